From an optimization exercise on the open Yosys and OpenROAD flow, aimed at small area, a short achievable clock period and few clock cycles per item; shortcuts taken in it are not production practice.
Where RTL was checked, it was by simulation tests only, not by an equivalence proof against the original.
The runs stand in the order in which they began. Some may have run side by side, so a run need not build on the results above it, and the first need not be the original design.
Not every run is shown, and edits may drop behaviour that the tests do not exercise.
Function not checked in runs 2 to 14, 16, 17, 21 to 23, 25 to 31 and 34: the RTL went through the layout flow alone.

==> flow/config.mk <==
export PLATFORM = sky130hd
export DESIGN_NAME = mul_op
export DESIGN_NICKNAME = mul_op
export VERILOG_FILES = /design/flow/design.v
export SDC_FILE = /design/flow/constraint.sdc
export NUM_CORES = 4
export LEC_CHECK = 0
export CAP_MARGIN = 20
export CORE_MARGIN = 2
export CORE_UTILIZATION = 40
export SLEW_MARGIN = 20
==> flow/constraint.sdc <==
create_clock -name core_clock -period 8.0 [get_ports {clk}]
set_input_delay 1.6000 -clock core_clock [delete_from_list [all_inputs] [get_ports {clk}]]
set_output_delay 1.6000 -clock core_clock [all_outputs]
set_load 0.01 [all_outputs]
==> flow/design.v <==
module joinC #(parameter N = 2)(
	input [N - 1 : 0] valid_in,
	output reg  [N - 1 : 0] ready_in,
	output valid_out,
	input ready_out
);
	assign valid_out = &valid_in; 
	reg[N - 1 : 0] singleValid;
	integer i, j;
	always @(*)begin
		for(i = 0; i < N; i = i + 1)begin
			singleValid[i] = 1;
			for(j = 0; j < N; j = j + 1)
				if(i != j)
					singleValid[i] = singleValid[i] & valid_in[j];
		end
		for(i = 0; i < N; i = i + 1)begin
			ready_in[i] = singleValid[i] & ready_out;
		end
	end
endmodule
module OEHB #(parameter INPUTS = 2,
		parameter OUTPUTS = 1,
		parameter DATA_IN_SIZE = 32,
		parameter DATA_OUT_SIZE = 32)
	(
		input clk,
		input rst,
		input [INPUTS * (DATA_IN_SIZE)- 1 : 0]data_in_bus,
		input [INPUTS - 1 : 0]valid_in_bus,
		output [INPUTS - 1 : 0] ready_in_bus,
		output [OUTPUTS * (DATA_OUT_SIZE) - 1 : 0]data_out_bus,
		output reg [OUTPUTS - 1 : 0]valid_out_bus,
		input 	[OUTPUTS - 1 : 0] ready_out_bus
);
	wire reg_en;
	reg [DATA_IN_SIZE - 1 : 0] data_reg;
	always@(posedge clk, posedge rst)
		if(rst)
			valid_out_bus[0] <= 0;
		else
			valid_out_bus[0] <= valid_in_bus[0] | ~ready_in_bus[0];
	always@(posedge clk, posedge rst)
		if(rst)
			data_reg <= 0;
		else if(reg_en)
			data_reg <= data_in_bus[0 * DATA_IN_SIZE +: DATA_IN_SIZE];
	assign data_out_bus[0 * DATA_OUT_SIZE +: DATA_OUT_SIZE] = data_reg;
	assign ready_in_bus[0] = ~valid_out_bus[0] | ready_out_bus[0];
	assign reg_en = ready_in_bus[0] & valid_in_bus[0];
endmodule
module delay_buffer #(parameter SIZE = 32) (
	input clk, rst,
	input valid_in, ready_in,
	output valid_out
);
	reg [SIZE - 1 : 0] shift_reg;
	always @(posedge clk)begin
		if(ready_in | rst)
			shift_reg[0] <= valid_in;
	end
	always @(posedge clk)begin
		if(rst)
			shift_reg[SIZE - 1 : 1] <= 0;
		else if(ready_in)
			shift_reg[SIZE - 1 : 1] <= shift_reg[SIZE - 2 : 0];
	end
	assign valid_out = shift_reg[SIZE - 1];
endmodule
module mul_4_stage (
	input clk, ce,
	input[31 : 0] a,
	input [31 : 0] b,
	output [31 : 0] p
);
	reg [31 : 0] a_reg, b_reg, q0, q1, q2;
	wire [63 : 0] mul_wire;
	assign mul_wire = a_reg * b_reg;
	wire [31 : 0] mul;
	assign mul = mul_wire[31 : 0];
	always @(posedge clk)
		if(ce)begin
			a_reg <= a;
			b_reg <= b;
			q0 <= mul;
			q1 <= q0;
			q2 <= q1;
		end
	assign p = q2;
endmodule
module mul_op #(parameter INPUTS = 2,
		parameter OUTPUTS = 1,
		parameter DATA_IN_SIZE = 32,
		parameter DATA_OUT_SIZE = 32)
		(
		input clk,
		input rst,
		input [INPUTS * (DATA_IN_SIZE)- 1 : 0]data_in_bus,
		input [INPUTS - 1 : 0]valid_in_bus,
		output [INPUTS - 1 : 0] ready_in_bus,
		output [OUTPUTS * (DATA_OUT_SIZE) - 1 : 0]data_out_bus,
		output [OUTPUTS - 1 : 0]valid_out_bus,
		input 	[OUTPUTS - 1 : 0] ready_out_bus
);
	localparam LATENCY = 4;
	wire [2 * DATA_OUT_SIZE - 1 : 0] temp_result;
	wire join_valid;
	wire buff_valid, oehb_valid, oehb_ready;
	wire oehb_dataOut, oehb_datain;
	joinC #(.N(INPUTS)) add_fork(.valid_in(valid_in_bus), .ready_in(ready_in_bus), .valid_out(join_valid), .ready_out(oehb_ready));
	mul_4_stage multiply_unit (.clk(clk), .ce(oehb_ready), .a(data_in_bus[0 * DATA_IN_SIZE +: DATA_IN_SIZE]), .b(data_in_bus[1 * DATA_IN_SIZE +: DATA_IN_SIZE]), .p(data_out_bus[0 * DATA_OUT_SIZE +: DATA_OUT_SIZE]));
	delay_buffer #(.SIZE(LATENCY - 1))delay_buff(.clk(clk), .rst(rst), .valid_in(join_valid), .ready_in(oehb_ready), .valid_out(buff_valid));
	OEHB #(.INPUTS(1), .OUTPUTS(1), .DATA_IN_SIZE(1), .DATA_OUT_SIZE(1)) oehb_buffer (.clk(clk), .rst(rst),
										 .data_in_bus(1'b0), .valid_in_bus(buff_valid), .ready_in_bus(oehb_ready),
										 .data_out_bus(oehb_dataOut), .valid_out_bus(valid_out_bus[0]), .ready_out_bus(ready_out_bus[0]));
endmodule
==> flow/run.sh <==
#!/bin/bash
# synth_recipe.tcl (not shown) runs the flow's synth.tcl, then flattens the netlist and writes it again
# the make line also repeats each setting of config.mk as NAME=value (left out here)
make -C /OpenROAD-flow-scripts/flow DESIGN_CONFIG=/design/flow/config.mk WORK_HOME=/design/flow/orfs CLKGATE_MAP_FILE= SYNTH_SCRIPT=/design/flow/synth_recipe.tcl finish
==> results of run 1 <==
-- Yosys cell counts, drive strengths merged (5+ instances only) --
library cell  instances  area (µm²)
nor2                 17        63.8
nand2b                5        31.3
nand3                 5        25.0
nand2               163         612
ha                  123        1540
a21oi                23         126
and2                370        2310
o21bai                5        37.5
o21ai                12        71.3
clkbuf               82         309
xor2                 20         175
a21o                 12        90.1
inv                 366        1370
and3                  5        32.5
o21a                  6        45.0
xnor2                64         561
fa                  408        8170
edfxtp              161        4830
-- layer usage --
metal | part of all wire | vias up
met4 | 0.023 | 0
met1 | 0.45 | 6575
met3 | 0.037 | 48
met2 | 0.49 | 226
met5 | 0 | -
li1 | - | 5770
-- stage by stage --
stage | setup slack [ps] | cell area (µm²) | hold slack [ps]
after CTS | 565 | 23100 | 421
after floorplan | 1250 | 20800 | 400
final | 585 | 23100 | 419
after global routing | 259 | 23100 | 422
after detailed placement | 582 | 22500 | 405
after global placement | 741 | 22500 | 403
-- logic make-up after synthesis --
| family | after synthesis |
|---|---|
| and+or+nand+nor | 578 |
| buffers and inverters | 448 |
| DFF | 164 |
| muxes | 2 |
| adders and majority gates | 531 |
| xor gates and xnor gates | 84 |
| AOI/OAI and AO/OA | 78 |
-- critical path, delay by kind of cell, from the launching register on --
kind | cells | cell delay [ps]
flip-flops | 1 | 1010
adder cells (fa/ha/maj) | 9 | 4190
AO/OA/AOI/OAI | 7 | 1420
buffers and inverters | 3 | 200
AND/OR/NAND/NOR | 1 | 210
XOR/XNOR | 1 | 100
-- worst max path at each step --
stage	slack [ps]	cells after the start	endpoint	from
finish	590	21	multiply_unit.q0[31]$_DFFE_PN_	multiply_unit.b_reg[8]$_DFFE_PN_
global route	260	23	multiply_unit.q0[29]$_DFFE_PN_	multiply_unit.b_reg[8]$_DFFE_PN_
CTS	560	23	multiply_unit.q0[30]$_DFFE_PN_	multiply_unit.b_reg[8]$_DFFE_PN_
detailed placement	580	23	multiply_unit.q0[30]$_DFFE_PN_	multiply_unit.b_reg[8]$_DFFE_PN_
global placement	740	23	multiply_unit.q0[31]$_DFFE_PN_	multiply_unit.b_reg[8]$_DFFE_PN_
floorplan	1250	22	multiply_unit.q0[31]$_DFFE_PN_	multiply_unit.a_reg[13]$_DFFE_PN_
-- area by class of cell --
cell class	instances	area (µm²)
clock buffers	18	429
clock inverters	14	169
fillers	4740	28300
inverters	366	1370
multi-input cells	1273	14200
flip-flops and latches	164	4900
well taps	680	851
repair buffers	120	1180
==> reports/results.txt, run 1 <==
The xor/xnor cell area share of the yosys netlist is 0.0354. The flow ran to the end and the layout has no timing, DRC or antenna violations. In this run the critical register-to-register path is launched from multiply_unit.b_reg[8]$_DFFE_PN_. For the overflow left after global routing, the log shows 0.

At the pin with the least slew margin, the transition time is 1130 ps. The per-instance average area after synthesis was 11.0 µm². For the setup slack on the worst flop-to-flop path, the log shows 590 ps.

The non-filler instance count after layout came out at 2,635. The reported max-cap violation count is 0, and the post-route fraction of the period consumed by the critical path is 0.927. The synthesized-area fraction occupied by adder cells was 0.467; the met3 track demand over resource in global routing was 0.0338. The number of buffers inserted by hold repair at cts was 0; the highest cell delay on the worst timing path was 1010 ps.

The average routed wire per standard cell is 17.9 µm. The count of pins on the block boundary was 104; the final number of hold-violating endpoints was 0. The worst hold path passes through 0 cells. The area growth from synthesis to layout is 11.2%. For this block, the routed nets add up to 47.3 mm of wire. In this run the cell area of the synthesized design comes to 20,800 µm². The fraction of final layout cells sized beyond drive strength 1 was 0.0338. Number of setup buffers added after CTS: 0. The height of the die was 232 µm; the number of iterations in the first detailed-routing pass was 7.

The class of the tightest hold or removal check was reg2reg. The DRC violation count after routing is 0, and the post-cts repair resize count is 0. The path with the worst hold slack has its endpoint at multiply_unit.q2[9]$_DFFE_PN_.

The run gives 0.236 as the post-synthesis sequential area ratio. Kind of start point of the critical path: a flop. Setup skew after layout: 13.8 ps. The floorplan step defined a die boundary enclosing 53,800 µm².

The final layout net count was 2,542; the number of global-route vias before repair was 13,901. The number of sinks on the clock net was 164. Fraction of met2 tracks used by global routing: 0.313. The synthesized-area fraction occupied by ao, oa, aoi and oai cells is 0.0282, and the core area is 51,400 µm². The proportion of synthesized area in mux cells came out at 0.000963. Along the worst path, the maximum fanout reaches 24. The standard cell with the maximum stage delay on the critical path was edfxtp_1.

The first global-routing pass estimated 77.4 mm of wire. The worst register-to-register path has a depth of 21. The type of the worst setup path is reg2reg. The simple-gate portion of the synthesized area is 0.152, and the total number of vias is 12,619. Clock tree synthesis selected as its root buffer the cell clkbuf_16. Once detailed placement completed, the half-perimeter wirelength came to 37.9 mm.

By area, the combinational part of the netlist is dominated by adder cells. Final number of setup-violating endpoints: 0. The total count of max-transition violations in the final report came out at 0. Data on the critical path arrives at its endpoint at 7630 ps. TritonCTS built the clock tree. The run gives 490 ps as the clock insertion delay at the later pin of the skew report. The number of flip-flops and latches in the synthesized netlist came out at 164.

The worst slew slack as a fraction of its limit was 0.244. The most common flop cell mapped by yosys was edfxtp_1. The number of unique standard cell types used by synthesis came out at 48. Static timing analysis puts the maximum clock frequency at 135 MHz.

The average via count per standard cell is 4.79. Critical hold path startpoint: multiply_unit.q1[9]$_DFFE_PN_. The count of buffers from port buffering is 103.

STA classifies the critical path endpoint as a flop. The H-tree was split into 4 levels. The library cells used most frequently in the layout, excluding fill and tap cells, are fa_1, and2_1, inv_1, nand2_1, edfxtp_1. The logs give 0 for the post-route antenna net violation count and 4 for the synthesis warning total. The number of antenna violations at the first check in global routing came out at 0.

The final-layout setup total negative slack came out at 0 ps. The die is 232 µm wide. The synthesized design contains 161 enable-type register cells. Entering global routing, the biggest net connects 73 pins. Setup repair after global routing left no endpoint under its margin. The worst endpoint required time came out at 8210 ps. Proportion of synthesized flip-flops having asynchronous set or reset: 0.00610. The logs give 2 for the buffer depth of the longest clock path and 0 for the number of antenna cells inserted. The cell count after placement was 2,600. The global-route usage over all layers came out at 0.191. Traced cell by cell, the critical path runs through nand2_1 > fa_1 > inv_1 > fa_1 > fa_1 > inv_1 > fa_1 > inv_1 > fa_1 > fa_1 > fa_1 > fa_1 > ha_1 > a21o_1 > a21oi_2 > o21ai_1 > a221o_1 > a21oi_2 > o31ai_4 > a311oi_2 > xnor2_1. After clock tree synthesis, the clock-pin slew on the worst setup and hold paths is 70 ps. Most common library cell in the layout ignoring fill and taps: fa_1. The logs give 0.844 for the global placer's final weighted congestion and 0.450 for the utilization of the core after routing.

After floorplanning, the core was divided into 83 placement rows. Cell type with the highest occurrence count on the critical path: fa_1. The run gives 1,885 as the number of cells produced by synthesis. Clock tree synthesis inserted a total of 17 buffers. In this run the critical register-to-register path is captured at multiply_unit.q0[31]$_DFFE_PN_. Global routing met1 resource utilization: 0.257. Initial core utilization: 0.405.

The most utilized layer in the global route result is met2. The worst path in the final design needs a cycle of 7410 ps, including I/O delays and setup. After the first detailed-routing iteration, the DRC count stood at 621.
Testbench counts, summed over its fixed seeds: cycles 2,432, items 2,400.
Power of run 1 is left out: the tool's default activity adds up to more than one toggle a clock period on the data nets, which glitch-free logic cannot reach.
==> inputs of run 2 (changes only) <==
==> flow/design.v (replaced) <==
module mul_op #(parameter INPUTS = 2,
		parameter OUTPUTS = 1,
		parameter DATA_IN_SIZE = 32,
		parameter DATA_OUT_SIZE = 32)
		(
		input clk,
		input rst,
		input [INPUTS * (DATA_IN_SIZE)- 1 : 0]data_in_bus,
		input [INPUTS - 1 : 0]valid_in_bus,
		output [INPUTS - 1 : 0] ready_in_bus,
		output [OUTPUTS * (DATA_OUT_SIZE) - 1 : 0]data_out_bus,
		output [OUTPUTS - 1 : 0]valid_out_bus,
		input 	[OUTPUTS - 1 : 0] ready_out_bus
);
  localparam L = 2;
  reg [L-1:0] v;
  wire ce = ~v[L-1] | ready_out_bus[0];
  assign ready_in_bus[0] = valid_in_bus[1] & ce;
  assign ready_in_bus[1] = valid_in_bus[0] & ce;
  wire join_valid = valid_in_bus[0] & valid_in_bus[1];
  always @(posedge clk, posedge rst)
    if (rst) v <= 0;
    else if (ce) v <= {v[L-2:0], join_valid};
  assign valid_out_bus[0] = v[L-1];
  wire [31:0] a_s = data_in_bus[31:0];
  wire [31:0] b_s = data_in_bus[63:32];
  wire one0;
  wire two0;
  wire neg0;
  wire pp0_0;
  wire pp0_1;
  wire pp0_2;
  wire pp0_3;
  wire pp0_4;
  wire pp0_5;
  wire pp0_6;
  wire pp0_7;
  wire pp0_8;
  wire pp0_9;
  wire pp0_10;
  wire pp0_11;
  wire pp0_12;
  wire pp0_13;
  wire pp0_14;
  wire pp0_15;
  wire pp0_16;
  wire pp0_17;
  wire pp0_18;
  wire pp0_19;
  wire pp0_20;
  wire pp0_21;
  wire pp0_22;
  wire pp0_23;
  wire pp0_24;
  wire pp0_25;
  wire pp0_26;
  wire pp0_27;
  wire pp0_28;
  wire pp0_29;
  wire pp0_30;
  wire pp0_31;
  wire one1;
  wire two1;
  wire neg1;
  wire pp1_0;
  wire pp1_1;
  wire pp1_2;
  wire pp1_3;
  wire pp1_4;
  wire pp1_5;
  wire pp1_6;
  wire pp1_7;
  wire pp1_8;
  wire pp1_9;
  wire pp1_10;
  wire pp1_11;
  wire pp1_12;
  wire pp1_13;
  wire pp1_14;
  wire pp1_15;
  wire pp1_16;
  wire pp1_17;
  wire pp1_18;
  wire pp1_19;
  wire pp1_20;
  wire pp1_21;
  wire pp1_22;
  wire pp1_23;
  wire pp1_24;
  wire pp1_25;
  wire pp1_26;
  wire pp1_27;
  wire pp1_28;
  wire pp1_29;
  wire one2;
  wire two2;
  wire neg2;
  wire pp2_0;
  wire pp2_1;
  wire pp2_2;
  wire pp2_3;
  wire pp2_4;
  wire pp2_5;
  wire pp2_6;
  wire pp2_7;
  wire pp2_8;
  wire pp2_9;
  wire pp2_10;
  wire pp2_11;
  wire pp2_12;
  wire pp2_13;
  wire pp2_14;
  wire pp2_15;
  wire pp2_16;
  wire pp2_17;
  wire pp2_18;
  wire pp2_19;
  wire pp2_20;
  wire pp2_21;
  wire pp2_22;
  wire pp2_23;
  wire pp2_24;
  wire pp2_25;
  wire pp2_26;
  wire pp2_27;
  wire one3;
  wire two3;
  wire neg3;
  wire pp3_0;
  wire pp3_1;
  wire pp3_2;
  wire pp3_3;
  wire pp3_4;
  wire pp3_5;
  wire pp3_6;
  wire pp3_7;
  wire pp3_8;
  wire pp3_9;
  wire pp3_10;
  wire pp3_11;
  wire pp3_12;
  wire pp3_13;
  wire pp3_14;
  wire pp3_15;
  wire pp3_16;
  wire pp3_17;
  wire pp3_18;
  wire pp3_19;
  wire pp3_20;
  wire pp3_21;
  wire pp3_22;
  wire pp3_23;
  wire pp3_24;
  wire pp3_25;
  wire one4;
  wire two4;
  wire neg4;
  wire pp4_0;
  wire pp4_1;
  wire pp4_2;
  wire pp4_3;
  wire pp4_4;
  wire pp4_5;
  wire pp4_6;
  wire pp4_7;
  wire pp4_8;
  wire pp4_9;
  wire pp4_10;
  wire pp4_11;
  wire pp4_12;
  wire pp4_13;
  wire pp4_14;
  wire pp4_15;
  wire pp4_16;
  wire pp4_17;
  wire pp4_18;
  wire pp4_19;
  wire pp4_20;
  wire pp4_21;
  wire pp4_22;
  wire pp4_23;
  wire one5;
  wire two5;
  wire neg5;
  wire pp5_0;
  wire pp5_1;
  wire pp5_2;
  wire pp5_3;
  wire pp5_4;
  wire pp5_5;
  wire pp5_6;
  wire pp5_7;
  wire pp5_8;
  wire pp5_9;
  wire pp5_10;
  wire pp5_11;
  wire pp5_12;
  wire pp5_13;
  wire pp5_14;
  wire pp5_15;
  wire pp5_16;
  wire pp5_17;
  wire pp5_18;
  wire pp5_19;
  wire pp5_20;
  wire pp5_21;
  wire one6;
  wire two6;
  wire neg6;
  wire pp6_0;
  wire pp6_1;
  wire pp6_2;
  wire pp6_3;
  wire pp6_4;
  wire pp6_5;
  wire pp6_6;
  wire pp6_7;
  wire pp6_8;
  wire pp6_9;
  wire pp6_10;
  wire pp6_11;
  wire pp6_12;
  wire pp6_13;
  wire pp6_14;
  wire pp6_15;
  wire pp6_16;
  wire pp6_17;
  wire pp6_18;
  wire pp6_19;
  wire one7;
  wire two7;
  wire neg7;
  wire pp7_0;
  wire pp7_1;
  wire pp7_2;
  wire pp7_3;
  wire pp7_4;
  wire pp7_5;
  wire pp7_6;
  wire pp7_7;
  wire pp7_8;
  wire pp7_9;
  wire pp7_10;
  wire pp7_11;
  wire pp7_12;
  wire pp7_13;
  wire pp7_14;
  wire pp7_15;
  wire pp7_16;
  wire pp7_17;
  wire one8;
  wire two8;
  wire neg8;
  wire pp8_0;
  wire pp8_1;
  wire pp8_2;
  wire pp8_3;
  wire pp8_4;
  wire pp8_5;
  wire pp8_6;
  wire pp8_7;
  wire pp8_8;
  wire pp8_9;
  wire pp8_10;
  wire pp8_11;
  wire pp8_12;
  wire pp8_13;
  wire pp8_14;
  wire pp8_15;
  wire one9;
  wire two9;
  wire neg9;
  wire pp9_0;
  wire pp9_1;
  wire pp9_2;
  wire pp9_3;
  wire pp9_4;
  wire pp9_5;
  wire pp9_6;
  wire pp9_7;
  wire pp9_8;
  wire pp9_9;
  wire pp9_10;
  wire pp9_11;
  wire pp9_12;
  wire pp9_13;
  wire one10;
  wire two10;
  wire neg10;
  wire pp10_0;
  wire pp10_1;
  wire pp10_2;
  wire pp10_3;
  wire pp10_4;
  wire pp10_5;
  wire pp10_6;
  wire pp10_7;
  wire pp10_8;
  wire pp10_9;
  wire pp10_10;
  wire pp10_11;
  wire one11;
  wire two11;
  wire neg11;
  wire pp11_0;
  wire pp11_1;
  wire pp11_2;
  wire pp11_3;
  wire pp11_4;
  wire pp11_5;
  wire pp11_6;
  wire pp11_7;
  wire pp11_8;
  wire pp11_9;
  wire one12;
  wire two12;
  wire neg12;
  wire pp12_0;
  wire pp12_1;
  wire pp12_2;
  wire pp12_3;
  wire pp12_4;
  wire pp12_5;
  wire pp12_6;
  wire pp12_7;
  wire one13;
  wire two13;
  wire neg13;
  wire pp13_0;
  wire pp13_1;
  wire pp13_2;
  wire pp13_3;
  wire pp13_4;
  wire pp13_5;
  wire one14;
  wire two14;
  wire neg14;
  wire pp14_0;
  wire pp14_1;
  wire pp14_2;
  wire pp14_3;
  wire one15;
  wire two15;
  wire neg15;
  wire pp15_0;
  wire pp15_1;
  wire s1;
  wire c2;
  wire s3;
  wire c4;
  wire s5;
  wire c6;
  wire s7;
  wire c8;
  wire s9;
  wire c10;
  wire s11;
  wire c12;
  wire s13;
  wire c14;
  wire s15;
  wire c16;
  wire s17;
  wire c18;
  wire s19;
  wire c20;
  wire s21;
  wire c22;
  wire s23;
  wire c24;
  wire s25;
  wire c26;
  wire s27;
  wire c28;
  wire s29;
  wire c30;
  wire s31;
  wire c32;
  wire s33;
  wire c34;
  wire s35;
  wire c36;
  wire s37;
  wire c38;
  wire s39;
  wire c40;
  wire s41;
  wire c42;
  wire s43;
  wire c44;
  wire s45;
  wire c46;
  wire s47;
  wire c48;
  wire s49;
  wire c50;
  wire s51;
  wire c52;
  wire s53;
  wire c54;
  wire s55;
  wire c56;
  wire s57;
  wire c58;
  wire s59;
  wire c60;
  wire s61;
  wire c62;
  wire s63;
  wire c64;
  wire s65;
  wire c66;
  wire s67;
  wire c68;
  wire s69;
  wire c70;
  wire s71;
  wire c72;
  wire s73;
  wire c74;
  wire s75;
  wire c76;
  wire s77;
  wire c78;
  wire s79;
  wire c80;
  wire s81;
  wire c82;
  wire s83;
  wire c84;
  wire s85;
  wire c86;
  wire s87;
  wire c88;
  wire s89;
  wire c90;
  wire s91;
  wire c92;
  wire s93;
  wire c94;
  wire s95;
  wire c96;
  wire s97;
  wire c98;
  wire s99;
  wire c100;
  wire s101;
  wire c102;
  wire s103;
  wire c104;
  wire s105;
  wire c106;
  wire s107;
  wire c108;
  wire s109;
  wire c110;
  wire s111;
  wire c112;
  wire s113;
  wire c114;
  wire s115;
  wire c116;
  wire s117;
  wire c118;
  wire s119;
  wire c120;
  wire s121;
  wire c122;
  wire s123;
  wire c124;
  wire s125;
  wire c126;
  wire s127;
  wire c128;
  wire s129;
  wire c130;
  wire s131;
  wire c132;
  wire s133;
  wire c134;
  wire s135;
  wire c136;
  wire s137;
  wire c138;
  wire s139;
  wire c140;
  wire s141;
  wire c142;
  wire s143;
  wire c144;
  wire s145;
  wire c146;
  wire s147;
  wire c148;
  wire s149;
  wire c150;
  wire s151;
  wire c152;
  wire s153;
  wire c154;
  wire s155;
  wire c156;
  wire s157;
  wire c158;
  wire s159;
  wire c160;
  wire s161;
  wire c162;
  wire s163;
  wire c164;
  wire s165;
  wire c166;
  wire s167;
  wire c168;
  wire s169;
  wire c170;
  wire s171;
  wire c172;
  wire s173;
  wire c174;
  wire s175;
  wire c176;
  wire s177;
  wire c178;
  wire s179;
  wire c180;
  wire s181;
  wire c182;
  wire s183;
  wire c184;
  wire s185;
  wire c186;
  wire s187;
  wire c188;
  wire s189;
  wire c190;
  wire s191;
  wire c192;
  wire s193;
  wire c194;
  wire s195;
  wire c196;
  wire s197;
  wire c198;
  wire s199;
  wire c200;
  wire s201;
  wire c202;
  wire s203;
  wire c204;
  wire s205;
  wire c206;
  wire s207;
  wire c208;
  wire s209;
  wire c210;
  wire s211;
  wire c212;
  wire s213;
  wire c214;
  wire s215;
  wire c216;
  wire s217;
  wire c218;
  wire s219;
  wire c220;
  wire s221;
  wire c222;
  wire s223;
  wire c224;
  wire s225;
  wire c226;
  wire s227;
  wire c228;
  wire s229;
  wire c230;
  wire s231;
  wire c232;
  wire s233;
  wire c234;
  wire s235;
  wire c236;
  wire s237;
  wire c238;
  wire s239;
  wire c240;
  wire s241;
  wire c242;
  wire s243;
  wire c244;
  wire s245;
  wire c246;
  wire s247;
  wire c248;
  wire s249;
  wire c250;
  wire s251;
  wire c252;
  wire s253;
  wire c254;
  wire s255;
  wire c256;
  wire s257;
  wire c258;
  wire s259;
  wire c260;
  wire s261;
  wire c262;
  wire s263;
  wire c264;
  reg [166:0] rL3;
  wire s265;
  wire c266;
  wire s267;
  wire c268;
  wire s269;
  wire c270;
  wire s271;
  wire c272;
  wire s273;
  wire c274;
  wire s275;
  wire c276;
  wire s277;
  wire c278;
  wire s279;
  wire c280;
  wire s281;
  wire c282;
  wire s283;
  wire c284;
  wire s285;
  wire c286;
  wire s287;
  wire c288;
  wire s289;
  wire c290;
  wire s291;
  wire c292;
  wire s293;
  wire c294;
  wire s295;
  wire c296;
  wire s297;
  wire c298;
  wire s299;
  wire c300;
  wire s301;
  wire c302;
  wire s303;
  wire c304;
  wire s305;
  wire c306;
  wire s307;
  wire c308;
  wire s309;
  wire c310;
  wire s311;
  wire c312;
  wire s313;
  wire c314;
  wire s315;
  wire c316;
  wire s317;
  wire c318;
  wire s319;
  wire c320;
  wire s321;
  wire c322;
  wire s323;
  wire c324;
  wire s325;
  wire c326;
  wire s327;
  wire c328;
  wire s329;
  wire c330;
  wire s331;
  wire c332;
  wire s333;
  wire c334;
  wire s335;
  wire c336;
  wire s337;
  wire c338;
  wire s339;
  wire c340;
  wire s341;
  wire c342;
  wire s343;
  wire c344;
  wire s345;
  wire c346;
  wire s347;
  wire c348;
  wire s349;
  wire c350;
  wire s351;
  wire c352;
  wire s353;
  wire c354;
  wire s355;
  wire c356;
  wire s357;
  wire c358;
  wire s359;
  wire c360;
  wire s361;
  wire c362;
  wire s363;
  wire c364;
  wire s365;
  wire c366;
  wire s367;
  wire c368;
  wire s369;
  wire c370;
  wire s371;
  wire c372;
  wire s373;
  wire c374;
  wire s375;
  wire c376;
  wire s377;
  wire c378;
  wire s379;
  wire c380;
  wire s381;
  wire c382;
  wire s383;
  wire c384;
  wire s385;
  wire c386;
  wire s387;
  wire c388;
  wire s389;
  wire c390;
  wire s391;
  wire c392;
  wire s393;
  wire c394;
  wire s395;
  wire c396;
  wire s397;
  wire c398;
  wire s399;
  wire c400;
  wire s401;
  wire c402;
  wire s403;
  wire c404;
  wire s405;
  wire c406;
  wire s407;
  wire c408;
  wire s409;
  wire c410;
  wire s411;
  wire c412;
  wire s413;
  wire c414;
  wire s415;
  wire c416;
  wire s417;
  wire c418;
  wire s419;
  wire c420;
  wire s421;
  wire c422;
  wire s423;
  wire c424;
  wire s425;
  wire c426;
  wire s427;
  wire c428;
  wire s429;
  wire c430;
  wire s431;
  wire c432;
  wire s433;
  wire c434;
  wire s435;
  wire c436;
  wire s437;
  wire c438;
  wire s439;
  wire c440;
  wire s441;
  wire c442;
  wire s443;
  wire c444;
  wire s445;
  wire c446;
  wire s447;
  wire c448;
  wire s449;
  wire c450;
  wire s451;
  wire c452;
  wire s453;
  wire c454;
  wire s455;
  wire c456;
  wire s457;
  wire c458;
  wire s459;
  wire c460;
  wire s461;
  wire c462;
  wire s463;
  wire c464;
  wire s465;
  wire c466;
  wire s467;
  wire c468;
  wire s469;
  wire c470;
  wire s471;
  wire c472;
  wire s473;
  wire c474;
  wire s475;
  wire c476;
  wire s477;
  wire c478;
  wire s479;
  wire c480;
  assign one0 = b_s[0] ^ 1'b0;
  assign two0 = (b_s[1] & ~b_s[0] & ~1'b0) | (~b_s[1] & b_s[0] & 1'b0);
  assign neg0 = b_s[1];
  assign pp0_0 = ((one0 & a_s[0]) | (two0 & 1'b0)) ^ neg0;
  assign pp0_1 = ((one0 & a_s[1]) | (two0 & a_s[0])) ^ neg0;
  assign pp0_2 = ((one0 & a_s[2]) | (two0 & a_s[1])) ^ neg0;
  assign pp0_3 = ((one0 & a_s[3]) | (two0 & a_s[2])) ^ neg0;
  assign pp0_4 = ((one0 & a_s[4]) | (two0 & a_s[3])) ^ neg0;
  assign pp0_5 = ((one0 & a_s[5]) | (two0 & a_s[4])) ^ neg0;
  assign pp0_6 = ((one0 & a_s[6]) | (two0 & a_s[5])) ^ neg0;
  assign pp0_7 = ((one0 & a_s[7]) | (two0 & a_s[6])) ^ neg0;
  assign pp0_8 = ((one0 & a_s[8]) | (two0 & a_s[7])) ^ neg0;
  assign pp0_9 = ((one0 & a_s[9]) | (two0 & a_s[8])) ^ neg0;
  assign pp0_10 = ((one0 & a_s[10]) | (two0 & a_s[9])) ^ neg0;
  assign pp0_11 = ((one0 & a_s[11]) | (two0 & a_s[10])) ^ neg0;
  assign pp0_12 = ((one0 & a_s[12]) | (two0 & a_s[11])) ^ neg0;
  assign pp0_13 = ((one0 & a_s[13]) | (two0 & a_s[12])) ^ neg0;
  assign pp0_14 = ((one0 & a_s[14]) | (two0 & a_s[13])) ^ neg0;
  assign pp0_15 = ((one0 & a_s[15]) | (two0 & a_s[14])) ^ neg0;
  assign pp0_16 = ((one0 & a_s[16]) | (two0 & a_s[15])) ^ neg0;
  assign pp0_17 = ((one0 & a_s[17]) | (two0 & a_s[16])) ^ neg0;
  assign pp0_18 = ((one0 & a_s[18]) | (two0 & a_s[17])) ^ neg0;
  assign pp0_19 = ((one0 & a_s[19]) | (two0 & a_s[18])) ^ neg0;
  assign pp0_20 = ((one0 & a_s[20]) | (two0 & a_s[19])) ^ neg0;
  assign pp0_21 = ((one0 & a_s[21]) | (two0 & a_s[20])) ^ neg0;
  assign pp0_22 = ((one0 & a_s[22]) | (two0 & a_s[21])) ^ neg0;
  assign pp0_23 = ((one0 & a_s[23]) | (two0 & a_s[22])) ^ neg0;
  assign pp0_24 = ((one0 & a_s[24]) | (two0 & a_s[23])) ^ neg0;
  assign pp0_25 = ((one0 & a_s[25]) | (two0 & a_s[24])) ^ neg0;
  assign pp0_26 = ((one0 & a_s[26]) | (two0 & a_s[25])) ^ neg0;
  assign pp0_27 = ((one0 & a_s[27]) | (two0 & a_s[26])) ^ neg0;
  assign pp0_28 = ((one0 & a_s[28]) | (two0 & a_s[27])) ^ neg0;
  assign pp0_29 = ((one0 & a_s[29]) | (two0 & a_s[28])) ^ neg0;
  assign pp0_30 = ((one0 & a_s[30]) | (two0 & a_s[29])) ^ neg0;
  assign pp0_31 = ((one0 & a_s[31]) | (two0 & a_s[30])) ^ neg0;
  assign one1 = b_s[2] ^ b_s[1];
  assign two1 = (b_s[3] & ~b_s[2] & ~b_s[1]) | (~b_s[3] & b_s[2] & b_s[1]);
  assign neg1 = b_s[3];
  assign pp1_0 = ((one1 & a_s[0]) | (two1 & 1'b0)) ^ neg1;
  assign pp1_1 = ((one1 & a_s[1]) | (two1 & a_s[0])) ^ neg1;
  assign pp1_2 = ((one1 & a_s[2]) | (two1 & a_s[1])) ^ neg1;
  assign pp1_3 = ((one1 & a_s[3]) | (two1 & a_s[2])) ^ neg1;
  assign pp1_4 = ((one1 & a_s[4]) | (two1 & a_s[3])) ^ neg1;
  assign pp1_5 = ((one1 & a_s[5]) | (two1 & a_s[4])) ^ neg1;
  assign pp1_6 = ((one1 & a_s[6]) | (two1 & a_s[5])) ^ neg1;
  assign pp1_7 = ((one1 & a_s[7]) | (two1 & a_s[6])) ^ neg1;
  assign pp1_8 = ((one1 & a_s[8]) | (two1 & a_s[7])) ^ neg1;
  assign pp1_9 = ((one1 & a_s[9]) | (two1 & a_s[8])) ^ neg1;
  assign pp1_10 = ((one1 & a_s[10]) | (two1 & a_s[9])) ^ neg1;
  assign pp1_11 = ((one1 & a_s[11]) | (two1 & a_s[10])) ^ neg1;
  assign pp1_12 = ((one1 & a_s[12]) | (two1 & a_s[11])) ^ neg1;
  assign pp1_13 = ((one1 & a_s[13]) | (two1 & a_s[12])) ^ neg1;
  assign pp1_14 = ((one1 & a_s[14]) | (two1 & a_s[13])) ^ neg1;
  assign pp1_15 = ((one1 & a_s[15]) | (two1 & a_s[14])) ^ neg1;
  assign pp1_16 = ((one1 & a_s[16]) | (two1 & a_s[15])) ^ neg1;
  assign pp1_17 = ((one1 & a_s[17]) | (two1 & a_s[16])) ^ neg1;
  assign pp1_18 = ((one1 & a_s[18]) | (two1 & a_s[17])) ^ neg1;
  assign pp1_19 = ((one1 & a_s[19]) | (two1 & a_s[18])) ^ neg1;
  assign pp1_20 = ((one1 & a_s[20]) | (two1 & a_s[19])) ^ neg1;
  assign pp1_21 = ((one1 & a_s[21]) | (two1 & a_s[20])) ^ neg1;
  assign pp1_22 = ((one1 & a_s[22]) | (two1 & a_s[21])) ^ neg1;
  assign pp1_23 = ((one1 & a_s[23]) | (two1 & a_s[22])) ^ neg1;
  assign pp1_24 = ((one1 & a_s[24]) | (two1 & a_s[23])) ^ neg1;
  assign pp1_25 = ((one1 & a_s[25]) | (two1 & a_s[24])) ^ neg1;
  assign pp1_26 = ((one1 & a_s[26]) | (two1 & a_s[25])) ^ neg1;
  assign pp1_27 = ((one1 & a_s[27]) | (two1 & a_s[26])) ^ neg1;
  assign pp1_28 = ((one1 & a_s[28]) | (two1 & a_s[27])) ^ neg1;
  assign pp1_29 = ((one1 & a_s[29]) | (two1 & a_s[28])) ^ neg1;
  assign one2 = b_s[4] ^ b_s[3];
  assign two2 = (b_s[5] & ~b_s[4] & ~b_s[3]) | (~b_s[5] & b_s[4] & b_s[3]);
  assign neg2 = b_s[5];
  assign pp2_0 = ((one2 & a_s[0]) | (two2 & 1'b0)) ^ neg2;
  assign pp2_1 = ((one2 & a_s[1]) | (two2 & a_s[0])) ^ neg2;
  assign pp2_2 = ((one2 & a_s[2]) | (two2 & a_s[1])) ^ neg2;
  assign pp2_3 = ((one2 & a_s[3]) | (two2 & a_s[2])) ^ neg2;
  assign pp2_4 = ((one2 & a_s[4]) | (two2 & a_s[3])) ^ neg2;
  assign pp2_5 = ((one2 & a_s[5]) | (two2 & a_s[4])) ^ neg2;
  assign pp2_6 = ((one2 & a_s[6]) | (two2 & a_s[5])) ^ neg2;
  assign pp2_7 = ((one2 & a_s[7]) | (two2 & a_s[6])) ^ neg2;
  assign pp2_8 = ((one2 & a_s[8]) | (two2 & a_s[7])) ^ neg2;
  assign pp2_9 = ((one2 & a_s[9]) | (two2 & a_s[8])) ^ neg2;
  assign pp2_10 = ((one2 & a_s[10]) | (two2 & a_s[9])) ^ neg2;
  assign pp2_11 = ((one2 & a_s[11]) | (two2 & a_s[10])) ^ neg2;
  assign pp2_12 = ((one2 & a_s[12]) | (two2 & a_s[11])) ^ neg2;
  assign pp2_13 = ((one2 & a_s[13]) | (two2 & a_s[12])) ^ neg2;
  assign pp2_14 = ((one2 & a_s[14]) | (two2 & a_s[13])) ^ neg2;
  assign pp2_15 = ((one2 & a_s[15]) | (two2 & a_s[14])) ^ neg2;
  assign pp2_16 = ((one2 & a_s[16]) | (two2 & a_s[15])) ^ neg2;
  assign pp2_17 = ((one2 & a_s[17]) | (two2 & a_s[16])) ^ neg2;
  assign pp2_18 = ((one2 & a_s[18]) | (two2 & a_s[17])) ^ neg2;
  assign pp2_19 = ((one2 & a_s[19]) | (two2 & a_s[18])) ^ neg2;
  assign pp2_20 = ((one2 & a_s[20]) | (two2 & a_s[19])) ^ neg2;
  assign pp2_21 = ((one2 & a_s[21]) | (two2 & a_s[20])) ^ neg2;
  assign pp2_22 = ((one2 & a_s[22]) | (two2 & a_s[21])) ^ neg2;
  assign pp2_23 = ((one2 & a_s[23]) | (two2 & a_s[22])) ^ neg2;
  assign pp2_24 = ((one2 & a_s[24]) | (two2 & a_s[23])) ^ neg2;
  assign pp2_25 = ((one2 & a_s[25]) | (two2 & a_s[24])) ^ neg2;
  assign pp2_26 = ((one2 & a_s[26]) | (two2 & a_s[25])) ^ neg2;
  assign pp2_27 = ((one2 & a_s[27]) | (two2 & a_s[26])) ^ neg2;
  assign one3 = b_s[6] ^ b_s[5];
  assign two3 = (b_s[7] & ~b_s[6] & ~b_s[5]) | (~b_s[7] & b_s[6] & b_s[5]);
  assign neg3 = b_s[7];
  assign pp3_0 = ((one3 & a_s[0]) | (two3 & 1'b0)) ^ neg3;
  assign pp3_1 = ((one3 & a_s[1]) | (two3 & a_s[0])) ^ neg3;
  assign pp3_2 = ((one3 & a_s[2]) | (two3 & a_s[1])) ^ neg3;
  assign pp3_3 = ((one3 & a_s[3]) | (two3 & a_s[2])) ^ neg3;
  assign pp3_4 = ((one3 & a_s[4]) | (two3 & a_s[3])) ^ neg3;
  assign pp3_5 = ((one3 & a_s[5]) | (two3 & a_s[4])) ^ neg3;
  assign pp3_6 = ((one3 & a_s[6]) | (two3 & a_s[5])) ^ neg3;
  assign pp3_7 = ((one3 & a_s[7]) | (two3 & a_s[6])) ^ neg3;
  assign pp3_8 = ((one3 & a_s[8]) | (two3 & a_s[7])) ^ neg3;
  assign pp3_9 = ((one3 & a_s[9]) | (two3 & a_s[8])) ^ neg3;
  assign pp3_10 = ((one3 & a_s[10]) | (two3 & a_s[9])) ^ neg3;
  assign pp3_11 = ((one3 & a_s[11]) | (two3 & a_s[10])) ^ neg3;
  assign pp3_12 = ((one3 & a_s[12]) | (two3 & a_s[11])) ^ neg3;
  assign pp3_13 = ((one3 & a_s[13]) | (two3 & a_s[12])) ^ neg3;
  assign pp3_14 = ((one3 & a_s[14]) | (two3 & a_s[13])) ^ neg3;
  assign pp3_15 = ((one3 & a_s[15]) | (two3 & a_s[14])) ^ neg3;
  assign pp3_16 = ((one3 & a_s[16]) | (two3 & a_s[15])) ^ neg3;
  assign pp3_17 = ((one3 & a_s[17]) | (two3 & a_s[16])) ^ neg3;
  assign pp3_18 = ((one3 & a_s[18]) | (two3 & a_s[17])) ^ neg3;
  assign pp3_19 = ((one3 & a_s[19]) | (two3 & a_s[18])) ^ neg3;
  assign pp3_20 = ((one3 & a_s[20]) | (two3 & a_s[19])) ^ neg3;
  assign pp3_21 = ((one3 & a_s[21]) | (two3 & a_s[20])) ^ neg3;
  assign pp3_22 = ((one3 & a_s[22]) | (two3 & a_s[21])) ^ neg3;
  assign pp3_23 = ((one3 & a_s[23]) | (two3 & a_s[22])) ^ neg3;
  assign pp3_24 = ((one3 & a_s[24]) | (two3 & a_s[23])) ^ neg3;
  assign pp3_25 = ((one3 & a_s[25]) | (two3 & a_s[24])) ^ neg3;
  assign one4 = b_s[8] ^ b_s[7];
  assign two4 = (b_s[9] & ~b_s[8] & ~b_s[7]) | (~b_s[9] & b_s[8] & b_s[7]);
  assign neg4 = b_s[9];
  assign pp4_0 = ((one4 & a_s[0]) | (two4 & 1'b0)) ^ neg4;
  assign pp4_1 = ((one4 & a_s[1]) | (two4 & a_s[0])) ^ neg4;
  assign pp4_2 = ((one4 & a_s[2]) | (two4 & a_s[1])) ^ neg4;
  assign pp4_3 = ((one4 & a_s[3]) | (two4 & a_s[2])) ^ neg4;
  assign pp4_4 = ((one4 & a_s[4]) | (two4 & a_s[3])) ^ neg4;
  assign pp4_5 = ((one4 & a_s[5]) | (two4 & a_s[4])) ^ neg4;
  assign pp4_6 = ((one4 & a_s[6]) | (two4 & a_s[5])) ^ neg4;
  assign pp4_7 = ((one4 & a_s[7]) | (two4 & a_s[6])) ^ neg4;
  assign pp4_8 = ((one4 & a_s[8]) | (two4 & a_s[7])) ^ neg4;
  assign pp4_9 = ((one4 & a_s[9]) | (two4 & a_s[8])) ^ neg4;
  assign pp4_10 = ((one4 & a_s[10]) | (two4 & a_s[9])) ^ neg4;
  assign pp4_11 = ((one4 & a_s[11]) | (two4 & a_s[10])) ^ neg4;
  assign pp4_12 = ((one4 & a_s[12]) | (two4 & a_s[11])) ^ neg4;
  assign pp4_13 = ((one4 & a_s[13]) | (two4 & a_s[12])) ^ neg4;
  assign pp4_14 = ((one4 & a_s[14]) | (two4 & a_s[13])) ^ neg4;
  assign pp4_15 = ((one4 & a_s[15]) | (two4 & a_s[14])) ^ neg4;
  assign pp4_16 = ((one4 & a_s[16]) | (two4 & a_s[15])) ^ neg4;
  assign pp4_17 = ((one4 & a_s[17]) | (two4 & a_s[16])) ^ neg4;
  assign pp4_18 = ((one4 & a_s[18]) | (two4 & a_s[17])) ^ neg4;
  assign pp4_19 = ((one4 & a_s[19]) | (two4 & a_s[18])) ^ neg4;
  assign pp4_20 = ((one4 & a_s[20]) | (two4 & a_s[19])) ^ neg4;
  assign pp4_21 = ((one4 & a_s[21]) | (two4 & a_s[20])) ^ neg4;
  assign pp4_22 = ((one4 & a_s[22]) | (two4 & a_s[21])) ^ neg4;
  assign pp4_23 = ((one4 & a_s[23]) | (two4 & a_s[22])) ^ neg4;
  assign one5 = b_s[10] ^ b_s[9];
  assign two5 = (b_s[11] & ~b_s[10] & ~b_s[9]) | (~b_s[11] & b_s[10] & b_s[9]);
  assign neg5 = b_s[11];
  assign pp5_0 = ((one5 & a_s[0]) | (two5 & 1'b0)) ^ neg5;
  assign pp5_1 = ((one5 & a_s[1]) | (two5 & a_s[0])) ^ neg5;
  assign pp5_2 = ((one5 & a_s[2]) | (two5 & a_s[1])) ^ neg5;
  assign pp5_3 = ((one5 & a_s[3]) | (two5 & a_s[2])) ^ neg5;
  assign pp5_4 = ((one5 & a_s[4]) | (two5 & a_s[3])) ^ neg5;
  assign pp5_5 = ((one5 & a_s[5]) | (two5 & a_s[4])) ^ neg5;
  assign pp5_6 = ((one5 & a_s[6]) | (two5 & a_s[5])) ^ neg5;
  assign pp5_7 = ((one5 & a_s[7]) | (two5 & a_s[6])) ^ neg5;
  assign pp5_8 = ((one5 & a_s[8]) | (two5 & a_s[7])) ^ neg5;
  assign pp5_9 = ((one5 & a_s[9]) | (two5 & a_s[8])) ^ neg5;
  assign pp5_10 = ((one5 & a_s[10]) | (two5 & a_s[9])) ^ neg5;
  assign pp5_11 = ((one5 & a_s[11]) | (two5 & a_s[10])) ^ neg5;
  assign pp5_12 = ((one5 & a_s[12]) | (two5 & a_s[11])) ^ neg5;
  assign pp5_13 = ((one5 & a_s[13]) | (two5 & a_s[12])) ^ neg5;
  assign pp5_14 = ((one5 & a_s[14]) | (two5 & a_s[13])) ^ neg5;
  assign pp5_15 = ((one5 & a_s[15]) | (two5 & a_s[14])) ^ neg5;
  assign pp5_16 = ((one5 & a_s[16]) | (two5 & a_s[15])) ^ neg5;
  assign pp5_17 = ((one5 & a_s[17]) | (two5 & a_s[16])) ^ neg5;
  assign pp5_18 = ((one5 & a_s[18]) | (two5 & a_s[17])) ^ neg5;
  assign pp5_19 = ((one5 & a_s[19]) | (two5 & a_s[18])) ^ neg5;
  assign pp5_20 = ((one5 & a_s[20]) | (two5 & a_s[19])) ^ neg5;
  assign pp5_21 = ((one5 & a_s[21]) | (two5 & a_s[20])) ^ neg5;
  assign one6 = b_s[12] ^ b_s[11];
  assign two6 = (b_s[13] & ~b_s[12] & ~b_s[11]) | (~b_s[13] & b_s[12] & b_s[11]);
  assign neg6 = b_s[13];
  assign pp6_0 = ((one6 & a_s[0]) | (two6 & 1'b0)) ^ neg6;
  assign pp6_1 = ((one6 & a_s[1]) | (two6 & a_s[0])) ^ neg6;
  assign pp6_2 = ((one6 & a_s[2]) | (two6 & a_s[1])) ^ neg6;
  assign pp6_3 = ((one6 & a_s[3]) | (two6 & a_s[2])) ^ neg6;
  assign pp6_4 = ((one6 & a_s[4]) | (two6 & a_s[3])) ^ neg6;
  assign pp6_5 = ((one6 & a_s[5]) | (two6 & a_s[4])) ^ neg6;
  assign pp6_6 = ((one6 & a_s[6]) | (two6 & a_s[5])) ^ neg6;
  assign pp6_7 = ((one6 & a_s[7]) | (two6 & a_s[6])) ^ neg6;
  assign pp6_8 = ((one6 & a_s[8]) | (two6 & a_s[7])) ^ neg6;
  assign pp6_9 = ((one6 & a_s[9]) | (two6 & a_s[8])) ^ neg6;
  assign pp6_10 = ((one6 & a_s[10]) | (two6 & a_s[9])) ^ neg6;
  assign pp6_11 = ((one6 & a_s[11]) | (two6 & a_s[10])) ^ neg6;
  assign pp6_12 = ((one6 & a_s[12]) | (two6 & a_s[11])) ^ neg6;
  assign pp6_13 = ((one6 & a_s[13]) | (two6 & a_s[12])) ^ neg6;
  assign pp6_14 = ((one6 & a_s[14]) | (two6 & a_s[13])) ^ neg6;
  assign pp6_15 = ((one6 & a_s[15]) | (two6 & a_s[14])) ^ neg6;
  assign pp6_16 = ((one6 & a_s[16]) | (two6 & a_s[15])) ^ neg6;
  assign pp6_17 = ((one6 & a_s[17]) | (two6 & a_s[16])) ^ neg6;
  assign pp6_18 = ((one6 & a_s[18]) | (two6 & a_s[17])) ^ neg6;
  assign pp6_19 = ((one6 & a_s[19]) | (two6 & a_s[18])) ^ neg6;
  assign one7 = b_s[14] ^ b_s[13];
  assign two7 = (b_s[15] & ~b_s[14] & ~b_s[13]) | (~b_s[15] & b_s[14] & b_s[13]);
  assign neg7 = b_s[15];
  assign pp7_0 = ((one7 & a_s[0]) | (two7 & 1'b0)) ^ neg7;
  assign pp7_1 = ((one7 & a_s[1]) | (two7 & a_s[0])) ^ neg7;
  assign pp7_2 = ((one7 & a_s[2]) | (two7 & a_s[1])) ^ neg7;
  assign pp7_3 = ((one7 & a_s[3]) | (two7 & a_s[2])) ^ neg7;
  assign pp7_4 = ((one7 & a_s[4]) | (two7 & a_s[3])) ^ neg7;
  assign pp7_5 = ((one7 & a_s[5]) | (two7 & a_s[4])) ^ neg7;
  assign pp7_6 = ((one7 & a_s[6]) | (two7 & a_s[5])) ^ neg7;
  assign pp7_7 = ((one7 & a_s[7]) | (two7 & a_s[6])) ^ neg7;
  assign pp7_8 = ((one7 & a_s[8]) | (two7 & a_s[7])) ^ neg7;
  assign pp7_9 = ((one7 & a_s[9]) | (two7 & a_s[8])) ^ neg7;
  assign pp7_10 = ((one7 & a_s[10]) | (two7 & a_s[9])) ^ neg7;
  assign pp7_11 = ((one7 & a_s[11]) | (two7 & a_s[10])) ^ neg7;
  assign pp7_12 = ((one7 & a_s[12]) | (two7 & a_s[11])) ^ neg7;
  assign pp7_13 = ((one7 & a_s[13]) | (two7 & a_s[12])) ^ neg7;
  assign pp7_14 = ((one7 & a_s[14]) | (two7 & a_s[13])) ^ neg7;
  assign pp7_15 = ((one7 & a_s[15]) | (two7 & a_s[14])) ^ neg7;
  assign pp7_16 = ((one7 & a_s[16]) | (two7 & a_s[15])) ^ neg7;
  assign pp7_17 = ((one7 & a_s[17]) | (two7 & a_s[16])) ^ neg7;
  assign one8 = b_s[16] ^ b_s[15];
  assign two8 = (b_s[17] & ~b_s[16] & ~b_s[15]) | (~b_s[17] & b_s[16] & b_s[15]);
  assign neg8 = b_s[17];
  assign pp8_0 = ((one8 & a_s[0]) | (two8 & 1'b0)) ^ neg8;
  assign pp8_1 = ((one8 & a_s[1]) | (two8 & a_s[0])) ^ neg8;
  assign pp8_2 = ((one8 & a_s[2]) | (two8 & a_s[1])) ^ neg8;
  assign pp8_3 = ((one8 & a_s[3]) | (two8 & a_s[2])) ^ neg8;
  assign pp8_4 = ((one8 & a_s[4]) | (two8 & a_s[3])) ^ neg8;
  assign pp8_5 = ((one8 & a_s[5]) | (two8 & a_s[4])) ^ neg8;
  assign pp8_6 = ((one8 & a_s[6]) | (two8 & a_s[5])) ^ neg8;
  assign pp8_7 = ((one8 & a_s[7]) | (two8 & a_s[6])) ^ neg8;
  assign pp8_8 = ((one8 & a_s[8]) | (two8 & a_s[7])) ^ neg8;
  assign pp8_9 = ((one8 & a_s[9]) | (two8 & a_s[8])) ^ neg8;
  assign pp8_10 = ((one8 & a_s[10]) | (two8 & a_s[9])) ^ neg8;
  assign pp8_11 = ((one8 & a_s[11]) | (two8 & a_s[10])) ^ neg8;
  assign pp8_12 = ((one8 & a_s[12]) | (two8 & a_s[11])) ^ neg8;
  assign pp8_13 = ((one8 & a_s[13]) | (two8 & a_s[12])) ^ neg8;
  assign pp8_14 = ((one8 & a_s[14]) | (two8 & a_s[13])) ^ neg8;
  assign pp8_15 = ((one8 & a_s[15]) | (two8 & a_s[14])) ^ neg8;
  assign one9 = b_s[18] ^ b_s[17];
  assign two9 = (b_s[19] & ~b_s[18] & ~b_s[17]) | (~b_s[19] & b_s[18] & b_s[17]);
  assign neg9 = b_s[19];
  assign pp9_0 = ((one9 & a_s[0]) | (two9 & 1'b0)) ^ neg9;
  assign pp9_1 = ((one9 & a_s[1]) | (two9 & a_s[0])) ^ neg9;
  assign pp9_2 = ((one9 & a_s[2]) | (two9 & a_s[1])) ^ neg9;
  assign pp9_3 = ((one9 & a_s[3]) | (two9 & a_s[2])) ^ neg9;
  assign pp9_4 = ((one9 & a_s[4]) | (two9 & a_s[3])) ^ neg9;
  assign pp9_5 = ((one9 & a_s[5]) | (two9 & a_s[4])) ^ neg9;
  assign pp9_6 = ((one9 & a_s[6]) | (two9 & a_s[5])) ^ neg9;
  assign pp9_7 = ((one9 & a_s[7]) | (two9 & a_s[6])) ^ neg9;
  assign pp9_8 = ((one9 & a_s[8]) | (two9 & a_s[7])) ^ neg9;
  assign pp9_9 = ((one9 & a_s[9]) | (two9 & a_s[8])) ^ neg9;
  assign pp9_10 = ((one9 & a_s[10]) | (two9 & a_s[9])) ^ neg9;
  assign pp9_11 = ((one9 & a_s[11]) | (two9 & a_s[10])) ^ neg9;
  assign pp9_12 = ((one9 & a_s[12]) | (two9 & a_s[11])) ^ neg9;
  assign pp9_13 = ((one9 & a_s[13]) | (two9 & a_s[12])) ^ neg9;
  assign one10 = b_s[20] ^ b_s[19];
  assign two10 = (b_s[21] & ~b_s[20] & ~b_s[19]) | (~b_s[21] & b_s[20] & b_s[19]);
  assign neg10 = b_s[21];
  assign pp10_0 = ((one10 & a_s[0]) | (two10 & 1'b0)) ^ neg10;
  assign pp10_1 = ((one10 & a_s[1]) | (two10 & a_s[0])) ^ neg10;
  assign pp10_2 = ((one10 & a_s[2]) | (two10 & a_s[1])) ^ neg10;
  assign pp10_3 = ((one10 & a_s[3]) | (two10 & a_s[2])) ^ neg10;
  assign pp10_4 = ((one10 & a_s[4]) | (two10 & a_s[3])) ^ neg10;
  assign pp10_5 = ((one10 & a_s[5]) | (two10 & a_s[4])) ^ neg10;
  assign pp10_6 = ((one10 & a_s[6]) | (two10 & a_s[5])) ^ neg10;
  assign pp10_7 = ((one10 & a_s[7]) | (two10 & a_s[6])) ^ neg10;
  assign pp10_8 = ((one10 & a_s[8]) | (two10 & a_s[7])) ^ neg10;
  assign pp10_9 = ((one10 & a_s[9]) | (two10 & a_s[8])) ^ neg10;
  assign pp10_10 = ((one10 & a_s[10]) | (two10 & a_s[9])) ^ neg10;
  assign pp10_11 = ((one10 & a_s[11]) | (two10 & a_s[10])) ^ neg10;
  assign one11 = b_s[22] ^ b_s[21];
  assign two11 = (b_s[23] & ~b_s[22] & ~b_s[21]) | (~b_s[23] & b_s[22] & b_s[21]);
  assign neg11 = b_s[23];
  assign pp11_0 = ((one11 & a_s[0]) | (two11 & 1'b0)) ^ neg11;
  assign pp11_1 = ((one11 & a_s[1]) | (two11 & a_s[0])) ^ neg11;
  assign pp11_2 = ((one11 & a_s[2]) | (two11 & a_s[1])) ^ neg11;
  assign pp11_3 = ((one11 & a_s[3]) | (two11 & a_s[2])) ^ neg11;
  assign pp11_4 = ((one11 & a_s[4]) | (two11 & a_s[3])) ^ neg11;
  assign pp11_5 = ((one11 & a_s[5]) | (two11 & a_s[4])) ^ neg11;
  assign pp11_6 = ((one11 & a_s[6]) | (two11 & a_s[5])) ^ neg11;
  assign pp11_7 = ((one11 & a_s[7]) | (two11 & a_s[6])) ^ neg11;
  assign pp11_8 = ((one11 & a_s[8]) | (two11 & a_s[7])) ^ neg11;
  assign pp11_9 = ((one11 & a_s[9]) | (two11 & a_s[8])) ^ neg11;
  assign one12 = b_s[24] ^ b_s[23];
  assign two12 = (b_s[25] & ~b_s[24] & ~b_s[23]) | (~b_s[25] & b_s[24] & b_s[23]);
  assign neg12 = b_s[25];
  assign pp12_0 = ((one12 & a_s[0]) | (two12 & 1'b0)) ^ neg12;
  assign pp12_1 = ((one12 & a_s[1]) | (two12 & a_s[0])) ^ neg12;
  assign pp12_2 = ((one12 & a_s[2]) | (two12 & a_s[1])) ^ neg12;
  assign pp12_3 = ((one12 & a_s[3]) | (two12 & a_s[2])) ^ neg12;
  assign pp12_4 = ((one12 & a_s[4]) | (two12 & a_s[3])) ^ neg12;
  assign pp12_5 = ((one12 & a_s[5]) | (two12 & a_s[4])) ^ neg12;
  assign pp12_6 = ((one12 & a_s[6]) | (two12 & a_s[5])) ^ neg12;
  assign pp12_7 = ((one12 & a_s[7]) | (two12 & a_s[6])) ^ neg12;
  assign one13 = b_s[26] ^ b_s[25];
  assign two13 = (b_s[27] & ~b_s[26] & ~b_s[25]) | (~b_s[27] & b_s[26] & b_s[25]);
  assign neg13 = b_s[27];
  assign pp13_0 = ((one13 & a_s[0]) | (two13 & 1'b0)) ^ neg13;
  assign pp13_1 = ((one13 & a_s[1]) | (two13 & a_s[0])) ^ neg13;
  assign pp13_2 = ((one13 & a_s[2]) | (two13 & a_s[1])) ^ neg13;
  assign pp13_3 = ((one13 & a_s[3]) | (two13 & a_s[2])) ^ neg13;
  assign pp13_4 = ((one13 & a_s[4]) | (two13 & a_s[3])) ^ neg13;
  assign pp13_5 = ((one13 & a_s[5]) | (two13 & a_s[4])) ^ neg13;
  assign one14 = b_s[28] ^ b_s[27];
  assign two14 = (b_s[29] & ~b_s[28] & ~b_s[27]) | (~b_s[29] & b_s[28] & b_s[27]);
  assign neg14 = b_s[29];
  assign pp14_0 = ((one14 & a_s[0]) | (two14 & 1'b0)) ^ neg14;
  assign pp14_1 = ((one14 & a_s[1]) | (two14 & a_s[0])) ^ neg14;
  assign pp14_2 = ((one14 & a_s[2]) | (two14 & a_s[1])) ^ neg14;
  assign pp14_3 = ((one14 & a_s[3]) | (two14 & a_s[2])) ^ neg14;
  assign one15 = b_s[30] ^ b_s[29];
  assign two15 = (b_s[31] & ~b_s[30] & ~b_s[29]) | (~b_s[31] & b_s[30] & b_s[29]);
  assign neg15 = b_s[31];
  assign pp15_0 = ((one15 & a_s[0]) | (two15 & 1'b0)) ^ neg15;
  assign pp15_1 = ((one15 & a_s[1]) | (two15 & a_s[0])) ^ neg15;
  assign s1 = pp0_24 ^ pp1_22;
  assign c2 = pp0_24 & pp1_22;
  assign s3 = pp0_25 ^ pp1_23;
  assign c4 = pp0_25 & pp1_23;
  assign s5 = pp0_26 ^ pp1_24 ^ pp2_22;
  assign c6 = (pp0_26 & pp1_24) | (pp0_26 & pp2_22) | (pp1_24 & pp2_22);
  assign s7 = pp3_20 ^ pp4_18;
  assign c8 = pp3_20 & pp4_18;
  assign s9 = pp0_27 ^ pp1_25 ^ pp2_23;
  assign c10 = (pp0_27 & pp1_25) | (pp0_27 & pp2_23) | (pp1_25 & pp2_23);
  assign s11 = pp3_21 ^ pp4_19;
  assign c12 = pp3_21 & pp4_19;
  assign s13 = pp0_28 ^ pp1_26 ^ pp2_24;
  assign c14 = (pp0_28 & pp1_26) | (pp0_28 & pp2_24) | (pp1_26 & pp2_24);
  assign s15 = pp3_22 ^ pp4_20 ^ pp5_18;
  assign c16 = (pp3_22 & pp4_20) | (pp3_22 & pp5_18) | (pp4_20 & pp5_18);
  assign s17 = pp6_16 ^ pp7_14;
  assign c18 = pp6_16 & pp7_14;
  assign s19 = pp0_29 ^ pp1_27 ^ pp2_25;
  assign c20 = (pp0_29 & pp1_27) | (pp0_29 & pp2_25) | (pp1_27 & pp2_25);
  assign s21 = pp3_23 ^ pp4_21 ^ pp5_19;
  assign c22 = (pp3_23 & pp4_21) | (pp3_23 & pp5_19) | (pp4_21 & pp5_19);
  assign s23 = pp6_17 ^ pp7_15;
  assign c24 = pp6_17 & pp7_15;
  assign s25 = pp0_30 ^ pp1_28 ^ pp2_26;
  assign c26 = (pp0_30 & pp1_28) | (pp0_30 & pp2_26) | (pp1_28 & pp2_26);
  assign s27 = pp3_24 ^ pp4_22 ^ pp5_20;
  assign c28 = (pp3_24 & pp4_22) | (pp3_24 & pp5_20) | (pp4_22 & pp5_20);
  assign s29 = pp6_18 ^ pp7_16 ^ pp8_14;
  assign c30 = (pp6_18 & pp7_16) | (pp6_18 & pp8_14) | (pp7_16 & pp8_14);
  assign s31 = pp9_12 ^ pp10_10;
  assign c32 = pp9_12 & pp10_10;
  assign s33 = pp0_31 ^ pp1_29 ^ pp2_27;
  assign c34 = (pp0_31 & pp1_29) | (pp0_31 & pp2_27) | (pp1_29 & pp2_27);
  assign s35 = pp3_25 ^ pp4_23 ^ pp5_21;
  assign c36 = (pp3_25 & pp4_23) | (pp3_25 & pp5_21) | (pp4_23 & pp5_21);
  assign s37 = pp6_19 ^ pp7_17 ^ pp8_15;
  assign c38 = (pp6_19 & pp7_17) | (pp6_19 & pp8_15) | (pp7_17 & pp8_15);
  assign s39 = pp9_13 ^ pp10_11;
  assign c40 = pp9_13 & pp10_11;
  assign s41 = pp0_16 ^ pp1_14;
  assign c42 = pp0_16 & pp1_14;
  assign s43 = pp0_17 ^ pp1_15;
  assign c44 = pp0_17 & pp1_15;
  assign s45 = pp0_18 ^ pp1_16 ^ pp2_14;
  assign c46 = (pp0_18 & pp1_16) | (pp0_18 & pp2_14) | (pp1_16 & pp2_14);
  assign s47 = pp3_12 ^ pp4_10;
  assign c48 = pp3_12 & pp4_10;
  assign s49 = pp0_19 ^ pp1_17 ^ pp2_15;
  assign c50 = (pp0_19 & pp1_17) | (pp0_19 & pp2_15) | (pp1_17 & pp2_15);
  assign s51 = pp3_13 ^ pp4_11;
  assign c52 = pp3_13 & pp4_11;
  assign s53 = pp0_20 ^ pp1_18 ^ pp2_16;
  assign c54 = (pp0_20 & pp1_18) | (pp0_20 & pp2_16) | (pp1_18 & pp2_16);
  assign s55 = pp3_14 ^ pp4_12 ^ pp5_10;
  assign c56 = (pp3_14 & pp4_12) | (pp3_14 & pp5_10) | (pp4_12 & pp5_10);
  assign s57 = pp6_8 ^ pp7_6;
  assign c58 = pp6_8 & pp7_6;
  assign s59 = pp0_21 ^ pp1_19 ^ pp2_17;
  assign c60 = (pp0_21 & pp1_19) | (pp0_21 & pp2_17) | (pp1_19 & pp2_17);
  assign s61 = pp3_15 ^ pp4_13 ^ pp5_11;
  assign c62 = (pp3_15 & pp4_13) | (pp3_15 & pp5_11) | (pp4_13 & pp5_11);
  assign s63 = pp6_9 ^ pp7_7;
  assign c64 = pp6_9 & pp7_7;
  assign s65 = pp0_22 ^ pp1_20 ^ pp2_18;
  assign c66 = (pp0_22 & pp1_20) | (pp0_22 & pp2_18) | (pp1_20 & pp2_18);
  assign s67 = pp3_16 ^ pp4_14 ^ pp5_12;
  assign c68 = (pp3_16 & pp4_14) | (pp3_16 & pp5_12) | (pp4_14 & pp5_12);
  assign s69 = pp6_10 ^ pp7_8 ^ pp8_6;
  assign c70 = (pp6_10 & pp7_8) | (pp6_10 & pp8_6) | (pp7_8 & pp8_6);
  assign s71 = pp9_4 ^ pp10_2;
  assign c72 = pp9_4 & pp10_2;
  assign s73 = pp0_23 ^ pp1_21 ^ pp2_19;
  assign c74 = (pp0_23 & pp1_21) | (pp0_23 & pp2_19) | (pp1_21 & pp2_19);
  assign s75 = pp3_17 ^ pp4_15 ^ pp5_13;
  assign c76 = (pp3_17 & pp4_15) | (pp3_17 & pp5_13) | (pp4_15 & pp5_13);
  assign s77 = pp6_11 ^ pp7_9 ^ pp8_7;
  assign c78 = (pp6_11 & pp7_9) | (pp6_11 & pp8_7) | (pp7_9 & pp8_7);
  assign s79 = pp9_5 ^ pp10_3;
  assign c80 = pp9_5 & pp10_3;
  assign s81 = s1 ^ pp2_20 ^ pp3_18;
  assign c82 = (s1 & pp2_20) | (s1 & pp3_18) | (pp2_20 & pp3_18);
  assign s83 = pp4_16 ^ pp5_14 ^ pp6_12;
  assign c84 = (pp4_16 & pp5_14) | (pp4_16 & pp6_12) | (pp5_14 & pp6_12);
  assign s85 = pp7_10 ^ pp8_8 ^ pp9_6;
  assign c86 = (pp7_10 & pp8_8) | (pp7_10 & pp9_6) | (pp8_8 & pp9_6);
  assign s87 = pp10_4 ^ pp11_2 ^ pp12_0;
  assign c88 = (pp10_4 & pp11_2) | (pp10_4 & pp12_0) | (pp11_2 & pp12_0);
  assign s89 = s3 ^ pp2_21 ^ pp3_19;
  assign c90 = (s3 & pp2_21) | (s3 & pp3_19) | (pp2_21 & pp3_19);
  assign s91 = pp4_17 ^ pp5_15 ^ pp6_13;
  assign c92 = (pp4_17 & pp5_15) | (pp4_17 & pp6_13) | (pp5_15 & pp6_13);
  assign s93 = pp7_11 ^ pp8_9 ^ pp9_7;
  assign c94 = (pp7_11 & pp8_9) | (pp7_11 & pp9_7) | (pp8_9 & pp9_7);
  assign s95 = pp10_5 ^ pp11_3 ^ pp12_1;
  assign c96 = (pp10_5 & pp11_3) | (pp10_5 & pp12_1) | (pp11_3 & pp12_1);
  assign s97 = s5 ^ s7 ^ pp5_16;
  assign c98 = (s5 & s7) | (s5 & pp5_16) | (s7 & pp5_16);
  assign s99 = pp6_14 ^ pp7_12 ^ pp8_10;
  assign c100 = (pp6_14 & pp7_12) | (pp6_14 & pp8_10) | (pp7_12 & pp8_10);
  assign s101 = pp9_8 ^ pp10_6 ^ pp11_4;
  assign c102 = (pp9_8 & pp10_6) | (pp9_8 & pp11_4) | (pp10_6 & pp11_4);
  assign s103 = pp12_2 ^ pp13_0 ^ neg13;
  assign c104 = (pp12_2 & pp13_0) | (pp12_2 & neg13) | (pp13_0 & neg13);
  assign s105 = s9 ^ s11 ^ pp5_17;
  assign c106 = (s9 & s11) | (s9 & pp5_17) | (s11 & pp5_17);
  assign s107 = pp6_15 ^ pp7_13 ^ pp8_11;
  assign c108 = (pp6_15 & pp7_13) | (pp6_15 & pp8_11) | (pp7_13 & pp8_11);
  assign s109 = pp9_9 ^ pp10_7 ^ pp11_5;
  assign c110 = (pp9_9 & pp10_7) | (pp9_9 & pp11_5) | (pp10_7 & pp11_5);
  assign s111 = pp12_3 ^ pp13_1 ^ c6;
  assign c112 = (pp12_3 & pp13_1) | (pp12_3 & c6) | (pp13_1 & c6);
  assign s113 = s13 ^ s15 ^ s17;
  assign c114 = (s13 & s15) | (s13 & s17) | (s15 & s17);
  assign s115 = pp8_12 ^ pp9_10 ^ pp10_8;
  assign c116 = (pp8_12 & pp9_10) | (pp8_12 & pp10_8) | (pp9_10 & pp10_8);
  assign s117 = pp11_6 ^ pp12_4 ^ pp13_2;
  assign c118 = (pp11_6 & pp12_4) | (pp11_6 & pp13_2) | (pp12_4 & pp13_2);
  assign s119 = pp14_0 ^ neg14 ^ c10;
  assign c120 = (pp14_0 & neg14) | (pp14_0 & c10) | (neg14 & c10);
  assign s121 = s19 ^ s21 ^ s23;
  assign c122 = (s19 & s21) | (s19 & s23) | (s21 & s23);
  assign s123 = pp8_13 ^ pp9_11 ^ pp10_9;
  assign c124 = (pp8_13 & pp9_11) | (pp8_13 & pp10_9) | (pp9_11 & pp10_9);
  assign s125 = pp11_7 ^ pp12_5 ^ pp13_3;
  assign c126 = (pp11_7 & pp12_5) | (pp11_7 & pp13_3) | (pp12_5 & pp13_3);
  assign s127 = pp14_1 ^ c14 ^ c16;
  assign c128 = (pp14_1 & c14) | (pp14_1 & c16) | (c14 & c16);
  assign s129 = s25 ^ s27 ^ s29;
  assign c130 = (s25 & s27) | (s25 & s29) | (s27 & s29);
  assign s131 = s31 ^ pp11_8 ^ pp12_6;
  assign c132 = (s31 & pp11_8) | (s31 & pp12_6) | (pp11_8 & pp12_6);
  assign s133 = pp13_4 ^ pp14_2 ^ pp15_0;
  assign c134 = (pp13_4 & pp14_2) | (pp13_4 & pp15_0) | (pp14_2 & pp15_0);
  assign s135 = neg15 ^ c20 ^ c22;
  assign c136 = (neg15 & c20) | (neg15 & c22) | (c20 & c22);
  assign s137 = s33 ^ s35 ^ s37;
  assign c138 = (s33 & s35) | (s33 & s37) | (s35 & s37);
  assign s139 = s39 ^ pp11_9 ^ pp12_7;
  assign c140 = (s39 & pp11_9) | (s39 & pp12_7) | (pp11_9 & pp12_7);
  assign s141 = pp13_5 ^ pp14_3 ^ pp15_1;
  assign c142 = (pp13_5 & pp14_3) | (pp13_5 & pp15_1) | (pp14_3 & pp15_1);
  assign s143 = c26 ^ c28 ^ c30;
  assign c144 = (c26 & c28) | (c26 & c30) | (c28 & c30);
  assign s145 = pp0_10 ^ pp1_8;
  assign c146 = pp0_10 & pp1_8;
  assign s147 = pp0_11 ^ pp1_9;
  assign c148 = pp0_11 & pp1_9;
  assign s149 = pp0_12 ^ pp1_10 ^ pp2_8;
  assign c150 = (pp0_12 & pp1_10) | (pp0_12 & pp2_8) | (pp1_10 & pp2_8);
  assign s151 = pp3_6 ^ pp4_4;
  assign c152 = pp3_6 & pp4_4;
  assign s153 = pp0_13 ^ pp1_11 ^ pp2_9;
  assign c154 = (pp0_13 & pp1_11) | (pp0_13 & pp2_9) | (pp1_11 & pp2_9);
  assign s155 = pp3_7 ^ pp4_5;
  assign c156 = pp3_7 & pp4_5;
  assign s157 = pp0_14 ^ pp1_12 ^ pp2_10;
  assign c158 = (pp0_14 & pp1_12) | (pp0_14 & pp2_10) | (pp1_12 & pp2_10);
  assign s159 = pp3_8 ^ pp4_6 ^ pp5_4;
  assign c160 = (pp3_8 & pp4_6) | (pp3_8 & pp5_4) | (pp4_6 & pp5_4);
  assign s161 = pp6_2 ^ pp7_0;
  assign c162 = pp6_2 & pp7_0;
  assign s163 = pp0_15 ^ pp1_13 ^ pp2_11;
  assign c164 = (pp0_15 & pp1_13) | (pp0_15 & pp2_11) | (pp1_13 & pp2_11);
  assign s165 = pp3_9 ^ pp4_7 ^ pp5_5;
  assign c166 = (pp3_9 & pp4_7) | (pp3_9 & pp5_5) | (pp4_7 & pp5_5);
  assign s167 = pp6_3 ^ pp7_1;
  assign c168 = pp6_3 & pp7_1;
  assign s169 = s41 ^ pp2_12 ^ pp3_10;
  assign c170 = (s41 & pp2_12) | (s41 & pp3_10) | (pp2_12 & pp3_10);
  assign s171 = pp4_8 ^ pp5_6 ^ pp6_4;
  assign c172 = (pp4_8 & pp5_6) | (pp4_8 & pp6_4) | (pp5_6 & pp6_4);
  assign s173 = pp7_2 ^ pp8_0 ^ neg8;
  assign c174 = (pp7_2 & pp8_0) | (pp7_2 & neg8) | (pp8_0 & neg8);
  assign s175 = s43 ^ pp2_13 ^ pp3_11;
  assign c176 = (s43 & pp2_13) | (s43 & pp3_11) | (pp2_13 & pp3_11);
  assign s177 = pp4_9 ^ pp5_7 ^ pp6_5;
  assign c178 = (pp4_9 & pp5_7) | (pp4_9 & pp6_5) | (pp5_7 & pp6_5);
  assign s179 = pp7_3 ^ pp8_1 ^ c42;
  assign c180 = (pp7_3 & pp8_1) | (pp7_3 & c42) | (pp8_1 & c42);
  assign s181 = s45 ^ s47 ^ pp5_8;
  assign c182 = (s45 & s47) | (s45 & pp5_8) | (s47 & pp5_8);
  assign s183 = pp6_6 ^ pp7_4 ^ pp8_2;
  assign c184 = (pp6_6 & pp7_4) | (pp6_6 & pp8_2) | (pp7_4 & pp8_2);
  assign s185 = pp9_0 ^ neg9 ^ c44;
  assign c186 = (pp9_0 & neg9) | (pp9_0 & c44) | (neg9 & c44);
  assign s187 = s49 ^ s51 ^ pp5_9;
  assign c188 = (s49 & s51) | (s49 & pp5_9) | (s51 & pp5_9);
  assign s189 = pp6_7 ^ pp7_5 ^ pp8_3;
  assign c190 = (pp6_7 & pp7_5) | (pp6_7 & pp8_3) | (pp7_5 & pp8_3);
  assign s191 = pp9_1 ^ c46 ^ c48;
  assign c192 = (pp9_1 & c46) | (pp9_1 & c48) | (c46 & c48);
  assign s193 = s53 ^ s55 ^ s57;
  assign c194 = (s53 & s55) | (s53 & s57) | (s55 & s57);
  assign s195 = pp8_4 ^ pp9_2 ^ pp10_0;
  assign c196 = (pp8_4 & pp9_2) | (pp8_4 & pp10_0) | (pp9_2 & pp10_0);
  assign s197 = neg10 ^ c50 ^ c52;
  assign c198 = (neg10 & c50) | (neg10 & c52) | (c50 & c52);
  assign s199 = s59 ^ s61 ^ s63;
  assign c200 = (s59 & s61) | (s59 & s63) | (s61 & s63);
  assign s201 = pp8_5 ^ pp9_3 ^ pp10_1;
  assign c202 = (pp8_5 & pp9_3) | (pp8_5 & pp10_1) | (pp9_3 & pp10_1);
  assign s203 = c54 ^ c56 ^ c58;
  assign c204 = (c54 & c56) | (c54 & c58) | (c56 & c58);
  assign s205 = s65 ^ s67 ^ s69;
  assign c206 = (s65 & s67) | (s65 & s69) | (s67 & s69);
  assign s207 = s71 ^ pp11_0 ^ neg11;
  assign c208 = (s71 & pp11_0) | (s71 & neg11) | (pp11_0 & neg11);
  assign s209 = c60 ^ c62 ^ c64;
  assign c210 = (c60 & c62) | (c60 & c64) | (c62 & c64);
  assign s211 = s73 ^ s75 ^ s77;
  assign c212 = (s73 & s75) | (s73 & s77) | (s75 & s77);
  assign s213 = s79 ^ pp11_1 ^ c66;
  assign c214 = (s79 & pp11_1) | (s79 & c66) | (pp11_1 & c66);
  assign s215 = c68 ^ c70 ^ c72;
  assign c216 = (c68 & c70) | (c68 & c72) | (c70 & c72);
  assign s217 = s81 ^ s83 ^ s85;
  assign c218 = (s81 & s83) | (s81 & s85) | (s83 & s85);
  assign s219 = s87 ^ neg12 ^ c74;
  assign c220 = (s87 & neg12) | (s87 & c74) | (neg12 & c74);
  assign s221 = c76 ^ c78 ^ c80;
  assign c222 = (c76 & c78) | (c76 & c80) | (c78 & c80);
  assign s223 = s89 ^ s91 ^ s93;
  assign c224 = (s89 & s91) | (s89 & s93) | (s91 & s93);
  assign s225 = s95 ^ c2 ^ c82;
  assign c226 = (s95 & c2) | (s95 & c82) | (c2 & c82);
  assign s227 = c84 ^ c86 ^ c88;
  assign c228 = (c84 & c86) | (c84 & c88) | (c86 & c88);
  assign s229 = s97 ^ s99 ^ s101;
  assign c230 = (s97 & s99) | (s97 & s101) | (s99 & s101);
  assign s231 = s103 ^ c4 ^ c90;
  assign c232 = (s103 & c4) | (s103 & c90) | (c4 & c90);
  assign s233 = c92 ^ c94 ^ c96;
  assign c234 = (c92 & c94) | (c92 & c96) | (c94 & c96);
  assign s235 = s105 ^ s107 ^ s109;
  assign c236 = (s105 & s107) | (s105 & s109) | (s107 & s109);
  assign s237 = s111 ^ c8 ^ c98;
  assign c238 = (s111 & c8) | (s111 & c98) | (c8 & c98);
  assign s239 = c100 ^ c102 ^ c104;
  assign c240 = (c100 & c102) | (c100 & c104) | (c102 & c104);
  assign s241 = s113 ^ s115 ^ s117;
  assign c242 = (s113 & s115) | (s113 & s117) | (s115 & s117);
  assign s243 = s119 ^ c12 ^ c106;
  assign c244 = (s119 & c12) | (s119 & c106) | (c12 & c106);
  assign s245 = c108 ^ c110 ^ c112;
  assign c246 = (c108 & c110) | (c108 & c112) | (c110 & c112);
  assign s247 = s121 ^ s123 ^ s125;
  assign c248 = (s121 & s123) | (s121 & s125) | (s123 & s125);
  assign s249 = s127 ^ c18 ^ c114;
  assign c250 = (s127 & c18) | (s127 & c114) | (c18 & c114);
  assign s251 = c116 ^ c118 ^ c120;
  assign c252 = (c116 & c118) | (c116 & c120) | (c118 & c120);
  assign s253 = s129 ^ s131 ^ s133;
  assign c254 = (s129 & s131) | (s129 & s133) | (s131 & s133);
  assign s255 = s135 ^ c24 ^ c122;
  assign c256 = (s135 & c24) | (s135 & c122) | (c24 & c122);
  assign s257 = c124 ^ c126 ^ c128;
  assign c258 = (c124 & c126) | (c124 & c128) | (c126 & c128);
  assign s259 = s137 ^ s139 ^ s141;
  assign c260 = (s137 & s139) | (s137 & s141) | (s139 & s141);
  assign s261 = s143 ^ c32 ^ c130;
  assign c262 = (s143 & c32) | (s143 & c130) | (c32 & c130);
  assign s263 = c132 ^ c134 ^ c136;
  assign c264 = (c132 & c134) | (c132 & c136) | (c134 & c136);
  assign s265 = rL3[15] ^ rL3[16];
  assign c266 = rL3[15] & rL3[16];
  assign s267 = rL3[20] ^ rL3[21];
  assign c268 = rL3[20] & rL3[21];
  assign s269 = rL3[24] ^ rL3[25] ^ rL3[26];
  assign c270 = (rL3[24] & rL3[25]) | (rL3[24] & rL3[26]) | (rL3[25] & rL3[26]);
  assign s271 = rL3[27] ^ rL3[28];
  assign c272 = rL3[27] & rL3[28];
  assign s273 = rL3[30] ^ rL3[31] ^ rL3[32];
  assign c274 = (rL3[30] & rL3[31]) | (rL3[30] & rL3[32]) | (rL3[31] & rL3[32]);
  assign s275 = rL3[33] ^ rL3[34];
  assign c276 = rL3[33] & rL3[34];
  assign s277 = rL3[35] ^ rL3[36] ^ rL3[37];
  assign c278 = (rL3[35] & rL3[36]) | (rL3[35] & rL3[37]) | (rL3[36] & rL3[37]);
  assign s279 = rL3[38] ^ rL3[39] ^ rL3[40];
  assign c280 = (rL3[38] & rL3[39]) | (rL3[38] & rL3[40]) | (rL3[39] & rL3[40]);
  assign s281 = rL3[41] ^ rL3[42] ^ rL3[43];
  assign c282 = (rL3[41] & rL3[42]) | (rL3[41] & rL3[43]) | (rL3[42] & rL3[43]);
  assign s283 = rL3[44] ^ rL3[45] ^ rL3[46];
  assign c284 = (rL3[44] & rL3[45]) | (rL3[44] & rL3[46]) | (rL3[45] & rL3[46]);
  assign s285 = rL3[47] ^ rL3[48] ^ rL3[49];
  assign c286 = (rL3[47] & rL3[48]) | (rL3[47] & rL3[49]) | (rL3[48] & rL3[49]);
  assign s287 = rL3[50] ^ rL3[51] ^ rL3[52];
  assign c288 = (rL3[50] & rL3[51]) | (rL3[50] & rL3[52]) | (rL3[51] & rL3[52]);
  assign s289 = rL3[53] ^ rL3[54] ^ rL3[55];
  assign c290 = (rL3[53] & rL3[54]) | (rL3[53] & rL3[55]) | (rL3[54] & rL3[55]);
  assign s291 = rL3[56] ^ rL3[57] ^ rL3[58];
  assign c292 = (rL3[56] & rL3[57]) | (rL3[56] & rL3[58]) | (rL3[57] & rL3[58]);
  assign s293 = rL3[59] ^ rL3[60] ^ rL3[61];
  assign c294 = (rL3[59] & rL3[60]) | (rL3[59] & rL3[61]) | (rL3[60] & rL3[61]);
  assign s295 = rL3[62] ^ rL3[63] ^ rL3[64];
  assign c296 = (rL3[62] & rL3[63]) | (rL3[62] & rL3[64]) | (rL3[63] & rL3[64]);
  assign s297 = rL3[65] ^ rL3[66] ^ rL3[67];
  assign c298 = (rL3[65] & rL3[66]) | (rL3[65] & rL3[67]) | (rL3[66] & rL3[67]);
  assign s299 = rL3[68] ^ rL3[69] ^ rL3[70];
  assign c300 = (rL3[68] & rL3[69]) | (rL3[68] & rL3[70]) | (rL3[69] & rL3[70]);
  assign s301 = rL3[71] ^ rL3[72] ^ rL3[73];
  assign c302 = (rL3[71] & rL3[72]) | (rL3[71] & rL3[73]) | (rL3[72] & rL3[73]);
  assign s303 = rL3[74] ^ rL3[75] ^ rL3[76];
  assign c304 = (rL3[74] & rL3[75]) | (rL3[74] & rL3[76]) | (rL3[75] & rL3[76]);
  assign s305 = rL3[77] ^ rL3[78] ^ rL3[79];
  assign c306 = (rL3[77] & rL3[78]) | (rL3[77] & rL3[79]) | (rL3[78] & rL3[79]);
  assign s307 = rL3[80] ^ rL3[81] ^ rL3[82];
  assign c308 = (rL3[80] & rL3[81]) | (rL3[80] & rL3[82]) | (rL3[81] & rL3[82]);
  assign s309 = rL3[83] ^ rL3[84] ^ rL3[85];
  assign c310 = (rL3[83] & rL3[84]) | (rL3[83] & rL3[85]) | (rL3[84] & rL3[85]);
  assign s311 = rL3[86] ^ rL3[87] ^ rL3[88];
  assign c312 = (rL3[86] & rL3[87]) | (rL3[86] & rL3[88]) | (rL3[87] & rL3[88]);
  assign s313 = rL3[89] ^ rL3[90] ^ rL3[91];
  assign c314 = (rL3[89] & rL3[90]) | (rL3[89] & rL3[91]) | (rL3[90] & rL3[91]);
  assign s315 = rL3[92] ^ rL3[93] ^ rL3[94];
  assign c316 = (rL3[92] & rL3[93]) | (rL3[92] & rL3[94]) | (rL3[93] & rL3[94]);
  assign s317 = rL3[95] ^ rL3[96] ^ rL3[97];
  assign c318 = (rL3[95] & rL3[96]) | (rL3[95] & rL3[97]) | (rL3[96] & rL3[97]);
  assign s319 = rL3[98] ^ rL3[99] ^ rL3[100];
  assign c320 = (rL3[98] & rL3[99]) | (rL3[98] & rL3[100]) | (rL3[99] & rL3[100]);
  assign s321 = rL3[101] ^ rL3[102] ^ rL3[103];
  assign c322 = (rL3[101] & rL3[102]) | (rL3[101] & rL3[103]) | (rL3[102] & rL3[103]);
  assign s323 = rL3[104] ^ rL3[105] ^ rL3[106];
  assign c324 = (rL3[104] & rL3[105]) | (rL3[104] & rL3[106]) | (rL3[105] & rL3[106]);
  assign s325 = rL3[107] ^ rL3[108] ^ rL3[109];
  assign c326 = (rL3[107] & rL3[108]) | (rL3[107] & rL3[109]) | (rL3[108] & rL3[109]);
  assign s327 = rL3[110] ^ rL3[111] ^ rL3[112];
  assign c328 = (rL3[110] & rL3[111]) | (rL3[110] & rL3[112]) | (rL3[111] & rL3[112]);
  assign s329 = rL3[113] ^ rL3[114] ^ rL3[115];
  assign c330 = (rL3[113] & rL3[114]) | (rL3[113] & rL3[115]) | (rL3[114] & rL3[115]);
  assign s331 = rL3[116] ^ rL3[117] ^ rL3[118];
  assign c332 = (rL3[116] & rL3[117]) | (rL3[116] & rL3[118]) | (rL3[117] & rL3[118]);
  assign s333 = rL3[119] ^ rL3[120] ^ rL3[121];
  assign c334 = (rL3[119] & rL3[120]) | (rL3[119] & rL3[121]) | (rL3[120] & rL3[121]);
  assign s335 = rL3[122] ^ rL3[123] ^ rL3[124];
  assign c336 = (rL3[122] & rL3[123]) | (rL3[122] & rL3[124]) | (rL3[123] & rL3[124]);
  assign s337 = rL3[125] ^ rL3[126] ^ rL3[127];
  assign c338 = (rL3[125] & rL3[126]) | (rL3[125] & rL3[127]) | (rL3[126] & rL3[127]);
  assign s339 = rL3[128] ^ rL3[129] ^ rL3[130];
  assign c340 = (rL3[128] & rL3[129]) | (rL3[128] & rL3[130]) | (rL3[129] & rL3[130]);
  assign s341 = rL3[131] ^ rL3[132] ^ rL3[133];
  assign c342 = (rL3[131] & rL3[132]) | (rL3[131] & rL3[133]) | (rL3[132] & rL3[133]);
  assign s343 = rL3[134] ^ rL3[135] ^ rL3[136];
  assign c344 = (rL3[134] & rL3[135]) | (rL3[134] & rL3[136]) | (rL3[135] & rL3[136]);
  assign s345 = rL3[137] ^ rL3[138] ^ rL3[139];
  assign c346 = (rL3[137] & rL3[138]) | (rL3[137] & rL3[139]) | (rL3[138] & rL3[139]);
  assign s347 = rL3[140] ^ rL3[141] ^ rL3[142];
  assign c348 = (rL3[140] & rL3[141]) | (rL3[140] & rL3[142]) | (rL3[141] & rL3[142]);
  assign s349 = rL3[143] ^ rL3[144] ^ rL3[145];
  assign c350 = (rL3[143] & rL3[144]) | (rL3[143] & rL3[145]) | (rL3[144] & rL3[145]);
  assign s351 = rL3[146] ^ rL3[147] ^ rL3[148];
  assign c352 = (rL3[146] & rL3[147]) | (rL3[146] & rL3[148]) | (rL3[147] & rL3[148]);
  assign s353 = rL3[149] ^ rL3[150] ^ rL3[151];
  assign c354 = (rL3[149] & rL3[150]) | (rL3[149] & rL3[151]) | (rL3[150] & rL3[151]);
  assign s355 = rL3[152] ^ rL3[153] ^ rL3[154];
  assign c356 = (rL3[152] & rL3[153]) | (rL3[152] & rL3[154]) | (rL3[153] & rL3[154]);
  assign s357 = rL3[155] ^ rL3[156] ^ rL3[157];
  assign c358 = (rL3[155] & rL3[156]) | (rL3[155] & rL3[157]) | (rL3[156] & rL3[157]);
  assign s359 = rL3[158] ^ rL3[159] ^ rL3[160];
  assign c360 = (rL3[158] & rL3[159]) | (rL3[158] & rL3[160]) | (rL3[159] & rL3[160]);
  assign s361 = rL3[161] ^ rL3[162] ^ rL3[163];
  assign c362 = (rL3[161] & rL3[162]) | (rL3[161] & rL3[163]) | (rL3[162] & rL3[163]);
  assign s363 = rL3[164] ^ rL3[165] ^ rL3[166];
  assign c364 = (rL3[164] & rL3[165]) | (rL3[164] & rL3[166]) | (rL3[165] & rL3[166]);
  assign s365 = rL3[8] ^ rL3[9];
  assign c366 = rL3[8] & rL3[9];
  assign s367 = rL3[12] ^ rL3[13];
  assign c368 = rL3[12] & rL3[13];
  assign s369 = s265 ^ rL3[17] ^ rL3[18];
  assign c370 = (s265 & rL3[17]) | (s265 & rL3[18]) | (rL3[17] & rL3[18]);
  assign s371 = s267 ^ rL3[22] ^ rL3[23];
  assign c372 = (s267 & rL3[22]) | (s267 & rL3[23]) | (rL3[22] & rL3[23]);
  assign s373 = s269 ^ s271 ^ rL3[29];
  assign c374 = (s269 & s271) | (s269 & rL3[29]) | (s271 & rL3[29]);
  assign s375 = s273 ^ s275 ^ c270;
  assign c376 = (s273 & s275) | (s273 & c270) | (s275 & c270);
  assign s377 = s277 ^ s279 ^ c274;
  assign c378 = (s277 & s279) | (s277 & c274) | (s279 & c274);
  assign s379 = s281 ^ s283 ^ c278;
  assign c380 = (s281 & s283) | (s281 & c278) | (s283 & c278);
  assign s381 = s285 ^ s287 ^ c282;
  assign c382 = (s285 & s287) | (s285 & c282) | (s287 & c282);
  assign s383 = s289 ^ s291 ^ c286;
  assign c384 = (s289 & s291) | (s289 & c286) | (s291 & c286);
  assign s385 = s293 ^ s295 ^ c290;
  assign c386 = (s293 & s295) | (s293 & c290) | (s295 & c290);
  assign s387 = s297 ^ s299 ^ c294;
  assign c388 = (s297 & s299) | (s297 & c294) | (s299 & c294);
  assign s389 = s301 ^ s303 ^ c298;
  assign c390 = (s301 & s303) | (s301 & c298) | (s303 & c298);
  assign s391 = s305 ^ s307 ^ c302;
  assign c392 = (s305 & s307) | (s305 & c302) | (s307 & c302);
  assign s393 = s309 ^ s311 ^ c306;
  assign c394 = (s309 & s311) | (s309 & c306) | (s311 & c306);
  assign s395 = s313 ^ s315 ^ c310;
  assign c396 = (s313 & s315) | (s313 & c310) | (s315 & c310);
  assign s397 = s317 ^ s319 ^ c314;
  assign c398 = (s317 & s319) | (s317 & c314) | (s319 & c314);
  assign s399 = s321 ^ s323 ^ c318;
  assign c400 = (s321 & s323) | (s321 & c318) | (s323 & c318);
  assign s401 = s325 ^ s327 ^ c322;
  assign c402 = (s325 & s327) | (s325 & c322) | (s327 & c322);
  assign s403 = s329 ^ s331 ^ c326;
  assign c404 = (s329 & s331) | (s329 & c326) | (s331 & c326);
  assign s405 = s333 ^ s335 ^ c330;
  assign c406 = (s333 & s335) | (s333 & c330) | (s335 & c330);
  assign s407 = s337 ^ s339 ^ c334;
  assign c408 = (s337 & s339) | (s337 & c334) | (s339 & c334);
  assign s409 = s341 ^ s343 ^ c338;
  assign c410 = (s341 & s343) | (s341 & c338) | (s343 & c338);
  assign s411 = s345 ^ s347 ^ c342;
  assign c412 = (s345 & s347) | (s345 & c342) | (s347 & c342);
  assign s413 = s349 ^ s351 ^ c346;
  assign c414 = (s349 & s351) | (s349 & c346) | (s351 & c346);
  assign s415 = s353 ^ s355 ^ c350;
  assign c416 = (s353 & s355) | (s353 & c350) | (s355 & c350);
  assign s417 = s357 ^ s359 ^ c354;
  assign c418 = (s357 & s359) | (s357 & c354) | (s359 & c354);
  assign s419 = s361 ^ s363 ^ c358;
  assign c420 = (s361 & s363) | (s361 & c358) | (s363 & c358);
  assign s421 = rL3[3] ^ rL3[4];
  assign c422 = rL3[3] & rL3[4];
  assign s423 = rL3[6] ^ rL3[7];
  assign c424 = rL3[6] & rL3[7];
  assign s425 = s365 ^ rL3[10] ^ rL3[11];
  assign c426 = (s365 & rL3[10]) | (s365 & rL3[11]) | (rL3[10] & rL3[11]);
  assign s427 = s367 ^ rL3[14] ^ c366;
  assign c428 = (s367 & rL3[14]) | (s367 & c366) | (rL3[14] & c366);
  assign s429 = s369 ^ rL3[19] ^ c368;
  assign c430 = (s369 & rL3[19]) | (s369 & c368) | (rL3[19] & c368);
  assign s431 = s371 ^ c266 ^ c370;
  assign c432 = (s371 & c266) | (s371 & c370) | (c266 & c370);
  assign s433 = s373 ^ c268 ^ c372;
  assign c434 = (s373 & c268) | (s373 & c372) | (c268 & c372);
  assign s435 = s375 ^ c272 ^ c374;
  assign c436 = (s375 & c272) | (s375 & c374) | (c272 & c374);
  assign s437 = s377 ^ c276 ^ c376;
  assign c438 = (s377 & c276) | (s377 & c376) | (c276 & c376);
  assign s439 = s379 ^ c280 ^ c378;
  assign c440 = (s379 & c280) | (s379 & c378) | (c280 & c378);
  assign s441 = s381 ^ c284 ^ c380;
  assign c442 = (s381 & c284) | (s381 & c380) | (c284 & c380);
  assign s443 = s383 ^ c288 ^ c382;
  assign c444 = (s383 & c288) | (s383 & c382) | (c288 & c382);
  assign s445 = s385 ^ c292 ^ c384;
  assign c446 = (s385 & c292) | (s385 & c384) | (c292 & c384);
  assign s447 = s387 ^ c296 ^ c386;
  assign c448 = (s387 & c296) | (s387 & c386) | (c296 & c386);
  assign s449 = s389 ^ c300 ^ c388;
  assign c450 = (s389 & c300) | (s389 & c388) | (c300 & c388);
  assign s451 = s391 ^ c304 ^ c390;
  assign c452 = (s391 & c304) | (s391 & c390) | (c304 & c390);
  assign s453 = s393 ^ c308 ^ c392;
  assign c454 = (s393 & c308) | (s393 & c392) | (c308 & c392);
  assign s455 = s395 ^ c312 ^ c394;
  assign c456 = (s395 & c312) | (s395 & c394) | (c312 & c394);
  assign s457 = s397 ^ c316 ^ c396;
  assign c458 = (s397 & c316) | (s397 & c396) | (c316 & c396);
  assign s459 = s399 ^ c320 ^ c398;
  assign c460 = (s399 & c320) | (s399 & c398) | (c320 & c398);
  assign s461 = s401 ^ c324 ^ c400;
  assign c462 = (s401 & c324) | (s401 & c400) | (c324 & c400);
  assign s463 = s403 ^ c328 ^ c402;
  assign c464 = (s403 & c328) | (s403 & c402) | (c328 & c402);
  assign s465 = s405 ^ c332 ^ c404;
  assign c466 = (s405 & c332) | (s405 & c404) | (c332 & c404);
  assign s467 = s407 ^ c336 ^ c406;
  assign c468 = (s407 & c336) | (s407 & c406) | (c336 & c406);
  assign s469 = s409 ^ c340 ^ c408;
  assign c470 = (s409 & c340) | (s409 & c408) | (c340 & c408);
  assign s471 = s411 ^ c344 ^ c410;
  assign c472 = (s411 & c344) | (s411 & c410) | (c344 & c410);
  assign s473 = s413 ^ c348 ^ c412;
  assign c474 = (s413 & c348) | (s413 & c412) | (c348 & c412);
  assign s475 = s415 ^ c352 ^ c414;
  assign c476 = (s415 & c352) | (s415 & c414) | (c352 & c414);
  assign s477 = s417 ^ c356 ^ c416;
  assign c478 = (s417 & c356) | (s417 & c416) | (c356 & c416);
  assign s479 = s419 ^ c360 ^ c418;
  assign c480 = (s419 & c360) | (s419 & c418) | (c360 & c418);
  wire [31:0] x0 = {s479, s477, s475, s473, s471, s469, s467, s465, s463, s461, s459, s457, s455, s453, s451, s449, s447, s445, s443, s441, s439, s437, s435, s433, s431, s429, s427, s425, s423, s421, rL3[2], rL3[0]};
  wire [31:0] x1 = {c478, c476, c474, c472, c470, c468, c466, c464, c462, c460, c458, c456, c454, c452, c450, c448, c446, c444, c442, c440, c438, c436, c434, c432, c430, c428, c426, c424, c422, rL3[5], 1'b0, rL3[1]};
  wire [31:0] prod = x0 + x1;
  always @(posedge clk) if (ce) begin
    rL3[0] <= pp0_0;
    rL3[1] <= neg0;
    rL3[2] <= pp0_1;
    rL3[3] <= pp0_2;
    rL3[4] <= pp1_0;
    rL3[5] <= neg1;
    rL3[6] <= pp0_3;
    rL3[7] <= pp1_1;
    rL3[8] <= pp0_4;
    rL3[9] <= pp1_2;
    rL3[10] <= pp2_0;
    rL3[11] <= neg2;
    rL3[12] <= pp0_5;
    rL3[13] <= pp1_3;
    rL3[14] <= pp2_1;
    rL3[15] <= pp0_6;
    rL3[16] <= pp1_4;
    rL3[17] <= pp2_2;
    rL3[18] <= pp3_0;
    rL3[19] <= neg3;
    rL3[20] <= pp0_7;
    rL3[21] <= pp1_5;
    rL3[22] <= pp2_3;
    rL3[23] <= pp3_1;
    rL3[24] <= pp0_8;
    rL3[25] <= pp1_6;
    rL3[26] <= pp2_4;
    rL3[27] <= pp3_2;
    rL3[28] <= pp4_0;
    rL3[29] <= neg4;
    rL3[30] <= pp0_9;
    rL3[31] <= pp1_7;
    rL3[32] <= pp2_5;
    rL3[33] <= pp3_3;
    rL3[34] <= pp4_1;
    rL3[35] <= s145;
    rL3[36] <= pp2_6;
    rL3[37] <= pp3_4;
    rL3[38] <= pp4_2;
    rL3[39] <= pp5_0;
    rL3[40] <= neg5;
    rL3[41] <= s147;
    rL3[42] <= pp2_7;
    rL3[43] <= pp3_5;
    rL3[44] <= pp4_3;
    rL3[45] <= pp5_1;
    rL3[46] <= c146;
    rL3[47] <= s149;
    rL3[48] <= s151;
    rL3[49] <= pp5_2;
    rL3[50] <= pp6_0;
    rL3[51] <= neg6;
    rL3[52] <= c148;
    rL3[53] <= s153;
    rL3[54] <= s155;
    rL3[55] <= pp5_3;
    rL3[56] <= pp6_1;
    rL3[57] <= c150;
    rL3[58] <= c152;
    rL3[59] <= s157;
    rL3[60] <= s159;
    rL3[61] <= s161;
    rL3[62] <= neg7;
    rL3[63] <= c154;
    rL3[64] <= c156;
    rL3[65] <= s163;
    rL3[66] <= s165;
    rL3[67] <= s167;
    rL3[68] <= c158;
    rL3[69] <= c160;
    rL3[70] <= c162;
    rL3[71] <= s169;
    rL3[72] <= s171;
    rL3[73] <= s173;
    rL3[74] <= c164;
    rL3[75] <= c166;
    rL3[76] <= c168;
    rL3[77] <= s175;
    rL3[78] <= s177;
    rL3[79] <= s179;
    rL3[80] <= c170;
    rL3[81] <= c172;
    rL3[82] <= c174;
    rL3[83] <= s181;
    rL3[84] <= s183;
    rL3[85] <= s185;
    rL3[86] <= c176;
    rL3[87] <= c178;
    rL3[88] <= c180;
    rL3[89] <= s187;
    rL3[90] <= s189;
    rL3[91] <= s191;
    rL3[92] <= c182;
    rL3[93] <= c184;
    rL3[94] <= c186;
    rL3[95] <= s193;
    rL3[96] <= s195;
    rL3[97] <= s197;
    rL3[98] <= c188;
    rL3[99] <= c190;
    rL3[100] <= c192;
    rL3[101] <= s199;
    rL3[102] <= s201;
    rL3[103] <= s203;
    rL3[104] <= c194;
    rL3[105] <= c196;
    rL3[106] <= c198;
    rL3[107] <= s205;
    rL3[108] <= s207;
    rL3[109] <= s209;
    rL3[110] <= c200;
    rL3[111] <= c202;
    rL3[112] <= c204;
    rL3[113] <= s211;
    rL3[114] <= s213;
    rL3[115] <= s215;
    rL3[116] <= c206;
    rL3[117] <= c208;
    rL3[118] <= c210;
    rL3[119] <= s217;
    rL3[120] <= s219;
    rL3[121] <= s221;
    rL3[122] <= c212;
    rL3[123] <= c214;
    rL3[124] <= c216;
    rL3[125] <= s223;
    rL3[126] <= s225;
    rL3[127] <= s227;
    rL3[128] <= c218;
    rL3[129] <= c220;
    rL3[130] <= c222;
    rL3[131] <= s229;
    rL3[132] <= s231;
    rL3[133] <= s233;
    rL3[134] <= c224;
    rL3[135] <= c226;
    rL3[136] <= c228;
    rL3[137] <= s235;
    rL3[138] <= s237;
    rL3[139] <= s239;
    rL3[140] <= c230;
    rL3[141] <= c232;
    rL3[142] <= c234;
    rL3[143] <= s241;
    rL3[144] <= s243;
    rL3[145] <= s245;
    rL3[146] <= c236;
    rL3[147] <= c238;
    rL3[148] <= c240;
    rL3[149] <= s247;
    rL3[150] <= s249;
    rL3[151] <= s251;
    rL3[152] <= c242;
    rL3[153] <= c244;
    rL3[154] <= c246;
    rL3[155] <= s253;
    rL3[156] <= s255;
    rL3[157] <= s257;
    rL3[158] <= c248;
    rL3[159] <= c250;
    rL3[160] <= c252;
    rL3[161] <= s259;
    rL3[162] <= s261;
    rL3[163] <= s263;
    rL3[164] <= c254;
    rL3[165] <= c256;
    rL3[166] <= c258;
  end
  reg [31:0] p_reg;
  always @(posedge clk) if (ce) p_reg <= prod;
  assign data_out_bus[31:0] = p_reg;
endmodule
==> run 2 against run 1 <==
- still clean
- global-route usage rose by 4.7 points
- synthesized cell count rose by 52%
- critical path depth fell by 13
- count of clock-buffer cells in the layout rose by 13
- first-iteration DRC count rose to 3.7 times the previous value
- die area rose by 12%
- fmax rose by 54%
- sequential cell count rose by 37
- critical path type is now in2reg
==> reports/results.txt, run 2 <==
The number of enable-type register cells in the synthesized netlist is 199 (+24%). The global placer's final weighted congestion came out at 0.867 (+2.7%). The post-cts repair resize count was 0 (unchanged). The tools report the worst flop-to-flop path endpoint as p_reg[31]$_DFFE_PN_. By instance count, the cell type seen most on the critical path is fa_1. The run gives 201 (+23%) as the number of sinks on the clock net.

By count the netlist is led by inv_1, a21oi_1, nor2_1. The run gives 57,600 µm² (+12%) as the core area. TritonCTS built the clock tree. The synthesis warning total is 1 (-3).

The logs give 0.237 (+0.0467) for the global-route usage over all layers and 5120 ps (-2510 ps) for the data arrival time at the worst-slack endpoint. The area of the die is 60,100 µm² (+12%). Buffer depth of the longest clock path: 3 (+1). The tools report the floorplan row count as 88 (+6.0%). Among all flip-flop cells after synthesis, the most frequent one is edfxtp_1. The kind of start point of the critical path was an input pin. The cell depth of the worst hold path came out at 2 (+2). The average via count per standard cell is 5.85 (+22%). Relative to the synthesized area, the layout overhead comes to 8.61%. The level count of the clock H-tree was 1 (-3).

The run gives 26 (+9) as the total clock buffers created by CTS. Overall routed net length: 72.3 mm (+53%). The top-area cell type share of the netlist area is 0.257 (-0.136). The number of setup buffers added after CTS was 0 (unchanged).

The fraction of final layout cells sized beyond drive strength 1 was 0.0449 (+0.0111). The proportion of synthesized flip-flops having asynchronous set or reset is 0.00995 (+0.00385). Of all cell types, the one taking the most synthesized area is edfxtp_1.

The slew at the pin closest to its max-slew limit was 1100 ps (-30.9 ps); the overflow left after global routing was 0 (unchanged). The maximum clock rate was 207 MHz (+54%). Most numerous cell in the Yosys netlist: inv_1.

The run gives 65 (+35%) as the number of unique standard cell types used by synthesis. The run gives 8290 ps (+80 ps) as the worst endpoint required time. The height of the die came out at 245 µm (+5.7%). For the worst slew slack as a fraction of its limit, the log shows 0.265 (+0.0206). The most common library cell in the layout ignoring fill and taps was inv_1. Per-instance average area after synthesis: 8.14 µm² (-26%).

The min-delay analysis places its worst path in the category reg2reg. By area the synthesized netlist is led by edfxtp_1, fa_1, a21oi_1. The setup skew after layout was 22.1 ps (+8.37 ps).

The logs give 2,856 (+52%) for the number of cells produced by synthesis and 20,503 (+62%) for the total number of vias. The highest cell delay on the worst timing path came out at 960 ps (-50 ps). The flow ran to the end and the layout has no timing, DRC or antenna violations. Average routed wire per standard cell: 20.6 µm (+15%). The logs give 3190 ps (+2600 ps) for the setup slack on the worst flop-to-flop path and 6 (-1) for the number of iterations in the first detailed-routing pass.

The count of buffers from port buffering is 103 (unchanged), and the number of global-route vias before repair is 18,760 (+35%). The count of pins on the block boundary was 104 (unchanged). The run gives 51.7 mm (+36%) as the HPWL after detailed placement. The DRC violation count after routing is 0 (unchanged), and the die extent in x is 245 µm (+5.7%). The cell sitting at the root of the clock tree is a clkbuf_16.

The final layout net count is 3,041 (+20%). Setup repair after global routing left no endpoint under its margin. STA classifies the critical path endpoint as a flop. Traced cell by cell, the critical path runs through clkdlybuf4s50_1 > nand2_1 > a211oi_1 > nor2_1 > a221oi_1 > ha_1 > fa_1 > fa_1. The startpoint identified for the worst hold timing path is v[0]$_DFFE_PP0N_. The register with the most flip-flops in the layout has 167 of them. The post-route antenna net violation count is 0 (unchanged), and the number of buffers inserted by hold repair at cts is 0 (unchanged). The tools report the final number of setup-violating endpoints as 0 (unchanged).

The logs give 0 (unchanged) for the total count of max-transition violations in the final report and 111 mm (+44%) for the wire length of the first global-routing pass. The worst hold path endpoint is v[1]$_DFFE_PP0N_. The number of flip-flops and latches in the synthesized netlist was 201 (+23%).

The reported max-cap violation count came out at 0 (unchanged). Post-route fraction of the period consumed by the critical path: 0.603 (-0.324). The maximum fanout encountered on the critical timing path is 22 (-8.3%), and the cell count of the worst reg-to-reg path is 14 (-33%). The clock slew at the register clock pins of the worst setup and hold paths is 60 ps (about the same). For the pin count of the biggest net entering global routing, the log shows 109 (+49%).

The source of the worst register-to-register timing path is rL3[45]$_DFFE_PN_. The slowest stage of the critical path is the clkdlybuf4s50_1 cell. The run gives 2,274 (+270%) as the count of routing violations after the opening detailed-route iteration.

The minimum period implied by the final worst setup slack came out at 4820 ps (-2590 ps). The most critical setup path has its startpoint at data_in_bus[51]. The number of antenna violations at the first check in global routing came out at 1 (+1). The run gives 23,300 µm² (+12%) as the synthesized area. In the layout the commonest cells are inv_1, a21oi_1, nor2_1, nand2_1, o21ai_0.

The worst setup path is of the in2reg kind. The logs give 0 (unchanged) for the final number of hold-violating endpoints and 560 ps (+70 ps) for the clock insertion delay at the later pin of the skew report. The final-layout setup total negative slack was 0 ps (unchanged); the initial core utilization was 0.404 (-0.000659). Post-synthesis sequential area ratio: 0.259 (+0.0235).
-- run 2: cell count changes in the layout (fill, tap and decap cells not counted), moves of 68 or more --
| cell | previous run | this run |
|---|---|---|
| and2_1 | 370 | 19 |
| nor2_1 | 17 | 291 |
| a21oi_1 | 20 | 295 |
| a211oi_1 | 1 | 98 |
| maj3_1 | 0 | 70 |
| fa_1 | 408 | 191 |
| inv_1 | 366 | 298 |
| nand2_1 | 163 | 286 |
| o22ai_1 | 0 | 95 |
| o21ai_0 | 7 | 207 |
-- run 2: metal layers --
metal,wire length [µm],up-vias,GRT usage
met3,5470,128,0.0260
met5,0,-,0
li1,-,9560,-
met2,33400,956,0.381
met4,2750,0,0.0870
met1,30700,9859,0.331
-- run 2: cell families (layout without fill, tap and decap cells) --
| kind of cell | Yosys count | after routing | share of synthesized area |
|---|---|---|---|
| other cells | 0 | 1 | 0 |
| fa+ha+maj | 321 | 321 | 0.227 |
| mux | 5 | 5 | 0.00237 |
| simple gates | 669 | 669 | 0.118 |
| compound gates | 914 | 914 | 0.244 |
| buf+inv | 611 | 496 | 0.0989 |
| xor+xnor | 135 | 135 | 0.0514 |
| flops | 201 | 201 | 0.259 |
-- run 2: worst max-delay path, delay by kind of cell --
| family | cells | cell delay (ps) |
|---|---|---|
| AO/OA/AOI/OAI | 2 | 610 |
| adder cells (fa/ha/maj) | 3 | 1300 |
| buffers and inverters | 1 | 960 |
| AND/OR/NAND/NOR | 2 | 630 |
-- run 2: layout make-up --
type	instances	area, µm²
inverters	299	1120
well taps	765	957
multi-input cells	2044	14900
repair buffers	149	1300
diodes	1	2.50
clock inverters	17	213
fillers	5587	32300
clock buffers	31	691
flip-flops and latches	201	6030
-- run 2: how the worst max path moves through the flow --
stage | end | slack (ps) | cells after the start
detailed placement | rL3[155]$_DFFE_PN_ | 2650 | 8
floorplan | ready_in_bus[0] | 1830 | 2
CTS | p_reg[31]$_DFFE_PN_ | 2990 | 14
global route | rL3[155]$_DFFE_PN_ | 2900 | 8
finish | rL3[155]$_DFFE_PN_ | 3180 | 8
global placement | rL3[155]$_DFFE_PN_ | 2730 | 8
-- run 2: metrics by stage --
step,hold WS [ps],util,setup slack (ps),area [µm²],std cells
after CTS,452,0.439,2990,25300,3506
after detailed placement,437,0.423,2650,24400,3458
after global placement,425,0.423,2730,24400,3458
after floorplan,411,-,1830,23300,2856
after global routing,489,0.439,2900,25300,3507
final,444,0.439,3180,25300,3507
Power of run 2 is not shown: the default activity estimate is doubtful for this run.
--- run 3: outline of the changes from run 2 ---
flow/design.v: 1803 -> 1632 lines; modules unchanged: 0
  mul_op: edited, 1803 -> 1632 lines, shown in part
==> module mul_op, changes in run 3, first 34 of 464 lines <==
@@ -12,16 +12,15 @@
 		output [OUTPUTS - 1 : 0]valid_out_bus,
 		input 	[OUTPUTS - 1 : 0] ready_out_bus
 );
-  localparam L = 2;
-  reg [L-1:0] v;
-  wire ce = ~v[L-1] | ready_out_bus[0];
+  reg v;
+  wire ce = ~v | ready_out_bus[0];
   assign ready_in_bus[0] = valid_in_bus[1] & ce;
   assign ready_in_bus[1] = valid_in_bus[0] & ce;
   wire join_valid = valid_in_bus[0] & valid_in_bus[1];
   always @(posedge clk, posedge rst)
     if (rst) v <= 0;
-    else if (ce) v <= {v[L-2:0], join_valid};
-  assign valid_out_bus[0] = v[L-1];
+    else if (ce) v <= join_valid;
+  assign valid_out_bus[0] = v;
   wire [31:0] a_s = data_in_bus[31:0];
   wire [31:0] b_s = data_in_bus[63:32];
   wire one0;
@@ -608,7 +607,6 @@
   wire c262;
   wire s263;
   wire c264;
-  reg [166:0] rL3;
   wire s265;
   wire c266;
   wire s267;
@@ -1409,116 +1407,116 @@
   assign c262 = (s143 & c32) | (s143 & c130) | (c32 & c130);
   assign s263 = c132 ^ c134 ^ c136;
   assign c264 = (c132 & c134) | (c132 & c136) | (c134 & c136);
-  assign s265 = rL3[15] ^ rL3[16];
==> run 3 against run 2 <==
- register-to-register slack improved by 3400 ps
- clock skew decreased by 19 ps
- critical path type unchanged
- synthesized area decreased by 27%
- largest cell class unchanged
==> reports/results.txt, run 3 <==
The number of iterations in the first detailed-routing pass was 6 (unchanged); the per-instance average area after synthesis was 7.11 µm² (-13%). The average via count per standard cell is 6.16 (+5.3%). The logs give 101 mm (-9.8%) for the wire length of the first global-routing pass and 0 (unchanged) for the overflow left after global routing. Buffer depth of the longest clock path: 2 (-1). The flip-flop count of the largest register after layout was 32 (-81%); the core area was 41,800 µm² (-27%). The maximum fanout encountered on the critical timing path is 6 (-73%). The xor/xnor cell area share of the yosys netlist was 0.0676 (+0.0161). The tools report the count of routing violations after the opening detailed-route iteration as 2,166 (-4.7%).

Reported max-cap violation count: 0 (unchanged). For the synthesis warning total, the log shows 1 (unchanged). The worst slew slack as a fraction of its limit was 0.438 (+0.173).

The setup slack on the worst flop-to-flop path is 6610 ps (+3420 ps), and the synthesized-area fraction occupied by adder cells is 0.291 (+0.0640). The HPWL after detailed placement was 50.6 mm (-2.0%). The worst hold path endpoint was v$_DFFE_PP0N_. The main combinational cell family by area after synthesis was compound AO/OA/AOI/OAI gates. The final layout net count was 2,689 (-12%); the number of flip-flops and latches in the synthesized netlist was 33 (-84%).

The cell count of the worst reg-to-reg path was 1 (-13); the sequential cell area was 986 µm² (-84%). The worst endpoint required time was 8040 ps (-250 ps); the data arrival time at the worst-slack endpoint was 7700 ps (+2580 ps). The total count of max-transition violations in the final report is 0 (unchanged).

The number of sinks on the clock net was 33 (-84%). The proportion of synthesized flip-flops having asynchronous set or reset was 0.0303 (+0.0204). The area growth from synthesis to layout is 13.4%, and the synthesized area is 16,900 µm² (-27%). The maximum clock rate is 130 MHz (-37%), and the number of global-route vias before repair is 16,851 (-10%). The die extent in x was 209 µm (-15%). The slew at the pin closest to its max-slew limit works out to 843 ps (-259 ps).

The count of buffers from port buffering came out at 103 (unchanged). The global placer's final weighted congestion was 1.01 (+16%). The tools report the clock insertion delay at the later pin of the skew report as 290 ps (-270 ps).

For the total number of vias, the log shows 17,931 (-13%). The setup skew after layout came out at 3.55 ps (-18.6 ps). The average routed wire per standard cell works out to 22.4 µm (+8.6%). Among the stages of the critical path, the cell type that occurs most often is fa_1. TritonCTS built the clock tree. The post-cts repair resize count is 0 (unchanged), and the height of the die is 209 µm (-15%).

Minimum period implied by the final worst setup slack: 7660 ps (+2840 ps). Broken down by cell family, the worst path's largest delay share belongs to adder cells. Critical hold path startpoint: v$_DFFE_PP0N_.

The logs give 0 (unchanged) for the number of buffers inserted by hold repair at cts and 65.2 mm (-9.8%) for the overall routed net length. The clock slew at the register clock pins of the worst setup and hold paths was 60 ps (about the same). For the number of antenna cells inserted, the log shows 0 (-1). The worst setup path is captured at a flop.

The tools report the count of pins on the block boundary as 104 (unchanged). The logs give 0.458 (+0.0194) for the utilization of the core after routing and 0 (unchanged) for the final number of hold-violating endpoints. Post-route antenna net violation count: 0 (unchanged). Setup repair after global routing left no endpoint under its margin.

The endpoint identified for the worst register-to-register timing path is p_reg[26]$_DFFE_PN_. The logs give 5 (-81%) for the total clock buffers created by CTS and 19,100 µm² (-24%) for the final instance area. The flow ran to the end and the layout has no timing, DRC or antenna violations. Standard cell area after detailed placement: 18,900 µm² (-22%). Most numerous cell in the Yosys netlist: nor2_1. The proportion of synthesized area in mux cells is 0.00579 (+0.00342), and the number of enable-type register cells in the synthesized netlist is 32 (-84%). The setup path with the least slack is of type in2reg.

The tools report the number of antenna violations at the first check in global routing as 1 (unchanged). The fraction of final layout cells sized beyond drive strength 1 is 0.100 (+0.0554). The cell accounting for the most synthesized area was fa_1.

The most common library cell in the layout ignoring fill and taps was nor2_1. Simple-gate portion of the synthesized area: 0.147 (+0.0293). The highest cell delay on the worst timing path was 690 ps (-270 ps); the level count of the clock H-tree was 2 (+1). Sorting the synthesized cells by area gives the leading types as fa_1, a21oi_1, nor2_1.

The floorplan row count was 75 (-15%). The run gives 2,374 (-17%) as the number of cells produced by synthesis. STA classifies the critical path startpoint as an input pin. The tightest min-delay check is of the reg2reg type.

The synthesized-area fraction occupied by ao, oa, aoi and oai cells was 0.320 (+0.0760); the final number of setup-violating endpoints was 0 (unchanged). The logs give 71 (-35%) for the pin count of the biggest net entering global routing and 14,100 µm² (-5.8%) for the area of the multi-input gates. The top-area cell type share of the netlist area was 0.223 (-0.0338). The largest individual stage delay along the critical path comes from the cell clkdlybuf4s50_1. Number of setup buffers added after CTS: 0 (unchanged).

The source of the worst register-to-register timing path is v$_DFFE_PP0N_. Area of the die: 43,800 µm² (-27%). The post-synthesis sequential area ratio came out at 0.0584 (-0.201). The library cells used most frequently in the layout, excluding fill and tap cells, are nor2_1, a21oi_1, inv_1, fa_1, nand2_1. The cell depth of the worst hold path was 2 (unchanged).

The filler cell count is 4,226 (-24%). The worst path buffer plus inverter count was 2 (+1). The post-route fraction of the period consumed by the critical path is 0.958 (+0.355).

The DRC violation count after routing is 0 (unchanged), and the instance count on the critical path is 20 (+12). The CTS root buffer is clkbuf_16. Number of unique standard cell types used by synthesis: 66 (+1.5%).

The logs give 0.295 (+0.0575) for the global-route usage over all layers and 0.404 (about the same) for the initial core utilization. For this run, the leading register cell type out of synthesis is edfxtp_1. The signal on the critical path passes through clkdlybuf4s50_1 > and2_1 > nor2_1 > a211oi_1 > o21ai_0 > fa_1 > fa_1 > fa_1 > fa_1 > fa_1 > inv_1 > fa_1 > xor2_1 > xnor2_1 > xnor2_1 > xnor2_1 > xnor2_1 > xnor3_1 > xnor3_1 > xnor2_1. The commonest cells after synthesis are nor2_1, a21oi_1, clkbuf_1.
-- run 3: changes by cell type after synthesis, sizes merged, moves of 16 or more --
cell,change
nand2,-104
a22oi,+18
inv,-98
o22ai,+28
nor2b,+16
buf,-17
a211oi,-49
o31ai,-19
edfxtp,-167
o21ai,-69
a221oi,+43
a21oi,-41
xnor2,-22
maj3,-31
-- run 3: worst max path at each step --
| stage | from | end | slack [ps] |
|---|---|---|---|
| final | data_in_bus[46] | p_reg[31]$_DFFE_PN_ | 340 |
| after global routing | data_in_bus[38] | p_reg[31]$_DFFE_PN_ | 40 |
| after CTS | data_in_bus[34] | p_reg[30]$_DFFE_PN_ | 80 |
| after detailed placement | data_in_bus[34] | p_reg[30]$_DFFE_PN_ | -190 |
| after global placement | data_in_bus[34] | p_reg[30]$_DFFE_PN_ | -70 |
| after floorplan | data_in_bus[35] | p_reg[31]$_DFFE_PN_ | 500 |
-- run 3: cell type report --
cell class / count / share of cell area
flip-flops and latches: 33 / 0.0515
clock inverters: 2 / 0.000523
clock buffers: 6 / 0.00674
repair buffers: 281 / 0.130
inverters: 205 / 0.0402
multi-input cells: 1846 / 0.736
well taps: 539 / 0.0353
-- run 3: through the flow --
step / setup TNS [ps] / std cells / hold slack [ps] / worst slack [ps]
floorplan: 0 / 2374 / 1210 / 502
global placement: -77.9 / 2904 / 1070 / -71.9
detailed placement: -466 / 2904 / 1080 / -190
CTS: 0 / 2912 / 1100 / 84.4
global route: 0 / 2912 / 1160 / 39.2
finish: 0 / 2912 / 1050 / 335
-- run 3: worst min-delay path, delay by kind of cell, from the launching register on --
kind | cells | cell delay (ps)
AND/OR/NAND/NOR | 2 | 650
flip-flops | 1 | 360
-- run 3: kinds of logic (layout without fill, tap and decap cells) --
family                   after synthesis  in the layout
XOR/XNOR                             127            127
flip-flops                            33             33
AND/OR/NAND/NOR                      585            585
AO/OA/AOI/OAI                        838            838
buffers and inverters                495            494
multiplexers                           9              9
adder cells (fa/ha/maj)              287            287
-- run 3: routing by layer --
metal,up-vias,track usage,routed length (µm)
li1,8271,-,-
met1,8578,0.401,27100
met2,938,0.464,29000
met3,142,0.0459,5830
met4,2,0.132,3230
met5,-,0,11
Power of run 3 is not shown: the default activity estimate is doubtful for this run.
==> inputs of run 4 (changes only) <==
--- a/flow/config.mk
+++ b/flow/config.mk
@@ -8,4 +8,5 @@
 export CAP_MARGIN = 20
 export CORE_MARGIN = 2
 export CORE_UTILIZATION = 40
+export SETUP_SLACK_MARGIN = 3
 export SLEW_MARGIN = 20
==> run 4 against run 3 <==
- final cell count grew 3.8%
- synthesized area is the same
- wire length increased by 5.6%
- still clean
- via count is 4.1% higher
- count of clock-buffer cells in the layout increased by 2
- sequential cell count unchanged
- worst setup slack better by 720 ps
- critical path type unchanged
- clock skew rose by 3.9 ps
==> reports/results.txt, run 4 <==
The flow ran to the end and the layout has no timing, DRC or antenna violations. The number of antenna violations at the first check in global routing was 0 (-1); the initial core utilization was 0.404 (unchanged). The worst endpoint required time was 8040 ps (about the same); the number of sinks on the clock net was 33 (unchanged). For the DRC violation count after routing, the log shows 0 (unchanged). The final layout net count was 2,800 (+4.1%). Maximum fanout encountered on the critical timing path: 6 (unchanged).

Among all cell types in the netlist, the one instantiated most often is nor2_1. The count of buffers from port buffering is 103 (unchanged). The run gives 290 ps (about the same) as the clock insertion delay at the later pin of the skew report. Total clock buffers created by CTS: 5 (unchanged). The count of routing violations after the opening detailed-route iteration is 2,167 (+0.046%).

The slew at the pin closest to its max-slew limit was 789 ps (-54.7 ps); the final number of hold-violating endpoints was 0 (unchanged). The number of buffers inserted by hold repair at cts was 0 (unchanged). The number of enable-type register cells in the synthesized netlist came out at 32 (unchanged). The logs give 1 (unchanged) for the synthesis warning total and 41,800 µm² (unchanged) for the core area. Data arrival time at the worst-slack endpoint: 6990 ps (-710 ps). The tools report the count of pins on the block boundary as 104 (unchanged).

The clock slew at the register clock pins of the worst setup and hold paths was 60 ps (about the same). The number of cells produced by synthesis was 2,374 (unchanged); the global placer's final weighted congestion was 0.946 (-6.2%). Number of flip-flops and latches in the synthesized netlist: 33 (unchanged). The final number of setup-violating endpoints was 0 (unchanged); the setup skew after layout was 7.48 ps (+3.93 ps).

In this run the worst setup path terminates at p_reg[31]$_DFFE_PN_. The total count of max-transition violations in the final report is 0 (unchanged). Worst flop-to-flop path endpoint: p_reg[23]$_DFFE_PN_.

TritonCTS built the clock tree. Leaving out fill and tap cells, the most frequent cells in the layout are nor2_1, a21oi_1, buf_4, inv_1, nand2_1. The type of the worst setup path is in2reg. Final-layout setup total negative slack: 0 ps (unchanged). The pin count of the biggest net entering global routing came out at 58 (-18%). In this run the critical register-to-register path is launched from v$_DFFE_PP0N_. The number of global-route vias before repair is 17,589 (+4.4%). The reported max-cap violation count came out at 0 (unchanged). The setup slack on the worst flop-to-flop path came out at 6830 ps (+220 ps). The logs give 16,900 µm² (unchanged) for the synthesized area and 66 (unchanged) for the number of unique standard cell types used by synthesis. The floorplan row count is 75 (unchanged). The flip-flop count of the largest register after layout was 32 (unchanged). STA classifies the critical path endpoint as a flop. The timing startpoint of the critical path was data_in_bus[34]. The overflow left after global routing is 0 (unchanged). The fraction of final layout cells sized beyond drive strength 1 was 0.225 (+0.125); the top-area cell type share of the netlist area was 0.223 (unchanged). The most common library cell in the layout ignoring fill and taps is nor2_1.

The level count of the clock H-tree is 2 (unchanged). The utilization of the core after routing was 0.521 (+0.0629). The tools report the buffer depth of the longest clock path as 2 (unchanged). The wire length of the first global-routing pass is 105 mm (+4.9%), and the number of antenna cells inserted is 0 (unchanged). The minimum period implied by the final worst setup slack is 6950 ps (-715 ps), and the cell count of the worst reg-to-reg path is 1 (unchanged). The post-route antenna net violation count is 0 (unchanged), and the cell depth of the worst hold path is 2 (unchanged). The tools report the maximum clock rate as 144 MHz (+10%).

The number of iterations in the first detailed-routing pass is 6 (unchanged), and the post-synthesis sequential area ratio is 0.0584 (unchanged). The final instance area came out at 21,800 µm² (+14%). The die extent in x was 209 µm (unchanged); the standard cell area after detailed placement was 19,300 µm² (+2.0%).

The synthesized design spends more area on one cell type than any other, namely fa_1. The class of the tightest hold or removal check is reg2reg. Ranked by total cell area, the synthesized netlist is headed by fa_1, a21oi_1, nor2_1. The area growth from synthesis to layout came out at 29.0%. The worst setup path is launched from an input pin.

For the HPWL after detailed placement, the log shows 50.4 mm (-0.45%). The post-route fraction of the period consumed by the critical path works out to 0.869 (-0.0894). The average via count per standard cell was 6.17 (+0.28%). Clock tree synthesis selected as its root buffer the cell clkbuf_16. The global-route usage over all layers was 0.309 (+0.0141); the filler cell count was 3,965 (-6.2%). For this run, the leading register cell type out of synthesis is edfxtp_1.

The height of the die came out at 209 µm (unchanged). The area of the die is 43,800 µm² (unchanged). Setup repair after global routing could not meet its margin everywhere. Overall routed net length: 68.9 mm (+5.6%).

The average routed wire per standard cell came out at 22.8 µm (+1.8%). For the worst slew slack as a fraction of its limit, the log shows 0.474 (+0.0359). The per-instance average area after synthesis came out at 7.11 µm² (unchanged). The run gives 18,666 (+4.1%) as the total number of vias.

The commonest cells after synthesis are nor2_1, a21oi_1, clkbuf_1. The proportion of synthesized flip-flops having asynchronous set or reset came out at 0.0303 (unchanged).
==> run 4: cell counts after synthesis <==
Identical to the previous run, type by type.
==> run 4: through the flow <==
step / hold slack, ps / instances / setup WS, ps
global route: 916 / 3023 / 846
finish: 851 / 3023 / 1050
CTS: 881 / 2999 / 1020
global placement: 1080 / 2900 / 25.3
floorplan: 1210 / 2374 / 1020
detailed placement: 1110 / 2900 / 2.39
==> run 4: metal layers <==
layer | vias up | track usage | part of all wire
met4 | 0 | 0.150 | 0.053
li1 | 8506 | - | -
met3 | 149 | 0.0259 | 0.073
met5 | - | 0 | 0
met1 | 9052 | 0.417 | 0.42
met2 | 959 | 0.502 | 0.46
==> run 4: worst max-delay path, stage by stage <==
cell and delay [ps]:
buf_8 110, buf_8 130, buf_4 150, nor2_4 250, a211oi_1 90, o21ai_2 180, fa_2 490, fa_1 600
fa_1 450, fa_1 480, fa_1 500, inv_2 40, fa_2 390, xor2_2 160, xnor2_1 180, xnor2_1 160
xnor2_1 150, xnor2_1 140, xnor3_1 240, xnor3_2 330, xnor2_1 160
==> run 4: layout make-up <==
class                      count  area (µm²)  area share
clock buffer                   8         146     0.00673
inverter                     205         790      0.0363
multi-input combinational   1851       15400       0.706
sequential                    33         986      0.0453
tap                          539         674      0.0310
timing repair buffer         387        3790       0.174
==> run 4: repair_timing <==
action	4_1_cts	5_1_grt
setup buffers	79	22
hold endpoints to repair	0	0
pin swaps	98	56
gates cloned	12	2
endpoints found under the setup margin	28	26
gates resized for setup	356	86
==> run 4: worst min path at each step <==
stage | end | slack (ps) | start
global route | v$_DFFE_PP0N_ | 920 | v$_DFFE_PP0N_
finish | v$_DFFE_PP0N_ | 850 | v$_DFFE_PP0N_
CTS | v$_DFFE_PP0N_ | 880 | v$_DFFE_PP0N_
detailed placement | v$_DFFE_PP0N_ | 1110 | v$_DFFE_PP0N_
floorplan | v$_DFFE_PP0N_ | 1210 | v$_DFFE_PP0N_
global placement | v$_DFFE_PP0N_ | 1080 | v$_DFFE_PP0N_
==> run 4: cells by family after synthesis <==
kind of cell,Yosys count,share of synthesized area
AOI/OAI and AO/OA,838,0.320
and+or+nand+nor,585,0.147
xor gates and xnor gates,127,0.0676
buffers and inverters,495,0.111
adders and majority gates,287,0.291
DFF,33,0.0584
muxes,9,0.00579
Power of run 4 is not shown: the default activity estimate is doubtful for this run.
==> inputs of run 5 (changes only) <==
==> flow/design.v: back to that of run 2 <==
--- a/flow/config.mk
+++ b/flow/config.mk
@@ -8,5 +8,5 @@
 export CAP_MARGIN = 20
 export CORE_MARGIN = 2
 export CORE_UTILIZATION = 40
-export SETUP_SLACK_MARGIN = 3
+export SETUP_SLACK_MARGIN = 4
 export SLEW_MARGIN = 20
==> run 5 against run 4 <==
- still clean
- clock skew increased by 31 ps
- final cell count grew 18%
- via count up 12%
==> reports/results.txt, run 5 <==
The timing startpoint of the critical path is rL3[42]$_DFFE_PN_. The number of unique standard cell types used by synthesis is 65 (-1.5%). TritonCTS built the clock tree. The proportion of synthesized flip-flops having asynchronous set or reset works out to 0.00995 (-0.0204). The worst setup slack after layout is 3740 ps (+2690 ps). Worst hold path endpoint: v[1]$_DFFE_PP0N_. The post-route fraction of the period consumed by the critical path works out to 0.533 (-0.336).

The number of cells produced by synthesis was 2,856 (+20%). The run gives 0.248 (-0.0609) as the global-route usage over all layers. For the post-synthesis sequential area ratio, the log shows 0.259 (+0.201). Leaving out fill and tap cells, the most frequent cell in the layout is a21oi_1. The tools report the number of antenna violations at the first check in global routing as 0 (unchanged). The count of buffers from port buffering is 103 (unchanged), and the total clock buffers created by CTS is 26 (+21). The number of sinks on the clock net is 201 (+510%). The tools report the pin count of the biggest net entering global routing as 85 (+47%). In the post-synthesis netlist, the biggest area contributors are edfxtp_1, fa_1, a21oi_1. The logs give 19,143 (+8.8%) for the number of global-route vias before repair and 8300 ps (+260 ps) for the worst endpoint required time. The setup slack on the worst flop-to-flop path is 3740 ps (-3090 ps).

The endpoint identified for the worst register-to-register timing path is p_reg[31]$_DFFE_PN_. The tools report the endpoint class of the critical path as a flop. The synthesized area was 23,300 µm² (+38%); the wire length of the first global-routing pass was 115 mm (+9.3%).

The count of routing violations after the opening detailed-route iteration was 2,335 (+7.8%); the clock slew at the register clock pins of the worst setup and hold paths was 60 ps (about the same). The logs give 0.404 (about the same) for the initial core utilization and 3,567 (+18%) for the non-filler instance count after layout. Counting instances in the post-synthesis netlist gives the leading cell types as inv_1, a21oi_1, nor2_1. Fraction of final layout cells sized beyond drive strength 1: 0.118 (-0.107). Setup repair after global routing could not meet its margin everywhere. For the maximum clock rate, the log shows 235 MHz (+63%). The cell count after placement came out at 3,453 (+19%). The type of the worst setup path is reg2reg.

Kind of start point of the critical path: a flop. The total number of vias was 20,985 (+12%). The cell count of the worst reg-to-reg path was 15 (+14). The filler cell count came out at 5,416 (+37%).

The tools report the CTS root buffer as clkbuf_16. For the floorplan row count, the log shows 88 (+17%). The average routed wire per standard cell is 21.7 µm (-4.9%), and the average via count per standard cell is 5.88 (-4.7%). The top-area cell type share of the netlist area came out at 0.257 (+0.0338). For the overflow left after global routing, the log shows 0 (unchanged).

The per-instance average area after synthesis is 8.14 µm² (+15%). The tightest min-delay check is of the reg2reg type. The level count of the clock H-tree was 1 (-1); the die extent in x was 245 µm (+17%).

Number of enable-type register cells in the synthesized netlist: 199 (+520%). The most numerous cell in the Yosys netlist is inv_1. Global placer's final weighted congestion: 0.878 (-7.2%).

The reported max-cap violation count came out at 0 (unchanged). The final number of hold-violating endpoints was 0 (unchanged); the slew at the pin closest to its max-slew limit was 1000 ps (+213 ps). The tools report the area of the die as 60,100 µm² (+37%). The height of the die was 245 µm (+17%).

For the final layout net count, the log shows 3,103 (+11%). Post-route antenna net violation count: 0 (unchanged). In the layout the commonest cells are a21oi_1, nor2_1, nand2_1, inv_1, edfxtp_1. The tools report the worst slack at placement as 2600 ps (+2600 ps).

The cell accounting for the most synthesized area is edfxtp_1. The number of buffers inserted by hold repair at cts came out at 0 (unchanged). The DRC violation count after routing was 0 (unchanged). The flow ran to the end and the layout has no timing, DRC or antenna violations. The cell depth of the worst hold path is 2 (unchanged), and the core area is 57,600 µm² (+38%). Minimum period implied by the final worst setup slack: 4260 ps (-2690 ps). The flip-flop count of the largest register after layout is 167 (+420%). The tools report the overall routed net length as 77.2 mm (+12%). The data arrival time at the worst-slack endpoint was 4560 ps (-2430 ps); the area growth from synthesis to layout was 15.3%.

The final-layout setup total negative slack came out at 0 ps (unchanged). Synthesis warning total: 1 (unchanged). The number of flip-flops and latches in the synthesized netlist was 201 (+510%); the setup skew after layout was 38.1 ps (+30.7 ps).

The maximum fanout encountered on the critical timing path was 5 (-1); the worst hold margin was 443 ps (-408 ps). The tools report the critical hold path startpoint as v[0]$_DFFE_PP0N_. The logs give 0 (unchanged) for the number of antenna cells inserted and 560 ps (+270 ps) for the clock insertion delay at the later pin of the skew report.

The run gives 104 (unchanged) as the count of pins on the block boundary. The most common flop cell mapped by yosys is edfxtp_1. The total count of max-transition violations in the final report is 0 (unchanged), and the final number of setup-violating endpoints is 0 (unchanged). The logs give 3 (+1) for the buffer depth of the longest clock path and 0.332 (-0.142) for the worst slew slack as a fraction of its limit. The source of the worst register-to-register timing path was rL3[42]$_DFFE_PN_.

The number of iterations in the first detailed-routing pass was 9 (+3). The HPWL after detailed placement was 51.3 mm (+1.8%).
run 5: how the worst max path moves through the flow:
stage / to / slack [ps] / cells after the start
after CTS: p_reg[31]$_DFFE_PN_ / 3720 / 14
after global routing: p_reg[31]$_DFFE_PN_ / 3610 / 14
after floorplan: ready_in_bus[0] / 3030 / 2
after global placement: rL3[155]$_DFFE_PN_ / 2670 / 8
final: p_reg[31]$_DFFE_PN_ / 3740 / 15
after detailed placement: rL3[155]$_DFFE_PN_ / 2600 / 8
run 5: repair_timing:
action,in CTS,in global routing
cloned,8,5
pin swaps,17,23
gates resized for setup,194,103
buffers inserted,43,11
endpoints found under the setup margin,175,62
run 5: layout make-up:
type | instances | area [µm²] | share of cell area
timing repair inverter | 1 | 5.00 | 0.000187
sequential | 201 | 6030 | 0.225
tap | 765 | 957 | 0.0357
timing repair buffer | 208 | 2260 | 0.0843
inverter | 299 | 1180 | 0.0440
clock inverter | 17 | 201 | 0.00751
clock buffer | 30 | 687 | 0.0256
multi-input combinational | 2046 | 15500 | 0.578
run 5: routing by layer:
metal  global-route usage  part of all wire
met1                0.337              0.41
met2                0.396              0.46
met3               0.0414             0.087
met4               0.0951             0.045
met5                    0                 0
run 5: worst max-delay path, cell delays in order, from the launching register on:
cell      delay [ps]
edfxtp_1         370
inv_1            170
fa_1             430
inv_1             80
fa_2             430
fa_1             490
ha_4             330
and3_4           210
nand2_4           70
buf_4            130
nor3_2           170
a221oi_4         120
a41o_4           270
or3b_4           420
a311oi_2         230
xnor2_1          110
run 5: cells by family after synthesis:
group / synth area share
muxes: 0.00237
DFF: 0.259
AOI/OAI and AO/OA: 0.244
buffers and inverters: 0.0989
xor gates and xnor gates: 0.0514
adders and majority gates: 0.227
and+or+nand+nor: 0.118
run 5: per-stage QoR:
stage	area [µm²]	utilization
CTS	26500	0.459
floorplan	23900	-
global route	26800	0.466
finish	26800	0.466
detailed placement	24500	0.425
global placement	24500	0.425
Power of run 5 is not shown: the default activity estimate is doubtful for this run.
## Run 6: large edit since run 5, in outline
flow/design.v: 1803 -> 1614 lines; modules unchanged: 0
  mul_op: edited, 1803 -> 1604 lines, shown in part
  mul_fa: new, 4 lines
  mul_bsel: new, 3 lines
  mul_xor: new, 3 lines
==> module mul_op, changes in run 6, first 14 of 2688 lines <==
@@ -12,16 +12,17 @@
 		output [OUTPUTS - 1 : 0]valid_out_bus,
 		input 	[OUTPUTS - 1 : 0] ready_out_bus
 );
-  localparam L = 2;
-  reg [L-1:0] v;
-  wire ce = ~v[L-1] | ready_out_bus[0];
+  reg [1:0] v;
+  wire ce = ~v[1] | ready_out_bus[0];
   assign ready_in_bus[0] = valid_in_bus[1] & ce;
   assign ready_in_bus[1] = valid_in_bus[0] & ce;
   wire join_valid = valid_in_bus[0] & valid_in_bus[1];
   always @(posedge clk, posedge rst)
     if (rst) v <= 0;
==> module mul_fa as of run 6 <==
module mul_fa (input a, input b, input c, output s, output co);
  assign s = a ^ b ^ c;
  assign co = (a & b) | (a & c) | (b & c);
endmodule
==> module mul_bsel as of run 6 <==
module mul_bsel (input one, input two, input neg, input a, input am, output p);
  assign p = ((one & a) | (two & am)) ^ neg;
endmodule
==> module mul_xor as of run 6 <==
module mul_xor (input a, input b, output y);
  assign y = a ^ b;
endmodule
--- a/flow/config.mk
+++ b/flow/config.mk
@@ -10,3 +10,4 @@
 export CORE_UTILIZATION = 40
 export SETUP_SLACK_MARGIN = 4
 export SLEW_MARGIN = 20
+export SYNTH_HIERARCHICAL = 1
==> run 6 against run 5 <==
- sequential cell count is the same
- global-route usage is 1.8 points lower
- count of clock-buffer cells in the layout is 1 lower
- sequential share of layout area is 3.7 points higher
- critical path depth down 5
- critical endpoint is now p_reg[30]$_DFFE_PN_
- die area fell by 19%
- wire length down 27%
- still clean
- fmax increased by 7.2%
- worst setup slack better by 280 ps
- clock skew decreased by 27 ps
- first-iteration DRC count decreased by 61%
==> reports/results.txt, run 6 <==
The number of antenna cells inserted was 0 (unchanged). The met2 wire length was 28.1 mm (-20%); the clock slew at the register clock pins of the worst setup and hold paths was 60 ps (about the same). The cell accounting for the most synthesized area was edfxtp_1. The worst slack at placement was 2440 ps (-159 ps); the slew at the pin closest to its max-slew limit was 1090 ps (+90.3 ps). The clock insertion delay at the later pin of the skew report is 560 ps (about the same).

The most common flop cell mapped by yosys was edfxtp_1. The highest cell delay on the worst timing path was 610 ps (+120 ps); the top-area cell type share of the netlist area was 0.317 (+0.0601). The flip-flop count of the largest register after layout is 167 (unchanged). The number of flip-flops and latches in the synthesized netlist came out at 201 (unchanged). Uppermost metal layer occupied by signal nets: met5.

The synthesis warning total was 7 (+6); the overall routed net length was 56.7 mm (-27%). The overflow left after global routing was 0 (unchanged). STA classifies the critical path endpoint as a flop. The type of the worst setup path is reg2reg. The minimum period implied by the final worst setup slack was 3980 ps (-285 ps). The tools report the initial core utilization as 0.405 (+0.000934). The cell depth of the worst hold path is 2 (unchanged), and the number of antenna violations at the first check in global routing is 2 (+2). The post-route fraction of the period consumed by the critical path is 0.497 (-0.0356), and the worst setup slack after layout is 4020 ps (+285 ps). The logs give 201 (unchanged) for the number of sinks on the clock net and 0.271 (-0.0614) for the worst slew slack as a fraction of its limit. The final number of setup-violating endpoints is 0 (unchanged), and the area growth from synthesis to layout is 22.4%. In this run the critical register-to-register path is captured at p_reg[30]$_DFFE_PN_. The average via count per standard cell is 5.69 (-3.2%). The setup slack on the worst flop-to-flop path came out at 4020 ps (+280 ps). The DRC violation count after routing was 0 (unchanged). Proportion of synthesized flip-flops having asynchronous set or reset: 0.00995 (unchanged).

Buffer depth of the longest clock path: 3 (unchanged). The per-instance average area after synthesis is 13.9 µm² (+70%), and the final number of hold-violating endpoints is 0 (unchanged). For the area of the multi-input gates, the log shows 13,400 µm² (-14%). The filler cell count was 4,089 (-25%). Setup repair after global routing could not meet its margin everywhere. For the total number of vias, the log shows 12,588 (-40%). Post-route antenna net violation count: 0 (unchanged). The number of cells produced by synthesis was 1,360 (-52%). The signal on the critical path passes through fa_1 > fa_1 > fa_1 > ha_1 > a21oi_1 > o21ai_0 > a2111oi_1 > o21bai_1 > a211oi_1 > xnor2_1. The maximum fanout encountered on the critical timing path came out at 6 (+1). The met1 wire length is 24.7 mm (-22%), and the count of routing violations after the opening detailed-route iteration is 921 (-61%). The HPWL after detailed placement is 38.0 mm (-26%), and the reported max-cap violation count is 0 (unchanged).

The library cells used most frequently in the layout, excluding fill and tap cells, are xnor2_1, a22oi_2, edfxtp_1, fa_1, clkdlybuf4s50_1. The root buffer cell chosen for the clock tree is clkbuf_16. Die extent in x: 221 µm (-9.8%). Leaving out fill and tap cells, the most frequent cell in the layout is xnor2_1. The logs give 2.34 mm (-65%) for the met3 layer wire length in the routed design and 46,600 µm² (-19%) for the core area. The run gives 4 (-5) as the number of iterations in the first detailed-routing pass. Worst endpoint required time: 8290 ps (about the same).

TritonCTS built the clock tree. The height of the die is 221 µm (-9.8%). Number of enable-type register cells in the synthesized netlist: 199 (unchanged). The sequential cell area is 6030 µm² (unchanged).

The class of the tightest hold or removal check was reg2reg. Count of buffers from port buffering: 103 (unchanged). The kind of cell with the highest combined delay along the critical path is adder cells. The fraction of final layout cells sized beyond drive strength 1 was 0.319 (+0.201); the final-layout setup total negative slack was 0 ps (unchanged).

The maximum clock rate was 251 MHz (+7.2%); the setup skew after layout was 11.3 ps (-26.8 ps). The worst setup path is launched from a flop. The data arrival time at the worst-slack endpoint is 4270 ps (-290 ps), and the total count of max-transition violations in the final report is 0 (unchanged). Worst hold path endpoint: v[1]$_DFFE_PP0N_. The floorplan row count is 79 (-10%), and the final layout net count is 1,911 (-38%). The pin count of the biggest net entering global routing is 77 (-9.4%), and the number of global-route vias before repair is 13,849 (-28%). The worst path buffer plus inverter count was 0 (-3). In the synthesized netlist, the cells that appear most often are xnor2_1, a22oi_2, edfxtp_1.

For the number of buffers inserted by hold repair at cts, the log shows 0 (unchanged). After synthesis, the cell types taking the most area are edfxtp_1, fa_1, a22oi_2. The count of pins on the block boundary is 104 (unchanged), and the total clock buffers created by CTS is 25 (-3.8%). The level count of the clock H-tree is 1 (unchanged). Critical hold path startpoint: v[0]$_DFFE_PP0N_. Cell count of the worst reg-to-reg path: 10 (-5). The global-route usage over all layers is 0.230 (-0.0178). The run finished with no timing, DRC or antenna violations. On the critical path, the stage with the largest delay is an instance of fa_1. The tools report the number of unique standard cell types used by synthesis as 63 (-3.1%). The logs give 85.9 mm (-25%) for the wire length of the first global-routing pass and 0.320 (+0.0606) for the post-synthesis sequential area ratio. Most numerous cell in the Yosys netlist: xnor2_1.

For the synthesized area, the log shows 18,800 µm² (-19%). The global placer's final weighted congestion was 0.864 (-1.6%). The cell that appears most often on the critical path is fa_1. The tools report the area of the die as 48,900 µm² (-19%). The standard cell area after detailed placement was 21,200 µm² (-13%); the final instance area was 23,100 µm² (-14%). The average routed wire per standard cell works out to 25.7 µm (+19%). The worst register-to-register path begins at rc3[125]$_DFFE_PN_.
## run 6: changes by cell type in the layout (fill, tap and decap cells not counted), sizes merged, moves of 19 or more
cell / before / now
o31ai: 20 / 1
xnor2: 90 / 291
a221oi: 65 / 0
nand2: 286 / 30
inv: 287 / 13
a22oi: 49 / 272
maj3: 70 / 0
o22ai: 95 / 2
a21oi: 295 / 38
a211oi: 98 / 8
o21ai: 210 / 35
buf: 119 / 99
nor2: 293 / 25
## run 6: worst max path at each step
stage | start | depth (start not counted) | end | slack, ps
3_3_place_gp | data_in_bus[55] | 7 | rc3[157]$_DFFE_PN_ | 2510
4_1_cts | valid_in_bus[1] | 3 | ready_in_bus[0] | 3940
6_report | rc3[125]$_DFFE_PN_ | 10 | p_reg[30]$_DFFE_PN_ | 4020
2_1_floorplan | ready_out_bus[0] | 2 | ready_in_bus[0] | 3030
5_1_grt | rc3[125]$_DFFE_PN_ | 10 | p_reg[30]$_DFFE_PN_ | 3890
3_5_place_dp | data_in_bus[55] | 7 | rc3[157]$_DFFE_PN_ | 2440
## run 6: cells by family after synthesis
family | after synthesis | synth area share
AO/OA/AOI/OAI | 406 | 0.230
AND/OR/NAND/NOR | 128 | 0.0366
flip-flops | 201 | 0.320
adder cells (fa/ha/maj) | 256 | 0.248
XOR/XNOR | 339 | 0.158
other | 1 | 0.000199
buffers and inverters | 26 | 0.00604
multiplexers | 3 | 0.00173
## run 6: stage by stage
stage	hold slack (ps)	cells	util
after floorplan	411	1375	-
after detailed placement	424	2117	0.455
final	435	2211	0.496
after global placement	423	2116	0.455
after global routing	479	2211	0.496
after CTS	440	2202	0.487
## run 6: cell type report
| cell class | instances | area share |
|---|---|---|
| Timing Repair Buffer | 195 | 0.0888 |
| Clock inverter | 16 | 0.00645 |
| Clock buffer | 29 | 0.0278 |
| Tap cell | 607 | 0.0329 |
| Multi-Input combinational cell | 1151 | 0.581 |
| Sequential cell | 201 | 0.261 |
| Inverter | 12 | 0.00195 |
## run 6: what timing repair did
| action | 4_1_cts | 5_1_grt |
|---|---|---|
| setup endpoints to repair | 81 | 37 |
| gates resized for setup | 107 | 68 |
| pin swaps | 17 | 18 |
| gates cloned | 5 | 4 |
| hold endpoints to repair | 0 | 0 |
| buffers inserted | 35 | 5 |
## run 6: Yosys stat by module, one instance, submodules excluded
module | cells inside | times used | area (µm²) | flops+latches
mul_bsel | 2 | 272 | 21.3 | 0
mul_fa | 1 | 196 | 20.0 | 0
mul_op | 591 | 1 | 8890 | 201
mul_xor | 1 | 29 | 8.76 | 0
## run 6: layer usage
layer  track usage  vias to the layer above
li1              -                     5571
met1         0.307                     6611
met2         0.396                      321
met3        0.0263                       83
met4        0.0658                        2
met5             0                        -
## run 6: worst register-to-register path, stage by stage (launching register included)
cell,delay (ps)
edfxtp_1,440
fa_1,610
fa_1,450
fa_1,480
ha_1,400
a21oi_1,200
o21ai_0,210
a2111oi_1,390
o21bai_1,160
a211oi_1,250
xnor2_1,110
Power of run 6 is not shown: default switching activity piles up to over one toggle a cycle in this logic, so the estimate is an artifact.
==> inputs of run 7 (changes only) <==
--- a/flow/design.v
+++ b/flow/design.v
@@ -12,19 +12,34 @@
 		output [OUTPUTS - 1 : 0]valid_out_bus,
 		input 	[OUTPUTS - 1 : 0] ready_out_bus
 );
+  reg fa, fb;
+  reg [31:0] a_s, b_s;
+  reg sv;             
+  wire ce = ~sv;      
+  wire fire = fa & fb & ce;
+  assign ready_in_bus[0] = ~fa | fire;
+  assign ready_in_bus[1] = ~fb | fire;
+  always @(posedge clk, posedge rst)
+    if (rst) begin fa <= 1'b0; fb <= 1'b0; end
+    else begin
+      if (ready_in_bus[0]) fa <= valid_in_bus[0];
+      if (ready_in_bus[1]) fb <= valid_in_bus[1];
+    end
+  always @(posedge clk) begin
+    if (ready_in_bus[0]) a_s <= data_in_bus[31:0];
+    if (ready_in_bus[1]) b_s <= data_in_bus[63:32];
+  end
   reg [1:0] v;
-  wire ce = ~v[1] | ready_out_bus[0];
-  assign ready_in_bus[0] = valid_in_bus[1] & ce;
-  assign ready_in_bus[1] = valid_in_bus[0] & ce;
-  wire join_valid = valid_in_bus[0] & valid_in_bus[1];
   always @(posedge clk, posedge rst)
     if (rst) v <= 0;
-    else if (ce) v <= {v[0:0], join_valid};
-  assign valid_out_bus[0] = v[1];
-  reg [31:0] p_reg;
-  assign data_out_bus[31:0] = p_reg;
-  wire [31:0] a_s = data_in_bus[31:0];
-  wire [31:0] b_s = data_in_bus[63:32];
+    else if (ce) v <= {v[0:0], fire};
+  reg [31:0] s_reg, p_reg;
+  always @(posedge clk, posedge rst)
+    if (rst) sv <= 1'b0;
+    else sv <= sv ? ~ready_out_bus[0] : (v[1] & ~ready_out_bus[0]);
+  always @(posedge clk) if (ce) s_reg <= p_reg;
+  assign valid_out_bus[0] = sv | v[1];
+  assign data_out_bus[31:0] = sv ? s_reg : p_reg;
   wire one0;
   wire two0;
   wire neg0;
--- a/flow/config.mk
+++ b/flow/config.mk
@@ -8,6 +8,6 @@
 export CAP_MARGIN = 20
 export CORE_MARGIN = 2
 export CORE_UTILIZATION = 40
-export SETUP_SLACK_MARGIN = 4
+export SETUP_SLACK_MARGIN = 5
 export SLEW_MARGIN = 20
 export SYNTH_HIERARCHICAL = 1
==> run 7 against run 6 <==
- still clean
- via count grew 11%
- register-to-register slack gained 200 ps
- die area grew 14%
- wire length grew 15%
- fmax grew 5.4%
- sequential cell count grew 99
- final cell count grew 13%
- first-iteration DRC count shrank 11%
- cell area grew 22%
- hold slack gained 42 ps
==> reports/results.txt, run 7 <==
The synthesized design spends more area on one cell type than any other, namely edfxtp_1. The slowest stage of the critical path is the fa_1 cell. The final number of setup-violating endpoints came out at 0 (unchanged).

The library cell used most frequently in the layout, excluding fill and tap cells, is xnor2_1. The slew at the pin closest to its max-slew limit was 1110 ps (+22.2 ps); the core area was 53,500 µm² (+15%). The flow ran to the end and the layout has no timing, DRC or antenna violations. In the layout the commonest cells are xnor2_1, a22oi_2, edfxtp_1, fa_1, buf_4. The total count of max-transition violations in the final report was 0 (unchanged); the proportion of synthesized area in mux cells was 0.0173 (+0.0155). The total clock buffers created by CTS is 36 (+44%), and the synthesized-area fraction occupied by adder cells is 0.217 (-0.0308). The number of global-route vias before repair was 15,091 (+9.0%); the initial core utilization was 0.402 (-0.00254). Compared with the post-synthesis result, the final layout area differs by 30.2%. The HPWL after detailed placement is 39.0 mm (+2.6%), and the floorplan row count is 85 (+7.6%). Overflow left after global routing: 0 (unchanged). Setup repair after global routing could not meet its margin everywhere.

The worst endpoint required time was 8290 ps (about the same). The average via count per standard cell works out to 5.59 (-1.9%). The standard cell area after detailed placement was 24,400 µm² (+15%); the height of the die was 236 µm (+6.7%).

The highest cell delay on the worst timing path is 570 ps (-40 ps), and the buffer depth of the longest clock path is 3 (unchanged). The tools report the clock insertion delay at the later pin of the skew report as 560 ps (about the same). The per-instance average area after synthesis was 14.9 µm² (+7.4%).

Class of the tightest hold or removal check: reg2reg. The flip-flop count of the largest register after layout was 167 (unchanged); the simple-gate portion of the synthesized area was 0.0240 (-0.0127). The minimum period implied by the final worst setup slack was 3780 ps (-203 ps).

For the wire length of the first global-routing pass, the log shows 97.4 mm (+13%). TritonCTS built the clock tree. For the reported max-cap violation count, the log shows 0 (unchanged).

The tree is rooted in a clkbuf_16. The count of buffers from port buffering is 103 (unchanged). The pin count of the biggest net entering global routing was 180 (+130%); the synthesized area was 21,500 µm² (+14%).

The average routed wire per standard cell was 26.1 µm (+1.8%). For the final instance area, the log shows 28,000 µm² (+22%). The number of iterations in the first detailed-routing pass is 7 (+3), and the number of sinks on the clock net is 300 (+49%). The die extent in x was 236 µm (+6.7%). The maximum clock rate was 265 MHz (+5.4%); the final-layout setup total negative slack was 0 ps (unchanged).

The overall routed net length is 65.4 mm (+15%), and the post-route fraction of the period consumed by the critical path is 0.472 (-0.0254). The global placer's final weighted congestion is 0.837 (-3.1%). The worst setup path is of the reg2reg kind. The worst path buffer plus inverter count came out at 0 (unchanged). The number of enable-type register cells in the synthesized netlist is 263 (+32%). The post-synthesis sequential area ratio came out at 0.403 (+0.0828).

The maximum fanout encountered on the critical timing path is 6 (unchanged), and the setup skew after layout is 20.9 ps (+9.60 ps). The worst setup path is captured at a flop. The xor/xnor cell area share of the yosys netlist was 0.141 (-0.0167); the sequential cell area was 8670 µm² (+44%). The most numerous cell in the Yosys netlist is xnor2_1.

The number of antenna violations at the first check in global routing came out at 0 (-2). Ranked by instance count, the synthesized netlist is headed by xnor2_1, a22oi_2, edfxtp_1. The final number of hold-violating endpoints is 0 (unchanged).

By area the synthesized netlist is led by edfxtp_1, fa_1, a22oi_2. The tools report the level count of the clock H-tree as 2 (+1). The worst slew slack as a fraction of its limit came out at 0.257 (-0.0136).

The tools report the number of buffers inserted by hold repair at cts as 0 (unchanged). STA classifies the critical path startpoint as a flop. The number of flip-flops and latches in the synthesized netlist is 300 (+49%), and the synthesized-area fraction occupied by ao, oa, aoi and oai cells is 0.193 (-0.0373). The data arrival time at the worst-slack endpoint is 4070 ps (-200 ps).

The run gives 4,410 (+7.9%) as the filler cell count. The final layout net count was 2,104 (+10%). The number of unique standard cell types used by synthesis was 57 (-9.5%). Grouping stages by cell kind, the critical path spends the most delay in adder cells.

Fraction of final layout cells sized beyond drive strength 1: 0.424 (+0.105). The post-route antenna net violation count was 0 (unchanged); the count of routing violations after the opening detailed-route iteration was 819 (-11%). The proportion of synthesized flip-flops having asynchronous set or reset was 0.0167 (+0.00672); the total number of vias was 13,974 (+11%). For the synthesis warning total, the log shows 7 (unchanged). By instance count, the cell type seen most on the critical path is fa_2. The clock slew at the register clock pins of the worst setup and hold paths was 70 ps (about the same).

Most common flop cell mapped by yosys: edfxtp_1. For the global-route usage over all layers, the log shows 0.236 (+0.00593). The run gives 13,900 µm² (+3.8%) as the area of the multi-input gates. Traced cell by cell, the critical path runs through fa_2 > fa_1 > fa_2 > ha_4 > nand4_1 > nor2_1 > nand3_1 > o221ai_4 > o21ai_4 > o311ai_2 > xnor2_1.

The DRC violation count after routing is 0 (unchanged), and the top-area cell type share of the netlist area is 0.367 (+0.0499). After synthesis, the largest family of logic cells by area is adder cells. The count of pins on the block boundary was 104 (unchanged); the area of the die was 55,700 µm² (+14%). For the number of cells produced by synthesis, the log shows 1,446 (+6.3%).
run 7: cell count changes after synthesis, sizes merged, moves of 6 or more:
cell    change
edfxtp     +64
nor2        -7
and2        -6
dfxtp      +32
mux2       +31
a211oi      -6
nand2      -12
a21oi       -6
run 7: path summary, 6_finish.rpt:
kind	slack, ps	endpoint	from	cells after the start
setup / recovery	4220	p_reg[29]$_DFFE_PN_	rc3[53]$_DFFE_PN_	11
hold / removal	480	s_reg[23]$_DFF_P_	s_reg[23]$_DFF_P_	1
setup reg to reg	4220	p_reg[29]$_DFFE_PN_	rc3[53]$_DFFE_PN_	11
hold reg to reg	480	s_reg[23]$_DFF_P_	s_reg[23]$_DFF_P_	1
max in group asynchronous	6540	sv$_DFF_PP0_	rst	2
min in group asynchronous	1250	v[1]$_DFFE_PP0N_	rst	2
run 7: cell families after synthesis:
group                      Yosys count
other                                1
and+or+nand+nor                     94
adders and majority gates          256
DFF                                300
muxes                               33
xor gates and xnor gates           346
AOI/OAI and AO/OA                  388
buffers and inverters               28
run 7: final cells by class:
type | instances | share of cell area
Multi-Input combinational cell | 1133 | 0.496
Sequential cell | 300 | 0.309
Timing Repair Buffer | 293 | 0.121
Clock buffer | 41 | 0.0328
Tap cell | 696 | 0.0311
Clock inverter | 23 | 0.00750
Inverter | 15 | 0.00214
Antenna cell | 1 | 0.0000893
run 7: timing repair:
action / CTS / global route
resized for setup: 292 / 94
gates cloned: 13 / 3
pin swaps: 30 / 34
setup buffers: 85 / 38
endpoints found under the setup margin: 128 / 79
run 7: per-module statistics from Yosys, one instance, submodules excluded:
module    cells inside  copies in the design  flip-flops and latches  cell area (µm²)
mul_bsel             2                   272                       0             21.3
mul_fa               1                   196                       0             20.0
mul_xor              1                    29                       0             8.76
mul_op             677                     1                     300            11600
run 7: per-layer routing:
layer	GRT usage	vias to the layer above	part of all wire
met5	0	-	0
met4	0.0903	0	0.032
met3	0.0355	118	0.062
met2	0.387	482	0.47
met1	0.318	7262	0.43
li1	-	6112	-
run 7: per-stage QoR:
stage / utilization / worst slack, ps / std cells / hold WS, ps
after detailed placement: 0.456 / 3920 / 2298 / 462
after floorplan: - / 3580 / 1461 / 448
after global placement: 0.456 / 4030 / 2298 / 456
final: 0.524 / 4220 / 2502 / 477
after CTS: 0.509 / 4210 / 2460 / 475
after global routing: 0.524 / 4120 / 2501 / 501
Power of run 7 is left out for the same reason.
==> run 8: too many edits to list; what changed since run 7 <==
flow/design.v: 1629 -> 1581 lines; modules unchanged: 3
  mul_op: edited, 1619 -> 1571 lines, shown in part
==> module mul_op, changes in run 8, first 32 of 554 lines <==
@@ -623,7 +623,6 @@
   wire n261;
   wire n262;
   wire n263;
-  reg [166:0] rc3;
   wire n264;
   wire n265;
   wire n266;
@@ -724,6 +723,7 @@
   wire n361;
   wire n362;
   wire n363;
+  reg [118:0] rc4;
   wire n364;
   wire n365;
   wire n366;
@@ -1323,297 +1323,249 @@
   mul_xor xr19 (.a(n143), .b(n258), .y(n261));
   mul_xor xr20 (.a(n259), .b(n260), .y(n262));
   mul_xor xr21 (.a(n133), .b(n261), .y(n263));
-  assign n264 = rc3[15] ^ rc3[16];
-  assign n265 = rc3[15] & rc3[16];
-  assign n266 = rc3[20] ^ rc3[21];
-  assign n267 = rc3[20] & rc3[21];
-  mul_fa fa124 (.a(rc3[24]), .b(rc3[25]), .c(rc3[26]), .s(n268), .co(n269));
-  assign n270 = rc3[27] ^ rc3[28];
-  assign n271 = rc3[27] & rc3[28];
-  mul_fa fa126 (.a(rc3[30]), .b(rc3[31]), .c(rc3[32]), .s(n272), .co(n273));
-  assign n274 = rc3[33] ^ rc3[34];
-  assign n275 = rc3[33] & rc3[34];
-  mul_fa fa128 (.a(rc3[35]), .b(rc3[36]), .c(rc3[37]), .s(n276), .co(n277));
-  mul_fa fa129 (.a(rc3[38]), .b(rc3[39]), .c(rc3[40]), .s(n278), .co(n279));
==> run 8 against run 7 <==
- wire length decreased by 5.7%
- final cell count fell by 0.44%
- sequential share of layout area shrank 4.9 points
- hold slack improved by 4.7 ps
- critical path depth is 1 lower
- global-route usage grew 0.12 points
- synthesized area decreased by 6.7%
- utilization up 3.2 points
- first-iteration DRC count up 6.6%
- fmax rose by 5.1%
- critical endpoint is now p_reg[27]$_DFFE_PN_
- highest routed layer unchanged
==> reports/results.txt, run 8 <==
Standard cell area after detailed placement: 22,800 µm² (-6.4%). The total count of max-transition violations in the final report is 0 (unchanged), and the synthesis warning total is 7 (unchanged). The proportion of synthesized flip-flops having asynchronous set or reset is 0.0198 (+0.00317), and the worst setup slack after layout is 4410 ps (+182 ps). The minimum period implied by the final worst setup slack is 3590 ps (-182 ps), and the final layout net count is 2,121 (+0.81%). The tools report the global-route usage over all layers as 0.237 (+0.00116). The number of unique standard cell types used by synthesis came out at 57 (unchanged). The tools report the kind of start point of the critical path as a flop. The cell depth of the worst hold path was 1 (unchanged); the post-route fraction of the period consumed by the critical path was 0.449 (-0.0228).

Setup repair after global routing could not meet its margin everywhere. The DRC violation count after routing came out at 0 (unchanged). The average routed wire per standard cell was 24.7 µm (-5.3%); the overflow left after global routing was 0 (unchanged). The post-synthesis sequential area ratio came out at 0.360 (-0.0429). The endpoint class of the critical path was a flop. The tools report the worst flop-to-flop path endpoint as p_reg[27]$_DFFE_PN_. The data arrival time at the worst-slack endpoint was 3900 ps (-170 ps). Per-instance average area after synthesis: 14.4 µm² (-3.5%). The run finished with no timing, DRC or antenna violations. The total number of vias is 13,622 (-2.5%), and the top-area cell type share of the netlist area is 0.321 (-0.0454). The logs give 1 (-1) for the level count of the clock H-tree and 0 (unchanged) for the number of antenna violations at the first check in global routing. The worst slew slack as a fraction of its limit came out at 0.401 (+0.144). The min-delay analysis places its worst path in the category reg2reg. The worst hold path terminates at s_reg[15]$_DFF_P_. For the count of routing violations after the opening detailed-route iteration, the log shows 873 (+6.6%). The cell count of the worst reg-to-reg path works out to 10 (-1). The logs give 72 (-60%) for the pin count of the biggest net entering global routing and 20,100 µm² (-6.7%) for the synthesized area. The slew at the pin closest to its max-slew limit is 898 ps (-216 ps). Final instance area: 27,700 µm² (-1.0%).

The count of pins on the block boundary is 104 (unchanged), and the area growth from synthesis to layout is 38.2%. Final number of hold-violating endpoints: 0 (unchanged). The type of the worst setup path was reg2reg. The CTS root buffer is clkbuf_16. The number of global-route vias before repair was 14,444 (-4.3%); the reported max-cap violation count was 0 (unchanged). The run gives 4410 ps (+180 ps) as the setup slack on the worst flop-to-flop path. The wire length of the first global-routing pass is 93.4 mm (-4.1%). The worst register-to-register path begins at rc4[27]$_DFFE_PN_.

The fraction of final layout cells sized beyond drive strength 1 is 0.488 (+0.0638). The worst hold margin was 482 ps (+4.67 ps). The worst slack at placement is 3460 ps (-461 ps). Yosys attributes the largest share of cell area to edfxtp_1, fa_1, a22oi_2. Critical hold path startpoint: s_reg[15]$_DFF_P_. Total clock buffers created by CTS: 29 (-19%). xnor2_1 is the most common cell in the netlist.

The global placer's final weighted congestion was 0.841 (+0.48%); the flip-flop count of the largest register after layout was 119 (-29%). The overall routed net length is 61.6 mm (-5.7%). The count of buffers from port buffering came out at 103 (unchanged).

The maximum clock rate is 278 MHz (+5.1%), and the initial core utilization is 0.403 (about the same). The number of antenna cells inserted is 0 (-1). The die extent in x came out at 228 µm (-3.3%). The tools report the setup skew after layout as 29.1 ps (+8.18 ps). Post-route antenna net violation count: 0 (unchanged). Summed over all instances, the cell type with the most area after synthesis is edfxtp_1. The logs give 1,398 (-3.3%) for the number of cells produced by synthesis and 252 (-16%) for the number of sinks on the clock net. In the layout the commonest cells are a22oi_2, xnor2_1, edfxtp_1, buf_4, fa_1.

Core area: 49,900 µm² (-6.8%). After synthesis, the most frequently instantiated cells are xnor2_1, a22oi_2, edfxtp_1. The worst endpoint required time is 8300 ps (about the same), and the number of enable-type register cells in the synthesized netlist is 215 (-18%). The run gives 0 ps (unchanged) as the final-layout setup total negative slack. The logs give 52,000 µm² (-6.6%) for the area of the die and 82 (-3.5%) for the floorplan row count. The most common flop cell mapped by yosys was edfxtp_1. The buffer depth of the longest clock path is 3 (unchanged), and the clock slew at the register clock pins of the worst setup and hold paths is 60 ps (about the same). For the final number of setup-violating endpoints, the log shows 0 (unchanged). The number of flip-flops and latches in the synthesized netlist works out to 252 (-16%). The height of the die is 228 µm (-3.3%).

TritonCTS built the clock tree. The maximum fanout encountered on the critical timing path was 5 (-1); the filler cell count was 4,058 (-8.0%). The HPWL after detailed placement is 37.8 mm (-3.0%). The average via count per standard cell works out to 5.47 (-2.1%).

Leaving out fill and tap cells, the most frequent cell in the layout is a22oi_2. Number of iterations in the first detailed-routing pass: 5 (-2). The clock insertion delay at the later pin of the skew report is 580 ps (+20 ps).
## run 8: per-layer routing
metal  vias up  track usage  part of all wire
met4         0       0.0605             0.026
met2       388        0.397              0.49
li1       6061            -                 -
met3        88       0.0309             0.048
met1      7085        0.327              0.44
met5         -            0                 0
## run 8: critical path, cell delays in order, from the launching register on
cell and delay, ps:
edfxtp_1 470, fa_1 580, fa_1 450, ha_4 270, and3_4 170, a221o_1 380
a221oi_4 370, nor2_4 90, a21oi_4 240, o31ai_1 130, xor2_1 150
## run 8: logic make-up (layout without fill, tap and decap cells)
| kind of cell | count (synthesis) | after routing | share of synthesized area |
|---|---|---|---|
| AOI/OAI and AO/OA | 388 | 390 | 0.207 |
| xor gates and xnor gates | 346 | 348 | 0.151 |
| adders and majority gates | 256 | 256 | 0.233 |
| buffers and inverters | 28 | 430 | 0.00561 |
| DFF | 252 | 252 | 0.360 |
| muxes | 33 | 33 | 0.0185 |
| other | 1 | 16 | 0.000187 |
| and+or+nand+nor | 94 | 94 | 0.0257 |
## run 8: how the worst max path moves through the flow
stage                     endpoint              start  depth (start not counted)  slack [ps]
2_1_floorplan   rc4[104]$_DFFE_PN_   b_s[3]$_DFFE_PP_                          8        3110
3_3_place_gp    rc4[108]$_DFFE_PN_  b_s[21]$_DFFE_PP_                          7        3570
3_5_place_dp    rc4[108]$_DFFE_PN_  b_s[21]$_DFFE_PP_                          7        3460
4_1_cts        p_reg[31]$_DFFE_PN_  rc4[16]$_DFFE_PN_                         10        4420
5_1_grt        p_reg[30]$_DFFE_PN_  rc4[59]$_DFFE_PN_                         10        4330
6_report       p_reg[27]$_DFFE_PN_  rc4[27]$_DFFE_PN_                         10        4410
## run 8: repair_timing
| action | in CTS | in global routing |
|---|---|---|
| cloned | 29 | 0 |
| setup buffers | 146 | 41 |
| hold buffers | 0 | 0 |
| pin swaps | 126 | 71 |
| setup endpoints to repair | 195 | 112 |
| gates resized for setup | 428 | 66 |
## run 8: modules after synthesis (local to each module, per instance)
module / cells / copies in the design
mul_bsel: 2 / 272
mul_fa: 1 / 196
mul_op: 629 / 1
mul_xor: 1 / 29
## run 8: layout make-up
cell class,count,area [µm²],share of cell area
clock buffers,32,737,0.0266
multi-input cells,1137,14300,0.515
clock inverters,22,230,0.00830
well taps,672,841,0.0303
flip-flops and latches,252,7230,0.260
repair buffers,361,4350,0.157
inverters,15,60.1,0.00216
## run 8: stage by stage
step | utilization | cells
2_1_floorplan | - | 1413
3_3_place_gp | 0.457 | 2220
3_5_place_dp | 0.458 | 2221
4_1_cts | 0.544 | 2450
5_1_grt | 0.556 | 2491
6_report | 0.556 | 2491
Power of run 8 is left out for the same reason.
==> inputs of run 9 (changes only) <==
==> flow/design.v: back to that of run 6 <==
--- a/flow/config.mk
+++ b/flow/config.mk
@@ -8,6 +8,6 @@
 export CAP_MARGIN = 20
 export CORE_MARGIN = 2
 export CORE_UTILIZATION = 40
-export SETUP_SLACK_MARGIN = 5
+export SETUP_SLACK_MARGIN = 4.5
 export SLEW_MARGIN = 20
 export SYNTH_HIERARCHICAL = 1
==> run 9 against run 8 <==
- still clean
- die area fell by 6.0%
- first-iteration DRC count shrank 3.9%
- synthesized area decreased by 6.1%
- sequential cell count is 51 lower
==> reports/results.txt, run 9 <==
For the worst endpoint required time, the log shows 8390 ps (+90 ps). Leaving out fill and tap cells, the most frequent cell in the layout is a22oi_2. The core area came out at 46,600 µm² (-6.6%). The run finished with no timing, DRC or antenna violations. The floorplan row count is 79 (-3.7%), and the filler cell count is 3,744 (-7.7%). The post-route antenna net violation count was 0 (unchanged); the global placer's final weighted congestion was 0.840 (-0.11%). The library cells used most frequently in the layout, excluding fill and tap cells, are a22oi_2, xnor2_1, edfxtp_1, buf_4, fa_1. The setup skew after layout is 31.6 ps (+2.51 ps). Count of pins on the block boundary: 104 (unchanged). The logs give 3 (unchanged) for the buffer depth of the longest clock path and 6 (+1) for the number of iterations in the first detailed-routing pass. The top-area cell type share of the netlist area works out to 0.317 (-0.00447). The area growth from synthesis to layout was 38.1% (about the same); the DRC violation count after routing was 0 (unchanged). The number of flip-flops and latches in the synthesized netlist was 201 (-20%); the level count of the clock H-tree was 1 (unchanged).

In this run the worst hold path is classified as reg2reg. The synthesis warning total was 7 (unchanged); the number of enable-type register cells in the synthesized netlist was 199 (-7.4%). The clock slew at the register clock pins of the worst setup and hold paths was 60 ps (about the same); the number of unique standard cell types used by synthesis was 63 (+11%).

The area of the die came out at 48,900 µm² (-6.0%). The final-layout setup total negative slack is 0 ps (unchanged), and the HPWL after detailed placement is 38.8 mm (+2.5%). The number of antenna cells inserted is 0 (unchanged), and the reported max-cap violation count is 0 (unchanged).

The fraction of final layout cells sized beyond drive strength 1 is 0.489 (+0.00119). The type of the worst setup path is reg2reg. STA classifies the critical path startpoint as a flop. The tools report the sequential cell area as 6030 µm² (-17%). The minimum period implied by the final worst setup slack works out to 3830 ps (+233 ps).

Synthesized area: 18,800 µm² (-6.1%). The slew at the pin closest to its max-slew limit is 1020 ps (+125 ps), and the area of the multi-input gates is 14,400 µm² (+1.0%). The final number of setup-violating endpoints is 0 (unchanged), and the number of global-route vias before repair is 13,938 (-3.5%). The proportion of synthesized flip-flops having asynchronous set or reset is 0.00995 (-0.00989). In the post-synthesis netlist, the cell with the most instances is xnor2_1. The height of the die was 221 µm (-3.1%); the final number of hold-violating endpoints was 0 (unchanged).

The per-instance average area after synthesis is 13.9 µm² (-3.5%). Worst slew slack as a fraction of its limit: 0.318 (-0.0835). After synthesis, the most frequently instantiated cells are xnor2_1, a22oi_2, edfxtp_1. The number of cells produced by synthesis was 1,360 (-2.7%); the final layout net count was 2,054 (-3.2%). The total count of max-transition violations in the final report came out at 0 (unchanged).

Cell accounting for the most synthesized area: edfxtp_1. The tools report the number of sinks on the clock net as 201 (-20%). For the global-route usage over all layers, the log shows 0.246 (+0.00836). The worst setup path is captured at a flop. The average routed wire per standard cell was 26.1 µm (+5.4%); the clock insertion delay at the later pin of the skew report was 580 ps (about the same). The count of buffers from port buffering was 103 (unchanged); the flip-flop count of the largest register after layout was 167 (+40%). The tools report the post-synthesis sequential area ratio as 0.320 (-0.0399).

The run gives 61.4 mm (-0.44%) as the overall routed net length. The tools report the CTS root buffer as clkbuf_16. Pin count of the biggest net entering global routing: 80 (+11%).

Setup repair after global routing could not meet its margin everywhere. By area the synthesized netlist is led by edfxtp_1, fa_1, a22oi_2. The die extent in x works out to 221 µm (-3.1%). The most used flip-flop cell after synthesis is edfxtp_1. The maximum clock rate came out at 261 MHz (-6.1%).

The run gives 26 (-10%) as the total clock buffers created by CTS. Total number of vias: 13,367 (-1.9%). TritonCTS built the clock tree. Wire length of the first global-routing pass: 90.7 mm (-2.8%). The run gives 839 (-3.9%) as the count of routing violations after the opening detailed-route iteration. The run gives 0 (unchanged) as the number of buffers inserted by hold repair at cts. The average via count per standard cell is 5.68 (+3.9%), and the overflow left after global routing is 0 (unchanged). The post-route fraction of the period consumed by the critical path was 0.478 (+0.0291); the data arrival time at the worst-slack endpoint was 4210 ps (+310 ps).

For the number of antenna violations at the first check in global routing, the log shows 2 (+2). The maximum fanout encountered on the critical timing path was 4 (-1); the initial core utilization was 0.405 (+0.00214).
run 9: cell count changes after synthesis, sizes merged, moves of 7 or more:
cell | previous run | this run
dfxtp | 32 | 0
nor2 | 18 | 25
edfxtp | 215 | 199
mux2 | 33 | 2
nand2 | 18 | 30
run 9: path summary, 6_finish.rpt:
path	from	endpoint	slack, ps	cells after the start
max in group asynchronous	rst	v[0]$_DFFE_PP0N_	6720	2
min in group asynchronous	rst	v[1]$_DFFE_PP0N_	1170	2
max	rc3[55]$_DFFE_PN_	p_reg[26]$_DFFE_PN_	4170	12
max reg2reg	rc3[55]$_DFFE_PN_	p_reg[26]$_DFFE_PN_	4170	12
min	v[0]$_DFFE_PP0N_	v[1]$_DFFE_PP0N_	440	2
min reg2reg	v[0]$_DFFE_PP0N_	v[1]$_DFFE_PP0N_	440	2
run 9: layout make-up:
type,instances,area share
inverters,12,0.00173
flip-flops and latches,201,0.231
clock inverters,16,0.00793
well taps,607,0.0292
multi-input cells,1150,0.555
repair buffers,338,0.149
clock buffers,28,0.0253
run 9: per-stage QoR:
step | std cells | worst slack (ps) | utilization | hold slack (ps) | instance area, µm²
finish | 2352 | 4170 | 0.559 | 438 | 26000
global placement | 2109 | 2520 | 0.459 | 424 | 21400
floorplan | 1375 | 3030 | - | 411 | 19400
CTS | 2289 | 4140 | 0.537 | 441 | 25000
global route | 2352 | 4060 | 0.559 | 501 | 26000
detailed placement | 2109 | 2490 | 0.459 | 426 | 21400
run 9: critical path, cell delays in order, from the launching register on:
cell       delay [ps]
edfxtp_1          400
fa_1              590
fa_1              450
fa_1              540
ha_4              310
and3_4            180
buf_6             100
a31oi_4            70
buf_6             150
a2111oi_4         350
buf_6             190
nor4_4             40
a311oi_2          240
run 9: modules after synthesis, one instance, submodules excluded:
module    cell area, µm²  flops+latches  cells inside  times used
mul_op              8890            201           591           1
mul_bsel            21.3              0             2         272
mul_fa              20.0              0             1         196
mul_xor             8.76              0             1          29
run 9: timing repair:
item,in CTS,in global routing
pin swaps,95,107
gates cloned,17,0
gates resized for setup,392,132
endpoints found under the setup margin,212,51
hold endpoints to repair,0,0
buffers inserted,119,63
run 9: cell families (layout without fill, tap and decap cells):
group                      after synthesis  after routing  share of synthesized area
AOI/OAI and AO/OA                      406            406                      0.230
xor gates and xnor gates               339            339                      0.158
adders and majority gates              256            256                      0.248
DFF                                    201            201                      0.320
and+or+nand+nor                        128            130                     0.0366
buffers and inverters                   26            394                    0.00604
muxes                                    3              3                    0.00173
other                                    1             16                   0.000199
run 9: layer usage:
metal / track usage / wire length [µm] / vias to the layer above
met2: 0.421 / 30700 / 417
met4: 0.0649 / 1710 / 4
met3: 0.0308 / 2960 / 105
met1: 0.329 / 25900 / 6961
met5: 0 / 24 / -
li1: - / - / 5880
Power of run 9 is left out for the same reason.
==> inputs of run 10 (changes only) <==
==> flow/flow/run.sh (new file) <==
#!/bin/bash
# The standard layout, with resizing free to change a cell's footprint (so the
# port buffers and other cells can be swapped for faster ones) and port
# buffers that are plain buffers rather than delay cells.
set -euo pipefail
bash standard.sh MATCH_CELL_FOOTPRINT=0 BUFFER_PORTS_ARGS="-buffer_cell sky130_fd_sc_hd__buf_2" finish > standard.log 2>&1
==> flow/standard.sh (new file) <==
#!/bin/bash
# synth_recipe.tcl (not shown) runs the flow's synth.tcl, then flattens the netlist and writes it again
# the make line also repeats each setting of config.mk as NAME=value (left out here)
make -C /OpenROAD-flow-scripts/flow DESIGN_CONFIG=/design/flow/config.mk WORK_HOME=/design/flow/orfs CLKGATE_MAP_FILE= SYNTH_SCRIPT=/design/flow/synth_recipe.tcl "${@:-finish}"
--- a/flow/config.mk
+++ b/flow/config.mk
@@ -8,6 +8,6 @@
 export CAP_MARGIN = 20
 export CORE_MARGIN = 2
 export CORE_UTILIZATION = 40
-export SETUP_SLACK_MARGIN = 4.5
+export SETUP_SLACK_MARGIN = 4
 export SLEW_MARGIN = 20
 export SYNTH_HIERARCHICAL = 1
removed: flow/run.sh
==> run 10 against run 9 <==
- sequential share of layout area rose by 4.1 points
- first-iteration DRC count rose by 2.0%
- synthesized area did not move
- non-clock buffer count fell by 168
- cell area fell by 15%
- synthesized cell count did not move
- wire length fell by 10%
- die area did not move
- critical endpoint is now rc3[127]$_DFFE_PN_
- largest cell class unchanged
==> reports/results.txt, run 10 <==
The maximum clock rate is 252 MHz (-3.5%). The run finished with no timing, DRC or antenna violations. Number of enable-type register cells in the synthesized netlist: 199 (unchanged). Filler cell count: 4,137 (+10%).

The path class of the tightest hold or removal check is reg2reg. The critical path in this run is classified as in2reg. The maximum fanout encountered on the critical timing path works out to 33 (+29). The worst path buffer plus inverter count was 2 (-1). The run gives 48,900 µm² (unchanged) as the area of the die. Leaving out fill and tap cells, the most frequent cells in the layout are xnor2_1, a22oi_2, edfxtp_1, fa_1, buf_2. For the utilization of the core after routing, the log shows 0.475 (-0.0841). The final layout net count is 1,886 (-8.2%). The core area is 46,600 µm² (unchanged), and the minimum period implied by the final worst setup slack is 3960 ps (+139 ps). Highest cell delay on the worst timing path: 460 ps (-130 ps). The data arrival time at the worst-slack endpoint is 4240 ps (+30 ps), and the slew at the pin closest to its max-slew limit is 1030 ps (+3.20 ps).

Clock insertion delay at the later pin of the skew report: 540 ps (-40 ps). The number of antenna violations at the first check in global routing is 2 (unchanged), and the total number of vias is 12,592 (-5.8%). The tools report the setup skew after layout as 15.6 ps (-16.0 ps).

The height of the die is 221 µm (unchanged), and the synthesis warning total is 7 (unchanged). The logs give 0.844 (+0.46%) for the global placer's final weighted congestion and 0.316 (-0.00213) for the worst slew slack as a fraction of its limit. The floorplan row count was 79 (unchanged). The tools report the kind of start point of the critical path as an input pin.

The top-area cell type share of the netlist area came out at 0.317 (unchanged). Summed over all instances, the cell type with the most area after synthesis is edfxtp_1. The global-route usage over all layers is 0.225 (-0.0205). The most common flop cell mapped by yosys is edfxtp_1. By area the synthesized netlist is led by edfxtp_1, fa_1, a22oi_2. Buffer depth of the longest clock path: 3 (unchanged). The number of sinks on the clock net was 201 (unchanged). The most common library cell in the layout ignoring fill and taps was xnor2_1.

The average via count per standard cell works out to 5.77 (+1.4%). The CTS root buffer was clkbuf_16. Final number of hold-violating endpoints: 0 (unchanged). Post-route antenna net violation count: 0 (unchanged). The cell type with the highest occurrence count on the critical path was fa_1. The area growth from synthesis to layout is 17.3%. Number of iterations in the first detailed-routing pass: 5 (-1). The count of pins on the block boundary is 104 (unchanged). The number of flip-flops and latches in the synthesized netlist was 201 (unchanged); the reported max-cap violation count was 0 (unchanged).

The logs give 0 (unchanged) for the final number of setup-violating endpoints and 83.3 mm (-8.2%) for the wire length of the first global-routing pass. The number of cells produced by synthesis was 1,360 (unchanged). The run gives 0 (unchanged) as the DRC violation count after routing. The total count of max-transition violations in the final report came out at 0 (unchanged).

The fraction of final layout cells sized beyond drive strength 1 is 0.355 (-0.134). The flip-flop count of the largest register after layout came out at 167 (unchanged). Endpoint class of the critical path: a flop.

The proportion of synthesized flip-flops having asynchronous set or reset was 0.00995 (unchanged). For the initial core utilization, the log shows 0.405 (unchanged). Setup repair after global routing could not meet its margin everywhere.

The post-route fraction of the period consumed by the critical path is 0.496 (+0.0173), and the level count of the clock H-tree is 1 (unchanged). The pin count of the biggest net entering global routing came out at 78 (-2.5%). The tools report the number of global-route vias before repair as 13,090 (-6.1%). The die extent in x is 221 µm (unchanged), and the overflow left after global routing is 0 (unchanged).

The synthesized area was 18,800 µm² (unchanged). The clock slew at the register clock pins of the worst setup and hold paths works out to 60 ps (about the same). Walking the worst path, the cells encountered are clkbuf_4 > nor2b_4 > buf_4 > a22oi_2 > xnor2_1 > ha_1 > fa_1 > fa_1. The final-layout setup total negative slack was 0 ps (unchanged); the per-instance average area after synthesis was 13.9 µm² (unchanged).

For this design, the slowest cell found on the critical path is fa_1. For the post-synthesis sequential area ratio, the log shows 0.320 (unchanged). The HPWL after detailed placement was 38.0 mm (-2.1%). TritonCTS built the clock tree. The count of buffers from port buffering was 103 (unchanged). The tools report the overall routed net length as 55.1 mm (-10%). The average routed wire per standard cell is 25.2 µm (-3.4%), and the count of routing violations after the opening detailed-route iteration is 856 (+2.0%). The number of buffers inserted by hold repair at cts is 0 (unchanged).

The total clock buffers created by CTS came out at 24 (-7.7%). The worst endpoint required time is 8270 ps (-120 ps). Counting instances in the post-synthesis netlist gives the leading cell types as xnor2_1, a22oi_2, edfxtp_1.

The number of unique standard cell types used by synthesis was 63 (unchanged). The kind of cell with the highest combined delay on the critical path was adder cells. Most numerous cell in the Yosys netlist: xnor2_1.
run 10: cell types whose count changed in the layout (fill, tap and decap cells not counted), moves of 32 or more:
| cell | change |
|---|---|
| buf_12 | -39 |
| buf_4 | -93 |
| clkdlybuf4s50_1 | -40 |
| fa_2 | -61 |
| xnor2_2 | -47 |
| buf_6 | -32 |
| xnor2_1 | +47 |
| fa_1 | +61 |
| buf_2 | +79 |
run 10: path summary, 6_finish.rpt:
| kind | from | end | slack (ps) | depth (start not counted) |
|---|---|---|---|---|
| setup / recovery | data_in_bus[32] | rc3[127]$_DFFE_PN_ | 4040 | 8 |
| min in group asynchronous | rst | v[1]$_DFFE_PP0N_ | 910 | 2 |
| hold / removal | v[0]$_DFFE_PP0N_ | v[1]$_DFFE_PP0N_ | 450 | 2 |
| max in group asynchronous | rst | v[0]$_DFFE_PP0N_ | 6990 | 2 |
| setup reg to reg | rc3[125]$_DFFE_PN_ | p_reg[30]$_DFFE_PN_ | 4100 | 10 |
| hold reg to reg | v[0]$_DFFE_PP0N_ | v[1]$_DFFE_PP0N_ | 450 | 2 |
run 10: cell type report:
cell class | count | area, µm² | area share
Clock buffer | 27 | 633 | 0.0286
Multi-Input combinational cell | 1152 | 13300 | 0.603
Inverter | 12 | 45.0 | 0.00204
Tap cell | 607 | 759 | 0.0343
Timing Repair Buffer | 170 | 1220 | 0.0551
Clock inverter | 14 | 88.8 | 0.00402
Sequential cell | 201 | 6030 | 0.272
Antenna cell | 1 | 2.50 | 0.000113
run 10: per-stage QoR:
stage / setup slack, ps / instances / instance area [µm²] / hold slack (ps)
CTS: 3920 / 2160 / 21700 / 455
global route: 3940 / 2183 / 22100 / 470
finish: 4040 / 2184 / 22100 / 451
floorplan: 3030 / 1375 / 19200 / 411
detailed placement: 2660 / 2101 / 20600 / 439
global placement: 2730 / 2101 / 20600 / 421
run 10: per-module statistics from Yosys (local to each module, per instance):
module	cells	cell area [µm²]	flip-flops and latches	times used
mul_bsel	2	21.3	0	272
mul_fa	1	20.0	0	196
mul_op	591	8890	201	1
mul_xor	1	8.76	0	29
run 10: timing repair:
action | in CTS | in global routing
resized for setup | 46 | 53
setup buffers | 14 | 23
pin swaps | 10 | 9
endpoints found under the setup margin | 83 | 34
cloned | 4 | 0
run 10: tightest hold or removal path, stage by stage (launching register included):
cell and delay (ps):
dfrtp_1 330, inv_1 50, nand2_1 40
run 10: cells by family after synthesis:
group | Yosys count | share of synthesized area
adders and majority gates | 256 | 0.248
muxes | 3 | 0.00173
AOI/OAI and AO/OA | 406 | 0.230
DFF | 201 | 0.320
buffers and inverters | 26 | 0.00604
and+or+nand+nor | 128 | 0.0366
xor gates and xnor gates | 339 | 0.158
other | 1 | 0.000199
run 10: metal layers:
layer  vias to the layer above  GRT usage  wire length [µm]
met4                         4     0.0779              2140
met3                       106     0.0430              3300
li1                       5536          -                 -
met5                         -          0                23
met2                       396      0.368             26300
met1                      6550      0.300             23300
Power of run 10 is left out for the same reason.
--- run 11: outline of the changes from run 10 ---
flow/design.v: 1614 -> 1028 lines; modules unchanged: 2
  mul_op: edited, 1604 -> 999 lines, shown in part
  mul_benc: new, 5 lines
  mul_row: new, 7 lines, not shown
  mul_fx: new, 6 lines, not shown
  mul_ha: new, 4 lines
  removed: mul_bsel
==> module mul_op as of run 11, first 10 of 999 lines <==
module mul_op #(parameter INPUTS = 2,
		parameter OUTPUTS = 1,
		parameter DATA_IN_SIZE = 32,
		parameter DATA_OUT_SIZE = 32)
		(
		input clk,
		input rst,
		input [INPUTS * (DATA_IN_SIZE)- 1 : 0]data_in_bus,
		input [INPUTS - 1 : 0]valid_in_bus,
		output [INPUTS - 1 : 0] ready_in_bus,
==> module mul_benc as of run 11 <==
module mul_benc (input [2:0] b, output [2:0] sel);
  assign sel[0] = b[1] ^ b[0];
  assign sel[1] = (b[2] & ~b[1] & ~b[0]) | (~b[2] & b[1] & b[0]);
  assign sel[2] = b[2];
endmodule
==> module mul_ha as of run 11 <==
module mul_ha (input a, input b, output s, output co);
  assign s = a ^ b;
  assign co = a & b;
endmodule
removed: flow/flow/run.sh
removed: flow/standard.sh
==> flow/run.sh (new file) <==
#!/bin/bash
# synth_recipe.tcl (not shown) runs the flow's synth.tcl, then flattens the netlist and writes it again
# the make line also repeats each setting of config.mk as NAME=value (left out here)
make -C /OpenROAD-flow-scripts/flow DESIGN_CONFIG=/design/flow/config.mk WORK_HOME=/design/flow/orfs CLKGATE_MAP_FILE= SYNTH_SCRIPT=/design/flow/synth_recipe.tcl finish
==> run 11 against run 10 <==
- final cell count decreased by 1.0%
- die area decreased by 0.60%
- via count decreased by 3.7%
- clock skew increased by 12 ps
- global-route usage decreased by 0.61 points
- worst setup slack got worse by 150 ps
- critical endpoint is now p_reg[25]$_DFFE_PN_
- count of clock-buffer cells in the layout increased by 1
- synthesized area decreased by 0.60%
- first-iteration DRC count increased by 2.7%
- still clean
==> reports/results.txt, run 11 <==
The flow ran to the end and the layout has no timing, DRC or antenna violations. TritonCTS built the clock tree. Global placer's final weighted congestion: 0.854 (+1.1%).

The tools report the total clock buffers created by CTS as 24 (unchanged). The number of enable-type register cells in the synthesized netlist is 199 (unchanged), and the global-route usage over all layers is 0.219 (-0.00615). The run gives 1,414 (+4.0%) as the number of cells produced by synthesis. The most used flip-flop cell after synthesis is edfxtp_1. The count of buffers from port buffering was 103 (unchanged); the floorplan row count was 79 (unchanged). The most numerous cell in the Yosys netlist was xnor2_1. For the buffer depth of the longest clock path, the log shows 3 (unchanged).

The logs give 8260 ps (about the same) for the worst endpoint required time and 12,122 (-3.7%) for the total number of vias. The number of buffers inserted by hold repair at cts came out at 0 (unchanged). The core area was 46,400 µm² (-0.42%). Leaving out fill and tap cells, the most frequent cell in the layout is xnor2_1.

The tools report the final number of setup-violating endpoints as 0 (unchanged). The worst hold margin came out at 453 ps (+1.61 ps). The number of iterations in the first detailed-routing pass is 8 (+3). The total count of max-transition violations in the final report is 0 (unchanged).

The run gives 12,857 (-1.8%) as the number of global-route vias before repair. Type of the worst setup path: reg2reg. For the filler cell count, the log shows 4,111 (-0.63%).

The area of the die came out at 48,600 µm² (-0.60%). The average routed wire per standard cell is 24.1 µm (-4.3%). The maximum clock rate is 243 MHz (-3.6%), and the height of the die is 220 µm (-0.30%).

Endpoint class of the critical path: a flop. The setup slack on the worst flop-to-flop path was 3890 ps (-210 ps). Ranked by instance count, the synthesized netlist is headed by xnor2_1, edfxtp_1, fa_1. The fraction of final layout cells sized beyond drive strength 1 is 0.231 (-0.124), and the initial core utilization is 0.404 (-0.000730).

The slew at the pin closest to its max-slew limit was 1100 ps (+73.5 ps). The worst setup path is launched from a flop. The clock slew at the register clock pins of the worst setup and hold paths works out to 60 ps (about the same).

For the count of pins on the block boundary, the log shows 104 (unchanged). The count of routing violations after the opening detailed-route iteration is 879 (+2.7%), and the number of unique standard cell types used by synthesis is 60 (-4.8%). The final-layout setup total negative slack is 0 ps (unchanged). The final layout net count was 1,863 (-1.2%); the reported max-cap violation count was 0 (unchanged). The tools report the cell count after placement as 2,065 (-1.7%). Summed over all instances, the cell type with the most area after synthesis is edfxtp_1. Pin count of the biggest net entering global routing: 80 (+2.6%). The area growth from synthesis to layout was 17.2%.

The overflow left after global routing was 0 (unchanged); the wire length of the first global-routing pass was 79.2 mm (-4.9%). The top-area cell type share of the netlist area was 0.319 (+0.00193). Data arrival time at the worst-slack endpoint: 4370 ps (+130 ps).

The top cell types in the final layout, fill and taps aside, are xnor2_1, edfxtp_1, fa_1, a22oi_2, a22oi_1. The die extent in x works out to 220 µm (-0.30%). The average via count per standard cell is 5.61 (-2.8%), and the HPWL after detailed placement is 36.5 mm (-4.0%). The minimum period implied by the final worst setup slack was 4110 ps (+148 ps). The level count of the clock H-tree was 1 (unchanged); the synthesis warning total was 7 (unchanged).

Synthesized area: 18,700 µm² (-0.60%). The logs give 201 (unchanged) for the number of sinks on the clock net and 28.0 ps (+12.4 ps) for the setup skew after layout. The flip-flop count of the largest register after layout came out at 167 (unchanged). The run gives 0 (unchanged) as the DRC violation count after routing. The overall routed net length was 52.1 mm (-5.3%); the area of the multi-input gates was 12,300 µm² (-7.7%). The CTS root buffer is clkbuf_16. For the number of antenna violations at the first check in global routing, the log shows 0 (-2). The per-instance average area after synthesis came out at 13.2 µm² (-4.4%). The logs give 6030 µm² (unchanged) for the sequential cell area and 0 (unchanged) for the post-route antenna net violation count. For the number of antenna cells inserted, the log shows 0 (-1). The run gives 0.322 (+0.00194) as the post-synthesis sequential area ratio.

The post-route fraction of the period consumed by the critical path was 0.514 (+0.0185). The run gives 0 (unchanged) as the final number of hold-violating endpoints. The utilization of the core after routing is 0.473 (-0.00151).

The clock insertion delay at the later pin of the skew report came out at 550 ps (about the same). Setup repair after global routing could not meet its margin everywhere. Class of the tightest hold or removal check: reg2reg. The worst slew slack as a fraction of its limit is 0.267 (-0.0490), and the maximum fanout encountered on the critical timing path is 2 (-94%). The proportion of synthesized flip-flops having asynchronous set or reset is 0.00995 (unchanged), and the number of flip-flops and latches in the synthesized netlist is 201 (unchanged). The non-filler instance count after layout was 2,162 (-1.0%). By area the synthesized netlist is led by edfxtp_1, fa_1, xnor2_1.
run 11: changes by cell type after synthesis, sizes merged, moves of 8 or more:
| cell | delta |
|---|---|
| nor2 | -8 |
| buf | +87 |
| a22oi | -16 |
| xor2 | +8 |
| nand2 | +22 |
| a21oi | -9 |
| nand3b | -13 |
| o21ai | -16 |
| o22ai | +14 |
run 11: modules after synthesis, one instance, submodules excluded, a selection:
module,cell area (µm²),flip-flops and latches,cells inside
mul_benc,38.8,0,5
mul_op,7760,201,453
mul_fa,20.0,0,1
mul_ha,12.5,0,1
mul_xor,8.76,0,1
run 11: timing repair:
item | CTS | global route
gates cloned | 6 | 2
endpoints found under the setup margin | 114 | 41
setup buffers | 37 | 9
pin swaps | 35 | 15
gates resized for setup | 141 | 50
run 11: cell type report:
class,instances,area share
Multi-Input combinational cell,1102,0.561
Sequential cell,201,0.275
Timing Repair Buffer,201,0.0938
Tap cell,607,0.0346
Clock buffer,28,0.0280
Clock inverter,15,0.00638
Inverter,8,0.00137
run 11: kinds of logic after synthesis:
| family | after synthesis | share of synthesized area |
|---|---|---|
| simple gates | 128 | 0.0329 |
| fa+ha+maj | 256 | 0.249 |
| compound gates | 371 | 0.185 |
| other cells | 1 | 0.000200 |
| mux | 1 | 0.000534 |
| buf+inv | 115 | 0.0506 |
| flops | 201 | 0.322 |
| xor+xnor | 341 | 0.159 |
run 11: stage by stage:
stage | cell area, µm² | setup slack [ps]
2_1_floorplan | 18800 | 3030
3_3_place_gp | 20000 | 2310
3_5_place_dp | 20000 | 2250
4_1_cts | 21700 | 3780
5_1_grt | 21900 | 3820
6_report | 21900 | 3890
run 11: worst paths after layout:
check,from,to,cells past startpoint
max,rc3[37]$_DFFE_PN_,p_reg[25]$_DFFE_PN_,11
min,v[0]$_DFFE_PP0N_,v[1]$_DFFE_PP0N_,2
min in group asynchronous,rst,v[0]$_DFFE_PP0N_,2
max reg2reg,rc3[37]$_DFFE_PN_,p_reg[25]$_DFFE_PN_,11
max in group asynchronous,rst,v[1]$_DFFE_PP0N_,2
min reg2reg,v[0]$_DFFE_PP0N_,v[1]$_DFFE_PP0N_,2
run 11: routing by layer:
metal  GRT usage  up-vias  share of wire
li1            -     5405              -
met1       0.298     6233           0.43
met2       0.357      404           0.48
met3      0.0404       80          0.069
met4      0.0667        0          0.030
met5           0        -              0
run 11: worst max-delay path, cell delays in order, from the launching register on:
cell	delay (ps)
edfxtp_1	400
fa_1	560
fa_1	460
fa_1	500
ha_4	320
nand3_4	70
or3_4	330
o311a_4	150
or4b_4	520
a31oi_4	280
o211a_1	190
a311oi_2	40
Power of run 11 is left out for the same reason.
==> run 12: too many edits to list; what changed since run 11 <==
flow/design.v: 1028 -> 1028 lines; modules unchanged: 6
  mul_op: edited, 999 -> 999 lines, not shown
removed: flow/run.sh
==> flow/flow/run.sh (new file) <==
#!/bin/bash
# The standard layout, with resizing free to change a cell's footprint (so the
# port buffers and other cells can be swapped for faster ones) and port
# buffers that are plain buffers rather than delay cells.
set -euo pipefail
bash standard.sh MATCH_CELL_FOOTPRINT=0 BUFFER_PORTS_ARGS="-buffer_cell sky130_fd_sc_hd__buf_2" finish > standard.log 2>&1
==> flow/standard.sh (new file) <==
#!/bin/bash
# synth_recipe.tcl (not shown) runs the flow's synth.tcl, then flattens the netlist and writes it again
# the make line also repeats each setting of config.mk as NAME=value (left out here)
make -C /OpenROAD-flow-scripts/flow DESIGN_CONFIG=/design/flow/config.mk WORK_HOME=/design/flow/orfs CLKGATE_MAP_FILE= SYNTH_SCRIPT=/design/flow/synth_recipe.tcl "${@:-finish}"
--- a/flow/config.mk
+++ b/flow/config.mk
@@ -8,6 +8,6 @@
 export CAP_MARGIN = 20
 export CORE_MARGIN = 2
 export CORE_UTILIZATION = 40
-export SETUP_SLACK_MARGIN = 4
+export SETUP_SLACK_MARGIN = 4.5
 export SLEW_MARGIN = 20
 export SYNTH_HIERARCHICAL = 1
==> run 12 against run 11 <==
- register-to-register slack better by 450 ps
- global-route usage is 0.75 points lower
- worst setup slack better by 410 ps
- largest cell class unchanged
==> reports/results.txt, run 12 <==
The total count of max-transition violations in the final report came out at 0 (unchanged). By startpoint and endpoint, the worst setup path is classified as in2out. The run finished with no timing, DRC or antenna violations. Clock insertion delay at the later pin of the skew report: 560 ps (about the same). The most numerous cell in the Yosys netlist was xor2_1. The logs give 0.332 (+0.0651) for the worst slew slack as a fraction of its limit and 86.8 mm (+9.7%) for the wire length of the first global-routing pass. The minimum period implied by the final worst setup slack was 3700 ps (-411 ps). The run gives 82 (+3.8%) as the floorplan row count. TritonCTS built the clock tree. The area growth from synthesis to layout came out at 17.2% (about the same). The endpoint class of the critical path is an output port. The number of enable-type register cells in the synthesized netlist was 199 (unchanged); the overflow left after global routing was 0 (unchanged). The worst endpoint required time was 6400 ps (-1860 ps). The flip-flop count of the largest register after layout works out to 167 (unchanged).

The slew at the pin closest to its max-slew limit was 1000 ps (-97.6 ps); the initial core utilization was 0.407 (+0.00267). The proportion of synthesized flip-flops having asynchronous set or reset works out to 0.00995 (unchanged). The total number of vias was 14,700 (+21%); the buffer depth of the longest clock path was 3 (unchanged). The synthesis warning total is 7 (unchanged). The maximum fanout encountered on the critical timing path is 3 (+1).

The final layout net count came out at 2,095 (+12%). The die extent in x came out at 230 µm (+4.4%). The logs give 0 (unchanged) for the DRC violation count after routing and 38.6 mm (+5.9%) for the HPWL after detailed placement. The worst setup path is launched from an input pin.

The run gives 6030 µm² (unchanged) as the sequential cell area. For the overall routed net length, the log shows 57.9 mm (+11%). The count of pins on the block boundary was 104 (unchanged). The final-layout setup total negative slack was 0 ps (unchanged). Highest cell delay on the worst timing path: 160 ps (-400 ps). Ranked by total cell area, the synthesized netlist is headed by edfxtp_1, xor2_1, xnor2_1. The number of buffers inserted by hold repair at cts came out at 0 (unchanged).

The library cell used most frequently in the layout, excluding fill and tap cells, is xor2_1. The count of routing violations after the opening detailed-route iteration is 1,080 (+23%), and the setup skew after layout is 18.7 ps (-9.29 ps). Setup repair after global routing could not meet its margin everywhere. The class of the tightest hold or removal check was reg2reg.

The run gives 1 (unchanged) as the level count of the clock H-tree. The number of sinks on the clock net came out at 201 (unchanged). The run gives 14,200 µm² (+15%) as the area of the multi-input gates. Synthesized area: 20,500 µm² (+9.2%). The tools report the total clock buffers created by CTS as 24 (unchanged). The average routed wire per standard cell was 21.8 µm (-9.6%). The data arrival time at the worst-slack endpoint was 2100 ps (-2270 ps).

The core area came out at 50,300 µm² (+8.4%). The reported max-cap violation count is 0 (unchanged), and the clock slew at the register clock pins of the worst setup and hold paths is 50 ps (about the same). The logs give 0.865 (+1.3%) for the global placer's final weighted congestion and 14,624 (+14%) for the number of global-route vias before repair.

The final number of hold-violating endpoints came out at 0 (unchanged). The most common flop cell mapped by yosys is edfxtp_1. The post-route antenna net violation count came out at 0 (unchanged). The number of antenna violations at the first check in global routing came out at 4 (+4). The post-route fraction of the period consumed by the critical path was 0.463 (-0.0514).

The area of the die is 53,000 µm² (+9.0%). The tools report the CTS root buffer as clkbuf_16. The number of flip-flops and latches in the synthesized netlist was 201 (unchanged); the maximum clock rate was 270 MHz (+11%).

In the layout the commonest cells are xor2_1, xnor2_1, edfxtp_1, maj3_2, a22oi_2. The number of cells produced by synthesis is 1,806 (+28%), and the final number of setup-violating endpoints is 0 (unchanged). Filler cell count: 4,658 (+13%). Traced cell by cell, the critical path runs through buf_8 > nand2b_4 > and2_4 > buf_6.

Cell accounting for the most synthesized area: edfxtp_1. The pin count of the biggest net entering global routing is 78 (-2.5%), and the number of iterations in the first detailed-routing pass is 5 (-3). The top-area cell type share of the netlist area came out at 0.292 (-0.0268). The number of unique standard cell types used by synthesis was 60 (unchanged).

The run gives 0.212 (-0.00751) as the global-route usage over all layers. The count of buffers from port buffering works out to 103 (unchanged). The standard cell with the maximum stage delay on the critical path is and2_4. Fraction of final layout cells sized beyond drive strength 1: 0.351 (+0.120). By count the netlist is led by xor2_1, xnor2_1, edfxtp_1. Height of the die: 230 µm (+4.4%). The post-synthesis sequential area ratio came out at 0.295 (-0.0270).

The average via count per standard cell is 5.53 (-1.3%), and the per-instance average area after synthesis is 11.3 µm² (-15%).
==> run 12: changes by cell type after synthesis <==
cell    before  now
maj3_2       0  196
fa_1       196    0
xor2_1      56  448
==> run 12: through the flow <==
step | hold slack (ps) | instance area, µm² | utilization | setup WS [ps] | std cells
6_report | 454 | 24000 | 0.477 | 4300 | 2656
5_1_grt | 486 | 24000 | 0.477 | 4260 | 2655
4_1_cts | 459 | 23100 | 0.460 | 4290 | 2609
3_5_place_dp | 445 | 21200 | 0.423 | 3150 | 2508
3_3_place_gp | 420 | 21200 | 0.423 | 3230 | 2508
2_1_floorplan | 411 | 20500 | - | 3030 | 1808
==> run 12: critical path: cells and delay by family <==
kind	cells	cell delay, ps
and+or+nand+nor	2	290
buffers and inverters	2	200
==> run 12: per-layer routing <==
| layer | up-vias | GRT usage | part of all wire |
|---|---|---|---|
| met5 | - | 0 | 0.00036 |
| met4 | 4 | 0.0718 | 0.031 |
| met3 | 95 | 0.0216 | 0.045 |
| met2 | 394 | 0.357 | 0.48 |
| met1 | 7315 | 0.282 | 0.44 |
| li1 | 6892 | - | - |
==> run 12: final cells by class <==
cell class	count	share of cell area
sequential	201	0.251
multi-input combinational	1498	0.594
antenna	2	0.000209
timing repair buffer	233	0.0871
inverter	8	0.00125
tap	672	0.0351
clock inverter	13	0.00527
clock buffer	29	0.0258
==> run 12: cell families after synthesis <==
kind of cell,share of synthesized area
buffers and inverters,0.0463
muxes,0.000489
adders and majority gates,0.145
xor gates and xnor gates,0.314
and+or+nand+nor,0.0302
other,0.000183
DFF,0.295
AOI/OAI and AO/OA,0.170
==> run 12: worst paths after layout <==
check	start	slack (ps)	end	cells past startpoint
worst max-delay path	ready_out_bus[0]	4300	ready_in_bus[0]	4
worst min-delay path	v[0]$_DFFE_PP0N_	450	v[1]$_DFFE_PP0N_	2
min in group asynchronous	rst	890	v[0]$_DFFE_PP0N_	2
worst min register to register	v[0]$_DFFE_PP0N_	450	v[1]$_DFFE_PP0N_	2
max in group asynchronous	rst	7010	v[1]$_DFFE_PP0N_	2
worst max register to register	rc3[24]$_DFFE_PN_	4340	p_reg[25]$_DFFE_PN_	12
==> run 12: repair_timing <==
action	CTS	global route
cloned	9	7
setup buffers	50	38
pin swaps	33	41
gates resized for setup	118	66
endpoints found under the setup margin	134	44
==> run 12: modules after synthesis, one instance, submodules excluded, excerpt <==
module / copies in the design / flip-flops and latches / cells inside / area (µm²)
mul_fx: 196 / 0 / 1 / 11.3
mul_benc: 16 / 0 / 5 / 38.8
mul_op: 1 / 201 / 453 / 7760
mul_ha: 29 / 0 / 1 / 12.5
mul_xor: 421 / 0 / 1 / 8.76
Power of run 12 is left out for the same reason.
--- run 13: outline of the changes from run 12 ---
flow/design.v: 1028 -> 1521 lines; modules unchanged: 6
  mul_op: edited, 999 -> 1474 lines, not shown
  mul_xnor: new, 3 lines
  mul_nand2: new, 3 lines, not shown
  mul_nor2: new, 3 lines
  mul_inv: new, 3 lines
  mul_aoi21: new, 3 lines, not shown
  mul_oai21: new, 3 lines, not shown
==> module mul_xnor as of run 13 <==
module mul_xnor (input a, input b, output y);
  assign y = ~(a ^ b);
endmodule
==> module mul_nor2 as of run 13 <==
module mul_nor2 (input a, input b, output y);
  assign y = ~(a | b);
endmodule
==> module mul_inv as of run 13 <==
module mul_inv (input a, output y);
  assign y = ~a;
endmodule
--- a/flow/config.mk
+++ b/flow/config.mk
@@ -8,6 +8,6 @@
 export CAP_MARGIN = 20
 export CORE_MARGIN = 2
 export CORE_UTILIZATION = 40
-export SETUP_SLACK_MARGIN = 4.5
+export SETUP_SLACK_MARGIN = 5
 export SLEW_MARGIN = 20
 export SYNTH_HIERARCHICAL = 1
==> run 13 against run 12 <==
- highest routed layer is now met4
- via count rose by 5.3%
- register-to-register slack better by 330 ps
- non-clock buffer count rose by 159
- largest cell class unchanged
- sequential share of layout area decreased by 0.25 points
- count of clock-buffer cells in the layout grew 11
==> reports/results.txt, run 13 <==
Post-synthesis sequential area ratio: 0.320 (+0.0250). The number of flip-flops and latches in the synthesized netlist works out to 238 (+18%). Average routed wire per standard cell: 22.1 µm (+1.3%). The highest cell delay on the worst timing path was 520 ps (+360 ps).

The level count of the clock H-tree is 1 (unchanged). Counting instances in the post-synthesis netlist gives the leading cell types as xor2_1, xnor2_1, edfxtp_1. By area, the combinational part of the netlist is dominated by XOR/XNOR gates. The source of the worst register-to-register timing path is b_s[5]$_DFFE_PP_.

The fraction of final layout cells sized beyond drive strength 1 was 0.457 (+0.106); the maximum fanout encountered on the critical timing path was 5 (+2). The reported max-cap violation count is 0 (unchanged). The tools report the capturing element of the worst setup path as data_out_bus[1]. In this run the critical register-to-register path is captured at rc4[7]$_DFFE_PN_.

The run gives 27 (+13%) as the total clock buffers created by CTS. The number of antenna violations at the first check in global routing came out at 0 (-4). The per-instance average area after synthesis came out at 11.6 µm² (+2.4%). Setup repair after global routing could not meet its margin everywhere. The global placer's final weighted congestion came out at 0.840 (-2.8%).

The maximum clock rate was 292 MHz (+8.1%); the die extent in x was 235 µm (+2.0%). Traced cell by cell, the critical path runs through buf_12 > buf_4 > mux2_2 > buf_2. The final number of setup-violating endpoints was 0 (unchanged).

The post-route antenna net violation count was 0 (unchanged); the global-route usage over all layers was 0.217 (+0.00573). The number of sinks on the clock net was 238 (+18%). The overall routed net length came out at 63.4 mm (+9.4%). For the number of antenna cells inserted, the log shows 0 (-2). The number of global-route vias before repair came out at 15,313 (+4.7%). For the number of unique standard cell types used by synthesis, the log shows 43 (-28%). The count of buffers from port buffering is 103 (unchanged).

The floorplan row count was 84 (+2.4%). The synthesized-area fraction occupied by ao, oa, aoi and oai cells was 0.162 (-0.00767). Height of the die: 235 µm (+2.0%). The final layout net count is 2,311 (+10%). Buffer depth of the longest clock path: 3 (unchanged). The post-route fraction of the period consumed by the critical path works out to 0.428 (-0.0347).

The xor/xnor cell area share of the yosys netlist was 0.277 (-0.0373); the minimum period implied by the final worst setup slack was 3420 ps (-278 ps). The kind of start point of the critical path is a flop. The logs give 5 (unchanged) for the number of iterations in the first detailed-routing pass and 55,100 µm² (+4.0%) for the area of the die.

For the final-layout setup total negative slack, the log shows 0 ps (unchanged). The proportion of synthesized area in mux cells came out at 0.0175 (+0.0170). The most used flip-flop cell after synthesis is edfxtp_1.

For the clock insertion delay at the later pin of the skew report, the log shows 560 ps (about the same). Pin count of the biggest net entering global routing: 73 (-6.4%). The critical path is of the reg2out type.

The total number of vias is 15,474 (+5.3%). The synthesized-area fraction occupied by adder cells came out at 0.145 (+0.000477). Total count of max-transition violations in the final report: 0 (unchanged). The number of enable-type register cells in the synthesized netlist works out to 201 (+1.0%). The most common library cell in the layout ignoring fill and taps was xor2_1.

The final number of hold-violating endpoints came out at 0 (unchanged). The most numerous cell in the Yosys netlist is xor2_1. The wire length of the first global-routing pass is 93.2 mm (+7.3%). The HPWL after detailed placement was 39.6 mm (+2.6%). TritonCTS built the clock tree. The run finished with no timing, DRC or antenna violations. The filler cell count was 4,507 (-3.2%); the count of pins on the block boundary was 104 (unchanged).

The worst endpoint required time is 6400 ps (about the same). The cell accounting for the most synthesized area is edfxtp_1. The slew at the pin closest to its max-slew limit is 939 ps (-63.7 ps), and the core area is 52,600 µm² (+4.5%).

The clock slew at the register clock pins of the worst setup and hold paths works out to 60 ps (about the same). The tools report the synthesis warning total as 7 (unchanged). The run gives 0 (unchanged) as the DRC violation count after routing.

The average via count per standard cell came out at 5.40 (-2.5%). In this run the worst setup path begins at sv$_DFF_PP0_. Standard cell with the maximum stage delay on the critical path: dfrtp_4. The flip-flop count of the largest register after layout is 105 (-37%), and the cell count of the worst reg-to-reg path is 14 (+2). The synthesized area came out at 21,300 µm² (+4.1%).

The cell sitting at the root of the clock tree is a clkbuf_16. The tightest min-delay check is of the reg2reg type. The data arrival time at the worst-slack endpoint came out at 1820 ps (-280 ps). Compared with the post-synthesis result, the final layout area differs by 28.4%. The logs give 0.374 (+0.0425) for the worst slew slack as a fraction of its limit and 0.405 (-0.00184) for the initial core utilization.

The setup skew after layout came out at 33.8 ps (+15.1 ps). Count of routing violations after the opening detailed-route iteration: 1,088 (+0.74%). The top-area cell type share of the netlist area was 0.284 (-0.00857); the proportion of synthesized flip-flops having asynchronous set or reset was 0.0210 (+0.0111). The top cell types in the final layout, fill and taps aside, are xor2_1, xnor2_1, edfxtp_1, buf_4.

The endpoint class of the critical path was an output port. For the overflow left after global routing, the log shows 0 (unchanged). Number of cells produced by synthesis: 1,836 (+1.7%). The setup slack on the worst flop-to-flop path was 4670 ps (+330 ps); the simple-gate portion of the synthesized area was 0.0347 (+0.00459).

By area the synthesized netlist is led by edfxtp_1, xor2_1, xnor2_1.
==> run 13: changes by cell type after synthesis, sizes merged, moves of 34 or more <==
| cell | previous run | this run |
|---|---|---|
| fa | 0 | 45 |
| xor2 | 448 | 387 |
| maj3 | 196 | 152 |
| o21ai | 18 | 52 |
| nor2 | 17 | 62 |
==> run 13: cells by family after synthesis <==
family	count (synthesis)
other	1
AOI/OAI and AO/OA	369
xor gates and xnor gates	672
DFF	238
adders and majority gates	235
buffers and inverters	113
and+or+nand+nor	175
muxes	33
==> run 13: how the worst min path moves through the flow <==
| stage | start | to | slack [ps] | cells after the start |
|---|---|---|---|---|
| finish | rc4[0]$_DFFE_PN_ | p_reg[0]$_DFFE_PN_ | 420 | 0 |
| global route | rc4[3]$_DFFE_PN_ | p_reg[3]$_DFFE_PN_ | 430 | 0 |
| CTS | rc4[0]$_DFFE_PN_ | p_reg[0]$_DFFE_PN_ | 420 | 0 |
| detailed placement | rc4[5]$_DFFE_PN_ | p_reg[5]$_DFFE_PN_ | 410 | 0 |
| global placement | rc4[0]$_DFFE_PN_ | p_reg[0]$_DFFE_PN_ | 410 | 0 |
| floorplan | rc4[0]$_DFFE_PN_ | p_reg[0]$_DFFE_PN_ | 400 | 0 |
==> run 13: critical path: cells and delay by family (launching register included) <==
family	cells	cell delay [ps]
multiplexers	1	300
buffers and inverters	3	470
flip-flops	1	520
==> run 13: per-stage QoR <==
step / std cells / utilization / hold slack [ps] / instance area (µm²) / worst slack (ps)
after floorplan: 1838 / - / 400 / 21400 / 3530
after global placement: 2572 / 0.423 / 408 / 22200 / 3370
after detailed placement: 2572 / 0.424 / 407 / 22300 / 3220
after CTS: 2763 / 0.487 / 422 / 25600 / 4540
after global routing: 2867 / 0.520 / 431 / 27300 / 4510
final: 2867 / 0.520 / 419 / 27300 / 4580
==> run 13: metal layers <==
metal	vias up	global-route usage	wire [µm]
li1	7166	-	-
met1	7696	0.292	27100
met2	500	0.367	30700
met3	112	0.0250	3470
met4	0	0.0635	2070
met5	-	0	0
==> run 13: per-module statistics from Yosys (local to each module, per instance), excerpt <==
module     times used  area (µm²)  cells
mul_fa             45        20.0      1
mul_nor2           58        3.75      1
mul_aoi21          36        8.76      1
mul_xor           369        8.76      1
mul_nand2          49        3.75      1
mul_benc           16        38.8      5
mul_inv             7        3.75      1
mul_ha             30        12.5      1
mul_xnor           11        8.76      1
mul_op              1        7550    324
mul_fx            152        11.3      1
mul_oai21          48        5.00      1
==> run 13: cell type report <==
| class | instances | area (µm²) | area share |
|---|---|---|---|
| Sequential cell | 238 | 6810 | 0.249 |
| Clock inverter | 9 | 80.1 | 0.00293 |
| Inverter | 10 | 41.3 | 0.00151 |
| Multi-Input combinational cell | 1490 | 15100 | 0.551 |
| Timing Repair Buffer | 392 | 3730 | 0.137 |
| Tap cell | 688 | 861 | 0.0315 |
| Clock buffer | 40 | 756 | 0.0277 |
==> run 13: what timing repair did <==
| item | CTS | global route |
|---|---|---|
| endpoints found under the setup margin | 141 | 94 |
| gates cloned | 16 | 6 |
| buffers inserted | 126 | 98 |
| resized for setup | 189 | 148 |
| pin swaps | 67 | 142 |
| hold buffers | 0 | 0 |
Power of run 13 is left out for the same reason.
==> inputs of run 14 (changes only) <==
--- a/flow/design.v
+++ b/flow/design.v
@@ -12,34 +12,19 @@
 		output [OUTPUTS - 1 : 0]valid_out_bus,
 		input 	[OUTPUTS - 1 : 0] ready_out_bus
 );
-  reg fa, fb;
-  reg [31:0] a_s, b_s;
-  reg sv;             
-  wire ce = ~sv;      
-  wire fire = fa & fb & ce;
-  assign ready_in_bus[0] = ~fa | fire;
-  assign ready_in_bus[1] = ~fb | fire;
-  always @(posedge clk, posedge rst)
-    if (rst) begin fa <= 1'b0; fb <= 1'b0; end
-    else begin
-      if (ready_in_bus[0]) fa <= valid_in_bus[0];
-      if (ready_in_bus[1]) fb <= valid_in_bus[1];
-    end
-  always @(posedge clk) begin
-    if (ready_in_bus[0]) a_s <= data_in_bus[31:0];
-    if (ready_in_bus[1]) b_s <= data_in_bus[63:32];
-  end
   reg [1:0] v;
+  wire ce = ~v[1] | ready_out_bus[0];
+  assign ready_in_bus[0] = valid_in_bus[1] & ce;
+  assign ready_in_bus[1] = valid_in_bus[0] & ce;
+  wire join_valid = valid_in_bus[0] & valid_in_bus[1];
   always @(posedge clk, posedge rst)
     if (rst) v <= 0;
-    else if (ce) v <= {v[0:0], fire};
-  reg [31:0] s_reg, p_reg;
-  always @(posedge clk, posedge rst)
-    if (rst) sv <= 1'b0;
-    else sv <= sv ? ~ready_out_bus[0] : (v[1] & ~ready_out_bus[0]);
-  always @(posedge clk) if (ce) s_reg <= p_reg;
-  assign valid_out_bus[0] = sv | v[1];
-  assign data_out_bus[31:0] = sv ? s_reg : p_reg;
+    else if (ce) v <= {v[0:0], join_valid};
+  assign valid_out_bus[0] = v[1];
+  reg [31:0] p_reg;
+  assign data_out_bus[31:0] = p_reg;
+  wire [31:0] a_s = data_in_bus[31:0];
+  wire [31:0] b_s = data_in_bus[63:32];
   wire [31:0] pp0;
   wire [2:0] sel0;
   wire [29:0] pp1;
--- a/flow/config.mk
+++ b/flow/config.mk
@@ -8,6 +8,6 @@
 export CAP_MARGIN = 20
 export CORE_MARGIN = 2
 export CORE_UTILIZATION = 40
-export SETUP_SLACK_MARGIN = 5
+export SETUP_SLACK_MARGIN = 4.2
 export SLEW_MARGIN = 20
 export SYNTH_HIERARCHICAL = 1
==> run 14 against run 13 <==
- sequential cell count shrank 99
- cell area shrank 19%
- final cell count down 13%
- register-to-register slack better by 80 ps
- hold slack better by 8.6 ps
- still clean on timing, DRC and antenna
- utilization is 2.9 points lower
- die area is 14% lower
- fmax shrank 12%
- critical endpoint is now rc4[7]$_DFFE_PN_
==> reports/results.txt, run 14 <==
The top cell types in the final layout, fill and taps aside, are xor2_1, xnor2_1, maj3_2, a22oi_2, edfxtp_1. The pin count of the biggest net entering global routing is 62 (-15%), and the overall routed net length is 53.5 mm (-15%). The tools report the standard cell area after detailed placement as 19,000 µm² (-15%). The slew at the pin closest to its max-slew limit was 836 ps (-103 ps). The startpoint identified for the worst hold timing path is rc4[2]$_DFFE_PN_.

The tools report the final instance area as 22,200 µm² (-19%). The post-synthesis sequential area ratio came out at 0.228 (-0.0913). The run gives 258 MHz (-12%) as the maximum clock rate. The total count of max-transition violations in the final report is 0 (unchanged), and the setup skew after layout is 10.9 ps (-22.8 ps). The run gives 2320 ps (-897 ps) as the worst slack at placement. The worst setup path is captured at a flop. The synthesis warning total came out at 7 (unchanged).

Of all cell types, the one taking the most synthesized area is edfxtp_1. TritonCTS built the clock tree. The number of flip-flops and latches in the synthesized netlist was 139 (-42%); the post-route antenna net violation count was 0 (unchanged).

The post-route fraction of the period consumed by the critical path is 0.485 (+0.0566), and the proportion of synthesized flip-flops having asynchronous set or reset is 0.0144 (-0.00662). Minimum period implied by the final worst setup slack: 3880 ps (+453 ps). The number of enable-type register cells in the synthesized netlist was 137 (-32%). Total clock buffers created by CTS: 17 (-37%). Ranked by instance count, the synthesized netlist is headed by xor2_1, xnor2_1, maj3_2.

The floorplan row count came out at 78 (-7.1%). The HPWL after detailed placement is 37.0 mm (-6.7%), and the area of the die is 47,300 µm² (-14%). The tools report the wire length of the first global-routing pass as 80.3 mm (-14%). The worst setup slack after layout was 4120 ps (-453 ps); the top-area cell type share of the netlist area was 0.226 (-0.0581).

The most common library cell in the layout ignoring fill and taps was xor2_1. From synthesis to final layout, the design area changed by 21.7%. For the global-route usage over all layers, the log shows 0.225 (+0.00787).

The maximum fanout encountered on the critical timing path was 6 (+1); the number of cells produced by synthesis was 1,697 (-7.6%). Yosys attributes the largest share of cell area to edfxtp_1, xor2_1, xnor2_1. The average via count per standard cell is 5.46 (+1.2%), and the number of sinks on the clock net is 139 (-42%). In this run the critical register-to-register path is launched from rc4[10]$_DFFE_PN_.

For the number of unique standard cell types used by synthesis, the log shows 39 (-9.3%). The worst hold path belongs to the class reg2reg. For the worst hold margin, the log shows 428 ps (+8.64 ps). The fraction of final layout cells sized beyond drive strength 1 works out to 0.390 (-0.0664).

Setup repair after global routing could not meet its margin everywhere. STA classifies the critical path startpoint as an input pin. The worst slew slack as a fraction of its limit is 0.443 (+0.0689), and the count of routing violations after the opening detailed-route iteration is 837 (-23%). By instance count, the leading cell after synthesis is xor2_1. The per-instance average area after synthesis came out at 10.7 µm² (-7.3%). The count of buffers from port buffering was 103 (unchanged); the overflow left after global routing was 0 (unchanged).

The tools report the number of antenna cells inserted as 0 (unchanged). The reported max-cap violation count is 0 (unchanged). The tools report the final-layout setup total negative slack as 0 ps (unchanged). The clock slew at the register clock pins of the worst setup and hold paths is 70 ps (about the same). The run gives 490 ps (-70 ps) as the clock insertion delay at the later pin of the skew report.

The timing startpoint of the critical path was data_in_bus[34]. The run gives 4750 ps (+80 ps) as the setup slack on the worst flop-to-flop path. The total number of vias came out at 13,682 (-12%). The tools report the final layout net count as 2,043 (-12%).

The run finished with no timing, DRC or antenna violations. The logs give 5 (unchanged) for the number of iterations in the first detailed-routing pass and 8230 ps (+1830 ps) for the worst endpoint required time. The worst setup path is of the in2reg kind.

The data arrival time at the worst-slack endpoint is 4110 ps (+2290 ps). The buffer depth of the longest clock path is 2 (-1), and the flip-flop count of the largest register after layout is 105 (unchanged). For the final number of hold-violating endpoints, the log shows 0 (unchanged). Height of the die: 218 µm (-7.3%). The tools report the number of global-route vias before repair as 13,313 (-13%). The synthesized area is 18,200 µm² (-14%), and the count of pins on the block boundary is 104 (unchanged).

The core area is 45,200 µm² (-14%), and the die extent in x is 218 µm (-7.3%). The average routed wire per standard cell works out to 21.4 µm (-3.2%). For the global placer's final weighted congestion, the log shows 0.865 (+3.0%). The logs give 4 (+3) for the level count of the clock H-tree and 0.404 (-0.00134) for the initial core utilization.

Among all flip-flop cells after synthesis, the most frequent one is edfxtp_1. The tools report the DRC violation count after routing as 0 (unchanged). The final number of setup-violating endpoints was 0 (unchanged). The number of antenna violations at the first check in global routing was 0 (unchanged). CTS placed an instance of clkbuf_16 at the clock tree root.
run 14: changes by cell type after synthesis, moves of 2 or more:
cell and change:
dfrtp_1 -3, buf_2 -4, o21ai_0 -2, dfxtp_1 -32, mux2_2 -33, and2_1 +2, edfxtp_1 -64, nor2b_1 -2
run 14: kinds of logic after synthesis:
family / Yosys count / share of synthesized area
AO/OA/AOI/OAI: 366 / 0.188
buffers and inverters: 109 / 0.0506
adder cells (fa/ha/maj): 235 / 0.169
flip-flops: 139 / 0.228
XOR/XNOR: 672 / 0.323
other: 1 / 0.000206
AND/OR/NAND/NOR: 174 / 0.0401
multiplexers: 1 / 0.000549
run 14: critical path, cell delays in order:
cell	delay [ps]
buf_4	140
nand2b_4	140
o22ai_4	220
buf_12	160
a22oi_2	70
xnor2_2	190
buf_4	140
maj3_2	310
xor2_1	170
xor2_1	160
ha_1	300
nor2b_4	140
a221oi_2	260
nand2_1	90
run 14: modules after synthesis (local to each module, per instance), excerpt:
module | cells | flops+latches | area (µm²) | times used
mul_xor | 1 | 0 | 8.76 | 369
mul_aoi21 | 1 | 0 | 8.76 | 36
mul_fa | 1 | 0 | 20.0 | 45
mul_inv | 1 | 0 | 3.75 | 7
mul_oai21 | 1 | 0 | 5.00 | 48
mul_op | 185 | 139 | 4510 | 1
mul_xnor | 1 | 0 | 8.76 | 11
mul_benc | 5 | 0 | 38.8 | 16
mul_nand2 | 1 | 0 | 3.75 | 49
mul_fx | 1 | 0 | 11.3 | 152
mul_ha | 1 | 0 | 12.5 | 30
mul_nor2 | 1 | 0 | 3.75 | 58
run 14: repair_timing:
item / in CTS / in global routing
setup buffers: 53 / 74
gates cloned: 9 / 7
endpoints found under the setup margin: 98 / 42
pin swaps: 33 / 64
resized for setup: 131 / 122
hold buffers: 0 / 0
run 14: stage by stage:
step	std cells	utilization
after global routing	2504	0.491
after floorplan	1699	-
after global placement	2329	0.421
after CTS	2423	0.461
after detailed placement	2329	0.421
final	2504	0.491
run 14: layout make-up:
type | instances | area [µm²]
timing repair buffer | 269 | 2540
multi-input combinational | 1454 | 14100
sequential | 139 | 4160
clock buffer | 17 | 425
clock inverter | 15 | 163
inverter | 10 | 40.0
fill | 4033 | 23000
tap | 600 | 751
run 14: final timing paths:
path | endpoint | cells after the start
setup reg to reg | p_reg[30]$_DFFE_PN_ | 9
min in group asynchronous | v[1]$_DFFE_PP0N_ | 2
hold reg to reg | p_reg[2]$_DFFE_PN_ | 0
max in group asynchronous | v[0]$_DFFE_PP0N_ | 2
setup / recovery | rc4[7]$_DFFE_PN_ | 14
hold / removal | p_reg[2]$_DFFE_PN_ | 0
run 14: metal layers:
metal | GRT usage | part of all wire | vias to the layer above | wire length, µm
met3 | 0.0428 | 0.059 | 74 | 3160
li1 | - | - | 6403 | -
met4 | 0.0728 | 0.025 | 0 | 1350
met1 | 0.306 | 0.45 | 6796 | 23900
met2 | 0.360 | 0.47 | 409 | 25100
met5 | 0 | 0 | - | 0
Power of run 14 is not shown: the default activity estimate is doubtful for this run.
==> inputs of run 15 (changes only) <==
--- a/flow/design.v
+++ b/flow/design.v
@@ -542,264 +542,6 @@
   wire n481;
   wire n482;
   wire n483;
-  wire k1;
-  wire k2;
-  wire k3;
-  wire k4;
-  wire k5;
-  wire k6;
-  wire k7;
-  wire k8;
-  wire k9;
-  wire k10;
-  wire k11;
-  wire k12;
-  wire k13;
-  wire k14;
-  wire k15;
-  wire k16;
-  wire k17;
-  wire k18;
-  wire k19;
-  wire k20;
-  wire k21;
-  wire k22;
-  wire k23;
-  wire k24;
-  wire k25;
-  wire k26;
-  wire k27;
-  wire k28;
-  wire k29;
-  wire k30;
-  wire k31;
-  wire k32;
-  wire k33;
-  wire k34;
-  wire k35;
-  wire k36;
-  wire k37;
-  wire k38;
-  wire k39;
-  wire k40;
-  wire k41;
-  wire k42;
-  wire k43;
-  wire k44;
-  wire k45;
-  wire k46;
-  wire k47;
-  wire k48;
-  wire k49;
-  wire k50;
-  wire k51;
-  wire k52;
-  wire k53;
-  wire k54;
-  wire k55;
-  wire k56;
-  wire k57;
-  wire k58;
-  wire k59;
-  wire k60;
-  wire k61;
-  wire k62;
-  wire k63;
-  wire k64;
-  wire k65;
-  wire k66;
-  wire k67;
-  wire k68;
-  wire k69;
-  wire k70;
-  wire k71;
-  wire k72;
-  wire k73;
-  wire k74;
-  wire k75;
-  wire k76;
-  wire k77;
-  wire k78;
-  wire k79;
-  wire k80;
-  wire k81;
-  wire k82;
-  wire k83;
-  wire k84;
-  wire k85;
-  wire k86;
-  wire k87;
-  wire k88;
-  wire k89;
-  wire k90;
-  wire k91;
-  wire k92;
-  wire k93;
-  wire k94;
-  wire k95;
-  wire k96;
-  wire k97;
-  wire k98;
-  wire k99;
-  wire k100;
-  wire k101;
-  wire k102;
-  wire k103;
-  wire k104;
-  wire k105;
-  wire k106;
-  wire k107;
-  wire k108;
-  wire k109;
-  wire k110;
-  wire k111;
-  wire k112;
-  wire k113;
-  wire k114;
-  wire k115;
-  wire k116;
-  wire k117;
-  wire k118;
-  wire k119;
-  wire k120;
-  wire k121;
-  wire k122;
-  wire k123;
-  wire k124;
-  wire k125;
-  wire k126;
-  wire k127;
-  wire k128;
-  wire k129;
-  wire k130;
-  wire k131;
-  wire k132;
-  wire k133;
-  wire k134;
-  wire k135;
-  wire k136;
-  wire k137;
-  wire k138;
-  wire k139;
-  wire k140;
-  wire k141;
-  wire k142;
-  wire k143;
-  wire k144;
-  wire k145;
-  wire k146;
-  wire k147;
-  wire k148;
-  wire k149;
-  wire k150;
-  wire k151;
-  wire k152;
-  wire k153;
-  wire k154;
-  wire k155;
-  wire k156;
-  wire k157;
-  wire k158;
-  wire k159;
-  wire k160;
-  wire k161;
-  wire k162;
-  wire k163;
-  wire k164;
-  wire k165;
-  wire k166;
-  wire k167;
-  wire k168;
-  wire k169;
-  wire k170;
-  wire k171;
-  wire k172;
-  wire k173;
-  wire k174;
-  wire k175;
-  wire k176;
-  wire k177;
-  wire k178;
-  wire k179;
-  wire k180;
-  wire k181;
-  wire k182;
-  wire k183;
-  wire k184;
-  wire k185;
-  wire k186;
-  wire k187;
-  wire k188;
-  wire k189;
-  wire k190;
-  wire k191;
-  wire k192;
-  wire k193;
-  wire k194;
-  wire k195;
-  wire k196;
-  wire k197;
-  wire k198;
-  wire k199;
-  wire k200;
-  wire k201;
-  wire k202;
-  wire k203;
-  wire k204;
-  wire k205;
-  wire k206;
-  wire k207;
-  wire k208;
-  wire k209;
-  wire k210;
-  wire k211;
-  wire k212;
-  wire k213;
-  wire k214;
-  wire k215;
-  wire k216;
-  wire k217;
-  wire k218;
-  wire k219;
-  wire k220;
-  wire k221;
-  wire k222;
-  wire k223;
-  wire k224;
-  wire k225;
-  wire k226;
-  wire k227;
-  wire k228;
-  wire k229;
-  wire k230;
-  wire k231;
-  wire k232;
-  wire k233;
-  wire k234;
-  wire k235;
-  wire k236;
-  wire k237;
-  wire k238;
-  wire k239;
-  wire k240;
-  wire k241;
-  wire k242;
-  wire k243;
-  wire k244;
-  wire k245;
-  wire k246;
-  wire k247;
-  wire k248;
-  wire k249;
-  wire k250;
-  wire k251;
-  wire k252;
-  wire k253;
-  wire k254;
-  wire k255;
-  wire k256;
-  wire k257;
-  wire k258;
   mul_benc enc0 (.b({b_s[1], b_s[0], 1'b0}), .sel(sel0));
   mul_row #(.W(32)) row0 (.sel(sel0), .a(a_s[31:0]), .p(pp0));
   mul_benc enc1 (.b({b_s[3], b_s[2], b_s[1]}), .sel(sel1));
@@ -1089,265 +831,9 @@
   mul_fa fa45 (.a(rc4[99]), .b(n431), .c(n432), .s(n480), .co(n481));
   mul_xor xr28 (.a(n434), .b(n435), .y(n482));
   mul_xor xr29 (.a(n482), .b(n433), .y(n483));
-  mul_xor g1 (.a(n388), .b(n436), .y(k1));
-  mul_xor g2 (.a(n438), .b(n437), .y(k2));
-  mul_xor g3 (.a(n440), .b(n439), .y(k3));
-  mul_xor g4 (.a(n442), .b(n441), .y(k4));
-  mul_xor g5 (.a(n444), .b(n443), .y(k5));
-  mul_xor g6 (.a(n446), .b(n445), .y(k6));
-  mul_xor g7 (.a(n448), .b(n447), .y(k7));
-  mul_xor g8 (.a(n450), .b(n449), .y(k8));
-  mul_xor g9 (.a(n452), .b(n451), .y(k9));
-  mul_xor g10 (.a(n454), .b(n453), .y(k10));
-  mul_xor g11 (.a(n456), .b(n455), .y(k11));
-  mul_xor g12 (.a(n458), .b(n457), .y(k12));
-  mul_xor g13 (.a(n460), .b(n459), .y(k13));
-  mul_xor g14 (.a(n462), .b(n461), .y(k14));
-  mul_xor g15 (.a(n464), .b(n463), .y(k15));
-  mul_xor g16 (.a(n466), .b(n465), .y(k16));
-  mul_xor g17 (.a(n468), .b(n467), .y(k17));
-  mul_xor g18 (.a(n470), .b(n469), .y(k18));
-  mul_xor g19 (.a(n472), .b(n471), .y(k19));
-  mul_xor g20 (.a(n474), .b(n473), .y(k20));
-  mul_xor g21 (.a(n476), .b(n475), .y(k21));
-  mul_xor g22 (.a(n478), .b(n477), .y(k22));
-  mul_xor g23 (.a(n480), .b(n479), .y(k23));
-  mul_xor g24 (.a(n483), .b(n481), .y(k24));
-  mul_nand2 g25 (.a(n388), .b(n436), .y(k25));
-  mul_nand2 g26 (.a(n438), .b(n437), .y(k26));
-  mul_nand2 g27 (.a(n440), .b(n439), .y(k27));
-  mul_nand2 g28 (.a(n442), .b(n441), .y(k28));
-  mul_nand2 g29 (.a(n444), .b(n443), .y(k29));
-  mul_nand2 g30 (.a(n446), .b(n445), .y(k30));
-  mul_nand2 g31 (.a(n448), .b(n447), .y(k31));
-  mul_nand2 g32 (.a(n450), .b(n449), .y(k32));
-  mul_nand2 g33 (.a(n452), .b(n451), .y(k33));
-  mul_nand2 g34 (.a(n454), .b(n453), .y(k34));
-  mul_nand2 g35 (.a(n456), .b(n455), .y(k35));
-  mul_nand2 g36 (.a(n458), .b(n457), .y(k36));
-  mul_nand2 g37 (.a(n460), .b(n459), .y(k37));
-  mul_nand2 g38 (.a(n462), .b(n461), .y(k38));
-  mul_nand2 g39 (.a(n464), .b(n463), .y(k39));
-  mul_nand2 g40 (.a(n466), .b(n465), .y(k40));
-  mul_nand2 g41 (.a(n468), .b(n467), .y(k41));
-  mul_nand2 g42 (.a(n470), .b(n469), .y(k42));
-  mul_nand2 g43 (.a(n472), .b(n471), .y(k43));
-  mul_nand2 g44 (.a(n474), .b(n473), .y(k44));
-  mul_nand2 g45 (.a(n476), .b(n475), .y(k45));
-  mul_nand2 g46 (.a(n478), .b(n477), .y(k46));
-  mul_nand2 g47 (.a(n480), .b(n479), .y(k47));
-  mul_nand2 g48 (.a(n483), .b(n481), .y(k48));
-  mul_nor2 g49 (.a(n388), .b(n436), .y(k49));
-  mul_nor2 g50 (.a(n438), .b(n437), .y(k50));
-  mul_nor2 g51 (.a(n440), .b(n439), .y(k51));
-  mul_nor2 g52 (.a(n442), .b(n441), .y(k52));
-  mul_nor2 g53 (.a(n444), .b(n443), .y(k53));
-  mul_nor2 g54 (.a(n446), .b(n445), .y(k54));
-  mul_nor2 g55 (.a(n448), .b(n447), .y(k55));
-  mul_nor2 g56 (.a(n450), .b(n449), .y(k56));
-  mul_nor2 g57 (.a(n452), .b(n451), .y(k57));
-  mul_nor2 g58 (.a(n454), .b(n453), .y(k58));
-  mul_nor2 g59 (.a(n456), .b(n455), .y(k59));
-  mul_nor2 g60 (.a(n458), .b(n457), .y(k60));
-  mul_nor2 g61 (.a(n460), .b(n459), .y(k61));
-  mul_nor2 g62 (.a(n462), .b(n461), .y(k62));
-  mul_nor2 g63 (.a(n464), .b(n463), .y(k63));
-  mul_nor2 g64 (.a(n466), .b(n465), .y(k64));
-  mul_nor2 g65 (.a(n468), .b(n467), .y(k65));
-  mul_nor2 g66 (.a(n470), .b(n469), .y(k66));
-  mul_nor2 g67 (.a(n472), .b(n471), .y(k67));
-  mul_nor2 g68 (.a(n474), .b(n473), .y(k68));
-  mul_nor2 g69 (.a(n476), .b(n475), .y(k69));
-  mul_nor2 g70 (.a(n478), .b(n477), .y(k70));
-  mul_nor2 g71 (.a(n480), .b(n479), .y(k71));
-  mul_nor2 g72 (.a(n483), .b(n481), .y(k72));
-  mul_oai21 g73 (.a(k50), .b(k25), .c(k26), .y(k73));
-  mul_oai21 g74 (.a(k51), .b(k26), .c(k27), .y(k74));
-  mul_nor2 g75 (.a(k51), .b(k50), .y(k75));
-  mul_oai21 g76 (.a(k52), .b(k27), .c(k28), .y(k76));
-  mul_nor2 g77 (.a(k52), .b(k51), .y(k77));
-  mul_oai21 g78 (.a(k53), .b(k28), .c(k29), .y(k78));
-  mul_nor2 g79 (.a(k53), .b(k52), .y(k79));
-  mul_oai21 g80 (.a(k54), .b(k29), .c(k30), .y(k80));
-  mul_nor2 g81 (.a(k54), .b(k53), .y(k81));
-  mul_oai21 g82 (.a(k55), .b(k30), .c(k31), .y(k82));
-  mul_nor2 g83 (.a(k55), .b(k54), .y(k83));
-  mul_oai21 g84 (.a(k56), .b(k31), .c(k32), .y(k84));
-  mul_nor2 g85 (.a(k56), .b(k55), .y(k85));
-  mul_oai21 g86 (.a(k57), .b(k32), .c(k33), .y(k86));
-  mul_nor2 g87 (.a(k57), .b(k56), .y(k87));
-  mul_oai21 g88 (.a(k58), .b(k33), .c(k34), .y(k88));
-  mul_nor2 g89 (.a(k58), .b(k57), .y(k89));
-  mul_oai21 g90 (.a(k59), .b(k34), .c(k35), .y(k90));
-  mul_nor2 g91 (.a(k59), .b(k58), .y(k91));
-  mul_oai21 g92 (.a(k60), .b(k35), .c(k36), .y(k92));
-  mul_nor2 g93 (.a(k60), .b(k59), .y(k93));
-  mul_oai21 g94 (.a(k61), .b(k36), .c(k37), .y(k94));
-  mul_nor2 g95 (.a(k61), .b(k60), .y(k95));
-  mul_oai21 g96 (.a(k62), .b(k37), .c(k38), .y(k96));
-  mul_nor2 g97 (.a(k62), .b(k61), .y(k97));
-  mul_oai21 g98 (.a(k63), .b(k38), .c(k39), .y(k98));
-  mul_nor2 g99 (.a(k63), .b(k62), .y(k99));
-  mul_oai21 g100 (.a(k64), .b(k39), .c(k40), .y(k100));
-  mul_nor2 g101 (.a(k64), .b(k63), .y(k101));
-  mul_oai21 g102 (.a(k65), .b(k40), .c(k41), .y(k102));
-  mul_nor2 g103 (.a(k65), .b(k64), .y(k103));
-  mul_oai21 g104 (.a(k66), .b(k41), .c(k42), .y(k104));
-  mul_nor2 g105 (.a(k66), .b(k65), .y(k105));
-  mul_oai21 g106 (.a(k67), .b(k42), .c(k43), .y(k106));
-  mul_nor2 g107 (.a(k67), .b(k66), .y(k107));
-  mul_oai21 g108 (.a(k68), .b(k43), .c(k44), .y(k108));
-  mul_nor2 g109 (.a(k68), .b(k67), .y(k109));
-  mul_oai21 g110 (.a(k69), .b(k44), .c(k45), .y(k110));
-  mul_nor2 g111 (.a(k69), .b(k68), .y(k111));
-  mul_oai21 g112 (.a(k70), .b(k45), .c(k46), .y(k112));
-  mul_nor2 g113 (.a(k70), .b(k69), .y(k113));
-  mul_oai21 g114 (.a(k71), .b(k46), .c(k47), .y(k114));
-  mul_nor2 g115 (.a(k71), .b(k70), .y(k115));
-  mul_oai21 g116 (.a(k72), .b(k47), .c(k48), .y(k116));
-  mul_nor2 g117 (.a(k72), .b(k71), .y(k117));
-  mul_inv g118 (.a(k25), .y(k118));
-  mul_aoi21 g119 (.a(k75), .b(k118), .c(k74), .y(k119));
-  mul_aoi21 g120 (.a(k77), .b(k73), .c(k76), .y(k120));
-  mul_aoi21 g121 (.a(k79), .b(k74), .c(k78), .y(k121));
-  mul_nand2 g122 (.a(k79), .b(k75), .y(k122));
-  mul_aoi21 g123 (.a(k81), .b(k76), .c(k80), .y(k123));
-  mul_nand2 g124 (.a(k81), .b(k77), .y(k124));
-  mul_aoi21 g125 (.a(k83), .b(k78), .c(k82), .y(k125));
-  mul_nand2 g126 (.a(k83), .b(k79), .y(k126));
-  mul_aoi21 g127 (.a(k85), .b(k80), .c(k84), .y(k127));
-  mul_nand2 g128 (.a(k85), .b(k81), .y(k128));
-  mul_aoi21 g129 (.a(k87), .b(k82), .c(k86), .y(k129));
-  mul_nand2 g130 (.a(k87), .b(k83), .y(k130));
-  mul_aoi21 g131 (.a(k89), .b(k84), .c(k88), .y(k131));
-  mul_nand2 g132 (.a(k89), .b(k85), .y(k132));
-  mul_aoi21 g133 (.a(k91), .b(k86), .c(k90), .y(k133));
-  mul_nand2 g134 (.a(k91), .b(k87), .y(k134));
-  mul_aoi21 g135 (.a(k93), .b(k88), .c(k92), .y(k135));
-  mul_nand2 g136 (.a(k93), .b(k89), .y(k136));
-  mul_aoi21 g137 (.a(k95), .b(k90), .c(k94), .y(k137));
-  mul_nand2 g138 (.a(k95), .b(k91), .y(k138));
-  mul_aoi21 g139 (.a(k97), .b(k92), .c(k96), .y(k139));
-  mul_nand2 g140 (.a(k97), .b(k93), .y(k140));
-  mul_aoi21 g141 (.a(k99), .b(k94), .c(k98), .y(k141));
-  mul_nand2 g142 (.a(k99), .b(k95), .y(k142));
-  mul_aoi21 g143 (.a(k101), .b(k96), .c(k100), .y(k143));
-  mul_nand2 g144 (.a(k101), .b(k97), .y(k144));
-  mul_aoi21 g145 (.a(k103), .b(k98), .c(k102), .y(k145));
-  mul_nand2 g146 (.a(k103), .b(k99), .y(k146));
-  mul_aoi21 g147 (.a(k105), .b(k100), .c(k104), .y(k147));
-  mul_nand2 g148 (.a(k105), .b(k101), .y(k148));
-  mul_aoi21 g149 (.a(k107), .b(k102), .c(k106), .y(k149));
-  mul_nand2 g150 (.a(k107), .b(k103), .y(k150));
-  mul_aoi21 g151 (.a(k109), .b(k104), .c(k108), .y(k151));
-  mul_nand2 g152 (.a(k109), .b(k105), .y(k152));
-  mul_aoi21 g153 (.a(k111), .b(k106), .c(k110), .y(k153));
-  mul_nand2 g154 (.a(k111), .b(k107), .y(k154));
-  mul_aoi21 g155 (.a(k113), .b(k108), .c(k112), .y(k155));
-  mul_nand2 g156 (.a(k113), .b(k109), .y(k156));
-  mul_aoi21 g157 (.a(k115), .b(k110), .c(k114), .y(k157));
-  mul_nand2 g158 (.a(k115), .b(k111), .y(k158));
-  mul_aoi21 g159 (.a(k117), .b(k112), .c(k116), .y(k159));
-  mul_nand2 g160 (.a(k117), .b(k113), .y(k160));
-  mul_oai21 g161 (.a(k122), .b(k25), .c(k121), .y(k161));
-  mul_inv g162 (.a(k73), .y(k162));
-  mul_oai21 g163 (.a(k124), .b(k162), .c(k123), .y(k163));
-  mul_oai21 g164 (.a(k126), .b(k119), .c(k125), .y(k164));
-  mul_oai21 g165 (.a(k128), .b(k120), .c(k127), .y(k165));
-  mul_oai21 g166 (.a(k130), .b(k121), .c(k129), .y(k166));
-  mul_nor2 g167 (.a(k130), .b(k122), .y(k167));
-  mul_oai21 g168 (.a(k132), .b(k123), .c(k131), .y(k168));
-  mul_nor2 g169 (.a(k132), .b(k124), .y(k169));
-  mul_oai21 g170 (.a(k134), .b(k125), .c(k133), .y(k170));
-  mul_nor2 g171 (.a(k134), .b(k126), .y(k171));
-  mul_oai21 g172 (.a(k136), .b(k127), .c(k135), .y(k172));
-  mul_nor2 g173 (.a(k136), .b(k128), .y(k173));
-  mul_oai21 g174 (.a(k138), .b(k129), .c(k137), .y(k174));
-  mul_nor2 g175 (.a(k138), .b(k130), .y(k175));
-  mul_oai21 g176 (.a(k140), .b(k131), .c(k139), .y(k176));
-  mul_nor2 g177 (.a(k140), .b(k132), .y(k177));
-  mul_oai21 g178 (.a(k142), .b(k133), .c(k141), .y(k178));
-  mul_nor2 g179 (.a(k142), .b(k134), .y(k179));
-  mul_oai21 g180 (.a(k144), .b(k135), .c(k143), .y(k180));
-  mul_nor2 g181 (.a(k144), .b(k136), .y(k181));
-  mul_oai21 g182 (.a(k146), .b(k137), .c(k145), .y(k182));
-  mul_nor2 g183 (.a(k146), .b(k138), .y(k183));
-  mul_oai21 g184 (.a(k148), .b(k139), .c(k147), .y(k184));
-  mul_nor2 g185 (.a(k148), .b(k140), .y(k185));
-  mul_oai21 g186 (.a(k150), .b(k141), .c(k149), .y(k186));
-  mul_nor2 g187 (.a(k150), .b(k142), .y(k187));
-  mul_oai21 g188 (.a(k152), .b(k143), .c(k151), .y(k188));
-  mul_nor2 g189 (.a(k152), .b(k144), .y(k189));
-  mul_oai21 g190 (.a(k154), .b(k145), .c(k153), .y(k190));
-  mul_nor2 g191 (.a(k154), .b(k146), .y(k191));
-  mul_oai21 g192 (.a(k156), .b(k147), .c(k155), .y(k192));
-  mul_nor2 g193 (.a(k156), .b(k148), .y(k193));
-  mul_oai21 g194 (.a(k158), .b(k149), .c(k157), .y(k194));
-  mul_nor2 g195 (.a(k158), .b(k150), .y(k195));
-  mul_oai21 g196 (.a(k160), .b(k151), .c(k159), .y(k196));
-  mul_nor2 g197 (.a(k160), .b(k152), .y(k197));
-  mul_aoi21 g198 (.a(k167), .b(k118), .c(k166), .y(k198));
-  mul_aoi21 g199 (.a(k169), .b(k73), .c(k168), .y(k199));
-  mul_inv g200 (.a(k119), .y(k200));
-  mul_aoi21 g201 (.a(k171), .b(k200), .c(k170), .y(k201));
-  mul_inv g202 (.a(k120), .y(k202));
-  mul_aoi21 g203 (.a(k173), .b(k202), .c(k172), .y(k203));
-  mul_aoi21 g204 (.a(k175), .b(k161), .c(k174), .y(k204));
-  mul_aoi21 g205 (.a(k177), .b(k163), .c(k176), .y(k205));
-  mul_aoi21 g206 (.a(k179), .b(k164), .c(k178), .y(k206));
-  mul_aoi21 g207 (.a(k181), .b(k165), .c(k180), .y(k207));
-  mul_aoi21 g208 (.a(k183), .b(k166), .c(k182), .y(k208));
-  mul_nand2 g209 (.a(k183), .b(k167), .y(k209));
-  mul_aoi21 g210 (.a(k185), .b(k168), .c(k184), .y(k210));
-  mul_nand2 g211 (.a(k185), .b(k169), .y(k211));
-  mul_aoi21 g212 (.a(k187), .b(k170), .c(k186), .y(k212));
-  mul_nand2 g213 (.a(k187), .b(k171), .y(k213));
-  mul_aoi21 g214 (.a(k189), .b(k172), .c(k188), .y(k214));
-  mul_nand2 g215 (.a(k189), .b(k173), .y(k215));
-  mul_aoi21 g216 (.a(k191), .b(k174), .c(k190), .y(k216));
-  mul_nand2 g217 (.a(k191), .b(k175), .y(k217));
-  mul_aoi21 g218 (.a(k193), .b(k176), .c(k192), .y(k218));
-  mul_nand2 g219 (.a(k193), .b(k177), .y(k219));
-  mul_aoi21 g220 (.a(k195), .b(k178), .c(k194), .y(k220));
-  mul_nand2 g221 (.a(k195), .b(k179), .y(k221));
-  mul_aoi21 g222 (.a(k197), .b(k180), .c(k196), .y(k222));
-  mul_nand2 g223 (.a(k197), .b(k181), .y(k223));
-  mul_oai21 g224 (.a(k209), .b(k25), .c(k208), .y(k224));
-  mul_oai21 g225 (.a(k211), .b(k162), .c(k210), .y(k225));
-  mul_oai21 g226 (.a(k213), .b(k119), .c(k212), .y(k226));
-  mul_oai21 g227 (.a(k215), .b(k120), .c(k214), .y(k227));
-  mul_inv g228 (.a(k161), .y(k228));
-  mul_oai21 g229 (.a(k217), .b(k228), .c(k216), .y(k229));
-  mul_inv g230 (.a(k163), .y(k230));
-  mul_oai21 g231 (.a(k219), .b(k230), .c(k218), .y(k231));
-  mul_inv g232 (.a(k164), .y(k232));
-  mul_oai21 g233 (.a(k221), .b(k232), .c(k220), .y(k233));
-  mul_inv g234 (.a(k165), .y(k234));
-  mul_oai21 g235 (.a(k223), .b(k234), .c(k222), .y(k235));
-  mul_xnor g236 (.a(k2), .b(k25), .y(k236));
-  mul_xor g237 (.a(k3), .b(k73), .y(k237));
-  mul_xnor g238 (.a(k4), .b(k119), .y(k238));
-  mul_xnor g239 (.a(k5), .b(k120), .y(k239));
-  mul_xor g240 (.a(k6), .b(k161), .y(k240));
-  mul_xor g241 (.a(k7), .b(k163), .y(k241));
-  mul_xor g242 (.a(k8), .b(k164), .y(k242));
-  mul_xor g243 (.a(k9), .b(k165), .y(k243));
-  mul_xnor g244 (.a(k10), .b(k198), .y(k244));
-  mul_xnor g245 (.a(k11), .b(k199), .y(k245));
-  mul_xnor g246 (.a(k12), .b(k201), .y(k246));
-  mul_xnor g247 (.a(k13), .b(k203), .y(k247));
-  mul_xnor g248 (.a(k14), .b(k204), .y(k248));
-  mul_xnor g249 (.a(k15), .b(k205), .y(k249));
-  mul_xnor g250 (.a(k16), .b(k206), .y(k250));
-  mul_xnor g251 (.a(k17), .b(k207), .y(k251));
-  mul_xor g252 (.a(k18), .b(k224), .y(k252));
-  mul_xor g253 (.a(k19), .b(k225), .y(k253));
-  mul_xor g254 (.a(k20), .b(k226), .y(k254));
-  mul_xor g255 (.a(k21), .b(k227), .y(k255));
-  mul_xor g256 (.a(k22), .b(k229), .y(k256));
-  mul_xor g257 (.a(k23), .b(k231), .y(k257));
-  mul_xor g258 (.a(k24), .b(k233), .y(k258));
-  wire [31:0] prod = {k258, k257, k256, k255, k254, k253, k252, k251, k250, k249, k248, k247, k246, k245, k244, k243, k242, k241, k240, k239, k238, k237, k236, k1, rc4[7], rc4[6], rc4[5], rc4[4], rc4[3], rc4[2], rc4[1], rc4[0]};
+  wire [23:0] x0 = {n483, n480, n478, n476, n474, n472, n470, n468, n466, n464, n462, n460, n458, n456, n454, n452, n450, n448, n446, n444, n442, n440, n438, n388};
+  wire [23:0] x1 = {n481, n479, n477, n475, n473, n471, n469, n467, n465, n463, n461, n459, n457, n455, n453, n451, n449, n447, n445, n443, n441, n439, n437, n436};
+  wire [31:0] prod = {x0 + x1, rc4[7], rc4[6], rc4[5], rc4[4], rc4[3], rc4[2], rc4[1], rc4[0]};
   always @(posedge clk) if (ce) begin
     rc4[0] <= lsum[0];
     rc4[1] <= lsum[1];
@@ -1486,21 +972,3 @@
 module mul_xor (input a, input b, output y);
   assign y = a ^ b;
 endmodule
-module mul_xnor (input a, input b, output y);
-  assign y = ~(a ^ b);
-endmodule
-module mul_nand2 (input a, input b, output y);
-  assign y = ~(a & b);
-endmodule
-module mul_nor2 (input a, input b, output y);
-  assign y = ~(a | b);
-endmodule
-module mul_inv (input a, output y);
-  assign y = ~a;
-endmodule
-module mul_aoi21 (input a, input b, input c, output y);
-  assign y = ~((a & b) | c);
-endmodule
-module mul_oai21 (input a, input b, input c, output y);
-  assign y = ~((a | b) & c);
-endmodule
--- a/flow/config.mk
+++ b/flow/config.mk
@@ -8,6 +8,6 @@
 export CAP_MARGIN = 20
 export CORE_MARGIN = 2
 export CORE_UTILIZATION = 40
-export SETUP_SLACK_MARGIN = 4.2
+export SETUP_SLACK_MARGIN = 4
 export SLEW_MARGIN = 20
 export SYNTH_HIERARCHICAL = 1
==> run 15 against run 14 <==
- still clean on timing, DRC and antenna
- cell area shrank 6.2%
- synthesized cell count shrank 4.2%
- final cell count down 5.5%
- critical endpoint is now rc4[96]$_DFFE_PN_
==> reports/results.txt, run 15 <==
The tools report the endpoint class of the critical path as a flop. The slew at the pin closest to its max-slew limit is 1020 ps (+189 ps), and the filler cell count is 4,062 (+0.72%). The min-delay analysis places its worst path in the category reg2reg. The post-route fraction of the period consumed by the critical path is 0.498 (+0.0131). The run finished with no timing, DRC or antenna violations. The number of flip-flops and latches in the synthesized netlist was 139 (unchanged). Grouping stages by cell kind, the critical path spends the most delay in adder cells. The final number of setup-violating endpoints is 0 (unchanged), and the height of the die is 217 µm (-0.46%).

Area of the die: 46,900 µm² (-0.92%). For the total number of vias, the log shows 13,222 (-3.4%). The minimum period implied by the final worst setup slack came out at 3980 ps (+105 ps). The per-instance average area after synthesis is 11.1 µm² (+3.4%), and the pin count of the biggest net entering global routing is 77 (+24%). Setup repair after global routing could not meet its margin everywhere.

In the synthesized netlist, the cells that appear most often are xor2_1, xnor2_1, maj3_2. The run gives 0 (unchanged) as the total count of max-transition violations in the final report. The flip-flop count of the largest register after layout is 105 (unchanged).

The cell that appears most often on the critical path is maj3_2. The tools report the level count of the clock H-tree as 4 (unchanged). For the number of unique standard cell types used by synthesis, the log shows 54 (+38%). The global-route usage over all layers is 0.216 (-0.00891). The run gives 13,400 µm² (-4.9%) as the area of the multi-input gates. The average routed wire per standard cell is 21.7 µm (+1.4%), and the setup skew after layout is 11.2 ps (+0.263 ps). The worst path buffer plus inverter count was 3 (unchanged); the buffer depth of the longest clock path was 2 (unchanged). The synthesized area is 18,100 µm² (-0.94%), and the number of enable-type register cells in the synthesized netlist is 137 (unchanged).

Standard cell with the maximum stage delay on the critical path: maj3_2. The utilization of the core after routing is 0.469 (-0.0226), and the worst setup slack after layout is 4020 ps (-105 ps). The tools report the global placer's final weighted congestion as 0.812 (-6.1%).

The number of iterations in the first detailed-routing pass came out at 5 (unchanged). The logs give 911 (+8.8%) for the count of routing violations after the opening detailed-route iteration and 104 (unchanged) for the count of pins on the block boundary. The worst register-to-register path begins at rc4[25]$_DFFE_PN_. The worst hold path begins at rc4[2]$_DFFE_PN_.

Compared with the post-synthesis result, the final layout area differs by 15.2%. The most common library cell in the layout ignoring fill and taps is xor2_1. The root buffer cell chosen for the clock tree is clkbuf_16.

The final number of hold-violating endpoints was 0 (unchanged). The proportion of synthesized flip-flops having asynchronous set or reset is 0.0144 (unchanged), and the DRC violation count after routing is 0 (unchanged). The wire length of the first global-routing pass came out at 77.5 mm (-3.5%). The floorplan row count is 77 (-1.3%).

Worst hold margin: 423 ps (-4.26 ps). The critical path is of the in2reg type. The reported max-cap violation count came out at 0 (unchanged).

The total clock buffers created by CTS is 17 (unchanged). The run gives 0 (unchanged) as the overflow left after global routing. The final-layout setup total negative slack was 0 ps (unchanged); the number of sinks on the clock net was 139 (unchanged). Count of buffers from port buffering: 103 (unchanged). The top-area cell type share of the netlist area came out at 0.228 (+0.00214). The final layout net count is 1,938 (-5.1%), and the highest cell delay on the worst timing path is 370 ps (+60 ps). The number of cells produced by synthesis was 1,626 (-4.2%).

The synthesis warning total was 7 (unchanged); the maximum fanout encountered on the critical timing path was 7 (+1). The average via count per standard cell came out at 5.59 (+2.2%). Of all cell types, the one taking the most synthesized area is edfxtp_1. For this run, the leading register cell type out of synthesis is edfxtp_1. The tools report the maximum clock rate as 251 MHz (-2.6%). TritonCTS built the clock tree. The logs give 44,400 µm² (-1.7%) for the core area and 2370 ps (+46.5 ps) for the worst slack at placement. For the clock insertion delay at the later pin of the skew report, the log shows 460 ps (-30 ps). The initial core utilization is 0.407 (+0.00316), and the worst endpoint required time is 8200 ps (-30 ps). The overall routed net length was 51.3 mm (-4.2%).

The worst slew slack as a fraction of its limit was 0.317 (-0.126). The number of antenna violations at the first check in global routing is 1 (+1), and the die extent in x is 217 µm (-0.46%). The fraction of final layout cells sized beyond drive strength 1 was 0.338 (-0.0526). The tools report the post-synthesis sequential area ratio as 0.230 (+0.00217). Clock slew at the register clock pins of the worst setup and hold paths: 60 ps (about the same). The most numerous cell in the Yosys netlist was xor2_1. The data arrival time at the worst-slack endpoint was 4180 ps (+70 ps). The kind of start point of the critical path was an input pin. The tools report the sequential cell area as 4160 µm² (unchanged). By area the synthesized netlist is led by edfxtp_1, xor2_1, xnor2_1. The run gives 34.6 mm (-6.4%) as the HPWL after detailed placement. In the layout the commonest cells are xor2_1, xnor2_1, maj3_2, edfxtp_1, a22oi_2. The tools report the timing startpoint of the critical path as data_in_bus[32]. For the number of global-route vias before repair, the log shows 13,243 (-0.53%).

The post-route antenna net violation count was 0 (unchanged). The signal on the critical path passes through buf_2 > nand2b_1 > o22ai_4 > buf_4 > a22oi_1 > xnor2_1 > maj3_2 > maj3_2 > xor2_1 > xor2_1 > buf_4 > maj3_2.
==> run 15: cell count changes in the layout (fill, tap and decap cells not counted), sizes merged, moves of 15 or more <==
cell,before,now
nor2,61,15
buf,246,201
o21ai,51,10
nand2,85,49
xor2,389,356
ha,38,61
a21o,0,15
==> run 15: per-stage QoR <==
step | instances | cell area [µm²]
6_report | 2367 | 20800
5_1_grt | 2366 | 20800
4_1_cts | 2315 | 20000
3_5_place_dp | 2250 | 18700
3_3_place_gp | 2249 | 18700
2_1_floorplan | 1628 | 18100
==> run 15: kinds of logic (layout without fill, tap and decap cells) <==
kind of cell	count (synthesis)	after routing	share of synthesized area
simple gates	112	112	0.0296
other cells	1	4	0.000208
buf+inv	113	259	0.0522
compound gates	356	356	0.186
xor+xnor	645	645	0.313
fa+ha+maj	259	259	0.188
mux	1	1	0.000554
flops	139	139	0.230
==> run 15: timing repair <==
action | in CTS | in global routing
pin swaps | 16 | 30
gates cloned | 2 | 5
buffers inserted | 32 | 46
gates resized for setup | 80 | 66
hold buffers | 0 | 0
endpoints found under the setup margin | 100 | 30
==> run 15: final timing paths <==
path	to	slack, ps	cells after the start
max	rc4[96]$_DFFE_PN_	4020	12
min	p_reg[2]$_DFFE_PN_	420	0
max in group asynchronous	v[0]$_DFFE_PP0N_	6900	2
max reg2reg	p_reg[28]$_DFFE_PN_	4220	9
min in group asynchronous	v[1]$_DFFE_PP0N_	990	2
min reg2reg	p_reg[2]$_DFFE_PN_	420	0
==> run 15: per-module statistics from Yosys (local to each module, per instance), excerpt <==
module	cells inside	flip-flops and latches
mul_op	359	139
mul_benc	5	0
mul_fa	1	0
mul_ha	1	0
mul_fx	1	0
mul_xor	1	0
==> run 15: layout make-up <==
type / count / area share
Antenna cell: 1 / 0.000120
Clock buffer: 18 / 0.0206
Clock inverter: 13 / 0.00613
Inverter: 8 / 0.00144
Multi-Input combinational cell: 1376 / 0.645
Sequential cell: 139 / 0.200
Tap cell: 592 / 0.0356
Timing Repair Buffer: 220 / 0.0914
==> run 15: worst reg2reg max path, cell delays in order (launching register included) <==
cell and delay, ps:
edfxtp_1 410, fa_1 590, fa_1 440, ha_1 380, nand2_1 70, o21ai_0 580, a21oi_1 350, a211oi_2 420
mux2i_1 120, and4_1 180
==> run 15: metal layers <==
metal,GRT usage,part of all wire,up-vias
li1,-,-,6125
met1,0.288,0.44,6584
met3,0.0392,0.058,90
met5,0,0.00021,-
met2,0.350,0.47,421
met4,0.0801,0.029,2
Testbench counts for the RTL of run 15, summed over its fixed seeds: cycles 2,416, items 2,400.
Power of run 15 is not shown: the default activity estimate is doubtful for this run.
==> run 16: too many edits to list; what changed since run 15 <==
flow/design.v: 974 -> 1528 lines; modules unchanged: 6
  mul_op: edited, 945 -> 1481 lines, not shown
  mul_xnor: new, 3 lines
  mul_nand2: new, 3 lines, not shown
  mul_nor2: new, 3 lines
  mul_inv: new, 3 lines
  mul_aoi21: new, 3 lines, not shown
  mul_oai21: new, 3 lines, not shown
==> module mul_xnor as of run 16 <==
module mul_xnor (input a, input b, output y);
  assign y = ~(a ^ b);
endmodule
==> module mul_nor2 as of run 16 <==
module mul_nor2 (input a, input b, output y);
  assign y = ~(a | b);
endmodule
==> module mul_inv as of run 16 <==
module mul_inv (input a, output y);
  assign y = ~a;
endmodule
--- a/flow/config.mk
+++ b/flow/config.mk
@@ -8,6 +8,6 @@
 export CAP_MARGIN = 20
 export CORE_MARGIN = 2
 export CORE_UTILIZATION = 40
-export SETUP_SLACK_MARGIN = 4
+export SETUP_SLACK_MARGIN = 4.8
 export SLEW_MARGIN = 20
 export SYNTH_HIERARCHICAL = 1
==> run 16 against run 15 <==
- register-to-register slack improved by 620 ps
- die area is 20% higher
- sequential share of layout area grew 8.1 points
- sequential cell count is 103 higher
- hold slack got worse by 7.0 ps
- still clean on timing, DRC and antenna
- count of clock-buffer cells in the layout grew 13
- cell area is 23% higher
- clock skew increased by 3.2 ps
- highest routed layer is now met4
- worst setup slack gained 810 ps
- synthesized cell count rose by 14%
==> reports/results.txt, run 16 <==
The HPWL after detailed placement is 39.1 mm (+13%), and the post-route antenna net violation count is 0 (unchanged). The clock insertion delay at the later pin of the skew report is 570 ps (+110 ps), and the minimum period implied by the final worst setup slack is 3170 ps (-814 ps). Setup repair after global routing could not meet its margin everywhere. The worst setup path is of the reg2out kind.

In the synthesized netlist the dominant register cell turns out to be edfxtp_1. For the pin count of the biggest net entering global routing, the log shows 170 (+120%). For the total count of max-transition violations in the final report, the log shows 0 (unchanged). The buffer depth of the longest clock path is 3 (+1). The library cells used most frequently in the layout, excluding fill and tap cells, are xor2_1, xnor2_1, edfxtp_1, maj3_2, a22oi_2. Sorting the synthesized cells by area gives the leading types as edfxtp_1, xor2_1, xnor2_1. The source of the worst register-to-register timing path was b_s[3]$_DFFE_PP_. The number of global-route vias before repair came out at 14,806 (+12%).

The tools report the endpoint class of the critical path as an output port. The tools report the DRC violation count after routing as 0 (unchanged). The clock slew at the register clock pins of the worst setup and hold paths is 60 ps (about the same). The average routed wire per standard cell is 21.4 µm (-1.2%), and the slew at the pin closest to its max-slew limit is 938 ps (-86.7 ps). The most critical setup path has its startpoint at svo[0]$_DFF_PP0_.

Overflow left after global routing: 0 (unchanged). The kind of cell with the highest combined delay along the critical path is flip-flops. The run gives 0 (unchanged) as the number of buffers inserted by hold repair at cts. The area growth from synthesis to layout came out at 18.4%.

Per-instance average area after synthesis: 11.7 µm² (+5.7%). The number of antenna cells inserted is 0 (-1), and the synthesis warning total is 7 (unchanged). The floorplan row count was 85 (+10%). For the final number of hold-violating endpoints, the log shows 0 (unchanged). The logs give 53,700 µm² (+21%) for the core area and 28 (+11) for the total clock buffers created by CTS.

The count of pins on the block boundary was 104 (unchanged); the die extent in x was 237 µm (+9.5%). The synthesized area is 21,700 µm² (+20%), and the number of cells produced by synthesis is 1,849 (+14%). The worst setup path is launched from a flop. The run gives 59.3 mm (+16%) as the overall routed net length. TritonCTS built the clock tree. The count of routing violations after the opening detailed-route iteration was 946 (+3.8%). For the setup slack on the worst flop-to-flop path, the log shows 4840 ps (+620 ps). The tools report the maximum clock rate as 316 MHz (+26%).

In the synthesized netlist, the cells that appear most often are xor2_1, xnor2_1, edfxtp_1. The number of antenna violations at the first check in global routing was 0 (-1). Global-route usage over all layers: 0.201 (-0.0151). The worst endpoint required time is 6400 ps (-1800 ps). The final layout net count was 2,204 (+14%). The capturing element of the worst setup path is data_out_bus[5]. xor2_1 is the most common cell in the netlist.

The total number of vias is 14,975 (+13%), and the wire length of the first global-routing pass is 87.0 mm (+12%). The height of the die was 237 µm (+9.5%); the average via count per standard cell was 5.41 (-3.2%). The number of iterations in the first detailed-routing pass is 5 (unchanged), and the flip-flop count of the largest register after layout is 105 (unchanged). Leaving out fill and tap cells, the most frequent cell in the layout is xor2_1. The endpoint identified for the worst register-to-register timing path is rc4[7]$_DFFE_PN_. The count of buffers from port buffering is 103 (unchanged).

The instance count on the critical path is 3 (-9), and the cell count of the worst reg-to-reg path is 12 (+3). In this run the clock root is driven by a clkbuf_16. The worst slew slack as a fraction of its limit is 0.375 (+0.0578), and the area of the die is 56,200 µm² (+20%).

The worst slack at placement is 4040 ps (+1670 ps), and the fraction of final layout cells sized beyond drive strength 1 is 0.355 (+0.0177). The flow ran to the end and the layout has no timing, DRC or antenna violations. For the number of sinks on the clock net, the log shows 242 (+74%).

The reported max-cap violation count is 0 (unchanged). The global placer's final weighted congestion was 0.834 (+2.6%). Standard cell with the maximum stage delay on the critical path: dfrtp_2.

The setup skew after layout came out at 14.4 ps (+3.18 ps). The logs give 4830 ps (+814 ps) for the worst setup slack after layout and 0.333 (+0.102) for the post-synthesis sequential area ratio. The top-area cell type share of the netlist area is 0.322 (+0.0945), and the initial core utilization is 0.404 (-0.00244).

Highest cell delay on the worst timing path: 420 ps (+50 ps). The post-route fraction of the period consumed by the critical path is 0.396 (-0.102), and the number of unique standard cell types used by synthesis is 42 (-22%). The data arrival time at the worst-slack endpoint was 1570 ps (-2610 ps). Walking the worst path, the cells encountered are buf_8 > mux2_4 > buf_6.

The number of enable-type register cells in the synthesized netlist works out to 233 (+70%). The proportion of synthesized flip-flops having asynchronous set or reset is 0.0372 (+0.0228). The synthesized design spends more area on one cell type than any other, namely edfxtp_1. The class of the tightest hold or removal check was reg2reg. The maximum fanout encountered on the critical timing path was 5 (-2); the worst path buffer plus inverter count was 2 (-1).

The number of flip-flops and latches in the synthesized netlist was 242 (+74%); the final number of setup-violating endpoints was 0 (unchanged). The level count of the clock H-tree is 1 (-3). The final-layout setup total negative slack is 0 ps (unchanged).
-- run 16: modules after synthesis (local to each module, per instance), a selection --
module,flops+latches,cells inside,copies in the design
mul_aoi21,0,1,36
mul_benc,0,5,16
mul_ha,0,1,30
mul_fx,0,1,152
mul_fa,0,1,45
mul_nand2,0,1,49
mul_oai21,0,1,48
-- run 16: final cells by class --
type,count,area (µm²)
clock buffer,31,712
timing repair buffer,272,2510
tap,696,871
clock inverter,21,258
multi-input combinational,1496,14100
sequential,242,7230
inverter,12,48.8
fill,4787,28000
-- run 16: how the worst min path moves through the flow --
stage	start	to	slack [ps]	depth (start not counted)
final	rc4[0]$_DFFE_PN_	p_reg[0]$_DFFE_PN_	420	0
after global routing	rc4[3]$_DFFE_PN_	p_reg[3]$_DFFE_PN_	420	0
after CTS	rc4[3]$_DFFE_PN_	p_reg[3]$_DFFE_PN_	420	0
after detailed placement	rc4[0]$_DFFE_PN_	p_reg[0]$_DFFE_PN_	410	0
after global placement	rc4[2]$_DFFE_PN_	p_reg[2]$_DFFE_PN_	410	0
after floorplan	rc4[0]$_DFFE_PN_	p_reg[0]$_DFFE_PN_	400	0
-- run 16: layer usage --
layer,up-vias,part of all wire,global-route usage
met3,101,0.050,0.0266
met2,447,0.49,0.349
met4,0,0.030,0.0625
met5,-,0,0
li1,7024,-,-
met1,7403,0.43,0.260
-- run 16: per-stage QoR --
stage,hold WS [ps],util,cell area [µm²],instances
CTS,417,0.454,24400,2691
detailed placement,405,0.423,22700,2596
finish,416,0.479,25700,2770
global route,420,0.479,25700,2770
floorplan,400,-,21700,1851
global placement,406,0.423,22700,2596
-- run 16: cell families after synthesis --
| logic type | share of synthesized area |
|---|---|
| AOI/OAI and AO/OA | 0.160 |
| xor gates and xnor gates | 0.271 |
| adders and majority gates | 0.142 |
| buffers and inverters | 0.0436 |
| DFF | 0.333 |
| muxes | 0.0171 |
| other | 0.000173 |
| and+or+nand+nor | 0.0329 |
-- run 16: timing repair --
action | CTS | global route
endpoints found under the setup margin | 111 | 64
gates cloned | 5 | 11
pin swaps | 9 | 21
gates resized for setup | 75 | 95
buffers inserted | 38 | 68
Power of run 16 is left out: the tool's default activity adds up to more than one toggle a clock period on the data nets, which glitch-free logic cannot reach.
==> inputs of run 17 (changes only) <==
--- a/flow/config.mk
+++ b/flow/config.mk
@@ -8,6 +8,6 @@
 export CAP_MARGIN = 20
 export CORE_MARGIN = 2
 export CORE_UTILIZATION = 40
-export SETUP_SLACK_MARGIN = 4.8
+export SETUP_SLACK_MARGIN = 5
 export SLEW_MARGIN = 20
 export SYNTH_HIERARCHICAL = 1
==> run 17 against run 16 <==
- critical endpoint is now data_out_bus[26]
- synthesized area unchanged
- synthesized cell count is the same
- utilization is 4.3 points higher
- hold slack improved by 0.85 ps
- sequential cell count did not move
- die area unchanged
- non-clock buffer count is 105 higher
- fmax rose by 0.40%
- clock skew rose by 7.9 ps
- wire length grew 5.2%
- largest cell class unchanged
==> reports/results.txt, run 17 <==
The cell count of the worst reg-to-reg path was 14 (+2). The cell depth of the worst hold path is 0 (unchanged). The height of the die came out at 237 µm (unchanged). The count of buffers from port buffering came out at 103 (unchanged). The tools report the number of unique standard cell types used by synthesis as 42 (unchanged). The tools report the clock insertion delay at the later pin of the skew report as 570 ps (about the same). The worst endpoint required time is 6400 ps (about the same).

Most numerous cell in the Yosys netlist: xor2_1. The post-synthesis sequential area ratio is 0.333 (unchanged), and the number of enable-type register cells in the synthesized netlist is 233 (unchanged). The worst setup path is of the reg2out kind.

The instance count on the critical path works out to 3 (unchanged). The per-instance average area after synthesis was 11.7 µm² (unchanged); the number of cells produced by synthesis was 1,849 (unchanged). The DRC violation count after routing was 0 (unchanged); the area growth from synthesis to layout was 28.9%. The logs give 0 (unchanged) for the number of antenna cells inserted and 7 (unchanged) for the synthesis warning total. The final number of hold-violating endpoints was 0 (unchanged); the post-route antenna net violation count was 0 (unchanged). The reported max-cap violation count was 0 (unchanged).

Total number of vias: 15,594 (+4.1%). The cell family contributing the most delay on the critical path is flip-flops. Overflow left after global routing: 0 (unchanged).

The tools report the kind of start point of the critical path as a flop. Highest cell delay on the worst timing path: 420 ps (about the same). The maximum fanout encountered on the critical timing path is 4 (-1), and the final layout net count is 2,310 (+4.8%). Setup repair after global routing could not meet its margin everywhere. The most common library cell in the layout ignoring fill and taps was xor2_1. Standard cell with the maximum stage delay on the critical path: dfrtp_2.

The core area is 53,700 µm² (unchanged), and the overall routed net length is 62.4 mm (+5.2%). Utilization of the core after routing: 0.521 (+0.0426). The uppermost metal layer occupied by signal nets is met4.

TritonCTS built the clock tree. The flip-flop count of the largest register after layout is 105 (unchanged). Walking the worst path, the cells encountered are buf_6 > mux2_4 > buf_6. The area of the die came out at 56,200 µm² (unchanged). For the setup skew after layout, the log shows 22.3 ps (+7.88 ps). The logs give 30.2 mm (+4.6%) for the met2 wire length and 4,530 (-5.4%) for the filler cell count. The commonest cells after synthesis are xor2_1, xnor2_1, edfxtp_1. Leaving out fill and tap cells, the most frequent cells in the layout are xor2_1, edfxtp_1, xnor2_1, buf_4. Minimum period implied by the final worst setup slack: 3160 ps (-12.6 ps). For the initial core utilization, the log shows 0.404 (unchanged).

The wire length of the first global-routing pass was 91.1 mm (+4.7%); the worst path buffer plus inverter count was 2 (unchanged). The maximum clock rate came out at 317 MHz (+0.40%). The met3 layer wire length in the routed design is 2.64 mm (-11%), and the floorplan row count is 85 (unchanged).

The run gives 0.844 (+1.3%) as the global placer's final weighted congestion. The logs give 1 (unchanged) for the level count of the clock H-tree and 39.2 mm (about the same) for the HPWL after detailed placement. In this design, the critical path's most frequently occurring cell is buf_6.

The final-layout setup total negative slack was 0 ps (unchanged); the count of pins on the block boundary was 104 (unchanged). Proportion of synthesized flip-flops having asynchronous set or reset: 0.0372 (unchanged). The logs give 0 (unchanged) for the number of antenna violations at the first check in global routing and 1,167 (+23%) for the count of routing violations after the opening detailed-route iteration. The pin count of the biggest net entering global routing was 170 (unchanged). The cell accounting for the most synthesized area was edfxtp_1.

The data arrival time at the worst-slack endpoint was 1560 ps (about the same); the synthesized area was 21,700 µm² (unchanged). The met1 wire length came out at 27.5 mm (+7.1%). The buffer depth of the longest clock path is 3 (unchanged), and the clock slew at the register clock pins of the worst setup and hold paths is 60 ps (about the same). The logs give 0.212 (+0.0105) for the global-route usage over all layers and 15,400 (+4.0%) for the number of global-route vias before repair. The average routed wire per standard cell was 21.7 µm (+1.4%). The worst slew slack as a fraction of its limit came out at 0.373 (-0.00169). The tools report the total count of max-transition violations in the final report as 0 (unchanged). Average via count per standard cell: 5.42 (+0.33%). The endpoint class of the critical path was an output port. The class of the tightest hold or removal check is reg2reg. The tools report the number of iterations in the first detailed-routing pass as 5 (unchanged). The number of buffers inserted by hold repair at cts came out at 0 (unchanged). The run finished with no timing, DRC or antenna violations. The run gives 242 (unchanged) as the number of sinks on the clock net.

The die extent in x was 237 µm (unchanged); the top-area cell type share of the netlist area was 0.322 (unchanged). Number of flip-flops and latches in the synthesized netlist: 242 (unchanged). The cell sitting at the root of the clock tree is a clkbuf_16. For the total clock buffers created by CTS, the log shows 29 (+3.6%). Among all flip-flop cells after synthesis, the most frequent one is edfxtp_1. Fraction of final layout cells sized beyond drive strength 1: 0.455 (+0.0999).

The final number of setup-violating endpoints is 0 (unchanged). Ranked by total cell area, the synthesized netlist is headed by edfxtp_1, xor2_1, xnor2_1. The post-route fraction of the period consumed by the critical path was 0.394 (-0.00157); the slew at the pin closest to its max-slew limit was 940 ps (+2.53 ps).
==> run 17: per-layer routing <==
metal / vias up / track usage
met5: - / 0
met3: 112 / 0.0256
met4: 0 / 0.0779
met2: 455 / 0.359
li1: 7204 / -
met1: 7823 / 0.277
==> run 17: worst paths after layout <==
| check | startpoint | to | slack (ps) |
|---|---|---|---|
| worst max-delay path | svo[3]$_DFF_PP0_ | data_out_bus[26] | 4840 |
| worst min-delay path | rc4[3]$_DFFE_PN_ | p_reg[3]$_DFFE_PN_ | 420 |
| worst max register to register | b_s[5]$_DFFE_PP_ | rc4[7]$_DFFE_PN_ | 4900 |
| worst min register to register | rc4[3]$_DFFE_PN_ | p_reg[3]$_DFFE_PN_ | 420 |
| max in group asynchronous | rst | svo[0]$_DFF_PP0_ | 6710 |
| min in group asynchronous | rst | svo[2]$_DFF_PP0_ | 1000 |
==> run 17: timing repair <==
action,CTS,global route
gates cloned,13,8
setup endpoints to repair,134,89
pin swaps,25,126
gates resized for setup,210,199
setup buffers,98,111
==> run 17: worst reg2reg max path, cell delays in order (launching register included) <==
cell,delay (ps)
edfxtp_1,440
buf_12,170
buf_6,120
o22ai_4,160
buf_12,170
a22oi_2,60
xnor2_1,160
ha_1,240
xor2_1,180
xor2_1,160
ha_1,290
ha_1,360
nor2_1,80
a21oi_1,160
nand3_1,100
==> run 17: through the flow <==
stage                     setup WS [ps]  cells  hold slack, ps  instance area [µm²]
final                              4840   2875             417                28000
after global routing               4800   2875             428                28000
after CTS                          4810   2756             419                25700
after detailed placement           3870   2593             405                22700
after global placement             4010   2593             405                22700
after floorplan                    4660   1851             400                21700
==> run 17: final cells by class <==
type                    instances  area (µm²)  area share
multi-input cells            1496       15200       0.542
clock inverters                17         129     0.00460
inverters                      12        48.8     0.00174
flip-flops and latches        242        7230       0.258
repair buffers                377        3770       0.135
well taps                     696         871      0.0311
clock buffers                  35         758      0.0271
==> run 17: Yosys stat by module (local to each module, per instance), excerpt <==
module,area (µm²),flops+latches,cells inside
mul_aoi21,8.76,0,1
mul_benc,38.8,0,5
mul_fx,11.3,0,1
mul_ha,12.5,0,1
mul_inv,3.75,0,1
mul_op,7980,242,337
mul_xnor,8.76,0,1
mul_xor,8.76,0,1
==> run 17: logic make-up after synthesis <==
| logic type | after synthesis | share of synthesized area |
|---|---|---|
| multiplexers | 33 | 0.0171 |
| XOR/XNOR | 673 | 0.271 |
| AND/OR/NAND/NOR | 176 | 0.0329 |
| AO/OA/AOI/OAI | 374 | 0.160 |
| other | 1 | 0.000173 |
| buffers and inverters | 115 | 0.0436 |
| adder cells (fa/ha/maj) | 235 | 0.142 |
| flip-flops | 242 | 0.333 |
Power of run 17 is left out for the same reason.
==> inputs of run 18 (changes only) <==
--- a/flow/design.v
+++ b/flow/design.v
@@ -13,7 +13,9 @@
 		input 	[OUTPUTS - 1 : 0] ready_out_bus
 );
   reg fa, fb;
-  reg [31:0] a_s, b_s;
+  reg [31:0] a_s;
+  reg [47:0] sel_s;       
+  wire [47:0] sel_in;
   reg sv;             
   wire ce = ~sv;      
   wire fire = fa & fb & ce;
@@ -27,58 +29,43 @@
     end
   always @(posedge clk) begin
     if (ready_in_bus[0]) a_s <= data_in_bus[31:0];
-    if (ready_in_bus[1]) b_s <= data_in_bus[63:32];
+    if (ready_in_bus[1]) sel_s <= sel_in;
   end
-  reg [1:0] v;
+  reg [0:0] v;
   always @(posedge clk, posedge rst)
     if (rst) v <= 0;
-    else if (ce) v <= {v[0:0], fire};
+    else if (ce) v <= fire;
+  reg vp;
   reg [31:0] s_reg, p_reg;
+  wire p_en = ~vp | ready_out_bus[0];
   always @(posedge clk, posedge rst)
-    if (rst) sv <= 1'b0;
-    else sv <= sv ? ~ready_out_bus[0] : (v[1] & ~ready_out_bus[0]);
-  always @(posedge clk) if (ce) s_reg <= p_reg;
-  assign valid_out_bus[0] = sv | v[1];
-  reg [3:0] svo;
-  genvar gi;
-  generate for (gi = 0; gi < 4; gi = gi + 1) begin : svc
-    always @(posedge clk, posedge rst)
-      if (rst) svo[gi] <= 1'b0;
-      else svo[gi] <= svo[gi] ? ~ready_out_bus[0] : (v[1] & ~ready_out_bus[0]);
-    assign data_out_bus[gi*8 +: 8] = svo[gi] ? s_reg[gi*8 +: 8] : p_reg[gi*8 +: 8];
-  end endgenerate
+    if (rst) begin vp <= 1'b0; sv <= 1'b0; end
+    else begin
+      if (p_en) vp <= sv | v[0];
+      sv <= sv ? ~ready_out_bus[0] : (vp & ~ready_out_bus[0] & v[0]);
+    end
+  always @(posedge clk) begin
+    if (ce) s_reg <= prod;
+    if (p_en) p_reg <= p_next;
+  end
+  assign valid_out_bus[0] = vp;
+  assign data_out_bus[31:0] = p_reg;
   wire [31:0] pp0;
-  wire [2:0] sel0;
   wire [29:0] pp1;
-  wire [2:0] sel1;
   wire [27:0] pp2;
-  wire [2:0] sel2;
   wire [25:0] pp3;
-  wire [2:0] sel3;
   wire [23:0] pp4;
-  wire [2:0] sel4;
   wire [21:0] pp5;
-  wire [2:0] sel5;
   wire [19:0] pp6;
-  wire [2:0] sel6;
   wire [17:0] pp7;
-  wire [2:0] sel7;
   wire [15:0] pp8;
-  wire [2:0] sel8;
   wire [13:0] pp9;
-  wire [2:0] sel9;
   wire [11:0] pp10;
-  wire [2:0] sel10;
   wire [9:0] pp11;
-  wire [2:0] sel11;
   wire [7:0] pp12;
-  wire [2:0] sel12;
   wire [5:0] pp13;
-  wire [2:0] sel13;
   wire [3:0] pp14;
-  wire [2:0] sel14;
   wire [1:0] pp15;
-  wire [2:0] sel15;
   wire n1;
   wire n2;
   wire n3;
@@ -822,58 +809,90 @@
   wire k256;
   wire k257;
   wire k258;
-  mul_benc enc0 (.b({b_s[1], b_s[0], 1'b0}), .sel(sel0));
-  mul_row #(.W(32)) row0 (.sel(sel0), .a(a_s[31:0]), .p(pp0));
-  mul_benc enc1 (.b({b_s[3], b_s[2], b_s[1]}), .sel(sel1));
-  mul_row #(.W(30)) row1 (.sel(sel1), .a(a_s[29:0]), .p(pp1));
-  mul_benc enc2 (.b({b_s[5], b_s[4], b_s[3]}), .sel(sel2));
-  mul_row #(.W(28)) row2 (.sel(sel2), .a(a_s[27:0]), .p(pp2));
-  mul_benc enc3 (.b({b_s[7], b_s[6], b_s[5]}), .sel(sel3));
-  mul_row #(.W(26)) row3 (.sel(sel3), .a(a_s[25:0]), .p(pp3));
-  mul_benc enc4 (.b({b_s[9], b_s[8], b_s[7]}), .sel(sel4));
-  mul_row #(.W(24)) row4 (.sel(sel4), .a(a_s[23:0]), .p(pp4));
-  mul_benc enc5 (.b({b_s[11], b_s[10], b_s[9]}), .sel(sel5));
-  mul_row #(.W(22)) row5 (.sel(sel5), .a(a_s[21:0]), .p(pp5));
-  mul_benc enc6 (.b({b_s[13], b_s[12], b_s[11]}), .sel(sel6));
-  mul_row #(.W(20)) row6 (.sel(sel6), .a(a_s[19:0]), .p(pp6));
-  mul_benc enc7 (.b({b_s[15], b_s[14], b_s[13]}), .sel(sel7));
-  mul_row #(.W(18)) row7 (.sel(sel7), .a(a_s[17:0]), .p(pp7));
-  mul_benc enc8 (.b({b_s[17], b_s[16], b_s[15]}), .sel(sel8));
-  mul_row #(.W(16)) row8 (.sel(sel8), .a(a_s[15:0]), .p(pp8));
-  mul_benc enc9 (.b({b_s[19], b_s[18], b_s[17]}), .sel(sel9));
-  mul_row #(.W(14)) row9 (.sel(sel9), .a(a_s[13:0]), .p(pp9));
-  mul_benc enc10 (.b({b_s[21], b_s[20], b_s[19]}), .sel(sel10));
-  mul_row #(.W(12)) row10 (.sel(sel10), .a(a_s[11:0]), .p(pp10));
-  mul_benc enc11 (.b({b_s[23], b_s[22], b_s[21]}), .sel(sel11));
-  mul_row #(.W(10)) row11 (.sel(sel11), .a(a_s[9:0]), .p(pp11));
-  mul_benc enc12 (.b({b_s[25], b_s[24], b_s[23]}), .sel(sel12));
-  mul_row #(.W(8)) row12 (.sel(sel12), .a(a_s[7:0]), .p(pp12));
-  mul_benc enc13 (.b({b_s[27], b_s[26], b_s[25]}), .sel(sel13));
-  mul_row #(.W(6)) row13 (.sel(sel13), .a(a_s[5:0]), .p(pp13));
-  mul_benc enc14 (.b({b_s[29], b_s[28], b_s[27]}), .sel(sel14));
-  mul_row #(.W(4)) row14 (.sel(sel14), .a(a_s[3:0]), .p(pp14));
-  mul_benc enc15 (.b({b_s[31], b_s[30], b_s[29]}), .sel(sel15));
-  mul_row #(.W(2)) row15 (.sel(sel15), .a(a_s[1:0]), .p(pp15));
-  mul_ha ha1 (.a(b_s[3]), .b(pp0[2]), .s(n1), .co(n2));
+  wire k259;
+  wire k260;
+  wire k261;
+  wire k262;
+  wire k263;
+  wire k264;
+  wire k265;
+  wire k266;
+  wire k267;
+  wire k268;
+  wire k269;
+  wire k270;
+  wire k271;
+  wire k272;
+  wire k273;
+  wire k274;
+  wire k275;
+  wire k276;
+  wire k277;
+  wire k278;
+  wire k279;
+  wire k280;
+  wire k281;
+  wire k282;
+  wire k283;
+  wire k284;
+  wire k285;
+  wire k286;
+  wire k287;
+  wire k288;
+  wire k289;
+  wire k290;
+  mul_benc enc0 (.b({data_in_bus[33], data_in_bus[32], 1'b0}), .sel(sel_in[2:0]));
+  mul_row #(.W(32)) row0 (.sel(sel_s[2:0]), .a(a_s[31:0]), .p(pp0));
+  mul_benc enc1 (.b({data_in_bus[35], data_in_bus[34], data_in_bus[33]}), .sel(sel_in[5:3]));
+  mul_row #(.W(30)) row1 (.sel(sel_s[5:3]), .a(a_s[29:0]), .p(pp1));
+  mul_benc enc2 (.b({data_in_bus[37], data_in_bus[36], data_in_bus[35]}), .sel(sel_in[8:6]));
+  mul_row #(.W(28)) row2 (.sel(sel_s[8:6]), .a(a_s[27:0]), .p(pp2));
+  mul_benc enc3 (.b({data_in_bus[39], data_in_bus[38], data_in_bus[37]}), .sel(sel_in[11:9]));
+  mul_row #(.W(26)) row3 (.sel(sel_s[11:9]), .a(a_s[25:0]), .p(pp3));
+  mul_benc enc4 (.b({data_in_bus[41], data_in_bus[40], data_in_bus[39]}), .sel(sel_in[14:12]));
+  mul_row #(.W(24)) row4 (.sel(sel_s[14:12]), .a(a_s[23:0]), .p(pp4));
+  mul_benc enc5 (.b({data_in_bus[43], data_in_bus[42], data_in_bus[41]}), .sel(sel_in[17:15]));
+  mul_row #(.W(22)) row5 (.sel(sel_s[17:15]), .a(a_s[21:0]), .p(pp5));
+  mul_benc enc6 (.b({data_in_bus[45], data_in_bus[44], data_in_bus[43]}), .sel(sel_in[20:18]));
+  mul_row #(.W(20)) row6 (.sel(sel_s[20:18]), .a(a_s[19:0]), .p(pp6));
+  mul_benc enc7 (.b({data_in_bus[47], data_in_bus[46], data_in_bus[45]}), .sel(sel_in[23:21]));
+  mul_row #(.W(18)) row7 (.sel(sel_s[23:21]), .a(a_s[17:0]), .p(pp7));
+  mul_benc enc8 (.b({data_in_bus[49], data_in_bus[48], data_in_bus[47]}), .sel(sel_in[26:24]));
+  mul_row #(.W(16)) row8 (.sel(sel_s[26:24]), .a(a_s[15:0]), .p(pp8));
+  mul_benc enc9 (.b({data_in_bus[51], data_in_bus[50], data_in_bus[49]}), .sel(sel_in[29:27]));
+  mul_row #(.W(14)) row9 (.sel(sel_s[29:27]), .a(a_s[13:0]), .p(pp9));
+  mul_benc enc10 (.b({data_in_bus[53], data_in_bus[52], data_in_bus[51]}), .sel(sel_in[32:30]));
+  mul_row #(.W(12)) row10 (.sel(sel_s[32:30]), .a(a_s[11:0]), .p(pp10));
+  mul_benc enc11 (.b({data_in_bus[55], data_in_bus[54], data_in_bus[53]}), .sel(sel_in[35:33]));
+  mul_row #(.W(10)) row11 (.sel(sel_s[35:33]), .a(a_s[9:0]), .p(pp11));
+  mul_benc enc12 (.b({data_in_bus[57], data_in_bus[56], data_in_bus[55]}), .sel(sel_in[38:36]));
+  mul_row #(.W(8)) row12 (.sel(sel_s[38:36]), .a(a_s[7:0]), .p(pp12));
+  mul_benc enc13 (.b({data_in_bus[59], data_in_bus[58], data_in_bus[57]}), .sel(sel_in[41:39]));
+  mul_row #(.W(6)) row13 (.sel(sel_s[41:39]), .a(a_s[5:0]), .p(pp13));
+  mul_benc enc14 (.b({data_in_bus[61], data_in_bus[60], data_in_bus[59]}), .sel(sel_in[44:42]));
+  mul_row #(.W(4)) row14 (.sel(sel_s[44:42]), .a(a_s[3:0]), .p(pp14));
+  mul_benc enc15 (.b({data_in_bus[63], data_in_bus[62], data_in_bus[61]}), .sel(sel_in[47:45]));
+  mul_row #(.W(2)) row15 (.sel(sel_s[47:45]), .a(a_s[1:0]), .p(pp15));
+  mul_ha ha1 (.a(sel_s[5]), .b(pp0[2]), .s(n1), .co(n2));
   mul_ha ha2 (.a(pp0[3]), .b(pp1[1]), .s(n3), .co(n4));
-  mul_fx fx1 (.a(b_s[5]), .b(pp0[4]), .c(pp1[2]), .s(n5), .co(n6));
+  mul_fx fx1 (.a(sel_s[8]), .b(pp0[4]), .c(pp1[2]), .s(n5), .co(n6));
   mul_fx fx2 (.a(pp0[5]), .b(pp1[3]), .c(pp2[1]), .s(n7), .co(n8));
-  mul_fx fx3 (.a(b_s[7]), .b(pp0[6]), .c(pp1[4]), .s(n9), .co(n10));
+  mul_fx fx3 (.a(sel_s[11]), .b(pp0[6]), .c(pp1[4]), .s(n9), .co(n10));
   mul_ha ha3 (.a(pp2[2]), .b(pp3[0]), .s(n11), .co(n12));
   mul_fx fx4 (.a(pp0[7]), .b(pp1[5]), .c(pp2[3]), .s(n13), .co(n14));
-  mul_ha ha4 (.a(b_s[25]), .b(pp0[24]), .s(n15), .co(n16));
+  mul_ha ha4 (.a(sel_s[38]), .b(pp0[24]), .s(n15), .co(n16));
   mul_ha ha5 (.a(pp0[25]), .b(pp10[5]), .s(n17), .co(n18));
-  mul_fx fx5 (.a(b_s[27]), .b(pp0[26]), .c(pp10[6]), .s(n19), .co(n20));
+  mul_fx fx5 (.a(sel_s[41]), .b(pp0[26]), .c(pp10[6]), .s(n19), .co(n20));
   mul_ha ha6 (.a(pp11[4]), .b(pp12[2]), .s(n21), .co(n22));
   mul_fx fx6 (.a(pp0[27]), .b(pp10[7]), .c(pp11[5]), .s(n23), .co(n24));
   mul_ha ha7 (.a(pp12[3]), .b(pp13[1]), .s(n25), .co(n26));
-  mul_fx fx7 (.a(b_s[29]), .b(pp0[28]), .c(pp10[8]), .s(n27), .co(n28));
+  mul_fx fx7 (.a(sel_s[44]), .b(pp0[28]), .c(pp10[8]), .s(n27), .co(n28));
   mul_fx fx8 (.a(pp11[6]), .b(pp12[4]), .c(pp13[2]), .s(n29), .co(n30));
   mul_ha ha8 (.a(pp14[0]), .b(pp1[26]), .s(n31), .co(n32));
   mul_fx fx9 (.a(pp0[29]), .b(pp10[9]), .c(pp11[7]), .s(n33), .co(n34));
   mul_fx fx10 (.a(pp12[5]), .b(pp13[3]), .c(pp14[1]), .s(n35), .co(n36));
   mul_ha ha9 (.a(pp1[27]), .b(pp2[25]), .s(n37), .co(n38));
-  mul_fx fx11 (.a(b_s[31]), .b(pp0[30]), .c(pp10[10]), .s(n39), .co(n40));
+  mul_fx fx11 (.a(sel_s[47]), .b(pp0[30]), .c(pp10[10]), .s(n39), .co(n40));
   mul_fx fx12 (.a(pp11[8]), .b(pp12[6]), .c(pp13[4]), .s(n41), .co(n42));
   mul_fx fx13 (.a(pp14[2]), .b(pp15[0]), .c(pp1[28]), .s(n43), .co(n44));
   mul_ha ha10 (.a(pp2[26]), .b(pp3[24]), .s(n45), .co(n46));
@@ -888,19 +907,19 @@
   mul_ha ha12 (.a(n6), .b(n7), .s(n56), .co(n57));
   mul_fx fx14 (.a(n11), .b(n8), .c(n9), .s(n58), .co(n59));
   mul_fx fx15 (.a(pp3[1]), .b(n12), .c(n10), .s(n60), .co(n61));
-  mul_ha ha13 (.a(b_s[17]), .b(pp0[16]), .s(n62), .co(n63));
+  mul_ha ha13 (.a(sel_s[26]), .b(pp0[16]), .s(n62), .co(n63));
   mul_ha ha14 (.a(pp0[17]), .b(pp1[15]), .s(n64), .co(n65));
-  mul_fx fx16 (.a(b_s[19]), .b(pp0[18]), .c(pp1[16]), .s(n66), .co(n67));
+  mul_fx fx16 (.a(sel_s[29]), .b(pp0[18]), .c(pp1[16]), .s(n66), .co(n67));
   mul_ha ha15 (.a(pp2[14]), .b(pp3[12]), .s(n68), .co(n69));
   mul_fx fx17 (.a(pp0[19]), .b(pp1[17]), .c(pp2[15]), .s(n70), .co(n71));
   mul_ha ha16 (.a(pp3[13]), .b(pp4[11]), .s(n72), .co(n73));
-  mul_fx fx18 (.a(b_s[21]), .b(pp0[20]), .c(pp10[0]), .s(n74), .co(n75));
+  mul_fx fx18 (.a(sel_s[32]), .b(pp0[20]), .c(pp10[0]), .s(n74), .co(n75));
   mul_fx fx19 (.a(pp1[18]), .b(pp2[16]), .c(pp3[14]), .s(n76), .co(n77));
   mul_ha ha17 (.a(pp4[12]), .b(pp5[10]), .s(n78), .co(n79));
   mul_fx fx20 (.a(pp0[21]), .b(pp10[1]), .c(pp1[19]), .s(n80), .co(n81));
   mul_fx fx21 (.a(pp2[17]), .b(pp3[15]), .c(pp4[13]), .s(n82), .co(n83));
   mul_ha ha18 (.a(pp5[11]), .b(pp6[9]), .s(n84), .co(n85));
-  mul_fx fx22 (.a(b_s[23]), .b(pp0[22]), .c(pp10[2]), .s(n86), .co(n87));
+  mul_fx fx22 (.a(sel_s[35]), .b(pp0[22]), .c(pp10[2]), .s(n86), .co(n87));
   mul_fx fx23 (.a(pp11[0]), .b(pp1[20]), .c(pp2[18]), .s(n88), .co(n89));
   mul_fx fx24 (.a(pp3[16]), .b(pp4[14]), .c(pp5[12]), .s(n90), .co(n91));
   mul_ha ha19 (.a(pp6[10]), .b(pp7[8]), .s(n92), .co(n93));
@@ -945,16 +964,16 @@
   mul_xor xr14 (.a(n42), .b(n44), .y(n164));
   mul_xor xr15 (.a(n159), .b(n160), .y(n165));
   mul_ha ha21 (.a(n13), .b(n60), .s(n166), .co(n167));
-  mul_fx fx56 (.a(b_s[9]), .b(pp0[8]), .c(pp1[6]), .s(n168), .co(n169));
+  mul_fx fx56 (.a(sel_s[14]), .b(pp0[8]), .c(pp1[6]), .s(n168), .co(n169));
   mul_ha ha22 (.a(pp2[4]), .b(pp3[2]), .s(n170), .co(n171));
   mul_ha ha23 (.a(pp0[9]), .b(pp1[7]), .s(n172), .co(n173));
-  mul_fx fx57 (.a(b_s[11]), .b(pp0[10]), .c(pp1[8]), .s(n174), .co(n175));
+  mul_fx fx57 (.a(sel_s[17]), .b(pp0[10]), .c(pp1[8]), .s(n174), .co(n175));
   mul_ha ha24 (.a(pp0[11]), .b(pp1[9]), .s(n176), .co(n177));
-  mul_fx fx58 (.a(b_s[13]), .b(pp0[12]), .c(pp1[10]), .s(n178), .co(n179));
+  mul_fx fx58 (.a(sel_s[20]), .b(pp0[12]), .c(pp1[10]), .s(n178), .co(n179));
   mul_ha ha25 (.a(pp2[8]), .b(pp3[6]), .s(n180), .co(n181));
   mul_fx fx59 (.a(pp0[13]), .b(pp1[11]), .c(pp2[9]), .s(n182), .co(n183));
   mul_ha ha26 (.a(pp3[7]), .b(pp4[5]), .s(n184), .co(n185));
-  mul_fx fx60 (.a(b_s[15]), .b(pp0[14]), .c(pp1[12]), .s(n186), .co(n187));
+  mul_fx fx60 (.a(sel_s[23]), .b(pp0[14]), .c(pp1[12]), .s(n186), .co(n187));
   mul_fx fx61 (.a(pp2[10]), .b(pp3[8]), .c(pp4[6]), .s(n188), .co(n189));
   mul_ha ha27 (.a(pp5[4]), .b(pp6[2]), .s(n190), .co(n191));
   mul_fx fx62 (.a(pp0[15]), .b(pp1[13]), .c(pp2[11]), .s(n192), .co(n193));
@@ -1060,7 +1079,7 @@
   mul_xor xr23 (.a(n292), .b(n293), .y(n385));
   mul_xor xr24 (.a(n384), .b(n285), .y(n386));
   mul_xor xr25 (.a(n385), .b(n287), .y(n387));
-  assign lsum = {1'b0, n59, n57, n55, n5, n2, pp1[0], pp0[1], b_s[1]} + {1'b0, n166, n58, n56, n54, n3, n1, 1'b0, pp0[0]};
+  assign lsum = {1'b0, n59, n57, n55, n5, n2, pp1[0], pp0[1], sel_s[2]} + {1'b0, n166, n58, n56, n54, n3, n1, 1'b0, pp0[0]};
   mul_fa fa1 (.a(rc4[10]), .b(rc4[11]), .c(rc4[12]), .s(n388), .co(n389));
   mul_fa fa2 (.a(rc4[13]), .b(rc4[14]), .c(rc4[15]), .s(n390), .co(n391));
   mul_fa fa3 (.a(rc4[17]), .b(rc4[18]), .c(rc4[19]), .s(n392), .co(n393));
@@ -1370,6 +1389,39 @@
   mul_xor g257 (.a(k23), .b(k231), .y(k257));
   mul_xor g258 (.a(k24), .b(k233), .y(k258));
   wire [31:0] prod = {k258, k257, k256, k255, k254, k253, k252, k251, k250, k249, k248, k247, k246, k245, k244, k243, k242, k241, k240, k239, k238, k237, k236, k1, rc4[7], rc4[6], rc4[5], rc4[4], rc4[3], rc4[2], rc4[1], rc4[0]};
+  mul_sel g259 (.s(sv), .a(s_reg[8]), .b(k1), .y(k259));
+  mul_selxn g260 (.s(sv), .a(s_reg[9]), .b(k2), .c(k25), .y(k260));
+  mul_selx g261 (.s(sv), .a(s_reg[10]), .b(k3), .c(k73), .y(k261));
+  mul_selxn g262 (.s(sv), .a(s_reg[11]), .b(k4), .c(k119), .y(k262));
+  mul_selxn g263 (.s(sv), .a(s_reg[12]), .b(k5), .c(k120), .y(k263));
+  mul_selx g264 (.s(sv), .a(s_reg[13]), .b(k6), .c(k161), .y(k264));
+  mul_selx g265 (.s(sv), .a(s_reg[14]), .b(k7), .c(k163), .y(k265));
+  mul_selx g266 (.s(sv), .a(s_reg[15]), .b(k8), .c(k164), .y(k266));
+  mul_selx g267 (.s(sv), .a(s_reg[16]), .b(k9), .c(k165), .y(k267));
+  mul_selxn g268 (.s(sv), .a(s_reg[17]), .b(k10), .c(k198), .y(k268));
+  mul_selxn g269 (.s(sv), .a(s_reg[18]), .b(k11), .c(k199), .y(k269));
+  mul_selxn g270 (.s(sv), .a(s_reg[19]), .b(k12), .c(k201), .y(k270));
+  mul_selxn g271 (.s(sv), .a(s_reg[20]), .b(k13), .c(k203), .y(k271));
+  mul_selxn g272 (.s(sv), .a(s_reg[21]), .b(k14), .c(k204), .y(k272));
+  mul_selxn g273 (.s(sv), .a(s_reg[22]), .b(k15), .c(k205), .y(k273));
+  mul_selxn g274 (.s(sv), .a(s_reg[23]), .b(k16), .c(k206), .y(k274));
+  mul_selxn g275 (.s(sv), .a(s_reg[24]), .b(k17), .c(k207), .y(k275));
+  mul_selx g276 (.s(sv), .a(s_reg[25]), .b(k18), .c(k224), .y(k276));
+  mul_selx g277 (.s(sv), .a(s_reg[26]), .b(k19), .c(k225), .y(k277));
+  mul_selx g278 (.s(sv), .a(s_reg[27]), .b(k20), .c(k226), .y(k278));
+  mul_selx g279 (.s(sv), .a(s_reg[28]), .b(k21), .c(k227), .y(k279));
+  mul_selx g280 (.s(sv), .a(s_reg[29]), .b(k22), .c(k229), .y(k280));
+  mul_selx g281 (.s(sv), .a(s_reg[30]), .b(k23), .c(k231), .y(k281));
+  mul_selx g282 (.s(sv), .a(s_reg[31]), .b(k24), .c(k233), .y(k282));
+  mul_sel g283 (.s(sv), .a(s_reg[0]), .b(rc4[0]), .y(k283));
+  mul_sel g284 (.s(sv), .a(s_reg[1]), .b(rc4[1]), .y(k284));
+  mul_sel g285 (.s(sv), .a(s_reg[2]), .b(rc4[2]), .y(k285));
+  mul_sel g286 (.s(sv), .a(s_reg[3]), .b(rc4[3]), .y(k286));
+  mul_sel g287 (.s(sv), .a(s_reg[4]), .b(rc4[4]), .y(k287));
+  mul_sel g288 (.s(sv), .a(s_reg[5]), .b(rc4[5]), .y(k288));
+  mul_sel g289 (.s(sv), .a(s_reg[6]), .b(rc4[6]), .y(k289));
+  mul_sel g290 (.s(sv), .a(s_reg[7]), .b(rc4[7]), .y(k290));
+  wire [31:0] p_next = {k282, k281, k280, k279, k278, k277, k276, k275, k274, k273, k272, k271, k270, k269, k268, k267, k266, k265, k264, k263, k262, k261, k260, k259, k290, k289, k288, k287, k286, k285, k284, k283};
   always @(posedge clk) if (ce) begin
     rc4[0] <= lsum[0];
     rc4[1] <= lsum[1];
@@ -1477,7 +1529,6 @@
     rc4[103] <= n381;
     rc4[104] <= n383;
   end
-  always @(posedge clk) if (ce) p_reg <= prod;
 endmodule
 module mul_benc (input [2:0] b, output [2:0] sel);
   assign sel[0] = b[1] ^ b[0];
@@ -1526,3 +1577,12 @@
 module mul_oai21 (input a, input b, input c, output y);
   assign y = ~((a | b) & c);
 endmodule
+module mul_selx (input s, input a, input b, input c, output y);
+  assign y = s ? a : (b ^ c);
+endmodule
+module mul_selxn (input s, input a, input b, input c, output y);
+  assign y = s ? a : ~(b ^ c);
+endmodule
+module mul_sel (input s, input a, input b, output y);
+  assign y = s ? a : b;
+endmodule
--- a/flow/config.mk
+++ b/flow/config.mk
@@ -7,7 +7,7 @@
 export LEC_CHECK = 0
 export CAP_MARGIN = 20
 export CORE_MARGIN = 2
-export CORE_UTILIZATION = 40
+export CORE_UTILIZATION = 55
 export SETUP_SLACK_MARGIN = 5
 export SLEW_MARGIN = 20
 export SYNTH_HIERARCHICAL = 1
==> run 18 against run 17 <==
- hold slack gained 40 ps
- worst setup slack gained 50 ps
- final cell count shrank 8.5%
- non-clock buffer count shrank 124
- fmax grew 1.6%
- register-to-register slack gained 50 ps
- global-route usage grew 7.6 points
- synthesized area grew 2.4%
- utilization grew 12 points
- critical path depth shrank 1
- critical path type unchanged
==> reports/results.txt, run 18 <==
The flow ran to the end and the layout has no timing, DRC or antenna violations. The global routing stage identified its most utilized layer as met2. The worst endpoint required time is 6400 ps (about the same), and the synthesis warning total is 7 (unchanged). The fraction of met2 tracks used by global routing is 0.495 (+0.136), and the setup skew after layout is 43.1 ps (+20.8 ps). The tools report the number of iterations in the first detailed-routing pass as 5 (unchanged). The overflow left after global routing came out at 0 (unchanged). The average routed wire per standard cell is 22.9 µm (+5.4%), and the setup slack on the worst flop-to-flop path is 4950 ps (+50 ps). The number of antenna violations at the first check in global routing was 2 (+2).

Maximum fanout encountered on the critical timing path: 4 (unchanged). TritonCTS built the clock tree. The worst slew slack as a fraction of its limit came out at 0.318 (-0.0556). Among all flip-flop cells after synthesis, the most frequent one is edfxtp_1.

The tools report the number of antenna cells inserted as 0 (unchanged). Setup repair after global routing could not meet its margin everywhere. Kind of start point of the critical path: a flop.

The tools report the met3 track demand over resource in global routing as 0.0321 (+0.00649). The clock insertion delay at the later pin of the skew report is 600 ps (+30 ps). By area the synthesized netlist is led by edfxtp_1, xor2_1, xnor2_1. The worst hold margin is 457 ps (+40.2 ps), and the clock slew at the register clock pins of the worst setup and hold paths is 60 ps (about the same). The fraction of final layout cells sized beyond drive strength 1 was 0.355 (-0.101). Global-route usage over all layers: 0.288 (+0.0759). For the post-synthesis sequential area ratio, the log shows 0.342 (+0.00946). Summed over all instances, the cell type with the most area after synthesis is edfxtp_1.

For the maximum clock rate, the log shows 322 MHz (+1.6%). The tools report the number of global-route vias before repair as 15,409 (+0.058%). The average via count per standard cell was 5.84 (+7.6%); the total clock buffers created by CTS was 28 (-3.4%). The height of the die was 205 µm (-13%). CTS root buffer: clkbuf_16. The wire length of the first global-routing pass is 90.9 mm (-0.27%), and the area growth from synthesis to layout is 14.3%. The count of routing violations after the opening detailed-route iteration was 917 (-21%); the floorplan row count was 73 (-14%). The buffer depth of the longest clock path is 3 (unchanged), and the area of the die is 42,000 µm² (-25%). The minimum period implied by the final worst setup slack works out to 3110 ps (-49.9 ps). Class of the tightest hold or removal check: reg2reg. The logs give 0.888 (+5.2%) for the global placer's final weighted congestion and 0.558 (+0.154) for the initial core utilization. Yosys instantiated no cell more often than xor2_1. The die extent in x was 205 µm (-13%); the count of buffers from port buffering was 103 (unchanged). The proportion of synthesized flip-flops having asynchronous set or reset was 0.0197 (-0.0175); the number of flip-flops and latches in the synthesized netlist was 254 (+5.0%). The utilization of the core after routing was 0.638 (+0.117); the overall routed net length was 60.2 mm (-3.5%). Level count of the clock H-tree: 1 (unchanged). The worst setup path is captured at an output port. The library cells used most frequently in the layout, excluding fill and tap cells, are xor2_1, xnor2_1, edfxtp_1, maj3_2, a22oi_2. The run gives 254 (+5.0%) as the number of sinks on the clock net.

The post-route antenna net violation count was 0 (unchanged). The number of enable-type register cells in the synthesized netlist was 249 (+6.9%). Per-instance average area after synthesis: 11.7 µm² (-0.23%). The tools report the core area as 39,800 µm² (-26%). The commonest cells after synthesis are xor2_1, xnor2_1, edfxtp_1. The flip-flop count of the largest register after layout is 105 (unchanged). The post-route fraction of the period consumed by the critical path was 0.388 (-0.00623).

Leaving out fill and tap cells, the most frequent cell in the layout is xor2_1. The run gives 0 (unchanged) as the final number of hold-violating endpoints. The reported max-cap violation count came out at 0 (unchanged).

The logs give 22,200 µm² (+2.4%) for the synthesized area and 40.5 mm (+3.3%) for the HPWL after detailed placement. The total count of max-transition violations in the final report is 0 (unchanged), and the final layout net count is 2,237 (-3.2%). The DRC violation count after routing is 0 (unchanged).

The number of unique standard cell types used by synthesis is 39 (-7.1%), and the slew at the pin closest to its max-slew limit is 1020 ps (+83.3 ps). The data arrival time at the worst-slack endpoint was 1510 ps (-50 ps); the count of pins on the block boundary was 104 (unchanged). Number of cells produced by synthesis: 1,897 (+2.6%). The run gives 0 ps (unchanged) as the final-layout setup total negative slack. The final number of setup-violating endpoints is 0 (unchanged), and the total number of vias is 15,362 (-1.5%). The type of the worst setup path is reg2out.

The global routing met1 resource utilization is 0.367 (+0.0905), and the top-area cell type share of the netlist area is 0.336 (+0.0142). The pin count of the biggest net entering global routing came out at 68 (-60%).
-- run 18: changes by cell type in the layout (fill, tap and decap cells not counted), moves of 40 or more --
cell,before,now
buf_4,180,118
buf_6,59,17
nor2_1,60,20
xnor2_1,228,296
xnor2_2,59,3
xor2_1,326,395
xor2_2,48,2
-- run 18: final timing paths --
| kind | start | to | cells past startpoint |
|---|---|---|---|
| worst max-delay path | sv$_DFF_PP0_ | ready_in_bus[1] | 2 |
| worst min-delay path | rc4[1]$_DFFE_PN_ | s_reg[1]$_DFFE_PN_ | 0 |
| worst max register to register | rc4[17]$_DFFE_PN_ | p_reg[31]$_DFFE_PP_ | 10 |
| worst min register to register | rc4[1]$_DFFE_PN_ | s_reg[1]$_DFFE_PN_ | 0 |
| max in group asynchronous | rst | sv$_DFF_PP0_ | 2 |
| min in group asynchronous | rst | fb$_DFFE_PP0P_ | 2 |
-- run 18: modules after synthesis (local to each module, per instance), a selection --
module,cells inside,copies in the design,flops+latches,cell area [µm²]
mul_nand2,1,49,0,3.75
mul_benc,5,16,0,38.8
mul_xor,1,369,0,8.76
mul_xnor,1,11,0,8.76
mul_inv,1,7,0,3.75
mul_oai21,1,48,0,5.00
mul_sel,1,9,0,15.0
mul_selxn,3,11,0,17.5
mul_selx,3,12,0,17.5
mul_fa,1,45,0,20.0
mul_aoi21,1,36,0,8.76
mul_fx,1,152,0,11.3
mul_op,307,1,254,7960
mul_nor2,1,58,0,3.75
mul_ha,1,30,0,12.5
-- run 18: cell families after synthesis --
logic type,after synthesis,synth area share
DFF,254,0.342
muxes,9,0.00608
and+or+nand+nor,193,0.0349
AOI/OAI and AO/OA,398,0.162
buffers and inverters,111,0.0419
adders and majority gates,235,0.139
other,1,0.000169
xor gates and xnor gates,696,0.274
-- run 18: final cells by class --
cell class | count | area [µm²]
Clock buffer | 34 | 723
Multi-Input combinational cell | 1535 | 14300
Inverter | 12 | 51.3
Sequential cell | 254 | 7610
Timing Repair inverter | 1 | 5.00
Timing Repair Buffer | 253 | 1910
Tap cell | 525 | 657
Fill cell | 3200 | 14400
Clock inverter | 17 | 144
-- run 18: metal layers --
| layer | up-vias | share of wire |
|---|---|---|
| met3 | 158 | 0.053 |
| met4 | 2 | 0.042 |
| met1 | 7531 | 0.42 |
| met5 | - | 0.00022 |
| li1 | 7169 | - |
| met2 | 502 | 0.49 |
-- run 18: stage by stage --
step / area [µm²] / cells / worst slack (ps)
after detailed placement: 22900 / 2469 / 4450
after global placement: 22900 / 2469 / 4500
after global routing: 25400 / 2631 / 4810
after floorplan: 22300 / 1899 / 4620
final: 25400 / 2631 / 4890
after CTS: 24300 / 2564 / 4820
-- run 18: critical path, stage by stage, from the launching register on --
cell	delay [ps]
dfrtp_4	510
o21ai_4	240
buf_6	150
-- run 18: what timing repair did --
item	in CTS	in global routing
pin swaps	8	32
endpoints found under the setup margin	152	150
gates resized for setup	49	112
gates cloned	1	1
hold buffers	0	0
setup buffers	43	65
Testbench counts for the RTL of run 18, summed over its fixed seeds: cycles 2,424, items 2,400.
Power of run 18 is left out for the same reason.
==> inputs of run 19 (changes only) <==
--- a/flow/config.mk
+++ b/flow/config.mk
@@ -7,7 +7,7 @@
 export LEC_CHECK = 0
 export CAP_MARGIN = 20
 export CORE_MARGIN = 2
-export CORE_UTILIZATION = 55
-export SETUP_SLACK_MARGIN = 5
+export CORE_UTILIZATION = 40
+export SETUP_SLACK_MARGIN = 4.8
 export SLEW_MARGIN = 20
 export SYNTH_HIERARCHICAL = 1
==> run 19 against run 18 <==
- synthesized area is the same
- count of clock-buffer cells in the layout unchanged
- worst setup slack lost 36 ps
- register-to-register slack got worse by 70 ps
- cell area down 3.5%
- utilization down 19 points
- sequential cell count stayed put
- critical endpoint unchanged
==> reports/results.txt, run 19 <==
The flow ran to the end and the layout has no timing, DRC or antenna violations. After synthesis, the largest family of logic cells by area is XOR/XNOR gates. The area of the die was 57,500 µm² (+37%); the floorplan row count was 86 (+18%). The fraction of final layout cells sized beyond drive strength 1 is 0.292 (-0.0627), and the initial core utilization is 0.404 (-0.154). The setup skew after layout is 18.2 ps (-24.9 ps). The tools report the maximum clock rate as 318 MHz (-1.1%). The cell count of the worst reg-to-reg path was 10 (unchanged). Relative to the synthesized area, the layout overhead comes to 10.3%. The number of flip-flops and latches in the synthesized netlist came out at 254 (unchanged). Setup repair after global routing could not meet its margin everywhere. The height of the die was 240 µm (+17%); the final number of setup-violating endpoints was 0 (unchanged). The fraction of met2 tracks used by global routing is 0.334 (-0.161), and the global-route usage over all layers is 0.200 (-0.0880). Average routed wire per standard cell: 20.7 µm (-9.4%). The tools report the DRC violation count after routing as 0 (unchanged). Leaving out fill and tap cells, the most frequent cell in the layout is xor2_1.

The most common flop cell mapped by yosys is edfxtp_1. The logs give 5,155 (+61%) for the filler cell count and 1,897 (unchanged) for the number of cells produced by synthesis. STA classifies the critical path endpoint as an output port.

The cell depth of the worst hold path was 0 (unchanged). The final number of hold-violating endpoints was 0 (unchanged). TritonCTS built the clock tree.

The clock slew at the register clock pins of the worst setup and hold paths is 60 ps (about the same), and the area of the multi-input gates is 13,800 µm² (-3.3%). The worst setup slack after layout was 4860 ps (-36.1 ps); the per-instance average area after synthesis was 11.7 µm² (unchanged). The total count of max-transition violations in the final report came out at 0 (unchanged).

The proportion of synthesized flip-flops having asynchronous set or reset was 0.0197 (unchanged); the average via count per standard cell was 5.28 (-9.5%). The logs give 0.342 (unchanged) for the post-synthesis sequential area ratio and 23,200 µm² (+1.3%) for the standard cell area after detailed placement. For the sequential cell area, the log shows 7610 µm² (about the same).

The run gives 0 ps (unchanged) as the final-layout setup total negative slack. The reported max-cap violation count was 0 (unchanged). The buffer depth of the longest clock path is 3 (unchanged), and the instance count on the critical path is 3 (+1).

The flip-flop count of the largest register after layout is 105 (unchanged). Top-area cell type share of the netlist area: 0.336 (unchanged). Walking the worst path, the cells encountered are buf_4 > o21ai_4 > buf_6. The tools report the number of iterations in the first detailed-routing pass as 5 (unchanged).

For the worst endpoint required time, the log shows 6400 ps (about the same). The minimum period implied by the final worst setup slack came out at 3140 ps (+36.1 ps). The count of pins on the block boundary is 104 (unchanged), and the die extent in x is 240 µm (+17%). Total number of vias: 14,645 (-4.7%). The kind of cell with the highest combined delay on the critical path was flip-flops.

For the wire length of the first global-routing pass, the log shows 87.4 mm (-3.8%). The logs give 0.267 (-0.101) for the global routing met1 resource utilization and 29 (+3.6%) for the total clock buffers created by CTS. The worst path buffer plus inverter count was 2 (+1); the slew at the pin closest to its max-slew limit was 1120 ps (+99.7 ps).

The level count of the clock H-tree was 1 (unchanged). The number of antenna violations at the first check in global routing is 0 (-2). The type of the worst setup path is reg2out. The number of unique standard cell types used by synthesis is 39 (unchanged), and the xor/xnor cell area share of the yosys netlist is 0.274 (unchanged).

The post-route fraction of the period consumed by the critical path is 0.393 (+0.00451). Post-route antenna net violation count: 0 (unchanged). The cell accounting for the most synthesized area is edfxtp_1. The synthesized area was 22,200 µm² (unchanged). The final instance area came out at 24,500 µm² (-3.5%).

The worst hold path belongs to the class reg2reg. After global routing, the most crowded layer is met2. The tools report the synthesis warning total as 7 (unchanged).

The highest cell delay on the worst timing path works out to 490 ps (-20 ps). The run gives 40.6 mm (+0.32%) as the HPWL after detailed placement. The simple-gate portion of the synthesized area is 0.0349 (unchanged).

The core area was 55,000 µm² (+38%). The overall routed net length was 57.5 mm (-4.5%); the number of buffers inserted by hold repair at cts was 0 (unchanged). For the clock insertion delay at the later pin of the skew report, the log shows 570 ps (-30 ps). The slowest stage of the critical path is the dfrtp_4 cell. The root buffer cell chosen for the clock tree is clkbuf_16.

The maximum fanout encountered on the critical timing path works out to 2 (-2). The logs give 0 (unchanged) for the overflow left after global routing and 2,153 (-3.8%) for the final layout net count. The most numerous cell in the Yosys netlist is xor2_1.

For the number of sinks on the clock net, the log shows 254 (unchanged). The kind of start point of the critical path is a flop. The number of enable-type register cells in the synthesized netlist was 249 (unchanged); the global placer's final weighted congestion was 0.881 (-0.84%). The number of global-route vias before repair is 14,873 (-3.5%). The worst slew slack as a fraction of its limit is 0.251 (-0.0665). The run gives 81 (+19%) as the pin count of the biggest net entering global routing. For the worst slack at placement, the log shows 4570 ps (+121 ps). By count the netlist is led by xor2_1, xnor2_1, edfxtp_1. Yosys attributes the largest share of cell area to edfxtp_1, xor2_1, xnor2_1.

The count of routing violations after the opening detailed-route iteration came out at 977 (+6.5%). Synthesized-area fraction occupied by adder cells: 0.139 (unchanged). Leaving out fill and tap cells, the most frequent cells in the layout are xor2_1, xnor2_1, edfxtp_1, maj3_2, a22oi_2. The data arrival time at the worst-slack endpoint is 1540 ps (+30 ps), and the count of buffers from port buffering is 103 (unchanged). The synthesized-area fraction occupied by ao, oa, aoi and oai cells works out to 0.162 (unchanged). The proportion of synthesized area in mux cells is 0.00608 (unchanged). The met3 track demand over resource in global routing is 0.0240 (-0.00816).
-- run 19: cell counts after synthesis --
Identical to the previous run, type by type.
-- run 19: modules after synthesis, one instance, submodules excluded, excerpt --
module	cells	copies in the design	flops+latches	cell area [µm²]
mul_selx	3	12	0	17.5
mul_aoi21	1	36	0	8.76
mul_op	307	1	254	7960
mul_xor	1	369	0	8.76
mul_fx	1	152	0	11.3
mul_nand2	1	49	0	3.75
mul_xnor	1	11	0	8.76
mul_ha	1	30	0	12.5
mul_inv	1	7	0	3.75
mul_benc	5	16	0	38.8
mul_fa	1	45	0	20.0
mul_oai21	1	48	0	5.00
mul_selxn	3	11	0	17.5
-- run 19: logic make-up (layout without fill, tap and decap cells) --
| family | count (synthesis) | after routing |
|---|---|---|
| buf+inv | 111 | 236 |
| mux | 9 | 9 |
| xor+xnor | 696 | 696 |
| compound gates | 398 | 398 |
| fa+ha+maj | 235 | 235 |
| other cells | 1 | 4 |
| simple gates | 193 | 193 |
| flops | 254 | 254 |
-- run 19: metal layers --
metal / up-vias / routed length, µm
met5: - / 0
met4: 0 / 1930
met3: 106 / 2810
met2: 390 / 27200
met1: 7143 / 25600
li1: 7006 / -
-- run 19: path summary, 6_finish.rpt --
path	to	from	slack [ps]
max	ready_in_bus[1]	sv$_DFF_PP0_	4860
min	s_reg[2]$_DFFE_PN_	rc4[2]$_DFFE_PN_	450
max reg2reg	p_reg[27]$_DFFE_PP_	rc4[82]$_DFFE_PN_	4880
min reg2reg	s_reg[2]$_DFFE_PN_	rc4[2]$_DFFE_PN_	450
max in group asynchronous	sv$_DFF_PP0_	rst	6900
min in group asynchronous	vp$_DFFE_PP0P_	rst	910
-- run 19: through the flow --
stage                     cells  utilization  hold WS, ps
final                      2773        0.446          449
after global routing       2772        0.446          458
after CTS                  2758        0.441          455
after detailed placement   2695        0.421          439
after global placement     2695        0.421          442
after floorplan            1899            -          427
-- run 19: repair_timing --
item                                    4_1_cts  5_1_grt
pin swaps                                     0        3
gates cloned                                  0        1
gates resized for setup                       8       27
endpoints found under the setup margin       13       23
setup buffers                                 9       13
-- run 19: cell type report --
cell class	instances	area share
Antenna cell	1	0.000102
Clock buffer	34	0.0304
Clock inverter	20	0.00995
Inverter	12	0.00199
Multi-Input combinational cell	1534	0.564
Sequential cell	254	0.310
Tap cell	748	0.0382
Timing Repair Buffer	170	0.0450
Power of run 19 is left out for the same reason.
==> inputs of run 20 (changes only) <==
--- a/flow/config.mk
+++ b/flow/config.mk
@@ -8,6 +8,6 @@
 export CAP_MARGIN = 20
 export CORE_MARGIN = 2
 export CORE_UTILIZATION = 40
-export SETUP_SLACK_MARGIN = 4.8
+export SETUP_SLACK_MARGIN = 5
 export SLEW_MARGIN = 20
 export SYNTH_HIERARCHICAL = 1
==> run 20 against run 19 <==
- register-to-register slack better by 130 ps
- critical path depth is 1 lower
- worst setup slack better by 130 ps
- final cell count increased by 1.9%
- hold slack better by 5.2 ps
- die area unchanged
==> reports/results.txt, run 20 <==
For the floorplan row count, the log shows 86 (unchanged). The average routed wire per standard cell came out at 21.2 µm (+2.4%). The flow ran to the end and the layout has no timing, DRC or antenna violations. The endpoint identified for the worst register-to-register timing path is rc4[101]$_DFFE_PN_. The core area came out at 55,000 µm² (unchanged).

Worst slack at placement: 4560 ps (-17.5 ps). The largest total area in the synthesized netlist belongs to edfxtp_1. After synthesis, the cell types taking the most area are edfxtp_1, xor2_1, xnor2_1. Clock insertion delay at the later pin of the skew report: 570 ps (about the same).

The final layout net count came out at 2,208 (+2.6%). In this run the worst hold path is classified as reg2reg. The worst setup path is captured at an output port. The tools report the critical hold path startpoint as rc4[6]$_DFFE_PN_. The final number of hold-violating endpoints was 0 (unchanged).

For the number of iterations in the first detailed-routing pass, the log shows 5 (unchanged). In the synthesized netlist the dominant register cell turns out to be edfxtp_1. By area, the combinational part of the netlist is dominated by XOR/XNOR gates.

The total number of vias was 15,219 (+3.9%); the wire length of the first global-routing pass was 90.9 mm (+4.0%). The global-route usage over all layers is 0.207 (+0.00753), and the per-instance average area after synthesis is 11.7 µm² (unchanged). The synthesized-area fraction occupied by ao, oa, aoi and oai cells was 0.162 (unchanged). The flip-flop count of the largest register after layout was 105 (unchanged).

xor2_1 is the most common cell in the netlist. The logs give 14,946 (+0.49%) for the number of global-route vias before repair and 454 ps (+5.23 ps) for the worst hold margin. The run gives 0 (unchanged) as the post-route antenna net violation count. The count of routing violations after the opening detailed-route iteration is 1,153 (+18%), and the HPWL after detailed placement is 41.2 mm (+1.4%). The setup slack on the worst flop-to-flop path is 5010 ps (+130 ps). The setup skew after layout came out at 13.3 ps (-4.90 ps).

The number of enable-type register cells in the synthesized netlist is 249 (unchanged), and the maximum fanout encountered on the critical timing path is 4 (+2). Post-route fraction of the period consumed by the critical path: 0.376 (-0.0168). The run gives 76 (-6.2%) as the pin count of the biggest net entering global routing. TritonCTS built the clock tree. The run gives 29 (unchanged) as the total clock buffers created by CTS. The number of flip-flops and latches in the synthesized netlist was 254 (unchanged); the count of buffers from port buffering was 103 (unchanged).

The logs give 333 MHz (+4.5%) for the maximum clock rate and 0.342 (unchanged) for the post-synthesis sequential area ratio. The number of antenna cells inserted was 0 (-1); the number of unique standard cell types used by synthesis was 39 (unchanged). The xor/xnor cell area share of the yosys netlist works out to 0.274 (unchanged).

The top cell types in the final layout, fill and taps aside, are xor2_1, xnor2_1, edfxtp_1, maj3_2, a22oi_2. The run gives 2,692 (-0.11%) as the cell count after placement. The final number of setup-violating endpoints was 0 (unchanged); the cell count of the worst reg-to-reg path was 8 (-2). The cell sitting at the root of the clock tree is a clkbuf_16. The run gives 60.0 mm (+4.3%) as the overall routed net length. The logs give 104 (unchanged) for the count of pins on the block boundary and 1,897 (unchanged) for the number of cells produced by synthesis. The simple-gate portion of the synthesized area is 0.0349 (unchanged), and the total count of max-transition violations in the final report is 0 (unchanged).

Slew at the pin closest to its max-slew limit: 972 ps (-151 ps). For the area of the die, the log shows 57,500 µm² (unchanged). For hold timing, the worst endpoint is s_reg[6]$_DFFE_PN_.

Area growth from synthesis to layout: 14.1%. The synthesized-area fraction occupied by adder cells was 0.139 (unchanged); the synthesized area was 22,200 µm² (unchanged). The average via count per standard cell is 5.39 (+2.0%), and the number of sinks on the clock net is 254 (unchanged). The run gives 1410 ps (-130 ps) as the data arrival time at the worst-slack endpoint. Leaving out fill and tap cells, the most frequent cell in the layout is xor2_1. For the global placer's final weighted congestion, the log shows 0.882 (+0.15%).

For the worst endpoint required time, the log shows 6400 ps (about the same). The number of antenna violations at the first check in global routing is 1 (+1), and the worst setup slack after layout is 4990 ps (+134 ps). The die extent in x was 240 µm (unchanged). Type of the worst setup path: reg2out. The commonest cells after synthesis are xor2_1, xnor2_1, edfxtp_1.

The tools report the kind of start point of the critical path as a flop. The non-filler instance count after layout was 2,826 (+1.9%); the height of the die was 240 µm (unchanged). The DRC violation count after routing is 0 (unchanged), and the buffer depth of the longest clock path is 3 (unchanged).

The proportion of synthesized flip-flops having asynchronous set or reset is 0.0197 (unchanged), and the cell depth of the worst hold path is 0 (unchanged). The worst slew slack as a fraction of its limit is 0.352 (+0.101), and the initial core utilization is 0.404 (unchanged). Setup repair after global routing could not meet its margin everywhere. The minimum period implied by the final worst setup slack was 3010 ps (-134 ps). The proportion of synthesized area in mux cells works out to 0.00608 (unchanged). The reported max-cap violation count came out at 0 (unchanged).

The clock slew at the register clock pins of the worst setup and hold paths came out at 60 ps (about the same). The startpoint identified for the worst register-to-register timing path is sel_s[28]$_DFFE_PP_. The fraction of final layout cells sized beyond drive strength 1 was 0.342 (+0.0502); the top-area cell type share of the netlist area was 0.336 (unchanged). The logs give 0 (unchanged) for the overflow left after global routing and 0 ps (unchanged) for the final-layout setup total negative slack. The run gives 7 (unchanged) as the synthesis warning total. The level count of the clock H-tree came out at 1 (unchanged). The number of buffers inserted by hold repair at cts came out at 0 (unchanged).
## run 20: cells by family (layout without fill, tap and decap cells)
family                     Yosys count  count (layout)
other                                1               3
xor gates and xnor gates           696             696
and+or+nand+nor                    193             193
buffers and inverters              111             290
muxes                                9               9
DFF                                254             254
AOI/OAI and AO/OA                  398             398
adders and majority gates          235             235
## run 20: repair_timing
action	4_1_cts	5_1_grt
gates resized for setup	34	105
buffers inserted	21	60
setup endpoints to repair	63	43
pin swaps	2	19
## run 20: layer usage
metal,part of all wire,vias to the layer above,global-route usage
met5,0,-,0
met4,0.035,0,0.0667
met3,0.052,130,0.0273
met2,0.47,502,0.345
met1,0.44,7481,0.279
li1,-,7106,-
## run 20: per-stage QoR
stage / instance area, µm² / utilization
2_1_floorplan: 22300 / -
3_3_place_gp: 23100 / 0.421
3_5_place_dp: 23100 / 0.421
4_1_cts: 24400 / 0.444
5_1_grt: 25400 / 0.461
6_report: 25400 / 0.461
## run 20: critical path, stage by stage (launching register included)
cell and delay [ps]:
dfrtp_4 520, o21ai_4 200, buf_6 130
## run 20: Yosys stat by module (local to each module, per instance), excerpt
module | times used | flip-flops and latches | cells
mul_xor | 369 | 0 | 1
mul_benc | 16 | 0 | 5
mul_op | 1 | 254 | 307
mul_fx | 152 | 0 | 1
mul_nand2 | 49 | 0 | 1
mul_selxn | 11 | 0 | 3
mul_oai21 | 48 | 0 | 1
mul_fa | 45 | 0 | 1
mul_nor2 | 58 | 0 | 1
mul_selx | 12 | 0 | 3
mul_xnor | 11 | 0 | 1
mul_sel | 9 | 0 | 1
mul_inv | 7 | 0 | 1
## run 20: final cells by class
type / instances / area (µm²)
Timing Repair Buffer: 225 / 1660
Fill cell: 5104 / 29600
Multi-Input combinational cell: 1534 / 14200
Inverter: 12 / 48.8
Clock inverter: 12 / 75.1
Clock buffer: 41 / 811
Tap cell: 748 / 936
Sequential cell: 254 / 7610
## run 20: worst max path at each step
| stage | start | slack [ps] | end | cells after the start |
|---|---|---|---|---|
| 2_1_floorplan | sv$_DFF_PP0_ | 4620 | rc4[0]$_DFFE_PN_ | 1 |
| 3_3_place_gp | rc4[12]$_DFFE_PN_ | 4610 | p_reg[31]$_DFFE_PP_ | 10 |
| 3_5_place_dp | rc4[12]$_DFFE_PN_ | 4560 | p_reg[31]$_DFFE_PP_ | 10 |
| 4_1_cts | rc4[12]$_DFFE_PN_ | 4870 | p_reg[31]$_DFFE_PP_ | 10 |
| 5_1_grt | rc4[31]$_DFFE_PN_ | 4930 | p_reg[31]$_DFFE_PP_ | 10 |
| 6_report | sv$_DFF_PP0_ | 4990 | ready_in_bus[0] | 2 |
Power of run 20 is left out for the same reason.
==> inputs of run 21 (changes only) <==
--- a/flow/design.v
+++ b/flow/design.v
@@ -19,13 +19,19 @@
   reg sv;             
   wire ce = ~sv;      
   wire fire = fa & fb & ce;
-  assign ready_in_bus[0] = ~fa | fire;
-  assign ready_in_bus[1] = ~fb | fire;
+  reg [1:0] rdy;
+  assign ready_in_bus = rdy;
+  wire fa_n = ready_in_bus[0] ? valid_in_bus[0] : (fa & ~fire);
+  wire fb_n = ready_in_bus[1] ? valid_in_bus[1] : (fb & ~fire);
+  reg vp;
+  wire sv_n = sv ? ~ready_out_bus[0] : (vp & ~ready_out_bus[0] & v[0]);
   always @(posedge clk, posedge rst)
-    if (rst) begin fa <= 1'b0; fb <= 1'b0; end
+    if (rst) begin fa <= 1'b0; fb <= 1'b0; rdy <= 2'b11; end
     else begin
-      if (ready_in_bus[0]) fa <= valid_in_bus[0];
-      if (ready_in_bus[1]) fb <= valid_in_bus[1];
+      fa <= fa_n;
+      fb <= fb_n;
+      rdy[0] <= ~fa_n | (fb_n & ~sv_n);
+      rdy[1] <= ~fb_n | (fa_n & ~sv_n);
     end
   always @(posedge clk) begin
     if (ready_in_bus[0]) a_s <= data_in_bus[31:0];
@@ -35,14 +41,13 @@
   always @(posedge clk, posedge rst)
     if (rst) v <= 0;
     else if (ce) v <= fire;
-  reg vp;
   reg [31:0] s_reg, p_reg;
   wire p_en = ~vp | ready_out_bus[0];
   always @(posedge clk, posedge rst)
     if (rst) begin vp <= 1'b0; sv <= 1'b0; end
     else begin
       if (p_en) vp <= sv | v[0];
-      sv <= sv ? ~ready_out_bus[0] : (vp & ~ready_out_bus[0] & v[0]);
+      sv <= sv_n;
     end
   always @(posedge clk) begin
     if (ce) s_reg <= prod;
@@ -1080,56 +1085,56 @@
   mul_xor xr24 (.a(n384), .b(n285), .y(n386));
   mul_xor xr25 (.a(n385), .b(n287), .y(n387));
   assign lsum = {1'b0, n59, n57, n55, n5, n2, pp1[0], pp0[1], sel_s[2]} + {1'b0, n166, n58, n56, n54, n3, n1, 1'b0, pp0[0]};
-  mul_fa fa1 (.a(rc4[10]), .b(rc4[11]), .c(rc4[12]), .s(n388), .co(n389));
-  mul_fa fa2 (.a(rc4[13]), .b(rc4[14]), .c(rc4[15]), .s(n390), .co(n391));
-  mul_fa fa3 (.a(rc4[17]), .b(rc4[18]), .c(rc4[19]), .s(n392), .co(n393));
-  mul_fa fa4 (.a(rc4[21]), .b(rc4[22]), .c(rc4[23]), .s(n394), .co(n395));
-  mul_fa fa5 (.a(rc4[25]), .b(rc4[26]), .c(rc4[27]), .s(n396), .co(n397));
-  mul_fa fa6 (.a(rc4[29]), .b(rc4[30]), .c(rc4[31]), .s(n398), .co(n399));
-  mul_fa fa7 (.a(rc4[33]), .b(rc4[34]), .c(rc4[35]), .s(n400), .co(n401));
-  mul_fa fa8 (.a(rc4[37]), .b(rc4[38]), .c(rc4[39]), .s(n402), .co(n403));
-  mul_fa fa9 (.a(rc4[41]), .b(rc4[42]), .c(rc4[43]), .s(n404), .co(n405));
-  mul_fa fa10 (.a(rc4[45]), .b(rc4[46]), .c(rc4[47]), .s(n406), .co(n407));
-  mul_fa fa11 (.a(rc4[49]), .b(rc4[50]), .c(rc4[51]), .s(n408), .co(n409));
-  mul_fa fa12 (.a(rc4[53]), .b(rc4[54]), .c(rc4[55]), .s(n410), .co(n411));
-  mul_fa fa13 (.a(rc4[57]), .b(rc4[58]), .c(rc4[59]), .s(n412), .co(n413));
-  mul_fa fa14 (.a(rc4[61]), .b(rc4[62]), .c(rc4[63]), .s(n414), .co(n415));
-  mul_fa fa15 (.a(rc4[65]), .b(rc4[66]), .c(rc4[67]), .s(n416), .co(n417));
-  mul_fa fa16 (.a(rc4[69]), .b(rc4[70]), .c(rc4[71]), .s(n418), .co(n419));
-  mul_fa fa17 (.a(rc4[73]), .b(rc4[74]), .c(rc4[75]), .s(n420), .co(n421));
-  mul_fa fa18 (.a(rc4[77]), .b(rc4[78]), .c(rc4[79]), .s(n422), .co(n423));
-  mul_fa fa19 (.a(rc4[81]), .b(rc4[82]), .c(rc4[83]), .s(n424), .co(n425));
-  mul_fa fa20 (.a(rc4[85]), .b(rc4[86]), .c(rc4[87]), .s(n426), .co(n427));
-  mul_fa fa21 (.a(rc4[89]), .b(rc4[90]), .c(rc4[91]), .s(n428), .co(n429));
-  mul_fa fa22 (.a(rc4[93]), .b(rc4[94]), .c(rc4[95]), .s(n430), .co(n431));
-  mul_fa fa23 (.a(rc4[100]), .b(rc4[97]), .c(rc4[98]), .s(n432), .co(n433));
+  mul_fx fx153 (.a(rc4[10]), .b(rc4[11]), .c(rc4[12]), .s(n388), .co(n389));
+  mul_fx fx154 (.a(rc4[13]), .b(rc4[14]), .c(rc4[15]), .s(n390), .co(n391));
+  mul_fx fx155 (.a(rc4[17]), .b(rc4[18]), .c(rc4[19]), .s(n392), .co(n393));
+  mul_fx fx156 (.a(rc4[21]), .b(rc4[22]), .c(rc4[23]), .s(n394), .co(n395));
+  mul_fx fx157 (.a(rc4[25]), .b(rc4[26]), .c(rc4[27]), .s(n396), .co(n397));
+  mul_fx fx158 (.a(rc4[29]), .b(rc4[30]), .c(rc4[31]), .s(n398), .co(n399));
+  mul_fx fx159 (.a(rc4[33]), .b(rc4[34]), .c(rc4[35]), .s(n400), .co(n401));
+  mul_fx fx160 (.a(rc4[37]), .b(rc4[38]), .c(rc4[39]), .s(n402), .co(n403));
+  mul_fx fx161 (.a(rc4[41]), .b(rc4[42]), .c(rc4[43]), .s(n404), .co(n405));
+  mul_fx fx162 (.a(rc4[45]), .b(rc4[46]), .c(rc4[47]), .s(n406), .co(n407));
+  mul_fx fx163 (.a(rc4[49]), .b(rc4[50]), .c(rc4[51]), .s(n408), .co(n409));
+  mul_fx fx164 (.a(rc4[53]), .b(rc4[54]), .c(rc4[55]), .s(n410), .co(n411));
+  mul_fx fx165 (.a(rc4[57]), .b(rc4[58]), .c(rc4[59]), .s(n412), .co(n413));
+  mul_fx fx166 (.a(rc4[61]), .b(rc4[62]), .c(rc4[63]), .s(n414), .co(n415));
+  mul_fx fx167 (.a(rc4[65]), .b(rc4[66]), .c(rc4[67]), .s(n416), .co(n417));
+  mul_fx fx168 (.a(rc4[69]), .b(rc4[70]), .c(rc4[71]), .s(n418), .co(n419));
+  mul_fx fx169 (.a(rc4[73]), .b(rc4[74]), .c(rc4[75]), .s(n420), .co(n421));
+  mul_fx fx170 (.a(rc4[77]), .b(rc4[78]), .c(rc4[79]), .s(n422), .co(n423));
+  mul_fx fx171 (.a(rc4[81]), .b(rc4[82]), .c(rc4[83]), .s(n424), .co(n425));
+  mul_fx fx172 (.a(rc4[85]), .b(rc4[86]), .c(rc4[87]), .s(n426), .co(n427));
+  mul_fx fx173 (.a(rc4[89]), .b(rc4[90]), .c(rc4[91]), .s(n428), .co(n429));
+  mul_fx fx174 (.a(rc4[93]), .b(rc4[94]), .c(rc4[95]), .s(n430), .co(n431));
+  mul_fx fx175 (.a(rc4[100]), .b(rc4[97]), .c(rc4[98]), .s(n432), .co(n433));
   mul_xor xr26 (.a(rc4[101]), .b(rc4[102]), .y(n434));
   mul_xor xr27 (.a(rc4[103]), .b(rc4[104]), .y(n435));
   mul_ha ha30 (.a(rc4[8]), .b(rc4[9]), .s(n436), .co(n437));
-  mul_fa fa24 (.a(rc4[16]), .b(n389), .c(n390), .s(n438), .co(n439));
-  mul_fa fa25 (.a(rc4[20]), .b(n391), .c(n392), .s(n440), .co(n441));
-  mul_fa fa26 (.a(rc4[24]), .b(n393), .c(n394), .s(n442), .co(n443));
-  mul_fa fa27 (.a(rc4[28]), .b(n395), .c(n396), .s(n444), .co(n445));
-  mul_fa fa28 (.a(rc4[32]), .b(n397), .c(n398), .s(n446), .co(n447));
-  mul_fa fa29 (.a(rc4[36]), .b(n399), .c(n400), .s(n448), .co(n449));
-  mul_fa fa30 (.a(rc4[40]), .b(n401), .c(n402), .s(n450), .co(n451));
-  mul_fa fa31 (.a(rc4[44]), .b(n403), .c(n404), .s(n452), .co(n453));
-  mul_fa fa32 (.a(rc4[48]), .b(n405), .c(n406), .s(n454), .co(n455));
-  mul_fa fa33 (.a(rc4[52]), .b(n407), .c(n408), .s(n456), .co(n457));
-  mul_fa fa34 (.a(rc4[56]), .b(n409), .c(n410), .s(n458), .co(n459));
-  mul_fa fa35 (.a(rc4[60]), .b(n411), .c(n412), .s(n460), .co(n461));
-  mul_fa fa36 (.a(rc4[64]), .b(n413), .c(n414), .s(n462), .co(n463));
-  mul_fa fa37 (.a(rc4[68]), .b(n415), .c(n416), .s(n464), .co(n465));
-  mul_fa fa38 (.a(rc4[72]), .b(n417), .c(n418), .s(n466), .co(n467));
-  mul_fa fa39 (.a(rc4[76]), .b(n419), .c(n420), .s(n468), .co(n469));
-  mul_fa fa40 (.a(rc4[80]), .b(n421), .c(n422), .s(n470), .co(n471));
-  mul_fa fa41 (.a(rc4[84]), .b(n423), .c(n424), .s(n472), .co(n473));
-  mul_fa fa42 (.a(rc4[88]), .b(n425), .c(n426), .s(n474), .co(n475));
-  mul_fa fa43 (.a(rc4[92]), .b(n427), .c(n428), .s(n476), .co(n477));
-  mul_fa fa44 (.a(rc4[96]), .b(n429), .c(n430), .s(n478), .co(n479));
-  mul_fa fa45 (.a(rc4[99]), .b(n431), .c(n432), .s(n480), .co(n481));
+  mul_fx fx176 (.a(rc4[16]), .b(n389), .c(n390), .s(n438), .co(n439));
+  mul_fx fx177 (.a(rc4[20]), .b(n391), .c(n392), .s(n440), .co(n441));
+  mul_fx fx178 (.a(rc4[24]), .b(n393), .c(n394), .s(n442), .co(n443));
+  mul_fx fx179 (.a(rc4[28]), .b(n395), .c(n396), .s(n444), .co(n445));
+  mul_fx fx180 (.a(rc4[32]), .b(n397), .c(n398), .s(n446), .co(n447));
+  mul_fx fx181 (.a(rc4[36]), .b(n399), .c(n400), .s(n448), .co(n449));
+  mul_fx fx182 (.a(rc4[40]), .b(n401), .c(n402), .s(n450), .co(n451));
+  mul_fx fx183 (.a(rc4[44]), .b(n403), .c(n404), .s(n452), .co(n453));
+  mul_fx fx184 (.a(rc4[48]), .b(n405), .c(n406), .s(n454), .co(n455));
+  mul_fx fx185 (.a(rc4[52]), .b(n407), .c(n408), .s(n456), .co(n457));
+  mul_fx fx186 (.a(rc4[56]), .b(n409), .c(n410), .s(n458), .co(n459));
+  mul_fx fx187 (.a(rc4[60]), .b(n411), .c(n412), .s(n460), .co(n461));
+  mul_fx fx188 (.a(rc4[64]), .b(n413), .c(n414), .s(n462), .co(n463));
+  mul_fx fx189 (.a(rc4[68]), .b(n415), .c(n416), .s(n464), .co(n465));
+  mul_fx fx190 (.a(rc4[72]), .b(n417), .c(n418), .s(n466), .co(n467));
+  mul_fx fx191 (.a(rc4[76]), .b(n419), .c(n420), .s(n468), .co(n469));
+  mul_fx fx192 (.a(rc4[80]), .b(n421), .c(n422), .s(n470), .co(n471));
+  mul_fx fx193 (.a(rc4[84]), .b(n423), .c(n424), .s(n472), .co(n473));
+  mul_fx fx194 (.a(rc4[88]), .b(n425), .c(n426), .s(n474), .co(n475));
+  mul_fx fx195 (.a(rc4[92]), .b(n427), .c(n428), .s(n476), .co(n477));
+  mul_fx fx196 (.a(rc4[96]), .b(n429), .c(n430), .s(n478), .co(n479));
+  mul_fx fx197 (.a(rc4[99]), .b(n431), .c(n432), .s(n480), .co(n481));
   mul_xor xr28 (.a(n434), .b(n435), .y(n482));
-  mul_xor xr29 (.a(n482), .b(n433), .y(n483));
+  mul_xor xr29 (.a(n433), .b(n482), .y(n483));
   mul_xor g1 (.a(n388), .b(n436), .y(k1));
   mul_xor g2 (.a(n438), .b(n437), .y(k2));
   mul_xor g3 (.a(n440), .b(n439), .y(k3));
==> run 21 against run 20 <==
- wire length about the same
- critical path type is now reg2reg
- count of clock-buffer cells in the layout decreased by 4
- final cell count grew 4.1%
- critical endpoint is now rc4[7]$_DFFE_PN_
- register-to-register slack hardly changed
- sequential share of layout area is 0.66 points lower
- global-route usage decreased by 0.97 points
- largest cell class unchanged
- still clean on timing, DRC and antenna
- sequential cell count is 2 higher
- hold slack got worse by 1.9 ps
- fmax up 1.0%
==> reports/results.txt, run 21 <==
Among all cell types in the netlist, the one instantiated most often is xor2_1. STA classifies the critical path startpoint as a flop. The level count of the clock H-tree was 1 (unchanged). The post-route fraction of the period consumed by the critical path is 0.372 (-0.00382). The highest cell delay on the worst timing path is 440 ps (-80 ps), and the global-route usage over all layers is 0.198 (-0.00970). The total clock buffers created by CTS is 31 (+6.9%). Cell accounting for the most synthesized area: edfxtp_1. The flip-flop count of the largest register after layout came out at 105 (unchanged).

For the buffer depth of the longest clock path, the log shows 3 (unchanged). For the maximum clock rate, the log shows 336 MHz (+1.0%). Counting instances in the post-synthesis netlist gives the leading cell types as xor2_1, xnor2_1, edfxtp_1. The type of the worst setup path was reg2reg. The tools report the HPWL after detailed placement as 41.6 mm (+1.2%). The per-instance average area after synthesis was 11.4 µm² (-2.7%). In the synthesized netlist the dominant register cell turns out to be edfxtp_1.

For the worst setup slack after layout, the log shows 5020 ps (+30.5 ps). The number of iterations in the first detailed-routing pass is 5 (unchanged). The critical path goes through buf_12 > buf_4 > a22oi_2 > xnor2_2 > maj3_2 > xor2_1 > ha_1 > ha_4 > nor2b_2 > a221o_1 > a211o_1. The number of antenna violations at the first check in global routing is 2 (+1). The fraction of final layout cells sized beyond drive strength 1 is 0.339 (-0.00272). The worst hold path belongs to the class reg2reg. The cell count of the worst reg-to-reg path came out at 11 (+3).

The floorplan row count was 87 (+1.2%). The synthesized area is 22,700 µm² (+2.2%), and the die extent in x is 242 µm (+1.1%). For the post-route antenna net violation count, the log shows 0 (unchanged). For the overall routed net length, the log shows 60.0 mm (about the same). Leaving out fill and tap cells, the most frequent cells in the layout are xor2_1, xnor2_1, edfxtp_1, maj3_2, a22oi_2.

The global placer's final weighted congestion was 0.875 (-0.77%); the core area was 56,300 µm² (+2.4%). After synthesis, the cell types taking the most area are edfxtp_1, xor2_1, xnor2_1. The logs give 15,692 (+3.1%) for the total number of vias and 104 (unchanged) for the count of pins on the block boundary. Standard cell with the maximum stage delay on the critical path: edfxtp_1. The final number of setup-violating endpoints came out at 0 (unchanged).

The worst endpoint required time is 8340 ps (+1940 ps). The slew at the pin closest to its max-slew limit came out at 996 ps (+24.3 ps). The final layout net count came out at 2,268 (+2.7%).

The tools report the number of sinks on the clock net as 256 (+0.79%). TritonCTS built the clock tree. The total count of max-transition violations in the final report came out at 0 (unchanged). Count of routing violations after the opening detailed-route iteration: 1,024 (-11%). STA classifies the critical path endpoint as a flop.

The average routed wire per standard cell was 20.4 µm (-3.9%); the proportion of synthesized flip-flops having asynchronous set or reset was 0.0273 (+0.00766). The final-layout setup total negative slack is 0 ps (unchanged). The logs give 90.6 mm (-0.36%) for the wire length of the first global-routing pass and 0 (unchanged) for the number of antenna cells inserted. The DRC violation count after routing is 0 (unchanged), and the clock slew at the register clock pins of the worst setup and hold paths is 60 ps (about the same). The logs give 0 (unchanged) for the reported max-cap violation count and 4470 ps (-85.1 ps) for the worst slack at placement.

The instance count on the critical path works out to 11 (+9). The run gives 600 ps (+30 ps) as the clock insertion delay at the later pin of the skew report. Broken down by cell family, the worst path's largest delay share belongs to adder cells. Cell depth of the worst hold path: 0 (unchanged). The data arrival time at the worst-slack endpoint was 3320 ps (+1910 ps). Leaving out fill and tap cells, the most frequent cell in the layout is xor2_1.

For the initial core utilization, the log shows 0.404 (-0.000658). Setup repair after global routing could not meet its margin everywhere. The number of unique standard cell types used by synthesis is 42 (+7.7%). The flow ran to the end and the layout has no timing, DRC or antenna violations. The area of the die was 58,700 µm² (+2.1%). The post-synthesis sequential area ratio was 0.337 (-0.00500). The setup skew after layout was 42.2 ps (+28.9 ps); the minimum period implied by the final worst setup slack was 2980 ps (-30.5 ps). The logs give 0 (unchanged) for the final number of hold-violating endpoints and 1,993 (+5.1%) for the number of cells produced by synthesis.

The height of the die was 242 µm (+1.1%); the maximum fanout encountered on the critical timing path was 6 (+2). The run gives 5,186 (+1.6%) as the filler cell count. The synthesis warning total was 7 (unchanged); the average via count per standard cell was 5.33 (-0.96%). Number of enable-type register cells in the synthesized netlist: 249 (unchanged). Worst path buffer plus inverter count: 2 (+1). The count of buffers from port buffering works out to 103 (unchanged).

The CTS root buffer is clkbuf_16. Overflow left after global routing: 0 (unchanged). From synthesis to final layout, the design area changed by 15.0%. The top-area cell type share of the netlist area is 0.329 (-0.00719).

The number of flip-flops and latches in the synthesized netlist was 256 (+0.79%); the worst slew slack as a fraction of its limit was 0.336 (-0.0162). The pin count of the biggest net entering global routing came out at 74 (-2.6%). The tools report the number of global-route vias before repair as 15,340 (+2.6%).
run 21: changes by cell type after synthesis, sizes merged, moves of 2 or more:
cell | previous run | this run
dfstp | 0 | 2
nor2b | 0 | 3
nand2b | 19 | 17
fa | 45 | 0
a21bo | 0 | 2
nand2 | 107 | 110
xnor2 | 299 | 297
xor2 | 397 | 488
maj3 | 152 | 197
o21ai | 75 | 77
run 21: cell families after synthesis:
| kind of cell | count (synthesis) | share of synthesized area |
|---|---|---|
| other cells | 1 | 0.000165 |
| fa+ha+maj | 235 | 0.119 |
| flops | 256 | 0.337 |
| compound gates | 397 | 0.158 |
| buf+inv | 111 | 0.0410 |
| mux | 9 | 0.00595 |
| xor+xnor | 785 | 0.303 |
| simple gates | 199 | 0.0362 |
run 21: layer usage:
layer / routed length [µm] / vias up / GRT usage / share of wire
met1: 27000 / 7699 / 0.265 / 0.45
met5: 0 / - / 0 / 0
met2: 28200 / 437 / 0.330 / 0.47
met4: 1950 / 0 / 0.0643 / 0.033
li1: - / 7448 / - / -
met3: 2830 / 108 / 0.0241 / 0.047
run 21: through the flow:
step / util / instance area, µm² / hold slack, ps / std cells
4_1_cts: 0.449 / 25300 / 452 / 2882
3_5_place_dp: 0.421 / 23700 / 441 / 2796
6_report: 0.464 / 26100 / 452 / 2942
2_1_floorplan: - / 22800 / 427 / 1995
3_3_place_gp: 0.420 / 23700 / 435 / 2794
5_1_grt: 0.464 / 26100 / 465 / 2942
run 21: modules after synthesis (local to each module, per instance), excerpt:
module     copies in the design  flip-flops and latches
mul_aoi21                    36                       0
mul_benc                     16                       0
mul_fx                      197                       0
mul_ha                       30                       0
mul_inv                       7                       0
mul_nand2                    49                       0
mul_oai21                    48                       0
mul_op                        1                     256
mul_sel                       9                       0
mul_selx                     12                       0
mul_selxn                    11                       0
mul_xnor                     11                       0
mul_xor                     459                       0
run 21: repair_timing:
action / in CTS / in global routing
resized for setup: 43 / 54
endpoints found under the hold margin: 0 / 0
hold buffers: 0 / 0
pin swaps: 1 / 16
buffers inserted: 26 / 57
cloned: 2 / 2
endpoints found under the setup margin: 51 / 90
run 21: final timing paths:
path / endpoint / slack, ps / start
min in group asynchronous: fa$_DFF_PP0_ / 930 / rst
max: rc4[7]$_DFFE_PN_ / 5020 / a_s[3]$_DFFE_PP_
max in group asynchronous: rdy[1]$_DFF_PP1_ / 6800 / rst
min reg2reg: s_reg[7]$_DFFE_PN_ / 450 / rc4[7]$_DFFE_PN_
max reg2reg: rc4[7]$_DFFE_PN_ / 5020 / a_s[3]$_DFFE_PP_
min: s_reg[7]$_DFFE_PN_ / 450 / rc4[7]$_DFFE_PN_
run 21: final cells by class:
class / instances / area, µm² / area share
clock buffers: 37 / 828 / 0.0317
inverters: 12 / 48.8 / 0.00187
repair buffers: 232 / 1870 / 0.0714
multi-input cells: 1628 / 14500 / 0.554
clock inverters: 21 / 304 / 0.0116
well taps: 756 / 946 / 0.0362
flip-flops and latches: 256 / 7660 / 0.293
Power of run 21 is left out for the same reason.
==> inputs of run 22 (changes only) <==
--- a/flow/config.mk
+++ b/flow/config.mk
@@ -8,6 +8,7 @@
 export CAP_MARGIN = 20
 export CORE_MARGIN = 2
 export CORE_UTILIZATION = 40
+export CTS_BUF_LIST = sky130_fd_sc_hd__clkbuf_4 sky130_fd_sc_hd__clkbuf_8
 export SETUP_SLACK_MARGIN = 5
 export SLEW_MARGIN = 20
 export SYNTH_HIERARCHICAL = 1
==> run 22 against run 21 <==
- sequential share of layout area about the same
- synthesized cell count did not move
- wire length up 1.4%
- synthesized area is the same
- final cell count is 1.3% higher
==> reports/results.txt, run 22 <==
The die extent in x is 242 µm (unchanged). Among cell families on the critical path, the largest total delay comes from adder cells. For the final layout net count, the log shows 2,292 (+1.1%). The endpoint class of the critical path was a flop.

The number of antenna violations at the first check in global routing is 1 (-1). The minimum period implied by the final worst setup slack is 2990 ps (+8.51 ps). The critical path goes through buf_12 > a22oi_2 > xnor2_1 > ha_2 > xor2_2 > xor2_1 > ha_1 > ha_4 > nor2b_2 > a221o_1 > a211o_1. The final number of hold-violating endpoints came out at 0 (unchanged). The tools report the setup skew after layout as 60.2 ps (+18.0 ps). Among all flip-flop cells after synthesis, the most frequent one is edfxtp_1. Leaving out fill and tap cells, the most frequent cell in the layout is xor2_1. Number of iterations in the first detailed-routing pass: 7 (+2). Average routed wire per standard cell: 20.4 µm (about the same). The worst setup slack after layout is 5010 ps (-8.51 ps).

The average via count per standard cell works out to 5.31 (-0.52%). Setup repair after global routing could not meet its margin everywhere. The highest cell delay on the worst timing path is 430 ps (about the same), and the non-filler instance count after layout is 2,980 (+1.3%). The standard cell with the maximum stage delay on the critical path was edfxtp_1. CTS root buffer: clkbuf_8. For the global-route usage over all layers, the log shows 0.201 (+0.00323). The worst path buffer plus inverter count was 1 (-1); the count of buffers from port buffering was 103 (unchanged). Level count of the clock H-tree: 2 (+1). The library cells used most frequently in the layout, excluding fill and tap cells, are xor2_1, xnor2_1, edfxtp_1, maj3_2, a22oi_2. The number of global-route vias before repair was 15,490 (+0.98%). The final number of setup-violating endpoints was 0 (unchanged).

The tools report the source of the worst register-to-register timing path as sel_s[6]$_DFFE_PP_. The buffer depth of the longest clock path came out at 3 (unchanged). The core area is 56,300 µm² (unchanged). The flow ran to the end and the layout has no timing, DRC or antenna violations. The post-route antenna net violation count came out at 0 (unchanged). The worst slack at placement was 4470 ps (unchanged); the overflow left after global routing was 0 (unchanged).

The count of pins on the block boundary is 104 (unchanged). Number of antenna cells inserted: 0 (unchanged). The proportion of synthesized flip-flops having asynchronous set or reset is 0.0273 (unchanged). The count of routing violations after the opening detailed-route iteration was 1,001 (-2.2%); the per-instance average area after synthesis was 11.4 µm² (unchanged).

The clock insertion delay at the later pin of the skew report was 650 ps (+50 ps). Tracing the worst setup path back leads to its startpoint at sel_s[6]$_DFFE_PP_. The tools report the worst endpoint required time as 8350 ps (about the same). The slew at the pin closest to its max-slew limit came out at 1000 ps (+3.07 ps). The pin count of the biggest net entering global routing was 74 (unchanged); the worst slew slack as a fraction of its limit was 0.334 (-0.00204). Ranked by total cell area, the synthesized netlist is headed by edfxtp_1, xor2_1, xnor2_1. The most numerous cell in the Yosys netlist was xor2_1.

The utilization of the core after routing is 0.464 (-0.000756), and the maximum fanout encountered on the critical timing path is 14 (+8). The total number of vias was 15,812 (+0.76%); the area of the die was 58,700 µm² (unchanged). The DRC violation count after routing came out at 0 (unchanged).

TritonCTS built the clock tree. The run gives 1,993 (unchanged) as the number of cells produced by synthesis. The min-delay analysis places its worst path in the category reg2reg. The top-area cell type share of the netlist area was 0.329 (unchanged); the area growth from synthesis to layout was 14.8%. The flip-flop count of the largest register after layout was 105 (unchanged).

The number of sinks on the clock net is 256 (unchanged), and the floorplan row count is 87 (unchanged). The number of flip-flops and latches in the synthesized netlist works out to 256 (unchanged). The tools report the data arrival time at the worst-slack endpoint as 3340 ps (+20 ps). The logs give 48 (+55%) for the total clock buffers created by CTS and 0.404 (unchanged) for the initial core utilization. For the cell count after placement, the log shows 2,796 (unchanged).

The maximum clock rate is 335 MHz (-0.28%). The fraction of final layout cells sized beyond drive strength 1 works out to 0.344 (+0.00409). Of all cell types, the one taking the most synthesized area is edfxtp_1. The post-route fraction of the period consumed by the critical path works out to 0.373 (+0.00106). The worst hold path begins at rc4[7]$_DFFE_PN_. Height of the die: 242 µm (unchanged). The tools report the wire length of the first global-routing pass as 91.3 mm (+0.75%). Post-synthesis sequential area ratio: 0.337 (unchanged). The reported max-cap violation count was 0 (unchanged); the clock slew at the register clock pins of the worst setup and hold paths was 60 ps (about the same). Kind of start point of the critical path: a flop.

The total count of max-transition violations in the final report is 0 (unchanged), and the synthesis warning total is 7 (unchanged). The final-layout setup total negative slack came out at 0 ps (unchanged). The HPWL after detailed placement was 41.6 mm (unchanged); the overall routed net length was 60.9 mm (+1.4%). The critical path is of the reg2reg type. The tools report the global placer's final weighted congestion as 0.875 (unchanged). By count the netlist is led by xor2_1, xnor2_1, edfxtp_1.

The number of unique standard cell types used by synthesis came out at 42 (unchanged). The run gives 22,700 µm² (unchanged) as the synthesized area. The number of enable-type register cells in the synthesized netlist came out at 249 (unchanged).
run 22: modules after synthesis (local to each module, per instance), a selection:
module / cell area [µm²] / flops+latches
mul_nand2: 3.75 / 0
mul_fx: 11.3 / 0
mul_ha: 12.5 / 0
mul_selx: 17.5 / 0
mul_inv: 3.75 / 0
mul_nor2: 3.75 / 0
mul_benc: 38.8 / 0
mul_op: 8050 / 256
mul_xor: 8.76 / 0
run 22: repair_timing:
item                       4_1_cts  5_1_grt
setup buffers                   27       61
gates cloned                     2        4
resized for setup               43       49
hold buffers                     0        0
setup endpoints to repair       48       94
pin swaps                        1       13
run 22: area by class of cell:
cell class                 count  area [µm²]
fill                        5214       30200
inverter                      12        48.8
clock buffer                  58         736
tap                          756         946
clock inverter                31         255
sequential                   256        7660
timing repair buffer         239        1970
multi-input combinational   1628       14500
run 22: worst paths after layout:
path / slack (ps) / end / cells after the start
setup reg to reg: 5010 / rc4[7]$_DFFE_PN_ / 11
hold / removal: 450 / s_reg[7]$_DFFE_PN_ / 0
max in group asynchronous: 6810 / rdy[1]$_DFF_PP1_ / 2
min in group asynchronous: 920 / sv$_DFF_PP0_ / 2
hold reg to reg: 450 / s_reg[7]$_DFFE_PN_ / 0
setup / recovery: 5010 / rc4[7]$_DFFE_PN_ / 11
run 22: logic make-up (layout without fill, tap and decap cells):
family / count (synthesis) / count (layout) / share of synthesized area
AOI/OAI and AO/OA: 397 / 397 / 0.158
xor gates and xnor gates: 785 / 785 / 0.303
adders and majority gates: 235 / 235 / 0.119
buffers and inverters: 111 / 340 / 0.0410
DFF: 256 / 256 / 0.337
muxes: 9 / 9 / 0.00595
other: 1 / 3 / 0.000165
and+or+nand+nor: 199 / 199 / 0.0362
run 22: per-layer routing:
metal	vias up	wire length, µm	GRT usage
met4	0	1800	0.0730
met5	-	0	0
met2	479	28500	0.333
met3	117	3530	0.0280
met1	7709	27000	0.267
li1	7507	-	-
run 22: per-stage QoR:
| stage | area (µm²) | hold slack (ps) |
|---|---|---|
| floorplan | 22800 | 427 |
| global placement | 23700 | 435 |
| detailed placement | 23700 | 441 |
| CTS | 25100 | 450 |
| global route | 26100 | 462 |
| finish | 26100 | 448 |
Power of run 22 is left out for the same reason.
==> inputs of run 23 (changes only) <==
==> flow/flow/run.sh (replaced) <==
#!/bin/bash
# The standard layout, with resizing free to change a cell's footprint (so the
# port buffers and other cells can be swapped for faster ones), port buffers
# that are plain buffers rather than delay cells, and timing repair aiming at
# a setup slack of 5.3 ns.
set -euo pipefail
bash standard.sh MATCH_CELL_FOOTPRINT=0 BUFFER_PORTS_ARGS="-buffer_cell sky130_fd_sc_hd__buf_2" SETUP_SLACK_5.3=5.3 finish > standard.log 2>&1
--- a/flow/config.mk
+++ b/flow/config.mk
@@ -8,7 +8,6 @@
 export CAP_MARGIN = 20
 export CORE_MARGIN = 2
 export CORE_UTILIZATION = 40
-export CTS_BUF_LIST = sky130_fd_sc_hd__clkbuf_4 sky130_fd_sc_hd__clkbuf_8
 export SETUP_SLACK_MARGIN = 5
 export SLEW_MARGIN = 20
 export SYNTH_HIERARCHICAL = 1
==> run 23 against run 22 <==
- critical path depth unchanged
- cell area up 0.16%
- synthesized area unchanged
- die area unchanged
- final cell count down 1.3%
- highest routed layer unchanged
==> reports/results.txt, run 23 <==
TritonCTS built the clock tree. The proportion of synthesized flip-flops having asynchronous set or reset is 0.0273 (unchanged), and the non-filler instance count after layout is 2,942 (-1.3%). Total clock buffers created by CTS: 31 (-35%).

Average routed wire per standard cell: 20.4 µm (about the same). The tools report the final-layout setup total negative slack as 0 ps (unchanged). The number of flip-flops and latches in the synthesized netlist is 256 (unchanged), and the HPWL after detailed placement is 41.6 mm (unchanged). The final number of setup-violating endpoints came out at 0 (unchanged).

The core area is 56,300 µm² (unchanged), and the number of buffers inserted by hold repair at cts is 0 (unchanged). Relative to the synthesized area, the layout overhead comes to 15.0%. Sorting the synthesized cells by how often they occur yields xor2_1, xnor2_1, edfxtp_1.

The global placer's final weighted congestion came out at 0.875 (unchanged). The tools report the number of global-route vias before repair as 15,340 (-0.97%). The main combinational cell family by area after synthesis was XOR/XNOR gates. The maximum fanout encountered on the critical timing path is 6 (-8), and the pin count of the biggest net entering global routing is 74 (unchanged). The final instance area was 26,100 µm² (+0.16%). The most numerous cell in the Yosys netlist was xor2_1. The maximum clock rate is 336 MHz (+0.29%).

Sorting the synthesized cells by area gives the leading types as edfxtp_1, xor2_1, xnor2_1. The run gives 0 (unchanged) as the overflow left after global routing. The height of the die was 242 µm (unchanged); the initial core utilization was 0.404 (unchanged).

The area of the die was 58,700 µm² (unchanged); the standard cell area after detailed placement was 23,700 µm² (unchanged). The run gives 28.2 mm (-0.99%) as the met2 wire length. The final layout net count was 2,268 (-1.0%); the post-route antenna net violation count was 0 (unchanged). The tools report the data arrival time at the worst-slack endpoint as 3320 ps (-20 ps). Cell depth of the worst hold path: 0 (unchanged).

The library cell used most frequently in the layout, excluding fill and tap cells, is xor2_1. The per-instance average area after synthesis came out at 11.4 µm² (unchanged). The kind of start point of the critical path was a flop. The cell accounting for the most synthesized area is edfxtp_1. For the DRC violation count after routing, the log shows 0 (unchanged).

Total count of max-transition violations in the final report: 0 (unchanged). Floorplan row count: 87 (unchanged). The tightest min-delay check is of the reg2reg type. The minimum period implied by the final worst setup slack was 2980 ps (-8.51 ps).

The run gives 15,692 (-0.76%) as the total number of vias. Clock slew at the register clock pins of the worst setup and hold paths: 60 ps (about the same). The flow ran to the end and the layout has no timing, DRC or antenna violations.

The average via count per standard cell was 5.33 (+0.52%); the worst slew slack as a fraction of its limit was 0.336 (+0.00204). The count of buffers from port buffering is 103 (unchanged), and the utilization of the core after routing is 0.464 (+0.000756). The count of routing violations after the opening detailed-route iteration was 1,024 (+2.3%); the wire length of the first global-routing pass was 90.6 mm (-0.75%).

The cell count of the worst reg-to-reg path is 11 (unchanged). The clock insertion delay at the later pin of the skew report was 600 ps (-50 ps); the slew at the pin closest to its max-slew limit was 996 ps (-3.07 ps). The top-area cell type share of the netlist area was 0.329 (unchanged); the cell count after placement was 2,796 (unchanged). The number of unique standard cell types used by synthesis is 42 (unchanged). The proportion of synthesized area in mux cells was 0.00595 (unchanged).

The level count of the clock H-tree is 1 (-1), and the number of antenna violations at the first check in global routing is 2 (+1). The setup skew after layout is 42.2 ps (-18.0 ps), and the buffer depth of the longest clock path is 3 (unchanged). The synthesis warning total is 7 (unchanged), and the post-route fraction of the period consumed by the critical path is 0.372 (-0.00106).

The overall routed net length was 60.0 mm (-1.4%); the die extent in x was 242 µm (unchanged). The type of the worst setup path was reg2reg. Number of cells produced by synthesis: 1,993 (unchanged).

Among all flip-flop cells after synthesis, the most frequent one is edfxtp_1. Setup repair after global routing could not meet its margin everywhere. The run gives 0 (unchanged) as the number of antenna cells inserted. In the layout the commonest cells are xor2_1, xnor2_1, edfxtp_1, maj3_2, a22oi_2.

The simple-gate portion of the synthesized area is 0.0362 (unchanged), and the reported max-cap violation count is 0 (unchanged). Flip-flop count of the largest register after layout: 105 (unchanged). The tools report the CTS root buffer as clkbuf_16. The number of sinks on the clock net came out at 256 (unchanged). The synthesized area is 22,700 µm² (unchanged), and the synthesized-area fraction occupied by adder cells is 0.119 (unchanged).

The tools report the met1 wire length as 27.0 mm (about the same). The synthesized-area fraction occupied by ao, oa, aoi and oai cells is 0.158 (unchanged). The xor/xnor cell area share of the yosys netlist came out at 0.303 (unchanged).

The number of iterations in the first detailed-routing pass came out at 5 (-2). The endpoint class of the critical path is a flop. The logs give 0.198 (-0.00323) for the global-route usage over all layers and 8340 ps (about the same) for the worst endpoint required time. The met3 layer wire length in the routed design was 2.83 mm (-20%). The highest metal layer carrying signal wires in the routed design is met4. Count of pins on the block boundary: 104 (unchanged). The number of enable-type register cells in the synthesized netlist is 249 (unchanged), and the post-synthesis sequential area ratio is 0.337 (unchanged).

The fraction of final layout cells sized beyond drive strength 1 works out to 0.339 (-0.00409). The final number of hold-violating endpoints is 0 (unchanged).
-- run 23: cell counts after synthesis --
Identical to the previous run, type by type.
-- run 23: kinds of logic after synthesis --
group	count (synthesis)
other cells	1
buf+inv	111
compound gates	397
fa+ha+maj	235
xor+xnor	785
mux	9
flops	256
simple gates	199
-- run 23: layout make-up --
type                    count  area [µm²]
flip-flops and latches    256        7660
repair buffers            232        1870
multi-input cells        1628       14500
clock inverters            21         304
fillers                  5186       30200
inverters                  12        48.8
clock buffers              37         828
well taps                 756         946
-- run 23: critical path: stages (launching register included) --
cell,delay [ps]
edfxtp_1,440
buf_12,160
buf_4,140
a22oi_2,190
xnor2_2,110
maj3_2,320
xor2_1,150
ha_1,310
ha_4,310
nor2b_2,50
a221o_1,310
a211o_1,230
-- run 23: metrics by stage --
stage,setup slack (ps),hold slack (ps)
floorplan,4660,427
global placement,4390,435
detailed placement,4470,441
CTS,5000,452
global route,4850,465
finish,5020,452
-- run 23: layer usage --
layer / global-route usage / vias to the layer above
met5: 0 / -
met4: 0.0643 / 0
met3: 0.0241 / 108
met2: 0.330 / 437
met1: 0.265 / 7699
li1: - / 7448
-- run 23: modules after synthesis, one instance, submodules excluded, a selection --
module / cell area (µm²) / flops+latches
mul_aoi21: 8.76 / 0
mul_fx: 11.3 / 0
mul_nand2: 3.75 / 0
mul_nor2: 3.75 / 0
mul_op: 8050 / 256
mul_sel: 15.0 / 0
mul_selx: 17.5 / 0
mul_selxn: 17.5 / 0
mul_xnor: 8.76 / 0
mul_xor: 8.76 / 0
-- run 23: path summary, 6_finish.rpt --
path                                  start            endpoint  slack, ps
max reg2reg                a_s[3]$_DFFE_PP_    rc4[7]$_DFFE_PN_       5020
min reg2reg                rc4[7]$_DFFE_PN_  s_reg[7]$_DFFE_PN_        450
min                        rc4[7]$_DFFE_PN_  s_reg[7]$_DFFE_PN_        450
max                        a_s[3]$_DFFE_PP_    rc4[7]$_DFFE_PN_       5020
max in group asynchronous               rst    rdy[1]$_DFF_PP1_       6800
min in group asynchronous               rst        fa$_DFF_PP0_        930
-- run 23: timing repair --
action                     CTS  global route
setup endpoints to repair   51            90
gates resized for setup     43            54
gates cloned                 2             2
buffers inserted            26            57
pin swaps                    1            16
Power of run 23 is left out for the same reason.
==> inputs of run 24 (changes only) <==
==> flow/design.v: back to that of run 18 <==
==> flow/flow/run.sh (replaced) <==
#!/bin/bash
# The standard layout, with resizing free to change a cell's footprint (so the
# port buffers and other cells can be swapped for faster ones), port buffers
# that are plain buffers rather than delay cells, and timing repair aiming at
# a setup slack of 5.3 ns.
set -euo pipefail
bash standard.sh MATCH_CELL_FOOTPRINT=0 BUFFER_PORTS_ARGS="-buffer_cell sky130_fd_sc_hd__buf_2" SETUP_SLACK_MARGIN=5.3 finish > standard.log 2>&1
==> run 24 against run 23 <==
- wire length increased by 7.3%
- sequential cell count decreased by 2
- sequential share of layout area decreased by 2.4 points
- non-clock buffer count increased by 120
- worst setup slack got worse by 150 ps
- global-route usage increased by 2.2 points
- largest cell class unchanged
==> reports/results.txt, run 24 <==
The area of the die is 57,500 µm² (-2.1%). In the layout the commonest cells are xor2_1, xnor2_1, edfxtp_1, a22oi_2. The startpoint identified for the worst hold timing path is rc4[1]$_DFFE_PN_. The pin count of the biggest net entering global routing is 77 (+4.1%).

The global-route usage over all layers is 0.219 (+0.0220), and the core area is 55,000 µm² (-2.3%). The initial core utilization is 0.404 (+0.000658), and the minimum period implied by the final worst setup slack is 3130 ps (+155 ps). The most numerous cell in the Yosys netlist was xor2_1. The post-route fraction of the period consumed by the critical path is 0.391 (+0.0194).

The overflow left after global routing is 0 (unchanged). The floorplan row count came out at 86 (-1.1%). The cell depth of the worst hold path is 0 (unchanged). CTS placed an instance of clkbuf_16 at the clock tree root.

The tools report the HPWL after detailed placement as 41.1 mm (-1.3%). Ranked by instance count, the synthesized netlist is headed by xor2_1, xnor2_1, edfxtp_1. The tools report the total count of max-transition violations in the final report as 0 (unchanged). The most common flop cell mapped by yosys is edfxtp_1. The final number of setup-violating endpoints was 0 (unchanged); the overall routed net length was 64.4 mm (+7.3%). The tools report the number of buffers inserted by hold repair at cts as 0 (unchanged). The utilization of the core after routing is 0.515 (+0.0503), and the average via count per standard cell is 5.37 (+0.63%). Endpoint class of the critical path: an output port. Compared with the post-synthesis result, the final layout area differs by 27.3%. The total clock buffers created by CTS is 30 (-3.2%), and the height of the die is 240 µm (-1.1%).

The flow ran to the end and the layout has no timing, DRC or antenna violations. The kind of start point of the critical path was a flop. The logs give 0 (unchanged) for the post-route antenna net violation count and 319 MHz (-4.9%) for the maximum clock rate. The clock insertion delay at the later pin of the skew report was 610 ps (about the same); the count of routing violations after the opening detailed-route iteration was 1,096 (+7.0%).

The tools report the buffer depth of the longest clock path as 3 (unchanged). The data arrival time at the worst-slack endpoint is 1530 ps (-1790 ps), and the proportion of synthesized flip-flops having asynchronous set or reset is 0.0197 (-0.00766). The logs give 52.5 ps (+10.4 ps) for the setup skew after layout and 22,200 µm² (-2.1%) for the synthesized area.

Wire length of the first global-routing pass: 95.9 mm (+5.9%). Standard cell with the maximum stage delay on the critical path: dfrtp_4. TritonCTS built the clock tree.

The DRC violation count after routing is 0 (unchanged), and the global placer's final weighted congestion is 0.841 (-3.9%). The per-instance average area after synthesis works out to 11.7 µm² (+2.8%). For the level count of the clock H-tree, the log shows 1 (unchanged). The count of pins on the block boundary came out at 104 (unchanged). The number of iterations in the first detailed-routing pass is 5 (unchanged). The number of unique standard cell types used by synthesis is 39 (-7.1%). The count of buffers from port buffering is 103 (unchanged). The average routed wire per standard cell came out at 21.8 µm (+6.8%). The worst setup path is of the reg2out kind.

The final layout net count was 2,336 (+3.0%). The most common library cell in the layout ignoring fill and taps was xor2_1. Instance count on the critical path: 3 (-8). In the post-synthesis netlist, the biggest area contributors are edfxtp_1, xor2_1, xnor2_1. The logs give 4870 ps (-155 ps) for the worst setup slack after layout and 0 ps (unchanged) for the final-layout setup total negative slack. The worst slack at placement was 4720 ps (+244 ps); the clock slew at the register clock pins of the worst setup and hold paths was 60 ps (about the same).

The tools report the number of sinks on the clock net as 254 (-0.78%). The cell count of the worst reg-to-reg path works out to 10 (-1). The flip-flop count of the largest register after layout works out to 105 (unchanged). Reported max-cap violation count: 0 (unchanged). Walking the worst path, the cells encountered are buf_8 > o21ai_4 > buf_6. Setup repair after global routing could not meet its margin everywhere. The worst hold path belongs to the class reg2reg. The highest cell delay on the worst timing path works out to 510 ps (+70 ps). The number of flip-flops and latches in the synthesized netlist was 254 (-0.78%); the filler cell count was 4,745 (-8.5%). The tools report the synthesis warning total as 7 (unchanged). Worst path buffer plus inverter count: 2 (unchanged).

The slew at the pin closest to its max-slew limit works out to 1010 ps (+16.7 ps). The top-area cell type share of the netlist area was 0.336 (+0.00719). Worst endpoint required time: 6400 ps (-1940 ps). The fraction of final layout cells sized beyond drive strength 1 works out to 0.460 (+0.120). The worst slew slack as a fraction of its limit came out at 0.325 (-0.0112). The die extent in x was 240 µm (-1.1%); the final number of hold-violating endpoints was 0 (unchanged).

The cell accounting for the most synthesized area was edfxtp_1. The number of cells produced by synthesis is 1,897 (-4.8%), and the maximum fanout encountered on the critical timing path is 2 (-4). The logs give 16,044 (+4.6%) for the number of global-route vias before repair and 0.342 (+0.00500) for the post-synthesis sequential area ratio. Broken down by cell family, the worst path's largest delay share belongs to flip-flops. The total number of vias was 15,871 (+1.1%); the number of enable-type register cells in the synthesized netlist was 249 (unchanged).

The number of antenna violations at the first check in global routing came out at 3 (+1). The startpoint identified for the worst register-to-register timing path is rc4[15]$_DFFE_PN_. In this run the worst setup path begins at sv$_DFF_PP0_.
run 24: cells by family (layout without fill, tap and decap cells):
group | Yosys count | in the layout | synth area share
adder cells (fa/ha/maj) | 235 | 235 | 0.139
XOR/XNOR | 696 | 696 | 0.274
other | 1 | 4 | 0.000169
buffers and inverters | 111 | 420 | 0.0419
flip-flops | 254 | 254 | 0.342
AND/OR/NAND/NOR | 193 | 193 | 0.0349
multiplexers | 9 | 9 | 0.00608
AO/OA/AOI/OAI | 398 | 398 | 0.162
run 24: layer usage:
| layer | vias up | wire length (µm) | global-route usage |
|---|---|---|---|
| met4 | 4 | 1930 | 0.0773 |
| met3 | 136 | 3590 | 0.0313 |
| met1 | 7893 | 27500 | 0.285 |
| met2 | 496 | 31300 | 0.372 |
| li1 | 7342 | - | - |
| met5 | - | 27 | 0 |
run 24: final timing paths:
check	endpoint	slack [ps]
hold reg to reg	s_reg[1]$_DFFE_PN_	440
setup / recovery	ready_in_bus[1]	4870
min in group asynchronous	fb$_DFFE_PP0P_	890
setup reg to reg	p_reg[23]$_DFFE_PP_	4910
max in group asynchronous	sv$_DFF_PP0_	6900
hold / removal	s_reg[1]$_DFFE_PN_	440
run 24: per-stage QoR:
| step | area (µm²) | hold slack [ps] | std cells |
|---|---|---|---|
| 2_1_floorplan | 22500 | 427 | 1899 |
| 3_3_place_gp | 23400 | 435 | 2694 |
| 3_5_place_dp | 23400 | 440 | 2694 |
| 4_1_cts | 26900 | 449 | 2897 |
| 5_1_grt | 28300 | 459 | 2956 |
| 6_report | 28300 | 443 | 2957 |
run 24: repair_timing:
action | 4_1_cts | 5_1_grt
resized for setup | 268 | 162
buffers inserted | 139 | 57
setup endpoints to repair | 193 | 186
pin swaps | 107 | 135
gates cloned | 8 | 2
run 24: modules after synthesis, one instance, submodules excluded, a selection:
module	cell area (µm²)	copies in the design	flops+latches
mul_nand2	3.75	49	0
mul_oai21	5.00	48	0
mul_ha	12.5	30	0
mul_op	7960	1	254
mul_selx	17.5	12	0
mul_nor2	3.75	58	0
mul_selxn	17.5	11	0
mul_sel	15.0	9	0
mul_inv	3.75	7	0
mul_fa	20.0	45	0
mul_aoi21	8.76	36	0
mul_fx	11.3	152	0
run 24: area by class of cell:
type	count	area, µm²	area share
timing repair buffer	352	3240	0.114
inverter	12	51.3	0.00181
multi-input combinational	1534	15500	0.549
clock inverter	23	178	0.00628
clock buffer	33	762	0.0269
antenna	1	2.50	0.0000884
tap	748	936	0.0331
sequential	254	7610	0.269
run 24: worst register-to-register path, delay by kind of cell (launching register included):
family,cells,cell delay (ps)
flops,1,420
xor+xnor,1,180
buf+inv,1,140
compound gates,4,630
simple gates,2,300
fa+ha+maj,2,1130
Testbench counts for the RTL of run 24, summed over its fixed seeds: cycles 2,424, items 2,400.
Power of run 24 is left out for the same reason.
==> inputs of run 25 (changes only) <==
==> flow/design.v: back to that of run 21 <==
==> run 25 against run 24 <==
- largest cell class unchanged
- still clean
- highest routed layer is now met4
- via count rose by 4.0%
- count of clock-buffer cells in the layout up 6
- final cell count is 4.0% higher
- critical endpoint is now rc4[7]$_DFFE_PN_
==> reports/results.txt, run 25 <==
The logs give 2,400 (+2.7%) for the final layout net count and 33.7 ps (-18.9 ps) for the setup skew after layout. The synthesis warning total is 7 (unchanged), and the average routed wire per standard cell is 20.9 µm (-4.2%). For the area of the die, the log shows 58,700 µm² (+2.1%). The largest total area in the synthesized netlist belongs to edfxtp_1. The global-route usage over all layers is 0.211 (-0.00853).

The number of buffers inserted by hold repair at cts was 0 (unchanged). The maximum clock rate is 338 MHz (+5.8%), and the initial core utilization is 0.404 (-0.000658). The endpoint class of the critical path was a flop. The overall routed net length was 64.2 mm (-0.39%); the final number of hold-violating endpoints was 0 (unchanged). The non-filler instance count after layout is 3,075 (+4.0%), and the maximum fanout encountered on the critical timing path is 16 (+14). The fraction of final layout cells sized beyond drive strength 1 came out at 0.463 (+0.00321).

The CTS root buffer is clkbuf_16. The floorplan row count is 87 (+1.2%). The run finished with no timing, DRC or antenna violations.

The run gives 5040 ps (+130 ps) as the setup slack on the worst flop-to-flop path. The pin count of the biggest net entering global routing is 64 (-17%), and the DRC violation count after routing is 0 (unchanged). Setup repair after global routing could not meet its margin everywhere. For the utilization of the core after routing, the log shows 0.512 (-0.00224). The total clock buffers created by CTS was 31 (+3.3%); the filler cell count was 4,901 (+3.3%). The top-area cell type share of the netlist area is 0.329 (-0.00719). The tools report the count of routing violations after the opening detailed-route iteration as 1,230 (+12%). The overflow left after global routing is 0 (unchanged).

The tools report the total number of vias as 16,512 (+4.0%). The flip-flop count of the largest register after layout came out at 105 (unchanged). The logs give 0.354 (+0.0299) for the worst slew slack as a fraction of its limit and 0 (unchanged) for the final number of setup-violating endpoints. The run gives 0 (-3) as the number of antenna violations at the first check in global routing. Final-layout setup total negative slack: 0 ps (unchanged). The number of cells produced by synthesis came out at 1,993 (+5.1%).

The proportion of synthesized flip-flops having asynchronous set or reset was 0.0273 (+0.00766); the post-route fraction of the period consumed by the critical path was 0.370 (-0.0215). For this run, the leading register cell type out of synthesis is edfxtp_1. The buffer depth of the longest clock path is 3 (unchanged).

The average via count per standard cell was 5.37 (about the same). The die extent in x is 242 µm (+1.1%), and the number of global-route vias before repair is 16,325 (+1.8%). Leaving out fill and tap cells, the most frequent cells in the layout are xor2_1, xnor2_1, edfxtp_1, maj3_2, buf_4. The slew at the pin closest to its max-slew limit was 968 ps (-44.9 ps); the post-route antenna net violation count was 0 (unchanged). Count of buffers from port buffering: 103 (unchanged). The number of unique standard cell types used by synthesis is 42 (+7.7%), and the core area is 56,300 µm² (+2.4%). The worst hold path belongs to the class reg2reg.

The total count of max-transition violations in the final report is 0 (unchanged), and the area growth from synthesis to layout is 26.9%. The run gives 3310 ps (+1780 ps) as the data arrival time at the worst-slack endpoint. The number of enable-type register cells in the synthesized netlist is 249 (unchanged), and the number of flip-flops and latches in the synthesized netlist is 256 (+0.79%). The per-instance average area after synthesis was 11.4 µm² (-2.7%); the clock slew at the register clock pins of the worst setup and hold paths was 60 ps (about the same).

After synthesis, the cell types taking the most area are edfxtp_1, xor2_1, xnor2_1. The library cell used most frequently in the layout, excluding fill and tap cells, is xor2_1. Number of sinks on the clock net: 256 (+0.79%). The minimum period implied by the final worst setup slack was 2960 ps (-172 ps); the count of pins on the block boundary was 104 (unchanged). Counting instances in the post-synthesis netlist gives the leading cell types as xor2_1, xnor2_1, edfxtp_1. The run gives 0.865 (+2.8%) as the global placer's final weighted congestion. The most numerous cell in the Yosys netlist is xor2_1. Type of the worst setup path: reg2reg. The run gives 600 ps (about the same) as the clock insertion delay at the later pin of the skew report.

Height of the die: 242 µm (+1.1%). Kind of start point of the critical path: a flop. TritonCTS built the clock tree.

Reported max-cap violation count: 0 (unchanged). The tools report the level count of the clock H-tree as 1 (unchanged). The logs give 0.337 (-0.00500) for the post-synthesis sequential area ratio and 8350 ps (+1950 ps) for the worst endpoint required time. The cell count after placement came out at 2,798 (+3.9%). HPWL after detailed placement: 40.9 mm (-0.48%). The tools report the synthesized area as 22,700 µm² (+2.2%). The logs give 96.2 mm (+0.35%) for the wire length of the first global-routing pass and 5 (unchanged) for the number of iterations in the first detailed-routing pass.
-- run 25: timing repair --
item / in CTS / in global routing
pin swaps: 52 / 131
endpoints found under the hold margin: 0 / 0
setup buffers: 148 / 59
setup endpoints to repair: 178 / 162
gates cloned: 10 / 1
gates resized for setup: 177 / 233
-- run 25: per-module statistics from Yosys, one instance, submodules excluded, a selection --
module	cells inside	area [µm²]	flip-flops and latches
mul_sel	1	15.0	0
mul_nor2	1	3.75	0
mul_oai21	1	5.00	0
mul_fx	1	11.3	0
mul_xor	1	8.76	0
mul_aoi21	1	8.76	0
mul_op	313	8050	256
mul_benc	5	38.8	0
mul_xnor	1	8.76	0
-- run 25: cell families (layout without fill, tap and decap cells) --
family,Yosys count,in the layout,synth area share
adder cells (fa/ha/maj),235,235,0.119
multiplexers,9,9,0.00595
other,1,4,0.000165
AND/OR/NAND/NOR,199,199,0.0362
XOR/XNOR,785,785,0.303
flip-flops,256,256,0.337
buffers and inverters,111,434,0.0410
AO/OA/AOI/OAI,397,397,0.158
-- run 25: worst max-delay path, stage by stage (launching register included) --
cell	delay, ps
edfxtp_1	430
buf_12	200
a22oi_1	220
xnor2_1	130
maj3_2	350
xor2_1	170
xor2_1	150
ha_1	320
nor2b_2	170
a221o_1	320
a211o_1	250
-- run 25: final timing paths --
path,start,to,cells after the start
hold / removal,rc4[4]$_DFFE_PN_,s_reg[4]$_DFFE_PN_,0
hold reg to reg,rc4[4]$_DFFE_PN_,s_reg[4]$_DFFE_PN_,0
setup reg to reg,a_s[1]$_DFFE_PP_,rc4[7]$_DFFE_PN_,10
max in group asynchronous,rst,rdy[1]$_DFF_PP1_,2
setup / recovery,a_s[1]$_DFFE_PP_,rc4[7]$_DFFE_PN_,10
min in group asynchronous,rst,vp$_DFFE_PP0P_,2
-- run 25: area by class of cell --
class                      count  area [µm²]  share of cell area
antenna                        1        2.50           0.0000868
sequential                   256        7660               0.266
timing repair inverter         1        5.00            0.000174
tap                          756         946              0.0328
multi-input combinational   1628       15900               0.550
timing repair buffer         363        3260               0.113
clock buffer                  39         858              0.0298
inverter                      12        53.8             0.00187
clock inverter                19         186             0.00647
-- run 25: routing by layer --
metal | GRT usage | routed length (µm)
met2 | 0.357 | 30700
met5 | 0 | 0
met1 | 0.278 | 27600
met4 | 0.0657 | 2070
met3 | 0.0302 | 3830
-- run 25: through the flow --
| stage | hold slack (ps) | area (µm²) | setup slack, ps |
|---|---|---|---|
| after floorplan | 427 | 22800 | 4660 |
| after global placement | 438 | 23700 | 4390 |
| after detailed placement | 443 | 23800 | 4510 |
| after CTS | 454 | 27200 | 4980 |
| after global routing | 471 | 28800 | 4960 |
| final | 454 | 28800 | 5040 |
Power of run 25 is left out for the same reason.
## Run 26: large edit since run 25, in outline
flow/design.v: 1593 -> 1475 lines; modules unchanged: 15
  mul_op: edited, 1537 -> 1419 lines, shown in part
==> module mul_op, changes in run 26, first 24 of 762 lines <==
@@ -14,15 +14,15 @@
 );
   reg fa, fb;
   reg [31:0] a_s;
-  reg [47:0] sel_s;       
-  wire [47:0] sel_in;
+  reg [31:0] b_s;
   reg sv;             
   wire ce = ~sv;      
   wire fire = fa & fb & ce;
+  wire [1:0] rin = {~fb | fire, ~fa | fire};
   reg [1:0] rdy;
   assign ready_in_bus = rdy;
-  wire fa_n = ready_in_bus[0] ? valid_in_bus[0] : (fa & ~fire);
-  wire fb_n = ready_in_bus[1] ? valid_in_bus[1] : (fb & ~fire);
+  wire fa_n = rin[0] ? valid_in_bus[0] : fa;
+  wire fb_n = rin[1] ? valid_in_bus[1] : fb;
   reg vp;
   wire sv_n = sv ? ~ready_out_bus[0] : (vp & ~ready_out_bus[0] & v[0]);
   always @(posedge clk, posedge rst)
@@ -34,8 +34,8 @@
       rdy[1] <= ~fb_n | (fa_n & ~sv_n);
     end
   always @(posedge clk) begin
==> flow/flow/run.sh (replaced) <==
#!/bin/bash
# The standard layout, with resizing free to change a cell's footprint (so the
# port buffers and other cells can be swapped for faster ones) and port
# buffers that are plain buffers rather than delay cells.
set -euo pipefail
bash standard.sh MATCH_CELL_FOOTPRINT=0 BUFFER_PORTS_ARGS="-buffer_cell sky130_fd_sc_hd__buf_2" finish > standard.log 2>&1
==> run 26 against run 25 <==
- sequential cell count is 16 lower
- synthesized cell count is 8.7% lower
- sequential share of layout area is 1.2 points lower
- non-clock buffer count is 81 higher
- via count is 5.9% lower
- synthesized area is 5.5% lower
- cell area is 1.9% lower
- critical path type unchanged
==> reports/results.txt, run 26 <==
The flow ran to the end and the layout has no timing, DRC or antenna violations. The count of routing violations after the opening detailed-route iteration was 1,069 (-13%); the global placer's final weighted congestion was 0.820 (-5.2%). The final layout net count was 2,350 (-2.1%); the proportion of synthesized flip-flops having asynchronous set or reset was 0.0292 (+0.00182). The synthesis warning total was 7 (unchanged).

The height of the die works out to 236 µm (-2.7%). The buffer depth of the longest clock path was 3 (unchanged). The number of sinks on the clock net is 240 (-6.3%), and the maximum fanout encountered on the critical timing path is 5 (-11).

The class of the tightest hold or removal check was reg2reg. Top-area cell type share of the netlist area: 0.326 (-0.00327). Leaving out fill and tap cells, the most frequent cells in the layout are xor2_1, xnor2_1, buf_4, edfxtp_1, a22oi_2. The number of unique standard cell types used by synthesis is 42 (unchanged). The run gives 29 (-6.5%) as the total clock buffers created by CTS.

For the number of antenna violations at the first check in global routing, the log shows 1 (+1). The total number of vias was 15,540 (-5.9%); the HPWL after detailed placement was 37.8 mm (-7.5%). The synthesized-area fraction occupied by adder cells was 0.144 (+0.0252). The slew at the pin closest to its max-slew limit was 986 ps (+17.4 ps); the post-synthesis sequential area ratio was 0.334 (-0.00282). Worst slew slack as a fraction of its limit: 0.343 (-0.0116). For the met3 layer wire length in the routed design, the log shows 2.98 mm (-22%).

The run gives 1 (unchanged) as the level count of the clock H-tree. Final instance area: 28,300 µm² (-1.9%). The highest cell delay on the worst timing path was 430 ps (about the same); the area growth from synthesis to layout was 31.8%. The count of pins on the block boundary is 104 (unchanged). STA classifies the critical path startpoint as a flop. The clock slew at the register clock pins of the worst setup and hold paths works out to 60 ps (about the same). For the reported max-cap violation count, the log shows 0 (unchanged).

After synthesis, the largest family of logic cells by area is XOR/XNOR gates. The minimum period implied by the final worst setup slack was 3430 ps (+473 ps). The average via count per standard cell is 5.34 (-0.48%). The die extent in x was 236 µm (-2.7%).

The tools report the met2 wire length as 29.1 mm (-5.0%). The most common library cell in the layout ignoring fill and taps was xor2_1. By startpoint and endpoint, the worst setup path is classified as reg2reg. The number of buffers inserted by hold repair at cts was 0 (unchanged); the number of flip-flops and latches in the synthesized netlist was 240 (-6.3%). The overall routed net length was 61.1 mm (-4.8%); the met1 wire length was 26.4 mm (-4.4%).

The setup slack on the worst flop-to-flop path was 4570 ps (-470 ps). Fraction of final layout cells sized beyond drive strength 1: 0.482 (+0.0186). For the standard cell area after detailed placement, the log shows 22,500 µm² (-5.3%).

The core area was 52,800 µm² (-6.2%); the number of global-route vias before repair was 15,087 (-7.6%). For the number of cells produced by synthesis, the log shows 1,820 (-8.7%). For this design, the slowest cell found on the critical path is edfxtp_1. The tools report the cell count after placement as 2,562 (-8.4%). The signal on the critical path passes through buf_12 > buf_8 > xor2_4 > buf_6 > a22oi_2 > xnor2_2 > xor2_1 > xor2_1 > ha_1 > ha_4 > buf_4 > o2111a_1 > nor4b_2 > a211o_1.

The xor/xnor cell area share of the yosys netlist was 0.284 (-0.0191). The cell type with the highest occurrence count on the critical path was xor2_1. The per-instance average area after synthesis is 11.8 µm² (+3.5%).

Cell accounting for the most synthesized area: edfxtp_1. The final number of setup-violating endpoints was 0 (unchanged); the pin count of the biggest net entering global routing was 80 (+25%). The most common flop cell mapped by yosys was edfxtp_1. The tools report the DRC violation count after routing as 0 (unchanged). The most common cell in the synthesized netlist is xor2_1. For the non-filler instance count after layout, the log shows 2,908 (-5.4%). TritonCTS built the clock tree. The post-route antenna net violation count was 0 (unchanged); the final-layout setup total negative slack was 0 ps (unchanged). The run gives 291 MHz (-14%) as the maximum clock rate.

In this run the top signal layer used is met4. The flip-flop count of the largest register after layout was 105 (unchanged). The synthesized area is 21,500 µm² (-5.5%). The post-route fraction of the period consumed by the critical path was 0.429 (+0.0591).

The total count of max-transition violations in the final report came out at 0 (unchanged). The floorplan row count is 84 (-3.4%), and the number of enable-type register cells in the synthesized netlist is 233 (-6.4%). For the wire length of the first global-routing pass, the log shows 88.5 mm (-8.1%). The run gives 8320 ps (-30 ps) as the worst endpoint required time. The proportion of synthesized area in mux cells was 0.00629 (+0.000345); the final number of hold-violating endpoints was 0 (unchanged). The clock insertion delay at the later pin of the skew report is 570 ps (-30 ps), and the number of antenna cells inserted is 0 (-1). For the area of the die, the log shows 55,500 µm² (-5.4%).

CTS placed an instance of clkbuf_16 at the clock tree root. The data arrival time at the worst-slack endpoint is 3750 ps (+440 ps). The global-route usage over all layers was 0.205 (-0.00564). The number of iterations in the first detailed-routing pass is 7 (+2), and the count of buffers from port buffering is 103 (unchanged). Setup skew after layout: 22.2 ps (-11.5 ps). The initial core utilization was 0.407 (+0.00329); the average routed wire per standard cell was 21.0 µm (+0.65%). Setup repair after global routing could not meet its margin everywhere. Yosys attributes the largest share of cell area to edfxtp_1, xor2_1, xnor2_1. The overflow left after global routing was 0 (unchanged). Synthesized-area fraction occupied by ao, oa, aoi and oai cells: 0.156 (-0.00275). The simple-gate portion of the synthesized area is 0.0328 (-0.00344). The tools report the endpoint class of the critical path as a flop. Ranked by instance count, the synthesized netlist is headed by xor2_1, xnor2_1, edfxtp_1.
-- run 26: path summary, 6_finish.rpt --
path	startpoint	endpoint	cells after the start
max	b_s[1]$_DFFE_PP_	rc4[7]$_DFFE_PN_	14
max reg2reg	b_s[1]$_DFFE_PP_	rc4[7]$_DFFE_PN_	14
min	rc4[0]$_DFFE_PN_	s_reg[0]$_DFFE_PN_	0
max in group asynchronous	rst	rdy[1]$_DFF_PP1_	2
min reg2reg	rc4[0]$_DFFE_PN_	s_reg[0]$_DFFE_PN_	0
min in group asynchronous	rst	fb$_DFF_PP0_	2
-- run 26: critical path: cells and delay by family, from the launching register on --
kind,cells,cell delay (ps)
compound gates,3,750
xor+xnor,4,780
fa+ha+maj,2,590
buf+inv,4,540
flops,1,430
simple gates,1,80
-- run 26: logic make-up (layout without fill, tap and decap cells) --
group,Yosys count,after routing
flip-flops,240,240
multiplexers,9,9
adder cells (fa/ha/maj),235,235
AO/OA/AOI/OAI,362,362
AND/OR/NAND/NOR,166,166
other,1,3
buffers and inverters,112,510
XOR/XNOR,695,695
-- run 26: timing repair --
| action | in CTS | in global routing |
|---|---|---|
| gates cloned | 12 | 8 |
| gates resized for setup | 241 | 196 |
| buffers inserted | 124 | 148 |
| setup endpoints to repair | 122 | 153 |
| endpoints found under the hold margin | 0 | 0 |
| pin swaps | 98 | 182 |
-- run 26: layer usage --
layer | global-route usage | vias up
met1 | 0.277 | 7722
met4 | 0.0787 | 0
li1 | - | 7225
met2 | 0.335 | 462
met5 | 0 | -
met3 | 0.0278 | 131
-- run 26: cell type report --
class	instances	area, µm²
Clock buffer	32	737
Clock inverter	21	220
Fill cell	4465	24500
Inverter	13	57.6
Multi-Input combinational cell	1470	15200
Sequential cell	240	7180
Tap cell	688	861
Timing Repair Buffer	444	4020
-- run 26: modules after synthesis, one instance, submodules excluded, a selection --
| module | flops+latches | cells inside |
|---|---|---|
| mul_ha | 0 | 1 |
| mul_selx | 0 | 3 |
| mul_nand2 | 0 | 1 |
| mul_oai21 | 0 | 1 |
| mul_benc | 0 | 5 |
| mul_fx | 0 | 1 |
| mul_op | 240 | 296 |
| mul_xnor | 0 | 1 |
| mul_xor | 0 | 1 |
| mul_aoi21 | 0 | 1 |
| mul_inv | 0 | 1 |
| mul_fa | 0 | 1 |
| mul_selxn | 0 | 3 |
-- run 26: per-stage QoR --
stage               setup WS, ps  hold slack [ps]   util
floorplan                   4650              427      -
global placement            3750              439  0.426
finish                      4570              450  0.536
detailed placement          3660              437  0.426
global route                4490              463  0.536
CTS                         4730              451  0.489
Power of run 26 is left out for the same reason.
==> inputs of run 27 (changes only) <==
--- a/flow/design.v
+++ b/flow/design.v
@@ -14,7 +14,8 @@
 );
   reg fa, fb;
   reg [31:0] a_s;
-  reg [31:0] b_s;
+  reg [47:0] sel_s;       
+  wire [47:0] sel_in;
   reg sv;             
   wire ce = ~sv;      
   wire fire = fa & fb & ce;
@@ -35,7 +36,7 @@
     end
   always @(posedge clk) begin
     if (rin[0]) a_s <= data_in_bus[31:0];
-    if (rin[1]) b_s <= data_in_bus[63:32];
+    if (rin[1]) sel_s <= sel_in;
   end
   reg [0:0] v;
   always @(posedge clk, posedge rst)
@@ -56,37 +57,21 @@
   assign valid_out_bus[0] = vp;
   assign data_out_bus[31:0] = p_reg;
   wire [31:0] pp0;
-  wire [2:0] sel0;
   wire [29:0] pp1;
-  wire [2:0] sel1;
   wire [27:0] pp2;
-  wire [2:0] sel2;
   wire [25:0] pp3;
-  wire [2:0] sel3;
   wire [23:0] pp4;
-  wire [2:0] sel4;
   wire [21:0] pp5;
-  wire [2:0] sel5;
   wire [19:0] pp6;
-  wire [2:0] sel6;
   wire [17:0] pp7;
-  wire [2:0] sel7;
   wire [15:0] pp8;
-  wire [2:0] sel8;
   wire [13:0] pp9;
-  wire [2:0] sel9;
   wire [11:0] pp10;
-  wire [2:0] sel10;
   wire [9:0] pp11;
-  wire [2:0] sel11;
   wire [7:0] pp12;
-  wire [2:0] sel12;
   wire [5:0] pp13;
-  wire [2:0] sel13;
   wire [3:0] pp14;
-  wire [2:0] sel14;
   wire [1:0] pp15;
-  wire [2:0] sel15;
   wire n1;
   wire n2;
   wire n3;
@@ -795,58 +780,58 @@
   wire k221;
   wire k222;
   wire k223;
-  mul_benc enc0 (.b({b_s[1], b_s[0], 1'b0}), .sel(sel0));
-  mul_row #(.W(32)) row0 (.sel(sel0), .a(a_s[31:0]), .p(pp0));
-  mul_benc enc1 (.b({b_s[3], b_s[2], b_s[1]}), .sel(sel1));
-  mul_row #(.W(30)) row1 (.sel(sel1), .a(a_s[29:0]), .p(pp1));
-  mul_benc enc2 (.b({b_s[5], b_s[4], b_s[3]}), .sel(sel2));
-  mul_row #(.W(28)) row2 (.sel(sel2), .a(a_s[27:0]), .p(pp2));
-  mul_benc enc3 (.b({b_s[7], b_s[6], b_s[5]}), .sel(sel3));
-  mul_row #(.W(26)) row3 (.sel(sel3), .a(a_s[25:0]), .p(pp3));
-  mul_benc enc4 (.b({b_s[9], b_s[8], b_s[7]}), .sel(sel4));
-  mul_row #(.W(24)) row4 (.sel(sel4), .a(a_s[23:0]), .p(pp4));
-  mul_benc enc5 (.b({b_s[11], b_s[10], b_s[9]}), .sel(sel5));
-  mul_row #(.W(22)) row5 (.sel(sel5), .a(a_s[21:0]), .p(pp5));
-  mul_benc enc6 (.b({b_s[13], b_s[12], b_s[11]}), .sel(sel6));
-  mul_row #(.W(20)) row6 (.sel(sel6), .a(a_s[19:0]), .p(pp6));
-  mul_benc enc7 (.b({b_s[15], b_s[14], b_s[13]}), .sel(sel7));
-  mul_row #(.W(18)) row7 (.sel(sel7), .a(a_s[17:0]), .p(pp7));
-  mul_benc enc8 (.b({b_s[17], b_s[16], b_s[15]}), .sel(sel8));
-  mul_row #(.W(16)) row8 (.sel(sel8), .a(a_s[15:0]), .p(pp8));
-  mul_benc enc9 (.b({b_s[19], b_s[18], b_s[17]}), .sel(sel9));
-  mul_row #(.W(14)) row9 (.sel(sel9), .a(a_s[13:0]), .p(pp9));
-  mul_benc enc10 (.b({b_s[21], b_s[20], b_s[19]}), .sel(sel10));
-  mul_row #(.W(12)) row10 (.sel(sel10), .a(a_s[11:0]), .p(pp10));
-  mul_benc enc11 (.b({b_s[23], b_s[22], b_s[21]}), .sel(sel11));
-  mul_row #(.W(10)) row11 (.sel(sel11), .a(a_s[9:0]), .p(pp11));
-  mul_benc enc12 (.b({b_s[25], b_s[24], b_s[23]}), .sel(sel12));
-  mul_row #(.W(8)) row12 (.sel(sel12), .a(a_s[7:0]), .p(pp12));
-  mul_benc enc13 (.b({b_s[27], b_s[26], b_s[25]}), .sel(sel13));
-  mul_row #(.W(6)) row13 (.sel(sel13), .a(a_s[5:0]), .p(pp13));
-  mul_benc enc14 (.b({b_s[29], b_s[28], b_s[27]}), .sel(sel14));
-  mul_row #(.W(4)) row14 (.sel(sel14), .a(a_s[3:0]), .p(pp14));
-  mul_benc enc15 (.b({b_s[31], b_s[30], b_s[29]}), .sel(sel15));
-  mul_row #(.W(2)) row15 (.sel(sel15), .a(a_s[1:0]), .p(pp15));
-  mul_ha ha1 (.a(b_s[3]), .b(pp0[2]), .s(n1), .co(n2));
+  mul_benc enc0 (.b({data_in_bus[33], data_in_bus[32], 1'b0}), .sel(sel_in[2:0]));
+  mul_row #(.W(32)) row0 (.sel(sel_s[2:0]), .a(a_s[31:0]), .p(pp0));
+  mul_benc enc1 (.b({data_in_bus[35], data_in_bus[34], data_in_bus[33]}), .sel(sel_in[5:3]));
+  mul_row #(.W(30)) row1 (.sel(sel_s[5:3]), .a(a_s[29:0]), .p(pp1));
+  mul_benc enc2 (.b({data_in_bus[37], data_in_bus[36], data_in_bus[35]}), .sel(sel_in[8:6]));
+  mul_row #(.W(28)) row2 (.sel(sel_s[8:6]), .a(a_s[27:0]), .p(pp2));
+  mul_benc enc3 (.b({data_in_bus[39], data_in_bus[38], data_in_bus[37]}), .sel(sel_in[11:9]));
+  mul_row #(.W(26)) row3 (.sel(sel_s[11:9]), .a(a_s[25:0]), .p(pp3));
+  mul_benc enc4 (.b({data_in_bus[41], data_in_bus[40], data_in_bus[39]}), .sel(sel_in[14:12]));
+  mul_row #(.W(24)) row4 (.sel(sel_s[14:12]), .a(a_s[23:0]), .p(pp4));
+  mul_benc enc5 (.b({data_in_bus[43], data_in_bus[42], data_in_bus[41]}), .sel(sel_in[17:15]));
+  mul_row #(.W(22)) row5 (.sel(sel_s[17:15]), .a(a_s[21:0]), .p(pp5));
+  mul_benc enc6 (.b({data_in_bus[45], data_in_bus[44], data_in_bus[43]}), .sel(sel_in[20:18]));
+  mul_row #(.W(20)) row6 (.sel(sel_s[20:18]), .a(a_s[19:0]), .p(pp6));
+  mul_benc enc7 (.b({data_in_bus[47], data_in_bus[46], data_in_bus[45]}), .sel(sel_in[23:21]));
+  mul_row #(.W(18)) row7 (.sel(sel_s[23:21]), .a(a_s[17:0]), .p(pp7));
+  mul_benc enc8 (.b({data_in_bus[49], data_in_bus[48], data_in_bus[47]}), .sel(sel_in[26:24]));
+  mul_row #(.W(16)) row8 (.sel(sel_s[26:24]), .a(a_s[15:0]), .p(pp8));
+  mul_benc enc9 (.b({data_in_bus[51], data_in_bus[50], data_in_bus[49]}), .sel(sel_in[29:27]));
+  mul_row #(.W(14)) row9 (.sel(sel_s[29:27]), .a(a_s[13:0]), .p(pp9));
+  mul_benc enc10 (.b({data_in_bus[53], data_in_bus[52], data_in_bus[51]}), .sel(sel_in[32:30]));
+  mul_row #(.W(12)) row10 (.sel(sel_s[32:30]), .a(a_s[11:0]), .p(pp10));
+  mul_benc enc11 (.b({data_in_bus[55], data_in_bus[54], data_in_bus[53]}), .sel(sel_in[35:33]));
+  mul_row #(.W(10)) row11 (.sel(sel_s[35:33]), .a(a_s[9:0]), .p(pp11));
+  mul_benc enc12 (.b({data_in_bus[57], data_in_bus[56], data_in_bus[55]}), .sel(sel_in[38:36]));
+  mul_row #(.W(8)) row12 (.sel(sel_s[38:36]), .a(a_s[7:0]), .p(pp12));
+  mul_benc enc13 (.b({data_in_bus[59], data_in_bus[58], data_in_bus[57]}), .sel(sel_in[41:39]));
+  mul_row #(.W(6)) row13 (.sel(sel_s[41:39]), .a(a_s[5:0]), .p(pp13));
+  mul_benc enc14 (.b({data_in_bus[61], data_in_bus[60], data_in_bus[59]}), .sel(sel_in[44:42]));
+  mul_row #(.W(4)) row14 (.sel(sel_s[44:42]), .a(a_s[3:0]), .p(pp14));
+  mul_benc enc15 (.b({data_in_bus[63], data_in_bus[62], data_in_bus[61]}), .sel(sel_in[47:45]));
+  mul_row #(.W(2)) row15 (.sel(sel_s[47:45]), .a(a_s[1:0]), .p(pp15));
+  mul_ha ha1 (.a(sel_s[5]), .b(pp0[2]), .s(n1), .co(n2));
   mul_ha ha2 (.a(pp0[3]), .b(pp1[1]), .s(n3), .co(n4));
-  mul_fx fx1 (.a(b_s[5]), .b(pp0[4]), .c(pp1[2]), .s(n5), .co(n6));
+  mul_fx fx1 (.a(sel_s[8]), .b(pp0[4]), .c(pp1[2]), .s(n5), .co(n6));
   mul_fx fx2 (.a(pp0[5]), .b(pp1[3]), .c(pp2[1]), .s(n7), .co(n8));
-  mul_fx fx3 (.a(b_s[7]), .b(pp0[6]), .c(pp1[4]), .s(n9), .co(n10));
+  mul_fx fx3 (.a(sel_s[11]), .b(pp0[6]), .c(pp1[4]), .s(n9), .co(n10));
   mul_ha ha3 (.a(pp2[2]), .b(pp3[0]), .s(n11), .co(n12));
   mul_fx fx4 (.a(pp0[7]), .b(pp1[5]), .c(pp2[3]), .s(n13), .co(n14));
-  mul_ha ha4 (.a(b_s[25]), .b(pp0[24]), .s(n15), .co(n16));
+  mul_ha ha4 (.a(sel_s[38]), .b(pp0[24]), .s(n15), .co(n16));
   mul_ha ha5 (.a(pp0[25]), .b(pp10[5]), .s(n17), .co(n18));
-  mul_fx fx5 (.a(b_s[27]), .b(pp0[26]), .c(pp10[6]), .s(n19), .co(n20));
+  mul_fx fx5 (.a(sel_s[41]), .b(pp0[26]), .c(pp10[6]), .s(n19), .co(n20));
   mul_ha ha6 (.a(pp11[4]), .b(pp12[2]), .s(n21), .co(n22));
   mul_fx fx6 (.a(pp0[27]), .b(pp10[7]), .c(pp11[5]), .s(n23), .co(n24));
   mul_ha ha7 (.a(pp12[3]), .b(pp13[1]), .s(n25), .co(n26));
-  mul_fx fx7 (.a(b_s[29]), .b(pp0[28]), .c(pp10[8]), .s(n27), .co(n28));
+  mul_fx fx7 (.a(sel_s[44]), .b(pp0[28]), .c(pp10[8]), .s(n27), .co(n28));
   mul_fx fx8 (.a(pp11[6]), .b(pp12[4]), .c(pp13[2]), .s(n29), .co(n30));
   mul_ha ha8 (.a(pp14[0]), .b(pp1[26]), .s(n31), .co(n32));
   mul_fx fx9 (.a(pp0[29]), .b(pp10[9]), .c(pp11[7]), .s(n33), .co(n34));
   mul_fx fx10 (.a(pp12[5]), .b(pp13[3]), .c(pp14[1]), .s(n35), .co(n36));
   mul_ha ha9 (.a(pp1[27]), .b(pp2[25]), .s(n37), .co(n38));
-  mul_fx fx11 (.a(b_s[31]), .b(pp0[30]), .c(pp10[10]), .s(n39), .co(n40));
+  mul_fx fx11 (.a(sel_s[47]), .b(pp0[30]), .c(pp10[10]), .s(n39), .co(n40));
   mul_fx fx12 (.a(pp11[8]), .b(pp12[6]), .c(pp13[4]), .s(n41), .co(n42));
   mul_fx fx13 (.a(pp14[2]), .b(pp15[0]), .c(pp1[28]), .s(n43), .co(n44));
   mul_ha ha10 (.a(pp2[26]), .b(pp3[24]), .s(n45), .co(n46));
@@ -861,19 +846,19 @@
   mul_ha ha12 (.a(n6), .b(n7), .s(n56), .co(n57));
   mul_fx fx14 (.a(n11), .b(n8), .c(n9), .s(n58), .co(n59));
   mul_fx fx15 (.a(pp3[1]), .b(n12), .c(n10), .s(n60), .co(n61));
-  mul_ha ha13 (.a(b_s[17]), .b(pp0[16]), .s(n62), .co(n63));
+  mul_ha ha13 (.a(sel_s[26]), .b(pp0[16]), .s(n62), .co(n63));
   mul_ha ha14 (.a(pp0[17]), .b(pp1[15]), .s(n64), .co(n65));
-  mul_fx fx16 (.a(b_s[19]), .b(pp0[18]), .c(pp1[16]), .s(n66), .co(n67));
+  mul_fx fx16 (.a(sel_s[29]), .b(pp0[18]), .c(pp1[16]), .s(n66), .co(n67));
   mul_ha ha15 (.a(pp2[14]), .b(pp3[12]), .s(n68), .co(n69));
   mul_fx fx17 (.a(pp0[19]), .b(pp1[17]), .c(pp2[15]), .s(n70), .co(n71));
   mul_ha ha16 (.a(pp3[13]), .b(pp4[11]), .s(n72), .co(n73));
-  mul_fx fx18 (.a(b_s[21]), .b(pp0[20]), .c(pp10[0]), .s(n74), .co(n75));
+  mul_fx fx18 (.a(sel_s[32]), .b(pp0[20]), .c(pp10[0]), .s(n74), .co(n75));
   mul_fx fx19 (.a(pp1[18]), .b(pp2[16]), .c(pp3[14]), .s(n76), .co(n77));
   mul_ha ha17 (.a(pp4[12]), .b(pp5[10]), .s(n78), .co(n79));
   mul_fx fx20 (.a(pp0[21]), .b(pp10[1]), .c(pp1[19]), .s(n80), .co(n81));
   mul_fx fx21 (.a(pp2[17]), .b(pp3[15]), .c(pp4[13]), .s(n82), .co(n83));
   mul_ha ha18 (.a(pp5[11]), .b(pp6[9]), .s(n84), .co(n85));
-  mul_fx fx22 (.a(b_s[23]), .b(pp0[22]), .c(pp10[2]), .s(n86), .co(n87));
+  mul_fx fx22 (.a(sel_s[35]), .b(pp0[22]), .c(pp10[2]), .s(n86), .co(n87));
   mul_fx fx23 (.a(pp11[0]), .b(pp1[20]), .c(pp2[18]), .s(n88), .co(n89));
   mul_fx fx24 (.a(pp3[16]), .b(pp4[14]), .c(pp5[12]), .s(n90), .co(n91));
   mul_ha ha19 (.a(pp6[10]), .b(pp7[8]), .s(n92), .co(n93));
@@ -918,16 +903,16 @@
   mul_xor xr14 (.a(n42), .b(n44), .y(n164));
   mul_xor xr15 (.a(n159), .b(n160), .y(n165));
   mul_ha ha21 (.a(n13), .b(n60), .s(n166), .co(n167));
-  mul_fx fx56 (.a(b_s[9]), .b(pp0[8]), .c(pp1[6]), .s(n168), .co(n169));
+  mul_fx fx56 (.a(sel_s[14]), .b(pp0[8]), .c(pp1[6]), .s(n168), .co(n169));
   mul_ha ha22 (.a(pp2[4]), .b(pp3[2]), .s(n170), .co(n171));
   mul_ha ha23 (.a(pp0[9]), .b(pp1[7]), .s(n172), .co(n173));
-  mul_fx fx57 (.a(b_s[11]), .b(pp0[10]), .c(pp1[8]), .s(n174), .co(n175));
+  mul_fx fx57 (.a(sel_s[17]), .b(pp0[10]), .c(pp1[8]), .s(n174), .co(n175));
   mul_ha ha24 (.a(pp0[11]), .b(pp1[9]), .s(n176), .co(n177));
-  mul_fx fx58 (.a(b_s[13]), .b(pp0[12]), .c(pp1[10]), .s(n178), .co(n179));
+  mul_fx fx58 (.a(sel_s[20]), .b(pp0[12]), .c(pp1[10]), .s(n178), .co(n179));
   mul_ha ha25 (.a(pp2[8]), .b(pp3[6]), .s(n180), .co(n181));
   mul_fx fx59 (.a(pp0[13]), .b(pp1[11]), .c(pp2[9]), .s(n182), .co(n183));
   mul_ha ha26 (.a(pp3[7]), .b(pp4[5]), .s(n184), .co(n185));
-  mul_fx fx60 (.a(b_s[15]), .b(pp0[14]), .c(pp1[12]), .s(n186), .co(n187));
+  mul_fx fx60 (.a(sel_s[23]), .b(pp0[14]), .c(pp1[12]), .s(n186), .co(n187));
   mul_fx fx61 (.a(pp2[10]), .b(pp3[8]), .c(pp4[6]), .s(n188), .co(n189));
   mul_ha ha27 (.a(pp5[4]), .b(pp6[2]), .s(n190), .co(n191));
   mul_fx fx62 (.a(pp0[15]), .b(pp1[13]), .c(pp2[11]), .s(n192), .co(n193));
@@ -1033,7 +1018,7 @@
   mul_xor xr23 (.a(n292), .b(n293), .y(n385));
   mul_xor xr24 (.a(n384), .b(n285), .y(n386));
   mul_xor xr25 (.a(n385), .b(n287), .y(n387));
-  assign lsum = {1'b0, n59, n57, n55, n5, n2, pp1[0], pp0[1], b_s[1]} + {1'b0, n166, n58, n56, n54, n3, n1, 1'b0, pp0[0]};
+  assign lsum = {1'b0, n59, n57, n55, n5, n2, pp1[0], pp0[1], sel_s[2]} + {1'b0, n166, n58, n56, n54, n3, n1, 1'b0, pp0[0]};
   mul_fa fa1 (.a(rc4[10]), .b(rc4[11]), .c(rc4[12]), .s(n388), .co(n389));
   mul_fa fa2 (.a(rc4[13]), .b(rc4[14]), .c(rc4[15]), .s(n390), .co(n391));
   mul_fa fa3 (.a(rc4[17]), .b(rc4[18]), .c(rc4[19]), .s(n392), .co(n393));
==> run 27 against run 26 <==
- final cell count is 5.3% lower
- non-clock buffer count down 182
- wire length down 3.2%
- critical path type unchanged
- synthesized area is 2.2% higher
- largest cell class unchanged
- highest routed layer unchanged
==> reports/results.txt, run 27 <==
For the global-route usage over all layers, the log shows 0.199 (-0.00628). The core area came out at 54,000 µm² (+2.4%). The flip-flop count of the largest register after layout is 105 (unchanged), and the number of antenna cells inserted is 0 (unchanged). The worst hold path belongs to the class reg2reg. For the pin count of the biggest net entering global routing, the log shows 89 (+11%).

Setup skew after layout: 47.7 ps (+25.5 ps). For the final-layout setup total negative slack, the log shows 0 ps (unchanged). The kind of cell with the highest combined delay on the critical path is adder cells. The slew at the pin closest to its max-slew limit works out to 1100 ps (+113 ps).

The per-instance average area after synthesis was 12.0 µm² (+1.3%). The floorplan row count was 85 (+1.2%). The count of pins on the block boundary is 104 (unchanged), and the worst slew slack as a fraction of its limit is 0.265 (-0.0780). The initial core utilization was 0.406 (-0.000643). The cell type with the highest occurrence count on the critical path was o21ai_4. Endpoint class of the critical path: a flop. The number of unique standard cell types used by synthesis is 42 (unchanged), and the reported max-cap violation count is 0 (unchanged).

The height of the die is 238 µm (+1.1%). The tools report the synthesis warning total as 7 (unchanged). Standard cell with the maximum stage delay on the critical path: fa_2. For the final number of hold-violating endpoints, the log shows 0 (unchanged).

The number of buffers inserted by hold repair at cts was 0 (unchanged). The minimum period implied by the final worst setup slack is 3100 ps (-329 ps). TritonCTS built the clock tree. The highest cell delay on the worst timing path was 630 ps (+200 ps).

The most common library cell in the layout ignoring fill and taps is xor2_1. The cell sitting at the root of the clock tree is a clkbuf_16. The number of flip-flops and latches in the synthesized netlist was 256 (+6.7%); the post-synthesis sequential area ratio was 0.349 (+0.0146). The synthesized area was 21,900 µm² (+2.2%). The final number of setup-violating endpoints came out at 0 (unchanged). Level count of the clock H-tree: 1 (unchanged). The worst setup path is of the reg2reg kind.

The average via count per standard cell came out at 5.46 (+2.1%). The kind of start point of the critical path is a flop. The average routed wire per standard cell works out to 21.5 µm (+2.2%). The total count of max-transition violations in the final report came out at 0 (unchanged).

The number of cells produced by synthesis came out at 1,836 (+0.88%). By area the synthesized netlist is led by edfxtp_1, xor2_1, xnor2_1. Die extent in x: 238 µm (+1.1%).

The post-route fraction of the period consumed by the critical path works out to 0.388 (-0.0411). The DRC violation count after routing is 0 (unchanged). The top-area cell type share of the netlist area was 0.341 (+0.0148). Summed over all instances, the cell type with the most area after synthesis is edfxtp_1. The logs give 7 (unchanged) for the number of iterations in the first detailed-routing pass and 56,800 µm² (+2.2%) for the area of the die.

The run gives 15,032 (-3.3%) as the total number of vias. The number of antenna violations at the first check in global routing was 0 (-1). The buffer depth of the longest clock path is 3 (unchanged), and the clock slew at the register clock pins of the worst setup and hold paths is 60 ps (about the same).

Global placer's final weighted congestion: 0.844 (+2.9%). The post-route antenna net violation count came out at 0 (unchanged). The worst endpoint required time is 8290 ps (-30 ps), and the count of routing violations after the opening detailed-route iteration is 1,113 (+4.1%). The maximum clock rate is 322 MHz (+11%), and the number of enable-type register cells in the synthesized netlist is 249 (+6.9%). The proportion of synthesized flip-flops having asynchronous set or reset was 0.0273 (-0.00182). xor2_1 is the most common cell in the netlist. The area growth from synthesis to layout works out to 17.7%. Leaving out fill and tap cells, the most frequent cells in the layout are xor2_1, xnor2_1, edfxtp_1, maj3_2, a22oi_2. The final layout net count was 2,186 (-7.0%); the maximum fanout encountered on the critical timing path was 4 (-1). The clock insertion delay at the later pin of the skew report came out at 600 ps (+30 ps). The total clock buffers created by CTS came out at 31 (+6.9%). The wire length of the first global-routing pass is 87.4 mm (-1.2%). The HPWL after detailed placement was 38.8 mm (+2.6%); the fraction of final layout cells sized beyond drive strength 1 was 0.371 (-0.111).

The run finished with no timing, DRC or antenna violations. By count the netlist is led by xor2_1, xnor2_1, edfxtp_1. For the data arrival time at the worst-slack endpoint, the log shows 3390 ps (-360 ps).

The number of global-route vias before repair is 14,661 (-2.8%). Setup repair after global routing could not meet its margin everywhere. The worst path buffer plus inverter count came out at 4 (unchanged). The count of buffers from port buffering is 103 (unchanged), and the overall routed net length is 59.2 mm (-3.2%). The logs give 256 (+6.7%) for the number of sinks on the clock net and 0 (unchanged) for the overflow left after global routing.

The most common flop cell mapped by yosys was edfxtp_1. Walking the worst path, the cells encountered are fa_2 > fa_2 > nor2_4 > o21ai_4 > buf_12 > inv_4 > o21ai_4 > inv_2 > o21ai_4 > inv_2 > o21ai_4 > xnor2_1 > o21ai_1.
run 27: stage by stage:
step	hold slack (ps)	setup slack, ps	util	std cells	cell area, µm²
final	454	4900	0.478	2754	25800
after global routing	473	4780	0.478	2754	25800
after CTS	456	4930	0.460	2694	24800
after detailed placement	442	4310	0.424	2583	22900
after global placement	436	4380	0.424	2583	22900
after floorplan	427	4640	-	1838	22000
run 27: timing repair:
item,CTS,global route
cloned,0,6
setup buffers,54,54
resized for setup,122,84
setup endpoints to repair,57,36
pin swaps,43,52
run 27: layout make-up:
cell class / instances / area [µm²]
Inverter: 13 / 55.1
Clock buffer: 32 / 779
Clock inverter: 25 / 231
Fill cell: 4847 / 28200
Tap cell: 696 / 871
Timing Repair Buffer: 262 / 2110
Multi-Input combinational cell: 1470 / 14100
Sequential cell: 256 / 7660
run 27: logic make-up (layout without fill, tap and decap cells):
kind of cell	Yosys count	after routing	share of synthesized area
compound gates	362	362	0.152
xor+xnor	695	695	0.277
fa+ha+maj	235	235	0.141
buf+inv	112	332	0.0426
flops	256	256	0.349
mux	9	9	0.00616
other cells	1	3	0.000171
simple gates	166	166	0.0320
run 27: worst paths after layout:
path	cells after the start	to	startpoint	slack [ps]
max	13	p_reg[31]$_DFFE_PP_	rc4[15]$_DFFE_PN_	4900
max reg2reg	13	p_reg[31]$_DFFE_PP_	rc4[15]$_DFFE_PN_	4900
min reg2reg	0	s_reg[1]$_DFFE_PN_	rc4[1]$_DFFE_PN_	450
max in group asynchronous	2	rdy[0]$_DFF_PP1_	rst	6810
min in group asynchronous	2	vp$_DFFE_PP0P_	rst	920
min	0	s_reg[1]$_DFFE_PN_	rc4[1]$_DFFE_PN_	450
run 27: modules after synthesis (local to each module, per instance), a selection:
| module | copies in the design | cell area, µm² | flops+latches | cells |
|---|---|---|---|---|
| mul_fx | 152 | 11.3 | 0 | 1 |
| mul_oai21 | 34 | 5.00 | 0 | 1 |
| mul_aoi21 | 17 | 8.76 | 0 | 1 |
| mul_fa | 45 | 20.0 | 0 | 1 |
| mul_xnor | 6 | 8.76 | 0 | 1 |
| mul_xor | 374 | 8.76 | 0 | 1 |
| mul_sel | 9 | 15.0 | 0 | 1 |
| mul_nand2 | 35 | 3.75 | 0 | 1 |
| mul_selxn | 6 | 17.5 | 0 | 3 |
| mul_selx | 17 | 17.5 | 0 | 3 |
| mul_ha | 30 | 12.5 | 0 | 1 |
| mul_op | 1 | 8040 | 256 | 312 |
run 27: layer usage:
layer / part of all wire / GRT usage / vias up
li1: - / - / 6969
met1: 0.44 / 0.275 / 7506
met2: 0.47 / 0.330 / 454
met3: 0.056 / 0.0194 / 103
met4: 0.028 / 0.0608 / 0
met5: 0 / 0 / -
Power of run 27 is left out for the same reason.
## Run 28: large edit since run 27, in outline
flow/design.v: 1460 -> 1532 lines; modules unchanged: 15
  mul_op: edited, 1404 -> 1476 lines, shown in part
==> module mul_op, changes in run 28, first 63 of 1254 lines <==
@@ -459,8 +459,6 @@
   wire n385;
   wire n386;
   wire n387;
-  wire [8:0] lsum;
-  reg [104:0] rc4;
   wire n388;
   wire n389;
   wire n390;
@@ -469,6 +467,8 @@
   wire n393;
   wire n394;
   wire n395;
+  wire [10:0] lsum;
+  reg [98:0] rc4;
   wire n396;
   wire n397;
   wire n398;
@@ -780,6 +780,45 @@
   wire k221;
   wire k222;
   wire k223;
+  wire k224;
+  wire k225;
+  wire k226;
+  wire k227;
+  wire k228;
+  wire k229;
+  wire k230;
+  wire k231;
+  wire k232;
+  wire k233;
+  wire k234;
+  wire k235;
+  wire k236;
+  wire k237;
+  wire k238;
+  wire k239;
+  wire k240;
+  wire k241;
+  wire k242;
+  wire k243;
+  wire k244;
+  wire k245;
+  wire k246;
+  wire k247;
+  wire k248;
+  wire k249;
+  wire k250;
+  wire k251;
+  wire k252;
+  wire k253;
+  wire k254;
+  wire k255;
+  wire k256;
+  wire k257;
+  wire k258;
+  wire k259;
+  wire k260;
+  wire k261;
+  wire k262;
   mul_benc enc0 (.b({data_in_bus[33], data_in_bus[32], 1'b0}), .sel(sel_in[2:0]));
   mul_row #(.W(32)) row0 (.sel(sel_s[2:0]), .a(a_s[31:0]), .p(pp0));
==> run 28 against run 27 <==
- critical endpoint is now rc4[9]$_DFFE_PN_
- highest routed layer unchanged
- non-clock buffer count fell by 14
- still clean
- via count fell by 0.84%
- worst setup slack improved by 65 ps
- register-to-register slack improved by 60 ps
- critical path depth did not move
- first-iteration DRC count fell by 2.6%
- global-route usage fell by 0.45 points
- cell area fell by 0.94%
- clock skew fell by 29 ps
- sequential cell count fell by 6
- synthesized area rose by 0.75%
- final cell count rose by 1.5%
==> reports/results.txt, run 28 <==
The maximum clock rate was 329 MHz (+2.1%). The standard cell with the maximum stage delay on the critical path was edfxtp_1. The height of the die is 239 µm (+0.37%). The maximum fanout encountered on the critical timing path came out at 6 (+2). The global routing met1 resource utilization was 0.267 (-0.00823). The top cell types in the final layout, fill and taps aside, are xor2_1, xnor2_1, edfxtp_1, maj3_2, a22oi_2. The post-route antenna net violation count was 0 (unchanged). For the final-layout setup total negative slack, the log shows 0 ps (unchanged). In this run the most used layer during global routing was met2. The final layout net count was 2,219 (+1.5%). The slew at the pin closest to its max-slew limit came out at 1040 ps (-59.3 ps).

The number of sinks on the clock net was 250 (-2.3%). The worst slew slack as a fraction of its limit is 0.307 (+0.0423), and the area of the die is 57,200 µm² (+0.74%). The minimum period implied by the final worst setup slack came out at 3040 ps (-65.0 ps). The highest cell delay on the worst timing path is 430 ps (-200 ps). Count of pins on the block boundary: 104 (unchanged).

The DRC violation count after routing is 0 (unchanged). Level count of the clock H-tree: 1 (unchanged). The number of buffers inserted by hold repair at cts is 0 (unchanged), and the average via count per standard cell is 5.33 (-2.3%).

Data arrival time at the worst-slack endpoint: 3360 ps (-30 ps). The run gives 0.195 (-0.00447) as the global-route usage over all layers. The number of iterations in the first detailed-routing pass came out at 6 (-1). The flip-flop count of the largest register after layout works out to 99 (-5.7%). The count of routing violations after the opening detailed-route iteration was 1,084 (-2.6%); the per-instance average area after synthesis was 11.7 µm² (-2.0%). Sorting the synthesized cells by how often they occur yields xor2_1, xnor2_1, edfxtp_1.

The HPWL after detailed placement was 39.8 mm (+2.6%). The overflow left after global routing was 0 (unchanged); the total clock buffers created by CTS was 29 (-6.5%). The fraction of final layout cells sized beyond drive strength 1 works out to 0.358 (-0.0132).

The floorplan row count came out at 86 (+1.2%). The post-route fraction of the period consumed by the critical path came out at 0.380 (-0.00812). Setup skew after layout: 18.3 ps (-29.4 ps). By area the synthesized netlist is led by edfxtp_1, xor2_1, xnor2_1.

The filler cell count was 5,067 (+4.5%); the number of unique standard cell types used by synthesis was 43 (+2.4%). The proportion of synthesized flip-flops having asynchronous set or reset was 0.0280 (+0.000656). For the global placer's final weighted congestion, the log shows 0.899 (+6.6%).

The CTS root buffer was clkbuf_16. For the synthesis warning total, the log shows 7 (unchanged). The die extent in x was 239 µm (+0.37%); the post-synthesis sequential area ratio was 0.338 (-0.0107). The final number of hold-violating endpoints is 0 (unchanged). The most used flip-flop cell after synthesis is edfxtp_1. The count of buffers from port buffering works out to 103 (unchanged). STA classifies the critical path endpoint as a flop. The run gives 0.403 (-0.00331) as the initial core utilization. The proportion of synthesized area in mux cells is 0.00747 (+0.00131).

The most common library cell in the layout ignoring fill and taps was xor2_1. The wire length of the first global-routing pass was 86.2 mm (-1.4%). The run gives 0.0229 (+0.00343) as the met3 track demand over resource in global routing. TritonCTS built the clock tree. The top-area cell type share of the netlist area works out to 0.330 (-0.0107). Main combinational cell family by area after synthesis: XOR/XNOR gates. The synthesized-area fraction occupied by ao, oa, aoi and oai cells is 0.160 (+0.00764), and the reported max-cap violation count is 0 (unchanged). The clock insertion delay at the later pin of the skew report came out at 570 ps (-30 ps). The critical path is of the reg2reg type.

The run gives 75 (-16%) as the pin count of the biggest net entering global routing. Total count of max-transition violations in the final report: 0 (unchanged). The run gives 54,900 µm² (+1.6%) as the core area.

The run gives 0 (unchanged) as the final number of setup-violating endpoints. The total number of vias is 14,905 (-0.84%), and the buffer depth of the longest clock path is 3 (unchanged). The average routed wire per standard cell is 20.4 µm (-5.1%), and the fraction of met2 tracks used by global routing is 0.323 (-0.00730). Of all cell types, the one taking the most synthesized area is edfxtp_1. The simple-gate portion of the synthesized area works out to 0.0356 (+0.00361). The number of antenna violations at the first check in global routing was 3 (+3); the worst endpoint required time was 8320 ps (+30 ps). The xor/xnor cell area share of the yosys netlist was 0.277 (about the same); the area growth from synthesis to layout was 15.7%.

For the synthesized area, the log shows 22,100 µm² (+0.75%). In this run the worst hold path is classified as reg2reg. Traced cell by cell, the critical path runs through buf_12 > buf_4 > a22oi_1 > xnor2_1 > maj3_2 > xor2_1 > xor2_1 > ha_1 > ha_4 > a21oi_2 > o21ai_2 > a31oi_2 > xnor2_1. Most numerous cell in the Yosys netlist: xor2_1. The clock slew at the register clock pins of the worst setup and hold paths was 60 ps (about the same); the synthesized-area fraction occupied by adder cells was 0.139 (-0.00150).

The number of enable-type register cells in the synthesized netlist came out at 243 (-2.4%). Setup repair after global routing could not meet its margin everywhere. Overall routed net length: 56.9 mm (-3.8%). The number of flip-flops and latches in the synthesized netlist came out at 250 (-2.3%). Kind of start point of the critical path: a flop. The flow ran to the end and the layout has no timing, DRC or antenna violations. Number of global-route vias before repair: 14,642 (-0.13%). For the number of cells produced by synthesis, the log shows 1,888 (+2.8%).
==> run 28: cell count changes after synthesis, moves of 2 or more <==
cell      delta
xnor2_1      +2
mux2_4       +2
ha_1         +2
nor2_1      +13
o22ai_1      +2
o21ai_1      +6
xor2_1       +3
fa_1         -4
a21o_1       +2
maj3_2       +4
edfxtp_1     -6
nand2_1      +9
a21oi_2     +15
==> run 28: layer usage <==
layer | part of all wire | up-vias
met2 | 0.47 | 421
met3 | 0.049 | 96
met4 | 0.028 | 0
li1 | - | 7113
met5 | 0 | -
met1 | 0.46 | 7275
==> run 28: cell type report <==
type,count,area [µm²],share of cell area
diodes,1,2.50,0.0000978
flip-flops and latches,250,7480,0.292
clock inverters,17,193,0.00753
inverters,12,48.8,0.00191
clock buffers,34,744,0.0291
well taps,704,881,0.0344
repair buffers,248,1980,0.0774
multi-input cells,1528,14300,0.557
==> run 28: metrics by stage <==
stage | cell area [µm²] | std cells | utilization | setup WS (ps) | hold slack [ps]
floorplan | 22200 | 1890 | - | 4700 | 427
global placement | 23000 | 2638 | 0.419 | 4470 | 437
detailed placement | 23000 | 2638 | 0.419 | 4390 | 436
CTS | 24200 | 2698 | 0.441 | 4890 | 450
global route | 25600 | 2793 | 0.466 | 4780 | 456
finish | 25600 | 2794 | 0.466 | 4960 | 446
==> run 28: modules after synthesis, one instance, submodules excluded, a selection <==
module,copies in the design,area [µm²]
mul_benc,16,38.8
mul_fa,41,20.0
mul_selx,10,17.5
mul_selxn,11,17.5
mul_sel,11,15.0
mul_fx,156,11.3
mul_xnor,11,8.76
mul_xor,373,8.76
mul_oai21,42,5.00
mul_nand2,43,3.75
mul_nor2,52,3.75
mul_inv,5,3.75
==> run 28: path summary, 6_finish.rpt <==
kind / end / cells past startpoint / startpoint / slack [ps]
min: s_reg[1]$_DFFE_PN_ / 0 / rc4[1]$_DFFE_PN_ / 450
max: rc4[9]$_DFFE_PN_ / 13 / sel_s[1]$_DFFE_PN_ / 4960
max reg2reg: rc4[9]$_DFFE_PN_ / 13 / sel_s[1]$_DFFE_PN_ / 4960
max in group asynchronous: rdy[0]$_DFF_PP1_ / 2 / rst / 6800
min in group asynchronous: fa$_DFF_PP0_ / 2 / rst / 940
min reg2reg: s_reg[1]$_DFFE_PN_ / 0 / rc4[1]$_DFFE_PN_ / 450
==> run 28: cells by family after synthesis <==
family	after synthesis
AOI/OAI and AO/OA	388
adders and majority gates	237
DFF	250
and+or+nand+nor	189
muxes	11
other	1
xor gates and xnor gates	700
buffers and inverters	112
==> run 28: repair_timing <==
action | in CTS | in global routing
cloned | 0 | 3
endpoints found under the setup margin | 41 | 112
pin swaps | 2 | 35
setup buffers | 9 | 91
gates resized for setup | 49 | 120
hold endpoints to repair | 0 | 0
==> run 28: worst max-delay path: cells and delay by family, from the launching register on <==
kind	cells	cell delay, ps
AO/OA/AOI/OAI	4	550
XOR/XNOR	4	550
adder cells (fa/ha/maj)	3	970
flip-flops	1	430
buffers and inverters	2	280
Power of run 28 is left out for the same reason.
==> inputs of run 29 (changes only) <==
--- a/flow/design.v
+++ b/flow/design.v
@@ -1062,52 +1062,52 @@
   mul_xor xr24 (.a(n392), .b(n301), .y(n394));
   mul_xor xr25 (.a(n393), .b(n303), .y(n395));
   assign lsum = {1'b0, n183, n181, n67, n65, n63, n5, n2, pp1[0], pp0[1], sel_s[2]} + {1'b0, n184, n182, n180, n66, n64, n62, n3, n1, 1'b0, pp0[0]};
-  mul_fa fa1 (.a(rc4[10]), .b(rc4[11]), .c(rc4[12]), .s(n396), .co(n397));
-  mul_fa fa2 (.a(rc4[15]), .b(rc4[16]), .c(rc4[17]), .s(n398), .co(n399));
-  mul_fa fa3 (.a(rc4[19]), .b(rc4[20]), .c(rc4[21]), .s(n400), .co(n401));
-  mul_fa fa4 (.a(rc4[23]), .b(rc4[24]), .c(rc4[25]), .s(n402), .co(n403));
-  mul_fa fa5 (.a(rc4[27]), .b(rc4[28]), .c(rc4[29]), .s(n404), .co(n405));
-  mul_fa fa6 (.a(rc4[31]), .b(rc4[32]), .c(rc4[33]), .s(n406), .co(n407));
-  mul_fa fa7 (.a(rc4[35]), .b(rc4[36]), .c(rc4[37]), .s(n408), .co(n409));
-  mul_fa fa8 (.a(rc4[39]), .b(rc4[40]), .c(rc4[41]), .s(n410), .co(n411));
-  mul_fa fa9 (.a(rc4[43]), .b(rc4[44]), .c(rc4[45]), .s(n412), .co(n413));
-  mul_fa fa10 (.a(rc4[47]), .b(rc4[48]), .c(rc4[49]), .s(n414), .co(n415));
-  mul_fa fa11 (.a(rc4[51]), .b(rc4[52]), .c(rc4[53]), .s(n416), .co(n417));
-  mul_fa fa12 (.a(rc4[55]), .b(rc4[56]), .c(rc4[57]), .s(n418), .co(n419));
-  mul_fa fa13 (.a(rc4[59]), .b(rc4[60]), .c(rc4[61]), .s(n420), .co(n421));
-  mul_fa fa14 (.a(rc4[63]), .b(rc4[64]), .c(rc4[65]), .s(n422), .co(n423));
-  mul_fa fa15 (.a(rc4[67]), .b(rc4[68]), .c(rc4[69]), .s(n424), .co(n425));
-  mul_fa fa16 (.a(rc4[71]), .b(rc4[72]), .c(rc4[73]), .s(n426), .co(n427));
-  mul_fa fa17 (.a(rc4[75]), .b(rc4[76]), .c(rc4[77]), .s(n428), .co(n429));
-  mul_fa fa18 (.a(rc4[79]), .b(rc4[80]), .c(rc4[81]), .s(n430), .co(n431));
-  mul_fa fa19 (.a(rc4[83]), .b(rc4[84]), .c(rc4[85]), .s(n432), .co(n433));
-  mul_fa fa20 (.a(rc4[87]), .b(rc4[88]), .c(rc4[89]), .s(n434), .co(n435));
-  mul_fa fa21 (.a(rc4[91]), .b(rc4[92]), .c(rc4[93]), .s(n436), .co(n437));
+  mul_fx fx157 (.a(rc4[10]), .b(rc4[11]), .c(rc4[12]), .s(n396), .co(n397));
+  mul_fx fx158 (.a(rc4[15]), .b(rc4[16]), .c(rc4[17]), .s(n398), .co(n399));
+  mul_fx fx159 (.a(rc4[19]), .b(rc4[20]), .c(rc4[21]), .s(n400), .co(n401));
+  mul_fx fx160 (.a(rc4[23]), .b(rc4[24]), .c(rc4[25]), .s(n402), .co(n403));
+  mul_fx fx161 (.a(rc4[27]), .b(rc4[28]), .c(rc4[29]), .s(n404), .co(n405));
+  mul_fx fx162 (.a(rc4[31]), .b(rc4[32]), .c(rc4[33]), .s(n406), .co(n407));
+  mul_fx fx163 (.a(rc4[35]), .b(rc4[36]), .c(rc4[37]), .s(n408), .co(n409));
+  mul_fx fx164 (.a(rc4[39]), .b(rc4[40]), .c(rc4[41]), .s(n410), .co(n411));
+  mul_fx fx165 (.a(rc4[43]), .b(rc4[44]), .c(rc4[45]), .s(n412), .co(n413));
+  mul_fx fx166 (.a(rc4[47]), .b(rc4[48]), .c(rc4[49]), .s(n414), .co(n415));
+  mul_fx fx167 (.a(rc4[51]), .b(rc4[52]), .c(rc4[53]), .s(n416), .co(n417));
+  mul_fx fx168 (.a(rc4[55]), .b(rc4[56]), .c(rc4[57]), .s(n418), .co(n419));
+  mul_fx fx169 (.a(rc4[59]), .b(rc4[60]), .c(rc4[61]), .s(n420), .co(n421));
+  mul_fx fx170 (.a(rc4[63]), .b(rc4[64]), .c(rc4[65]), .s(n422), .co(n423));
+  mul_fx fx171 (.a(rc4[67]), .b(rc4[68]), .c(rc4[69]), .s(n424), .co(n425));
+  mul_fx fx172 (.a(rc4[71]), .b(rc4[72]), .c(rc4[73]), .s(n426), .co(n427));
+  mul_fx fx173 (.a(rc4[75]), .b(rc4[76]), .c(rc4[77]), .s(n428), .co(n429));
+  mul_fx fx174 (.a(rc4[79]), .b(rc4[80]), .c(rc4[81]), .s(n430), .co(n431));
+  mul_fx fx175 (.a(rc4[83]), .b(rc4[84]), .c(rc4[85]), .s(n432), .co(n433));
+  mul_fx fx176 (.a(rc4[87]), .b(rc4[88]), .c(rc4[89]), .s(n434), .co(n435));
+  mul_fx fx177 (.a(rc4[91]), .b(rc4[92]), .c(rc4[93]), .s(n436), .co(n437));
   mul_xor xr26 (.a(rc4[95]), .b(rc4[96]), .y(n438));
   mul_xor xr27 (.a(rc4[97]), .b(rc4[98]), .y(n439));
   mul_ha ha30 (.a(rc4[13]), .b(rc4[14]), .s(n440), .co(n441));
-  mul_fa fa22 (.a(rc4[18]), .b(n397), .c(n398), .s(n442), .co(n443));
-  mul_fa fa23 (.a(rc4[22]), .b(n399), .c(n400), .s(n444), .co(n445));
-  mul_fa fa24 (.a(rc4[26]), .b(n401), .c(n402), .s(n446), .co(n447));
-  mul_fa fa25 (.a(rc4[30]), .b(n403), .c(n404), .s(n448), .co(n449));
-  mul_fa fa26 (.a(rc4[34]), .b(n405), .c(n406), .s(n450), .co(n451));
-  mul_fa fa27 (.a(rc4[38]), .b(n407), .c(n408), .s(n452), .co(n453));
-  mul_fa fa28 (.a(rc4[42]), .b(n409), .c(n410), .s(n454), .co(n455));
-  mul_fa fa29 (.a(rc4[46]), .b(n411), .c(n412), .s(n456), .co(n457));
-  mul_fa fa30 (.a(rc4[50]), .b(n413), .c(n414), .s(n458), .co(n459));
-  mul_fa fa31 (.a(rc4[54]), .b(n415), .c(n416), .s(n460), .co(n461));
-  mul_fa fa32 (.a(rc4[58]), .b(n417), .c(n418), .s(n462), .co(n463));
-  mul_fa fa33 (.a(rc4[62]), .b(n419), .c(n420), .s(n464), .co(n465));
-  mul_fa fa34 (.a(rc4[66]), .b(n421), .c(n422), .s(n466), .co(n467));
-  mul_fa fa35 (.a(rc4[70]), .b(n423), .c(n424), .s(n468), .co(n469));
-  mul_fa fa36 (.a(rc4[74]), .b(n425), .c(n426), .s(n470), .co(n471));
-  mul_fa fa37 (.a(rc4[78]), .b(n427), .c(n428), .s(n472), .co(n473));
-  mul_fa fa38 (.a(rc4[82]), .b(n429), .c(n430), .s(n474), .co(n475));
-  mul_fa fa39 (.a(rc4[86]), .b(n431), .c(n432), .s(n476), .co(n477));
-  mul_fa fa40 (.a(rc4[90]), .b(n433), .c(n434), .s(n478), .co(n479));
-  mul_fa fa41 (.a(rc4[94]), .b(n435), .c(n436), .s(n480), .co(n481));
+  mul_fa fa1 (.a(rc4[18]), .b(n397), .c(n398), .s(n442), .co(n443));
+  mul_fa fa2 (.a(rc4[22]), .b(n399), .c(n400), .s(n444), .co(n445));
+  mul_fa fa3 (.a(rc4[26]), .b(n401), .c(n402), .s(n446), .co(n447));
+  mul_fa fa4 (.a(rc4[30]), .b(n403), .c(n404), .s(n448), .co(n449));
+  mul_fa fa5 (.a(rc4[34]), .b(n405), .c(n406), .s(n450), .co(n451));
+  mul_fa fa6 (.a(rc4[38]), .b(n407), .c(n408), .s(n452), .co(n453));
+  mul_fa fa7 (.a(rc4[42]), .b(n409), .c(n410), .s(n454), .co(n455));
+  mul_fa fa8 (.a(rc4[46]), .b(n411), .c(n412), .s(n456), .co(n457));
+  mul_fa fa9 (.a(rc4[50]), .b(n413), .c(n414), .s(n458), .co(n459));
+  mul_fa fa10 (.a(rc4[54]), .b(n415), .c(n416), .s(n460), .co(n461));
+  mul_fa fa11 (.a(rc4[58]), .b(n417), .c(n418), .s(n462), .co(n463));
+  mul_fa fa12 (.a(rc4[62]), .b(n419), .c(n420), .s(n464), .co(n465));
+  mul_fa fa13 (.a(rc4[66]), .b(n421), .c(n422), .s(n466), .co(n467));
+  mul_fa fa14 (.a(rc4[70]), .b(n423), .c(n424), .s(n468), .co(n469));
+  mul_fa fa15 (.a(rc4[74]), .b(n425), .c(n426), .s(n470), .co(n471));
+  mul_fa fa16 (.a(rc4[78]), .b(n427), .c(n428), .s(n472), .co(n473));
+  mul_fa fa17 (.a(rc4[82]), .b(n429), .c(n430), .s(n474), .co(n475));
+  mul_fa fa18 (.a(rc4[86]), .b(n431), .c(n432), .s(n476), .co(n477));
+  mul_fa fa19 (.a(rc4[90]), .b(n433), .c(n434), .s(n478), .co(n479));
+  mul_fa fa20 (.a(rc4[94]), .b(n435), .c(n436), .s(n480), .co(n481));
   mul_xor xr28 (.a(n438), .b(n439), .y(n482));
-  mul_xor xr29 (.a(n482), .b(n437), .y(n483));
+  mul_xor xr29 (.a(n437), .b(n482), .y(n483));
   mul_xor g1 (.a(n396), .b(n440), .y(k1));
   mul_xor g2 (.a(n442), .b(n441), .y(k2));
   mul_xor g3 (.a(n444), .b(n443), .y(k3));
==> run 29 against run 28 <==
- still clean
- worst setup slack improved by 11 ps
- register-to-register slack is essentially flat
- count of clock-buffer cells in the layout is 3 higher
- die area grew 0.82%
- sequential cell count did not move
- cell area is 0.64% higher
==> reports/results.txt, run 29 <==
The run finished with no timing, DRC or antenna violations. The number of unique standard cell types used by synthesis is 43 (unchanged). Type of the worst setup path: reg2reg. The wire length of the first global-routing pass is 87.1 mm (+1.1%), and the level count of the clock H-tree is 1 (unchanged). The average routed wire per standard cell was 20.2 µm (-0.98%); the number of antenna violations at the first check in global routing was 2 (-1). The tools report the critical hold path startpoint as rc4[8]$_DFFE_PN_. The worst slew slack as a fraction of its limit is 0.350 (+0.0425). The flip-flop count of the largest register after layout was 99 (unchanged).

The number of buffers inserted by hold repair at cts was 0 (unchanged). The most common library cell in the layout ignoring fill and taps was xor2_1. The HPWL after detailed placement is 39.4 mm (-1.1%), and the total number of vias is 15,126 (+1.5%). For the final layout net count, the log shows 2,241 (+0.99%). In the layout the commonest cells are xor2_1, xnor2_1, edfxtp_1, maj3_2, a22oi_2. The number of iterations in the first detailed-routing pass is 5 (-1), and the count of pins on the block boundary is 104 (unchanged). The area growth from synthesis to layout is 15.5%. The run gives 7 (unchanged) as the synthesis warning total. The slew at the pin closest to its max-slew limit was 976 ps (-63.8 ps); the total clock buffers created by CTS was 29 (unchanged). The worst endpoint required time is 8320 ps (about the same).

The per-instance average area after synthesis was 11.6 µm² (-1.4%). Maximum fanout encountered on the critical timing path: 5 (-1). The buffer depth of the longest clock path is 3 (unchanged), and the worst slack at placement is 4640 ps (+252 ps).

The endpoint class of the critical path is a flop. The post-route fraction of the period consumed by the critical path came out at 0.378 (-0.00140). Sorting the synthesized cells by how often they occur yields xor2_1, xnor2_1, edfxtp_1. The tools report the overall routed net length as 58.2 mm (+2.2%).

The number of flip-flops and latches in the synthesized netlist came out at 250 (unchanged). For the global placer's final weighted congestion, the log shows 0.860 (-4.4%). Global-route usage over all layers: 0.196 (+0.00183).

Setup repair after global routing could not meet its margin everywhere. The minimum period implied by the final worst setup slack is 3030 ps (-11.2 ps), and the final-layout setup total negative slack is 0 ps (unchanged). Post-route antenna net violation count: 0 (unchanged).

Fraction of final layout cells sized beyond drive strength 1: 0.342 (-0.0155). The startpoint identified for the worst register-to-register timing path is a_s[8]$_DFFE_PN_. Yosys attributes the largest share of cell area to edfxtp_1, xor2_1, xnor2_1. The core area is 55,100 µm² (+0.39%), and the final number of hold-violating endpoints is 0 (unchanged). Floorplan row count: 86 (unchanged). TritonCTS built the clock tree. The class of the tightest hold or removal check was reg2reg.

The total count of max-transition violations in the final report was 0 (unchanged); the proportion of synthesized flip-flops having asynchronous set or reset was 0.0280 (unchanged). The post-synthesis sequential area ratio is 0.335 (-0.00279). The cell accounting for the most synthesized area is edfxtp_1.

The die extent in x works out to 240 µm (+0.41%). The logs give 1,122 (+3.5%) for the count of routing violations after the opening detailed-route iteration and 570 ps (about the same) for the clock insertion delay at the later pin of the skew report. CTS root buffer: clkbuf_16. The reported max-cap violation count is 0 (unchanged), and the top-area cell type share of the netlist area is 0.327 (-0.00272). The most numerous cell in the Yosys netlist was xor2_1. The DRC violation count after routing is 0 (unchanged), and the final number of setup-violating endpoints is 0 (unchanged).

Among all flip-flop cells after synthesis, the most frequent one is edfxtp_1. The number of enable-type register cells in the synthesized netlist is 243 (unchanged). The number of sinks on the clock net was 250 (unchanged); the average via count per standard cell was 5.25 (-1.7%). The number of global-route vias before repair is 14,861 (+1.5%), and the height of the die is 240 µm (+0.41%).

The count of buffers from port buffering is 103 (unchanged). For the synthesized area, the log shows 22,300 µm² (+0.83%). The worst setup slack after layout is 4970 ps (+11.2 ps), and the initial core utilization is 0.405 (+0.00176). The run gives 57,600 µm² (+0.82%) as the area of the die. The clock slew at the register clock pins of the worst setup and hold paths works out to 60 ps (about the same). The pin count of the biggest net entering global routing was 74 (-1.3%). Data arrival time at the worst-slack endpoint: 3340 ps (-20 ps).

The run gives 1,930 (+2.2%) as the number of cells produced by synthesis. The setup skew after layout was 21.7 ps (+3.42 ps); the overflow left after global routing was 0 (unchanged). The worst setup path is launched from a flop. For the maximum clock rate, the log shows 330 MHz (+0.37%).

Tracing the worst setup path back leads to its startpoint at a_s[8]$_DFFE_PN_.
==> run 29: timing repair <==
action                                  4_1_cts  5_1_grt
cloned                                        6        5
gates resized for setup                      59       65
pin swaps                                     8       38
endpoints found under the setup margin      107      103
setup buffers                                37       54
==> run 29: stage by stage <==
step / std cells / instance area (µm²) / utilization / hold WS [ps]
detailed placement: 2725 / 23300 / 0.422 / 448
global placement: 2724 / 23200 / 0.422 / 440
CTS: 2821 / 24900 / 0.451 / 455
floorplan: 1932 / 22400 / - / 427
finish: 2883 / 25700 / 0.467 / 459
global route: 2882 / 25700 / 0.467 / 481
==> run 29: cell families (layout without fill, tap and decap cells) <==
group,count (synthesis),in the layout,synth area share
buffers and inverters,112,314,0.0420
flip-flops,250,250,0.335
XOR/XNOR,742,742,0.291
adder cells (fa/ha/maj),237,237,0.130
AND/OR/NAND/NOR,189,189,0.0354
AO/OA/AOI/OAI,388,388,0.159
other,1,4,0.000168
multiplexers,11,11,0.00741
==> run 29: modules after synthesis (local to each module, per instance), a selection <==
| module | flip-flops and latches | cell area [µm²] |
|---|---|---|
| mul_nor2 | 0 | 3.75 |
| mul_selx | 0 | 17.5 |
| mul_xor | 0 | 8.76 |
| mul_op | 250 | 7960 |
| mul_fa | 0 | 20.0 |
| mul_xnor | 0 | 8.76 |
| mul_benc | 0 | 38.8 |
==> run 29: critical path, cell delays in order, from the launching register on <==
cell and delay [ps]:
edfxtp_1 430, buf_12 160, a22oi_2 230, xnor2_2 160
xor2_1 190, xor2_1 270, xor2_1 200, xor2_1 170
ha_1 270, ha_4 300, and3_1 180, a31oi_1 90
xnor2_1 130
==> run 29: cell type report <==
type / instances / area (µm²)
fillers: 5128 / 29300
multi-input cells: 1570 / 14300
flip-flops and latches: 250 / 7480
repair buffers: 248 / 2130
well taps: 748 / 936
clock buffers: 37 / 756
clock inverters: 16 / 124
inverters: 12 / 48.8
repair inverters: 1 / 5.00
diodes: 1 / 2.50
==> run 29: worst paths after layout <==
path                                 endpoint  slack [ps]  depth (start not counted)
setup / recovery             rc4[9]$_DFFE_PN_        4970                         12
hold / removal             s_reg[8]$_DFFE_PN_         460                          0
max in group asynchronous    rdy[0]$_DFF_PP1_        6780                          2
setup reg to reg             rc4[9]$_DFFE_PN_        4970                         12
hold reg to reg            s_reg[8]$_DFFE_PN_         460                          0
min in group asynchronous        fa$_DFF_PP0_         950                          2
==> run 29: layer usage <==
layer	GRT usage	share of wire	routed length, µm
met3	0.0301	0.052	3020
met2	0.321	0.46	27000
met5	0	0.00022	13
met1	0.269	0.46	26600
met4	0.0553	0.026	1490
Power of run 29 is left out for the same reason.
## Run 30: large edit since run 29, in outline
flow/design.v: 1532 -> 1649 lines; modules unchanged: 15
  mul_op: edited, 1476 -> 1593 lines, shown in part
==> module mul_op, changes in run 30, first 73 of 1386 lines <==
@@ -449,6 +449,8 @@
   wire n375;
   wire n376;
   wire n377;
+  wire [6:0] lsum;
+  reg [110:0] rc4;
   wire n378;
   wire n379;
   wire n380;
@@ -467,8 +469,6 @@
   wire n393;
   wire n394;
   wire n395;
-  wire [10:0] lsum;
-  reg [98:0] rc4;
   wire n396;
   wire n397;
   wire n398;
@@ -555,8 +555,6 @@
   wire n479;
   wire n480;
   wire n481;
-  wire n482;
-  wire n483;
   wire k1;
   wire k2;
   wire k3;
@@ -819,6 +817,60 @@
   wire k260;
   wire k261;
   wire k262;
+  wire k263;
+  wire k264;
+  wire k265;
+  wire k266;
+  wire k267;
+  wire k268;
+  wire k269;
+  wire k270;
+  wire k271;
+  wire k272;
+  wire k273;
+  wire k274;
+  wire k275;
+  wire k276;
+  wire k277;
+  wire k278;
+  wire k279;
+  wire k280;
+  wire k281;
+  wire k282;
+  wire k283;
+  wire k284;
+  wire k285;
+  wire k286;
+  wire k287;
+  wire k288;
+  wire k289;
+  wire k290;
+  wire k291;
+  wire k292;
+  wire k293;
+  wire k294;
+  wire k295;
+  wire k296;
+  wire k297;
+  wire k298;
+  wire k299;
+  wire k300;
+  wire k301;
+  wire k302;
+  wire k303;
+  wire k304;
==> run 30 against run 29 <==
- final cell count down 1.8%
- count of clock-buffer cells in the layout up 2
- first-iteration DRC count down 3.6%
- global-route usage up 1.6 points
- critical path type unchanged
- wire length up 6.0%
- largest cell class unchanged
- fmax down 1.4%
- clock skew up 13 ps
- critical path depth down 2
==> reports/results.txt, run 30 <==
The post-route antenna net violation count was 0 (unchanged); the final layout net count was 2,213 (-1.2%). The maximum clock rate came out at 326 MHz (-1.4%). The number of antenna violations at the first check in global routing is 0 (-2), and the maximum fanout encountered on the critical timing path is 3 (-2).

The data arrival time at the worst-slack endpoint is 3370 ps (+30 ps), and the number of buffers inserted by hold repair at cts is 0 (unchanged). The number of cells produced by synthesis is 1,915 (-0.78%). The library cell used most frequently in the layout, excluding fill and tap cells, is xor2_1. The flip-flop count of the largest register after layout is 111 (+12%), and the total clock buffers created by CTS is 31 (+6.9%). Yosys attributes the largest share of cell area to edfxtp_1, xor2_1, xnor2_1. The tools report the overall routed net length as 61.7 mm (+6.0%). For the filler cell count, the log shows 5,164 (+0.70%). In the post-synthesis netlist, the cell with the most instances is xor2_1.

The run gives 262 (+4.8%) as the number of sinks on the clock net. The tools report the count of pins on the block boundary as 104 (unchanged). The overflow left after global routing is 0 (unchanged). The pin count of the biggest net entering global routing was 68 (-8.1%); the count of routing violations after the opening detailed-route iteration was 1,082 (-3.6%).

Die extent in x: 241 µm (+0.40%). The tools report the buffer depth of the longest clock path as 3 (unchanged). For the total number of vias, the log shows 15,221 (+0.63%). Compared with the post-synthesis result, the final layout area differs by 12.7%.

The clock insertion delay at the later pin of the skew report is 600 ps (+30 ps), and the number of antenna cells inserted is 0 (-1). The worst setup path is launched from a flop. Slew at the pin closest to its max-slew limit: 982 ps (+6.52 ps). For the total count of max-transition violations in the final report, the log shows 0 (unchanged). Floorplan row count: 86 (unchanged).

The biggest area contributor in the post-synthesis netlist is edfxtp_1. The number of global-route vias before repair is 15,498 (+4.3%), and the wire length of the first global-routing pass is 93.8 mm (+7.6%). The post-route fraction of the period consumed by the critical path was 0.384 (+0.00556).

The height of the die works out to 241 µm (+0.40%). The fraction of final layout cells sized beyond drive strength 1 was 0.330 (-0.0121). The logs give 34.4 ps (+12.7 ps) for the setup skew after layout and 33 (-23%) for the number of unique standard cell types used by synthesis. For the global placer's final weighted congestion, the log shows 0.909 (+5.7%). The minimum period implied by the final worst setup slack was 3070 ps (+44.5 ps). The clock slew at the register clock pins of the worst setup and hold paths was 60 ps (about the same). The run gives 1 (unchanged) as the level count of the clock H-tree.

The type of the worst setup path is reg2reg. The final-layout setup total negative slack came out at 0 ps (unchanged). The final instance area was 25,300 µm² (-1.6%); the reported max-cap violation count was 0 (unchanged).

The utilization of the core after routing is 0.458 (-0.00949). The non-filler instance count after layout is 2,830 (-1.8%), and the cell count after placement is 2,716 (-0.33%). Worst slew slack as a fraction of its limit: 0.345 (-0.00435). The synthesis warning total is 7 (unchanged). The final number of hold-violating endpoints came out at 0 (unchanged). The flow ran to the end and the layout has no timing, DRC or antenna violations. TritonCTS built the clock tree.

The run gives 5 (unchanged) as the number of iterations in the first detailed-routing pass. The number of flip-flops and latches in the synthesized netlist works out to 262 (+4.8%). The per-instance average area after synthesis was 11.7 µm² (+1.6%); the post-synthesis sequential area ratio was 0.349 (+0.0133).

The top-area cell type share of the netlist area is 0.341 (+0.0134), and the core area is 55,300 µm² (+0.39%). The synthesized area is 22,500 µm² (+0.81%), and the average routed wire per standard cell is 21.8 µm (+8.0%). The final number of setup-violating endpoints is 0 (unchanged), and the count of buffers from port buffering is 103 (unchanged). The run gives 23,400 µm² (+0.77%) as the standard cell area after detailed placement. The worst hold path belongs to the class reg2reg.

The DRC violation count after routing was 0 (unchanged). The library cells used most frequently in the layout, excluding fill and tap cells, are xor2_1, xnor2_1, edfxtp_1, maj3_2, a22oi_2. The global-route usage over all layers was 0.212 (+0.0159). Endpoint class of the critical path: a flop. The tools report the worst endpoint required time as 8290 ps (-30 ps). By count the netlist is led by xor2_1, xnor2_1, edfxtp_1. In this run the clock root is driven by a clkbuf_16. The average via count per standard cell is 5.38 (+2.5%).

Setup repair after global routing could not meet its margin everywhere. The initial core utilization is 0.406 (+0.00168). Proportion of synthesized flip-flops having asynchronous set or reset: 0.0267 (-0.00128). The run gives 58,100 µm² (+0.79%) as the area of the die.

The HPWL after detailed placement came out at 41.6 mm (+5.6%). The number of enable-type register cells in the synthesized netlist came out at 255 (+4.9%). The most common flop cell mapped by yosys was edfxtp_1.
run 30: cell count changes after synthesis, moves of 2 or more:
cell,change
edfxtp_1,+12
xor2_1,-49
mux2_4,-4
o22ai_1,-2
fa_1,+29
o21ai_1,+16
nand2_1,+15
maj3_2,-29
nor2b_1,-5
nor2_1,+9
a21oi_2,+7
nand3_1,-2
nand2b_1,+2
ha_1,-5
run 30: metal layers:
| metal | vias up | track usage | wire length [µm] |
|---|---|---|---|
| li1 | 7132 | - | - |
| met1 | 7487 | 0.286 | 27200 |
| met2 | 475 | 0.355 | 29200 |
| met3 | 127 | 0.0271 | 3400 |
| met4 | 0 | 0.0649 | 1920 |
| met5 | - | 0 | 0 |
run 30: final cells by class:
class / instances / area [µm²] / area share
Timing Repair inverter: 1 / 5.00 / 0.000198
Tap cell: 748 / 936 / 0.0370
Clock buffer: 39 / 806 / 0.0318
Clock inverter: 16 / 169 / 0.00667
Inverter: 13 / 52.6 / 0.00208
Timing Repair Buffer: 208 / 1440 / 0.0567
Multi-Input combinational cell: 1543 / 14100 / 0.556
Sequential cell: 262 / 7840 / 0.310
run 30: cells by family after synthesis:
family	after synthesis	share of synthesized area
xor gates and xnor gates	693	0.270
adders and majority gates	232	0.137
buffers and inverters	112	0.0416
AOI/OAI and AO/OA	405	0.162
muxes	7	0.00468
DFF	262	0.349
other	1	0.000167
and+or+nand+nor	203	0.0360
run 30: stage by stage:
stage,hold WS (ps),setup WS (ps)
floorplan,427,4570
global route,466,4840
finish,450,4930
detailed placement,443,4610
CTS,456,4910
global placement,437,4670
run 30: per-module statistics from Yosys, one instance, submodules excluded, excerpt:
module,cells,flip-flops and latches
mul_benc,5,0
mul_fx,1,0
mul_ha,1,0
mul_inv,1,0
mul_nand2,1,0
mul_op,303,262
mul_xor,1,0
run 30: final timing paths:
path | endpoint | cells after the start | start | slack (ps)
max in group asynchronous | rdy[0]$_DFF_PP1_ | 2 | rst | 6820
min | s_reg[4]$_DFFE_PN_ | 0 | rc4[4]$_DFFE_PN_ | 450
min reg2reg | s_reg[4]$_DFFE_PN_ | 0 | rc4[4]$_DFFE_PN_ | 450
max reg2reg | p_reg[31]$_DFFE_PP_ | 10 | rc4[21]$_DFFE_PN_ | 4930
min in group asynchronous | fb$_DFF_PP0_ | 2 | rst | 920
max | p_reg[31]$_DFFE_PP_ | 10 | rc4[21]$_DFFE_PN_ | 4930
run 30: critical path, stage by stage, from the launching register on:
cell and delay (ps):
edfxtp_1 440, fa_1 470, fa_1 570, nand2_1 120, o21ai_2 270, a21oi_2 100
o21ai_2 210, a21oi_2 90, o21ai_2 270, xnor2_1 160, o21ai_1 70
run 30: repair_timing:
action                                  CTS  global route
pin swaps                                 5             6
gates resized for setup                  38            74
cloned                                    0             1
endpoints found under the setup margin   87            93
buffers inserted                         20            38
Power of run 30 is left out for the same reason.
## Run 31: large edit since run 30, in outline
flow/design.v: 1649 -> 1594 lines; modules unchanged: 15
  mul_op: edited, 1593 -> 1538 lines, shown in part
==> module mul_op, changes in run 31, first 59 of 1392 lines <==
@@ -449,8 +449,6 @@
   wire n375;
   wire n376;
   wire n377;
-  wire [6:0] lsum;
-  reg [110:0] rc4;
   wire n378;
   wire n379;
   wire n380;
@@ -461,6 +459,8 @@
   wire n385;
   wire n386;
   wire n387;
+  wire [8:0] lsum;
+  reg [104:0] rc4;
   wire n388;
   wire n389;
   wire n390;
@@ -555,6 +555,8 @@
   wire n479;
   wire n480;
   wire n481;
+  wire n482;
+  wire n483;
   wire k1;
   wire k2;
   wire k3;
@@ -845,32 +847,6 @@
   wire k288;
   wire k289;
   wire k290;
-  wire k291;
-  wire k292;
-  wire k293;
-  wire k294;
-  wire k295;
-  wire k296;
-  wire k297;
-  wire k298;
-  wire k299;
-  wire k300;
-  wire k301;
-  wire k302;
-  wire k303;
-  wire k304;
-  wire k305;
-  wire k306;
-  wire k307;
-  wire k308;
-  wire k309;
-  wire k310;
-  wire k311;
-  wire k312;
-  wire k313;
-  wire k314;
-  wire k315;
-  wire k316;
   mul_benc enc0 (.b({data_in_bus[33], data_in_bus[32], 1'b0}), .sel(sel_in[2:0]));
   mul_row #(.W(32)) row0 (.sel(sel_s[2:0]), .a(a_s[31:0]), .p(pp0));
==> run 31 against run 30 <==
- count of clock-buffer cells in the layout decreased by 1
- non-clock buffer count increased by 37
- synthesized cell count decreased by 0.68%
- largest cell class unchanged
- fmax increased by 2.3%
- still clean on timing, DRC and antenna
- synthesized area decreased by 0.75%
- clock skew decreased by 3.6 ps
- worst setup slack improved by 69 ps
- critical path depth unchanged
- via count about the same
- utilization increased by 1.4 points
- sequential cell count decreased by 6
==> reports/results.txt, run 31 <==
The final number of hold-violating endpoints came out at 0 (unchanged). The average via count per standard cell is 5.33 (-0.82%). The logs give 0 ps (unchanged) for the final-layout setup total negative slack and 1 (unchanged) for the level count of the clock H-tree.

For the post-synthesis sequential area ratio, the log shows 0.343 (-0.00546). For the HPWL after detailed placement, the log shows 41.4 mm (-0.39%). Leaving out fill and tap cells, the most frequent cells in the layout are xor2_1, xnor2_1, edfxtp_1, maj3_2, a22oi_2. The endpoint class of the critical path is a flop. Count of buffers from port buffering: 103 (unchanged). The kind of start point of the critical path was a flop. The critical path goes through fa_1 > fa_2 > nor2_4 > nor2_2 > nand2_1 > nor2_2 > nand2_1 > o21ai_4 > xnor2_1 > o21ai_1. The final instance area was 26,000 µm² (+2.7%). The cell count after placement was 2,701 (-0.55%); the final number of setup-violating endpoints was 0 (unchanged). The worst slew slack as a fraction of its limit is 0.366 (+0.0212), and the setup skew after layout is 30.8 ps (-3.60 ps). The run gives 919 (-15%) as the count of routing violations after the opening detailed-route iteration.

The wire length of the first global-routing pass was 89.2 mm (-4.9%). The slew at the pin closest to its max-slew limit was 950 ps (-31.8 ps). xor2_1 is the most common cell in the netlist. The critical path is of the reg2reg type.

Maximum clock rate: 333 MHz (+2.3%). The run gives 22,300 µm² (-0.75%) as the synthesized area. The highest cell delay on the worst timing path is 590 ps (+20 ps), and the number of cells produced by synthesis is 1,902 (-0.68%). The floorplan row count is 86 (unchanged), and the final layout net count is 2,235 (+0.99%).

The height of the die was 240 µm (-0.37%); the global placer's final weighted congestion was 0.896 (-1.5%). The post-route fraction of the period consumed by the critical path was 0.375 (-0.00867). The clock slew at the register clock pins of the worst setup and hold paths was 60 ps (about the same); the reported max-cap violation count was 0 (unchanged).

The area of the die was 57,700 µm² (-0.73%). From synthesis to final layout, the design area changed by 16.6%. The tools report the number of global-route vias before repair as 14,728 (-5.0%).

The logs give 3300 ps (-70 ps) for the data arrival time at the worst-slack endpoint and 8300 ps (about the same) for the worst endpoint required time. The average routed wire per standard cell was 21.1 µm (-3.3%). The flow ran to the end and the layout has no timing, DRC or antenna violations.

The sequential cell area is 7660 µm² (-2.3%). The tools report the global-route usage over all layers as 0.203 (-0.00935). The number of buffers inserted by hold repair at cts was 0 (unchanged).

Number of flip-flops and latches in the synthesized netlist: 256 (-2.3%). The filler cell count is 5,048 (-2.2%). The number of antenna cells inserted is 0 (unchanged), and the per-instance average area after synthesis is 11.7 µm² (about the same).

The worst hold path belongs to the class reg2reg. Overall routed net length: 60.2 mm (-2.4%). The slowest stage of the critical path belongs to the cell fa_2. The most common library cell in the layout ignoring fill and taps was xor2_1. The total number of vias is 15,230 (+0.059%). The DRC violation count after routing is 0 (unchanged). The initial core utilization was 0.405 (-0.00146). For the count of pins on the block boundary, the log shows 104 (unchanged). The number of enable-type register cells in the synthesized netlist was 249 (-2.4%). The top-area cell type share of the netlist area was 0.335 (-0.00552). The largest total area in the synthesized netlist belongs to edfxtp_1. The logs give 3 (+3) for the number of antenna violations at the first check in global routing and 82 (+21%) for the pin count of the biggest net entering global routing. The buffer depth of the longest clock path came out at 3 (unchanged).

The proportion of synthesized flip-flops having asynchronous set or reset came out at 0.0273 (+0.000626). TritonCTS built the clock tree. In the post-synthesis netlist, the biggest area contributors are edfxtp_1, xor2_1, xnor2_1. The fraction of final layout cells sized beyond drive strength 1 was 0.357 (+0.0274); the maximum fanout encountered on the critical timing path was 3 (unchanged). In the synthesized netlist, the cells that appear most often are xor2_1, xnor2_1, edfxtp_1. For the post-route antenna net violation count, the log shows 0 (unchanged).

The minimum period implied by the final worst setup slack came out at 3000 ps (-69.3 ps). The area of the multi-input gates came out at 14,300 µm² (+1.6%). The number of iterations in the first detailed-routing pass was 5 (unchanged). The number of unique standard cell types used by synthesis was 42 (+27%). For the number of sinks on the clock net, the log shows 256 (-2.3%). Setup repair after global routing could not meet its margin everywhere. The total count of max-transition violations in the final report was 0 (unchanged). Clock insertion delay at the later pin of the skew report: 600 ps (about the same).

Worst hold margin: 454 ps (+3.50 ps). For this run, the leading register cell type out of synthesis is edfxtp_1. For the non-filler instance count after layout, the log shows 2,855 (+0.88%).

The core area was 55,100 µm² (-0.39%); the die extent in x was 240 µm (-0.37%). The tools report the overflow left after global routing as 0 (unchanged). The run gives 23,300 µm² (-0.55%) as the standard cell area after detailed placement. The run gives 7 (unchanged) as the synthesis warning total.

The total clock buffers created by CTS is 31 (unchanged). The flip-flop count of the largest register after layout was 105 (-5.4%). CTS root buffer: clkbuf_16.
-- run 31: final cells by class --
class,count,area share
repair buffers,245,0.0790
flip-flops and latches,256,0.295
inverters,13,0.00202
clock inverters,19,0.00727
multi-input cells,1536,0.550
clock buffers,38,0.0308
well taps,748,0.0360
-- run 31: path summary, 6_finish.rpt --
| kind | from | end | slack [ps] | depth (start not counted) |
|---|---|---|---|---|
| min in group asynchronous | rst | fb$_DFF_PP0_ | 920 | 2 |
| hold reg to reg | rc4[5]$_DFFE_PN_ | s_reg[5]$_DFFE_PN_ | 450 | 0 |
| setup reg to reg | rc4[25]$_DFFE_PN_ | p_reg[26]$_DFFE_PP_ | 5000 | 10 |
| hold / removal | rc4[5]$_DFFE_PN_ | s_reg[5]$_DFFE_PN_ | 450 | 0 |
| max in group asynchronous | rst | rdy[0]$_DFF_PP1_ | 6810 | 2 |
| setup / recovery | rc4[25]$_DFFE_PN_ | p_reg[26]$_DFFE_PP_ | 5000 | 10 |
-- run 31: cells by family (layout without fill, tap and decap cells) --
logic type      after synthesis  count (layout)  synth area share
mux                           9               9           0.00606
buf+inv                     112             315            0.0419
flops                       256             256             0.343
compound gates              395             395             0.160
xor+xnor                    695             695             0.273
fa+ha+maj                   235             235             0.138
simple gates                199             199            0.0371
other cells                   1               3          0.000168
-- run 31: worst max-delay path: cells and delay by family, from the launching register on --
family / cells / cell delay (ps)
DFF: 1 / 400
adders and majority gates: 2 / 1100
AOI/OAI and AO/OA: 2 / 290
and+or+nand+nor: 5 / 770
xor gates and xnor gates: 1 / 160
-- run 31: per-layer routing --
layer	GRT usage	vias up	routed length, µm
li1	-	7171	-
met1	0.276	7477	26700
met2	0.334	461	27800
met3	0.0316	117	3800
met4	0.0570	4	1910
met5	0	-	23
-- run 31: repair_timing --
action | CTS | global route
endpoints found under the hold margin | 0 | 0
endpoints found under the setup margin | 44 | 117
resized for setup | 62 | 120
buffers inserted | 27 | 61
pin swaps | 6 | 26
gates cloned | 1 | 7
-- run 31: Yosys stat by module (local to each module, per instance), a selection --
module     flip-flops and latches  area [µm²]
mul_fa                          0        20.0
mul_fx                          0        11.3
mul_op                        256        8040
mul_xnor                        0        8.76
mul_nor2                        0        3.75
mul_ha                          0        12.5
mul_xor                         0        8.76
mul_sel                         0        15.0
mul_aoi21                       0        8.76
mul_benc                        0        38.8
mul_nand2                       0        3.75
mul_selxn                       0        17.5
mul_selx                        0        17.5
mul_inv                         0        3.75
mul_oai21                       0        5.00
-- run 31: per-stage QoR --
stage,setup slack (ps),util
2_1_floorplan,4640,-
3_3_place_gp,4560,0.423
3_5_place_dp,4490,0.423
4_1_cts,4970,0.450
5_1_grt,4890,0.472
6_report,5000,0.472
Power of run 31 is left out for the same reason.
==> inputs of run 32 (changes only) <==
--- a/flow/design.v
+++ b/flow/design.v
@@ -19,36 +19,30 @@
   reg sv;             
   wire ce = ~sv;      
   wire fire = fa & fb & ce;
-  wire [1:0] rin = {~fb | fire, ~fa | fire};
-  reg [1:0] rdy;
-  assign ready_in_bus = rdy;
-  wire fa_n = rin[0] ? valid_in_bus[0] : fa;
-  wire fb_n = rin[1] ? valid_in_bus[1] : fb;
-  reg vp;
-  wire sv_n = sv ? ~ready_out_bus[0] : (vp & ~ready_out_bus[0] & v[0]);
+  assign ready_in_bus[0] = ~fa | fire;
+  assign ready_in_bus[1] = ~fb | fire;
   always @(posedge clk, posedge rst)
-    if (rst) begin fa <= 1'b0; fb <= 1'b0; rdy <= 2'b11; end
+    if (rst) begin fa <= 1'b0; fb <= 1'b0; end
     else begin
-      fa <= fa_n;
-      fb <= fb_n;
-      rdy[0] <= ~fa_n | (fb_n & ~sv_n);
-      rdy[1] <= ~fb_n | (fa_n & ~sv_n);
+      if (ready_in_bus[0]) fa <= valid_in_bus[0];
+      if (ready_in_bus[1]) fb <= valid_in_bus[1];
     end
   always @(posedge clk) begin
-    if (rin[0]) a_s <= data_in_bus[31:0];
-    if (rin[1]) sel_s <= sel_in;
+    if (ready_in_bus[0]) a_s <= data_in_bus[31:0];
+    if (ready_in_bus[1]) sel_s <= sel_in;
   end
   reg [0:0] v;
   always @(posedge clk, posedge rst)
     if (rst) v <= 0;
     else if (ce) v <= fire;
+  reg vp;
   reg [31:0] s_reg, p_reg;
   wire p_en = ~vp | ready_out_bus[0];
   always @(posedge clk, posedge rst)
     if (rst) begin vp <= 1'b0; sv <= 1'b0; end
     else begin
       if (p_en) vp <= sv | v[0];
-      sv <= sv_n;
+      sv <= sv ? ~ready_out_bus[0] : (vp & ~ready_out_bus[0] & v[0]);
     end
   always @(posedge clk) begin
     if (ce) s_reg <= prod;
--- a/flow/config.mk
+++ b/flow/config.mk
@@ -8,6 +8,7 @@
 export CAP_MARGIN = 20
 export CORE_MARGIN = 2
 export CORE_UTILIZATION = 40
+export PLACE_DENSITY = 0.75
 export SETUP_SLACK_MARGIN = 5
 export SLEW_MARGIN = 20
 export SYNTH_HIERARCHICAL = 1
==> run 32 against run 31 <==
- still clean on timing, DRC and antenna
- clock skew hardly changed
- sequential cell count is 2 lower
- non-clock buffer count is 25 lower
- critical path depth is 7 lower
- count of clock-buffer cells in the layout is 6 lower
- via count is 1.7% higher
- register-to-register slack worse by 40 ps
- first-iteration DRC count is 29% higher
- wire length is 2.1% lower
- hold slack better by 2.9 ps
- fmax is 5.2% lower
- synthesized cell count is 0.26% lower
- critical endpoint is now ready_in_bus[0]
- largest cell class unchanged
==> reports/results.txt, run 32 <==
The tools report the number of antenna violations at the first check in global routing as 0 (-3). The tools report the post-synthesis sequential area ratio as 0.342 (-0.00113). DRC violation count after routing: 0 (unchanged). The library cell used most frequently in the layout, excluding fill and tap cells, is xor2_1.

The cell depth of the worst hold path is 0 (unchanged). The floorplan row count was 86 (unchanged). By area the synthesized netlist is led by edfxtp_1, xor2_1, xnor2_1.

The tools report the number of cells produced by synthesis as 1,897 (-0.26%). The average routed wire per standard cell was 20.9 µm (-0.87%); the clock insertion delay at the later pin of the skew report was 570 ps (-30 ps). The final layout net count was 2,202 (-1.5%). The buffer depth of the longest clock path came out at 3 (unchanged).

The final-layout setup total negative slack was 0 ps (unchanged); the top-area cell type share of the netlist area was 0.336 (+0.00121). For the filler cell count, the log shows 4,972 (-1.5%). The worst register-to-register path ends at p_reg[27]$_DFFE_PP_. Core area: 55,000 µm² (-0.20%).

The tools report the number of iterations in the first detailed-routing pass as 5 (unchanged). TritonCTS built the clock tree. Leaving out fill and tap cells, the most frequent cells in the layout are xor2_1, xnor2_1, edfxtp_1, maj3_2, a22oi_2.

The number of global-route vias before repair is 15,590 (+5.9%), and the flip-flop count of the largest register after layout is 105 (unchanged). Number of sinks on the clock net: 254 (-0.78%). In this run the clock root is driven by a clkbuf_16. Yosys instantiated no cell more often than xor2_1.

The count of routing violations after the opening detailed-route iteration was 1,186 (+29%); the cell count of the worst reg-to-reg path was 10 (unchanged). The tools report the reported max-cap violation count as 0 (unchanged). The fraction of final layout cells sized beyond drive strength 1 is 0.333 (-0.0249). The data arrival time at the worst-slack endpoint is 1570 ps (-1730 ps). The startpoint identified for the worst hold timing path is rc4[4]$_DFFE_PN_. Relative to the synthesized area, the layout overhead comes to 13.3%. The die extent in x came out at 240 µm (-0.18%).

For the final number of hold-violating endpoints, the log shows 0 (unchanged). The worst slew slack as a fraction of its limit is 0.390 (+0.0238), and the synthesis warning total is 7 (unchanged). For the overall routed net length, the log shows 59.0 mm (-2.1%). STA classifies the critical path endpoint as an output port. The total number of vias came out at 15,490 (+1.7%). The run gives 104 (unchanged) as the count of pins on the block boundary. The initial core utilization is 0.404 (-0.000664).

The per-instance average area after synthesis was 11.7 µm² (about the same); the final number of setup-violating endpoints was 0 (unchanged). The maximum fanout encountered on the critical timing path is 2 (-1). The number of flip-flops and latches in the synthesized netlist is 254 (-0.78%). Setup slack on the worst flop-to-flop path: 4960 ps (-40 ps). The height of the die was 240 µm (-0.18%). The run gives 0 (unchanged) as the total count of max-transition violations in the final report.

The min-delay analysis places its worst path in the category reg2reg. The overflow left after global routing came out at 0 (unchanged). Number of unique standard cell types used by synthesis: 39 (-7.1%). The run gives 316 MHz (-5.2%) as the maximum clock rate. Setup repair after global routing could not meet its margin everywhere.

Level count of the clock H-tree: 1 (unchanged). Sorting the synthesized cells by how often they occur yields xor2_1, xnor2_1, edfxtp_1. Pin count of the biggest net entering global routing: 74 (-9.8%). The slew at the pin closest to its max-slew limit was 915 ps (-35.7 ps). The wire length of the first global-routing pass came out at 90.1 mm (+0.95%).

Worst hold path endpoint: s_reg[4]$_DFFE_PN_. For the global-route usage over all layers, the log shows 0.204 (+0.000691). The setup path with the least slack is of type reg2out. The kind of start point of the critical path was a flop. The HPWL after detailed placement was 40.0 mm (-3.5%); the clock slew at the register clock pins of the worst setup and hold paths was 70 ps (about the same). The number of enable-type register cells in the synthesized netlist is 249 (unchanged), and the global placer's final weighted congestion is 0.906 (+1.2%). The synthesized area was 22,200 µm² (-0.36%). Proportion of synthesized flip-flops having asynchronous set or reset: 0.0197 (-0.00766). The area of the die came out at 57,500 µm² (-0.35%). The run finished with no timing, DRC or antenna violations. The number of buffers inserted by hold repair at cts came out at 0 (unchanged).

The source of the worst register-to-register timing path was rc4[41]$_DFFE_PN_. Setup skew after layout: 30.7 ps (-0.0684 ps). The logs give 28 (-9.7%) for the total clock buffers created by CTS and 0 (unchanged) for the post-route antenna net violation count. The average via count per standard cell is 5.49 (+2.9%).

The post-route fraction of the period consumed by the critical path was 0.396 (+0.0207); the minimum period implied by the final worst setup slack was 3170 ps (+166 ps). The most common flop cell mapped by yosys is edfxtp_1. The cell accounting for the most synthesized area was edfxtp_1. The worst endpoint required time came out at 6400 ps (-1900 ps). Count of buffers from port buffering: 103 (unchanged).
[run 32: per-layer routing]
layer,share of wire,vias to the layer above,GRT usage
met2,0.47,677,0.339
met5,0,-,0
met3,0.074,161,0.0322
met4,0.041,0,0.0795
met1,0.41,7564,0.265
li1,-,7088,-
[run 32: per-stage QoR]
stage | hold slack [ps] | instance area [µm²] | util | setup slack, ps | std cells
3_3_place_gp | 440 | 23100 | 0.420 | 4610 | 2688
6_report | 457 | 25200 | 0.458 | 4830 | 2821
2_1_floorplan | 427 | 22300 | - | 4620 | 1899
3_5_place_dp | 443 | 23100 | 0.421 | 4540 | 2689
5_1_grt | 481 | 25200 | 0.458 | 4800 | 2820
4_1_cts | 459 | 24600 | 0.447 | 4790 | 2774
[run 32: critical path: stages, from the launching register on]
cell     delay (ps)
dfrtp_4         520
buf_6           140
o21ai_4         190
buf_6           140
[run 32: how the worst max path moves through the flow]
stage / slack, ps / endpoint / cells past startpoint / startpoint
2_1_floorplan: 4620 / rc4[0]$_DFFE_PN_ / 1 / sv$_DFF_PP0_
3_3_place_gp: 4610 / ready_in_bus[1] / 3 / sv$_DFF_PP0_
3_5_place_dp: 4540 / p_reg[31]$_DFFE_PP_ / 10 / rc4[13]$_DFFE_PN_
4_1_cts: 4790 / ready_in_bus[0] / 3 / sv$_DFF_PP0_
5_1_grt: 4800 / ready_in_bus[1] / 3 / sv$_DFF_PP0_
6_report: 4830 / ready_in_bus[0] / 3 / sv$_DFF_PP0_
[run 32: kinds of logic (layout without fill, tap and decap cells)]
group / after synthesis / in the layout / share of synthesized area
and+or+nand+nor: 193 / 193 / 0.0349
buffers and inverters: 111 / 284 / 0.0419
muxes: 9 / 9 / 0.00608
AOI/OAI and AO/OA: 398 / 398 / 0.162
xor gates and xnor gates: 696 / 696 / 0.274
other: 1 / 4 / 0.000169
adders and majority gates: 235 / 235 / 0.139
DFF: 254 / 254 / 0.342
[run 32: repair_timing]
item                       4_1_cts  5_1_grt
cloned                           2        1
resized for setup               41       63
setup endpoints to repair       52      106
setup buffers                   31       45
pin swaps                        8        7
[run 32: cell type report]
cell class / count / area [µm²] / area share
Clock buffer: 32 / 747 / 0.0297
Timing Repair Buffer: 220 / 1660 / 0.0659
Tap cell: 748 / 936 / 0.0372
Sequential cell: 254 / 7610 / 0.302
Clock inverter: 20 / 158 / 0.00626
Multi-Input combinational cell: 1534 / 14000 / 0.557
Inverter: 12 / 48.8 / 0.00194
Antenna cell: 1 / 2.50 / 0.0000994
[run 32: per-module statistics from Yosys, one instance, submodules excluded, a selection]
module / flops+latches / cells inside / copies in the design
mul_xor: 0 / 1 / 369
mul_inv: 0 / 1 / 7
mul_xnor: 0 / 1 / 11
mul_nand2: 0 / 1 / 49
mul_oai21: 0 / 1 / 48
mul_selxn: 0 / 3 / 11
mul_selx: 0 / 3 / 12
mul_ha: 0 / 1 / 30
mul_sel: 0 / 1 / 9
mul_aoi21: 0 / 1 / 36
mul_fa: 0 / 1 / 45
mul_benc: 0 / 5 / 16
mul_fx: 0 / 1 / 152
Testbench counts for the RTL of run 32, summed over its fixed seeds: cycles 2,424, items 2,400.
Power of run 32 is left out for the same reason.
==> inputs of run 33 (changes only) <==
--- a/flow/config.mk
+++ b/flow/config.mk
@@ -8,7 +8,7 @@
 export CAP_MARGIN = 20
 export CORE_MARGIN = 2
 export CORE_UTILIZATION = 40
-export PLACE_DENSITY = 0.75
+export PLACE_DENSITY = 0.45
 export SETUP_SLACK_MARGIN = 5
 export SLEW_MARGIN = 20
 export SYNTH_HIERARCHICAL = 1
==> run 33 against run 32 <==
- still clean on timing, DRC and antenna
- sequential share of layout area shrank 0.81 points
- final cell count grew 0.43%
- global-route usage grew 3.3 points
- largest cell class unchanged
==> reports/results.txt, run 33 <==
The final instance area came out at 25,900 µm² (+2.8%). The number of iterations in the first detailed-routing pass was 5 (unchanged). The area of the die came out at 57,500 µm² (unchanged).

CTS placed an instance of clkbuf_16 at the clock tree root. The run gives 4450 ps (-89.6 ps) as the worst slack at placement. For the core area, the log shows 55,000 µm² (unchanged). The commonest cells after synthesis are xor2_1, xnor2_1, edfxtp_1.

Average routed wire per standard cell: 23.8 µm (+14%). Sorting the synthesized cells by area gives the leading types as edfxtp_1, xor2_1, xnor2_1. The area of the multi-input gates came out at 14,500 µm² (+3.3%). For the standard cell area after detailed placement, the log shows 23,200 µm² (+0.45%).

The final layout net count was 2,213 (+0.50%); the synthesized area was 22,200 µm² (unchanged). Among all flip-flop cells after synthesis, the most frequent one is edfxtp_1. The number of flip-flops and latches in the synthesized netlist was 254 (unchanged); the initial core utilization was 0.404 (unchanged). Setup repair after global routing could not meet its margin everywhere. The flip-flop count of the largest register after layout was 105 (unchanged); the number of unique standard cell types used by synthesis was 39 (unchanged).

The number of antenna violations at the first check in global routing was 1 (+1); the HPWL after detailed placement was 46.0 mm (+15%). For the final number of hold-violating endpoints, the log shows 0 (unchanged). The worst setup path is of the reg2out kind. For the clock insertion delay at the later pin of the skew report, the log shows 600 ps (+30 ps). The proportion of synthesized flip-flops having asynchronous set or reset was 0.0197 (unchanged); the average via count per standard cell was 5.31 (-3.3%). The minimum period implied by the final worst setup slack came out at 3170 ps (-3.20 ps). The worst slew slack as a fraction of its limit is 0.265 (-0.125). The tools report the global placer's final weighted congestion as 0.899 (-0.74%).

The logs give 15,384 (-1.3%) for the number of global-route vias before repair and 14.4 ps (-16.3 ps) for the setup skew after layout. Compared with the post-synthesis result, the final layout area differs by 16.4%. The number of antenna cells inserted was 0 (-1).

The filler cell count was 5,070 (+2.0%); the number of enable-type register cells in the synthesized netlist was 249 (unchanged). The worst setup path is captured at an output port. The height of the die is 240 µm (unchanged), and the post-synthesis sequential area ratio is 0.342 (unchanged). The final-layout setup total negative slack came out at 0 ps (unchanged).

The tools report the maximum clock rate as 316 MHz (+0.10%). The flow ran to the end and the layout has no timing, DRC or antenna violations. The pin count of the biggest net entering global routing is 77 (+4.1%), and the count of buffers from port buffering is 103 (unchanged). The tools report the worst setup slack after layout as 4830 ps (+3.20 ps). For the overflow left after global routing, the log shows 0 (unchanged).

In the layout the commonest cells are xor2_1, xnor2_1, edfxtp_1, maj3_2, a22oi_2. The top-area cell type share of the netlist area was 0.336 (unchanged). For the number of cells produced by synthesis, the log shows 1,897 (unchanged).

The DRC violation count after routing is 0 (unchanged). The final number of setup-violating endpoints was 0 (unchanged); the buffer depth of the longest clock path was 3 (unchanged). TritonCTS built the clock tree. Fraction of final layout cells sized beyond drive strength 1: 0.360 (+0.0272).

Clock slew at the register clock pins of the worst setup and hold paths: 60 ps (about the same). The die extent in x was 240 µm (unchanged); the count of routing violations after the opening detailed-route iteration was 848 (-28%). The total clock buffers created by CTS was 31 (+11%). The synthesis warning total was 7 (unchanged); the sequential cell area was 7610 µm² (unchanged). The total count of max-transition violations in the final report was 0 (unchanged); the floorplan row count was 86 (unchanged). The slew at the pin closest to its max-slew limit came out at 1100 ps (+187 ps). The data arrival time at the worst-slack endpoint was 1570 ps (about the same). The cell accounting for the most synthesized area is edfxtp_1.

The global-route usage over all layers was 0.237 (+0.0334); the level count of the clock H-tree was 1 (unchanged). Kind of start point of the critical path: a flop. The total number of vias was 15,047 (-2.9%). The count of pins on the block boundary is 104 (unchanged). Post-route fraction of the period consumed by the critical path: 0.396 (-0.000400). The logs give 101 mm (+12%) for the wire length of the first global-routing pass and 254 (unchanged) for the number of sinks on the clock net. Overall routed net length: 67.5 mm (+14%).

The post-route antenna net violation count is 0 (unchanged), and the highest cell delay on the worst timing path is 500 ps (-20 ps). The most numerous cell in the Yosys netlist was xor2_1. The logs give 0 (unchanged) for the reported max-cap violation count and 6400 ps (about the same) for the worst endpoint required time. The critical path goes through buf_8 > o21ai_4 > buf_6. The number of buffers inserted by hold repair at cts came out at 0 (unchanged). Class of the tightest hold or removal check: reg2reg. The library cell used most frequently in the layout, excluding fill and tap cells, is xor2_1.

The maximum fanout encountered on the critical timing path was 2 (unchanged). The per-instance average area after synthesis is 11.7 µm² (unchanged). On the critical path, the stage with the largest delay is an instance of dfrtp_4.
run 33: cell counts after synthesis:
Identical to the previous run, type by type.
run 33: area by class of cell:
cell class / count / area share
Clock buffer: 37 / 0.0308
Clock inverter: 20 / 0.0112
Inverter: 12 / 0.00189
Multi-Input combinational cell: 1534 / 0.560
Sequential cell: 254 / 0.294
Tap cell: 748 / 0.0362
Timing Repair Buffer: 228 / 0.0661
run 33: cells by family after synthesis:
| family | share of synthesized area |
|---|---|
| AOI/OAI and AO/OA | 0.162 |
| xor gates and xnor gates | 0.274 |
| adders and majority gates | 0.139 |
| buffers and inverters | 0.0419 |
| DFF | 0.342 |
| muxes | 0.00608 |
| other | 0.000169 |
| and+or+nand+nor | 0.0349 |
run 33: critical path: cells and delay by family (launching register included):
family	cells	cell delay (ps)
AO/OA/AOI/OAI	1	190
buffers and inverters	2	280
flip-flops	1	500
run 33: layer usage:
| layer | vias to the layer above | GRT usage | wire length, µm |
|---|---|---|---|
| met5 | - | 0 | 13 |
| met4 | 2 | 0.0735 | 2200 |
| met3 | 113 | 0.0234 | 2350 |
| met2 | 351 | 0.401 | 32100 |
| met1 | 7457 | 0.319 | 30800 |
| li1 | 7124 | - | - |
run 33: per-stage QoR:
stage	util	hold WS, ps	std cells
detailed placement	0.423	440	2704
finish	0.471	449	2833
global route	0.471	478	2833
floorplan	-	427	1899
global placement	0.423	436	2704
CTS	0.454	450	2800
run 33: path summary, 6_finish.rpt:
check,start,endpoint,slack [ps],cells past startpoint
setup / recovery,sv$_DFF_PP0_,ready_in_bus[0],4830,3
max in group asynchronous,rst,sv$_DFF_PP0_,6910,2
hold reg to reg,rc4[4]$_DFFE_PN_,s_reg[4]$_DFFE_PN_,450,0
setup reg to reg,rc4[19]$_DFFE_PN_,p_reg[24]$_DFFE_PP_,4970,11
min in group asynchronous,rst,sv$_DFF_PP0_,890,2
hold / removal,rc4[4]$_DFFE_PN_,s_reg[4]$_DFFE_PN_,450,0
run 33: repair_timing:
| action | in CTS | in global routing |
|---|---|---|
| endpoints found under the hold margin | 0 | 0 |
| pin swaps | 9 | 48 |
| resized for setup | 63 | 148 |
| gates cloned | 1 | 0 |
| setup buffers | 38 | 33 |
| endpoints found under the setup margin | 147 | 39 |
run 33: Yosys stat by module (local to each module, per instance), excerpt:
module	copies in the design	area, µm²	cells inside	flip-flops and latches
mul_benc	16	38.8	5	0
mul_selx	12	17.5	3	0
mul_sel	9	15.0	1	0
mul_ha	30	12.5	1	0
mul_fx	152	11.3	1	0
mul_xnor	11	8.76	1	0
mul_xor	369	8.76	1	0
mul_nor2	58	3.75	1	0
mul_nand2	49	3.75	1	0
mul_inv	7	3.75	1	0
Power of run 33 is left out for the same reason.
==> inputs of run 34 (changes only) <==
--- a/flow/design.v
+++ b/flow/design.v
@@ -19,30 +19,36 @@
   reg sv;             
   wire ce = ~sv;      
   wire fire = fa & fb & ce;
-  assign ready_in_bus[0] = ~fa | fire;
-  assign ready_in_bus[1] = ~fb | fire;
+  wire [1:0] rin = {~fb | fire, ~fa | fire};
+  reg [1:0] rdy;
+  assign ready_in_bus = rdy;
+  wire fa_n = rin[0] ? valid_in_bus[0] : fa;
+  wire fb_n = rin[1] ? valid_in_bus[1] : fb;
+  reg vp;
+  wire sv_n = sv ? ~ready_out_bus[0] : (vp & ~ready_out_bus[0] & v[0]);
   always @(posedge clk, posedge rst)
-    if (rst) begin fa <= 1'b0; fb <= 1'b0; end
+    if (rst) begin fa <= 1'b0; fb <= 1'b0; rdy <= 2'b11; end
     else begin
-      if (ready_in_bus[0]) fa <= valid_in_bus[0];
-      if (ready_in_bus[1]) fb <= valid_in_bus[1];
+      fa <= fa_n;
+      fb <= fb_n;
+      rdy[0] <= ~fa_n | (fb_n & ~sv_n);
+      rdy[1] <= ~fb_n | (fa_n & ~sv_n);
     end
   always @(posedge clk) begin
-    if (ready_in_bus[0]) a_s <= data_in_bus[31:0];
-    if (ready_in_bus[1]) sel_s <= sel_in;
+    if (rin[0]) a_s <= data_in_bus[31:0];
+    if (rin[1]) sel_s <= sel_in;
   end
   reg [0:0] v;
   always @(posedge clk, posedge rst)
     if (rst) v <= 0;
     else if (ce) v <= fire;
-  reg vp;
   reg [31:0] s_reg, p_reg;
   wire p_en = ~vp | ready_out_bus[0];
   always @(posedge clk, posedge rst)
     if (rst) begin vp <= 1'b0; sv <= 1'b0; end
     else begin
       if (p_en) vp <= sv | v[0];
-      sv <= sv ? ~ready_out_bus[0] : (vp & ~ready_out_bus[0] & v[0]);
+      sv <= sv_n;
     end
   always @(posedge clk) begin
     if (ce) s_reg <= prod;
@@ -1020,10 +1026,10 @@
   mul_fx fx102 (.a(n138), .b(n133), .c(n140), .s(n274), .co(n275));
   mul_fx fx103 (.a(n135), .b(n137), .c(n142), .s(n276), .co(n277));
   mul_fx fx104 (.a(n144), .b(n35), .c(n139), .s(n278), .co(n279));
-  mul_fx fx105 (.a(n146), .b(n141), .c(n148), .s(n280), .co(n281));
+  mul_fx fx105 (.a(n146), .b(n148), .c(n141), .s(n280), .co(n281));
   mul_fx fx106 (.a(n143), .b(n145), .c(n150), .s(n282), .co(n283));
   mul_fx fx107 (.a(n152), .b(n43), .c(n147), .s(n284), .co(n285));
-  mul_fx fx108 (.a(n149), .b(n154), .c(n156), .s(n286), .co(n287));
+  mul_fx fx108 (.a(n154), .b(n149), .c(n156), .s(n286), .co(n287));
   mul_xor xr16 (.a(n151), .b(n153), .y(n288));
   mul_xor xr17 (.a(n161), .b(n162), .y(n289));
   mul_xor xr18 (.a(n163), .b(n164), .y(n290));
@@ -1052,33 +1058,33 @@
   mul_fx fx127 (.a(n205), .b(n207), .c(n210), .s(n332), .co(n333));
   mul_fx fx128 (.a(n212), .b(n209), .c(n214), .s(n334), .co(n335));
   mul_fx fx129 (.a(n211), .b(n213), .c(n216), .s(n336), .co(n337));
-  mul_fx fx130 (.a(n218), .b(n215), .c(n220), .s(n338), .co(n339));
+  mul_fx fx130 (.a(n218), .b(n220), .c(n215), .s(n338), .co(n339));
   mul_fx fx131 (.a(n217), .b(n222), .c(n219), .s(n340), .co(n341));
   mul_fx fx132 (.a(n224), .b(n221), .c(n226), .s(n342), .co(n343));
   mul_fx fx133 (.a(n223), .b(n228), .c(n225), .s(n344), .co(n345));
-  mul_fx fx134 (.a(n227), .b(n230), .c(n232), .s(n346), .co(n347));
+  mul_fx fx134 (.a(n230), .b(n227), .c(n232), .s(n346), .co(n347));
   mul_fx fx135 (.a(n229), .b(n234), .c(n231), .s(n348), .co(n349));
-  mul_fx fx136 (.a(n233), .b(n236), .c(n238), .s(n350), .co(n351));
+  mul_fx fx136 (.a(n236), .b(n233), .c(n238), .s(n350), .co(n351));
   mul_fx fx137 (.a(n235), .b(n240), .c(n237), .s(n352), .co(n353));
-  mul_fx fx138 (.a(n239), .b(n242), .c(n244), .s(n354), .co(n355));
-  mul_fx fx139 (.a(n241), .b(n243), .c(n245), .s(n356), .co(n357));
-  mul_fx fx140 (.a(n246), .b(n248), .c(n250), .s(n358), .co(n359));
-  mul_fx fx141 (.a(n247), .b(n249), .c(n251), .s(n360), .co(n361));
-  mul_fx fx142 (.a(n252), .b(n254), .c(n256), .s(n362), .co(n363));
-  mul_fx fx143 (.a(n253), .b(n255), .c(n258), .s(n364), .co(n365));
+  mul_fx fx138 (.a(n242), .b(n239), .c(n244), .s(n354), .co(n355));
+  mul_fx fx139 (.a(n241), .b(n243), .c(n246), .s(n356), .co(n357));
+  mul_fx fx140 (.a(n248), .b(n245), .c(n250), .s(n358), .co(n359));
+  mul_fx fx141 (.a(n247), .b(n252), .c(n254), .s(n360), .co(n361));
+  mul_fx fx142 (.a(n249), .b(n251), .c(n256), .s(n362), .co(n363));
+  mul_fx fx143 (.a(n253), .b(n258), .c(n255), .s(n364), .co(n365));
   mul_fx fx144 (.a(n257), .b(n260), .c(n262), .s(n366), .co(n367));
-  mul_fx fx145 (.a(n259), .b(n261), .c(n264), .s(n368), .co(n369));
+  mul_fx fx145 (.a(n259), .b(n264), .c(n261), .s(n368), .co(n369));
   mul_fx fx146 (.a(n266), .b(n263), .c(n268), .s(n370), .co(n371));
-  mul_fx fx147 (.a(n265), .b(n267), .c(n270), .s(n372), .co(n373));
-  mul_fx fx148 (.a(n272), .b(n274), .c(n269), .s(n374), .co(n375));
-  mul_fx fx149 (.a(n271), .b(n273), .c(n276), .s(n376), .co(n377));
+  mul_fx fx147 (.a(n265), .b(n270), .c(n267), .s(n372), .co(n373));
+  mul_fx fx148 (.a(n272), .b(n269), .c(n274), .s(n374), .co(n375));
+  mul_fx fx149 (.a(n271), .b(n276), .c(n273), .s(n376), .co(n377));
   mul_fx fx150 (.a(n278), .b(n275), .c(n280), .s(n378), .co(n379));
-  mul_fx fx151 (.a(n277), .b(n282), .c(n284), .s(n380), .co(n381));
+  mul_fx fx151 (.a(n282), .b(n277), .c(n284), .s(n380), .co(n381));
   mul_fx fx152 (.a(n279), .b(n281), .c(n286), .s(n382), .co(n383));
   mul_xor xr22 (.a(n283), .b(n291), .y(n384));
   mul_xor xr23 (.a(n292), .b(n293), .y(n385));
   mul_xor xr24 (.a(n384), .b(n285), .y(n386));
-  mul_xor xr25 (.a(n385), .b(n287), .y(n387));
+  mul_xor xr25 (.a(n287), .b(n385), .y(n387));
   assign lsum = {1'b0, n59, n57, n55, n5, n2, pp1[0], pp0[1], sel_s[2]} + {1'b0, n166, n58, n56, n54, n3, n1, 1'b0, pp0[0]};
   mul_fa fa1 (.a(rc4[10]), .b(rc4[11]), .c(rc4[12]), .s(n388), .co(n389));
   mul_fa fa2 (.a(rc4[13]), .b(rc4[14]), .c(rc4[15]), .s(n390), .co(n391));
--- a/flow/config.mk
+++ b/flow/config.mk
@@ -8,7 +8,6 @@
 export CAP_MARGIN = 20
 export CORE_MARGIN = 2
 export CORE_UTILIZATION = 40
-export PLACE_DENSITY = 0.45
 export SETUP_SLACK_MARGIN = 5
 export SLEW_MARGIN = 20
 export SYNTH_HIERARCHICAL = 1
==> run 34 against run 33 <==
- hold slack better by 5.8 ps
- synthesized cell count rose by 0.26%
- critical path type is now reg2reg
- still clean
- die area grew 0.35%
- worst setup slack better by 180 ps
==> reports/results.txt, run 34 <==
The overall routed net length was 59.7 mm (-12%). Number of antenna cells inserted: 0 (unchanged). Core area: 55,100 µm² (+0.20%).

Initial core utilization: 0.405 (+0.000664). The most numerous cell in the Yosys netlist is xor2_1. The clock insertion delay at the later pin of the skew report is 590 ps (about the same), and the clock slew at the register clock pins of the worst setup and hold paths is 60 ps (about the same). Post-route antenna net violation count: 0 (unchanged).

The run gives 3280 ps (+1710 ps) as the data arrival time at the worst-slack endpoint. Number of global-route vias before repair: 14,635 (-4.9%). The cell depth of the worst hold path works out to 0 (unchanged).

The number of enable-type register cells in the synthesized netlist was 249 (unchanged). Number of flip-flops and latches in the synthesized netlist: 256 (+0.79%). The cell count of the worst reg-to-reg path was 10 (-1). The library cell used most frequently in the layout, excluding fill and tap cells, is xor2_1. The fraction of final layout cells sized beyond drive strength 1 is 0.370 (+0.00987). Count of routing violations after the opening detailed-route iteration: 957 (+13%). For the total clock buffers created by CTS, the log shows 31 (unchanged). The number of buffers inserted by hold repair at cts is 0 (unchanged).

Sorting the synthesized cells by area gives the leading types as edfxtp_1, xor2_1, xnor2_1. The logs give 335 MHz (+6.0%) for the maximum clock rate and 104 (unchanged) for the count of pins on the block boundary. The setup slack on the worst flop-to-flop path is 5020 ps (+50 ps), and the average via count per standard cell is 5.29 (-0.41%).

The HPWL after detailed placement came out at 41.3 mm (-10%). The final-layout setup total negative slack is 0 ps (unchanged), and the area growth from synthesis to layout is 17.5%. The tools report the level count of the clock H-tree as 1 (unchanged). The endpoint class of the critical path is a flop. The flip-flop count of the largest register after layout works out to 105 (unchanged). The tools report the global-route usage over all layers as 0.198 (-0.0394). Post-route fraction of the period consumed by the critical path: 0.373 (-0.0225).

The maximum fanout encountered on the critical timing path works out to 5 (+3). For the standard cell area after detailed placement, the log shows 23,300 µm² (+0.29%). TritonCTS built the clock tree. For hold timing, the worst endpoint is s_reg[6]$_DFFE_PN_. Summed over all instances, the cell type with the most area after synthesis is edfxtp_1. The tools report the overflow left after global routing as 0 (unchanged). The proportion of synthesized flip-flops having asynchronous set or reset works out to 0.0273 (+0.00766).

The worst endpoint required time was 8290 ps (+1890 ps). The count of buffers from port buffering was 103 (unchanged). Leaving out fill and tap cells, the most frequent cells in the layout are xor2_1, xnor2_1, edfxtp_1, maj3_2, a22oi_2.

The worst setup path is launched from a flop. The run gives 22,300 µm² (+0.36%) as the synthesized area. The tools report the number of iterations in the first detailed-routing pass as 5 (unchanged). The run gives 0 (unchanged) as the total count of max-transition violations in the final report. The startpoint identified for the worst hold timing path is rc4[6]$_DFFE_PN_. For the worst slew slack as a fraction of its limit, the log shows 0.236 (-0.0291).

The top-area cell type share of the netlist area was 0.335 (-0.00121). Per-instance average area after synthesis: 11.7 µm² (about the same). Minimum period implied by the final worst setup slack: 2980 ps (-180 ps). The height of the die was 240 µm (+0.18%); the setup skew after layout was 35.5 ps (+21.1 ps). The run gives 57,700 µm² (+0.35%) as the area of the die. The global placer's final weighted congestion was 0.858 (-4.5%).

The tools report the worst flop-to-flop path endpoint as p_reg[30]$_DFFE_PP_. The number of cells produced by synthesis is 1,902 (+0.26%). After synthesis, the most frequently instantiated cells are xor2_1, xnor2_1, edfxtp_1. The CTS root buffer was clkbuf_16.

For the floorplan row count, the log shows 86 (unchanged). The run finished with no timing, DRC or antenna violations. The run gives 0 (unchanged) as the reported max-cap violation count. The run gives 0 (unchanged) as the final number of hold-violating endpoints. The die extent in x is 240 µm (+0.18%), and the buffer depth of the longest clock path is 3 (unchanged). The post-synthesis sequential area ratio is 0.343 (+0.00113). The run gives 2,254 (+1.9%) as the final layout net count.

The slew at the pin closest to its max-slew limit works out to 1150 ps (+43.6 ps). The run gives 0 (unchanged) as the final number of setup-violating endpoints. The source of the worst register-to-register timing path is rc4[10]$_DFFE_PN_. The type of the worst setup path was reg2reg. The number of sinks on the clock net came out at 256 (+0.79%). The tightest min-delay check is of the reg2reg type. Setup repair after global routing could not meet its margin everywhere. The DRC violation count after routing is 0 (unchanged), and the number of unique standard cell types used by synthesis is 42 (+7.7%). The run gives 15,192 (+0.96%) as the total number of vias. The pin count of the biggest net entering global routing was 92 (+19%); the synthesis warning total was 7 (unchanged). The wire length of the first global-routing pass is 86.9 mm (-14%), and the average routed wire per standard cell is 20.8 µm (-13%). The most common flop cell mapped by yosys is edfxtp_1. Final instance area: 26,200 µm² (+1.3%). The run gives 3 (+2) as the number of antenna violations at the first check in global routing.
[run 34: cell count changes in the layout (fill, tap and decap cells not counted), sizes merged, moves of 2 or more]
cell	change
buf	+32
clkbuf	+9
bufinv	-6
clkinv	-5
nor2b	+5
clkinvlp	+4
dfstp	+2
nand2b	-2
o21ai	+2
xnor2	-2
[run 34: layout make-up]
type / count / area [µm²]
fillers: 5070 / 28900
multi-input cells: 1536 / 14500
flip-flops and latches: 256 / 7660
repair buffers: 264 / 2150
well taps: 748 / 936
clock buffers: 42 / 837
clock inverters: 13 / 104
inverters: 13 / 52.6
[run 34: modules after synthesis, one instance, submodules excluded, a selection]
module     cells  area, µm²  flops+latches  times used
mul_xnor       1       8.76              0          11
mul_selx       3       17.5              0          12
mul_aoi21      1       8.76              0          36
mul_xor        1       8.76              0         369
mul_benc       5       38.8              0          16
mul_sel        1       15.0              0           9
mul_selxn      3       17.5              0          11
mul_op       312       8040            256           1
mul_nand2      1       3.75              0          49
mul_fx         1       11.3              0         152
[run 34: layer usage]
layer / track usage / vias up / share of wire
li1: - / 7192 / -
met1: 0.266 / 7398 / 0.44
met2: 0.319 / 484 / 0.46
met3: 0.0304 / 118 / 0.059
met4: 0.0777 / 0 / 0.040
met5: 0 / - / 0
[run 34: timing repair]
action                     CTS  global route
setup endpoints to repair   57            34
resized for setup           48           153
gates cloned                 0             6
buffers inserted            36            76
pin swaps                    1            43
[run 34: worst max-delay path: stages (launching register included)]
cell and delay [ps]:
edfxtp_1 400, fa_2 480, fa_2 620, nor2_2 80
o21ai_4 250, inv_1 160, o21ai_4 220, inv_1 90
o21ai_2 180, xnor2_1 140, o21ai_1 70
[run 34: worst max-delay path by stage]
stage,from,end,cells past startpoint
after floorplan,sv$_DFF_PP0_,rc4[0]$_DFFE_PN_,1
after global placement,rc4[10]$_DFFE_PN_,p_reg[30]$_DFFE_PP_,10
after detailed placement,rc4[10]$_DFFE_PN_,p_reg[30]$_DFFE_PP_,10
after CTS,rc4[10]$_DFFE_PN_,p_reg[30]$_DFFE_PP_,10
after global routing,sel_s[1]$_DFFE_PP_,rc4[104]$_DFFE_PN_,9
final,rc4[10]$_DFFE_PN_,p_reg[30]$_DFFE_PP_,10
[run 34: kinds of logic (layout without fill, tap and decap cells)]
kind of cell / count (synthesis) / in the layout / synth area share
other: 1 / 3 / 0.000168
buffers and inverters: 112 / 332 / 0.0419
multiplexers: 9 / 9 / 0.00606
AO/OA/AOI/OAI: 395 / 395 / 0.160
XOR/XNOR: 695 / 695 / 0.273
adder cells (fa/ha/maj): 235 / 235 / 0.138
flip-flops: 256 / 256 / 0.343
AND/OR/NAND/NOR: 199 / 199 / 0.0371
[run 34: stage by stage]
step / cells / setup slack [ps] / utilization / hold slack, ps
4_1_cts: 2789 / 4960 / 0.449 / 460
2_1_floorplan: 1904 / 4640 / - / 427
5_1_grt: 2872 / 4910 / 0.476 / 470
6_report: 2872 / 5020 / 0.476 / 455
3_5_place_dp: 2698 / 4540 / 0.423 / 445
3_3_place_gp: 2697 / 4620 / 0.423 / 437
Power of run 34 is left out for the same reason.

-- separate check: timing with driven ports --
Ports are ideal in the flow. The routed layouts listed here were re-timed in OpenROAD.
Step 1 (the two cells are an assumption about what drives the block):
set clk [get_ports {clk}]
set_driving_cell -lib_cell sky130_fd_sc_hd__clkbuf_16 $clk
set_driving_cell -lib_cell sky130_fd_sc_hd__buf_2 [delete_from_list [all_inputs] $clk]
Step 2 times the ports against the registers' clock, not the clock port: input delays grow and output delays shrink by t, the midpoint of the rising clock arrivals with the driver on.
Three values: no drivers, after step 1, after step 2; two values: the first two.
| run | t, ns | setup WS [ns] | hold slack, ns | worst setup path after step 2 |
|---|---|---|---|---|
| run 1 | 0.537 | 0.585 / 0.585 / 0.585 | 0.419 / 0.419 / 0.419 | register to register |
| run 2 | 0.607 | 3.177 / 3.185 / 2.579 | 0.444 / 0.444 / 0.444 | input to register |
| run 3 | 0.325 | 0.335 / 0.334 / 0.009 | 1.045 / 1.045 / 1.045 | input to register |
| run 4 | 0.333 | 1.050 / 1.048 / 0.715 | 0.851 / 0.851 / 0.851 | input to register |
| run 5 | 0.609 | 3.737 / 3.737 / 3.449 | 0.443 / 0.443 / 0.443 | input to register |
| run 6 | 0.604 | 4.021 / 4.021 / 3.498 | 0.435 / 0.435 / 0.435 | input to register |
| run 7 | 0.613 | 4.224 / 4.224 / 4.224 | 0.477 / 0.477 / 0.477 | register to register |
| run 8 | 0.626 | 4.406 / 4.406 / 4.406 | 0.482 / 0.482 / 0.482 | register to register |
| run 9 | 0.618 | 4.174 / 4.174 / 3.682 | 0.438 / 0.438 / 0.438 | input to register |
| run 10 | 0.583 | 4.035 / 4.059 / 3.476 | 0.451 / 0.451 / 0.451 | input to register |
| run 11 | 0.585 | 3.887 / 3.887 / 3.488 | 0.453 / 0.453 / 0.453 | input to register |
| run 12 | 0.603 | 4.299 / 4.259 / 3.933 | 0.454 / 0.454 / 0.454 | input to register |
| run 13 | 0.602 | 4.576 / 4.522 / 4.665 | 0.419 / 0.419 / 0.419 | register to register |
| run 14 | 0.537 | 4.123 / 4.088 / 3.551 | 0.428 / 0.428 / 0.428 | input to register |
| run 15 | 0.506 | 4.019 / 3.917 / 3.411 | 0.423 / 0.423 / 0.423 | input to register |
| run 16 | 0.615 | 4.832 / 4.779 / 4.844 | 0.416 / 0.416 / 0.416 | register to register |
| run 17 | 0.621 | 4.845 / 4.785 / 4.904 | 0.417 / 0.417 / 0.417 | register to register |
| run 18 | 0.633 | 4.894 / 4.838 / 4.948 | 0.457 / 0.457 / 0.457 | register to register |
| run 19 | 0.619 | 4.858 / 4.805 / 4.884 | 0.449 / 0.449 / 0.449 | register to register |
| run 20 | 0.619 | 4.993 / 4.941 / 5.014 | 0.454 / 0.454 / 0.454 | register to register |
| run 21 | 0.639 | 5.023 / 5.003 / 5.023 | 0.452 / 0.452 / 0.452 | register to register |
| run 22 | 0.678 | 5.015 / 5.009 / 5.015 | 0.448 / 0.448 / 0.448 | register to register |
| run 23 | 0.639 | 5.023 / 5.003 / 5.023 | 0.452 / 0.452 / 0.452 | register to register |
| run 24 | 0.637 | 4.868 / 4.818 / 4.914 | 0.443 / 0.443 / 0.443 | register to register |
| run 25 | 0.643 | 5.040 / 4.999 / 5.040 | 0.454 / 0.454 / 0.454 | register to register |
| run 26 | 0.628 | 4.567 / 4.567 / 4.567 | 0.450 / 0.450 / 0.450 | register to register |
| run 27 | 0.633 | 4.896 / 4.896 / 4.896 | 0.454 / 0.454 / 0.454 | register to register |
| run 28 | 0.617 | 4.961 / 4.961 / 4.961 | 0.446 / 0.446 / 0.446 | register to register |
| run 29 | 0.612 | 4.972 / 4.972 / 4.972 | 0.459 / 0.459 / 0.459 | register to register |
| run 30 | 0.637 | 4.928 / 4.928 / 4.928 | 0.450 / 0.450 / 0.450 | register to register |
| run 31 | 0.643 | 4.997 / 4.997 / 4.997 | 0.454 / 0.454 / 0.454 | register to register |
| run 32 | 0.609 | 4.831 / 4.777 / 4.962 | 0.457 / 0.457 / 0.457 | register to register |
| run 33 | 0.657 | 4.835 / 4.775 / 4.973 | 0.449 / 0.449 / 0.449 | register to register |
| run 34 | 0.630 | 5.015 / 5.015 / 5.015 | 0.455 / 0.455 / 0.455 | register to register |
After both steps setup and hold are still met in every run listed. For run 15, which loses most, drivers alone change the setup slack by -0.102 ns; drivers and shift together by -0.608 ns.
